Context: an optimization exercise on an open-source flow, tuned for small area, a short achievable clock period and few clock cycles. The choices shown serve that exercise and are no tape-out recipe.
At most, simulation tests tie the RTL to the original design; equivalence was not proved.
Runs are listed by start time; runs that overlapped did not see each other's results, and the first one shown may already differ from the original design.
Some runs may be left out. An edit can pass the tests and still lose a function that they never use.
Function not checked in runs 2, 4 to 6, 8, 10 to 14 and 19 to 21: the RTL went through the layout flow alone.
Power and IR drop assume default switching activity.

--- design.v ---
module alu(
  input wire [7:0] A, B,
  input wire [2:0] select,
  output wire [7:0] alu_out,
  output wire carry_out
);
  reg [7:0] temp_out;
  reg temp_carry;
  always @(*)
  begin
    temp_carry = 0;
    case (select)
      3'b000: {temp_carry, temp_out} = A + B;
      3'b001: temp_out = A - B;
      3'b010: temp_out = A * B;
      3'b011: temp_out = (B == 8'd0) ? 8'hff : A / B;
      3'b100: temp_out = A >> 1;
      default: temp_out = 8'b0000_0000;
    endcase
  end
  assign alu_out = temp_out;
  assign carry_out = temp_carry;
endmodule
module bus(
  input wire memory_enable, memory_load,
  input wire opcode_reg_load,
  input wire register_bank_enable, register_bank_load,
  input wire [7:0] memory_out,
  input wire [7:0] register_bank_out,
  output wire [7:0] memory_in,
  output wire [7:0] opcode_reg_in,
  output wire [7:0] register_bank_in
);
  wire [7:0] bus_driver;
  assign bus_driver = memory_enable ? memory_out : 
                      register_bank_enable ? register_bank_out :
                      8'b0;
  wire [7:0] bus = bus_driver;
  assign memory_in = memory_load ? bus : 8'b0;
  assign opcode_reg_in = opcode_reg_load ? bus : 8'b0;
  assign register_bank_in = register_bank_load ? bus : 8'b0;
endmodule
module register_8bit(
  input wire clk, reset,
  input wire load,
  input wire [7:0] reg_in,
  output wire [7:0] reg_out
);
  reg [7:0] reg_reg;
  wire [7:0] reg_next;
  always @(posedge clk, posedge reset)
    if (reset)
      reg_reg <= 8'h11;
    else
      reg_reg <= reg_next;
  assign reg_next = load ? reg_in : reg_reg;
  assign reg_out = reg_reg;
endmodule
module special_reg(
  input wire clk, reset,
  input wire load,
  input wire [7:0] reg_in,
  output wire [7:0] reg_out
);
  reg [7:0] reg_reg;
  wire [7:0] reg_next;
  always @(posedge clk, posedge reset)
    if (reset)
      reg_reg <= 8'h55;
    else
      reg_reg <= reg_next;
  assign reg_next = load ? reg_in : reg_reg;
  assign reg_out = reg_reg;
endmodule
module register_bank(
 input wire clk, reset,
 input wire acc_sel,
 input wire [1:0] alu_b_sel, bank_out_sel,
 input wire [3:0] destination_sel,
 input wire [2:0] source_sel, 
 input wire [7:0] bank_data_in,    
 input wire [7:0] acc_data_in,     
 output reg [7:0] bank_data_out,  
 output wire [7:0] alu_acc_out,         
 output reg [7:0] alu_B_out
);
  wire [7:0] a_out, b_out, c_out, d_out;
  wire [7:0] a_in, b_in, c_in, d_in;
  wire [7:0] source_a_in, source_b_in, source_c_in, source_d_in;
  wire [7:0] dest_a_out, dest_b_out, dest_c_out, dest_d_out;
  reg [7:0] source_out;
  wire load_a, load_b, load_c, load_d;
  special_reg register_a(
    .clk(clk), .reset(reset),
    .load(load_a),
    .reg_in(a_in),
    .reg_out(a_out)
  );
  register_8bit register_b(
    .clk(clk), .reset(reset),
    .load(load_b),
    .reg_in(b_in),
    .reg_out(b_out)
  );
  register_8bit register_c(
    .clk(clk), .reset(reset),
    .load(load_c),
    .reg_in(c_in),
    .reg_out(c_out)
  );
  register_8bit register_d(
    .clk(clk), .reset(reset),
    .load(load_d),
    .reg_in(d_in),
    .reg_out(d_out)
  );
  assign source_a_in = a_out;
  assign source_b_in = b_out;
  assign source_c_in = c_out;
  assign source_d_in = d_out;
  assign load_a = destination_sel[0];
  assign load_b = destination_sel[1];
  assign load_c = destination_sel[2];
  assign load_d = destination_sel[3];
  always @*
  begin
    case (source_sel)
      3'b000:
        source_out = source_a_in;
      3'b001:
        source_out = source_b_in;
      3'b010:
        source_out = source_c_in;
      3'b011:
        source_out = source_d_in;
      3'b100:
        source_out = bank_data_in;
      default:
        source_out = bank_data_in;
    endcase
  end
  assign a_in = acc_sel ? source_out : acc_data_in;
  assign b_in = source_out;
  assign c_in = source_out;
  assign d_in = source_out;
  always @*
  begin
    case (alu_b_sel)
      2'b01:
        alu_B_out = b_out;
      2'b10:
        alu_B_out = c_out;
      2'b11:
        alu_B_out = d_out;
      default:
        alu_B_out = 8'b0;
    endcase
    case (bank_out_sel)
      2'b00:
        bank_data_out = a_out;
      2'b01:
        bank_data_out = b_out;
      2'b10:
        bank_data_out = c_out;
      default:
        bank_data_out = d_out;
    endcase
  end
  assign alu_acc_out = a_out;
endmodule
module register_file(
  input wire clk, reset,
  input wire [7:0] in_data,
  input wire [7:0] address,
  input wire wr, rd,
  output wire [7:0] out_data
);
  reg [7:0] file [255:0];
  always @(posedge clk)
    if (wr)
      file[address] <= in_data;
  assign out_data = file[address];
endmodule
module move_decoder(
  input wire [7:0] opcode,
  output reg acc_sel,
  output reg [2:0] source_reg_sel,
  output reg [3:0] destination_reg_flag
);
  always @* begin
    source_reg_sel = 3'b000;
    acc_sel = 1'b0;
    destination_reg_flag = 4'b0000;
    case (opcode)
      8'h00:
      begin
        source_reg_sel = 3'b001;
        acc_sel = 1'b1;
        destination_reg_flag = 4'b0001;
      end
      8'h01:
      begin
        source_reg_sel = 3'b010;
        acc_sel = 1'b1;
        destination_reg_flag = 4'b0001;
      end
      8'h02:
      begin
        source_reg_sel = 3'b011;
        acc_sel = 1'b1;
        destination_reg_flag = 4'b0001;
      end
      8'h03:
      begin
        source_reg_sel = 3'b000;
        destination_reg_flag = 4'b0010;
      end
      8'h04:
      begin
        source_reg_sel = 3'b010;
        destination_reg_flag = 4'b0010;
      end
      8'h05:
      begin
        source_reg_sel = 3'b011;
        destination_reg_flag = 4'b0010;
      end
      8'h06:
      begin
        source_reg_sel = 3'b001;
        destination_reg_flag = 4'b0100;
      end
      8'h07:
      begin
        source_reg_sel = 3'b000;
        destination_reg_flag = 4'b0100;
      end
      8'h08:
      begin
        source_reg_sel = 3'b011;
        destination_reg_flag = 4'b0100;
      end
      8'h09:
      begin
        source_reg_sel = 3'b001;
        destination_reg_flag = 4'b1000;
      end
      8'h0a:
      begin
        source_reg_sel = 3'b010;
        destination_reg_flag = 4'b1000;
      end
      8'h0b:
      begin
        source_reg_sel = 3'b000;
        destination_reg_flag = 4'b1000;
      end
      default: ;
    endcase
  end
endmodule
module arithmetic_decoder(
  input wire [7:0] opcode,
  output reg [2:0] alu_sel,
  output reg acc_sel,
  output reg [1:0] alu_b_sel,
  output reg [3:0] destination_reg_flag
);
  always @* begin
    alu_sel = 3'b000;
    acc_sel = 1'b0;
    alu_b_sel = 2'b00;
    destination_reg_flag = 4'b0000;
    case (opcode)
      8'h0c:
      begin
        alu_sel = 3'b000;
        acc_sel = 1'b0;
        alu_b_sel = 2'b01;
        destination_reg_flag = 4'b0001;
      end
      8'h0d:
      begin
        alu_sel = 3'b000;
        acc_sel = 1'b0;
        alu_b_sel = 2'b10;
        destination_reg_flag = 4'b0001;
      end
      8'h0e:
      begin
        alu_sel = 3'b000;
        acc_sel = 1'b0;
        alu_b_sel = 2'b11;
        destination_reg_flag = 4'b0001;
      end
      8'h0f:
      begin
        alu_sel = 3'b001;
        acc_sel = 1'b0;
        alu_b_sel = 2'b01;
        destination_reg_flag = 4'b0001;
      end
      8'h10:
      begin
        alu_sel = 3'b001;
        acc_sel = 1'b0;
        alu_b_sel = 2'b10;
        destination_reg_flag = 4'b0001;
      end
      8'h11:
      begin
        alu_sel = 3'b001;
        acc_sel = 1'b0;
        alu_b_sel = 2'b11;
        destination_reg_flag = 4'b0001;
      end
      8'h12:
      begin
        alu_sel = 3'b010;
        acc_sel = 1'b0;
        alu_b_sel = 2'b01;
        destination_reg_flag = 4'b0001;
      end
      8'h13:
      begin
        alu_sel = 3'b010;
        acc_sel = 1'b0;
        alu_b_sel = 2'b10;
        destination_reg_flag = 4'b0001;
      end
      8'h14:
      begin
        alu_sel = 3'b010;
        acc_sel = 1'b0;
        alu_b_sel = 2'b11;
        destination_reg_flag = 4'b0001;
      end
      8'h15:
      begin
        alu_sel = 3'b011;
        acc_sel = 1'b0;
        alu_b_sel = 2'b01;
        destination_reg_flag = 4'b0001;
      end
      8'h16:
      begin
        alu_sel = 3'b011;
        acc_sel = 1'b0;
        alu_b_sel = 2'b10;
        destination_reg_flag = 4'b0001;
      end
      8'h17:
      begin
        alu_sel = 3'b011;
        acc_sel = 1'b0;
        alu_b_sel = 2'b11;
        destination_reg_flag = 4'b0001;
      end
      default: ;
    endcase
  end
endmodule
module memory_decoder(
  input wire [7:0] opcode,
  output reg [1:0] bank_out_sel,
  output reg [3:0] destination_reg_flag,
  output reg [1:0] state_control
);
  always @* begin
    bank_out_sel = 2'b00;
    destination_reg_flag = 4'b0000;
    state_control = 2'b00;
    case (opcode)
      8'h18:
      begin
        destination_reg_flag = 4'b0001;
        state_control = 2'b01;
      end
      8'h19:
      begin
        destination_reg_flag = 4'b0010;
        state_control = 2'b01;
      end
      8'h1a:
      begin
        destination_reg_flag = 4'b0100;
        state_control = 2'b01;
      end
      8'h1b:
      begin
        destination_reg_flag = 4'b1000;
        state_control = 2'b01;
      end
      8'h1c:
      begin
        bank_out_sel = 2'b00;
        state_control = 2'b10;
      end
      8'h1d:
      begin
        bank_out_sel = 2'b01;
        state_control = 2'b10;
      end
      8'h1e:
      begin
        bank_out_sel = 2'b10;
        state_control = 2'b10;
      end
      8'h1f:
      begin
        bank_out_sel = 2'b11;
        state_control = 2'b10;
      end
      default: ;
    endcase
  end
endmodule
module decoder(
  input wire [7:0] opcode,
  output reg [2:0] alu_sel,
  output reg acc_sel,
  output reg [1:0] alu_b_sel, bank_out_sel,
  output reg [2:0] source_reg_sel,
  output reg [3:0] destination_reg_flag,
  output reg [1:0] state_control
);
  wire acc_sel_move;
  wire [2:0] source_reg_sel_move;
  wire [3:0] destination_reg_flag_move;
  wire [2:0] alu_sel_arith;
  wire acc_sel_arith;
  wire [1:0] alu_b_sel_arith;
  wire [3:0] destination_reg_flag_arith;
  wire [1:0] bank_out_sel_memory;
  wire [3:0] destination_reg_flag_memory;
  wire [1:0] state_control_memory;
  move_decoder move_decoder_m(
    .opcode(opcode),
    .acc_sel(acc_sel_move),
    .source_reg_sel(source_reg_sel_move),
    .destination_reg_flag(destination_reg_flag_move)
  );
  arithmetic_decoder arithmetic_decoder_m(
    .opcode(opcode),
    .alu_sel(alu_sel_arith),
    .acc_sel(acc_sel_arith),
    .alu_b_sel(alu_b_sel_arith),
    .destination_reg_flag(destination_reg_flag_arith)
  );
  memory_decoder memory_decoder_m(
    .opcode(opcode),
    .bank_out_sel(bank_out_sel_memory),
    .destination_reg_flag(destination_reg_flag_memory),
    .state_control(state_control_memory)
  );
  always @* begin
    alu_sel = 3'b000;
    acc_sel = 1'b0;
    alu_b_sel = 2'b00; bank_out_sel = 2'b00;
    source_reg_sel = 3'b000;
    destination_reg_flag = 4'b0000;
    state_control = 2'b00;
    case ({(opcode >= 8'h00 && opcode <= 8'h0b), (opcode >= 8'h0c && opcode <= 8'h17), (opcode >= 8'h18 && opcode <= 8'h1f)})
      3'b100:   
      begin
        acc_sel = acc_sel_move;
        source_reg_sel = source_reg_sel_move;
        destination_reg_flag = destination_reg_flag_move;
      end
      3'b010:   
      begin
        alu_sel = alu_sel_arith;
        acc_sel = acc_sel_arith;
        alu_b_sel = alu_b_sel_arith;
        destination_reg_flag = destination_reg_flag_arith;
      end
      3'b001:
      begin
        bank_out_sel = bank_out_sel_memory;
        destination_reg_flag = destination_reg_flag_memory;
        state_control = state_control_memory;
      end
      default:   
        state_control = (opcode == 8'hff) ? 2'b11 : 2'b00;
    endcase
  end
endmodule
module controller(
  input wire clk, reset, op,
  input wire [7:0] opcode,
  output reg [2:0] alu_sel,
  output reg acc_sel,
  output reg [1:0] alu_b_sel, bank_out_sel,
  output reg [3:0] destination_reg_sel,
  output reg [2:0] source_reg_sel,
  output wire [7:0] bank_data_in,
  output reg memory_enable_bus, memory_load_bus,
  output reg opcode_reg_load_bus,
  output reg register_bank_enable_bus, register_bank_load_bus,
  output reg write,
  output reg [7:0] address,
  output wire done
);
  reg [7:0] opcode_reg, opcode_next;
  reg [7:0] pc_reg, pc_next;     
  reg [7:0] address_reg, address_next;   
  reg [3:0] state_reg, state_next;
  reg [7:0] source_reg, source_next;
  wire [2:0] alu_sel_decoder;
  wire acc_sel_decoder;
  wire [1:0] alu_b_sel_decoder, bank_out_sel_decoder;
  wire [2:0] source_reg_sel_decoder;
  wire [3:0] destination_reg_flag_decoder;
  wire [1:0] state_control;
  decoder decoder_module(
    .opcode(opcode_reg),
    .alu_sel(alu_sel_decoder),
    .acc_sel(acc_sel_decoder),
    .alu_b_sel(alu_b_sel_decoder), .bank_out_sel(bank_out_sel_decoder),
    .source_reg_sel(source_reg_sel_decoder),
    .destination_reg_flag(destination_reg_flag_decoder),
    .state_control(state_control)
  );
  always @(posedge clk, posedge reset)
    if (reset) 
    begin
      state_reg <= 4'b0000;
      pc_reg <= 8'b0;
      opcode_reg <= 8'b0;
      source_reg <= 8'b0;
      address_reg <= 8'b0;
    end
    else
    begin
      state_reg <= state_next;
      pc_reg <= pc_next;
      opcode_reg <= opcode_next;
      source_reg <= source_next;
      address_reg <= address_next;
    end
  always @* begin
    state_next = state_reg;
    pc_next = pc_reg;
    opcode_next = opcode_reg;
    source_next = source_reg;
    address_next = address_reg;
    alu_sel = alu_sel_decoder;
    acc_sel = acc_sel_decoder;
    alu_b_sel = alu_b_sel_decoder; bank_out_sel = bank_out_sel_decoder;
    source_reg_sel = source_reg_sel_decoder;
    destination_reg_sel = 4'b0;
    memory_enable_bus = 1'b0; memory_load_bus = 1'b0;
    opcode_reg_load_bus = 1'b0;
    register_bank_enable_bus = 1'b0; register_bank_load_bus = 1'b0;
    address = pc_reg;
    write = 1'b0;
    case (state_reg)
      4'b0000:
      begin
        if (op)
        begin
          state_next = 4'b0001;
          opcode_next = opcode;
          memory_enable_bus = 1'b1;
          opcode_reg_load_bus = 1'b1;
          pc_next = pc_reg + 1;
        end
      end
      4'b0001:
      begin
        state_next = 4'b0010;
      end
      4'b0010:
      begin
        case (state_control)
          2'b00:
          begin
            destination_reg_sel = destination_reg_flag_decoder;
            state_next = 4'b0000;
          end
          2'b01:
            state_next = 4'b0011;
          2'b10:
            state_next = 4'b0101;
          default:
            state_next = 4'b1000;
        endcase
      end
      4'b0011:
      begin
        memory_enable_bus = 1'b1;
        opcode_reg_load_bus = 1'b1;
        source_next = opcode;
        pc_next = pc_reg + 1;
        state_next = 4'b0100;
      end
      4'b0100:
      begin
        source_reg_sel = 3'b100;
        acc_sel = 1'b1;
        destination_reg_sel = destination_reg_flag_decoder;
        state_next = 4'b0000;
      end
      4'b0101:
      begin
        memory_enable_bus = 1'b1;
        opcode_reg_load_bus = 1'b1;
        address_next = opcode;
        pc_next = pc_reg + 1;
        state_next = 4'b0110;
      end
      4'b0110:
      begin
        address = address_reg;
        register_bank_enable_bus = 1'b1;
        memory_load_bus = 1'b1;
        state_next = 4'b0111;
      end
      4'b0111:
      begin
        address = address_reg;
        register_bank_enable_bus = 1'b1;
        memory_load_bus = 1'b1;
        write = 1'b1;
        state_next = 4'b0000;
      end
      4'b1000:
      begin
        if (!op)
          state_next = 4'b0000;
      end
      default:
        state_next = 4'b0000;
    endcase
  end
  assign bank_data_in = source_reg;
  assign done = (state_reg == 4'b1000);
endmodule
module processor(
  input wire clk, reset,
  input wire op,  
  input wire [7:0] in_data,
  input wire user_write_memory,
  input wire [7:0] user_address,
  output wire [7:0] out_data,  
  output wire done             
);
  wire [7:0] opcode_memory;
  wire [7:0] opcode;
  wire [7:0] address;
  wire [7:0] cu_address;
  wire [7:0] result;
  wire [7:0] result_memory;
  wire [7:0] register_bank_in;
  wire write;
  wire cu_write;
  wire [7:0] alu_out;    
  wire [7:0] alu_a;
  wire [7:0] alu_b;
  wire [2:0] alu_signals;
  wire acc_sel;
  wire [1:0] alu_b_sel, bank_out_sel;
  wire [3:0] destination_reg_sel;
  wire [2:0] source_reg_sel;
  wire memory_enable_bus, memory_load_bus;
  wire opcode_reg_load_bus;
  wire register_bank_enable_bus, register_bank_load_bus;
  wire [7:0] memory_input;
  assign address = (op) ? cu_address : user_address;
  assign write = (op) ? cu_write : user_write_memory;
  assign memory_input = (op) ? result_memory : in_data;
  alu alu_unit(
    .A(alu_a), .B(alu_b),
    .select(alu_signals),
    .alu_out(alu_out)
  );
  register_bank register_bank_unit(
    .clk(clk), .reset(reset),
    .acc_sel(acc_sel),
    .alu_b_sel(alu_b_sel), .bank_out_sel(bank_out_sel),
    .destination_sel(destination_reg_sel),
    .source_sel(source_reg_sel),
    .bank_data_in(register_bank_in),
    .acc_data_in(alu_out),
    .bank_data_out(result),
    .alu_acc_out(alu_a),
    .alu_B_out(alu_b)
  );
  bus bus_unit(
    .memory_enable(memory_enable_bus), .memory_load(memory_load_bus),
    .opcode_reg_load(opcode_reg_load_bus),
    .register_bank_enable(register_bank_enable_bus), .register_bank_load(register_bank_load_bus),
    .memory_out(opcode_memory),
    .memory_in(result_memory),
    .register_bank_out(result),
    .opcode_reg_in(opcode)
  );
  register_file memory_unit(
    .clk(clk), .reset(reset),
    .wr(write), .rd(1'b1),
    .address(address),
    .in_data(memory_input),
    .out_data(opcode_memory)
  );
  controller control_unit(
    .clk(clk), .reset(reset), .op(op),
    .opcode(opcode),
    .alu_sel(alu_signals),
    .acc_sel(acc_sel),
    .alu_b_sel(alu_b_sel), .bank_out_sel(bank_out_sel),
    .destination_reg_sel(destination_reg_sel),
    .source_reg_sel(source_reg_sel),
    .bank_data_in(register_bank_in),
    .memory_enable_bus(memory_enable_bus), .memory_load_bus(memory_load_bus),
    .opcode_reg_load_bus(opcode_reg_load_bus),
    .register_bank_enable_bus(register_bank_enable_bus), .register_bank_load_bus(register_bank_load_bus),
    .write(cu_write),
    .address(cu_address),
    .done(done)
  );
  assign out_data = opcode_memory;
endmodule
--- run.sh ---
#!/bin/bash
# synth_recipe.tcl (not shown) runs the flow's synth.tcl, then flattens the netlist and writes it again
# the make line also repeats each setting of config.mk as NAME=value (left out here)
make -C /OpenROAD-flow-scripts/flow DESIGN_CONFIG=/design/flow/config.mk WORK_HOME=/design/flow/orfs CLKGATE_MAP_FILE= SYNTH_SCRIPT=/design/flow/synth_recipe.tcl finish
--- config.mk ---
export PLATFORM = sky130hd
export DESIGN_NAME = processor
export DESIGN_NICKNAME = processor
export VERILOG_FILES = /design/flow/design.v
export SDC_FILE = /design/flow/constraint.sdc
export NUM_CORES = 8
export LEC_CHECK = 0
export CAP_MARGIN = 20
export CORE_MARGIN = 2
export CORE_UTILIZATION = 50
export PLACE_DENSITY = 0.6
export SLEW_MARGIN = 20
--- constraint.sdc ---
create_clock -name core_clock -period 12.5 [get_ports {clk}]
set_input_delay 2.5000 -clock core_clock [delete_from_list [all_inputs] [get_ports {clk}]]
set_output_delay 2.5000 -clock core_clock [all_outputs]
set_load 0.01 [all_outputs]
==> flow_metrics.tcl, run 1 <==
set metrics [dict create \
    gp_congestion 1.00 \
    wl_per_cell_um 37.5 \
    first_pass_iters 6 \
    wl_mm 292 \
    dieWidth_um 422 \
    grt_pass1_vias 49948 \
    combinationalPowerShare 0.412 \
    cts_hold_buf 0 \
    top_register "memory_unit.file" \
    hold_ws_ns 0.503 \
    skew_ns 0.0349 \
    pwr-share-clk 0.256 \
    ir_drop_uv 822 \
    avgSynthCellArea_um2 17.5 \
    p_int_w 0.0160 \
    rsz0062_at_grt "yes" \
    numCtsBuffers 208 \
    synth_sequential_area_ratio 0.724 \
    path_common_cell "buf_4" \
    io_pins 29 \
    cts_sinks 2116 \
    power_switching_w 0.00809 \
    setup_viol_count_final 0 \
    critPathMaxFanout 5 \
    grt_overflow_total 0 \
    rows 153 \
    final_common_cell "edfxtp_1" \
    worstSkewPairLatency_ns 0.86 \
    drv_cap 0 \
    finalMaxSlewViolations 0 \
    crit_type "reg -> reg" \
    syn_area_mm2 0.0874 \
    grt_pass1_wl_mm 404 \
    place_inst 7367 \
    worst_pin_slew_ns 1.29 \
    fin_cells 7782 \
    initial_core_util 0.503 \
    coreArea_mm2 0.174 \
    synth-edff-count 2048 \
    cts_htree_levels 4 \
    swShare 0.335 \
    root_buffer "clkbuf_16" \
    drc 0 \
    fp.dieH_um 422 \
    netlist-cell-type-count 89 \
    seqPwrFrac 0.332 \
    relSlewSlack 0.128 \
    drt-vias-per-instance 6.71 \
    postRouteAntennaNets 0 \
    antenna_found_initial 12 \
    worstSetupStartpointType "flip-flop" \
    ys.flop_type "edfxtp_1" \
    io_buffer_count 28 \
    power.density_mw_per_mm2 244 \
    clk_path_buf_depth 3 \
    ys_warn_count 10 \
    drive_gt1_frac 0.214 \
    hpwl_mm 190 \
    clkTransAtPathRegs_ns 0.06 \
    cp_slowest_stage_delay_ns 0.44 \
    syn-instance-count 5003 \
    outcome "timing/DRC/antenna clean" \
    synth-seq-cells 2116 \
    tritoncts "yes" \
    min_path_type "reg -> reg" \
    final_nets 5385 \
    crit_path_end_kind "flip-flop" \
    detail_route.iter0.violations 8451 \
    worstPathRequired_ns 13.28 \
    largest_reg_flops 2048 \
    fin_crit_sh 0.983 \
    p_leak_nw 32.4 \
    fmax_mhz 81.4 \
    grt_usage 0.327 \
    cp.arrival_ns 13.07 \
    grt_max_degree 197 \
    via_count 52222 \
    period_minus_slack_ns 12.29 \
    final_cell_mix "2048 x edfxtp_1, 428 x nor2_1, 398 x mux4_2, 291 x buf_4, 282 x nand2_1" \
    dieArea_mm2 0.178 \
    async_reset_ff_frac 0.0321 \
    hold_violations 0 \
    syn_to_final_growth_pct 13.2 \
    cp_slowest_cell "or4_4" \
]
==> cell families (layout without fill, tap and decap cells) <==
| kind of cell | count (synthesis) | after routing | synth area share |
|---|---|---|---|
| AO/OA/AOI/OAI | 702 | 702 | 0.0536 |
| other | 0 | 3 | 0 |
| flip-flops | 2116 | 2116 | 0.724 |
| AND/OR/NAND/NOR | 1087 | 1087 | 0.0560 |
| multiplexers | 609 | 609 | 0.129 |
| XOR/XNOR | 39 | 39 | 0.00407 |
| buffers and inverters | 360 | 811 | 0.0202 |
| adder cells (fa/ha/maj) | 90 | 90 | 0.0140 |
==> final timing paths <==
check                                                          from                                  endpoint  slack (ns)  cells past startpoint
max                                      control_unit.opcode_reg[1]  register_bank_unit.register_a.reg_reg[0]        0.21                     71
min                        register_bank_unit.register_d.reg_reg[4]  register_bank_unit.register_d.reg_reg[4]        0.50                      2
max reg2reg                              control_unit.opcode_reg[1]  register_bank_unit.register_a.reg_reg[0]        0.21                     71
min reg2reg                register_bank_unit.register_d.reg_reg[4]  register_bank_unit.register_d.reg_reg[4]        0.50                      2
max in group asynchronous                                     reset  register_bank_unit.register_a.reg_reg[1]        9.56                      3
min in group asynchronous                                     reset                 control_unit.state_reg[1]        2.27                      3
==> layer usage <==
| layer | vias up | global-route usage | wire length (µm) |
|---|---|---|---|
| li1 | 20688 | - | - |
| met1 | 27238 | 0.461 | 112000 |
| met2 | 3582 | 0.472 | 127000 |
| met3 | 704 | 0.0980 | 37400 |
| met4 | 10 | 0.146 | 15700 |
| met5 | - | 0 | 84 |
==> layout make-up <==
type / count / area [µm²]
clock inverter: 121 / 1150
timing repair buffer: 341 / 2860
inverter: 81 / 305
sequential: 2116 / 63200
multi-input combinational: 2527 / 23000
antenna: 3 / 7.51
clock buffer: 268 / 5480
tap: 2325 / 2910
fill: 13365 / 74900
==> what timing repair did <==
item                                    in CTS  in global routing
endpoints found under the setup margin       2                  1
resized for setup                           51                 23
setup buffers                               18                  5
pin swaps                                   25                 30
==> stage by stage <==
step | setup slack (ns) | power [W] | cell area [µm²] | TNS (ns) | util
detailed placement | -1.25 | 0.0168 | 91700 | -1.37 | 0.528
finish | 0.208 | 0.0241 | 98900 | 0 | 0.569
CTS | 0.0119 | 0.0238 | 98700 | 0 | 0.568
global placement | -1.06 | 0.0167 | 91700 | -1.06 | 0.528
floorplan | -3.74 | 0.0134 | 87400 | -7653.82 | -
global route | -0.390 | 0.0252 | 98900 | -0.390 | 0.569
==> Yosys cell counts, drive strengths merged (12+ instances only) <==
master	instances	area [µm²]
o211ai	22	165
o21a	17	128
mux4	405	9150
nand3	108	541
buf	152	983
nand3b	15	113
a221oi	17	149
nor2	441	1680
mux2	24	278
o2111ai	17	149
a22oi	168	1260
nand4	35	219
o22ai	73	463
a22o	17	149
xnor2	27	236
clkbuf	127	478
fa	13	260
a21oi	98	490
and3	24	150
o21ai	143	716
nor4	25	175
nor3b	12	90.1
edfxtp	2048	61500
nor3	51	260
mux2i	180	1800
ha	77	963
dfrtp	58	1450
nand2	300	1130
inv	76	285
a31oi	46	288
or2	16	100
==> worst max-delay path: cells and delay by family, from the launching register on <==
| kind | cells | cell delay (ns) |
|---|---|---|
| AO/OA/AOI/OAI | 32 | 4.79 |
| buffers and inverters | 12 | 1.54 |
| adder cells (fa/ha/maj) | 8 | 2.04 |
| multiplexers | 2 | 0.62 |
| XOR/XNOR | 1 | 0.13 |
| flip-flops | 1 | 0.39 |
| AND/OR/NAND/NOR | 16 | 2.66 |
==> power by group through the flow <==
| stage | logic [W] | registers [W] | clock network, W |
|---|---|---|---|
| 3_3_place_gp | 0.00852 | 0.00814 | 0 |
| 4_1_cts | 0.00958 | 0.00799 | 0.00622 |
| 3_5_place_dp | 0.00861 | 0.00814 | 0 |
| 5_1_grt | 0.0107 | 0.00800 | 0.00648 |
| 2_1_floorplan | 0.00519 | 0.00818 | 0 |
| 6_report | 0.00994 | 0.00800 | 0.00618 |
Testbench counts, summed over its fixed seeds: cycles 19,984.
==> inputs of run 2 (changes only) <==
==> design.v (replaced) <==
module div8(input wire [7:0] a, input wire [7:0] d, output wire [7:0] q);
  wire [3:0] x1 = a[7:4];
  wire [7:0] ix = {x1, d[3:0]};
  localparam [255:0] TQ0 = 256'hff3f7f153f931f910fcf07cd03eb01e100f70075003b0019000f000500030001;
  localparam [255:0] TR0 = 256'h55d52a00d57d0a80f5750288fd5500a0ff5d0020ffd50008fff50000fffd0000;
  localparam [255:0] TQ1 = 256'h00f700f700750075003b003b00190019000f000f000500050003000300010001;
  localparam [255:0] TR1 = 256'h335199590ca00620f319f99100c00068ff31ff9100080000fff1fff900000000;
  localparam [255:0] TQ2 = 256'h000f000f000f000f000500050005000500030003000300030001000100010001;
  localparam [255:0] TR2 = 256'h0f018721c381e18100c0004000200000ff01ff81ffc1ffe10000000000000000;
  localparam [255:0] TQ3 = 256'h0003000300030003000300030003000300010001000100010001000100010001;
  localparam [255:0] TR3 = 256'h00018001c001e001f001f801fc01fe0100000000000000000000000000000000;
  wire [3:0] qh0 = {TQ3[ix], TQ2[ix], TQ1[ix], TQ0[ix]};
  wire [3:0] r10 = {TR3[ix], TR2[ix], TR1[ix], TR0[ix]};
  wire dhi = |d[7:4];
  wire [3:0] qh = dhi ? 4'd0 : qh0;
  wire [3:0] r1 = dhi ? x1 : r10;
  wire [9:0]  d3  = {2'b0, d} + {1'b0, d, 1'b0};
  wire [10:0] d5  = {3'b0, d} + {1'b0, d, 2'b0};
  wire [10:0] d7  = {d, 3'b0} - {3'b0, d};
  wire [11:0] d9  = {1'b0, d, 3'b0} + {4'b0, d};
  wire [11:0] d11 = {1'b0, d, 3'b0} + {2'b0, d3};
  wire [11:0] d13 = {1'b0, d, 3'b0} + {1'b0, d5};
  wire [11:0] d15 = {d, 4'b0} - {4'b0, d};
  wire [11:0] m1  = {4'b0, d};
  wire [11:0] m2  = {3'b0, d, 1'b0};
  wire [11:0] m3  = {2'b0, d3};
  wire [11:0] m4  = {2'b0, d, 2'b0};
  wire [11:0] m5  = {1'b0, d5};
  wire [11:0] m6  = {1'b0, d3, 1'b0};
  wire [11:0] m7  = {1'b0, d7};
  wire [11:0] m8  = {1'b0, d, 3'b0};
  wire [11:0] m9  = d9;
  wire [11:0] m10 = {d5, 1'b0};
  wire [11:0] m11 = d11;
  wire [11:0] m12 = {d3, 2'b0};
  wire [11:0] m13 = d13;
  wire [11:0] m14 = {d7, 1'b0};
  wire [11:0] m15 = d15;
  wire [7:0] x2 = {r1, a[3:0]};
  wire [15:1] t;
  assign t[1]  = (m1[11:8]  == 4'd0) && (m1[7:0]  <= x2);
  assign t[2]  = (m2[11:8]  == 4'd0) && (m2[7:0]  <= x2);
  assign t[3]  = (m3[11:8]  == 4'd0) && (m3[7:0]  <= x2);
  assign t[4]  = (m4[11:8]  == 4'd0) && (m4[7:0]  <= x2);
  assign t[5]  = (m5[11:8]  == 4'd0) && (m5[7:0]  <= x2);
  assign t[6]  = (m6[11:8]  == 4'd0) && (m6[7:0]  <= x2);
  assign t[7]  = (m7[11:8]  == 4'd0) && (m7[7:0]  <= x2);
  assign t[8]  = (m8[11:8]  == 4'd0) && (m8[7:0]  <= x2);
  assign t[9]  = (m9[11:8]  == 4'd0) && (m9[7:0]  <= x2);
  assign t[10] = (m10[11:8] == 4'd0) && (m10[7:0] <= x2);
  assign t[11] = (m11[11:8] == 4'd0) && (m11[7:0] <= x2);
  assign t[12] = (m12[11:8] == 4'd0) && (m12[7:0] <= x2);
  assign t[13] = (m13[11:8] == 4'd0) && (m13[7:0] <= x2);
  assign t[14] = (m14[11:8] == 4'd0) && (m14[7:0] <= x2);
  assign t[15] = (m15[11:8] == 4'd0) && (m15[7:0] <= x2);
  wire [3:0] ql;
  assign ql[3] = t[8];
  assign ql[2] = t[4] & ~t[8] | t[12];
  assign ql[1] = t[2] & ~t[4] | t[6] & ~t[8] | t[10] & ~t[12] | t[14];
  assign ql[0] = t[1] & ~t[2] | t[3] & ~t[4] | t[5] & ~t[6] | t[7] & ~t[8]
               | t[9] & ~t[10] | t[11] & ~t[12] | t[13] & ~t[14] | t[15];
  assign q = {qh, ql};
endmodule
module execute(
  input wire [7:0] ra, rb, rc, rd,
  input wire [23:0] w,               
  input wire [3:0] u1a, u1b,
  input wire [1:0] u1op,
  input wire [3:0] u2a, u2b,
  input wire u2sub,
  input wire [3:0] ta, tb, tc, td, s0t, s1t,
  output wire [7:0] na, nb, nc, nd, s0d, s1d
);
  localparam [3:0] T_U1 = 4'd7, T_U2 = 4'd8;
  function [7:0] early;
    input [3:0] t;
    input [7:0] a, b, c, d;
    input [23:0] w;
    begin
      case (t[2:0])
        3'd0: early = a;
        3'd1: early = b;
        3'd2: early = c;
        3'd3: early = d;
        3'd4: early = w[7:0];
        3'd5: early = w[15:8];
        default: early = w[23:16];
      endcase
    end
  endfunction
  wire [7:0] x1a = early(u1a, ra, rb, rc, rd, w);
  wire [7:0] x1b = early(u1b, ra, rb, rc, rd, w);
  wire [7:0] q;
  div8 divider(.a(x1a), .d(x1b), .q(q));
  reg [7:0] u1;
  always @* begin
    case (u1op)
      2'd0: u1 = x1a + x1b;
      2'd1: u1 = x1a - x1b;
      2'd2: u1 = x1a * x1b;
      default: u1 = q;
    endcase
  end
  wire [7:0] x2a = (u2a == T_U1) ? u1 : early(u2a, ra, rb, rc, rd, w);
  wire [7:0] x2b = (u2b == T_U1) ? u1 : early(u2b, ra, rb, rc, rd, w);
  wire [7:0] u2 = u2sub ? x2a - x2b : x2a + x2b;
  function [7:0] pick;
    input [3:0] t;
    input [7:0] e, r1, r2;
    begin
      pick = (t == T_U2) ? r2 : (t == T_U1) ? r1 : e;
    end
  endfunction
  assign na = pick(ta, early(ta, ra, rb, rc, rd, w), u1, u2);
  assign nb = pick(tb, early(tb, ra, rb, rc, rd, w), u1, u2);
  assign nc = pick(tc, early(tc, ra, rb, rc, rd, w), u1, u2);
  assign nd = pick(td, early(td, ra, rb, rc, rd, w), u1, u2);
  assign s0d = pick(s0t, early(s0t, ra, rb, rc, rd, w), u1, u2);
  assign s1d = pick(s1t, early(s1t, ra, rb, rc, rd, w), u1, u2);
endmodule
module membank(
  input wire clk,
  input wire we,
  input wire [4:0] wrow,
  input wire [7:0] wdata,
  input wire [4:0] rrow,
  output wire [7:0] rdata
);
  reg [7:0] mem [0:31];
  always @(posedge clk)
    if (we)
      mem[wrow] <= wdata;
  assign rdata = mem[rrow];
endmodule
module group_decoder(
  input wire [63:0] win_all,      
  input wire [4:0] row_lo,        
  input wire [4:0] row_hi,        
  output wire [3:0] len,          
  output wire [8:1] len_oh,       
  output wire halt,
  output wire [3:0] u1a, u1b,     
  output wire [1:0] u1op,         
  output wire [3:0] u2a, u2b,     
  output wire u2sub,
  output wire [3:0] ta, tb, tc, td,  
  output wire [23:0] imm,         
  output wire s0v, s1v,           
  output wire [7:0] s0a, s1a,
  output wire [3:0] s0t, s1t
);
  localparam [3:0] T_U1 = 4'd7, T_U2 = 4'd8;
  wire [7:0] win [0:8];
  genvar j;
  generate for (j = 0; j < 8; j = j + 1) begin: wb
    assign win[j] = win_all[8*j +: 8];
  end endgenerate
  assign win[8] = 8'd0;
  wire [7:0] len2, is_mov, is_alu, is_as, is_mvi, is_st, is_halt;
  wire [1:0] mdst [0:7];
  wire [1:0] msrc [0:7];
  wire [1:0] asrc [0:7];
  wire [1:0] aop  [0:7];
  generate for (j = 0; j < 8; j = j + 1) begin: dc
    wire [7:0] o = win[j];
    assign len2[j]   = (o[7:3] == 5'b00011);
    assign is_mov[j] = (o <= 8'h0b);
    assign is_alu[j] = (o >= 8'h0c) && (o <= 8'h17);
    assign is_as[j]  = (o >= 8'h0c) && (o <= 8'h11);
    assign is_mvi[j] = (o[7:2] == 6'b000110);
    assign is_st[j]  = (o[7:2] == 6'b000111);
    assign is_halt[j] = (o == 8'hff);
    reg [1:0] d, s, as, ao;
    always @* begin
      case (o[3:0])
        4'h0: begin d = 2'd0; s = 2'd1; end
        4'h1: begin d = 2'd0; s = 2'd2; end
        4'h2: begin d = 2'd0; s = 2'd3; end
        4'h3: begin d = 2'd1; s = 2'd0; end
        4'h4: begin d = 2'd1; s = 2'd2; end
        4'h5: begin d = 2'd1; s = 2'd3; end
        4'h6: begin d = 2'd2; s = 2'd1; end
        4'h7: begin d = 2'd2; s = 2'd0; end
        4'h8: begin d = 2'd2; s = 2'd3; end
        4'h9: begin d = 2'd3; s = 2'd1; end
        4'ha: begin d = 2'd3; s = 2'd2; end
        default: begin d = 2'd3; s = 2'd0; end
      endcase
      case (o[4:0])
        5'h0c, 5'h0f, 5'h12, 5'h15: as = 2'd1;
        5'h0d, 5'h10, 5'h13, 5'h16: as = 2'd2;
        default: as = 2'd3;
      endcase
      ao = (o <= 8'h0e) ? 2'd0 : (o <= 8'h11) ? 2'd1 : (o <= 8'h14) ? 2'd2 : 2'd3;
    end
    assign mdst[j] = d;
    assign msrc[j] = s;
    assign asrc[j] = as;
    assign aop[j]  = ao;
  end endgenerate
  wire [7:0] st;
  assign st[0] = 1'b1;
  generate for (j = 1; j < 8; j = j + 1) begin: sc
    assign st[j] = ~(st[j-1] & len2[j-1]);
  end endgenerate
  wire [7:0] alu_s = st & is_alu;
  wire [7:0] st_s  = st & is_st;
  wire [7:0] mvi_s = st & is_mvi;
  wire [7:0] alu_ge1, alu_ge2, st_ge1, st_ge2, mvi_ge1, mvi_ge2, mvi_ge3;
  assign alu_ge1[0] = 1'b0; assign alu_ge2[0] = 1'b0;
  assign st_ge1[0]  = 1'b0; assign st_ge2[0]  = 1'b0;
  assign mvi_ge1[0] = 1'b0; assign mvi_ge2[0] = 1'b0; assign mvi_ge3[0] = 1'b0;
  generate for (j = 1; j < 8; j = j + 1) begin: cnt
    assign alu_ge1[j] = alu_ge1[j-1] | alu_s[j-1];
    assign alu_ge2[j] = alu_ge2[j-1] | (alu_ge1[j-1] & alu_s[j-1]);
    assign st_ge1[j]  = st_ge1[j-1] | st_s[j-1];
    assign st_ge2[j]  = st_ge2[j-1] | (st_ge1[j-1] & st_s[j-1]);
    assign mvi_ge1[j] = mvi_ge1[j-1] | mvi_s[j-1];
    assign mvi_ge2[j] = mvi_ge2[j-1] | (mvi_ge1[j-1] & mvi_s[j-1]);
    assign mvi_ge3[j] = mvi_ge3[j-1] | (mvi_ge2[j-1] & mvi_s[j-1]);
  end endgenerate
  wire [7:0] smc;
  generate for (j = 0; j < 8; j = j + 1) begin: sm
    assign smc[j] = (win[j+1][7:3] == row_lo) | (win[j+1][7:3] == row_hi);
  end endgenerate
  wire [7:0] bank_clash;
  generate for (j = 0; j < 8; j = j + 1) begin: bc
    if (j < 2) begin: n
      assign bank_clash[j] = 1'b0;
    end else begin: y
      wire [j-1:0] hit;
      genvar q;
      for (q = 0; q < j - 1; q = q + 1) begin: hq
        assign hit[q] = st_s[q] & (win[q+1][2:0] == win[j+1][2:0]);
      end
      assign hit[j-1] = 1'b0;
      assign bank_clash[j] = |hit;
    end
  end endgenerate
  wire [7:0] cb, ca;
  generate for (j = 0; j < 8; j = j + 1) begin: cut
    wire fits = (j < 7) ? 1'b1 : ~len2[j];
    assign cb[j] = st[j] & (~fits
                   | (is_alu[j] & (alu_ge2[j] | (alu_ge1[j] & ~is_as[j])))
                   | (is_st[j] & (st_ge2[j] | bank_clash[j]))
                   | (is_mvi[j] & mvi_ge3[j]));
    assign ca[j] = st[j] & (is_halt[j] | (is_st[j] & smc[j]));
  end endgenerate
  wire [8:1] bnd;
  generate for (j = 1; j <= 8; j = j + 1) begin: bd
    wire b_cb = (j < 8) ? cb[(j < 8) ? j : 0] : 1'b1;
    wire b_c1 = ca[j-1] & ~len2[j-1];
    wire b_c2 = (j >= 2) ? (ca[(j >= 2) ? j-2 : 0] & len2[(j >= 2) ? j-2 : 0]) : 1'b0;
    assign bnd[j] = b_cb | b_c1 | b_c2;
  end endgenerate
  wire [8:1] prior;    
  assign prior[1] = 1'b0;
  generate for (j = 2; j <= 8; j = j + 1) begin: bf
    assign prior[j] = prior[j-1] | bnd[j-1];
  end endgenerate
  assign len_oh = bnd & ~prior;
  assign len = len_oh[1] ? 4'd1 : len_oh[2] ? 4'd2 : len_oh[3] ? 4'd3 : len_oh[4] ? 4'd4 :
               len_oh[5] ? 4'd5 : len_oh[6] ? 4'd6 : len_oh[7] ? 4'd7 : 4'd8;
  wire [7:0] inc;
  generate for (j = 0; j < 8; j = j + 1) begin: ic
    assign inc[j] = st[j] & ~prior[j+1];
  end endgenerate
  wire [15:0] t [0:8];
  wire [3:0] srct [0:7];
  assign t[0] = {4'd3, 4'd2, 4'd1, 4'd0};
  generate for (j = 0; j < 8; j = j + 1) begin: tg
    wire [3:0] tcur [0:3];
    assign tcur[0] = t[j][3:0];
    assign tcur[1] = t[j][7:4];
    assign tcur[2] = t[j][11:8];
    assign tcur[3] = t[j][15:12];
    wire [1:0] ss = is_mov[j] ? msrc[j] : is_alu[j] ? asrc[j] : win[j][1:0];
    assign srct[j] = tcur[ss];
    wire [3:0] nv = is_mov[j] ? srct[j] :
                    is_mvi[j] ? (mvi_ge2[j] ? 4'd6 : mvi_ge1[j] ? 4'd5 : 4'd4) :
                    (alu_ge1[j] ? T_U2 : T_U1);
    wire wr = st[j] & (is_mov[j] | is_mvi[j] | is_alu[j]);
    wire [1:0] wd = is_mov[j] ? mdst[j] : is_mvi[j] ? win[j][1:0] : 2'd0;
    wire [3:0] tn [0:3];
    genvar r;
    for (r = 0; r < 4; r = r + 1) begin: rg
      assign tn[r] = (wr && wd == r) ? nv : tcur[r];
    end
    assign t[j+1] = {tn[3], tn[2], tn[1], tn[0]};
  end endgenerate
  reg [15:0] tend;
  integer k;
  always @* begin
    tend = 16'd0;
    for (k = 1; k <= 8; k = k + 1)
      tend = tend | ({16{len_oh[k]}} & t[k]);
  end
  assign ta = tend[3:0];
  assign tb = tend[7:4];
  assign tc = tend[11:8];
  assign td = tend[15:12];
  wire [7:0] first_alu  = alu_s & ~alu_ge1;
  wire [7:0] second_alu = alu_s & alu_ge1 & ~alu_ge2;
  wire [7:0] first_st   = st_s & ~st_ge1;
  wire [7:0] second_st  = st_s & st_ge1 & ~st_ge2;
  wire [7:0] mvi0 = mvi_s & ~mvi_ge1;
  wire [7:0] mvi1 = mvi_s & mvi_ge1 & ~mvi_ge2;
  wire [7:0] mvi2 = mvi_s & mvi_ge2 & ~mvi_ge3;
  reg [3:0] r_u1a, r_u1b, r_u2a, r_u2b, r_s0t, r_s1t;
  reg [1:0] r_u1op;
  reg       r_u2sub, r_s0v, r_s1v, r_halt;
  reg [7:0] r_s0a, r_s1a;
  reg [23:0] r_imm;
  integer i;
  always @* begin
    r_u1a = 4'd0; r_u1b = 4'd0; r_u2a = 4'd0; r_u2b = 4'd0;
    r_s0t = 4'd0; r_s1t = 4'd0; r_u1op = 2'd0; r_u2sub = 1'b0;
    r_s0v = 1'b0; r_s1v = 1'b0; r_halt = 1'b0;
    r_s0a = 8'd0; r_s1a = 8'd0; r_imm = 24'd0;
    for (i = 0; i < 8; i = i + 1) begin
      if (first_alu[i]) begin
        r_u1a = r_u1a | t[i][3:0];
        r_u1b = r_u1b | srct[i];
        r_u1op = r_u1op | aop[i];
      end
      if (second_alu[i]) begin
        r_u2a = r_u2a | t[i][3:0];
        r_u2b = r_u2b | srct[i];
        r_u2sub = r_u2sub | (aop[i] == 2'd1);
      end
      if (first_st[i]) begin
        r_s0t = r_s0t | srct[i];
        r_s0a = r_s0a | win[i+1];
        r_s0v = r_s0v | inc[i];
      end
      if (second_st[i]) begin
        r_s1t = r_s1t | srct[i];
        r_s1a = r_s1a | win[i+1];
        r_s1v = r_s1v | inc[i];
      end
      if (mvi0[i]) r_imm[7:0]   = r_imm[7:0]   | win[i+1];
      if (mvi1[i]) r_imm[15:8]  = r_imm[15:8]  | win[i+1];
      if (mvi2[i]) r_imm[23:16] = r_imm[23:16] | win[i+1];
      if (is_halt[i] & inc[i]) r_halt = 1'b1;
    end
  end
  assign u1a = r_u1a; assign u1b = r_u1b; assign u1op = r_u1op;
  assign u2a = r_u2a; assign u2b = r_u2b; assign u2sub = r_u2sub;
  assign s0t = r_s0t; assign s1t = r_s1t;
  assign s0v = r_s0v; assign s1v = r_s1v;
  assign s0a = r_s0a; assign s1a = r_s1a;
  assign imm = r_imm;
  assign halt = r_halt;
endmodule
module processor(
  input wire clk, reset,
  input wire op,  
  input wire [7:0] in_data,
  input wire user_write_memory,
  input wire [7:0] user_address,
  output wire [7:0] out_data,  
  output wire done             
);
  reg [7:0] reg_a, reg_b, reg_c, reg_d;
  reg [7:0] pc;
  reg [4:0] row_hi;       
  reg       f_halted;     
  reg       done_r;
  reg        g_valid;
  reg        g_halt;
  reg [23:0] g_imm;       
  reg [3:0]  g_u1a, g_u1b;
  reg [1:0]  g_u1op;
  reg [3:0]  g_u2a, g_u2b;
  reg        g_u2sub;
  reg [3:0]  g_ta, g_tb, g_tc, g_td;
  reg        g_s0v, g_s1v;
  reg [7:0]  g_s0a, g_s1a;
  reg [3:0]  g_s0t, g_s1t;
  wire [7:0] a_new, b_new, c_new, d_new, s0d, s1d;
  execute ex(
    .ra(reg_a), .rb(reg_b), .rc(reg_c), .rd(reg_d), .w(g_imm),
    .u1a(g_u1a), .u1b(g_u1b), .u1op(g_u1op),
    .u2a(g_u2a), .u2b(g_u2b), .u2sub(g_u2sub),
    .ta(g_ta), .tb(g_tb), .tc(g_tc), .td(g_td), .s0t(g_s0t), .s1t(g_s1t),
    .na(a_new), .nb(b_new), .nc(c_new), .nd(d_new), .s0d(s0d), .s1d(s1d)
  );
  wire [2:0] pcl = pc[2:0];
  wire [7:0] cw0 = {8{g_valid & g_s0v}} & (8'd1 << g_s0a[2:0]);
  wire [7:0] cw1 = {8{g_valid & g_s1v}} & (8'd1 << g_s1a[2:0]);
  wire [7:0] uwb = {8{~op & user_write_memory}} & (8'd1 << user_address[2:0]);
  wire [63:0] banks_all;
  genvar b;
  generate for (b = 0; b < 8; b = b + 1) begin: bk
    wire [4:0] rrow = op ? ((pcl > b) ? row_hi : pc[7:3]) : user_address[7:3];
    wire       we   = cw0[b] | cw1[b] | uwb[b];
    wire [4:0] wrow = cw0[b] ? g_s0a[7:3] : cw1[b] ? g_s1a[7:3] : user_address[7:3];
    wire [7:0] wdat = cw0[b] ? s0d : cw1[b] ? s1d : in_data;
    membank m(.clk(clk), .we(we), .wrow(wrow), .wdata(wdat), .rrow(rrow),
              .rdata(banks_all[8*b +: 8]));
  end endgenerate
  assign out_data = banks_all[{user_address[2:0], 3'b000} +: 8];
  wire [127:0] banks_2x = {banks_all, banks_all};
  wire [63:0] win_all = banks_2x[{pcl, 3'b000} +: 64];
  wire [3:0] f_len;
  wire [8:1] f_len_oh;
  wire [23:0] f_imm;
  wire       f_halt;
  wire [3:0] f_u1a, f_u1b, f_u2a, f_u2b;
  wire [1:0] f_u1op;
  wire       f_u2sub;
  wire [3:0] f_ta, f_tb, f_tc, f_td;
  wire       f_s0v, f_s1v;
  wire [7:0] f_s0a, f_s1a;
  wire [3:0] f_s0t, f_s1t;
  group_decoder dec(
    .win_all(win_all), .row_lo(pc[7:3]), .row_hi(row_hi),
    .len(f_len), .len_oh(f_len_oh), .halt(f_halt), .imm(f_imm),
    .u1a(f_u1a), .u1b(f_u1b), .u1op(f_u1op),
    .u2a(f_u2a), .u2b(f_u2b), .u2sub(f_u2sub),
    .ta(f_ta), .tb(f_tb), .tc(f_tc), .td(f_td),
    .s0v(f_s0v), .s1v(f_s1v), .s0a(f_s0a), .s1a(f_s1a), .s0t(f_s0t), .s1t(f_s1t)
  );
  wire hz0 = g_s0v & ((g_s0a[7:3] == pc[7:3]) | (g_s0a[7:3] == row_hi));
  wire hz1 = g_s1v & ((g_s1a[7:3] == pc[7:3]) | (g_s1a[7:3] == row_hi));
  wire f_go = op & ~f_halted & ~done_r & ~(g_valid & (hz0 | hz1));
  wire [3:0] pcl_sum = {1'b0, pcl} + f_len;
  wire       f_carry = pcl_sum[3];
  wire [7:0] pc_next = {f_carry ? row_hi : pc[7:3], pcl_sum[2:0]};
  wire [4:0] row_hi_next = f_carry ? row_hi + 5'd1 : row_hi;
  always @(posedge clk, posedge reset)
    if (reset) begin
      reg_a <= 8'h55; reg_b <= 8'h11; reg_c <= 8'h11; reg_d <= 8'h11;
      pc <= 8'd0; row_hi <= 5'd1;
      f_halted <= 1'b0; done_r <= 1'b0;
      g_valid <= 1'b0;
    end else begin
      if (g_valid) begin
        reg_a <= a_new; reg_b <= b_new; reg_c <= c_new; reg_d <= d_new;
      end
      if (f_go) begin
        pc <= pc_next;
        row_hi <= row_hi_next;
      end
      g_valid <= f_go;
      if (!op) begin
        f_halted <= 1'b0;
        done_r <= 1'b0;
      end else begin
        if (f_go && f_halt) f_halted <= 1'b1;
        if (g_valid && g_halt) done_r <= 1'b1;
      end
    end
  always @(posedge clk) begin
    g_halt <= f_halt;
    g_imm <= f_imm;
    g_u1a <= f_u1a; g_u1b <= f_u1b; g_u1op <= f_u1op;
    g_u2a <= f_u2a; g_u2b <= f_u2b; g_u2sub <= f_u2sub;
    g_ta <= f_ta; g_tb <= f_tb; g_tc <= f_tc; g_td <= f_td;
    g_s0v <= f_s0v; g_s0a <= f_s0a; g_s0t <= f_s0t;
    g_s1v <= f_s1v; g_s1a <= f_s1a; g_s1t <= f_s1t;
  end
  assign done = done_r;
endmodule
--- a/config.mk
+++ b/config.mk
@@ -9,4 +9,5 @@
 export CORE_MARGIN = 2
 export CORE_UTILIZATION = 50
 export PLACE_DENSITY = 0.6
+export SETUP_SLACK_MARGIN = 4
 export SLEW_MARGIN = 20
==> run 2 against run 1 <==
Effect of this change:
- still clean on timing, DRC and antenna
- first-iteration DRC count rose by 92%
- via count grew 100%
- clock-buffer cell count shrank 3
- final cell count increased by 93%
- global-route usage increased by 8.0 points
- synthesized cell count rose by 110%
- fmax is 22% higher
- core utilization increased by 6.7 points
- final area rose by 53%
- wire length increased by 77%
==> flow_metrics.tcl, run 2 <==
set metrics [dict create \
    initial_core_util 0.504 \
    worstSetupStartpointType "input pin" \
    hold_end "done_r" \
    rr_worst_depth 37 \
    period_minus_slack_ns 10.09 \
    crit_path_end_kind "flip-flop" \
    finalMaxSlewViolations 0 \
    async_reset_ff_frac 0.0220 \
    worstPathRequired_ns 13.21 \
    synth-edff-count 2048 \
    met3_usage 0.105 \
    cts_sinks 2180 \
    setup_viol_count_final 0 \
    rows 179 \
    drc 0 \
    coreArea_mm2 0.238 \
    synth.most_common_cell "edfxtp_1" \
    final_cell_mix "2048 x edfxtp_1, 1086 x nand2_1, 1035 x buf_4, 835 x nor2_1, 440 x a21oi_1" \
    grt_pass1_wl_mm 719 \
    wl_mm 516 \
    drive_gt1_frac 0.282 \
    io_pins 29 \
    hpwl_mm 343 \
    io_buffer_count 28 \
    min_path_cells 2 \
    numCtsBuffers 219 \
    synthTopCellsByCount "2048 x edfxtp_1, 1138 x nand2_1, 916 x nor2_1" \
    min_path_type "reg -> reg" \
    synth_sequential_area_ratio 0.536 \
    clkTransAtPathRegs_ns 0.07 \
    ys.flop_type "edfxtp_1" \
    fmax_mhz 99.1 \
    ys_warn_count 4 \
    worstReg2RegStart "pc[0]" \
    synth_area_leader_cell "edfxtp_1" \
    root_buffer "clkbuf_16" \
    final_common_cell "edfxtp_1" \
    dieArea_mm2 0.244 \
    postRouteAntennaNets 0 \
    grt-busiest-layer "met2" \
    cp_slowest_cell "mux4_2" \
    antenna_found_initial 22 \
    worstSkewPairLatency_ns 0.95 \
    first_pass_iters 9 \
    fin_crit_sh 0.807 \
    netlist-cell-type-count 144 \
    largest_reg_flops 2048 \
    final_nets 11913 \
    drv_cap 0 \
    synth_top_area_frac 0.512 \
    grt_pass1_vias 97089 \
    clk_path_buf_depth 3 \
    skew_ns 0.135 \
    synth_area_leaders "edfxtp_1 51%, mux4_2 4.1%, mux2i_1 3.6%, nand2_1 3.6%, nor2_1 2.9%" \
    use_met2 0.592 \
    path_common_cell "buf_6" \
    dieWidth_um 494 \
    via_count 104245 \
    fp.dieH_um 494 \
    top_register "bk.m.mem" \
    syn_to_final_growth_pct 26.2 \
    cp_slowest_stage_delay_ns 0.55 \
    top_regs "bk.m.mem (2048), g_imm (24)" \
    hold_violations 0 \
    avgSynthCellArea_um2 11.4 \
    rr_endpoint "g_ta[0]" \
    detail_route.iter0.violations 16258 \
    tritoncts "yes" \
    drt-vias-per-instance 6.96 \
    grt_overflow_total 0 \
    grt_max_degree 57 \
    outcome "timing/DRC/antenna clean" \
    fin_cells 14985 \
    wl_per_cell_um 34.4 \
    cts_htree_levels 4 \
    relSlewSlack 0.146 \
    worst_pin_slew_ns 1.27 \
    globalRouteMet1Util 0.559 \
    rsz0062_at_grt "yes" \
    synth-seq-cells 2180 \
    min_from "g_halt" \
    syn_area_mm2 0.120 \
    gp_congestion 1.06 \
    cp.arrival_ns 10.81 \
    grt_usage 0.406 \
    place_inst 13821 \
    syn-instance-count 10550 \
    critPathMaxFanout 7 \
    crit_type "in -> reg" \
    rrSetupSlack_ns 2.63 \
]
run 2: cell types whose count changed after synthesis, moves of 246 or more:
cell / before / now
nand2_1: 300 / 1138
nor2_1: 438 / 916
a21oi_1: 98 / 536
o21ai_0: 137 / 524
clkbuf_1: 126 / 392
mux2i_1: 180 / 436
nand3_1: 108 / 354
run 2: repair_timing:
action                                  in CTS  in global routing
hold buffers                                 0                  0
endpoints found under the setup margin    2180               2137
gates resized for setup                   1172                524
buffers inserted                           496                159
pin swaps                                  325                243
cloned                                      61                 33
run 2: critical path: cells and delay by family:
| family | cells | cell delay [ns] |
|---|---|---|
| compound gates | 13 | 2.83 |
| simple gates | 10 | 2.69 |
| buf+inv | 13 | 1.83 |
| mux | 3 | 0.89 |
run 2: metal layers:
metal / routed length, µm / vias to the layer above / part of all wire
li1: - / 43264 / -
met1: 197000 / 51619 / 0.38
met2: 220000 / 7723 / 0.43
met3: 65800 / 1633 / 0.13
met4: 33600 / 6 / 0.065
met5: 77 / - / 0.00015
run 2: area by class of cell:
cell class,count,area [µm²]
clock inverter,135,1550
clock buffer,265,5710
multi-input combinational,7453,58900
fill,18505,86700
antenna,12,30.0
sequential,2180,64400
tap,3167,3960
timing repair buffer,1546,16100
inverter,227,908
run 2: worst max path at each step:
stage / cells after the start / slack [ns] / endpoint / from
2_1_floorplan: 32 / 2.75 / g_ta[0] / op
4_1_cts: 38 / 2.64 / g_td[0] / op
3_3_place_gp: 32 / -0.67 / g_u1b[1] / user_address[3]
3_5_place_dp: 34 / -0.34 / g_ta[1] / user_address[3]
5_1_grt: 40 / 2.35 / g_s0t[1] / op
6_report: 39 / 2.41 / g_ta[0] / op
run 2: logic make-up (layout without fill, tap and decap cells):
| group | count (synthesis) | in the layout | synth area share |
|---|---|---|---|
| compound gates | 2924 | 2945 | 0.173 |
| other cells | 1 | 14 | 0.0000312 |
| xor+xnor | 204 | 204 | 0.0149 |
| mux | 728 | 728 | 0.0842 |
| flops | 2180 | 2180 | 0.536 |
| buf+inv | 945 | 2173 | 0.0355 |
| fa+ha+maj | 267 | 267 | 0.0290 |
| simple gates | 3301 | 3307 | 0.127 |
run 2: metrics by stage:
| step | instance area, µm² | setup TNS, ns | worst slack (ns) | utilization | hold slack, ns |
|---|---|---|---|---|---|
| detailed placement | 129000 | -5.75 | -0.340 | 0.540 | 0.473 |
| global placement | 129000 | -11.29 | -0.667 | 0.540 | 0.465 |
| global route | 152000 | 0 | 2.35 | 0.636 | 0.515 |
| CTS | 147000 | 0 | 2.64 | 0.618 | 0.485 |
| finish | 152000 | 0 | 2.41 | 0.636 | 0.480 |
| floorplan | 121000 | 0 | 2.75 | - | 0.447 |
Power of run 2 is not shown: the default activity estimate is doubtful for this run.
==> inputs of run 3 (changes only) <==
--- a/design.v
+++ b/design.v
@@ -90,8 +90,9 @@
   endfunction
   wire [7:0] x1a = early(u1a, ra, rb, rc, rd, w);
   wire [7:0] x1b = early(u1b, ra, rb, rc, rd, w);
+  wire [7:0] dv = u1b[1] ? (u1b[0] ? rd : rc) : rb;
   wire [7:0] q;
-  div8 divider(.a(x1a), .d(x1b), .q(q));
+  div8 divider(.a(ra), .d(dv), .q(q));
   reg [7:0] u1;
   always @* begin
     case (u1op)
@@ -136,7 +137,6 @@
   input wire [63:0] win_all,      
   input wire [4:0] row_lo,        
   input wire [4:0] row_hi,        
-  output wire [3:0] len,          
   output wire [8:1] len_oh,       
   output wire halt,
   output wire [3:0] u1a, u1b,     
@@ -151,52 +151,59 @@
 );
   localparam [3:0] T_U1 = 4'd7, T_U2 = 4'd8;
   wire [7:0] win [0:8];
-  genvar j;
+  genvar j, r, k;
   generate for (j = 0; j < 8; j = j + 1) begin: wb
     assign win[j] = win_all[8*j +: 8];
   end endgenerate
   assign win[8] = 8'd0;
-  wire [7:0] len2, is_mov, is_alu, is_as, is_mvi, is_st, is_halt;
-  wire [1:0] mdst [0:7];
-  wire [1:0] msrc [0:7];
-  wire [1:0] asrc [0:7];
-  wire [1:0] aop  [0:7];
+  wire [7:0] len2, is_mov, is_alu, is_as, is_mvi, is_st, is_halt, is_div;
+  wire [3:0] wr [0:7];    
+  wire [3:0] rd [0:7];    
+  wire [1:0] aop [0:7];
   generate for (j = 0; j < 8; j = j + 1) begin: dc
     wire [7:0] o = win[j];
-    assign len2[j]   = (o[7:3] == 5'b00011);
-    assign is_mov[j] = (o <= 8'h0b);
-    assign is_alu[j] = (o >= 8'h0c) && (o <= 8'h17);
-    assign is_as[j]  = (o >= 8'h0c) && (o <= 8'h11);
-    assign is_mvi[j] = (o[7:2] == 6'b000110);
-    assign is_st[j]  = (o[7:2] == 6'b000111);
+    assign len2[j]    = (o[7:3] == 5'b00011);
+    assign is_mov[j]  = (o <= 8'h0b);
+    assign is_alu[j]  = (o >= 8'h0c) && (o <= 8'h17);
+    assign is_as[j]   = (o >= 8'h0c) && (o <= 8'h11);
+    assign is_div[j]  = (o >= 8'h15) && (o <= 8'h17);
+    assign is_mvi[j]  = (o[7:2] == 6'b000110);
+    assign is_st[j]   = (o[7:2] == 6'b000111);
     assign is_halt[j] = (o == 8'hff);
-    reg [1:0] d, s, as, ao;
+    reg [3:0] w, s;
     always @* begin
-      case (o[3:0])
-        4'h0: begin d = 2'd0; s = 2'd1; end
-        4'h1: begin d = 2'd0; s = 2'd2; end
-        4'h2: begin d = 2'd0; s = 2'd3; end
-        4'h3: begin d = 2'd1; s = 2'd0; end
-        4'h4: begin d = 2'd1; s = 2'd2; end
-        4'h5: begin d = 2'd1; s = 2'd3; end
-        4'h6: begin d = 2'd2; s = 2'd1; end
-        4'h7: begin d = 2'd2; s = 2'd0; end
-        4'h8: begin d = 2'd2; s = 2'd3; end
-        4'h9: begin d = 2'd3; s = 2'd1; end
-        4'ha: begin d = 2'd3; s = 2'd2; end
-        default: begin d = 2'd3; s = 2'd0; end
-      endcase
-      case (o[4:0])
-        5'h0c, 5'h0f, 5'h12, 5'h15: as = 2'd1;
-        5'h0d, 5'h10, 5'h13, 5'h16: as = 2'd2;
-        default: as = 2'd3;
-      endcase
-      ao = (o <= 8'h0e) ? 2'd0 : (o <= 8'h11) ? 2'd1 : (o <= 8'h14) ? 2'd2 : 2'd3;
+      w = 4'b0000; s = 4'b0000;
+      if (o <= 8'h0b) begin
+        case (o[3:0])
+          4'h0: begin w = 4'b0001; s = 4'b0010; end
+          4'h1: begin w = 4'b0001; s = 4'b0100; end
+          4'h2: begin w = 4'b0001; s = 4'b1000; end
+          4'h3: begin w = 4'b0010; s = 4'b0001; end
+          4'h4: begin w = 4'b0010; s = 4'b0100; end
+          4'h5: begin w = 4'b0010; s = 4'b1000; end
+          4'h6: begin w = 4'b0100; s = 4'b0010; end
+          4'h7: begin w = 4'b0100; s = 4'b0001; end
+          4'h8: begin w = 4'b0100; s = 4'b1000; end
+          4'h9: begin w = 4'b1000; s = 4'b0010; end
+          4'ha: begin w = 4'b1000; s = 4'b0100; end
+          default: begin w = 4'b1000; s = 4'b0001; end
+        endcase
+      end else if (o <= 8'h17) begin
+        w = 4'b0001;
+        case (o[4:0])
+          5'h0c, 5'h0f, 5'h12, 5'h15: s = 4'b0010;
+          5'h0d, 5'h10, 5'h13, 5'h16: s = 4'b0100;
+          default: s = 4'b1000;
+        endcase
+      end else if (o[7:2] == 6'b000110) begin
+        w = 4'b0001 << o[1:0];
+      end else if (o[7:2] == 6'b000111) begin
+        s = 4'b0001 << o[1:0];
+      end
     end
-    assign mdst[j] = d;
-    assign msrc[j] = s;
-    assign asrc[j] = as;
-    assign aop[j]  = ao;
+    assign wr[j] = w;
+    assign rd[j] = s;
+    assign aop[j] = (o <= 8'h0e) ? 2'd0 : (o <= 8'h11) ? 2'd1 : (o <= 8'h14) ? 2'd2 : 2'd3;
   end endgenerate
   wire [7:0] st;
   assign st[0] = 1'b1;
@@ -207,9 +214,11 @@
   wire [7:0] st_s  = st & is_st;
   wire [7:0] mvi_s = st & is_mvi;
   wire [7:0] alu_ge1, alu_ge2, st_ge1, st_ge2, mvi_ge1, mvi_ge2, mvi_ge3;
+  wire [3:0] wb4 [0:7];
   assign alu_ge1[0] = 1'b0; assign alu_ge2[0] = 1'b0;
   assign st_ge1[0]  = 1'b0; assign st_ge2[0]  = 1'b0;
   assign mvi_ge1[0] = 1'b0; assign mvi_ge2[0] = 1'b0; assign mvi_ge3[0] = 1'b0;
+  assign wb4[0] = 4'b0000;
   generate for (j = 1; j < 8; j = j + 1) begin: cnt
     assign alu_ge1[j] = alu_ge1[j-1] | alu_s[j-1];
     assign alu_ge2[j] = alu_ge2[j-1] | (alu_ge1[j-1] & alu_s[j-1]);
@@ -218,6 +227,7 @@
     assign mvi_ge1[j] = mvi_ge1[j-1] | mvi_s[j-1];
     assign mvi_ge2[j] = mvi_ge2[j-1] | (mvi_ge1[j-1] & mvi_s[j-1]);
     assign mvi_ge3[j] = mvi_ge3[j-1] | (mvi_ge2[j-1] & mvi_s[j-1]);
+    assign wb4[j] = wb4[j-1] | ({4{st[j-1]}} & wr[j-1]);
   end endgenerate
   wire [7:0] smc;
   generate for (j = 0; j < 8; j = j + 1) begin: sm
@@ -228,20 +238,19 @@
     if (j < 2) begin: n
       assign bank_clash[j] = 1'b0;
     end else begin: y
-      wire [j-1:0] hit;
-      genvar q;
-      for (q = 0; q < j - 1; q = q + 1) begin: hq
-        assign hit[q] = st_s[q] & (win[q+1][2:0] == win[j+1][2:0]);
+      wire [j-2:0] hit;
+      for (k = 0; k < j - 1; k = k + 1) begin: hq
+        assign hit[k] = st_s[k] & (win[k+1][2:0] == win[j+1][2:0]);
       end
-      assign hit[j-1] = 1'b0;
       assign bank_clash[j] = |hit;
     end
   end endgenerate
   wire [7:0] cb, ca;
   generate for (j = 0; j < 8; j = j + 1) begin: cut
-    wire fits = (j < 7) ? 1'b1 : ~len2[j];
-    assign cb[j] = st[j] & (~fits
-                   | (is_alu[j] & (alu_ge2[j] | (alu_ge1[j] & ~is_as[j])))
+    wire nofit = (j == 7) & len2[j];
+    wire div_late = is_div[j] & (wb4[j][0] | |(wb4[j] & rd[j]));
+    assign cb[j] = st[j] & (nofit
+                   | (is_alu[j] & (alu_ge2[j] | (alu_ge1[j] & ~is_as[j]) | div_late))
                    | (is_st[j] & (st_ge2[j] | bank_clash[j]))
                    | (is_mvi[j] & mvi_ge3[j]));
     assign ca[j] = st[j] & (is_halt[j] | (is_st[j] & smc[j]));
@@ -259,46 +268,40 @@
     assign prior[j] = prior[j-1] | bnd[j-1];
   end endgenerate
   assign len_oh = bnd & ~prior;
-  assign len = len_oh[1] ? 4'd1 : len_oh[2] ? 4'd2 : len_oh[3] ? 4'd3 : len_oh[4] ? 4'd4 :
-               len_oh[5] ? 4'd5 : len_oh[6] ? 4'd6 : len_oh[7] ? 4'd7 : 4'd8;
   wire [7:0] inc;
   generate for (j = 0; j < 8; j = j + 1) begin: ic
     assign inc[j] = st[j] & ~prior[j+1];
   end endgenerate
-  wire [15:0] t [0:8];
+  wire [3:0] t [0:8][0:3];
   wire [3:0] srct [0:7];
-  assign t[0] = {4'd3, 4'd2, 4'd1, 4'd0};
+  generate for (r = 0; r < 4; r = r + 1) begin: t0
+    assign t[0][r] = r;
+  end endgenerate
   generate for (j = 0; j < 8; j = j + 1) begin: tg
-    wire [3:0] tcur [0:3];
-    assign tcur[0] = t[j][3:0];
-    assign tcur[1] = t[j][7:4];
-    assign tcur[2] = t[j][11:8];
-    assign tcur[3] = t[j][15:12];
-    wire [1:0] ss = is_mov[j] ? msrc[j] : is_alu[j] ? asrc[j] : win[j][1:0];
-    assign srct[j] = tcur[ss];
-    wire [3:0] nv = is_mov[j] ? srct[j] :
-                    is_mvi[j] ? (mvi_ge2[j] ? 4'd6 : mvi_ge1[j] ? 4'd5 : 4'd4) :
-                    (alu_ge1[j] ? T_U2 : T_U1);
-    wire wr = st[j] & (is_mov[j] | is_mvi[j] | is_alu[j]);
-    wire [1:0] wd = is_mov[j] ? mdst[j] : is_mvi[j] ? win[j][1:0] : 2'd0;
-    wire [3:0] tn [0:3];
-    genvar r;
+    assign srct[j] = ({4{rd[j][0]}} & t[j][0]) | ({4{rd[j][1]}} & t[j][1])
+                   | ({4{rd[j][2]}} & t[j][2]) | ({4{rd[j][3]}} & t[j][3]);
+    wire [3:0] cv = is_mvi[j] ? (mvi_ge2[j] ? 4'd6 : mvi_ge1[j] ? 4'd5 : 4'd4)
+                              : (alu_ge1[j] ? T_U2 : T_U1);
     for (r = 0; r < 4; r = r + 1) begin: rg
-      assign tn[r] = (wr && wd == r) ? nv : tcur[r];
+      wire w  = st[j] & wr[j][r];
+      wire wm = w & is_mov[j];
+      wire wc = w & ~is_mov[j];
+      assign t[j+1][r] = ({4{~w}} & t[j][r]) | ({4{wm}} & srct[j]) | ({4{wc}} & cv);
     end
-    assign t[j+1] = {tn[3], tn[2], tn[1], tn[0]};
   end endgenerate
-  reg [15:0] tend;
-  integer k;
+  reg [3:0] tend [0:3];
+  integer i, m;
   always @* begin
-    tend = 16'd0;
-    for (k = 1; k <= 8; k = k + 1)
-      tend = tend | ({16{len_oh[k]}} & t[k]);
+    for (m = 0; m < 4; m = m + 1) begin
+      tend[m] = 4'd0;
+      for (i = 1; i <= 8; i = i + 1)
+        tend[m] = tend[m] | ({4{len_oh[i]}} & t[i][m]);
+    end
   end
-  assign ta = tend[3:0];
-  assign tb = tend[7:4];
-  assign tc = tend[11:8];
-  assign td = tend[15:12];
+  assign ta = tend[0];
+  assign tb = tend[1];
+  assign tc = tend[2];
+  assign td = tend[3];
   wire [7:0] first_alu  = alu_s & ~alu_ge1;
   wire [7:0] second_alu = alu_s & alu_ge1 & ~alu_ge2;
   wire [7:0] first_st   = st_s & ~st_ge1;
@@ -311,37 +314,28 @@
   reg       r_u2sub, r_s0v, r_s1v, r_halt;
   reg [7:0] r_s0a, r_s1a;
   reg [23:0] r_imm;
-  integer i;
   always @* begin
     r_u1a = 4'd0; r_u1b = 4'd0; r_u2a = 4'd0; r_u2b = 4'd0;
     r_s0t = 4'd0; r_s1t = 4'd0; r_u1op = 2'd0; r_u2sub = 1'b0;
     r_s0v = 1'b0; r_s1v = 1'b0; r_halt = 1'b0;
     r_s0a = 8'd0; r_s1a = 8'd0; r_imm = 24'd0;
     for (i = 0; i < 8; i = i + 1) begin
-      if (first_alu[i]) begin
-        r_u1a = r_u1a | t[i][3:0];
-        r_u1b = r_u1b | srct[i];
-        r_u1op = r_u1op | aop[i];
-      end
-      if (second_alu[i]) begin
-        r_u2a = r_u2a | t[i][3:0];
-        r_u2b = r_u2b | srct[i];
-        r_u2sub = r_u2sub | (aop[i] == 2'd1);
-      end
-      if (first_st[i]) begin
-        r_s0t = r_s0t | srct[i];
-        r_s0a = r_s0a | win[i+1];
-        r_s0v = r_s0v | inc[i];
-      end
-      if (second_st[i]) begin
-        r_s1t = r_s1t | srct[i];
-        r_s1a = r_s1a | win[i+1];
-        r_s1v = r_s1v | inc[i];
-      end
-      if (mvi0[i]) r_imm[7:0]   = r_imm[7:0]   | win[i+1];
-      if (mvi1[i]) r_imm[15:8]  = r_imm[15:8]  | win[i+1];
-      if (mvi2[i]) r_imm[23:16] = r_imm[23:16] | win[i+1];
-      if (is_halt[i] & inc[i]) r_halt = 1'b1;
+      r_u1a = r_u1a | ({4{first_alu[i]}} & t[i][0]);
+      r_u1b = r_u1b | ({4{first_alu[i]}} & srct[i]);
+      r_u1op = r_u1op | ({2{first_alu[i]}} & aop[i]);
+      r_u2a = r_u2a | ({4{second_alu[i]}} & t[i][0]);
+      r_u2b = r_u2b | ({4{second_alu[i]}} & srct[i]);
+      r_u2sub = r_u2sub | (second_alu[i] & aop[i][0]);
+      r_s0t = r_s0t | ({4{first_st[i]}} & srct[i]);
+      r_s0a = r_s0a | ({8{first_st[i]}} & win[i+1]);
+      r_s0v = r_s0v | (first_st[i] & inc[i]);
+      r_s1t = r_s1t | ({4{second_st[i]}} & srct[i]);
+      r_s1a = r_s1a | ({8{second_st[i]}} & win[i+1]);
+      r_s1v = r_s1v | (second_st[i] & inc[i]);
+      r_imm[7:0]   = r_imm[7:0]   | ({8{mvi0[i]}} & win[i+1]);
+      r_imm[15:8]  = r_imm[15:8]  | ({8{mvi1[i]}} & win[i+1]);
+      r_imm[23:16] = r_imm[23:16] | ({8{mvi2[i]}} & win[i+1]);
+      r_halt = r_halt | (is_halt[i] & inc[i]);
     end
   end
   assign u1a = r_u1a; assign u1b = r_u1b; assign u1op = r_u1op;
@@ -363,9 +357,10 @@
 );
   reg [7:0] reg_a, reg_b, reg_c, reg_d;
   reg [7:0] pc;
-  reg [4:0] row_hi;       
   reg       f_halted;     
   reg       done_r;
+  reg [63:0] rb0, rb1;
+  reg [7:0]  rv0, rv1;    
   reg        g_valid;
   reg        g_halt;
   reg [23:0] g_imm;       
@@ -377,6 +372,9 @@
   reg        g_s0v, g_s1v;
   reg [7:0]  g_s0a, g_s1a;
   reg [3:0]  g_s0t, g_s1t;
+  wire [4:0] row0 = pc[7:3];
+  wire [4:0] row1 = row0 + 5'd1;
+  wire [4:0] row2 = row0 + 5'd2;
   wire [7:0] a_new, b_new, c_new, d_new, s0d, s1d;
   execute ex(
     .ra(reg_a), .rb(reg_b), .rc(reg_c), .rd(reg_d), .w(g_imm),
@@ -385,24 +383,26 @@
     .ta(g_ta), .tb(g_tb), .tc(g_tc), .td(g_td), .s0t(g_s0t), .s1t(g_s1t),
     .na(a_new), .nb(b_new), .nc(c_new), .nd(d_new), .s0d(s0d), .s1d(s1d)
   );
-  wire [2:0] pcl = pc[2:0];
+  wire all0 = &rv0;
+  wire all1 = &rv1;
+  wire [4:0] frow = ~all0 ? row0 : ~all1 ? row1 : row2;
+  wire [4:0] rrow = op ? frow : user_address[7:3];
   wire [7:0] cw0 = {8{g_valid & g_s0v}} & (8'd1 << g_s0a[2:0]);
   wire [7:0] cw1 = {8{g_valid & g_s1v}} & (8'd1 << g_s1a[2:0]);
   wire [7:0] uwb = {8{~op & user_write_memory}} & (8'd1 << user_address[2:0]);
-  wire [63:0] banks_all;
+  wire [63:0] bank_row;
   genvar b;
   generate for (b = 0; b < 8; b = b + 1) begin: bk
-    wire [4:0] rrow = op ? ((pcl > b) ? row_hi : pc[7:3]) : user_address[7:3];
     wire       we   = cw0[b] | cw1[b] | uwb[b];
     wire [4:0] wrow = cw0[b] ? g_s0a[7:3] : cw1[b] ? g_s1a[7:3] : user_address[7:3];
     wire [7:0] wdat = cw0[b] ? s0d : cw1[b] ? s1d : in_data;
     membank m(.clk(clk), .we(we), .wrow(wrow), .wdata(wdat), .rrow(rrow),
-              .rdata(banks_all[8*b +: 8]));
+              .rdata(bank_row[8*b +: 8]));
   end endgenerate
-  assign out_data = banks_all[{user_address[2:0], 3'b000} +: 8];
-  wire [127:0] banks_2x = {banks_all, banks_all};
-  wire [63:0] win_all = banks_2x[{pcl, 3'b000} +: 64];
-  wire [3:0] f_len;
+  assign out_data = bank_row[{user_address[2:0], 3'b000} +: 8];
+  wire [2:0] pcl = pc[2:0];
+  wire [127:0] rbuf = {rb1, rb0};
+  wire [63:0] win_all = rbuf[{pcl, 3'b000} +: 64];
   wire [8:1] f_len_oh;
   wire [23:0] f_imm;
   wire       f_halt;
@@ -414,34 +414,41 @@
   wire [7:0] f_s0a, f_s1a;
   wire [3:0] f_s0t, f_s1t;
   group_decoder dec(
-    .win_all(win_all), .row_lo(pc[7:3]), .row_hi(row_hi),
-    .len(f_len), .len_oh(f_len_oh), .halt(f_halt), .imm(f_imm),
+    .win_all(win_all), .row_lo(row0), .row_hi(row1),
+    .len_oh(f_len_oh), .halt(f_halt), .imm(f_imm),
     .u1a(f_u1a), .u1b(f_u1b), .u1op(f_u1op),
     .u2a(f_u2a), .u2b(f_u2b), .u2sub(f_u2sub),
     .ta(f_ta), .tb(f_tb), .tc(f_tc), .td(f_td),
     .s0v(f_s0v), .s1v(f_s1v), .s0a(f_s0a), .s1a(f_s1a), .s0t(f_s0t), .s1t(f_s1t)
   );
-  wire hz0 = g_s0v & ((g_s0a[7:3] == pc[7:3]) | (g_s0a[7:3] == row_hi));
-  wire hz1 = g_s1v & ((g_s1a[7:3] == pc[7:3]) | (g_s1a[7:3] == row_hi));
-  wire f_go = op & ~f_halted & ~done_r & ~(g_valid & (hz0 | hz1));
-  wire [3:0] pcl_sum = {1'b0, pcl} + f_len;
-  wire       f_carry = pcl_sum[3];
-  wire [7:0] pc_next = {f_carry ? row_hi : pc[7:3], pcl_sum[2:0]};
-  wire [4:0] row_hi_next = f_carry ? row_hi + 5'd1 : row_hi;
+  wire hz0 = g_s0v & ((g_s0a[7:3] == row0) | (g_s0a[7:3] == row1) | (g_s0a[7:3] == row2));
+  wire hz1 = g_s1v & ((g_s1a[7:3] == row0) | (g_s1a[7:3] == row1) | (g_s1a[7:3] == row2));
+  wire hz = g_valid & (hz0 | hz1);
+  wire f_run = op & ~f_halted & ~done_r;
+  wire f_go = f_run & all0 & all1 & ~hz;
+  wire f_load = f_run & ~(all0 & all1) & ~hz;    
+  reg [3:0] pcl_sum;
+  integer k;
+  always @* begin
+    pcl_sum = 4'd0;
+    for (k = 1; k <= 8; k = k + 1)
+      pcl_sum = pcl_sum | ({4{f_len_oh[k]}} & ({1'b0, pcl} + k));
+  end
+  wire f_carry = pcl_sum[3];
+  wire [7:0] snoop0 = {8{uwb != 8'd0 && user_address[7:3] == row0}} & uwb;
+  wire [7:0] snoop1 = {8{uwb != 8'd0 && user_address[7:3] == row1}} & uwb;
   always @(posedge clk, posedge reset)
     if (reset) begin
       reg_a <= 8'h55; reg_b <= 8'h11; reg_c <= 8'h11; reg_d <= 8'h11;
-      pc <= 8'd0; row_hi <= 5'd1;
+      pc <= 8'd0;
       f_halted <= 1'b0; done_r <= 1'b0;
       g_valid <= 1'b0;
+      rv0 <= 8'd0; rv1 <= 8'd0;
     end else begin
       if (g_valid) begin
         reg_a <= a_new; reg_b <= b_new; reg_c <= c_new; reg_d <= d_new;
       end
-      if (f_go) begin
-        pc <= pc_next;
-        row_hi <= row_hi_next;
-      end
+      if (f_go) pc <= {f_carry ? row1 : row0, pcl_sum[2:0]};
       g_valid <= f_go;
       if (!op) begin
         f_halted <= 1'b0;
@@ -450,7 +457,33 @@
         if (f_go && f_halt) f_halted <= 1'b1;
         if (g_valid && g_halt) done_r <= 1'b1;
       end
+      if (hz) begin
+        rv0 <= 8'd0; rv1 <= 8'd0;
+      end else if (f_go && f_carry) begin
+        rv0 <= rv1; rv1 <= 8'hff;
+      end else if (f_load) begin
+        if (!all0) rv0 <= 8'hff;
+        else rv1 <= 8'hff;
+      end else begin
+        rv0 <= rv0 | snoop0;
+        rv1 <= rv1 | snoop1;
+      end
     end
+  genvar y;
+  generate for (y = 0; y < 8; y = y + 1) begin: rbb
+    always @(posedge clk) begin
+      if (f_go && f_carry) begin
+        rb0[8*y +: 8] <= rb1[8*y +: 8];
+        rb1[8*y +: 8] <= bank_row[8*y +: 8];
+      end else if (f_load) begin
+        if (!all0) rb0[8*y +: 8] <= bank_row[8*y +: 8];
+        else rb1[8*y +: 8] <= bank_row[8*y +: 8];
+      end else begin
+        if (snoop0[y]) rb0[8*y +: 8] <= in_data;
+        if (snoop1[y]) rb1[8*y +: 8] <= in_data;
+      end
+    end
+  end endgenerate
   always @(posedge clk) begin
     g_halt <= f_halt;
     g_imm <= f_imm;
--- a/config.mk
+++ b/config.mk
@@ -9,5 +9,5 @@
 export CORE_MARGIN = 2
 export CORE_UTILIZATION = 50
 export PLACE_DENSITY = 0.6
-export SETUP_SLACK_MARGIN = 4
+export SETUP_SLACK_MARGIN = 5
 export SLEW_MARGIN = 20
==> run 3 against run 2 <==
Effect of this change:
- clock-buffer cell count grew 12
- synthesized cell count fell by 6.3%
- register-to-register slack better by 1.2 ns
- die area increased by 2.8%
- fmax increased by 16%
- sequential cell count rose by 139
- synthesized area grew 2.8%
- worst setup slack improved by 1.4 ns
- wire length decreased by 2.4%
- hold slack gained 0.015 ns
- critical endpoint is now bk[2].m.mem[19][7]
- largest cell class unchanged
==> flow_metrics.tcl, run 3 <==
set metrics [dict create \
    outcome "timing/DRC/antenna clean" \
    hold_ws_ns 0.495 \
    worstPathRequired_ns 13.28 \
    worst_pin_slew_ns 1.42 \
    dieArea_mm2 0.251 \
    final_cell_mix "2176 x edfxtp_1, 1080 x nand2_1, 795 x nor2_1, 632 x mux4_2, 553 x buf_4" \
    fin_crit_sh 0.696 \
    synth-seq-cells 2319 \
    drive_gt1_frac 0.254 \
    cts_htree_levels 4 \
    hpwl_mm 314 \
    numCtsBuffers 231 \
    wl_per_cell_um 36.3 \
    final_util 0.606 \
    syn_area_mm2 0.123 \
    root_buffer "clkbuf_16" \
    met3_usage 0.0829 \
    via_count 97817 \
    grt_max_degree 77 \
    synth-edff-count 2176 \
    cts_sinks 2319 \
    top_register "bk.m.mem" \
    post-place-ws_ns 1.51 \
    fp.dieH_um 501 \
    cp_slowest_stage_delay_ns 0.66 \
    syn_to_final_growth_pct 20.6 \
    final_common_cell "edfxtp_1" \
    largest_reg_flops 2048 \
    grt_overflow_total 0 \
    synthTopCellsByCount "2176 x edfxtp_1, 1117 x nand2_1, 852 x nor2_1" \
    wl_mm 503 \
    grt-busiest-layer "met2" \
    fin_ws_ns 3.81 \
    synth_area_leader_cell "edfxtp_1" \
    first_pass_iters 9 \
    detail_route.iter0.violations 14687 \
    relSlewSlack 0.0535 \
    crit_type "reg -> reg" \
    syn-instance-count 9882 \
    regArea_mm2 0.0685 \
    cts_hold_buf 0 \
    drc 0 \
    fmax_mhz 115 \
    rows 182 \
    grt_pass1_wl_mm 702 \
    avgSynthCellArea_um2 12.5 \
    grt_pass1_vias 92008 \
    synth_top_area_frac 0.529 \
    setup_viol_count_final 0 \
    use_met2 0.581 \
    top_regs "bk.m.mem (2048), rb0 (64), rb1 (64)" \
    synth_area_leaders "edfxtp_1 53%, mux4_2 12%, nand2_1 3.4%, nor2_1 2.6%, ha_1 2.4%" \
    ys_warn_count 5 \
    period_minus_slack_ns 8.69 \
    finalMaxSlewViolations 0 \
    worstSetupStartpointType "flip-flop" \
    coreArea_mm2 0.246 \
    ys.flop_type "edfxtp_1" \
    final_nets 10694 \
    tritoncts "yes" \
    synth.most_common_cell "edfxtp_1" \
    cp_slowest_cell "dfstp_4" \
    postRouteAntennaNets 0 \
    synth_sequential_area_ratio 0.555 \
    clk_path_buf_depth 3 \
    cp.arrival_ns 9.47 \
    skew_ns 0.127 \
    fin_setup_tns_ns 0 \
    drt-vias-per-instance 7.06 \
    multiInputGateArea_mm2 0.0567 \
    netlist-cell-type-count 108 \
    crit_path_end_kind "flip-flop" \
    globalRouteMet1Util 0.534 \
    clkTransAtPathRegs_ns 0.07 \
    fillers 18983 \
    initial_core_util 0.503 \
    worstSkewPairLatency_ns 0.95 \
    critPathMaxFanout 9 \
    io_buffer_count 28 \
    dieWidth_um 501 \
    path_common_cell "buf_6" \
    io_pins 29 \
    antenna_found_initial 29 \
    rsz0062_at_grt "yes" \
    async_reset_ff_frac 0.0254 \
    drv_cap 0 \
    min_path_type "reg -> reg" \
    hold_violations 0 \
    gp_congestion 1.01 \
    grt_usage 0.392 \
]
==> run 3: cell types whose count changed after synthesis, moves of 61 or more <==
cell	before	now
edfxtp_1	2048	2176
a21o_1	72	146
mux2i_1	436	240
mux4_2	217	632
buf_1	76	137
buf_2	150	60
a22oi_1	128	51
nor2_1	916	852
clkbuf_1	392	457
o21ai_0	524	444
==> run 3: repair_timing <==
| item | CTS | global route |
|---|---|---|
| resized for setup | 837 | 271 |
| pin swaps | 151 | 119 |
| setup buffers | 309 | 109 |
| gates cloned | 99 | 18 |
| setup endpoints to repair | 2408 | 2378 |
==> run 3: final timing paths <==
kind / slack (ns) / from / depth (start not counted) / to
max in group asynchronous: 9.40 / reset / 3 / pc[5]
min in group asynchronous: 2.26 / reset / 3 / pc[0]
max reg2reg: 3.81 / reg_b[0] / 51 / bk[2].m.mem[19][7]
min: 0.50 / rv1[6] / 1 / rv1[6]
max: 3.81 / reg_b[0] / 51 / bk[2].m.mem[19][7]
min reg2reg: 0.50 / rv1[6] / 1 / rv1[6]
==> run 3: cell type report <==
type                            instances  area share
Timing Repair Buffer                  935      0.0763
Clock buffer                          277      0.0400
Sequential cell                      2319       0.460
Inverter                              184     0.00507
Tap cell                             3220      0.0270
Clock inverter                        154      0.0105
Multi-Input combinational cell       6747       0.381
Antenna cell                           16    0.000269
Timing Repair inverter                  1   0.0000336
==> run 3: through the flow <==
stage / instance area (µm²) / std cells
after CTS: 146000 / 13706
after global placement: 129000 / 12866
after detailed placement: 129000 / 12867
final: 149000 / 13853
after floorplan: 124000 / 9883
after global routing: 149000 / 13848
==> run 3: kinds of logic (layout without fill, tap and decap cells) <==
| family | after synthesis | in the layout | share of synthesized area |
|---|---|---|---|
| adder cells (fa/ha/maj) | 256 | 256 | 0.0271 |
| buffers and inverters | 859 | 1551 | 0.0275 |
| AO/OA/AOI/OAI | 2359 | 2397 | 0.129 |
| flip-flops | 2319 | 2319 | 0.555 |
| XOR/XNOR | 225 | 225 | 0.0160 |
| multiplexers | 937 | 939 | 0.141 |
| other | 1 | 18 | 0.0000304 |
| AND/OR/NAND/NOR | 2926 | 2928 | 0.105 |
==> run 3: worst max-delay path: cells and delay by family, from the launching register on <==
kind,cells,cell delay [ns]
xor gates and xnor gates,2,0.28
muxes,3,0.96
adders and majority gates,4,0.84
buffers and inverters,15,1.92
and+or+nand+nor,5,0.43
AOI/OAI and AO/OA,22,3.46
DFF,1,0.66
==> run 3: layer usage <==
metal | share of wire | wire (µm)
met5 | 0.00015 | 77
met1 | 0.38 | 189000
met4 | 0.074 | 37500
met3 | 0.11 | 56100
met2 | 0.44 | 220000
Testbench counts for the RTL of run 3, summed over its fixed seeds: cycles 1,471.
Power of run 3 is left out: the tool's default activity adds up to more than one toggle a clock period on the data nets, which glitch-free logic cannot reach.
==> inputs of run 4 (changes only) <==
--- a/design.v
+++ b/design.v
@@ -356,11 +356,15 @@
   output wire done             
 );
   reg [7:0] reg_a, reg_b, reg_c, reg_d;
-  reg [7:0] pc;
+  reg [7:0] pc;           
+  reg       running;      
   reg       f_halted;     
   reg       done_r;
-  reg [63:0] rb0, rb1;
-  reg [7:0]  rv0, rv1;    
+  reg [63:0] rb0, rb1, rb2;
+  reg [7:0]  rv0, rv1, rv2;
+  reg        g_ready;
+  reg [7:0]  pcf;         
+  reg        pcf_up;      
   reg        g_valid;
   reg        g_halt;
   reg [23:0] g_imm;       
@@ -372,9 +376,22 @@
   reg        g_s0v, g_s1v;
   reg [7:0]  g_s0a, g_s1a;
   reg [3:0]  g_s0t, g_s1t;
+  wire       sel1 = g_ready & ~running;
+  wire       up1 = sel1 & pcf_up;
+  wire [7:0] fp = sel1 ? pcf : pc;
   wire [4:0] row0 = pc[7:3];
   wire [4:0] row1 = row0 + 5'd1;
   wire [4:0] row2 = row0 + 5'd2;
+  wire [4:0] frow0 = fp[7:3];
+  wire [4:0] frow1 = frow0 + 5'd1;
+  wire [4:0] frow2 = frow0 + 5'd2;
+  wire all0 = &rv0;
+  wire all1 = &rv1;
+  wire all2 = &rv2;
+  wire [63:0] pair_lo = up1 ? rb1 : rb0;
+  wire [63:0] pair_hi = up1 ? rb2 : rb1;
+  wire pair_ok = up1 ? (all1 & all2) : (all0 & all1);
+  wire e_go = g_valid | (sel1 & op);
   wire [7:0] a_new, b_new, c_new, d_new, s0d, s1d;
   execute ex(
     .ra(reg_a), .rb(reg_b), .rc(reg_c), .rd(reg_d), .w(g_imm),
@@ -383,12 +400,10 @@
     .ta(g_ta), .tb(g_tb), .tc(g_tc), .td(g_td), .s0t(g_s0t), .s1t(g_s1t),
     .na(a_new), .nb(b_new), .nc(c_new), .nd(d_new), .s0d(s0d), .s1d(s1d)
   );
-  wire all0 = &rv0;
-  wire all1 = &rv1;
-  wire [4:0] frow = ~all0 ? row0 : ~all1 ? row1 : row2;
+  wire [4:0] frow = ~all0 ? row0 : ~all1 ? row1 : frow2;
   wire [4:0] rrow = op ? frow : user_address[7:3];
-  wire [7:0] cw0 = {8{g_valid & g_s0v}} & (8'd1 << g_s0a[2:0]);
-  wire [7:0] cw1 = {8{g_valid & g_s1v}} & (8'd1 << g_s1a[2:0]);
+  wire [7:0] cw0 = {8{e_go & g_s0v}} & (8'd1 << g_s0a[2:0]);
+  wire [7:0] cw1 = {8{e_go & g_s1v}} & (8'd1 << g_s1a[2:0]);
   wire [7:0] uwb = {8{~op & user_write_memory}} & (8'd1 << user_address[2:0]);
   wire [63:0] bank_row;
   genvar b;
@@ -400,9 +415,9 @@
               .rdata(bank_row[8*b +: 8]));
   end endgenerate
   assign out_data = bank_row[{user_address[2:0], 3'b000} +: 8];
-  wire [2:0] pcl = pc[2:0];
-  wire [127:0] rbuf = {rb1, rb0};
-  wire [63:0] win_all = rbuf[{pcl, 3'b000} +: 64];
+  wire [2:0] fpl = fp[2:0];
+  wire [127:0] pair = {pair_hi, pair_lo};
+  wire [63:0] win_all = pair[{fpl, 3'b000} +: 64];
   wire [8:1] f_len_oh;
   wire [23:0] f_imm;
   wire       f_halt;
@@ -414,84 +429,114 @@
   wire [7:0] f_s0a, f_s1a;
   wire [3:0] f_s0t, f_s1t;
   group_decoder dec(
-    .win_all(win_all), .row_lo(row0), .row_hi(row1),
+    .win_all(win_all), .row_lo(frow0), .row_hi(frow1),
     .len_oh(f_len_oh), .halt(f_halt), .imm(f_imm),
     .u1a(f_u1a), .u1b(f_u1b), .u1op(f_u1op),
     .u2a(f_u2a), .u2b(f_u2b), .u2sub(f_u2sub),
     .ta(f_ta), .tb(f_tb), .tc(f_tc), .td(f_td),
     .s0v(f_s0v), .s1v(f_s1v), .s0a(f_s0a), .s1a(f_s1a), .s0t(f_s0t), .s1t(f_s1t)
   );
-  wire hz0 = g_s0v & ((g_s0a[7:3] == row0) | (g_s0a[7:3] == row1) | (g_s0a[7:3] == row2));
-  wire hz1 = g_s1v & ((g_s1a[7:3] == row0) | (g_s1a[7:3] == row1) | (g_s1a[7:3] == row2));
-  wire hz = g_valid & (hz0 | hz1);
-  wire f_run = op & ~f_halted & ~done_r;
-  wire f_go = f_run & all0 & all1 & ~hz;
-  wire f_load = f_run & ~(all0 & all1) & ~hz;    
-  reg [3:0] pcl_sum;
+  wire hz0 = g_s0v & ((g_s0a[7:3] == frow0) | (g_s0a[7:3] == frow1) | (g_s0a[7:3] == frow2));
+  wire hz1 = g_s1v & ((g_s1a[7:3] == frow0) | (g_s1a[7:3] == frow1) | (g_s1a[7:3] == frow2));
+  wire hz = e_go & (hz0 | hz1);
+  wire f_run = op & ~f_halted & ~done_r & ~(sel1 & g_halt);
+  wire f_go = f_run & pair_ok & ~hz;
+  wire f_load = f_run & ~pair_ok & ~hz;    
+  wire f_rb2 = op & ~f_run & ~sel1 & all0 & all1 & ~hz;
+  reg [3:0] fpl_sum;
   integer k;
   always @* begin
-    pcl_sum = 4'd0;
+    fpl_sum = 4'd0;
     for (k = 1; k <= 8; k = k + 1)
-      pcl_sum = pcl_sum | ({4{f_len_oh[k]}} & ({1'b0, pcl} + k));
+      fpl_sum = fpl_sum | ({4{f_len_oh[k]}} & ({1'b0, fpl} + k));
   end
-  wire f_carry = pcl_sum[3];
-  wire [7:0] snoop0 = {8{uwb != 8'd0 && user_address[7:3] == row0}} & uwb;
-  wire [7:0] snoop1 = {8{uwb != 8'd0 && user_address[7:3] == row1}} & uwb;
+  wire f_carry = fpl_sum[3];
+  wire [7:0] fp_next = {f_carry ? frow1 : frow0, fpl_sum[2:0]};
+  wire uw = ~op & user_write_memory;
+  wire [7:0] snoop0 = {8{uw && user_address[7:3] == row0}} & uwb;
+  wire [7:0] snoop1 = {8{uw && user_address[7:3] == row1}} & uwb;
+  wire [7:0] snoop2 = {8{uw && user_address[7:3] == row2}} & uwb;
+  wire snoop01 = |(snoop0 | snoop1);
   always @(posedge clk, posedge reset)
     if (reset) begin
       reg_a <= 8'h55; reg_b <= 8'h11; reg_c <= 8'h11; reg_d <= 8'h11;
       pc <= 8'd0;
-      f_halted <= 1'b0; done_r <= 1'b0;
-      g_valid <= 1'b0;
-      rv0 <= 8'd0; rv1 <= 8'd0;
+      running <= 1'b0; f_halted <= 1'b0; done_r <= 1'b0;
+      g_valid <= 1'b0; g_ready <= 1'b0;
+      rv0 <= 8'd0; rv1 <= 8'd0; rv2 <= 8'd0;
     end else begin
-      if (g_valid) begin
+      running <= op;
+      if (e_go) begin
         reg_a <= a_new; reg_b <= b_new; reg_c <= c_new; reg_d <= d_new;
       end
-      if (f_go) pc <= {f_carry ? row1 : row0, pcl_sum[2:0]};
       g_valid <= f_go;
-      if (!op) begin
+      if (op) begin
+        pc <= f_go ? fp_next : fp;
+        g_ready <= 1'b0;
+        if ((f_go && f_halt) || (sel1 && g_halt)) f_halted <= 1'b1;
+        if (e_go && g_halt) done_r <= 1'b1;
+        if (hz) begin
+          rv0 <= 8'd0; rv1 <= 8'd0; rv2 <= 8'd0;
+        end else if (sel1) begin
+          rv0 <= 8'hff; rv1 <= 8'hff; rv2 <= 8'd0;
+        end else if (f_go) begin
+          if (f_carry) begin
+            rv0 <= rv1; rv1 <= 8'hff;
+          end
+          rv2 <= 8'd0;
+        end else if (f_load) begin
+          if (!all0) rv0 <= 8'hff;
+          else rv1 <= 8'hff;
+        end else if (f_rb2) begin
+          rv2 <= 8'hff;
+        end
+      end else begin
         f_halted <= 1'b0;
         done_r <= 1'b0;
-      end else begin
-        if (f_go && f_halt) f_halted <= 1'b1;
-        if (g_valid && g_halt) done_r <= 1'b1;
-      end
-      if (hz) begin
-        rv0 <= 8'd0; rv1 <= 8'd0;
-      end else if (f_go && f_carry) begin
-        rv0 <= rv1; rv1 <= 8'hff;
-      end else if (f_load) begin
-        if (!all0) rv0 <= 8'hff;
-        else rv1 <= 8'hff;
-      end else begin
         rv0 <= rv0 | snoop0;
         rv1 <= rv1 | snoop1;
+        rv2 <= rv2 | snoop2;
+        if (!g_ready) begin
+          pcf <= fp_next;
+          pcf_up <= f_carry;
+          g_ready <= all0 & all1 & (all2 | ~f_carry) & ~snoop01;
+        end else if (snoop01) begin
+          g_ready <= 1'b0;
+        end
       end
     end
   genvar y;
   generate for (y = 0; y < 8; y = y + 1) begin: rbb
     always @(posedge clk) begin
-      if (f_go && f_carry) begin
-        rb0[8*y +: 8] <= rb1[8*y +: 8];
-        rb1[8*y +: 8] <= bank_row[8*y +: 8];
-      end else if (f_load) begin
-        if (!all0) rb0[8*y +: 8] <= bank_row[8*y +: 8];
-        else rb1[8*y +: 8] <= bank_row[8*y +: 8];
+      if (op) begin
+        if (sel1) begin
+          rb0[8*y +: 8] <= (f_go && f_carry) ? pair_hi[8*y +: 8] : pair_lo[8*y +: 8];
+          rb1[8*y +: 8] <= (f_go && f_carry) ? bank_row[8*y +: 8] : pair_hi[8*y +: 8];
+        end else if (f_go && f_carry) begin
+          rb0[8*y +: 8] <= rb1[8*y +: 8];
+          rb1[8*y +: 8] <= bank_row[8*y +: 8];
+        end else if (f_load) begin
+          if (!all0) rb0[8*y +: 8] <= bank_row[8*y +: 8];
+          else rb1[8*y +: 8] <= bank_row[8*y +: 8];
+        end else if (f_rb2) begin
+          rb2[8*y +: 8] <= bank_row[8*y +: 8];
+        end
       end else begin
         if (snoop0[y]) rb0[8*y +: 8] <= in_data;
         if (snoop1[y]) rb1[8*y +: 8] <= in_data;
+        if (snoop2[y]) rb2[8*y +: 8] <= in_data;
       end
     end
   end endgenerate
-  always @(posedge clk) begin
-    g_halt <= f_halt;
-    g_imm <= f_imm;
-    g_u1a <= f_u1a; g_u1b <= f_u1b; g_u1op <= f_u1op;
-    g_u2a <= f_u2a; g_u2b <= f_u2b; g_u2sub <= f_u2sub;
-    g_ta <= f_ta; g_tb <= f_tb; g_tc <= f_tc; g_td <= f_td;
-    g_s0v <= f_s0v; g_s0a <= f_s0a; g_s0t <= f_s0t;
-    g_s1v <= f_s1v; g_s1a <= f_s1a; g_s1t <= f_s1t;
-  end
+  always @(posedge clk)
+    if (op || !g_ready) begin
+      g_halt <= f_halt;
+      g_imm <= f_imm;
+      g_u1a <= f_u1a; g_u1b <= f_u1b; g_u1op <= f_u1op;
+      g_u2a <= f_u2a; g_u2b <= f_u2b; g_u2sub <= f_u2sub;
+      g_ta <= f_ta; g_tb <= f_tb; g_tc <= f_tc; g_td <= f_td;
+      g_s0v <= f_s0v; g_s0a <= f_s0a; g_s0t <= f_s0t;
+      g_s1v <= f_s1v; g_s1a <= f_s1a; g_s1t <= f_s1t;
+    end
   assign done = done_r;
 endmodule
--- a/config.mk
+++ b/config.mk
@@ -9,5 +9,5 @@
 export CORE_MARGIN = 2
 export CORE_UTILIZATION = 50
 export PLACE_DENSITY = 0.6
-export SETUP_SLACK_MARGIN = 5
+export SETUP_SLACK_MARGIN = 4
 export SLEW_MARGIN = 20
==> run 4 against run 3 <==
Effect of this change:
- still clean on timing, DRC and antenna
- hold slack got worse by 0.015 ns
- synthesized cell count is 11% higher
- fmax fell by 1.2%
- final cell count grew 9.0%
- critical endpoint is now bk[7].m.mem[17][7]
==> flow_metrics.tcl, run 4 <==
set metrics [dict create \
    outcome "timing/DRC/antenna clean" \
    drt-vias-per-instance 6.88 \
    syn_to_final_growth_pct 17.3 \
    wl_per_cell_um 34.8 \
    postRouteAntennaNets 0 \
    final_cell_mix "2333 x edfxtp_1, 1508 x nand2_1, 910 x nor2_1, 616 x buf_4, 576 x mux4_2" \
    synth_area_leader_cell "edfxtp_1" \
    drv_cap 0 \
    synthTopCellsByCount "2333 x edfxtp_1, 1528 x nand2_1, 946 x nor2_1" \
    skew_ns 0.0519 \
    antenna_found_initial 34 \
    path_delay_family "compound AO/OA/AOI/OAI gates" \
    period_minus_slack_ns 8.80 \
    initial_core_util 0.502 \
    syn-instance-count 10962 \
    cts_sinks 2402 \
    crit_buf_inv 9 \
    place_inst 14315 \
    grt_pass1_wl_mm 736 \
    via_count 103902 \
    clkTransAtPathRegs_ns 0.06 \
    path_common_cell "a21oi_2" \
    drive_gt1_frac 0.220 \
    dieWidth_um 517 \
    cp.arrival_ns 9.42 \
    fp.dieH_um 517 \
    ys_warn_count 5 \
    fin_setup_tns_ns 0 \
    grt_pass1_vias 99151 \
    crit_path_end_kind "flip-flop" \
    ys.flop_type "edfxtp_1" \
    root_buffer "clkbuf_16" \
    cts_hold_buf 0 \
    finalMaxSlewViolations 0 \
    fin_cells 15101 \
    netlist-cell-type-count 122 \
    largest_reg_flops 2048 \
    cp_slowest_cell "edfxtp_1" \
    synth.most_common_cell "edfxtp_1" \
    top_register "bk.m.mem" \
    grt_usage 0.384 \
    hpwl_mm 359 \
    synth-seq-cells 2402 \
    synth_area_leaders "edfxtp_1 53%, mux4_2 9.9%, nand2_1 4.4%, mux2i_1 3.3%, nor2_1 2.7%" \
    first_pass_iters 10 \
    top_regs "bk.m.mem (2048), rb1 (64), rb2 (64)" \
    final_nets 11653 \
    wl_mm 525 \
    hold_violations 0 \
    min_path_type "reg -> reg" \
    final_common_cell "edfxtp_1" \
    detail_route.iter0.violations 15693 \
    drc 0 \
    rsz0062_at_grt "yes" \
    tritoncts "yes" \
    setup_viol_count_final 0 \
    final_util 0.589 \
    async_reset_ff_frac 0.0287 \
    critPathMaxFanout 8 \
    avgSynthCellArea_um2 12.0 \
    grt_max_degree 119 \
    gp_congestion 1.02 \
    fillers 21113 \
    fmax_mhz 114 \
    relSlewSlack 0.105 \
    worstSetupStartpointType "flip-flop" \
    worst_pin_slew_ns 1.34 \
    io_buffer_count 28 \
    numCtsBuffers 262 \
    clk_path_buf_depth 4 \
    synth_sequential_area_ratio 0.546 \
    io_pins 29 \
    grt_overflow_total 0 \
    fin_crit_sh 0.704 \
    synth-edff-count 2333 \
    syn_area_mm2 0.132 \
    worstPathRequired_ns 13.12 \
    synth_top_area_frac 0.532 \
    coreArea_mm2 0.262 \
    dieArea_mm2 0.267 \
    worstSkewPairLatency_ns 0.91 \
    rows 188 \
    crit_type "reg -> reg" \
    cp_slowest_stage_delay_ns 0.46 \
    cts_htree_levels 5 \
]
## run 4: per-stage QoR
step                cell area [µm²]  setup slack (ns)  hold slack [ns]
floorplan                    132000              4.03            0.446
global route                 154000              3.42            0.513
finish                       154000              3.70            0.480
detailed placement           138000              1.11            0.472
CTS                          152000              3.91            0.484
global placement             138000              1.09            0.462
## run 4: routing by layer
| layer | track usage | share of wire |
|---|---|---|
| met5 | 0 | 0.00044 |
| met4 | 0.227 | 0.070 |
| met3 | 0.0903 | 0.11 |
| met2 | 0.583 | 0.45 |
| met1 | 0.503 | 0.37 |
## run 4: area by class of cell
cell class | count | area, µm² | share of cell area
Timing Repair Buffer | 873 | 8800 | 0.0570
Timing Repair inverter | 1 | 11.3 | 0.0000730
Sequential cell | 2402 | 71800 | 0.465
Tap cell | 3515 | 4400 | 0.0285
Antenna cell | 20 | 50.0 | 0.000324
Multi-Input combinational cell | 7665 | 60500 | 0.392
Inverter | 171 | 737 | 0.00477
Clock buffer | 325 | 6960 | 0.0451
Clock inverter | 129 | 1090 | 0.00705
## run 4: worst paths after layout
path                       cells after the start  slack, ns            endpoint  startpoint
setup / recovery                              44       3.70  bk[7].m.mem[17][7]    g_u1b[0]
setup reg to reg                              44       3.70  bk[7].m.mem[17][7]    g_u1b[0]
hold reg to reg                                2       0.48              rv1[6]      rv1[6]
hold / removal                                 2       0.48              rv1[6]      rv1[6]
min in group asynchronous                      2       2.47             running       reset
max in group asynchronous                      3       8.91            reg_c[1]       reset
## run 4: kinds of logic after synthesis
group,share of synthesized area
AOI/OAI and AO/OA,0.124
xor gates and xnor gates,0.0152
adders and majority gates,0.0257
buffers and inverters,0.0284
DFF,0.546
muxes,0.143
other,0.0000285
and+or+nand+nor,0.119
## run 4: timing repair
| action | in CTS | in global routing |
|---|---|---|
| pin swaps | 102 | 125 |
| resized for setup | 599 | 306 |
| cloned | 33 | 15 |
| setup endpoints to repair | 2412 | 1621 |
| setup buffers | 157 | 105 |
## run 4: worst min-delay path, cell delays in order, from the launching register on
cell and delay, ns:
dfrtp_1 0.34, nand2_1 0.05, o21ai_0 0.06
Power of run 4 is not shown: the default activity estimate is doubtful for this run.
==> inputs of run 5 (changes only) <==
--- a/design.v
+++ b/design.v
@@ -67,7 +67,7 @@
   input wire [3:0] u1a, u1b,
   input wire [1:0] u1op,
   input wire [3:0] u2a, u2b,
-  input wire u2sub,
+  input wire u2sub, u2mul,
   input wire [3:0] ta, tb, tc, td, s0t, s1t,
   output wire [7:0] na, nb, nc, nd, s0d, s1d
 );
@@ -93,18 +93,22 @@
   wire [7:0] dv = u1b[1] ? (u1b[0] ? rd : rc) : rb;
   wire [7:0] q;
   div8 divider(.a(ra), .d(dv), .q(q));
-  reg [7:0] u1;
+  reg [7:0] u1m;
   always @* begin
-    case (u1op)
-      2'd0: u1 = x1a + x1b;
-      2'd1: u1 = x1a - x1b;
-      2'd2: u1 = x1a * x1b;
-      default: u1 = q;
+    case (u1op[1:0])
+      2'd0: u1m = x1a + x1b;
+      2'd1: u1m = x1a - x1b;
+      default: u1m = x1a * x1b;
     endcase
   end
-  wire [7:0] x2a = (u2a == T_U1) ? u1 : early(u2a, ra, rb, rc, rd, w);
-  wire [7:0] x2b = (u2b == T_U1) ? u1 : early(u2b, ra, rb, rc, rd, w);
-  wire [7:0] u2 = u2sub ? x2a - x2b : x2a + x2b;
+  wire [7:0] u1 = (u1op == 2'd3) ? q : u1m;
+  wire [7:0] e2a = early(u2a, ra, rb, rc, rd, w);
+  wire [7:0] e2b = early(u2b, ra, rb, rc, rd, w);
+  wire [7:0] x2a = (u2a == T_U1) ? u1 : e2a;
+  wire [7:0] x2b = (u2b == T_U1) ? u1 : e2b;
+  wire [7:0] m2a = (u2a == T_U1) ? u1m : e2a;
+  wire [7:0] m2b = (u2b == T_U1) ? u1m : e2b;
+  wire [7:0] u2 = u2mul ? m2a * m2b : u2sub ? x2a - x2b : x2a + x2b;
   function [7:0] pick;
     input [3:0] t;
     input [7:0] e, r1, r2;
@@ -142,7 +146,7 @@
   output wire [3:0] u1a, u1b,     
   output wire [1:0] u1op,         
   output wire [3:0] u2a, u2b,     
-  output wire u2sub,
+  output wire u2sub, u2mul,
   output wire [3:0] ta, tb, tc, td,  
   output wire [23:0] imm,         
   output wire s0v, s1v,           
@@ -156,7 +160,7 @@
     assign win[j] = win_all[8*j +: 8];
   end endgenerate
   assign win[8] = 8'd0;
-  wire [7:0] len2, is_mov, is_alu, is_as, is_mvi, is_st, is_halt, is_div;
+  wire [7:0] len2, is_mov, is_alu, is_as, is_mul, is_mvi, is_st, is_halt, is_div;
   wire [3:0] wr [0:7];    
   wire [3:0] rd [0:7];    
   wire [1:0] aop [0:7];
@@ -166,6 +170,7 @@
     assign is_mov[j]  = (o <= 8'h0b);
     assign is_alu[j]  = (o >= 8'h0c) && (o <= 8'h17);
     assign is_as[j]   = (o >= 8'h0c) && (o <= 8'h11);
+    assign is_mul[j]  = (o >= 8'h12) && (o <= 8'h14);
     assign is_div[j]  = (o >= 8'h15) && (o <= 8'h17);
     assign is_mvi[j]  = (o[7:2] == 6'b000110);
     assign is_st[j]   = (o[7:2] == 6'b000111);
@@ -213,11 +218,12 @@
   wire [7:0] alu_s = st & is_alu;
   wire [7:0] st_s  = st & is_st;
   wire [7:0] mvi_s = st & is_mvi;
-  wire [7:0] alu_ge1, alu_ge2, st_ge1, st_ge2, mvi_ge1, mvi_ge2, mvi_ge3;
+  wire [7:0] alu_ge1, alu_ge2, st_ge1, st_ge2, mvi_ge1, mvi_ge2, mvi_ge3, div_ge1;
   wire [3:0] wb4 [0:7];
   assign alu_ge1[0] = 1'b0; assign alu_ge2[0] = 1'b0;
   assign st_ge1[0]  = 1'b0; assign st_ge2[0]  = 1'b0;
   assign mvi_ge1[0] = 1'b0; assign mvi_ge2[0] = 1'b0; assign mvi_ge3[0] = 1'b0;
+  assign div_ge1[0] = 1'b0;
   assign wb4[0] = 4'b0000;
   generate for (j = 1; j < 8; j = j + 1) begin: cnt
     assign alu_ge1[j] = alu_ge1[j-1] | alu_s[j-1];
@@ -227,8 +233,14 @@
     assign mvi_ge1[j] = mvi_ge1[j-1] | mvi_s[j-1];
     assign mvi_ge2[j] = mvi_ge2[j-1] | (mvi_ge1[j-1] & mvi_s[j-1]);
     assign mvi_ge3[j] = mvi_ge3[j-1] | (mvi_ge2[j-1] & mvi_s[j-1]);
+    assign div_ge1[j] = div_ge1[j-1] | (alu_s[j-1] & is_div[j-1]);
     assign wb4[j] = wb4[j-1] | ({4{st[j-1]}} & wr[j-1]);
   end endgenerate
+  wire [3:0] w2 [0:7];
+  assign w2[0] = 4'b0000;
+  generate for (j = 1; j < 8; j = j + 1) begin: w2c
+    assign w2[j] = w2[j-1] | ({4{st[j-1] & (alu_ge2[j-1] | (alu_ge1[j-1] & alu_s[j-1]))}} & wr[j-1]);
+  end endgenerate
   wire [7:0] smc;
   generate for (j = 0; j < 8; j = j + 1) begin: sm
     assign smc[j] = (win[j+1][7:3] == row_lo) | (win[j+1][7:3] == row_hi);
@@ -250,7 +262,9 @@
     wire nofit = (j == 7) & len2[j];
     wire div_late = is_div[j] & (wb4[j][0] | |(wb4[j] & rd[j]));
     assign cb[j] = st[j] & (nofit
-                   | (is_alu[j] & (alu_ge2[j] | (alu_ge1[j] & ~is_as[j]) | div_late))
+                   | (is_st[j] & |(w2[j] & rd[j]))
+                   | (is_alu[j] & (alu_ge2[j] | div_late
+                                   | (alu_ge1[j] & (is_div[j] | (is_mul[j] & div_ge1[j])))))
                    | (is_st[j] & (st_ge2[j] | bank_clash[j]))
                    | (is_mvi[j] & mvi_ge3[j]));
     assign ca[j] = st[j] & (is_halt[j] | (is_st[j] & smc[j]));
@@ -311,12 +325,12 @@
   wire [7:0] mvi2 = mvi_s & mvi_ge2 & ~mvi_ge3;
   reg [3:0] r_u1a, r_u1b, r_u2a, r_u2b, r_s0t, r_s1t;
   reg [1:0] r_u1op;
-  reg       r_u2sub, r_s0v, r_s1v, r_halt;
+  reg       r_u2sub, r_u2mul, r_s0v, r_s1v, r_halt;
   reg [7:0] r_s0a, r_s1a;
   reg [23:0] r_imm;
   always @* begin
     r_u1a = 4'd0; r_u1b = 4'd0; r_u2a = 4'd0; r_u2b = 4'd0;
-    r_s0t = 4'd0; r_s1t = 4'd0; r_u1op = 2'd0; r_u2sub = 1'b0;
+    r_s0t = 4'd0; r_s1t = 4'd0; r_u1op = 2'd0; r_u2sub = 1'b0; r_u2mul = 1'b0;
     r_s0v = 1'b0; r_s1v = 1'b0; r_halt = 1'b0;
     r_s0a = 8'd0; r_s1a = 8'd0; r_imm = 24'd0;
     for (i = 0; i < 8; i = i + 1) begin
@@ -325,7 +339,8 @@
       r_u1op = r_u1op | ({2{first_alu[i]}} & aop[i]);
       r_u2a = r_u2a | ({4{second_alu[i]}} & t[i][0]);
       r_u2b = r_u2b | ({4{second_alu[i]}} & srct[i]);
-      r_u2sub = r_u2sub | (second_alu[i] & aop[i][0]);
+      r_u2sub = r_u2sub | (second_alu[i] & (aop[i] == 2'd1));
+      r_u2mul = r_u2mul | (second_alu[i] & (aop[i] == 2'd2));
       r_s0t = r_s0t | ({4{first_st[i]}} & srct[i]);
       r_s0a = r_s0a | ({8{first_st[i]}} & win[i+1]);
       r_s0v = r_s0v | (first_st[i] & inc[i]);
@@ -339,7 +354,7 @@
     end
   end
   assign u1a = r_u1a; assign u1b = r_u1b; assign u1op = r_u1op;
-  assign u2a = r_u2a; assign u2b = r_u2b; assign u2sub = r_u2sub;
+  assign u2a = r_u2a; assign u2b = r_u2b; assign u2sub = r_u2sub; assign u2mul = r_u2mul;
   assign s0t = r_s0t; assign s1t = r_s1t;
   assign s0v = r_s0v; assign s1v = r_s1v;
   assign s0a = r_s0a; assign s1a = r_s1a;
@@ -356,54 +371,39 @@
   output wire done             
 );
   reg [7:0] reg_a, reg_b, reg_c, reg_d;
-  reg [7:0] pc;           
-  reg       running;      
+  reg [7:0] pc;
   reg       f_halted;     
   reg       done_r;
-  reg [63:0] rb0, rb1, rb2;
-  reg [7:0]  rv0, rv1, rv2;
-  reg        g_ready;
-  reg [7:0]  pcf;         
-  reg        pcf_up;      
+  reg [63:0] rb0, rb1;
+  reg [7:0]  rv0, rv1;    
   reg        g_valid;
   reg        g_halt;
   reg [23:0] g_imm;       
   reg [3:0]  g_u1a, g_u1b;
   reg [1:0]  g_u1op;
   reg [3:0]  g_u2a, g_u2b;
-  reg        g_u2sub;
+  reg        g_u2sub, g_u2mul;
   reg [3:0]  g_ta, g_tb, g_tc, g_td;
   reg        g_s0v, g_s1v;
   reg [7:0]  g_s0a, g_s1a;
   reg [3:0]  g_s0t, g_s1t;
-  wire       sel1 = g_ready & ~running;
-  wire       up1 = sel1 & pcf_up;
-  wire [7:0] fp = sel1 ? pcf : pc;
   wire [4:0] row0 = pc[7:3];
   wire [4:0] row1 = row0 + 5'd1;
   wire [4:0] row2 = row0 + 5'd2;
-  wire [4:0] frow0 = fp[7:3];
-  wire [4:0] frow1 = frow0 + 5'd1;
-  wire [4:0] frow2 = frow0 + 5'd2;
-  wire all0 = &rv0;
-  wire all1 = &rv1;
-  wire all2 = &rv2;
-  wire [63:0] pair_lo = up1 ? rb1 : rb0;
-  wire [63:0] pair_hi = up1 ? rb2 : rb1;
-  wire pair_ok = up1 ? (all1 & all2) : (all0 & all1);
-  wire e_go = g_valid | (sel1 & op);
   wire [7:0] a_new, b_new, c_new, d_new, s0d, s1d;
   execute ex(
     .ra(reg_a), .rb(reg_b), .rc(reg_c), .rd(reg_d), .w(g_imm),
     .u1a(g_u1a), .u1b(g_u1b), .u1op(g_u1op),
-    .u2a(g_u2a), .u2b(g_u2b), .u2sub(g_u2sub),
+    .u2a(g_u2a), .u2b(g_u2b), .u2sub(g_u2sub), .u2mul(g_u2mul),
     .ta(g_ta), .tb(g_tb), .tc(g_tc), .td(g_td), .s0t(g_s0t), .s1t(g_s1t),
     .na(a_new), .nb(b_new), .nc(c_new), .nd(d_new), .s0d(s0d), .s1d(s1d)
   );
-  wire [4:0] frow = ~all0 ? row0 : ~all1 ? row1 : frow2;
+  wire all0 = &rv0;
+  wire all1 = &rv1;
+  wire [4:0] frow = ~all0 ? row0 : ~all1 ? row1 : row2;
   wire [4:0] rrow = op ? frow : user_address[7:3];
-  wire [7:0] cw0 = {8{e_go & g_s0v}} & (8'd1 << g_s0a[2:0]);
-  wire [7:0] cw1 = {8{e_go & g_s1v}} & (8'd1 << g_s1a[2:0]);
+  wire [7:0] cw0 = {8{g_valid & g_s0v}} & (8'd1 << g_s0a[2:0]);
+  wire [7:0] cw1 = {8{g_valid & g_s1v}} & (8'd1 << g_s1a[2:0]);
   wire [7:0] uwb = {8{~op & user_write_memory}} & (8'd1 << user_address[2:0]);
   wire [63:0] bank_row;
   genvar b;
@@ -415,128 +415,98 @@
               .rdata(bank_row[8*b +: 8]));
   end endgenerate
   assign out_data = bank_row[{user_address[2:0], 3'b000} +: 8];
-  wire [2:0] fpl = fp[2:0];
-  wire [127:0] pair = {pair_hi, pair_lo};
-  wire [63:0] win_all = pair[{fpl, 3'b000} +: 64];
+  wire [2:0] pcl = pc[2:0];
+  wire [127:0] rbuf = {rb1, rb0};
+  wire [63:0] win_all = rbuf[{pcl, 3'b000} +: 64];
   wire [8:1] f_len_oh;
   wire [23:0] f_imm;
   wire       f_halt;
   wire [3:0] f_u1a, f_u1b, f_u2a, f_u2b;
   wire [1:0] f_u1op;
-  wire       f_u2sub;
+  wire       f_u2sub, f_u2mul;
   wire [3:0] f_ta, f_tb, f_tc, f_td;
   wire       f_s0v, f_s1v;
   wire [7:0] f_s0a, f_s1a;
   wire [3:0] f_s0t, f_s1t;
   group_decoder dec(
-    .win_all(win_all), .row_lo(frow0), .row_hi(frow1),
+    .win_all(win_all), .row_lo(row0), .row_hi(row1),
     .len_oh(f_len_oh), .halt(f_halt), .imm(f_imm),
     .u1a(f_u1a), .u1b(f_u1b), .u1op(f_u1op),
-    .u2a(f_u2a), .u2b(f_u2b), .u2sub(f_u2sub),
+    .u2a(f_u2a), .u2b(f_u2b), .u2sub(f_u2sub), .u2mul(f_u2mul),
     .ta(f_ta), .tb(f_tb), .tc(f_tc), .td(f_td),
     .s0v(f_s0v), .s1v(f_s1v), .s0a(f_s0a), .s1a(f_s1a), .s0t(f_s0t), .s1t(f_s1t)
   );
-  wire hz0 = g_s0v & ((g_s0a[7:3] == frow0) | (g_s0a[7:3] == frow1) | (g_s0a[7:3] == frow2));
-  wire hz1 = g_s1v & ((g_s1a[7:3] == frow0) | (g_s1a[7:3] == frow1) | (g_s1a[7:3] == frow2));
-  wire hz = e_go & (hz0 | hz1);
-  wire f_run = op & ~f_halted & ~done_r & ~(sel1 & g_halt);
-  wire f_go = f_run & pair_ok & ~hz;
-  wire f_load = f_run & ~pair_ok & ~hz;    
-  wire f_rb2 = op & ~f_run & ~sel1 & all0 & all1 & ~hz;
-  reg [3:0] fpl_sum;
+  wire hz0 = g_s0v & ((g_s0a[7:3] == row0) | (g_s0a[7:3] == row1) | (g_s0a[7:3] == row2));
+  wire hz1 = g_s1v & ((g_s1a[7:3] == row0) | (g_s1a[7:3] == row1) | (g_s1a[7:3] == row2));
+  wire hz = g_valid & (hz0 | hz1);
+  wire f_run = op & ~f_halted & ~done_r;
+  wire f_go = f_run & all0 & all1 & ~hz;
+  wire f_load = f_run & ~(all0 & all1) & ~hz;    
+  reg [3:0] pcl_sum;
   integer k;
   always @* begin
-    fpl_sum = 4'd0;
+    pcl_sum = 4'd0;
     for (k = 1; k <= 8; k = k + 1)
-      fpl_sum = fpl_sum | ({4{f_len_oh[k]}} & ({1'b0, fpl} + k));
+      pcl_sum = pcl_sum | ({4{f_len_oh[k]}} & ({1'b0, pcl} + k));
   end
-  wire f_carry = fpl_sum[3];
-  wire [7:0] fp_next = {f_carry ? frow1 : frow0, fpl_sum[2:0]};
-  wire uw = ~op & user_write_memory;
-  wire [7:0] snoop0 = {8{uw && user_address[7:3] == row0}} & uwb;
-  wire [7:0] snoop1 = {8{uw && user_address[7:3] == row1}} & uwb;
-  wire [7:0] snoop2 = {8{uw && user_address[7:3] == row2}} & uwb;
-  wire snoop01 = |(snoop0 | snoop1);
+  wire f_carry = pcl_sum[3];
+  wire [7:0] snoop0 = {8{uwb != 8'd0 && user_address[7:3] == row0}} & uwb;
+  wire [7:0] snoop1 = {8{uwb != 8'd0 && user_address[7:3] == row1}} & uwb;
   always @(posedge clk, posedge reset)
     if (reset) begin
       reg_a <= 8'h55; reg_b <= 8'h11; reg_c <= 8'h11; reg_d <= 8'h11;
       pc <= 8'd0;
-      running <= 1'b0; f_halted <= 1'b0; done_r <= 1'b0;
-      g_valid <= 1'b0; g_ready <= 1'b0;
-      rv0 <= 8'd0; rv1 <= 8'd0; rv2 <= 8'd0;
+      f_halted <= 1'b0; done_r <= 1'b0;
+      g_valid <= 1'b0;
+      rv0 <= 8'd0; rv1 <= 8'd0;
     end else begin
-      running <= op;
-      if (e_go) begin
+      if (g_valid) begin
         reg_a <= a_new; reg_b <= b_new; reg_c <= c_new; reg_d <= d_new;
       end
+      if (f_go) pc <= {f_carry ? row1 : row0, pcl_sum[2:0]};
       g_valid <= f_go;
-      if (op) begin
-        pc <= f_go ? fp_next : fp;
-        g_ready <= 1'b0;
-        if ((f_go && f_halt) || (sel1 && g_halt)) f_halted <= 1'b1;
-        if (e_go && g_halt) done_r <= 1'b1;
-        if (hz) begin
-          rv0 <= 8'd0; rv1 <= 8'd0; rv2 <= 8'd0;
-        end else if (sel1) begin
-          rv0 <= 8'hff; rv1 <= 8'hff; rv2 <= 8'd0;
-        end else if (f_go) begin
-          if (f_carry) begin
-            rv0 <= rv1; rv1 <= 8'hff;
-          end
-          rv2 <= 8'd0;
-        end else if (f_load) begin
-          if (!all0) rv0 <= 8'hff;
-          else rv1 <= 8'hff;
-        end else if (f_rb2) begin
-          rv2 <= 8'hff;
-        end
-      end else begin
+      if (!op) begin
         f_halted <= 1'b0;
         done_r <= 1'b0;
+      end else begin
+        if (f_go && f_halt) f_halted <= 1'b1;
+        if (g_valid && g_halt) done_r <= 1'b1;
+      end
+      if (hz) begin
+        rv0 <= 8'd0; rv1 <= 8'd0;
+      end else if (f_go && f_carry) begin
+        rv0 <= rv1; rv1 <= 8'hff;
+      end else if (f_load) begin
+        if (!all0) rv0 <= 8'hff;
+        else rv1 <= 8'hff;
+      end else begin
         rv0 <= rv0 | snoop0;
         rv1 <= rv1 | snoop1;
-        rv2 <= rv2 | snoop2;
-        if (!g_ready) begin
-          pcf <= fp_next;
-          pcf_up <= f_carry;
-          g_ready <= all0 & all1 & (all2 | ~f_carry) & ~snoop01;
-        end else if (snoop01) begin
-          g_ready <= 1'b0;
-        end
       end
     end
   genvar y;
   generate for (y = 0; y < 8; y = y + 1) begin: rbb
     always @(posedge clk) begin
-      if (op) begin
-        if (sel1) begin
-          rb0[8*y +: 8] <= (f_go && f_carry) ? pair_hi[8*y +: 8] : pair_lo[8*y +: 8];
-          rb1[8*y +: 8] <= (f_go && f_carry) ? bank_row[8*y +: 8] : pair_hi[8*y +: 8];
-        end else if (f_go && f_carry) begin
-          rb0[8*y +: 8] <= rb1[8*y +: 8];
-          rb1[8*y +: 8] <= bank_row[8*y +: 8];
-        end else if (f_load) begin
-          if (!all0) rb0[8*y +: 8] <= bank_row[8*y +: 8];
-          else rb1[8*y +: 8] <= bank_row[8*y +: 8];
-        end else if (f_rb2) begin
-          rb2[8*y +: 8] <= bank_row[8*y +: 8];
-        end
+      if (f_go && f_carry) begin
+        rb0[8*y +: 8] <= rb1[8*y +: 8];
+        rb1[8*y +: 8] <= bank_row[8*y +: 8];
+      end else if (f_load) begin
+        if (!all0) rb0[8*y +: 8] <= bank_row[8*y +: 8];
+        else rb1[8*y +: 8] <= bank_row[8*y +: 8];
       end else begin
         if (snoop0[y]) rb0[8*y +: 8] <= in_data;
         if (snoop1[y]) rb1[8*y +: 8] <= in_data;
-        if (snoop2[y]) rb2[8*y +: 8] <= in_data;
       end
     end
   end endgenerate
-  always @(posedge clk)
-    if (op || !g_ready) begin
-      g_halt <= f_halt;
-      g_imm <= f_imm;
-      g_u1a <= f_u1a; g_u1b <= f_u1b; g_u1op <= f_u1op;
-      g_u2a <= f_u2a; g_u2b <= f_u2b; g_u2sub <= f_u2sub;
-      g_ta <= f_ta; g_tb <= f_tb; g_tc <= f_tc; g_td <= f_td;
-      g_s0v <= f_s0v; g_s0a <= f_s0a; g_s0t <= f_s0t;
-      g_s1v <= f_s1v; g_s1a <= f_s1a; g_s1t <= f_s1t;
-    end
+  always @(posedge clk) begin
+    g_halt <= f_halt;
+    g_imm <= f_imm;
+    g_u1a <= f_u1a; g_u1b <= f_u1b; g_u1op <= f_u1op;
+    g_u2a <= f_u2a; g_u2b <= f_u2b; g_u2sub <= f_u2sub; g_u2mul <= f_u2mul;
+    g_ta <= f_ta; g_tb <= f_tb; g_tc <= f_tc; g_td <= f_td;
+    g_s0v <= f_s0v; g_s0a <= f_s0a; g_s0t <= f_s0t;
+    g_s1v <= f_s1v; g_s1a <= f_s1a; g_s1t <= f_s1t;
+  end
   assign done = done_r;
 endmodule
==> run 5 against run 4 <==
Effect of this change:
- die area decreased by 4.3%
- global-route usage decreased by 0.68 points
- first-iteration DRC count decreased by 13%
- sequential cell count decreased by 82
- critical path depth decreased by 7
- largest cell class unchanged
- highest routed layer unchanged
==> flow_metrics.tcl, run 5 <==
set metrics [dict create \
    outcome "timing/DRC/antenna clean" \
    synth_area_leaders "edfxtp_1 52%, mux4_2 11%, nand2_1 3.8%, ha_1 2.5%, nor2_1 2.4%" \
    synth_top_area_frac 0.519 \
    grt_max_degree 97 \
    cp.arrival_ns 9.50 \
    clkTransAtPathRegs_ns 0.06 \
    grt_usage 0.377 \
    worstSetupStartpointType "flip-flop" \
    hold_end "rv1[3]" \
    numCtsBuffers 231 \
    drv_cap 0 \
    synth-edff-count 2176 \
    worst_pin_slew_ns 1.26 \
    rr_worst_depth 37 \
    grt_pass1_wl_mm 697 \
    finalMaxSlewViolations 0 \
    final_common_cell "edfxtp_1" \
    coreArea_mm2 0.251 \
    gp_congestion 1.03 \
    grt_pass1_vias 93906 \
    top_register "bk.m.mem" \
    dieWidth_um 506 \
    min_path_cells 1 \
    fmax_mhz 112 \
    synthTopCellsByCount "2176 x edfxtp_1, 1260 x nand2_1, 817 x nor2_1" \
    critPathMaxFanout 32 \
    worstPathRequired_ns 13.08 \
    setup_viol_count_final 0 \
    netlist-cell-type-count 126 \
    drt-vias-per-instance 6.89 \
    wl_per_cell_um 34.9 \
    via_count 97562 \
    initial_core_util 0.502 \
    fin_crit_sh 0.713 \
    synth.most_common_cell "edfxtp_1" \
    hpwl_mm 337 \
    dieArea_mm2 0.256 \
    cp_slowest_stage_delay_ns 0.73 \
    cp_slowest_cell "dfxtp_1" \
    synth_sequential_area_ratio 0.544 \
    worstReg2RegStart "g_imm[11]" \
    wl_mm 494 \
    cts_htree_levels 4 \
    relSlewSlack 0.158 \
    drc 0 \
    postRouteAntennaNets 0 \
    syn_area_mm2 0.126 \
    io_pins 29 \
    rows 184 \
    rsz0062_at_grt "yes" \
    min_from "rv1[3]" \
    crit_type "reg -> reg" \
    hold_violations 0 \
    avgSynthCellArea_um2 12.3 \
    skew_ns 0.152 \
    async_reset_ff_frac 0.0254 \
    rr_endpoint "bk[6].m.mem[31][7]" \
    largest_reg_flops 2048 \
    final_nets 10905 \
    final_util 0.590 \
    fp.dieH_um 506 \
    rrSetupSlack_ns 3.59 \
    crit_path_end_kind "flip-flop" \
    grt_overflow_total 0 \
    min_path_type "reg -> reg" \
    worstSkewPairLatency_ns 0.95 \
    top_regs "bk.m.mem (2048), rb0 (64), rb1 (64)" \
    antenna_found_initial 27 \
    synth-seq-cells 2320 \
    root_buffer "clkbuf_16" \
    cts_sinks 2320 \
    ys_warn_count 5 \
    syn-instance-count 10222 \
    first_pass_iters 10 \
    synth_area_leader_cell "edfxtp_1" \
    syn_to_final_growth_pct 17.5 \
    drive_gt1_frac 0.239 \
    ys.flop_type "edfxtp_1" \
    tritoncts "yes" \
    cp-startpoint "g_imm[11]" \
    io_buffer_count 28 \
    period_minus_slack_ns 8.91 \
    clk_path_buf_depth 3 \
    final_cell_mix "2176 x edfxtp_1, 1249 x nand2_1, 778 x nor2_1, 630 x mux4_2, 599 x buf_4" \
    fin_setup_tns_ns 0 \
    detail_route.iter0.violations 13704 \
]
==> run 5: changes by cell type in the layout (fill, tap and decap cells not counted), sizes merged, moves of 50 or more <==
cell | previous run | this run
clkbuf | 336 | 286
nor2 | 946 | 820
edfxtp | 2333 | 2176
nand2 | 1531 | 1263
dfxtp | 0 | 85
mux2i | 437 | 240
o21ai | 653 | 519
nand3 | 407 | 341
mux4 | 576 | 630
==> run 5: area by class of cell <==
cell class,instances,area [µm²]
antenna,17,42.5
clock buffer,277,5960
timing repair inverter,1,5.00
multi-input combinational,6998,57400
tap,3348,4190
clock inverter,155,1840
timing repair buffer,850,9060
fill,19931,103000
sequential,2320,68600
inverter,201,790
==> run 5: timing repair <==
| action | 4_1_cts | 5_1_grt |
|---|---|---|
| buffers inserted | 195 | 103 |
| hold buffers | 0 | 0 |
| resized for setup | 584 | 241 |
| cloned | 39 | 8 |
| pin swaps | 65 | 99 |
| endpoints found under the setup margin | 2398 | 2086 |
==> run 5: how the worst max path moves through the flow <==
stage                          to  slack [ns]  cells after the start
6_report       bk[6].m.mem[31][7]        3.59                     37
5_1_grt        bk[6].m.mem[29][7]        3.27                     37
4_1_cts         bk[7].m.mem[4][7]        3.59                     37
3_5_place_dp    bk[7].m.mem[4][7]        1.46                     31
3_3_place_gp          out_data[0]        1.19                     11
2_1_floorplan   bk[4].m.mem[0][7]        4.01                     37
==> run 5: per-stage QoR <==
step	hold slack, ns	instance area [µm²]	instances	setup slack, ns
after floorplan	0.464	126000	10223	4.01
after global routing	0.502	148000	14164	3.27
final	0.490	148000	14167	3.59
after detailed placement	0.479	132000	13370	1.46
after CTS	0.493	146000	14036	3.59
after global placement	0.473	132000	13365	1.19
==> run 5: critical path: cells and delay by family (launching register included) <==
family / cells / cell delay (ns)
adder cells (fa/ha/maj): 9 / 3.85
XOR/XNOR: 7 / 1.09
buffers and inverters: 10 / 1.08
AO/OA/AOI/OAI: 6 / 0.90
flip-flops: 1 / 0.73
multiplexers: 3 / 0.65
AND/OR/NAND/NOR: 2 / 0.32
==> run 5: cell families (layout without fill, tap and decap cells) <==
kind of cell	after synthesis	after routing	synth area share
buf+inv	916	1484	0.0290
mux	1012	1014	0.145
simple gates	3115	3115	0.110
other cells	1	19	0.0000298
xor+xnor	237	237	0.0168
fa+ha+maj	284	284	0.0300
flops	2320	2320	0.544
compound gates	2337	2346	0.125
==> run 5: layer usage <==
layer / vias to the layer above / global-route usage / part of all wire
met4: 10 / 0.215 / 0.067
met1: 49571 / 0.509 / 0.38
met2: 6050 / 0.571 / 0.45
met3: 1290 / 0.0759 / 0.10
met5: - / 0 / 0.00051
li1: 40641 / - / -
Power of run 5 is not shown: default switching activity piles up to over one toggle a cycle in this logic, so the estimate is an artifact.
==> inputs of run 6 (changes only) <==
--- a/config.mk
+++ b/config.mk
@@ -9,5 +9,5 @@
 export CORE_MARGIN = 2
 export CORE_UTILIZATION = 50
 export PLACE_DENSITY = 0.6
-export SETUP_SLACK_MARGIN = 4
+export SETUP_SLACK_MARGIN = 3
 export SLEW_MARGIN = 20
==> run 6 against run 5 <==
Effect of this change:
- sequential share of layout area rose by 1.6 points
- final area fell by 3.4%
- via count fell by 2.3%
- worst setup slack got worse by 0.66 ns
- critical path type is now in -> out
- critical endpoint is now out_data[4]
==> flow_metrics.tcl, run 6 <==
set metrics [dict create \
    outcome "timing/DRC/antenna clean" \
    root_buffer "clkbuf_16" \
    synth_top_area_frac 0.519 \
    crit_path_end_kind "primary output" \
    period_minus_slack_ns 9.58 \
    skew_ns 0.140 \
    cts_htree_levels 4 \
    syn_area_mm2 0.126 \
    async_reset_ff_frac 0.0254 \
    cp_slowest_stage_delay_ns 0.92 \
    drt-vias-per-instance 6.84 \
    final_cell_mix "2176 x edfxtp_1, 1260 x nand2_1, 803 x nor2_1, 630 x mux4_2, 518 x a21oi_1" \
    postRouteAntennaNets 0 \
    critPathMaxFanout 20 \
    synth-seq-cells 2320 \
    hpwl_mm 329 \
    coreArea_mm2 0.251 \
    syn_to_final_growth_pct 13.5 \
    cp.arrival_ns 7.08 \
    numCtsBuffers 232 \
    path_delay_family "buffers and inverters" \
    syn-instance-count 10222 \
    regArea_mm2 0.0686 \
    wl_mm 471 \
    drc 0 \
    fillers 20458 \
    clkTransAtPathRegs_ns 0.05 \
    synth_area_leader_cell "edfxtp_1" \
    via_count 95319 \
    avgSynthCellArea_um2 12.3 \
    multiInputGateArea_mm2 0.0555 \
    dieArea_mm2 0.256 \
    fin_setup_tns_ns 0 \
    initial_core_util 0.502 \
    min_path_type "reg -> reg" \
    synth_area_leaders "edfxtp_1 52%, mux4_2 11%, nand2_1 3.8%, ha_1 2.5%, nor2_1 2.4%" \
    crit_buf_inv 7 \
    worst_pin_slew_ns 1.24 \
    grt_max_degree 65 \
    fmax_mhz 104 \
    finalMaxSlewViolations 0 \
    synth_sequential_area_ratio 0.544 \
    worstSkewPairLatency_ns 0.96 \
    rsz0062_at_grt "yes" \
    rr_worst_depth 22 \
    drive_gt1_frac 0.202 \
    place_inst 13374 \
    io_pins 29 \
    rrSetupSlack_ns 3.07 \
    cts_sinks 2320 \
    worstReg2RegStart "pc[1]" \
    wl_per_cell_um 33.8 \
    ys.flop_type "edfxtp_1" \
    cp-startpoint "user_address[3]" \
    dieWidth_um 506 \
    setup_viol_count_final 0 \
    top_register "bk.m.mem" \
    io_buffer_count 28 \
    netlist-cell-type-count 126 \
    largest_reg_flops 2048 \
    clk_path_buf_depth 3 \
    grt_usage 0.357 \
    top_regs "bk.m.mem (2048), rb0 (64), rb1 (64)" \
    final_nets 10672 \
    fin_ws_ns 2.92 \
    fin_cells 13932 \
    tritoncts "yes" \
    synth.most_common_cell "edfxtp_1" \
    fp.dieH_um 506 \
    antenna_found_initial 20 \
    hold_violations 0 \
    drv_cap 0 \
    synthTopCellsByCount "2176 x edfxtp_1, 1260 x nand2_1, 817 x nor2_1" \
    fin_crit_sh 0.766 \
    rr_endpoint "rb0[36]" \
    crit_cells 14 \
    relSlewSlack 0.169 \
    synth-edff-count 2176 \
    ys_warn_count 5 \
    cp_slowest_cell "a31oi_1" \
    detail_route.iter0.violations 13091 \
    rows 184 \
    grt_pass1_wl_mm 667 \
    gp_congestion 1.04 \
    post-place-ws_ns 1.32 \
    grt_overflow_total 0 \
    grt_pass1_vias 91371 \
    worstSetupStartpointType "input pin" \
    first_pass_iters 7 \
    crit_type "in -> out" \
    worstPathCellList "clkdlybuf4s50_1 -> buf_4 -> o21ai_4 -> buf_12 -> buf_4 -> buf_16 -> buf_16 -> mux4_2 -> nand2_1 -> nand3_1 -> a31oi_1 -> mux4_2 -> mux2i_4 -> clkdlybuf4s50_1" \
    final_common_cell "edfxtp_1" \
    worstPathRequired_ns 10.00 \
    setup.worst_path.end "out_data[4]" \
]
-- run 6: cell types whose count changed in the layout (fill, tap and decap cells not counted), sizes merged, moves of 6 or more --
cell,change
clkbuf,+6
clkdlybuf4s50,+9
clkinvlp,+8
buf,-227
bufbuf,-13
clkinv,-8
-- run 6: cell families after synthesis --
family / Yosys count / synth area share
AO/OA/AOI/OAI: 2337 / 0.125
XOR/XNOR: 237 / 0.0168
adder cells (fa/ha/maj): 284 / 0.0300
buffers and inverters: 916 / 0.0290
flip-flops: 2320 / 0.544
multiplexers: 1012 / 0.145
other: 1 / 0.0000298
AND/OR/NAND/NOR: 3115 / 0.110
-- run 6: per-stage QoR --
step / hold slack, ns / util / area (µm²)
5_1_grt: 0.501 / 0.569 / 143000
3_3_place_gp: 0.473 / 0.527 / 132000
3_5_place_dp: 0.481 / 0.528 / 132000
6_report: 0.492 / 0.569 / 143000
2_1_floorplan: 0.464 / - / 126000
4_1_cts: 0.493 / 0.564 / 141000
-- run 6: what timing repair did --
action | 4_1_cts | 5_1_grt
gates cloned | 4 | 14
hold buffers | 0 | 0
resized for setup | 177 | 138
hold endpoints to repair | 0 | 0
pin swaps | 8 | 37
buffers inserted | 35 | 56
setup endpoints to repair | 2091 | 725
-- run 6: worst min path at each step --
stage | start | to | slack, ns | depth (start not counted)
after detailed placement | rv1[4] | rv1[4] | 0.48 | 1
final | rv1[4] | rv1[4] | 0.49 | 1
after floorplan | rv1[3] | rv1[3] | 0.46 | 1
after global placement | rv1[4] | rv1[4] | 0.47 | 1
after global routing | rv1[2] | rv1[2] | 0.50 | 1
after CTS | rv1[4] | rv1[4] | 0.49 | 1
-- run 6: metal layers --
| layer | wire [µm] | part of all wire | GRT usage |
|---|---|---|---|
| met5 | 247 | 0.00052 | 0.00463 |
| met4 | 33300 | 0.071 | 0.203 |
| met3 | 45700 | 0.097 | 0.0700 |
| met2 | 213000 | 0.45 | 0.552 |
| met1 | 179000 | 0.38 | 0.473 |
-- run 6: area by class of cell --
| class | count | share of cell area |
|---|---|---|
| Antenna cell | 12 | 0.000210 |
| Timing Repair inverter | 2 | 0.0000876 |
| Tap cell | 3348 | 0.0293 |
| Clock buffer | 282 | 0.0427 |
| Clock inverter | 154 | 0.0121 |
| Inverter | 201 | 0.00546 |
| Sequential cell | 2320 | 0.480 |
| Multi-Input combinational cell | 6992 | 0.389 |
| Timing Repair Buffer | 621 | 0.0414 |
Power of run 6 is left out for the same reason.
==> inputs of run 7 (changes only) <==
==> design.v: back to that of run 3 <==
--- a/config.mk
+++ b/config.mk
@@ -9,5 +9,5 @@
 export CORE_MARGIN = 2
 export CORE_UTILIZATION = 50
 export PLACE_DENSITY = 0.6
-export SETUP_SLACK_MARGIN = 3
+export SETUP_SLACK_MARGIN = 4
 export SLEW_MARGIN = 20
==> run 7 against run 6 <==
Effect of this change:
- clock-buffer cell count is 24 lower
- core utilization is 0.86 points higher
- die area is 1.9% lower
- global-route usage is 0.93 points higher
- hold slack better by 0.0081 ns
- via count is 1.7% lower
- sequential share of layout area is 0.24 points higher
- non-clock buffer count is 14 higher
- synthesized area is 1.9% lower
- still clean
- largest cell class unchanged
==> flow_metrics.tcl, run 7 <==
set metrics [dict create \
    outcome "timing/DRC/antenna clean" \
    multiInputGateArea_mm2 0.0546 \
    relSlewSlack 0.0552 \
    grt_max_degree 106 \
    first_pass_iters 9 \
    path_delay_family "compound AO/OA/AOI/OAI gates" \
    async_reset_ff_frac 0.0254 \
    crit_type "reg -> reg" \
    dieArea_mm2 0.251 \
    drv_cap 0 \
    cts_htree_levels 4 \
    synth_area_leaders "edfxtp_1 53%, mux4_2 12%, nand2_1 3.4%, nor2_1 2.6%, ha_1 2.4%" \
    skew_ns 0.0592 \
    drc 0 \
    numCtsBuffers 223 \
    synth-seq-cells 2319 \
    fmax_mhz 115 \
    worst_pin_slew_ns 1.41 \
    dieWidth_um 501 \
    coreArea_mm2 0.246 \
    via_count 93664 \
    ys.flop_type "edfxtp_1" \
    top_regs "bk.m.mem (2048), rb0 (64), rb1 (64)" \
    worstSetupStartpointType "flip-flop" \
    grt_overflow_total 0 \
    largest_reg_flops 2048 \
    hpwl_mm 319 \
    synth_sequential_area_ratio 0.555 \
    io_buffer_count 28 \
    min_from "rv1[2]" \
    min_path_cells 1 \
    postRouteAntennaNets 0 \
    synth_top_area_frac 0.529 \
    ys_warn_count 5 \
    top_register "bk.m.mem" \
    hold_end "rv1[2]" \
    setup_viol_count_final 0 \
    rows 182 \
    detail_route.iter0.violations 13194 \
    worstPathRequired_ns 13.15 \
    final_nets 10359 \
    fin_setup_tns_ns 0 \
    grt_usage 0.366 \
    syn-instance-count 9882 \
    synth_area_leader_cell "edfxtp_1" \
    final_common_cell "edfxtp_1" \
    crit_path_end_kind "flip-flop" \
    syn_area_mm2 0.123 \
    wl_per_cell_um 34.6 \
    io_pins 29 \
    rr_worst_depth 41 \
    cp_slowest_cell "dfstp_4" \
    netlist-cell-type-count 108 \
    cts_sinks 2319 \
    grt_pass1_vias 90109 \
    initial_core_util 0.503 \
    clk_path_buf_depth 3 \
    synth-edff-count 2176 \
    synth.most_common_cell "edfxtp_1" \
    critPathMaxFanout 8 \
    crit_buf_inv 8 \
    period_minus_slack_ns 8.68 \
    final_cell_mix "2176 x edfxtp_1, 1111 x nand2_1, 828 x nor2_1, 632 x mux4_2, 506 x a21oi_1" \
    final_util 0.578 \
    tritoncts "yes" \
    cp_slowest_stage_delay_ns 0.67 \
    syn_to_final_growth_pct 15.0 \
    hold_violations 0 \
    rsz0062_at_grt "yes" \
    cts_hold_buf 0 \
    worstReg2RegStart "reg_d[0]" \
    cp.arrival_ns 9.33 \
    clkTransAtPathRegs_ns 0.06 \
    rrSetupSlack_ns 3.82 \
    min_path_type "reg -> reg" \
    drive_gt1_frac 0.207 \
    fp.dieH_um 501 \
    synthTopCellsByCount "2176 x edfxtp_1, 1117 x nand2_1, 852 x nor2_1" \
    rr_endpoint "bk[3].m.mem[23][7]" \
    wl_mm 468 \
    avgSynthCellArea_um2 12.5 \
    finalMaxSlewViolations 0 \
    antenna_found_initial 22 \
    root_buffer "clkbuf_16" \
    drt-vias-per-instance 6.93 \
    regArea_mm2 0.0685 \
    worstSkewPairLatency_ns 0.91 \
    gp_congestion 1.02 \
    fin_crit_sh 0.695 \
    grt_pass1_wl_mm 664 \
    fillers 19483 \
]
[run 7: what timing repair did]
item	CTS	global route
cloned	29	17
setup buffers	90	52
setup endpoints to repair	2402	1868
hold endpoints to repair	0	0
pin swaps	66	24
gates resized for setup	408	169
[run 7: layout make-up]
type	count	area share
sequential	2319	0.483
inverter	184	0.00513
antenna	14	0.000247
clock inverter	158	0.0113
clock buffer	258	0.0404
timing repair buffer	635	0.0478
multi-input combinational	6721	0.384
tap	3220	0.0284
[run 7: worst max-delay path by stage]
| stage | start | to | slack [ns] | depth (start not counted) |
|---|---|---|---|---|
| 3_5_place_dp | g_u1b[0] | bk[3].m.mem[29][7] | 1.58 | 34 |
| 3_3_place_gp | op | out_data[2] | 1.16 | 13 |
| 6_report | reg_d[0] | bk[3].m.mem[23][7] | 3.82 | 41 |
| 5_1_grt | reg_d[0] | bk[3].m.mem[23][7] | 3.46 | 44 |
| 4_1_cts | pc[2] | rb1[63] | 3.89 | 21 |
| 2_1_floorplan | reg_d[0] | bk[6].m.mem[0][7] | 4.04 | 41 |
[run 7: worst register-to-register path: cells and delay by family, from the launching register on]
family	cells	cell delay (ns)
muxes	3	0.79
xor gates and xnor gates	3	0.55
and+or+nand+nor	3	0.60
DFF	1	0.67
adders and majority gates	4	0.91
buffers and inverters	8	1.29
AOI/OAI and AO/OA	20	3.64
[run 7: logic make-up after synthesis]
kind of cell	count (synthesis)	share of synthesized area
compound gates	2359	0.129
xor+xnor	225	0.0160
fa+ha+maj	256	0.0271
buf+inv	859	0.0275
flops	2319	0.555
mux	937	0.141
other cells	1	0.0000304
simple gates	2926	0.105
[run 7: layer usage]
metal,share of wire,vias up,GRT usage
met3,0.096,1420,0.0664
met4,0.074,6,0.224
met1,0.37,47004,0.482
li1,-,39225,-
met5,0.00013,-,0
met2,0.46,6009,0.567
[run 7: per-stage QoR]
step | hold slack [ns] | cell area (µm²) | instances | setup WS, ns
floorplan | 0.464 | 124000 | 9883 | 4.04
global placement | 0.476 | 129000 | 12887 | 1.16
detailed placement | 0.485 | 129000 | 12889 | 1.58
CTS | 0.499 | 140000 | 13424 | 3.89
global route | 0.520 | 142000 | 13503 | 3.46
finish | 0.500 | 142000 | 13509 | 3.82
Testbench counts for the RTL of run 7, summed over its fixed seeds: cycles 1,471.
Power of run 7 is left out for the same reason.
==> inputs of run 8 (changes only) <==
==> design.v (replaced) <==
module div8(input wire [7:0] a, input wire [7:0] d, output wire [7:0] q);
  wire [3:0] x1 = a[7:4];
  wire [7:0] ix = {x1, d[3:0]};
  localparam [255:0] TQ0 = 256'hff3f7f153f931f910fcf07cd03eb01e100f70075003b0019000f000500030001;
  localparam [255:0] TR0 = 256'h55d52a00d57d0a80f5750288fd5500a0ff5d0020ffd50008fff50000fffd0000;
  localparam [255:0] TQ1 = 256'h00f700f700750075003b003b00190019000f000f000500050003000300010001;
  localparam [255:0] TR1 = 256'h335199590ca00620f319f99100c00068ff31ff9100080000fff1fff900000000;
  localparam [255:0] TQ2 = 256'h000f000f000f000f000500050005000500030003000300030001000100010001;
  localparam [255:0] TR2 = 256'h0f018721c381e18100c0004000200000ff01ff81ffc1ffe10000000000000000;
  localparam [255:0] TQ3 = 256'h0003000300030003000300030003000300010001000100010001000100010001;
  localparam [255:0] TR3 = 256'h00018001c001e001f001f801fc01fe0100000000000000000000000000000000;
  wire [3:0] qh0 = {TQ3[ix], TQ2[ix], TQ1[ix], TQ0[ix]};
  wire [3:0] r10 = {TR3[ix], TR2[ix], TR1[ix], TR0[ix]};
  wire dhi = |d[7:4];
  wire [3:0] qh = dhi ? 4'd0 : qh0;
  wire [3:0] r1 = dhi ? x1 : r10;
  wire [9:0]  d3  = {2'b0, d} + {1'b0, d, 1'b0};
  wire [10:0] d5  = {3'b0, d} + {1'b0, d, 2'b0};
  wire [10:0] d7  = {d, 3'b0} - {3'b0, d};
  wire [11:0] d9  = {1'b0, d, 3'b0} + {4'b0, d};
  wire [11:0] d11 = {1'b0, d, 3'b0} + {2'b0, d3};
  wire [11:0] d13 = {1'b0, d, 3'b0} + {1'b0, d5};
  wire [11:0] d15 = {d, 4'b0} - {4'b0, d};
  wire [11:0] m1  = {4'b0, d};
  wire [11:0] m2  = {3'b0, d, 1'b0};
  wire [11:0] m3  = {2'b0, d3};
  wire [11:0] m4  = {2'b0, d, 2'b0};
  wire [11:0] m5  = {1'b0, d5};
  wire [11:0] m6  = {1'b0, d3, 1'b0};
  wire [11:0] m7  = {1'b0, d7};
  wire [11:0] m8  = {1'b0, d, 3'b0};
  wire [11:0] m9  = d9;
  wire [11:0] m10 = {d5, 1'b0};
  wire [11:0] m11 = d11;
  wire [11:0] m12 = {d3, 2'b0};
  wire [11:0] m13 = d13;
  wire [11:0] m14 = {d7, 1'b0};
  wire [11:0] m15 = d15;
  wire [7:0] x2 = {r1, a[3:0]};
  wire [15:1] t;
  assign t[1]  = (m1[11:8]  == 4'd0) && (m1[7:0]  <= x2);
  assign t[2]  = (m2[11:8]  == 4'd0) && (m2[7:0]  <= x2);
  assign t[3]  = (m3[11:8]  == 4'd0) && (m3[7:0]  <= x2);
  assign t[4]  = (m4[11:8]  == 4'd0) && (m4[7:0]  <= x2);
  assign t[5]  = (m5[11:8]  == 4'd0) && (m5[7:0]  <= x2);
  assign t[6]  = (m6[11:8]  == 4'd0) && (m6[7:0]  <= x2);
  assign t[7]  = (m7[11:8]  == 4'd0) && (m7[7:0]  <= x2);
  assign t[8]  = (m8[11:8]  == 4'd0) && (m8[7:0]  <= x2);
  assign t[9]  = (m9[11:8]  == 4'd0) && (m9[7:0]  <= x2);
  assign t[10] = (m10[11:8] == 4'd0) && (m10[7:0] <= x2);
  assign t[11] = (m11[11:8] == 4'd0) && (m11[7:0] <= x2);
  assign t[12] = (m12[11:8] == 4'd0) && (m12[7:0] <= x2);
  assign t[13] = (m13[11:8] == 4'd0) && (m13[7:0] <= x2);
  assign t[14] = (m14[11:8] == 4'd0) && (m14[7:0] <= x2);
  assign t[15] = (m15[11:8] == 4'd0) && (m15[7:0] <= x2);
  wire [3:0] ql;
  assign ql[3] = t[8];
  assign ql[2] = t[4] & ~t[8] | t[12];
  assign ql[1] = t[2] & ~t[4] | t[6] & ~t[8] | t[10] & ~t[12] | t[14];
  assign ql[0] = t[1] & ~t[2] | t[3] & ~t[4] | t[5] & ~t[6] | t[7] & ~t[8]
               | t[9] & ~t[10] | t[11] & ~t[12] | t[13] & ~t[14] | t[15];
  assign q = {qh, ql};
endmodule
module add8c(input wire [7:0] x, input wire [7:0] y, input wire ci, output wire [7:0] s);
  wire [7:0] g0 = x & y;
  wire [7:0] p0 = x ^ y;
  wire [7:0] g1, p1, g2, p2, g3;
  genvar i;
  generate for (i = 0; i < 8; i = i + 1) begin: l1
    if (i == 0) begin: a
      assign g1[i] = g0[0] | (p0[0] & ci);
      assign p1[i] = 1'b0;
    end else begin: b
      assign g1[i] = g0[i] | (p0[i] & g0[i-1]);
      assign p1[i] = p0[i] & p0[i-1];
    end
  end endgenerate
  generate for (i = 0; i < 8; i = i + 1) begin: l2
    if (i == 1) begin: a
      assign g2[i] = g1[1] | (p1[1] & ci);
      assign p2[i] = 1'b0;
    end else if (i < 2) begin: b
      assign g2[i] = g1[i];
      assign p2[i] = 1'b0;
    end else begin: c
      assign g2[i] = g1[i] | (p1[i] & g1[i-2]);
      assign p2[i] = p1[i] & p1[i-2];
    end
  end endgenerate
  generate for (i = 0; i < 7; i = i + 1) begin: l3
    if (i < 4) begin: a
      assign g3[i] = (i == 2 || i == 3) ? (g2[i] | (p2[i] & ci)) : g2[i];
    end else begin: b
      assign g3[i] = g2[i] | (p2[i] & g2[i-4]);
    end
  end endgenerate
  assign g3[7] = 1'b0;
  wire [7:0] c = {g3[6:0], ci};
  assign s = p0 ^ c;
endmodule
module mul8(input wire [7:0] a, input wire [7:0] b, output wire [7:0] p);
  wire pp0_0 = a[0] & b[0];
  wire pp0_1 = a[1] & b[0];
  wire pp0_2 = a[2] & b[0];
  wire pp0_3 = a[3] & b[0];
  wire pp0_4 = a[4] & b[0];
  wire pp0_5 = a[5] & b[0];
  wire pp0_6 = a[6] & b[0];
  wire pp0_7 = a[7] & b[0];
  wire pp1_0 = a[0] & b[1];
  wire pp1_1 = a[1] & b[1];
  wire pp1_2 = a[2] & b[1];
  wire pp1_3 = a[3] & b[1];
  wire pp1_4 = a[4] & b[1];
  wire pp1_5 = a[5] & b[1];
  wire pp1_6 = a[6] & b[1];
  wire pp2_0 = a[0] & b[2];
  wire pp2_1 = a[1] & b[2];
  wire pp2_2 = a[2] & b[2];
  wire pp2_3 = a[3] & b[2];
  wire pp2_4 = a[4] & b[2];
  wire pp2_5 = a[5] & b[2];
  wire pp3_0 = a[0] & b[3];
  wire pp3_1 = a[1] & b[3];
  wire pp3_2 = a[2] & b[3];
  wire pp3_3 = a[3] & b[3];
  wire pp3_4 = a[4] & b[3];
  wire pp4_0 = a[0] & b[4];
  wire pp4_1 = a[1] & b[4];
  wire pp4_2 = a[2] & b[4];
  wire pp4_3 = a[3] & b[4];
  wire pp5_0 = a[0] & b[5];
  wire pp5_1 = a[1] & b[5];
  wire pp5_2 = a[2] & b[5];
  wire pp6_0 = a[0] & b[6];
  wire pp6_1 = a[1] & b[6];
  wire pp7_0 = a[0] & b[7];
  wire s1 = pp0_6 ^ pp1_5;
  wire c1 = pp0_6 & pp1_5;
  wire s2 = pp0_7 ^ pp1_6 ^ pp2_5;
  wire c2 = (pp0_7 & pp1_6) | (pp0_7 & pp2_5) | (pp1_6 & pp2_5);
  wire s3 = pp3_4 ^ pp4_3;
  wire c3 = pp3_4 & pp4_3;
  wire s4 = pp0_4 ^ pp1_3;
  wire c4 = pp0_4 & pp1_3;
  wire s5 = pp0_5 ^ pp1_4 ^ pp2_3;
  wire c5 = (pp0_5 & pp1_4) | (pp0_5 & pp2_3) | (pp1_4 & pp2_3);
  wire s6 = pp3_2 ^ pp4_1;
  wire c6 = pp3_2 & pp4_1;
  wire s7 = s1 ^ pp2_4 ^ pp3_3;
  wire c7 = (s1 & pp2_4) | (s1 & pp3_3) | (pp2_4 & pp3_3);
  wire s8 = pp4_2 ^ pp5_1 ^ pp6_0;
  wire c8 = (pp4_2 & pp5_1) | (pp4_2 & pp6_0) | (pp5_1 & pp6_0);
  wire s9 = c1 ^ s2 ^ s3;
  wire c9 = (c1 & s2) | (c1 & s3) | (s2 & s3);
  wire s10 = pp5_2 ^ pp6_1 ^ pp7_0;
  wire c10 = (pp5_2 & pp6_1) | (pp5_2 & pp7_0) | (pp6_1 & pp7_0);
  wire s11 = pp0_3 ^ pp1_2;
  wire c11 = pp0_3 & pp1_2;
  wire s12 = s4 ^ pp2_2 ^ pp3_1;
  wire c12 = (s4 & pp2_2) | (s4 & pp3_1) | (pp2_2 & pp3_1);
  wire s13 = c4 ^ s5 ^ s6;
  wire c13 = (c4 & s5) | (c4 & s6) | (s5 & s6);
  wire s14 = c5 ^ c6 ^ s7;
  wire c14 = (c5 & c6) | (c5 & s7) | (c6 & s7);
  wire s15 = c7 ^ c8 ^ s9;
  wire c15 = (c7 & c8) | (c7 & s9) | (c8 & s9);
  wire s16 = pp0_2 ^ pp1_1;
  wire c16 = pp0_2 & pp1_1;
  wire s17 = s11 ^ pp2_1 ^ pp3_0;
  wire c17 = (s11 & pp2_1) | (s11 & pp3_0) | (pp2_1 & pp3_0);
  wire s18 = c11 ^ s12 ^ pp4_0;
  wire c18 = (c11 & s12) | (c11 & pp4_0) | (s12 & pp4_0);
  wire s19 = c12 ^ s13 ^ pp5_0;
  wire c19 = (c12 & s13) | (c12 & pp5_0) | (s13 & pp5_0);
  wire s20 = c13 ^ s14 ^ s8;
  wire c20 = (c13 & s14) | (c13 & s8) | (s14 & s8);
  wire s21 = c14 ^ s15 ^ s10;
  wire c21 = (c14 & s15) | (c14 & s10) | (s15 & s10);
  wire [7:0] ra = {c20, c19, c18, c17, c16, s16, pp0_1, pp0_0};
  wire [7:0] rb = {s21, s20, s19, s18, s17, pp2_0, pp1_0, 1'b0};
  add8c fin(.x(ra), .y(rb), .ci(1'b0), .s(p));
endmodule
module execute(
  input wire [7:0] ra, rb, rc, rd,
  input wire [23:0] w,               
  input wire [3:0] u1a, u1b,
  input wire [1:0] u1op,
  input wire [3:0] u2a, u2b,
  input wire u2sub, u2mul,
  input wire [3:0] ta, tb, tc, td, s0t, s1t, s2t,
  output wire [7:0] na, nb, nc, nd, s0d, s1d, s2d
);
  localparam [3:0] T_U1 = 4'd7, T_U2 = 4'd8;
  function [7:0] early;
    input [3:0] t;
    input [7:0] a, b, c, d;
    input [23:0] w;
    begin
      case (t[2:0])
        3'd0: early = a;
        3'd1: early = b;
        3'd2: early = c;
        3'd3: early = d;
        3'd4: early = w[7:0];
        3'd5: early = w[15:8];
        default: early = w[23:16];
      endcase
    end
  endfunction
  wire [7:0] x1a = early(u1a, ra, rb, rc, rd, w);
  wire [7:0] x1b = early(u1b, ra, rb, rc, rd, w);
  wire [7:0] dv = u1b[1] ? (u1b[0] ? rd : rc) : rb;
  wire [7:0] q;
  div8 divider(.a(ra), .d(dv), .q(q));
  wire       sub1 = (u1op == 2'd1);
  wire [7:0] as1, mu1;
  add8c add1(.x(x1a), .y(x1b ^ {8{sub1}}), .ci(sub1), .s(as1));
  mul8 mul1(.a(x1a), .b(x1b), .p(mu1));
  wire [7:0] u1m = u1op[1] ? mu1 : as1;
  wire [7:0] u1 = (u1op == 2'd3) ? q : u1m;
  wire [7:0] e2a = early(u2a, ra, rb, rc, rd, w);
  wire [7:0] e2b = early(u2b, ra, rb, rc, rd, w);
  wire [7:0] x2a = (u2a == T_U1) ? u1 : e2a;
  wire [7:0] x2b = (u2b == T_U1) ? u1 : e2b;
  wire [7:0] m2a = (u2a == T_U1) ? u1m : e2a;
  wire [7:0] m2b = (u2b == T_U1) ? u1m : e2b;
  wire [7:0] as2, mu2;
  add8c add2(.x(x2a), .y(x2b ^ {8{u2sub}}), .ci(u2sub), .s(as2));
  mul8 mul2(.a(m2a), .b(m2b), .p(mu2));
  wire [7:0] u2 = u2mul ? mu2 : as2;
  function [7:0] pick;
    input [3:0] t;
    input [7:0] e, r1, r2;
    begin
      pick = (t == T_U2) ? r2 : (t == T_U1) ? r1 : e;
    end
  endfunction
  assign na = pick(ta, early(ta, ra, rb, rc, rd, w), u1, u2);
  assign nb = pick(tb, early(tb, ra, rb, rc, rd, w), u1, u2);
  assign nc = pick(tc, early(tc, ra, rb, rc, rd, w), u1, u2);
  assign nd = pick(td, early(td, ra, rb, rc, rd, w), u1, u2);
  assign s0d = pick(s0t, early(s0t, ra, rb, rc, rd, w), u1, u2);
  assign s1d = pick(s1t, early(s1t, ra, rb, rc, rd, w), u1, u2);
  assign s2d = pick(s2t, early(s2t, ra, rb, rc, rd, w), u1, u2);
endmodule
module membank(
  input wire clk,
  input wire we,
  input wire [4:0] wrow,
  input wire [7:0] wdata,
  input wire [4:0] rrow,
  output wire [7:0] rdata
);
  reg [7:0] mem [0:31];
  always @(posedge clk)
    if (we)
      mem[wrow] <= wdata;
  assign rdata = mem[rrow];
endmodule
module group_decoder(
  input wire [71:0] win_all,      
  input wire [4:0] row_lo,        
  input wire [4:0] row_hi,        
  input wire short,               
  output wire [9:1] len_oh,       
  output wire halt,
  output wire [3:0] u1a, u1b,     
  output wire [1:0] u1op,         
  output wire [3:0] u2a, u2b,     
  output wire u2sub, u2mul,
  output wire [3:0] ta, tb, tc, td,  
  output wire [23:0] imm,         
  output wire s0v, s1v, s2v,      
  output wire [7:0] s0a, s1a, s2a,
  output wire [3:0] s0t, s1t, s2t
);
  localparam integer W = 9;       
  localparam integer K = 6;       
  localparam [3:0] T_U1 = 4'd7, T_U2 = 4'd8;
  wire [7:0] win [0:W];
  genvar j, r, k;
  generate for (j = 0; j < W; j = j + 1) begin: wb
    assign win[j] = win_all[8*j +: 8];
  end endgenerate
  assign win[W] = 8'd0;
  wire [W:0] two;    
  generate for (j = 0; j < W; j = j + 1) begin: tw
    assign two[j] = (win[j][7:3] == 5'b00011);
  end endgenerate
  assign two[W] = 1'b0;
  wire [W+2:0] sp [0:K];
  assign sp[0] = {{(W+2){1'b0}}, 1'b1};
  generate for (k = 0; k < K; k = k + 1) begin: spk
    reg [W+2:0] nxt;
    integer p;
    always @* begin
      nxt = {(W+3){1'b0}};
      for (p = 0; p <= W; p = p + 1) begin
        nxt[p+1] = nxt[p+1] | (sp[k][p] & ~two[p]);
        nxt[p+2] = nxt[p+2] | (sp[k][p] & two[p]);
      end
    end
    assign sp[k+1] = nxt;
  end endgenerate
  wire [7:0] op [0:K-1];
  wire [7:0] nx [0:K-1];
  wire [K-1:0] fit;
  generate for (k = 0; k < K; k = k + 1) begin: sl
    reg [7:0] o, n;
    integer p;
    always @* begin
      o = 8'd0; n = 8'd0;
      for (p = k; p < W; p = p + 1) begin
        o = o | ({8{sp[k][p]}} & win[p]);
        n = n | ({8{sp[k][p]}} & win[p+1]);
      end
    end
    assign op[k] = o;
    assign nx[k] = n;
    assign fit[k] = ~|sp[k+1][W+2:W+1] & ~(short & sp[k+1][W]);
  end endgenerate
  wire [K-1:0] is_mov, is_alu, is_as, is_mul, is_mvi, is_st, is_halt, is_div;
  wire [3:0] wr [0:K-1];    
  wire [3:0] rd [0:K-1];    
  wire [1:0] aop [0:K-1];
  generate for (k = 0; k < K; k = k + 1) begin: dc
    wire [7:0] o = op[k];
    assign is_mov[k]  = (o <= 8'h0b);
    assign is_alu[k]  = (o >= 8'h0c) && (o <= 8'h17);
    assign is_as[k]   = (o >= 8'h0c) && (o <= 8'h11);
    assign is_mul[k]  = (o >= 8'h12) && (o <= 8'h14);
    assign is_div[k]  = (o >= 8'h15) && (o <= 8'h17);
    assign is_mvi[k]  = (o[7:2] == 6'b000110);
    assign is_st[k]   = (o[7:2] == 6'b000111);
    assign is_halt[k] = (o == 8'hff);
    reg [3:0] w, s;
    always @* begin
      w = 4'b0000; s = 4'b0000;
      if (o <= 8'h0b) begin
        case (o[3:0])
          4'h0: begin w = 4'b0001; s = 4'b0010; end
          4'h1: begin w = 4'b0001; s = 4'b0100; end
          4'h2: begin w = 4'b0001; s = 4'b1000; end
          4'h3: begin w = 4'b0010; s = 4'b0001; end
          4'h4: begin w = 4'b0010; s = 4'b0100; end
          4'h5: begin w = 4'b0010; s = 4'b1000; end
          4'h6: begin w = 4'b0100; s = 4'b0010; end
          4'h7: begin w = 4'b0100; s = 4'b0001; end
          4'h8: begin w = 4'b0100; s = 4'b1000; end
          4'h9: begin w = 4'b1000; s = 4'b0010; end
          4'ha: begin w = 4'b1000; s = 4'b0100; end
          default: begin w = 4'b1000; s = 4'b0001; end
        endcase
      end else if (o <= 8'h17) begin
        w = 4'b0001;
        case (o[4:0])
          5'h0c, 5'h0f, 5'h12, 5'h15: s = 4'b0010;
          5'h0d, 5'h10, 5'h13, 5'h16: s = 4'b0100;
          default: s = 4'b1000;
        endcase
      end else if (o[7:2] == 6'b000110) begin
        w = 4'b0001 << o[1:0];
      end else if (o[7:2] == 6'b000111) begin
        s = 4'b0001 << o[1:0];
      end
    end
    assign wr[k] = w;
    assign rd[k] = s;
    assign aop[k] = (o <= 8'h0e) ? 2'd0 : (o <= 8'h11) ? 2'd1 : (o <= 8'h14) ? 2'd2 : 2'd3;
  end endgenerate
  wire [K-1:0] alu_ge1, alu_ge2, st_ge1, st_ge2, st_ge3, mvi_ge1, mvi_ge2, mvi_ge3, div_ge1;
  wire [3:0] wb4 [0:K-1];
  wire [3:0] w2 [0:K-1];
  assign alu_ge1[0] = 1'b0; assign alu_ge2[0] = 1'b0;
  assign st_ge1[0]  = 1'b0; assign st_ge2[0]  = 1'b0; assign st_ge3[0] = 1'b0;
  assign mvi_ge1[0] = 1'b0; assign mvi_ge2[0] = 1'b0; assign mvi_ge3[0] = 1'b0;
  assign div_ge1[0] = 1'b0;
  assign wb4[0] = 4'b0000;
  assign w2[0] = 4'b0000;
  generate for (k = 1; k < K; k = k + 1) begin: cnt
    assign alu_ge1[k] = alu_ge1[k-1] | is_alu[k-1];
    assign alu_ge2[k] = alu_ge2[k-1] | (alu_ge1[k-1] & is_alu[k-1]);
    assign st_ge1[k]  = st_ge1[k-1] | is_st[k-1];
    assign st_ge2[k]  = st_ge2[k-1] | (st_ge1[k-1] & is_st[k-1]);
    assign st_ge3[k]  = st_ge3[k-1] | (st_ge2[k-1] & is_st[k-1]);
    assign mvi_ge1[k] = mvi_ge1[k-1] | is_mvi[k-1];
    assign mvi_ge2[k] = mvi_ge2[k-1] | (mvi_ge1[k-1] & is_mvi[k-1]);
    assign mvi_ge3[k] = mvi_ge3[k-1] | (mvi_ge2[k-1] & is_mvi[k-1]);
    assign div_ge1[k] = div_ge1[k-1] | (is_alu[k-1] & is_div[k-1]);
    assign wb4[k] = wb4[k-1] | wr[k-1];
    assign w2[k] = w2[k-1] | ({4{alu_ge2[k-1] | (alu_ge1[k-1] & is_alu[k-1])}} & wr[k-1]);
  end endgenerate
  wire [K-1:0] first_alu  = is_alu & ~alu_ge1;
  wire [K-1:0] second_alu = is_alu & alu_ge1 & ~alu_ge2;
  wire [K-1:0] first_st   = is_st & ~st_ge1;
  wire [K-1:0] second_st  = is_st & st_ge1 & ~st_ge2;
  wire [K-1:0] third_st   = is_st & st_ge2 & ~st_ge3;
  wire [K-1:0] mvi0 = is_mvi & ~mvi_ge1;
  wire [K-1:0] mvi1 = is_mvi & mvi_ge1 & ~mvi_ge2;
  wire [K-1:0] mvi2 = is_mvi & mvi_ge2 & ~mvi_ge3;
  reg [7:0] r_s0a, r_s1a, r_s2a;
  integer i;
  always @* begin
    r_s0a = 8'd0; r_s1a = 8'd0; r_s2a = 8'd0;
    for (i = 0; i < K; i = i + 1) begin
      r_s0a = r_s0a | ({8{first_st[i]}} & nx[i]);
      r_s1a = r_s1a | ({8{second_st[i]}} & nx[i]);
      r_s2a = r_s2a | ({8{third_st[i]}} & nx[i]);
    end
  end
  assign s0a = r_s0a; assign s1a = r_s1a; assign s2a = r_s2a;
  wire smc0 = (r_s0a[7:3] == row_lo) | (r_s0a[7:3] == row_hi);
  wire smc1 = (r_s1a[7:3] == row_lo) | (r_s1a[7:3] == row_hi);
  wire smc2 = (r_s2a[7:3] == row_lo) | (r_s2a[7:3] == row_hi);
  wire clash1 = (r_s1a[2:0] == r_s0a[2:0]);
  wire clash2 = (r_s2a[2:0] == r_s0a[2:0]) | (r_s2a[2:0] == r_s1a[2:0]);
  wire [K-1:0] cb, ca;
  generate for (k = 0; k < K; k = k + 1) begin: cut
    wire div_late = is_div[k] & (wb4[k][0] | |(wb4[k] & rd[k]));
    assign cb[k] = ~fit[k]
                 | (is_alu[k] & (alu_ge2[k] | div_late
                                 | (alu_ge1[k] & (is_div[k] | (is_mul[k] & div_ge1[k])))))
                 | (is_st[k] & (st_ge3[k] | |(w2[k] & rd[k])
                                | (second_st[k] & clash1) | (third_st[k] & clash2)))
                 | (is_mvi[k] & mvi_ge3[k]);
    assign ca[k] = is_halt[k] | (first_st[k] & smc0) | (second_st[k] & smc1) | (third_st[k] & smc2);
  end endgenerate
  wire [K:1] stop;
  generate for (k = 1; k <= K; k = k + 1) begin: sp1
    if (k < K) begin: m
      assign stop[k] = cb[k] | ca[k-1];
    end else begin: l
      assign stop[k] = 1'b1;
    end
  end endgenerate
  wire [K:1] prior;    
  assign prior[1] = 1'b0;
  generate for (k = 2; k <= K; k = k + 1) begin: pr
    assign prior[k] = prior[k-1] | stop[k-1];
  end endgenerate
  wire [K:1] n_oh = stop & ~prior;
  wire [K-1:0] inc;
  assign inc[0] = 1'b1;
  generate for (k = 1; k < K; k = k + 1) begin: ic
    assign inc[k] = ~prior[k+1 > K ? K : k+1] & ~stop[k];
  end endgenerate
  reg [9:1] r_len;
  always @* begin
    r_len = 9'd0;
    for (i = 1; i <= K; i = i + 1)
      r_len = r_len | ({9{n_oh[i]}} & sp[i][9:1]);
  end
  assign len_oh = r_len;
  wire [3:0] t [0:K][0:3];
  wire [3:0] srct [0:K-1];
  generate for (r = 0; r < 4; r = r + 1) begin: t0
    assign t[0][r] = r;
  end endgenerate
  generate for (k = 0; k < K; k = k + 1) begin: tg
    assign srct[k] = ({4{rd[k][0]}} & t[k][0]) | ({4{rd[k][1]}} & t[k][1])
                   | ({4{rd[k][2]}} & t[k][2]) | ({4{rd[k][3]}} & t[k][3]);
    wire [3:0] cv = is_mvi[k] ? (mvi_ge2[k] ? 4'd6 : mvi_ge1[k] ? 4'd5 : 4'd4)
                              : (alu_ge1[k] ? T_U2 : T_U1);
    for (r = 0; r < 4; r = r + 1) begin: rg
      wire w  = wr[k][r];
      wire wm = w & is_mov[k];
      wire wc = w & ~is_mov[k];
      assign t[k+1][r] = ({4{~w}} & t[k][r]) | ({4{wm}} & srct[k]) | ({4{wc}} & cv);
    end
  end endgenerate
  reg [3:0] tend [0:3];
  integer m;
  always @* begin
    for (m = 0; m < 4; m = m + 1) begin
      tend[m] = 4'd0;
      for (i = 1; i <= K; i = i + 1)
        tend[m] = tend[m] | ({4{n_oh[i]}} & t[i][m]);
    end
  end
  assign ta = tend[0];
  assign tb = tend[1];
  assign tc = tend[2];
  assign td = tend[3];
  reg [3:0] r_u1a, r_u1b, r_u2a, r_u2b, r_s0t, r_s1t, r_s2t;
  reg [1:0] r_u1op;
  reg       r_u2sub, r_u2mul, r_s0v, r_s1v, r_s2v, r_halt;
  reg [23:0] r_imm;
  always @* begin
    r_u1a = 4'd0; r_u1b = 4'd0; r_u2a = 4'd0; r_u2b = 4'd0;
    r_s0t = 4'd0; r_s1t = 4'd0; r_s2t = 4'd0;
    r_u1op = 2'd0; r_u2sub = 1'b0; r_u2mul = 1'b0;
    r_s0v = 1'b0; r_s1v = 1'b0; r_s2v = 1'b0; r_halt = 1'b0;
    r_imm = 24'd0;
    for (i = 0; i < K; i = i + 1) begin
      r_u1a = r_u1a | ({4{first_alu[i]}} & t[i][0]);
      r_u1b = r_u1b | ({4{first_alu[i]}} & srct[i]);
      r_u1op = r_u1op | ({2{first_alu[i]}} & aop[i]);
      r_u2a = r_u2a | ({4{second_alu[i]}} & t[i][0]);
      r_u2b = r_u2b | ({4{second_alu[i]}} & srct[i]);
      r_u2sub = r_u2sub | (second_alu[i] & (aop[i] == 2'd1));
      r_u2mul = r_u2mul | (second_alu[i] & (aop[i] == 2'd2));
      r_s0t = r_s0t | ({4{first_st[i]}} & srct[i]);
      r_s0v = r_s0v | (first_st[i] & inc[i]);
      r_s1t = r_s1t | ({4{second_st[i]}} & srct[i]);
      r_s1v = r_s1v | (second_st[i] & inc[i]);
      r_s2t = r_s2t | ({4{third_st[i]}} & srct[i]);
      r_s2v = r_s2v | (third_st[i] & inc[i]);
      r_imm[7:0]   = r_imm[7:0]   | ({8{mvi0[i]}} & nx[i]);
      r_imm[15:8]  = r_imm[15:8]  | ({8{mvi1[i]}} & nx[i]);
      r_imm[23:16] = r_imm[23:16] | ({8{mvi2[i]}} & nx[i]);
      r_halt = r_halt | (is_halt[i] & inc[i]);
    end
  end
  assign u1a = r_u1a; assign u1b = r_u1b; assign u1op = r_u1op;
  assign u2a = r_u2a; assign u2b = r_u2b; assign u2sub = r_u2sub; assign u2mul = r_u2mul;
  assign s0t = r_s0t; assign s1t = r_s1t; assign s2t = r_s2t;
  assign s0v = r_s0v; assign s1v = r_s1v; assign s2v = r_s2v;
  assign imm = r_imm;
  assign halt = r_halt;
endmodule
module processor(
  input wire clk, reset,
  input wire op,  
  input wire [7:0] in_data,
  input wire user_write_memory,
  input wire [7:0] user_address,
  output wire [7:0] out_data,  
  output wire done             
);
  reg [7:0] reg_a, reg_b, reg_c, reg_d;
  reg [7:0] pc;
  reg       f_halted;     
  reg       done_r;
  reg [63:0] rb0, rb1;
  reg [7:0]  rv0, rv1;    
  reg        g_valid;
  reg        g_halt;
  reg [23:0] g_imm;       
  reg [3:0]  g_u1a, g_u1b;
  reg [1:0]  g_u1op;
  reg [3:0]  g_u2a, g_u2b;
  reg        g_u2sub, g_u2mul;
  reg [3:0]  g_ta, g_tb, g_tc, g_td;
  reg        g_s0v, g_s1v, g_s2v;
  reg [7:0]  g_s0a, g_s1a, g_s2a;
  reg [3:0]  g_s0t, g_s1t, g_s2t;
  wire [4:0] row0 = pc[7:3];
  wire [4:0] row1 = row0 + 5'd1;
  wire [4:0] row2 = row0 + 5'd2;
  wire [7:0] a_new, b_new, c_new, d_new, s0d, s1d, s2d;
  execute ex(
    .ra(reg_a), .rb(reg_b), .rc(reg_c), .rd(reg_d), .w(g_imm),
    .u1a(g_u1a), .u1b(g_u1b), .u1op(g_u1op),
    .u2a(g_u2a), .u2b(g_u2b), .u2sub(g_u2sub), .u2mul(g_u2mul),
    .ta(g_ta), .tb(g_tb), .tc(g_tc), .td(g_td), .s0t(g_s0t), .s1t(g_s1t), .s2t(g_s2t),
    .na(a_new), .nb(b_new), .nc(c_new), .nd(d_new), .s0d(s0d), .s1d(s1d), .s2d(s2d)
  );
  wire all0 = &rv0;
  wire all1 = &rv1;
  wire [4:0] frow = ~all0 ? row0 : ~all1 ? row1 : row2;
  wire [4:0] rrow = op ? frow : user_address[7:3];
  wire [7:0] cw0 = {8{g_valid & g_s0v}} & (8'd1 << g_s0a[2:0]);
  wire [7:0] cw1 = {8{g_valid & g_s1v}} & (8'd1 << g_s1a[2:0]);
  wire [7:0] cw2 = {8{g_valid & g_s2v}} & (8'd1 << g_s2a[2:0]);
  wire [7:0] uwb = {8{~op & user_write_memory}} & (8'd1 << user_address[2:0]);
  wire [63:0] bank_row;
  genvar b;
  generate for (b = 0; b < 8; b = b + 1) begin: bk
    wire       we   = cw0[b] | cw1[b] | cw2[b] | uwb[b];
    wire [4:0] wrow = cw0[b] ? g_s0a[7:3] : cw1[b] ? g_s1a[7:3] : cw2[b] ? g_s2a[7:3] : user_address[7:3];
    wire [7:0] wdat = cw0[b] ? s0d : cw1[b] ? s1d : cw2[b] ? s2d : in_data;
    membank m(.clk(clk), .we(we), .wrow(wrow), .wdata(wdat), .rrow(rrow),
              .rdata(bank_row[8*b +: 8]));
  end endgenerate
  assign out_data = bank_row[{user_address[2:0], 3'b000} +: 8];
  wire [2:0] pcl = pc[2:0];
  wire [127:0] rbuf = {rb1, rb0};
  wire [71:0] win_all = rbuf[{pcl, 3'b000} +: 72];
  wire [9:1] f_len_oh;
  wire [23:0] f_imm;
  wire       f_halt;
  wire [3:0] f_u1a, f_u1b, f_u2a, f_u2b;
  wire [1:0] f_u1op;
  wire       f_u2sub, f_u2mul;
  wire [3:0] f_ta, f_tb, f_tc, f_td;
  wire       f_s0v, f_s1v, f_s2v;
  wire [7:0] f_s0a, f_s1a, f_s2a;
  wire [3:0] f_s0t, f_s1t, f_s2t;
  group_decoder dec(
    .win_all(win_all), .row_lo(row0), .row_hi(row1), .short(pcl == 3'd7),
    .len_oh(f_len_oh), .halt(f_halt), .imm(f_imm),
    .u1a(f_u1a), .u1b(f_u1b), .u1op(f_u1op),
    .u2a(f_u2a), .u2b(f_u2b), .u2sub(f_u2sub), .u2mul(f_u2mul),
    .ta(f_ta), .tb(f_tb), .tc(f_tc), .td(f_td),
    .s0v(f_s0v), .s1v(f_s1v), .s2v(f_s2v), .s0a(f_s0a), .s1a(f_s1a), .s2a(f_s2a),
    .s0t(f_s0t), .s1t(f_s1t), .s2t(f_s2t)
  );
  wire hz0 = g_s0v & ((g_s0a[7:3] == row0) | (g_s0a[7:3] == row1) | (g_s0a[7:3] == row2));
  wire hz1 = g_s1v & ((g_s1a[7:3] == row0) | (g_s1a[7:3] == row1) | (g_s1a[7:3] == row2));
  wire hz2 = g_s2v & ((g_s2a[7:3] == row0) | (g_s2a[7:3] == row1) | (g_s2a[7:3] == row2));
  wire hz = g_valid & (hz0 | hz1 | hz2);
  wire f_run = op & ~f_halted & ~done_r;
  wire f_go = f_run & all0 & all1 & ~hz;
  wire f_load = f_run & ~(all0 & all1) & ~hz;    
  reg [4:0] pcl_sum;
  integer k;
  always @* begin
    pcl_sum = 5'd0;
    for (k = 1; k <= 9; k = k + 1)
      pcl_sum = pcl_sum | ({5{f_len_oh[k]}} & ({2'b0, pcl} + k));
  end
  wire f_carry = pcl_sum[3];
  wire f_carry2 = pcl_sum[4];
  wire [7:0] snoop0 = {8{uwb != 8'd0 && user_address[7:3] == row0}} & uwb;
  wire [7:0] snoop1 = {8{uwb != 8'd0 && user_address[7:3] == row1}} & uwb;
  always @(posedge clk, posedge reset)
    if (reset) begin
      reg_a <= 8'h55; reg_b <= 8'h11; reg_c <= 8'h11; reg_d <= 8'h11;
      pc <= 8'd0;
      f_halted <= 1'b0; done_r <= 1'b0;
      g_valid <= 1'b0;
      rv0 <= 8'd0; rv1 <= 8'd0;
    end else begin
      if (g_valid) begin
        reg_a <= a_new; reg_b <= b_new; reg_c <= c_new; reg_d <= d_new;
      end
      if (f_go) pc <= {f_carry2 ? row2 : f_carry ? row1 : row0, pcl_sum[2:0]};
      g_valid <= f_go;
      if (!op) begin
        f_halted <= 1'b0;
        done_r <= 1'b0;
      end else begin
        if (f_go && f_halt) f_halted <= 1'b1;
        if (g_valid && g_halt) done_r <= 1'b1;
      end
      if (hz) begin
        rv0 <= 8'd0; rv1 <= 8'd0;
      end else if (f_go && f_carry2) begin
        rv0 <= 8'hff; rv1 <= 8'd0;
      end else if (f_go && f_carry) begin
        rv0 <= rv1; rv1 <= 8'hff;
      end else if (f_load) begin
        if (!all0) rv0 <= 8'hff;
        else rv1 <= 8'hff;
      end else begin
        rv0 <= rv0 | snoop0;
        rv1 <= rv1 | snoop1;
      end
    end
  genvar y;
  generate for (y = 0; y < 8; y = y + 1) begin: rbb
    always @(posedge clk) begin
      if (f_go && f_carry2) begin
        rb0[8*y +: 8] <= bank_row[8*y +: 8];
      end else if (f_go && f_carry) begin
        rb0[8*y +: 8] <= rb1[8*y +: 8];
        rb1[8*y +: 8] <= bank_row[8*y +: 8];
      end else if (f_load) begin
        if (!all0) rb0[8*y +: 8] <= bank_row[8*y +: 8];
        else rb1[8*y +: 8] <= bank_row[8*y +: 8];
      end else begin
        if (snoop0[y]) rb0[8*y +: 8] <= in_data;
        if (snoop1[y]) rb1[8*y +: 8] <= in_data;
      end
    end
  end endgenerate
  always @(posedge clk) begin
    g_halt <= f_halt;
    g_imm <= f_imm;
    g_u1a <= f_u1a; g_u1b <= f_u1b; g_u1op <= f_u1op;
    g_u2a <= f_u2a; g_u2b <= f_u2b; g_u2sub <= f_u2sub; g_u2mul <= f_u2mul;
    g_ta <= f_ta; g_tb <= f_tb; g_tc <= f_tc; g_td <= f_td;
    g_s0v <= f_s0v; g_s0a <= f_s0a; g_s0t <= f_s0t;
    g_s1v <= f_s1v; g_s1a <= f_s1a; g_s1t <= f_s1t;
    g_s2v <= f_s2v; g_s2a <= f_s2a; g_s2t <= f_s2t;
  end
  assign done = done_r;
endmodule
==> run 8 against run 7 <==
Effect of this change:
- still clean
- die area rose by 6.1%
- final cell count rose by 22%
- wire length rose by 19%
- final area rose by 9.5%
- first-iteration DRC count rose by 27%
- core utilization rose by 2.0 points
- fmax fell by 5.2%
- highest routed layer unchanged
==> flow_metrics.tcl, run 8 <==
set metrics [dict create \
    drive_gt1_frac 0.185 \
    final_common_cell "edfxtp_1" \
    fin_crit_sh 0.733 \
    final_nets 13100 \
    io_pins 29 \
    cp.arrival_ns 9.76 \
    globalRouteMet1Util 0.526 \
    drc 0 \
    synth_top_area_frac 0.498 \
    detail_route.iter0.violations 16704 \
    cts_htree_levels 4 \
    critPathMaxFanout 11 \
    dieArea_mm2 0.266 \
    skew_ns 0.133 \
    final_cell_mix "2176 x edfxtp_1, 1714 x nand2_1, 868 x nor2_1, 673 x a211oi_1, 658 x buf_4" \
    hpwl_mm 352 \
    first_pass_iters 13 \
    dieWidth_um 516 \
    drv_cap 0 \
    syn_area_mm2 0.131 \
    grt_usage 0.399 \
    setup_viol_count_final 0 \
    netlist-cell-type-count 133 \
    antenna_found_initial 25 \
    rr_worst_depth 38 \
    postRouteAntennaNets 0 \
    grt-busiest-layer "met2" \
    wl_per_cell_um 33.6 \
    hold_violations 0 \
    finalMaxSlewViolations 0 \
    outcome "timing/DRC/antenna clean" \
    synth_area_leader_cell "edfxtp_1" \
    grt_overflow_total 0 \
    synthTopCellsByCount "2176 x edfxtp_1, 1729 x nand2_1, 903 x nor2_1" \
    root_buffer "clkbuf_16" \
    rows 187 \
    via_count 113984 \
    use_met2 0.593 \
    path_common_cell "xnor2_1" \
    synth.most_common_cell "edfxtp_1" \
    numCtsBuffers 242 \
    wl_mm 556 \
    ys.flop_type "edfxtp_1" \
    top_register "bk.m.mem" \
    gp_congestion 1.08 \
    worstPathRequired_ns 13.10 \
    synth_sequential_area_ratio 0.525 \
    regArea_mm2 0.0689 \
    relSlewSlack 0.0749 \
    met3_usage 0.0907 \
    multiInputGateArea_mm2 0.0629 \
    rsz0062_at_grt "yes" \
    initial_core_util 0.504 \
    io_buffer_count 28 \
    period_minus_slack_ns 9.16 \
    grt_pass1_vias 105032 \
    synth-edff-count 2176 \
    syn_to_final_growth_pct 18.6 \
    synth-seq-cells 2333 \
    min_path_type "reg -> reg" \
    fp.dieH_um 516 \
    clkTransAtPathRegs_ns 0.06 \
    async_reset_ff_frac 0.0253 \
    fmax_mhz 109 \
    fin_setup_tns_ns 0 \
    crit_path_end_kind "flip-flop" \
    grt_pass1_wl_mm 770 \
    ys_warn_count 5 \
    grt_max_degree 129 \
    tritoncts "yes" \
    cp_slowest_cell "fa_1" \
    min_path_cells 1 \
    drt-vias-per-instance 6.89 \
    worst_pin_slew_ns 1.38 \
    worstSkewPairLatency_ns 0.97 \
    fillers 21313 \
    cts_sinks 2333 \
    top_regs "bk.m.mem (2048), rb0 (64), rb1 (64)" \
    clk_path_buf_depth 4 \
    crit_type "reg -> reg" \
    synth_area_leaders "edfxtp_1 50%, nand2_1 5.0%, a211oi_1 4.7%, and2_1 3.0%, a21oi_1 2.9%" \
    largest_reg_flops 2048 \
    cp_slowest_stage_delay_ns 0.58 \
    avgSynthCellArea_um2 10.5 \
    coreArea_mm2 0.260 \
    worstSetupStartpointType "flip-flop" \
    syn-instance-count 12533 \
]
-- run 8: timing repair --
| action | 4_1_cts | 5_1_grt |
|---|---|---|
| hold buffers | 0 | 0 |
| cloned | 67 | 25 |
| endpoints found under the setup margin | 2395 | 2353 |
| setup buffers | 250 | 168 |
| resized for setup | 770 | 383 |
| pin swaps | 185 | 136 |
-- run 8: cell type report --
type | count | area share
Sequential cell | 2333 | 0.443
Multi-Input combinational cell | 9004 | 0.405
Timing Repair Buffer | 952 | 0.0661
Clock buffer | 306 | 0.0416
Tap cell | 3496 | 0.0281
Clock inverter | 133 | 0.00879
Inverter | 287 | 0.00719
Antenna cell | 33 | 0.000531
-- run 8: cells by family after synthesis --
| logic type | Yosys count | synth area share |
|---|---|---|
| other | 1 | 0.0000286 |
| buffers and inverters | 1256 | 0.0383 |
| and+or+nand+nor | 4109 | 0.144 |
| adders and majority gates | 262 | 0.0265 |
| DFF | 2333 | 0.525 |
| xor gates and xnor gates | 195 | 0.0130 |
| AOI/OAI and AO/OA | 3846 | 0.202 |
| muxes | 531 | 0.0513 |
-- run 8: metrics by stage --
step                      setup slack [ns]  cells  hold slack, ns  cell area [µm²]  utilization
final                                 3.34  16544           0.495           155000        0.598
after global routing                  3.06  16526           0.498           155000        0.597
after CTS                             3.44  16316           0.493           152000        0.583
after detailed placement              1.67  15560           0.480           137000        0.526
after global placement                1.51  15554           0.476           137000        0.526
after floorplan                       3.86  12534           0.463           131000            -
-- run 8: critical path: cells and delay by family (launching register included) --
kind                       cells  cell delay, ns
DFF                            1            0.29
xor gates and xnor gates      11            1.77
buffers and inverters          5            0.68
and+or+nand+nor                5            0.80
adders and majority gates      8            3.54
AOI/OAI and AO/OA              8            1.50
muxes                          1            0.30
-- run 8: final timing paths --
path | start | slack (ns) | to
hold / removal | rv1[4] | 0.49 | rv1[4]
hold reg to reg | rv1[4] | 0.49 | rv1[4]
setup / recovery | g_imm[8] | 3.34 | bk[7].m.mem[26][7]
setup reg to reg | g_imm[8] | 3.34 | bk[7].m.mem[26][7]
max in group asynchronous | reset | 9.39 | pc[1]
min in group asynchronous | reset | 2.24 | reg_a[3]
-- run 8: metal layers --
layer	vias up	wire length, µm
li1	48402	-
met1	56341	210000
met2	7440	241000
met3	1785	61600
met4	16	43800
met5	-	248
Power of run 8 is not shown: the default activity estimate is doubtful for this run.
==> inputs of run 9 (changes only) <==
--- a/design.v
+++ b/design.v
@@ -1,102 +1,28 @@
-module div8(input wire [7:0] a, input wire [7:0] d, output wire [7:0] q);
-  wire [3:0] x1 = a[7:4];
-  wire [7:0] ix = {x1, d[3:0]};
-  localparam [255:0] TQ0 = 256'hff3f7f153f931f910fcf07cd03eb01e100f70075003b0019000f000500030001;
-  localparam [255:0] TR0 = 256'h55d52a00d57d0a80f5750288fd5500a0ff5d0020ffd50008fff50000fffd0000;
-  localparam [255:0] TQ1 = 256'h00f700f700750075003b003b00190019000f000f000500050003000300010001;
-  localparam [255:0] TR1 = 256'h335199590ca00620f319f99100c00068ff31ff9100080000fff1fff900000000;
-  localparam [255:0] TQ2 = 256'h000f000f000f000f000500050005000500030003000300030001000100010001;
-  localparam [255:0] TR2 = 256'h0f018721c381e18100c0004000200000ff01ff81ffc1ffe10000000000000000;
-  localparam [255:0] TQ3 = 256'h0003000300030003000300030003000300010001000100010001000100010001;
-  localparam [255:0] TR3 = 256'h00018001c001e001f001f801fc01fe0100000000000000000000000000000000;
-  wire [3:0] qh0 = {TQ3[ix], TQ2[ix], TQ1[ix], TQ0[ix]};
-  wire [3:0] r10 = {TR3[ix], TR2[ix], TR1[ix], TR0[ix]};
-  wire dhi = |d[7:4];
-  wire [3:0] qh = dhi ? 4'd0 : qh0;
-  wire [3:0] r1 = dhi ? x1 : r10;
-  wire [9:0]  d3  = {2'b0, d} + {1'b0, d, 1'b0};
-  wire [10:0] d5  = {3'b0, d} + {1'b0, d, 2'b0};
-  wire [10:0] d7  = {d, 3'b0} - {3'b0, d};
-  wire [11:0] d9  = {1'b0, d, 3'b0} + {4'b0, d};
-  wire [11:0] d11 = {1'b0, d, 3'b0} + {2'b0, d3};
-  wire [11:0] d13 = {1'b0, d, 3'b0} + {1'b0, d5};
-  wire [11:0] d15 = {d, 4'b0} - {4'b0, d};
-  wire [11:0] m1  = {4'b0, d};
-  wire [11:0] m2  = {3'b0, d, 1'b0};
-  wire [11:0] m3  = {2'b0, d3};
-  wire [11:0] m4  = {2'b0, d, 2'b0};
-  wire [11:0] m5  = {1'b0, d5};
-  wire [11:0] m6  = {1'b0, d3, 1'b0};
-  wire [11:0] m7  = {1'b0, d7};
-  wire [11:0] m8  = {1'b0, d, 3'b0};
-  wire [11:0] m9  = d9;
-  wire [11:0] m10 = {d5, 1'b0};
-  wire [11:0] m11 = d11;
-  wire [11:0] m12 = {d3, 2'b0};
-  wire [11:0] m13 = d13;
-  wire [11:0] m14 = {d7, 1'b0};
-  wire [11:0] m15 = d15;
-  wire [7:0] x2 = {r1, a[3:0]};
-  wire [15:1] t;
-  assign t[1]  = (m1[11:8]  == 4'd0) && (m1[7:0]  <= x2);
-  assign t[2]  = (m2[11:8]  == 4'd0) && (m2[7:0]  <= x2);
-  assign t[3]  = (m3[11:8]  == 4'd0) && (m3[7:0]  <= x2);
-  assign t[4]  = (m4[11:8]  == 4'd0) && (m4[7:0]  <= x2);
-  assign t[5]  = (m5[11:8]  == 4'd0) && (m5[7:0]  <= x2);
-  assign t[6]  = (m6[11:8]  == 4'd0) && (m6[7:0]  <= x2);
-  assign t[7]  = (m7[11:8]  == 4'd0) && (m7[7:0]  <= x2);
-  assign t[8]  = (m8[11:8]  == 4'd0) && (m8[7:0]  <= x2);
-  assign t[9]  = (m9[11:8]  == 4'd0) && (m9[7:0]  <= x2);
-  assign t[10] = (m10[11:8] == 4'd0) && (m10[7:0] <= x2);
-  assign t[11] = (m11[11:8] == 4'd0) && (m11[7:0] <= x2);
-  assign t[12] = (m12[11:8] == 4'd0) && (m12[7:0] <= x2);
-  assign t[13] = (m13[11:8] == 4'd0) && (m13[7:0] <= x2);
-  assign t[14] = (m14[11:8] == 4'd0) && (m14[7:0] <= x2);
-  assign t[15] = (m15[11:8] == 4'd0) && (m15[7:0] <= x2);
-  wire [3:0] ql;
-  assign ql[3] = t[8];
-  assign ql[2] = t[4] & ~t[8] | t[12];
-  assign ql[1] = t[2] & ~t[4] | t[6] & ~t[8] | t[10] & ~t[12] | t[14];
-  assign ql[0] = t[1] & ~t[2] | t[3] & ~t[4] | t[5] & ~t[6] | t[7] & ~t[8]
-               | t[9] & ~t[10] | t[11] & ~t[12] | t[13] & ~t[14] | t[15];
-  assign q = {qh, ql};
+module addk #(parameter W = 8) (input wire [W-1:0] x, input wire [W-1:0] y,
+                                input wire ci, output wire [W-1:0] s);
+  localparam integer NL = (W <= 1) ? 0 : (W <= 2) ? 1 : (W <= 4) ? 2 : (W <= 8) ? 3 : 4;
+  wire [W-1:0] p = x ^ y;
+  wire [W:0] P [0:NL];
+  wire [W:0] V [0:NL];
+  assign P[0] = {p, 1'b0};
+  assign V[0] = {x, ci};
+  genvar i, l;
+  generate for (l = 0; l < NL; l = l + 1) begin: lv
+    for (i = 0; i <= W; i = i + 1) begin: bt
+      if (i >= (1 << l)) begin: m
+        assign P[l+1][i] = P[l][i] & P[l][i - (1 << l)];
+        assign V[l+1][i] = P[l][i] ? V[l][i - (1 << l)] : V[l][i];
+      end else begin: k
+        assign P[l+1][i] = P[l][i];
+        assign V[l+1][i] = V[l][i];
+      end
+    end
+  end endgenerate
+  wire [W-1:0] c = V[NL][W-1:0];
+  assign s = p ^ c;
 endmodule
 module add8c(input wire [7:0] x, input wire [7:0] y, input wire ci, output wire [7:0] s);
-  wire [7:0] g0 = x & y;
-  wire [7:0] p0 = x ^ y;
-  wire [7:0] g1, p1, g2, p2, g3;
-  genvar i;
-  generate for (i = 0; i < 8; i = i + 1) begin: l1
-    if (i == 0) begin: a
-      assign g1[i] = g0[0] | (p0[0] & ci);
-      assign p1[i] = 1'b0;
-    end else begin: b
-      assign g1[i] = g0[i] | (p0[i] & g0[i-1]);
-      assign p1[i] = p0[i] & p0[i-1];
-    end
-  end endgenerate
-  generate for (i = 0; i < 8; i = i + 1) begin: l2
-    if (i == 1) begin: a
-      assign g2[i] = g1[1] | (p1[1] & ci);
-      assign p2[i] = 1'b0;
-    end else if (i < 2) begin: b
-      assign g2[i] = g1[i];
-      assign p2[i] = 1'b0;
-    end else begin: c
-      assign g2[i] = g1[i] | (p1[i] & g1[i-2]);
-      assign p2[i] = p1[i] & p1[i-2];
-    end
-  end endgenerate
-  generate for (i = 0; i < 7; i = i + 1) begin: l3
-    if (i < 4) begin: a
-      assign g3[i] = (i == 2 || i == 3) ? (g2[i] | (p2[i] & ci)) : g2[i];
-    end else begin: b
-      assign g3[i] = g2[i] | (p2[i] & g2[i-4]);
-    end
-  end endgenerate
-  assign g3[7] = 1'b0;
-  wire [7:0] c = {g3[6:0], ci};
-  assign s = p0 ^ c;
+  addk #(8) a(.x(x), .y(y), .ci(ci), .s(s));
 endmodule
 module mul8(input wire [7:0] a, input wire [7:0] b, output wire [7:0] p);
   wire pp0_0 = a[0] & b[0];
@@ -136,50 +62,136 @@
   wire pp6_1 = a[1] & b[6];
   wire pp7_0 = a[0] & b[7];
   wire s1 = pp0_6 ^ pp1_5;
-  wire c1 = pp0_6 & pp1_5;
-  wire s2 = pp0_7 ^ pp1_6 ^ pp2_5;
-  wire c2 = (pp0_7 & pp1_6) | (pp0_7 & pp2_5) | (pp1_6 & pp2_5);
+  wire c1 = s1 ? 1'b0 : pp0_6;
+  wire h2 = pp0_7 ^ pp1_6;
+  wire s2 = h2 ^ pp2_5;
+  wire c2 = h2 ? pp2_5 : pp0_7;
   wire s3 = pp3_4 ^ pp4_3;
-  wire c3 = pp3_4 & pp4_3;
+  wire c3 = s3 ? 1'b0 : pp3_4;
   wire s4 = pp0_4 ^ pp1_3;
-  wire c4 = pp0_4 & pp1_3;
-  wire s5 = pp0_5 ^ pp1_4 ^ pp2_3;
-  wire c5 = (pp0_5 & pp1_4) | (pp0_5 & pp2_3) | (pp1_4 & pp2_3);
+  wire c4 = s4 ? 1'b0 : pp0_4;
+  wire h5 = pp0_5 ^ pp1_4;
+  wire s5 = h5 ^ pp2_3;
+  wire c5 = h5 ? pp2_3 : pp0_5;
   wire s6 = pp3_2 ^ pp4_1;
-  wire c6 = pp3_2 & pp4_1;
-  wire s7 = s1 ^ pp2_4 ^ pp3_3;
-  wire c7 = (s1 & pp2_4) | (s1 & pp3_3) | (pp2_4 & pp3_3);
-  wire s8 = pp4_2 ^ pp5_1 ^ pp6_0;
-  wire c8 = (pp4_2 & pp5_1) | (pp4_2 & pp6_0) | (pp5_1 & pp6_0);
-  wire s9 = c1 ^ s2 ^ s3;
-  wire c9 = (c1 & s2) | (c1 & s3) | (s2 & s3);
-  wire s10 = pp5_2 ^ pp6_1 ^ pp7_0;
-  wire c10 = (pp5_2 & pp6_1) | (pp5_2 & pp7_0) | (pp6_1 & pp7_0);
+  wire c6 = s6 ? 1'b0 : pp3_2;
+  wire h7 = s1 ^ pp2_4;
+  wire s7 = h7 ^ pp3_3;
+  wire c7 = h7 ? pp3_3 : s1;
+  wire h8 = pp4_2 ^ pp5_1;
+  wire s8 = h8 ^ pp6_0;
+  wire c8 = h8 ? pp6_0 : pp4_2;
+  wire h9 = c1 ^ s2;
+  wire s9 = h9 ^ s3;
+  wire c9 = h9 ? s3 : c1;
+  wire h10 = pp5_2 ^ pp6_1;
+  wire s10 = h10 ^ pp7_0;
+  wire c10 = h10 ? pp7_0 : pp5_2;
   wire s11 = pp0_3 ^ pp1_2;
-  wire c11 = pp0_3 & pp1_2;
-  wire s12 = s4 ^ pp2_2 ^ pp3_1;
-  wire c12 = (s4 & pp2_2) | (s4 & pp3_1) | (pp2_2 & pp3_1);
-  wire s13 = c4 ^ s5 ^ s6;
-  wire c13 = (c4 & s5) | (c4 & s6) | (s5 & s6);
-  wire s14 = c5 ^ c6 ^ s7;
-  wire c14 = (c5 & c6) | (c5 & s7) | (c6 & s7);
-  wire s15 = c7 ^ c8 ^ s9;
-  wire c15 = (c7 & c8) | (c7 & s9) | (c8 & s9);
+  wire c11 = s11 ? 1'b0 : pp0_3;
+  wire h12 = s4 ^ pp2_2;
+  wire s12 = h12 ^ pp3_1;
+  wire c12 = h12 ? pp3_1 : s4;
+  wire h13 = c4 ^ s5;
+  wire s13 = h13 ^ s6;
+  wire c13 = h13 ? s6 : c4;
+  wire h14 = c5 ^ c6;
+  wire s14 = h14 ^ s7;
+  wire c14 = h14 ? s7 : c5;
+  wire h15 = c7 ^ c8;
+  wire s15 = h15 ^ s9;
+  wire c15 = h15 ? s9 : c7;
   wire s16 = pp0_2 ^ pp1_1;
-  wire c16 = pp0_2 & pp1_1;
-  wire s17 = s11 ^ pp2_1 ^ pp3_0;
-  wire c17 = (s11 & pp2_1) | (s11 & pp3_0) | (pp2_1 & pp3_0);
-  wire s18 = c11 ^ s12 ^ pp4_0;
-  wire c18 = (c11 & s12) | (c11 & pp4_0) | (s12 & pp4_0);
-  wire s19 = c12 ^ s13 ^ pp5_0;
-  wire c19 = (c12 & s13) | (c12 & pp5_0) | (s13 & pp5_0);
-  wire s20 = c13 ^ s14 ^ s8;
-  wire c20 = (c13 & s14) | (c13 & s8) | (s14 & s8);
-  wire s21 = c14 ^ s15 ^ s10;
-  wire c21 = (c14 & s15) | (c14 & s10) | (s15 & s10);
+  wire c16 = s16 ? 1'b0 : pp0_2;
+  wire h17 = s11 ^ pp2_1;
+  wire s17 = h17 ^ pp3_0;
+  wire c17 = h17 ? pp3_0 : s11;
+  wire h18 = c11 ^ s12;
+  wire s18 = h18 ^ pp4_0;
+  wire c18 = h18 ? pp4_0 : c11;
+  wire h19 = c12 ^ s13;
+  wire s19 = h19 ^ pp5_0;
+  wire c19 = h19 ? pp5_0 : c12;
+  wire h20 = c13 ^ s14;
+  wire s20 = h20 ^ s8;
+  wire c20 = h20 ? s8 : c13;
+  wire h21 = c14 ^ s15;
+  wire s21 = h21 ^ s10;
+  wire c21 = h21 ? s10 : c14;
   wire [7:0] ra = {c20, c19, c18, c17, c16, s16, pp0_1, pp0_0};
   wire [7:0] rb = {s21, s20, s19, s18, s17, pp2_0, pp1_0, 1'b0};
-  add8c fin(.x(ra), .y(rb), .ci(1'b0), .s(p));
+  addk #(8) fin(.x(ra), .y(rb), .ci(1'b0), .s(p));
+endmodule
+module ge8(input wire [7:0] x, input wire [7:0] y, output wire ge);
+  wire [7:0] eq = ~(x ^ y);
+  wire [3:0] e1, g1;
+  genvar i;
+  generate for (i = 0; i < 4; i = i + 1) begin: l1
+    assign e1[i] = eq[2*i+1] & eq[2*i];
+    assign g1[i] = eq[2*i+1] ? x[2*i] : x[2*i+1];
+  end endgenerate
+  wire [1:0] e2, g2;
+  generate for (i = 0; i < 2; i = i + 1) begin: l2
+    assign e2[i] = e1[2*i+1] & e1[2*i];
+    assign g2[i] = e1[2*i+1] ? g1[2*i] : g1[2*i+1];
+  end endgenerate
+  wire e3 = e2[1] & e2[0];
+  wire g3 = e2[1] ? g2[0] : g2[1];
+  assign ge = e3 | g3;
+endmodule
+module div8(input wire [7:0] a, input wire [7:0] d, output wire [7:0] q);
+  wire [3:0] x1 = a[7:4];
+  wire [7:0] ix = {x1, d[3:0]};
+  localparam [255:0] TQ0 = 256'hff3f7f153f931f910fcf07cd03eb01e100f70075003b0019000f000500030001;
+  localparam [255:0] TR0 = 256'h55d52a00d57d0a80f5750288fd5500a0ff5d0020ffd50008fff50000fffd0000;
+  localparam [255:0] TQ1 = 256'h00f700f700750075003b003b00190019000f000f000500050003000300010001;
+  localparam [255:0] TR1 = 256'h335199590ca00620f319f99100c00068ff31ff9100080000fff1fff900000000;
+  localparam [255:0] TQ2 = 256'h000f000f000f000f000500050005000500030003000300030001000100010001;
+  localparam [255:0] TR2 = 256'h0f018721c381e18100c0004000200000ff01ff81ffc1ffe10000000000000000;
+  localparam [255:0] TQ3 = 256'h0003000300030003000300030003000300010001000100010001000100010001;
+  localparam [255:0] TR3 = 256'h00018001c001e001f001f801fc01fe0100000000000000000000000000000000;
+  wire [3:0] qh0 = {TQ3[ix], TQ2[ix], TQ1[ix], TQ0[ix]};
+  wire [3:0] r10 = {TR3[ix], TR2[ix], TR1[ix], TR0[ix]};
+  wire dhi = |d[7:4];
+  wire [3:0] qh = dhi ? 4'd0 : qh0;
+  wire [3:0] r1 = dhi ? x1 : r10;
+  wire [11:0] m1  = {4'b0, d};
+  wire [11:0] m2  = {3'b0, d, 1'b0};
+  wire [11:0] m4  = {2'b0, d, 2'b0};
+  wire [11:0] m8  = {1'b0, d, 3'b0};
+  wire [11:0] m16 = {d, 4'b0};
+  wire [11:0] m3, m5, m7, m9, m11, m13, m15;
+  addk #(12) a3 (.x(m2),  .y(m1),  .ci(1'b0), .s(m3));
+  addk #(12) a5 (.x(m4),  .y(m1),  .ci(1'b0), .s(m5));
+  addk #(12) a7 (.x(m8),  .y(~m1), .ci(1'b1), .s(m7));
+  addk #(12) a9 (.x(m8),  .y(m1),  .ci(1'b0), .s(m9));
+  addk #(12) a11(.x(m8),  .y(m3),  .ci(1'b0), .s(m11));
+  addk #(12) a13(.x(m8),  .y(m5),  .ci(1'b0), .s(m13));
+  addk #(12) a15(.x(m16), .y(~m1), .ci(1'b1), .s(m15));
+  wire [11:0] m6  = {m3[10:0], 1'b0};
+  wire [11:0] m10 = {m5[10:0], 1'b0};
+  wire [11:0] m12 = {m3[9:0], 2'b0};
+  wire [11:0] m14 = {m7[10:0], 1'b0};
+  wire [11:0] mk [1:15];
+  assign mk[1] = m1;   assign mk[2] = m2;   assign mk[3] = m3;   assign mk[4] = m4;
+  assign mk[5] = m5;   assign mk[6] = m6;   assign mk[7] = m7;   assign mk[8] = m8;
+  assign mk[9] = m9;   assign mk[10] = m10; assign mk[11] = m11; assign mk[12] = m12;
+  assign mk[13] = m13; assign mk[14] = m14; assign mk[15] = m15;
+  wire [7:0] x2 = {r1, a[3:0]};
+  wire [15:1] t;
+  genvar k;
+  generate for (k = 1; k < 16; k = k + 1) begin: cmp
+    wire ge;
+    ge8 c(.x(x2), .y(mk[k][7:0]), .ge(ge));
+    assign t[k] = (mk[k][11:8] == 4'd0) & ge;
+  end endgenerate
+  wire [3:0] ql;
+  assign ql[3] = t[8];
+  assign ql[2] = t[4] & ~t[8] | t[12];
+  assign ql[1] = t[2] & ~t[4] | t[6] & ~t[8] | t[10] & ~t[12] | t[14];
+  assign ql[0] = t[1] & ~t[2] | t[3] & ~t[4] | t[5] & ~t[6] | t[7] & ~t[8]
+               | t[9] & ~t[10] | t[11] & ~t[12] | t[13] & ~t[14] | t[15];
+  assign q = {qh, ql};
 endmodule
 module execute(
   input wire [7:0] ra, rb, rc, rd,
@@ -249,14 +261,21 @@
   input wire we,
   input wire [4:0] wrow,
   input wire [7:0] wdata,
-  input wire [4:0] rrow,
+  input wire [31:0] rsel,
   output wire [7:0] rdata
 );
   reg [7:0] mem [0:31];
   always @(posedge clk)
     if (we)
       mem[wrow] <= wdata;
-  assign rdata = mem[rrow];
+  reg [7:0] r;
+  integer i;
+  always @* begin
+    r = 8'd0;
+    for (i = 0; i < 32; i = i + 1)
+      r = r | ({8{rsel[i]}} & mem[i]);
+  end
+  assign rdata = r;
 endmodule
 module group_decoder(
   input wire [71:0] win_all,      
@@ -560,6 +579,7 @@
   wire all1 = &rv1;
   wire [4:0] frow = ~all0 ? row0 : ~all1 ? row1 : row2;
   wire [4:0] rrow = op ? frow : user_address[7:3];
+  wire [31:0] rsel = 32'd1 << rrow;
   wire [7:0] cw0 = {8{g_valid & g_s0v}} & (8'd1 << g_s0a[2:0]);
   wire [7:0] cw1 = {8{g_valid & g_s1v}} & (8'd1 << g_s1a[2:0]);
   wire [7:0] cw2 = {8{g_valid & g_s2v}} & (8'd1 << g_s2a[2:0]);
@@ -570,7 +590,7 @@
     wire       we   = cw0[b] | cw1[b] | cw2[b] | uwb[b];
     wire [4:0] wrow = cw0[b] ? g_s0a[7:3] : cw1[b] ? g_s1a[7:3] : cw2[b] ? g_s2a[7:3] : user_address[7:3];
     wire [7:0] wdat = cw0[b] ? s0d : cw1[b] ? s1d : cw2[b] ? s2d : in_data;
-    membank m(.clk(clk), .we(we), .wrow(wrow), .wdata(wdat), .rrow(rrow),
+    membank m(.clk(clk), .we(we), .wrow(wrow), .wdata(wdat), .rsel(rsel),
               .rdata(bank_row[8*b +: 8]));
   end endgenerate
   assign out_data = bank_row[{user_address[2:0], 3'b000} +: 8];
==> flow/run.sh (new file) <==
#!/bin/bash
# The standard flow's own layout (standard.sh), except that synthesis skips ORFS's adder
# step (Yosys extract_fa and the full/half-adder cell map): ABC then maps the
# arithmetic as plain logic and times it as a whole. Everything else, the
# registers included, is the standard synthesis and layout.
set -euo pipefail
here=$(pwd)

# ORFS's synth.tcl without the block from "Technology mapping of adders" up
# to "Technology mapping of latches"
sed '/^# Technology mapping of adders/,/^# Technology mapping of latches/{/^# Technology mapping of latches/!d}' \
  "$FLOW_HOME/scripts/synth.tcl" > "$here/synth_noadder.tcl"
grep -q '^# Technology mapping of latches' "$here/synth_noadder.tcl"
! grep -q 'extract_fa' "$here/synth_noadder.tcl"

# The standard flow's synthesis script, sourcing that instead of ORFS's synth.tcl
sed "s#source \$::env(SCRIPTS_DIR)/synth.tcl#source $here/synth_noadder.tcl#" \
  synth_recipe.tcl > "$here/synth_recipe_noadder.tcl"
grep -q 'synth_noadder.tcl' "$here/synth_recipe_noadder.tcl"

# standard.sh with that synthesis script
sed "s#SYNTH_SCRIPT=[^ ]*#SYNTH_SCRIPT=$here/synth_recipe_noadder.tcl#" standard.sh > "$here/standard_noadder.sh"
grep -q 'synth_recipe_noadder.tcl' "$here/standard_noadder.sh"

bash "$here/standard_noadder.sh" finish > "$here/orfs_make.log" 2>&1
==> standard.sh (new file) <==
#!/bin/bash
# synth_recipe.tcl (not shown) runs the flow's synth.tcl, then flattens the netlist and writes it again
# the make line also repeats each setting of config.mk as NAME=value (left out here)
make -C /OpenROAD-flow-scripts/flow DESIGN_CONFIG=/design/flow/config.mk WORK_HOME=/design/flow/orfs CLKGATE_MAP_FILE= SYNTH_SCRIPT=/design/flow/synth_recipe.tcl "${@:-finish}"
removed: run.sh
==> run 9 against run 8 <==
Effect of this change:
- still clean
- fmax is 5.4% higher
- synthesized cell count decreased by 13%
- non-clock buffer count increased by 255
- highest routed layer unchanged
==> flow_metrics.tcl, run 9 <==
set metrics [dict create \
    outcome "timing/DRC/antenna clean" \
    top_register "bk.m.mem" \
    synth.most_common_cell "edfxtp_1" \
    fp.dieH_um 501 \
    synthTopCellsByCount "2176 x edfxtp_1, 1033 x nor2_1, 884 x nand2_1" \
    cp_slowest_stage_delay_ns 0.71 \
    rows 182 \
    tritoncts "yes" \
    grt_usage 0.485 \
    antenna_found_initial 54 \
    period_minus_slack_ns 8.69 \
    cp_slowest_cell "or4_4" \
    detail_route.iter0.violations 21016 \
    crit_type "in -> out" \
    postRouteAntennaNets 0 \
    top_regs "bk.m.mem (2048), rb0 (64), rb1 (64)" \
    syn_to_final_growth_pct 21.4 \
    final_cell_mix "2176 x edfxtp_1, 912 x nor2_1, 882 x buf_4, 853 x nand2_1, 673 x a22oi_1" \
    largest_reg_flops 2048 \
    numCtsBuffers 227 \
    final_nets 11602 \
    cts_htree_levels 4 \
    fmax_mhz 115 \
    syn-instance-count 10950 \
    synth-edff-count 2176 \
    cp.arrival_ns 6.19 \
    drv_cap 0 \
    drive_gt1_frac 0.228 \
    synth_sequential_area_ratio 0.557 \
    grt_overflow_total 0 \
    setup_viol_count_final 0 \
    crit_path_end_kind "primary output" \
    grt_max_degree 81 \
    synth-seq-cells 2333 \
    dieArea_mm2 0.251 \
    async_reset_ff_frac 0.0253 \
    rsz0062_at_grt "yes" \
    wl_per_cell_um 42.2 \
    root_buffer "clkbuf_16" \
    fin_setup_tns_ns 0 \
    io_pins 29 \
    synth_area_leaders "edfxtp_1 53%, a22oi_1 4.3%, nor2_1 3.1%, nand2_1 2.7%, mux4_2 2.7%" \
    netlist-cell-type-count 120 \
    worst_pin_slew_ns 1.30 \
    finalMaxSlewViolations 0 \
    worstPathRequired_ns 10.00 \
    grt_pass1_vias 102788 \
    gp_congestion 1.06 \
    min_path_type "reg -> reg" \
    clkTransAtPathRegs_ns 0.07 \
    dieWidth_um 501 \
    drt-vias-per-instance 7.59 \
    synth_top_area_frac 0.529 \
    fin_crit_sh 0.695 \
    worstPathCellList "buf_6 -> buf_12 -> o21ai_4 -> buf_12 -> nor2_4 -> nand2_4 -> buf_6 -> nor2_4 -> clkbuf_16 -> buf_8 -> a22oi_2 -> nand4_1 -> or4_4 -> mux4_2 -> mux2_4 -> buf_6" \
    io_buffer_count 28 \
    cts_sinks 2333 \
    ys_warn_count 8 \
    drc 0 \
    worstSkewPairLatency_ns 0.97 \
    critPathMaxFanout 7 \
    path_common_cell "buf_6" \
    first_pass_iters 10 \
    synth_area_leader_cell "edfxtp_1" \
    hpwl_mm 400 \
    grt_pass1_wl_mm 847 \
    wl_mm 635 \
    skew_ns 0.148 \
    worstSetupStartpointType "input pin" \
    cts_hold_buf 0 \
    syn_area_mm2 0.123 \
    hold_violations 0 \
    avgSynthCellArea_um2 11.3 \
    initial_core_util 0.503 \
    ys.flop_type "edfxtp_1" \
    coreArea_mm2 0.246 \
    final_common_cell "edfxtp_1" \
    via_count 114107 \
    clk_path_buf_depth 3 \
    relSlewSlack 0.132 \
]
-- run 9: worst max-delay path: cells and delay by family --
kind,cells,cell delay [ns]
AND/OR/NAND/NOR,5,1.12
buffers and inverters,7,1.07
multiplexers,2,0.91
AO/OA/AOI/OAI,2,0.54
-- run 9: layout make-up --
type | instances | area, µm²
Antenna cell | 48 | 120
Clock buffer | 270 | 5890
Clock inverter | 151 | 1910
Fill cell | 19250 | 95800
Inverter | 199 | 753
Multi-Input combinational cell | 7614 | 55700
Sequential cell | 2333 | 68800
Tap cell | 3220 | 4030
Timing Repair Buffer | 1207 | 12600
-- run 9: final timing paths --
path / startpoint / end / slack (ns) / cells after the start
setup / recovery: user_address[6] / out_data[3] / 3.81 / 16
hold / removal: rv0[0] / rv0[0] / 0.52 / 2
setup reg to reg: pc[1] / rb0[49] / 3.86 / 31
hold reg to reg: rv0[0] / rv0[0] / 0.52 / 2
max in group asynchronous: reset / pc[0] / 9.43 / 3
min in group asynchronous: reset / reg_c[6] / 2.19 / 3
-- run 9: per-layer routing --
metal	vias up	global-route usage	wire (µm)
met1	55561	0.591	210000
met4	52	0.400	67900
li1	44766	-	-
met2	10703	0.703	264000
met5	-	0.000965	696
met3	3025	0.156	91600
-- run 9: timing repair --
| action | CTS | global route |
|---|---|---|
| gates resized for setup | 708 | 386 |
| pin swaps | 189 | 135 |
| endpoints found under the setup margin | 1661 | 1233 |
| gates cloned | 51 | 20 |
| setup buffers | 297 | 166 |
-- run 9: metrics by stage --
| stage | cell area, µm² | util | setup WS [ns] | std cells | hold WS, ns |
|---|---|---|---|---|---|
| 3_5_place_dp | 131000 | 0.533 | 1.78 | 14033 | 0.511 |
| 4_1_cts | 146000 | 0.593 | 3.95 | 14802 | 0.524 |
| 5_1_grt | 150000 | 0.610 | 3.75 | 15005 | 0.557 |
| 2_1_floorplan | 123000 | - | 4.47 | 10951 | 0.469 |
| 3_3_place_gp | 131000 | 0.532 | 1.83 | 14028 | 0.502 |
| 6_report | 150000 | 0.610 | 3.81 | 15042 | 0.524 |
-- run 9: cell families (layout without fill, tap and decap cells) --
family	Yosys count	after routing	synth area share
flops	2333	2333	0.557
compound gates	3561	3572	0.204
simple gates	3187	3189	0.120
buf+inv	1017	1827	0.0329
mux	572	572	0.0646
xor+xnor	229	229	0.0173
fa+ha+maj	50	50	0.00405
other cells	1	50	0.0000304
Testbench counts for the RTL of run 9, summed over its fixed seeds: cycles 1,339.
Power of run 9 is not shown: the default activity estimate is doubtful for this run.
==> inputs of run 10 (changes only) <==
--- a/design.v
+++ b/design.v
@@ -262,20 +262,25 @@
   input wire [4:0] wrow,
   input wire [7:0] wdata,
   input wire [31:0] rsel,
-  output wire [7:0] rdata
+  input wire usel,             
+  output wire [7:0] rdata,
+  output wire [7:0] udata      
 );
   reg [7:0] mem [0:31];
   always @(posedge clk)
     if (we)
       mem[wrow] <= wdata;
-  reg [7:0] r;
-  integer i;
+  reg [7:0] qt [0:3];
+  integer i, j;
   always @* begin
-    r = 8'd0;
-    for (i = 0; i < 32; i = i + 1)
-      r = r | ({8{rsel[i]}} & mem[i]);
+    for (j = 0; j < 4; j = j + 1) begin
+      qt[j] = 8'd0;
+      for (i = 8 * j; i < 8 * j + 8; i = i + 1)
+        qt[j] = qt[j] | ({8{rsel[i]}} & mem[i]);
+    end
   end
-  assign rdata = r;
+  assign rdata = qt[0] | qt[1] | qt[2] | qt[3];
+  assign udata = ({8{usel}} & qt[0]) | ({8{usel}} & qt[1]) | ({8{usel}} & qt[2]) | ({8{usel}} & qt[3]);
 endmodule
 module group_decoder(
   input wire [71:0] win_all,      
@@ -585,15 +590,18 @@
   wire [7:0] cw2 = {8{g_valid & g_s2v}} & (8'd1 << g_s2a[2:0]);
   wire [7:0] uwb = {8{~op & user_write_memory}} & (8'd1 << user_address[2:0]);
   wire [63:0] bank_row;
+  wire [63:0] bank_user;
+  wire [7:0]  ubank = 8'd1 << user_address[2:0];
   genvar b;
   generate for (b = 0; b < 8; b = b + 1) begin: bk
     wire       we   = cw0[b] | cw1[b] | cw2[b] | uwb[b];
     wire [4:0] wrow = cw0[b] ? g_s0a[7:3] : cw1[b] ? g_s1a[7:3] : cw2[b] ? g_s2a[7:3] : user_address[7:3];
     wire [7:0] wdat = cw0[b] ? s0d : cw1[b] ? s1d : cw2[b] ? s2d : in_data;
     membank m(.clk(clk), .we(we), .wrow(wrow), .wdata(wdat), .rsel(rsel),
-              .rdata(bank_row[8*b +: 8]));
+              .usel(ubank[b]), .rdata(bank_row[8*b +: 8]), .udata(bank_user[8*b +: 8]));
   end endgenerate
-  assign out_data = bank_row[{user_address[2:0], 3'b000} +: 8];
+  assign out_data = bank_user[7:0] | bank_user[15:8] | bank_user[23:16] | bank_user[31:24]
+                  | bank_user[39:32] | bank_user[47:40] | bank_user[55:48] | bank_user[63:56];
   wire [2:0] pcl = pc[2:0];
   wire [127:0] rbuf = {rb1, rb0};
   wire [71:0] win_all = rbuf[{pcl, 3'b000} +: 72];
==> run 10 against run 9 <==
Effect of this change:
- clock-buffer cell count unchanged
- critical path depth did not move
- hold slack got worse by 0.026 ns
- synthesized area down 0.98%
- die area is 0.97% lower
- wire length down 6.9%
- final area fell by 2.7%
- final cell count shrank 1.4%
- still clean on timing, DRC and antenna
- clock skew decreased by 0.038 ns
- largest cell class unchanged
- non-clock buffer count down 50
- register-to-register slack worse by 0.02 ns
==> flow_metrics.tcl, run 10 <==
set metrics [dict create \
    outcome "timing/DRC/antenna clean" \
    rsz0062_at_grt "yes" \
    grt_pass1_vias 100844 \
    detail_route.iter0.violations 18794 \
    grt_overflow_total 0 \
    antenna_found_initial 28 \
    drive_gt1_frac 0.216 \
    grt_max_degree 79 \
    min_path_type "reg -> reg" \
    synth_sequential_area_ratio 0.563 \
    initial_core_util 0.503 \
    rr_endpoint "bk[1].m.mem[18][5]" \
    postRouteAntennaNets 0 \
    hpwl_mm 406 \
    synth-edff-count 2176 \
    critPathMaxFanout 8 \
    cp-startpoint "user_address[7]" \
    worstSkewPairLatency_ns 0.94 \
    place_inst 13940 \
    fin_ws_ns 3.79 \
    drt-vias-per-instance 7.40 \
    drc 0 \
    fillers 19549 \
    worstSetupStartpointType "input pin" \
    cts_hold_buf 0 \
    rrSetupSlack_ns 3.84 \
    clkTransAtPathRegs_ns 0.06 \
    setup_viol_count_final 0 \
    crit_path_end_kind "primary output" \
    largest_reg_flops 2048 \
    first_pass_iters 10 \
    syn_area_mm2 0.122 \
    drv_cap 0 \
    async_reset_ff_frac 0.0253 \
    finalMaxSlewViolations 0 \
    io_buffer_count 28 \
    top_regs "bk.m.mem (2048), rb0 (64), rb1 (64)" \
    fmax_mhz 115 \
    final_cell_mix "2176 x edfxtp_1, 922 x buf_4, 917 x nand2_1, 909 x nor2_1, 670 x a22oi_1" \
    root_buffer "clkbuf_16" \
    coreArea_mm2 0.243 \
    synth.most_common_cell "edfxtp_1" \
    fin_setup_tns_ns 0 \
    final_nets 11436 \
    fin_crit_sh 0.697 \
    synth_top_area_frac 0.534 \
    netlist-cell-type-count 142 \
    rr_worst_depth 26 \
    synthTopCellsByCount "2176 x edfxtp_1, 1028 x nor2_1, 941 x nand2_1" \
    io_pins 29 \
    dieArea_mm2 0.249 \
    synth-seq-cells 2333 \
    worst_pin_slew_ns 1.36 \
    synth_area_leaders "edfxtp_1 53%, a22oi_1 4.3%, nor2_1 3.2%, nand2_1 2.9%, o21ai_0 2.6%" \
    grt_pass1_wl_mm 803 \
    wl_per_cell_um 39.8 \
    fp.dieH_um 499 \
    cp.arrival_ns 6.21 \
    clk_path_buf_depth 3 \
    worstPathRequired_ns 10.00 \
    worstReg2RegStart "reg_d[4]" \
    dieWidth_um 499 \
    placed_cell_area_mm2 0.130 \
    skew_ns 0.110 \
    crit_type "in -> out" \
    setup.worst_path.end "out_data[6]" \
    tritoncts "yes" \
    ys_warn_count 9 \
    wl_mm 591 \
    ys.flop_type "edfxtp_1" \
    syn_to_final_growth_pct 19.3 \
    rows 181 \
    syn-instance-count 10814 \
    post-place-ws_ns 0.958 \
    via_count 109782 \
    numCtsBuffers 229 \
    relSlewSlack 0.0935 \
    fin_cells 14837 \
    period_minus_slack_ns 8.71 \
    gp_congestion 1.07 \
    final_cell_area_mm2 0.146 \
    final_common_cell "edfxtp_1" \
    hold_violations 0 \
    multiInputGateArea_mm2 0.0540 \
    top_register "bk.m.mem" \
    avgSynthCellArea_um2 11.3 \
    regArea_mm2 0.0688 \
    cts_htree_levels 4 \
    synth_area_leader_cell "edfxtp_1" \
    cts_sinks 2333 \
    grt_usage 0.458 \
]
==> run 10: critical path, cell delays in order <==
cell	delay, ns
buf_6	0.08
buf_12	0.12
nor2_4	0.04
a21oi_4	0.20
nand3b_1	0.19
buf_6	0.15
nor2_4	0.07
buf_8	0.17
buf_16	0.18
buf_8	0.17
a22oi_1	0.18
nand4_1	0.43
or4_4	0.68
a22oi_1	0.22
nand4_1	0.46
buf_2	0.33
==> run 10: worst min-delay path by stage <==
stage / startpoint / end / cells after the start
after global routing: rv0[1] / rv0[1] / 1
after detailed placement: rv0[1] / rv0[1] / 1
final: rv0[1] / rv0[1] / 1
after CTS: rv0[1] / rv0[1] / 1
after global placement: rv1[7] / rv1[7] / 1
after floorplan: rv0[3] / rv0[3] / 1
==> run 10: cell families (layout without fill, tap and decap cells) <==
family | after synthesis | after routing | synth area share
AOI/OAI and AO/OA | 3608 | 3614 | 0.209
xor gates and xnor gates | 235 | 235 | 0.0175
adders and majority gates | 51 | 51 | 0.00418
buffers and inverters | 936 | 1729 | 0.0337
DFF | 2333 | 2333 | 0.563
muxes | 543 | 543 | 0.0559
other | 1 | 19 | 0.0000307
and+or+nand+nor | 3107 | 3111 | 0.117
==> run 10: layout make-up <==
| type | count | area share |
|---|---|---|
| Timing Repair Buffer | 1157 | 0.0730 |
| Clock inverter | 163 | 0.0128 |
| Inverter | 139 | 0.00363 |
| Clock buffer | 270 | 0.0408 |
| Tap cell | 3202 | 0.0275 |
| Antenna cell | 17 | 0.000292 |
| Sequential cell | 2333 | 0.472 |
| Multi-Input combinational cell | 7556 | 0.370 |
==> run 10: repair_timing <==
item | 4_1_cts | 5_1_grt
hold endpoints to repair | 0 | 0
gates cloned | 13 | 15
gates resized for setup | 573 | 350
setup buffers | 241 | 173
pin swaps | 155 | 167
endpoints found under the setup margin | 1904 | 1559
==> run 10: per-stage QoR <==
| step | utilization | hold slack [ns] |
|---|---|---|
| floorplan | - | 0.464 |
| global placement | 0.531 | 0.475 |
| detailed placement | 0.532 | 0.483 |
| CTS | 0.585 | 0.496 |
| global route | 0.599 | 0.505 |
| finish | 0.600 | 0.498 |
==> run 10: layer usage <==
metal	share of wire	GRT usage
met2	0.43	0.683
met5	0.00050	0.000965
met1	0.34	0.566
met4	0.096	0.343
met3	0.13	0.129
Power of run 10 is not shown: the default activity estimate is doubtful for this run.
==> inputs of run 11 (changes only) <==
--- a/design.v
+++ b/design.v
@@ -200,10 +200,12 @@
   input wire [1:0] u1op,
   input wire [3:0] u2a, u2b,
   input wire u2sub, u2mul,
+  input wire [3:0] u3a, u3b,
+  input wire u3sub,
   input wire [3:0] ta, tb, tc, td, s0t, s1t, s2t,
   output wire [7:0] na, nb, nc, nd, s0d, s1d, s2d
 );
-  localparam [3:0] T_U1 = 4'd7, T_U2 = 4'd8;
+  localparam [3:0] T_U1 = 4'd7, T_U2 = 4'd8, T_U3 = 4'd9;
   function [7:0] early;
     input [3:0] t;
     input [7:0] a, b, c, d;
@@ -241,20 +243,24 @@
   add8c add2(.x(x2a), .y(x2b ^ {8{u2sub}}), .ci(u2sub), .s(as2));
   mul8 mul2(.a(m2a), .b(m2b), .p(mu2));
   wire [7:0] u2 = u2mul ? mu2 : as2;
+  wire [7:0] x3a = (u3a == T_U2) ? u2 : (u3a == T_U1) ? u1 : early(u3a, ra, rb, rc, rd, w);
+  wire [7:0] x3b = (u3b == T_U2) ? u2 : (u3b == T_U1) ? u1 : early(u3b, ra, rb, rc, rd, w);
+  wire [7:0] u3;
+  add8c add3(.x(x3a), .y(x3b ^ {8{u3sub}}), .ci(u3sub), .s(u3));
   function [7:0] pick;
     input [3:0] t;
-    input [7:0] e, r1, r2;
+    input [7:0] e, r1, r2, r3;
     begin
-      pick = (t == T_U2) ? r2 : (t == T_U1) ? r1 : e;
+      pick = (t == T_U3) ? r3 : (t == T_U2) ? r2 : (t == T_U1) ? r1 : e;
     end
   endfunction
-  assign na = pick(ta, early(ta, ra, rb, rc, rd, w), u1, u2);
-  assign nb = pick(tb, early(tb, ra, rb, rc, rd, w), u1, u2);
-  assign nc = pick(tc, early(tc, ra, rb, rc, rd, w), u1, u2);
-  assign nd = pick(td, early(td, ra, rb, rc, rd, w), u1, u2);
-  assign s0d = pick(s0t, early(s0t, ra, rb, rc, rd, w), u1, u2);
-  assign s1d = pick(s1t, early(s1t, ra, rb, rc, rd, w), u1, u2);
-  assign s2d = pick(s2t, early(s2t, ra, rb, rc, rd, w), u1, u2);
+  assign na = pick(ta, early(ta, ra, rb, rc, rd, w), u1, u2, u3);
+  assign nb = pick(tb, early(tb, ra, rb, rc, rd, w), u1, u2, u3);
+  assign nc = pick(tc, early(tc, ra, rb, rc, rd, w), u1, u2, u3);
+  assign nd = pick(td, early(td, ra, rb, rc, rd, w), u1, u2, u3);
+  assign s0d = pick(s0t, early(s0t, ra, rb, rc, rd, w), u1, u2, u3);
+  assign s1d = pick(s1t, early(s1t, ra, rb, rc, rd, w), u1, u2, u3);
+  assign s2d = pick(s2t, early(s2t, ra, rb, rc, rd, w), u1, u2, u3);
 endmodule
 module membank(
   input wire clk,
@@ -293,6 +299,8 @@
   output wire [1:0] u1op,         
   output wire [3:0] u2a, u2b,     
   output wire u2sub, u2mul,
+  output wire [3:0] u3a, u3b,     
+  output wire u3sub,
   output wire [3:0] ta, tb, tc, td,  
   output wire [23:0] imm,         
   output wire s0v, s1v, s2v,      
@@ -301,7 +309,7 @@
 );
   localparam integer W = 9;       
   localparam integer K = 6;       
-  localparam [3:0] T_U1 = 4'd7, T_U2 = 4'd8;
+  localparam [3:0] T_U1 = 4'd7, T_U2 = 4'd8, T_U3 = 4'd9;
   wire [7:0] win [0:W];
   genvar j, r, k;
   generate for (j = 0; j < W; j = j + 1) begin: wb
@@ -393,10 +401,10 @@
     assign rd[k] = s;
     assign aop[k] = (o <= 8'h0e) ? 2'd0 : (o <= 8'h11) ? 2'd1 : (o <= 8'h14) ? 2'd2 : 2'd3;
   end endgenerate
-  wire [K-1:0] alu_ge1, alu_ge2, st_ge1, st_ge2, st_ge3, mvi_ge1, mvi_ge2, mvi_ge3, div_ge1;
+  wire [K-1:0] alu_ge1, alu_ge2, alu_ge3, st_ge1, st_ge2, st_ge3, mvi_ge1, mvi_ge2, mvi_ge3, div_ge1;
   wire [3:0] wb4 [0:K-1];
   wire [3:0] w2 [0:K-1];
-  assign alu_ge1[0] = 1'b0; assign alu_ge2[0] = 1'b0;
+  assign alu_ge1[0] = 1'b0; assign alu_ge2[0] = 1'b0; assign alu_ge3[0] = 1'b0;
   assign st_ge1[0]  = 1'b0; assign st_ge2[0]  = 1'b0; assign st_ge3[0] = 1'b0;
   assign mvi_ge1[0] = 1'b0; assign mvi_ge2[0] = 1'b0; assign mvi_ge3[0] = 1'b0;
   assign div_ge1[0] = 1'b0;
@@ -405,6 +413,7 @@
   generate for (k = 1; k < K; k = k + 1) begin: cnt
     assign alu_ge1[k] = alu_ge1[k-1] | is_alu[k-1];
     assign alu_ge2[k] = alu_ge2[k-1] | (alu_ge1[k-1] & is_alu[k-1]);
+    assign alu_ge3[k] = alu_ge3[k-1] | (alu_ge2[k-1] & is_alu[k-1]);
     assign st_ge1[k]  = st_ge1[k-1] | is_st[k-1];
     assign st_ge2[k]  = st_ge2[k-1] | (st_ge1[k-1] & is_st[k-1]);
     assign st_ge3[k]  = st_ge3[k-1] | (st_ge2[k-1] & is_st[k-1]);
@@ -417,6 +426,7 @@
   end endgenerate
   wire [K-1:0] first_alu  = is_alu & ~alu_ge1;
   wire [K-1:0] second_alu = is_alu & alu_ge1 & ~alu_ge2;
+  wire [K-1:0] third_alu  = is_alu & alu_ge2 & ~alu_ge3;
   wire [K-1:0] first_st   = is_st & ~st_ge1;
   wire [K-1:0] second_st  = is_st & st_ge1 & ~st_ge2;
   wire [K-1:0] third_st   = is_st & st_ge2 & ~st_ge3;
@@ -443,7 +453,7 @@
   generate for (k = 0; k < K; k = k + 1) begin: cut
     wire div_late = is_div[k] & (wb4[k][0] | |(wb4[k] & rd[k]));
     assign cb[k] = ~fit[k]
-                 | (is_alu[k] & (alu_ge2[k] | div_late
+                 | (is_alu[k] & (alu_ge3[k] | (alu_ge2[k] & ~is_as[k]) | div_late
                                  | (alu_ge1[k] & (is_div[k] | (is_mul[k] & div_ge1[k])))))
                  | (is_st[k] & (st_ge3[k] | |(w2[k] & rd[k])
                                 | (second_st[k] & clash1) | (third_st[k] & clash2)))
@@ -485,7 +495,7 @@
     assign srct[k] = ({4{rd[k][0]}} & t[k][0]) | ({4{rd[k][1]}} & t[k][1])
                    | ({4{rd[k][2]}} & t[k][2]) | ({4{rd[k][3]}} & t[k][3]);
     wire [3:0] cv = is_mvi[k] ? (mvi_ge2[k] ? 4'd6 : mvi_ge1[k] ? 4'd5 : 4'd4)
-                              : (alu_ge1[k] ? T_U2 : T_U1);
+                              : (alu_ge2[k] ? T_U3 : alu_ge1[k] ? T_U2 : T_U1);
     for (r = 0; r < 4; r = r + 1) begin: rg
       wire w  = wr[k][r];
       wire wm = w & is_mov[k];
@@ -506,14 +516,15 @@
   assign tb = tend[1];
   assign tc = tend[2];
   assign td = tend[3];
-  reg [3:0] r_u1a, r_u1b, r_u2a, r_u2b, r_s0t, r_s1t, r_s2t;
+  reg [3:0] r_u1a, r_u1b, r_u2a, r_u2b, r_u3a, r_u3b, r_s0t, r_s1t, r_s2t;
   reg [1:0] r_u1op;
-  reg       r_u2sub, r_u2mul, r_s0v, r_s1v, r_s2v, r_halt;
+  reg       r_u2sub, r_u2mul, r_u3sub, r_s0v, r_s1v, r_s2v, r_halt;
   reg [23:0] r_imm;
   always @* begin
     r_u1a = 4'd0; r_u1b = 4'd0; r_u2a = 4'd0; r_u2b = 4'd0;
     r_s0t = 4'd0; r_s1t = 4'd0; r_s2t = 4'd0;
     r_u1op = 2'd0; r_u2sub = 1'b0; r_u2mul = 1'b0;
+    r_u3a = 4'd0; r_u3b = 4'd0; r_u3sub = 1'b0;
     r_s0v = 1'b0; r_s1v = 1'b0; r_s2v = 1'b0; r_halt = 1'b0;
     r_imm = 24'd0;
     for (i = 0; i < K; i = i + 1) begin
@@ -524,6 +535,9 @@
       r_u2b = r_u2b | ({4{second_alu[i]}} & srct[i]);
       r_u2sub = r_u2sub | (second_alu[i] & (aop[i] == 2'd1));
       r_u2mul = r_u2mul | (second_alu[i] & (aop[i] == 2'd2));
+      r_u3a = r_u3a | ({4{third_alu[i]}} & t[i][0]);
+      r_u3b = r_u3b | ({4{third_alu[i]}} & srct[i]);
+      r_u3sub = r_u3sub | (third_alu[i] & (aop[i] == 2'd1));
       r_s0t = r_s0t | ({4{first_st[i]}} & srct[i]);
       r_s0v = r_s0v | (first_st[i] & inc[i]);
       r_s1t = r_s1t | ({4{second_st[i]}} & srct[i]);
@@ -538,6 +552,7 @@
   end
   assign u1a = r_u1a; assign u1b = r_u1b; assign u1op = r_u1op;
   assign u2a = r_u2a; assign u2b = r_u2b; assign u2sub = r_u2sub; assign u2mul = r_u2mul;
+  assign u3a = r_u3a; assign u3b = r_u3b; assign u3sub = r_u3sub;
   assign s0t = r_s0t; assign s1t = r_s1t; assign s2t = r_s2t;
   assign s0v = r_s0v; assign s1v = r_s1v; assign s2v = r_s2v;
   assign imm = r_imm;
@@ -565,6 +580,8 @@
   reg [1:0]  g_u1op;
   reg [3:0]  g_u2a, g_u2b;
   reg        g_u2sub, g_u2mul;
+  reg [3:0]  g_u3a, g_u3b;
+  reg        g_u3sub;
   reg [3:0]  g_ta, g_tb, g_tc, g_td;
   reg        g_s0v, g_s1v, g_s2v;
   reg [7:0]  g_s0a, g_s1a, g_s2a;
@@ -577,6 +594,7 @@
     .ra(reg_a), .rb(reg_b), .rc(reg_c), .rd(reg_d), .w(g_imm),
     .u1a(g_u1a), .u1b(g_u1b), .u1op(g_u1op),
     .u2a(g_u2a), .u2b(g_u2b), .u2sub(g_u2sub), .u2mul(g_u2mul),
+    .u3a(g_u3a), .u3b(g_u3b), .u3sub(g_u3sub),
     .ta(g_ta), .tb(g_tb), .tc(g_tc), .td(g_td), .s0t(g_s0t), .s1t(g_s1t), .s2t(g_s2t),
     .na(a_new), .nb(b_new), .nc(c_new), .nd(d_new), .s0d(s0d), .s1d(s1d), .s2d(s2d)
   );
@@ -611,6 +629,8 @@
   wire [3:0] f_u1a, f_u1b, f_u2a, f_u2b;
   wire [1:0] f_u1op;
   wire       f_u2sub, f_u2mul;
+  wire [3:0] f_u3a, f_u3b;
+  wire       f_u3sub;
   wire [3:0] f_ta, f_tb, f_tc, f_td;
   wire       f_s0v, f_s1v, f_s2v;
   wire [7:0] f_s0a, f_s1a, f_s2a;
@@ -620,6 +640,7 @@
     .len_oh(f_len_oh), .halt(f_halt), .imm(f_imm),
     .u1a(f_u1a), .u1b(f_u1b), .u1op(f_u1op),
     .u2a(f_u2a), .u2b(f_u2b), .u2sub(f_u2sub), .u2mul(f_u2mul),
+    .u3a(f_u3a), .u3b(f_u3b), .u3sub(f_u3sub),
     .ta(f_ta), .tb(f_tb), .tc(f_tc), .td(f_td),
     .s0v(f_s0v), .s1v(f_s1v), .s2v(f_s2v), .s0a(f_s0a), .s1a(f_s1a), .s2a(f_s2a),
     .s0t(f_s0t), .s1t(f_s1t), .s2t(f_s2t)
@@ -698,6 +719,7 @@
     g_imm <= f_imm;
     g_u1a <= f_u1a; g_u1b <= f_u1b; g_u1op <= f_u1op;
     g_u2a <= f_u2a; g_u2b <= f_u2b; g_u2sub <= f_u2sub; g_u2mul <= f_u2mul;
+    g_u3a <= f_u3a; g_u3b <= f_u3b; g_u3sub <= f_u3sub;
     g_ta <= f_ta; g_tb <= f_tb; g_tc <= f_tc; g_td <= f_td;
     g_s0v <= f_s0v; g_s0a <= f_s0a; g_s0t <= f_s0t;
     g_s1v <= f_s1v; g_s1a <= f_s1a; g_s1t <= f_s1t;
==> run 11 against run 10 <==
Effect of this change:
- clock-buffer cell count is 9 higher
- synthesized cell count grew 4.3%
- hold slack got worse by 0.0054 ns
- synthesized area rose by 2.5%
- die area increased by 2.4%
- clock skew up 0.019 ns
- core utilization grew 0.70 points
- critical path type unchanged
==> flow_metrics.tcl, run 11 <==
set metrics [dict create \
    outcome "timing/DRC/antenna clean" \
    cp_slowest_stage_delay_ns 0.56 \
    dieArea_mm2 0.255 \
    drv_cap 0 \
    io_buffer_count 28 \
    worstPathRequired_ns 10.00 \
    fp.dieH_um 505 \
    syn_area_mm2 0.125 \
    rr_worst_depth 37 \
    clkTransAtPathRegs_ns 0.07 \
    top_regs "bk.m.mem (2048), rb0 (64), rb1 (64)" \
    post-place-ws_ns 1.44 \
    hpwl_mm 398 \
    relSlewSlack 0.120 \
    cp.arrival_ns 6.18 \
    largest_reg_flops 2048 \
    final_cell_mix "2176 x edfxtp_1, 981 x buf_4, 914 x nand2_1, 892 x nor2_1, 694 x a22oi_1" \
    fmax_mhz 115 \
    hold_violations 0 \
    fillers 19937 \
    via_count 114479 \
    final_nets 11946 \
    grt_pass1_wl_mm 818 \
    wl_per_cell_um 38.9 \
    top_register "bk.m.mem" \
    min_from "rv1[1]" \
    synth-edff-count 2176 \
    io_pins 29 \
    ys.flop_type "edfxtp_1" \
    rsz0062_at_grt "yes" \
    grt_overflow_total 0 \
    min_path_type "reg -> reg" \
    gp_congestion 1.10 \
    fin_crit_sh 0.695 \
    coreArea_mm2 0.249 \
    drc 0 \
    synth_area_leader_cell "edfxtp_1" \
    grt_usage 0.451 \
    final_common_cell "edfxtp_1" \
    path_common_cell "buf_4" \
    drt-vias-per-instance 7.40 \
    synth.most_common_cell "edfxtp_1" \
    grt_max_degree 79 \
    rr_endpoint "rb1[7]" \
    synthTopCellsByCount "2176 x edfxtp_1, 1015 x nor2_1, 953 x nand2_1" \
    skew_ns 0.129 \
    worstSetupStartpointType "input pin" \
    setup_viol_count_final 0 \
    crit_path_end_kind "primary output" \
    syn_to_final_growth_pct 20.5 \
    hold_end "rv1[1]" \
    period_minus_slack_ns 8.68 \
    critPathMaxFanout 21 \
    worst_pin_slew_ns 1.31 \
    root_buffer "clkbuf_16" \
    cts_htree_levels 4 \
    numCtsBuffers 228 \
    rows 183 \
    syn-instance-count 11276 \
    cts_hold_buf 0 \
    ys_warn_count 9 \
    avgSynthCellArea_um2 11.1 \
    worstPathCellList "buf_4 -> nor2_2 -> a21o_1 -> nor2_1 -> nand2_2 -> buf_4 -> nor2_4 -> buf_4 -> a22o_1 -> a221oi_2 -> nand4_1 -> or3_1 -> mux2_2 -> nand2_1 -> o211ai_1 -> buf_2" \
    synth_top_area_frac 0.522 \
    initial_core_util 0.503 \
    wl_mm 602 \
    cts_sinks 2342 \
    netlist-cell-type-count 143 \
    crit_type "in -> out" \
    drive_gt1_frac 0.229 \
    rrSetupSlack_ns 3.94 \
    dieWidth_um 505 \
    clk_path_buf_depth 3 \
    detail_route.iter0.violations 19894 \
    worstSkewPairLatency_ns 0.98 \
    worstReg2RegStart "pc[0]" \
    async_reset_ff_frac 0.0252 \
    fin_setup_tns_ns 0 \
    cp_slowest_cell "buf_4" \
    antenna_found_initial 30 \
    min_path_cells 1 \
    synth-seq-cells 2342 \
    synth_sequential_area_ratio 0.551 \
    finalMaxSlewViolations 0 \
    fin_ws_ns 3.82 \
    synth_area_leaders "edfxtp_1 52%, a22oi_1 4.3%, nor2_1 3.0%, nand2_1 2.9%, o21ai_0 2.4%" \
    tritoncts "yes" \
    first_pass_iters 11 \
    grt_pass1_vias 103026 \
    postRouteAntennaNets 0 \
]
==> run 11: cell count changes after synthesis, moves of 20 or more <==
cell / previous run / this run
a22oi_1: 693 / 713
nand4_1: 159 / 193
o21ai_1: 59 / 109
o211ai_1: 106 / 135
o21ai_0: 643 / 605
buf_2: 53 / 129
a21oi_1: 507 / 587
mux2_1: 53 / 1
mux2i_1: 301 / 266
nand2b_1: 54 / 88
o21a_1: 52 / 124
buf_6: 44 / 22
o221ai_1: 93 / 136
nand3_1: 281 / 317
==> run 11: routing by layer <==
layer | up-vias | GRT usage | wire, µm
met3 | 2515 | 0.110 | 81200
met5 | - | 0 | 111
met4 | 16 | 0.312 | 55300
met2 | 9971 | 0.670 | 257000
met1 | 55907 | 0.583 | 209000
li1 | 46070 | - | -
==> run 11: worst max-delay path by stage <==
stage                     from                 to  slack [ns]  cells after the start
2_1_floorplan         reg_b[0]  bk[0].m.mem[0][6]        3.97                     29
3_3_place_gp             pc[0]            rb1[19]        1.45                     28
3_5_place_dp             pc[0]             rb1[2]        1.44                     29
4_1_cts                  pc[0]            rb1[34]        4.00                     33
5_1_grt                  pc[0]             rb1[2]        3.80                     36
6_report       user_address[4]        out_data[7]        3.82                     16
==> run 11: cell families after synthesis <==
kind of cell | after synthesis | share of synthesized area
compound gates | 3935 | 0.224
mux | 473 | 0.0498
other cells | 1 | 0.0000299
xor+xnor | 250 | 0.0185
fa+ha+maj | 51 | 0.00417
simple gates | 3217 | 0.119
flops | 2342 | 0.551
buf+inv | 1007 | 0.0339
==> run 11: worst max-delay path, delay by kind of cell <==
kind,cells,cell delay [ns]
mux,1,0.25
compound gates,4,0.69
buf+inv,4,1.18
simple gates,7,1.54
==> run 11: cell type report <==
| class | instances | area (µm²) | area share |
|---|---|---|---|
| sequential | 2342 | 69000 | 0.457 |
| multi-input combinational | 7942 | 57400 | 0.380 |
| timing repair buffer | 1267 | 12300 | 0.0814 |
| clock buffer | 279 | 5930 | 0.0393 |
| tap | 3330 | 4170 | 0.0276 |
| clock inverter | 143 | 1510 | 0.0100 |
| inverter | 145 | 562 | 0.00372 |
| antenna | 29 | 72.6 | 0.000481 |
==> run 11: metrics by stage <==
step / hold slack [ns] / instance area, µm² / cells / util
3_5_place_dp: 0.479 / 131000 / 14362 / 0.528
5_1_grt: 0.503 / 151000 / 15450 / 0.606
2_1_floorplan: 0.463 / 125000 / 11277 / -
4_1_cts: 0.493 / 145000 / 15098 / 0.584
6_report: 0.492 / 151000 / 15477 / 0.607
3_3_place_gp: 0.477 / 131000 / 14355 / 0.528
==> run 11: what timing repair did <==
item	CTS	global route
buffers inserted	286	308
endpoints found under the hold margin	0	0
resized for setup	744	483
pin swaps	158	183
setup endpoints to repair	2402	2107
gates cloned	28	26
Power of run 11 is not shown: the default activity estimate is doubtful for this run.
==> inputs of run 12 (changes only) <==
--- a/config.mk
+++ b/config.mk
@@ -9,5 +9,5 @@
 export CORE_MARGIN = 2
 export CORE_UTILIZATION = 50
 export PLACE_DENSITY = 0.6
-export SETUP_SLACK_MARGIN = 4
+export SETUP_SLACK_MARGIN = 5
 export SLEW_MARGIN = 20
==> run 12 against run 11 <==
Effect of this change:
- still clean on timing, DRC and antenna
- synthesized area stayed put
- final area is 11% higher
- via count is 8.0% higher
- hold slack worse by 0.00063 ns
- clock skew decreased by 0.0053 ns
- critical path depth increased by 2
==> flow_metrics.tcl, run 12 <==
set metrics [dict create \
    synth_top_area_frac 0.522 \
    drive_gt1_frac 0.325 \
    dieWidth_um 505 \
    grt_pass1_vias 112419 \
    synth_sequential_area_ratio 0.551 \
    synth_area_leader_cell "edfxtp_1" \
    gp_congestion 1.10 \
    rr_worst_depth 38 \
    detail_route.iter0.violations 23315 \
    dieArea_mm2 0.255 \
    root_buffer "clkbuf_16" \
    crit_type "in -> out" \
    synthTopCellsByCount "2176 x edfxtp_1, 1015 x nor2_1, 953 x nand2_1" \
    worst_pin_slew_ns 1.34 \
    ys.flop_type "edfxtp_1" \
    syn_to_final_growth_pct 33.6 \
    rrSetupSlack_ns 3.76 \
    worstSkewPairLatency_ns 0.95 \
    clkTransAtPathRegs_ns 0.06 \
    hold_violations 0 \
    rows 183 \
    first_pass_iters 10 \
    initial_core_util 0.503 \
    setup_viol_count_final 0 \
    fmax_mhz 113 \
    top_regs "bk.m.mem (2048), rb0 (64), rb1 (64)" \
    postRouteAntennaNets 0 \
    antenna_found_initial 47 \
    grt_usage 0.504 \
    final_cell_mix "2176 x edfxtp_1, 1159 x buf_4, 828 x nor2_1, 822 x nand2_1, 674 x a22oi_1" \
    grt_max_degree 82 \
    numCtsBuffers 231 \
    fin_crit_sh 0.706 \
    syn_area_mm2 0.125 \
    async_reset_ff_frac 0.0252 \
    drt-vias-per-instance 7.62 \
    worstSetupStartpointType "input pin" \
    relSlewSlack 0.0990 \
    io_pins 29 \
    critPathMaxFanout 12 \
    worstPathRequired_ns 10.00 \
    hpwl_mm 416 \
    ys_warn_count 9 \
    final_nets 12672 \
    cts_hold_buf 0 \
    avgSynthCellArea_um2 11.1 \
    grt_overflow_total 0 \
    io_buffer_count 28 \
    cp-startpoint "op" \
    setup.worst_path.end "out_data[2]" \
    synth_area_leaders "edfxtp_1 52%, a22oi_1 4.3%, nor2_1 3.0%, nand2_1 2.9%, o21ai_0 2.4%" \
    worstReg2RegStart "pc[0]" \
    largest_reg_flops 2048 \
    skew_ns 0.124 \
    cts_sinks 2342 \
    syn-instance-count 11276 \
    cp.arrival_ns 6.32 \
    rsz0062_at_grt "yes" \
    grt_pass1_wl_mm 903 \
    fin_setup_tns_ns 0 \
    drv_cap 0 \
    clk_path_buf_depth 3 \
    drc 0 \
    cts_htree_levels 4 \
    tritoncts "yes" \
    via_count 123656 \
    synth-seq-cells 2342 \
    synth.most_common_cell "edfxtp_1" \
    min_path_type "reg -> reg" \
    outcome "timing/DRC/antenna clean" \
    wl_mm 681 \
    rr_endpoint "rb0[22]" \
    wl_per_cell_um 42.0 \
    hold_ws_ns 0.492 \
    crit_path_end_kind "primary output" \
    netlist-cell-type-count 143 \
    coreArea_mm2 0.249 \
    final_common_cell "edfxtp_1" \
    top_register "bk.m.mem" \
    fp.dieH_um 505 \
    period_minus_slack_ns 8.82 \
    finalMaxSlewViolations 0 \
    synth-edff-count 2176 \
]
==> run 12: cell counts after synthesis <==
Identical to the previous run, type by type.
==> run 12: final cells by class <==
| class | count | area (µm²) |
|---|---|---|
| clock inverters | 171 | 2090 |
| inverters | 145 | 573 |
| well taps | 3330 | 4170 |
| diodes | 32 | 80.1 |
| repair buffers | 1939 | 22000 |
| fillers | 17881 | 81500 |
| clock buffers | 266 | 5950 |
| flip-flops and latches | 2342 | 69000 |
| multi-input cells | 7993 | 63500 |
==> run 12: worst min path at each step <==
| stage | to | startpoint | cells past startpoint | slack (ns) |
|---|---|---|---|---|
| global route | rv1[6] | rv1[6] | 1 | 0.50 |
| finish | rv1[3] | rv1[3] | 1 | 0.49 |
| global placement | rv1[4] | rv1[4] | 1 | 0.47 |
| CTS | rv1[6] | rv1[6] | 1 | 0.49 |
| floorplan | rv0[0] | rv0[0] | 1 | 0.46 |
| detailed placement | rv1[6] | rv1[6] | 1 | 0.48 |
==> run 12: what timing repair did <==
item	in CTS	in global routing
endpoints found under the setup margin	2438	2391
hold endpoints to repair	0	0
buffers inserted	807	330
resized for setup	1802	950
cloned	142	57
pin swaps	455	437
==> run 12: worst max-delay path: stages <==
cell and delay [ns]:
buf_12 0.13, buf_12 0.14, nor2_4 0.04, a21oi_2 0.14
buf_6 0.16, nand2b_4 0.19, buf_12 0.14, nor2_4 0.06
buf_12 0.13, buf_4 0.15, buf_12 0.16, a22o_1 0.30
a221oi_1 0.45, nand4_1 0.19, or3_4 0.57, a22oi_1 0.20
nand4_1 0.33, buf_2 0.27
==> run 12: cell families (layout without fill, tap and decap cells) <==
logic type                 Yosys count  count (layout)  synth area share
DFF                               2342            2342             0.551
buffers and inverters             1007            2521            0.0339
muxes                              473             479            0.0498
AOI/OAI and AO/OA                 3935            3987             0.224
adders and majority gates           51              51           0.00417
other                                1              34         0.0000299
and+or+nand+nor                   3217            3224             0.119
xor gates and xnor gates           250             250            0.0185
==> run 12: through the flow <==
step                      setup slack, ns  instance area (µm²)   util  std cells
after floorplan                      4.72               126000      -      11277
after global placement               1.36               132000  0.531      14390
after detailed placement             1.44               132000  0.532      14399
after CTS                            3.90               159000  0.637      15785
after global routing                 3.72               167000  0.672      16193
final                                3.68               167000  0.672      16218
==> run 12: routing by layer <==
metal | global-route usage | wire [µm]
met2 | 0.724 | 278000
met5 | 0.00131 | 510
met4 | 0.451 | 83700
met3 | 0.180 | 103000
met1 | 0.592 | 215000
Power of run 12 is not shown: the default activity estimate is doubtful for this run.
==> inputs of run 13 (changes only) <==
--- a/config.mk
+++ b/config.mk
@@ -7,7 +7,7 @@
 export LEC_CHECK = 0
 export CAP_MARGIN = 20
 export CORE_MARGIN = 2
-export CORE_UTILIZATION = 50
-export PLACE_DENSITY = 0.6
-export SETUP_SLACK_MARGIN = 5
+export CORE_UTILIZATION = 65
+export PLACE_DENSITY = 0.75
+export SETUP_SLACK_MARGIN = 4
 export SLEW_MARGIN = 20
==> run 13 against run 12 <==
Effect of this change:
- the flow now stops in global routing (5_1_grt)
- synthesized area did not move
- synthesized cell count did not move
==> flow_metrics.tcl, run 13 <==
set metrics [dict create \
    synth_area_leaders "edfxtp_1 52%, a22oi_1 4.3%, nor2_1 3.0%, nand2_1 2.9%, o21ai_0 2.4%" \
    synth_sequential_area_ratio 0.551 \
    numCtsBuffers 210 \
    async_reset_ff_frac 0.0252 \
    outcome "stopped before the end" \
    hpwl_mm 391 \
    ys.flop_type "edfxtp_1" \
    place_inst 13508 \
    placed_cell_area_mm2 0.130 \
    rows 161 \
    clk_path_buf_depth 3 \
    io_pins 29 \
    synth.most_common_cell "edfxtp_1" \
    io_buffer_count 28 \
    error "[ERROR GRT-0116] Global routing finished with congestion. Check the congestion regions in the DRC Viewer." \
    cts_htree_levels 4 \
    avgSynthCellArea_um2 11.1 \
    root_buffer "clkbuf_16" \
    synth-edff-count 2176 \
    synthTopCellsByCount "2176 x edfxtp_1, 1015 x nor2_1, 953 x nand2_1" \
    grt_overflow_total 1240 \
    cts_hold_buf 0 \
    grt_pass1_vias 142397 \
    synth-seq-cells 2342 \
    grt_usage 0.843 \
    synth_area_leader_cell "edfxtp_1" \
    fp.dieH_um 443 \
    initial_core_util 0.653 \
    grt_max_degree 79 \
    synth_top_area_frac 0.522 \
    syn_area_mm2 0.125 \
    dieWidth_um 443 \
    gp_congestion 1.17 \
    cts_sinks 2342 \
    syn-instance-count 11276 \
    grt_pass1_wl_mm 1180 \
    ys_warn_count 9 \
    haltStage "global routing (5_1_grt)" \
    netlist-cell-type-count 143 \
]
-- run 13: cell counts after synthesis --
No cell type changed its count.
-- run 13: stage by stage --
step	hold WS, ns	setup slack (ns)
CTS	0.498	3.86
global placement	0.475	1.54
floorplan	0.463	3.97
detailed placement	0.481	1.42
-- run 13: how the worst min path moves through the flow --
| stage | to | startpoint | slack (ns) |
|---|---|---|---|
| 2_1_floorplan | rv0[0] | rv0[0] | 0.46 |
| 3_3_place_gp | rv1[6] | rv1[6] | 0.47 |
| 3_5_place_dp | rv1[6] | rv1[6] | 0.48 |
| 4_1_cts | rv0[0] | rv0[0] | 0.50 |
-- run 13: what timing repair did --
| item | in CTS |
|---|---|
| resized for setup | 970 |
| cloned | 47 |
| pin swaps | 248 |
| setup buffers | 431 |
| endpoints found under the setup margin | 2404 |
-- run 13: kinds of logic after synthesis --
| family | Yosys count | share of synthesized area |
|---|---|---|
| compound gates | 3935 | 0.224 |
| simple gates | 3217 | 0.119 |
| flops | 2342 | 0.551 |
| buf+inv | 1007 | 0.0339 |
| mux | 473 | 0.0498 |
| xor+xnor | 250 | 0.0185 |
| fa+ha+maj | 51 | 0.00417 |
| other cells | 1 | 0.0000299 |
-- run 13: per-layer routing --
layer	overflow	track usage
met1	181	0.845
met5	32	0.496
met2	456	0.951
met4	378	0.823
met3	193	0.756
==> inputs of run 14 (changes only) <==
--- a/config.mk
+++ b/config.mk
@@ -7,7 +7,9 @@
 export LEC_CHECK = 0
 export CAP_MARGIN = 20
 export CORE_MARGIN = 2
-export CORE_UTILIZATION = 65
-export PLACE_DENSITY = 0.75
+export CORE_UTILIZATION = 50
+export CTS_CLUSTER_DIAMETER = 100
+export CTS_CLUSTER_SIZE = 22
+export PLACE_DENSITY = 0.6
 export SETUP_SLACK_MARGIN = 4
 export SLEW_MARGIN = 20
==> run 14 against run 13 <==
Effect of this change:
- synthesized area did not move
- now clean on timing, DRC and antenna
- synthesized cell count stayed put
==> flow_metrics.tcl, run 14 <==
set metrics [dict create \
    min_path_type "reg -> reg" \
    numCtsBuffers 120 \
    fp.dieH_um 505 \
    io_pins 29 \
    ys.flop_type "edfxtp_1" \
    detail_route.iter0.violations 20051 \
    grt_overflow_total 0 \
    clkTransAtPathRegs_ns 0.10 \
    rsz0062_at_grt "yes" \
    crit_buf_inv 11 \
    largest_reg_flops 2048 \
    worstPathRequired_ns 13.20 \
    use_met2 0.663 \
    worstSetupStartpointType "flip-flop" \
    final_nets 11815 \
    synth_top_area_frac 0.522 \
    async_reset_ff_frac 0.0252 \
    dieArea_mm2 0.255 \
    synth_sequential_area_ratio 0.551 \
    wl_mm 600 \
    final_cell_mix "2176 x edfxtp_1, 958 x buf_4, 916 x nand2_1, 888 x nor2_1, 688 x a22oi_1" \
    relSlewSlack 0.134 \
    rows 183 \
    outcome "timing/DRC/antenna clean" \
    drc 0 \
    worst_pin_slew_ns 1.29 \
    syn_area_mm2 0.125 \
    path_delay_family "compound AO/OA/AOI/OAI gates" \
    syn_to_final_growth_pct 17.4 \
    dieWidth_um 505 \
    finalMaxSlewViolations 0 \
    synthTopCellsByCount "2176 x edfxtp_1, 1015 x nor2_1, 953 x nand2_1" \
    root_buffer "clkbuf_16" \
    globalRouteMet1Util 0.585 \
    drv_cap 0 \
    via_count 113315 \
    tritoncts "yes" \
    setup_viol_count_final 0 \
    syn-instance-count 11276 \
    worstSkewPairLatency_ns 0.91 \
    grt_pass1_vias 102038 \
    hpwl_mm 398 \
    synth_area_leaders "edfxtp_1 52%, a22oi_1 4.3%, nor2_1 3.0%, nand2_1 2.9%, o21ai_0 2.4%" \
    cp_slowest_cell "o221ai_1" \
    drt-vias-per-instance 7.46 \
    synth_area_leader_cell "edfxtp_1" \
    cts_htree_levels 3 \
    crit_type "reg -> reg" \
    clk_path_buf_depth 3 \
    crit_path_end_kind "flip-flop" \
    period_minus_slack_ns 8.58 \
    final_common_cell "edfxtp_1" \
    netlist-cell-type-count 143 \
    cts_sinks 2342 \
    gp_congestion 1.10 \
    initial_core_util 0.503 \
    antenna_found_initial 25 \
    hold_violations 0 \
    fmax_mhz 117 \
    grt_usage 0.450 \
    cp.arrival_ns 9.29 \
    fin_setup_tns_ns 0 \
    synth-seq-cells 2342 \
    synth.most_common_cell "edfxtp_1" \
    fin_crit_sh 0.687 \
    met3_usage 0.105 \
    io_buffer_count 28 \
    cp_slowest_stage_delay_ns 0.77 \
    top_regs "bk.m.mem (2048), rb0 (64), rb1 (64)" \
    grt_max_degree 79 \
    grt_pass1_wl_mm 816 \
    coreArea_mm2 0.249 \
    ys_warn_count 9 \
    postRouteAntennaNets 0 \
    first_pass_iters 20 \
    wl_per_cell_um 39.5 \
    drive_gt1_frac 0.219 \
    grt-busiest-layer "met2" \
    critPathMaxFanout 30 \
    skew_ns 0.131 \
    synth-edff-count 2176 \
    top_register "bk.m.mem" \
    avgSynthCellArea_um2 11.1 \
    cts_hold_buf 0 \
]
-- run 14: cell counts after synthesis --
Identical to the previous run, type by type.
-- run 14: cells by family after synthesis --
logic type	share of synthesized area
AND/OR/NAND/NOR	0.119
buffers and inverters	0.0339
multiplexers	0.0498
other	0.0000299
AO/OA/AOI/OAI	0.224
XOR/XNOR	0.0185
flip-flops	0.551
adder cells (fa/ha/maj)	0.00417
-- run 14: path summary, 6_finish.rpt --
kind	to	cells after the start	from	slack [ns]
min	rv1[4]	1	rv1[4]	0.50
max	rv1[4]	33	pc[0]	3.92
max in group asynchronous	pc[1]	3	reset	9.34
max reg2reg	rv1[4]	33	pc[0]	3.92
min in group asynchronous	reg_b[7]	3	reset	2.26
min reg2reg	rv1[4]	1	rv1[4]	0.50
-- run 14: through the flow --
step           setup WS, ns  cells  hold slack, ns  utilization  cell area, µm²
3_3_place_gp           1.45  14355           0.477        0.528          131000
6_report               3.92  15182           0.501        0.591          147000
3_5_place_dp           1.44  14362           0.479        0.528          131000
2_1_floorplan          3.97  11277           0.463            -          125000
5_1_grt                3.83  15162           0.511        0.591          147000
4_1_cts                4.00  14842           0.502        0.569          142000
-- run 14: area by class of cell --
type / instances / area, µm²
fillers: 20408 / 102000
flip-flops and latches: 2342 / 69000
multi-input cells: 7941 / 57600
repair buffers: 1245 / 12200
well taps: 3330 / 4170
clock buffers: 139 / 3070
inverters: 145 / 562
clock inverters: 17 / 307
diodes: 23 / 57.6
-- run 14: what timing repair did --
action,4_1_cts,5_1_grt
buffers inserted,292,285
pin swaps,159,201
gates cloned,32,20
resized for setup,771,495
setup endpoints to repair,2403,2108
-- run 14: per-layer routing --
layer | part of all wire | wire length [µm] | up-vias
met5 | 0.00014 | 86 | -
met3 | 0.13 | 80700 | 2354
met1 | 0.35 | 208000 | 55514
met2 | 0.43 | 255000 | 9815
li1 | - | - | 45618
met4 | 0.093 | 55900 | 14
Power of run 14 is not shown: the default activity estimate is doubtful for this run.
==> inputs of run 15 (changes only) <==
--- a/design.v
+++ b/design.v
@@ -155,35 +155,45 @@
   wire dhi = |d[7:4];
   wire [3:0] qh = dhi ? 4'd0 : qh0;
   wire [3:0] r1 = dhi ? x1 : r10;
-  wire [11:0] m1  = {4'b0, d};
-  wire [11:0] m2  = {3'b0, d, 1'b0};
-  wire [11:0] m4  = {2'b0, d, 2'b0};
-  wire [11:0] m8  = {1'b0, d, 3'b0};
-  wire [11:0] m16 = {d, 4'b0};
-  wire [11:0] m3, m5, m7, m9, m11, m13, m15;
-  addk #(12) a3 (.x(m2),  .y(m1),  .ci(1'b0), .s(m3));
-  addk #(12) a5 (.x(m4),  .y(m1),  .ci(1'b0), .s(m5));
-  addk #(12) a7 (.x(m8),  .y(~m1), .ci(1'b1), .s(m7));
-  addk #(12) a9 (.x(m8),  .y(m1),  .ci(1'b0), .s(m9));
-  addk #(12) a11(.x(m8),  .y(m3),  .ci(1'b0), .s(m11));
-  addk #(12) a13(.x(m8),  .y(m5),  .ci(1'b0), .s(m13));
-  addk #(12) a15(.x(m16), .y(~m1), .ci(1'b1), .s(m15));
-  wire [11:0] m6  = {m3[10:0], 1'b0};
-  wire [11:0] m10 = {m5[10:0], 1'b0};
-  wire [11:0] m12 = {m3[9:0], 2'b0};
-  wire [11:0] m14 = {m7[10:0], 1'b0};
-  wire [11:0] mk [1:15];
-  assign mk[1] = m1;   assign mk[2] = m2;   assign mk[3] = m3;   assign mk[4] = m4;
-  assign mk[5] = m5;   assign mk[6] = m6;   assign mk[7] = m7;   assign mk[8] = m8;
-  assign mk[9] = m9;   assign mk[10] = m10; assign mk[11] = m11; assign mk[12] = m12;
-  assign mk[13] = m13; assign mk[14] = m14; assign mk[15] = m15;
+  wire [8:0] m1 = {1'b0, d};
+  wire [8:0] m2 = {d, 1'b0};
+  wire [8:0] m4 = {d[6:0], 2'b0};
+  wire [8:0] m8 = {d[5:0], 3'b0};
+  wire [8:0] m3, m5, m7, m9, m11, m13, m15;
+  addk #(9) a3 (.x({1'b0, d[6:0], 1'b0}), .y({2'b0, d[6:0]}), .ci(1'b0), .s(m3));
+  addk #(9) a5 (.x({1'b0, d[5:0], 2'b0}), .y({3'b0, d[5:0]}), .ci(1'b0), .s(m5));
+  addk #(9) a7 (.x({d[5:0], 3'b0}),  .y(~{3'b0, d[5:0]}), .ci(1'b1), .s(m7));
+  addk #(9) a9 (.x({1'b0, d[4:0], 3'b0}), .y({4'b0, d[4:0]}), .ci(1'b0), .s(m9));
+  addk #(9) a11(.x({1'b0, d[4:0], 3'b0}), .y({2'b0, m3[6:0]}), .ci(1'b0), .s(m11));
+  addk #(9) a13(.x({1'b0, d[4:0], 3'b0}), .y({1'b0, m5[7:0]}), .ci(1'b0), .s(m13));
+  addk #(9) a15(.x({d[4:0], 4'b0}),  .y(~{4'b0, d[4:0]}), .ci(1'b1), .s(m15));
+  wire d7 = d[7];
+  wire d6 = |d[7:6];
+  wire d5 = |d[7:5];
+  wire [15:1] ov;
+  wire [7:0] mk [1:15];
+  assign ov[1]  = m1[8];                 assign mk[1]  = m1[7:0];
+  assign ov[2]  = m2[8];                 assign mk[2]  = m2[7:0];
+  assign ov[3]  = d7 | m3[8];            assign mk[3]  = m3[7:0];
+  assign ov[4]  = d6;                    assign mk[4]  = m4[7:0];
+  assign ov[5]  = d6 | m5[8];            assign mk[5]  = m5[7:0];
+  assign ov[6]  = d7 | m3[8] | m3[7];    assign mk[6]  = {m3[6:0], 1'b0};
+  assign ov[7]  = d6 | m7[8];            assign mk[7]  = m7[7:0];
+  assign ov[8]  = d5;                    assign mk[8]  = m8[7:0];
+  assign ov[9]  = d5 | m9[8];            assign mk[9]  = m9[7:0];
+  assign ov[10] = d6 | m5[8] | m5[7];    assign mk[10] = {m5[6:0], 1'b0};
+  assign ov[11] = d5 | m11[8];           assign mk[11] = m11[7:0];
+  assign ov[12] = d7 | |m3[8:6];         assign mk[12] = {m3[5:0], 2'b0};
+  assign ov[13] = d5 | m13[8];           assign mk[13] = m13[7:0];
+  assign ov[14] = d6 | m7[8] | m7[7];    assign mk[14] = {m7[6:0], 1'b0};
+  assign ov[15] = d5 | m15[8];           assign mk[15] = m15[7:0];
   wire [7:0] x2 = {r1, a[3:0]};
   wire [15:1] t;
   genvar k;
   generate for (k = 1; k < 16; k = k + 1) begin: cmp
     wire ge;
-    ge8 c(.x(x2), .y(mk[k][7:0]), .ge(ge));
-    assign t[k] = (mk[k][11:8] == 4'd0) & ge;
+    ge8 c(.x(x2), .y(mk[k]), .ge(ge));
+    assign t[k] = ~ov[k] & ge;
   end endgenerate
   wire [3:0] ql;
   assign ql[3] = t[8];
@@ -202,8 +212,8 @@
   input wire u2sub, u2mul,
   input wire [3:0] u3a, u3b,
   input wire u3sub,
-  input wire [3:0] ta, tb, tc, td, s0t, s1t, s2t,
-  output wire [7:0] na, nb, nc, nd, s0d, s1d, s2d
+  input wire [3:0] ta, tb, tc, td, s0t, s1t, s2t, s3t,
+  output wire [7:0] na, nb, nc, nd, s0d, s1d, s2d, s3d
 );
   localparam [3:0] T_U1 = 4'd7, T_U2 = 4'd8, T_U3 = 4'd9;
   function [7:0] early;
@@ -261,6 +271,7 @@
   assign s0d = pick(s0t, early(s0t, ra, rb, rc, rd, w), u1, u2, u3);
   assign s1d = pick(s1t, early(s1t, ra, rb, rc, rd, w), u1, u2, u3);
   assign s2d = pick(s2t, early(s2t, ra, rb, rc, rd, w), u1, u2, u3);
+  assign s3d = pick(s3t, early(s3t, ra, rb, rc, rd, w), u1, u2, u3);
 endmodule
 module membank(
   input wire clk,
@@ -289,11 +300,11 @@
   assign udata = ({8{usel}} & qt[0]) | ({8{usel}} & qt[1]) | ({8{usel}} & qt[2]) | ({8{usel}} & qt[3]);
 endmodule
 module group_decoder(
-  input wire [71:0] win_all,      
+  input wire [79:0] win_all,      
   input wire [4:0] row_lo,        
   input wire [4:0] row_hi,        
-  input wire short,               
-  output wire [9:1] len_oh,       
+  input wire [10:1] endok,        
+  output wire [10:1] len_oh,      
   output wire halt,
   output wire [3:0] u1a, u1b,     
   output wire [1:0] u1op,         
@@ -303,12 +314,12 @@
   output wire u3sub,
   output wire [3:0] ta, tb, tc, td,  
   output wire [23:0] imm,         
-  output wire s0v, s1v, s2v,      
-  output wire [7:0] s0a, s1a, s2a,
-  output wire [3:0] s0t, s1t, s2t
+  output wire s0v, s1v, s2v, s3v,  
+  output wire [7:0] s0a, s1a, s2a, s3a,
+  output wire [3:0] s0t, s1t, s2t, s3t
 );
-  localparam integer W = 9;       
-  localparam integer K = 6;       
+  localparam integer W = 10;      
+  localparam integer K = 7;       
   localparam [3:0] T_U1 = 4'd7, T_U2 = 4'd8, T_U3 = 4'd9;
   wire [7:0] win [0:W];
   genvar j, r, k;
@@ -335,22 +346,35 @@
     end
     assign sp[k+1] = nxt;
   end endgenerate
+  wire [W-1:0] smc_b;
+  wire [7:0] bank_b [0:W-1];
+  generate for (j = 0; j < W; j = j + 1) begin: sb
+    assign smc_b[j] = (win[j+1][7:3] == row_lo) | (win[j+1][7:3] == row_hi);
+    assign bank_b[j] = 8'd1 << win[j+1][2:0];
+  end endgenerate
   wire [7:0] op [0:K-1];
   wire [7:0] nx [0:K-1];
+  wire [7:0] sbank [0:K-1];
+  wire [K-1:0] ssmc;
   wire [K-1:0] fit;
   generate for (k = 0; k < K; k = k + 1) begin: sl
-    reg [7:0] o, n;
+    reg [7:0] o, n, bk;
+    reg sm;
     integer p;
     always @* begin
-      o = 8'd0; n = 8'd0;
+      o = 8'd0; n = 8'd0; bk = 8'd0; sm = 1'b0;
       for (p = k; p < W; p = p + 1) begin
         o = o | ({8{sp[k][p]}} & win[p]);
         n = n | ({8{sp[k][p]}} & win[p+1]);
+        bk = bk | ({8{sp[k][p]}} & bank_b[p]);
+        sm = sm | (sp[k][p] & smc_b[p]);
       end
     end
     assign op[k] = o;
     assign nx[k] = n;
-    assign fit[k] = ~|sp[k+1][W+2:W+1] & ~(short & sp[k+1][W]);
+    assign sbank[k] = bk;
+    assign ssmc[k] = sm;
+    assign fit[k] = |(sp[k+1][W:1] & endok);
   end endgenerate
   wire [K-1:0] is_mov, is_alu, is_as, is_mul, is_mvi, is_st, is_halt, is_div;
   wire [3:0] wr [0:K-1];    
@@ -401,11 +425,11 @@
     assign rd[k] = s;
     assign aop[k] = (o <= 8'h0e) ? 2'd0 : (o <= 8'h11) ? 2'd1 : (o <= 8'h14) ? 2'd2 : 2'd3;
   end endgenerate
-  wire [K-1:0] alu_ge1, alu_ge2, alu_ge3, st_ge1, st_ge2, st_ge3, mvi_ge1, mvi_ge2, mvi_ge3, div_ge1;
+  wire [K-1:0] alu_ge1, alu_ge2, alu_ge3, st_ge1, st_ge2, st_ge3, st_ge4, mvi_ge1, mvi_ge2, mvi_ge3, div_ge1;
   wire [3:0] wb4 [0:K-1];
   wire [3:0] w2 [0:K-1];
   assign alu_ge1[0] = 1'b0; assign alu_ge2[0] = 1'b0; assign alu_ge3[0] = 1'b0;
-  assign st_ge1[0]  = 1'b0; assign st_ge2[0]  = 1'b0; assign st_ge3[0] = 1'b0;
+  assign st_ge1[0]  = 1'b0; assign st_ge2[0]  = 1'b0; assign st_ge3[0] = 1'b0; assign st_ge4[0] = 1'b0;
   assign mvi_ge1[0] = 1'b0; assign mvi_ge2[0] = 1'b0; assign mvi_ge3[0] = 1'b0;
   assign div_ge1[0] = 1'b0;
   assign wb4[0] = 4'b0000;
@@ -417,6 +441,7 @@
     assign st_ge1[k]  = st_ge1[k-1] | is_st[k-1];
     assign st_ge2[k]  = st_ge2[k-1] | (st_ge1[k-1] & is_st[k-1]);
     assign st_ge3[k]  = st_ge3[k-1] | (st_ge2[k-1] & is_st[k-1]);
+    assign st_ge4[k]  = st_ge4[k-1] | (st_ge3[k-1] & is_st[k-1]);
     assign mvi_ge1[k] = mvi_ge1[k-1] | is_mvi[k-1];
     assign mvi_ge2[k] = mvi_ge2[k-1] | (mvi_ge1[k-1] & is_mvi[k-1]);
     assign mvi_ge3[k] = mvi_ge3[k-1] | (mvi_ge2[k-1] & is_mvi[k-1]);
@@ -430,35 +455,37 @@
   wire [K-1:0] first_st   = is_st & ~st_ge1;
   wire [K-1:0] second_st  = is_st & st_ge1 & ~st_ge2;
   wire [K-1:0] third_st   = is_st & st_ge2 & ~st_ge3;
+  wire [K-1:0] fourth_st  = is_st & st_ge3 & ~st_ge4;
   wire [K-1:0] mvi0 = is_mvi & ~mvi_ge1;
   wire [K-1:0] mvi1 = is_mvi & mvi_ge1 & ~mvi_ge2;
   wire [K-1:0] mvi2 = is_mvi & mvi_ge2 & ~mvi_ge3;
-  reg [7:0] r_s0a, r_s1a, r_s2a;
+  wire [7:0] sb4 [0:K-1];
+  assign sb4[0] = 8'd0;
+  generate for (k = 1; k < K; k = k + 1) begin: sbc
+    assign sb4[k] = sb4[k-1] | ({8{is_st[k-1]}} & sbank[k-1]);
+  end endgenerate
+  reg [7:0] r_s0a, r_s1a, r_s2a, r_s3a;
   integer i;
   always @* begin
-    r_s0a = 8'd0; r_s1a = 8'd0; r_s2a = 8'd0;
+    r_s0a = 8'd0; r_s1a = 8'd0; r_s2a = 8'd0; r_s3a = 8'd0;
     for (i = 0; i < K; i = i + 1) begin
       r_s0a = r_s0a | ({8{first_st[i]}} & nx[i]);
       r_s1a = r_s1a | ({8{second_st[i]}} & nx[i]);
       r_s2a = r_s2a | ({8{third_st[i]}} & nx[i]);
+      r_s3a = r_s3a | ({8{fourth_st[i]}} & nx[i]);
     end
   end
-  assign s0a = r_s0a; assign s1a = r_s1a; assign s2a = r_s2a;
-  wire smc0 = (r_s0a[7:3] == row_lo) | (r_s0a[7:3] == row_hi);
-  wire smc1 = (r_s1a[7:3] == row_lo) | (r_s1a[7:3] == row_hi);
-  wire smc2 = (r_s2a[7:3] == row_lo) | (r_s2a[7:3] == row_hi);
-  wire clash1 = (r_s1a[2:0] == r_s0a[2:0]);
-  wire clash2 = (r_s2a[2:0] == r_s0a[2:0]) | (r_s2a[2:0] == r_s1a[2:0]);
+  assign s0a = r_s0a; assign s1a = r_s1a; assign s2a = r_s2a; assign s3a = r_s3a;
   wire [K-1:0] cb, ca;
   generate for (k = 0; k < K; k = k + 1) begin: cut
     wire div_late = is_div[k] & (wb4[k][0] | |(wb4[k] & rd[k]));
     assign cb[k] = ~fit[k]
                  | (is_alu[k] & (alu_ge3[k] | (alu_ge2[k] & ~is_as[k]) | div_late
                                  | (alu_ge1[k] & (is_div[k] | (is_mul[k] & div_ge1[k])))))
-                 | (is_st[k] & (st_ge3[k] | |(w2[k] & rd[k])
-                                | (second_st[k] & clash1) | (third_st[k] & clash2)))
+                 | (is_st[k] & (st_ge4[k] | |(w2[k] & rd[k])
+                                | |(sbank[k] & sb4[k])))
                  | (is_mvi[k] & mvi_ge3[k]);
-    assign ca[k] = is_halt[k] | (first_st[k] & smc0) | (second_st[k] & smc1) | (third_st[k] & smc2);
+    assign ca[k] = is_halt[k] | (is_st[k] & ssmc[k]);
   end endgenerate
   wire [K:1] stop;
   generate for (k = 1; k <= K; k = k + 1) begin: sp1
@@ -479,11 +506,11 @@
   generate for (k = 1; k < K; k = k + 1) begin: ic
     assign inc[k] = ~prior[k+1 > K ? K : k+1] & ~stop[k];
   end endgenerate
-  reg [9:1] r_len;
+  reg [10:1] r_len;
   always @* begin
-    r_len = 9'd0;
+    r_len = 10'd0;
     for (i = 1; i <= K; i = i + 1)
-      r_len = r_len | ({9{n_oh[i]}} & sp[i][9:1]);
+      r_len = r_len | ({10{n_oh[i]}} & sp[i][10:1]);
   end
   assign len_oh = r_len;
   wire [3:0] t [0:K][0:3];
@@ -516,16 +543,16 @@
   assign tb = tend[1];
   assign tc = tend[2];
   assign td = tend[3];
-  reg [3:0] r_u1a, r_u1b, r_u2a, r_u2b, r_u3a, r_u3b, r_s0t, r_s1t, r_s2t;
+  reg [3:0] r_u1a, r_u1b, r_u2a, r_u2b, r_u3a, r_u3b, r_s0t, r_s1t, r_s2t, r_s3t;
   reg [1:0] r_u1op;
-  reg       r_u2sub, r_u2mul, r_u3sub, r_s0v, r_s1v, r_s2v, r_halt;
+  reg       r_u2sub, r_u2mul, r_u3sub, r_s0v, r_s1v, r_s2v, r_s3v, r_halt;
   reg [23:0] r_imm;
   always @* begin
     r_u1a = 4'd0; r_u1b = 4'd0; r_u2a = 4'd0; r_u2b = 4'd0;
-    r_s0t = 4'd0; r_s1t = 4'd0; r_s2t = 4'd0;
+    r_s0t = 4'd0; r_s1t = 4'd0; r_s2t = 4'd0; r_s3t = 4'd0;
     r_u1op = 2'd0; r_u2sub = 1'b0; r_u2mul = 1'b0;
     r_u3a = 4'd0; r_u3b = 4'd0; r_u3sub = 1'b0;
-    r_s0v = 1'b0; r_s1v = 1'b0; r_s2v = 1'b0; r_halt = 1'b0;
+    r_s0v = 1'b0; r_s1v = 1'b0; r_s2v = 1'b0; r_s3v = 1'b0; r_halt = 1'b0;
     r_imm = 24'd0;
     for (i = 0; i < K; i = i + 1) begin
       r_u1a = r_u1a | ({4{first_alu[i]}} & t[i][0]);
@@ -544,6 +571,8 @@
       r_s1v = r_s1v | (second_st[i] & inc[i]);
       r_s2t = r_s2t | ({4{third_st[i]}} & srct[i]);
       r_s2v = r_s2v | (third_st[i] & inc[i]);
+      r_s3t = r_s3t | ({4{fourth_st[i]}} & srct[i]);
+      r_s3v = r_s3v | (fourth_st[i] & inc[i]);
       r_imm[7:0]   = r_imm[7:0]   | ({8{mvi0[i]}} & nx[i]);
       r_imm[15:8]  = r_imm[15:8]  | ({8{mvi1[i]}} & nx[i]);
       r_imm[23:16] = r_imm[23:16] | ({8{mvi2[i]}} & nx[i]);
@@ -553,8 +582,8 @@
   assign u1a = r_u1a; assign u1b = r_u1b; assign u1op = r_u1op;
   assign u2a = r_u2a; assign u2b = r_u2b; assign u2sub = r_u2sub; assign u2mul = r_u2mul;
   assign u3a = r_u3a; assign u3b = r_u3b; assign u3sub = r_u3sub;
-  assign s0t = r_s0t; assign s1t = r_s1t; assign s2t = r_s2t;
-  assign s0v = r_s0v; assign s1v = r_s1v; assign s2v = r_s2v;
+  assign s0t = r_s0t; assign s1t = r_s1t; assign s2t = r_s2t; assign s3t = r_s3t;
+  assign s0v = r_s0v; assign s1v = r_s1v; assign s2v = r_s2v; assign s3v = r_s3v;
   assign imm = r_imm;
   assign halt = r_halt;
 endmodule
@@ -583,20 +612,20 @@
   reg [3:0]  g_u3a, g_u3b;
   reg        g_u3sub;
   reg [3:0]  g_ta, g_tb, g_tc, g_td;
-  reg        g_s0v, g_s1v, g_s2v;
-  reg [7:0]  g_s0a, g_s1a, g_s2a;
-  reg [3:0]  g_s0t, g_s1t, g_s2t;
+  reg        g_s0v, g_s1v, g_s2v, g_s3v;
+  reg [7:0]  g_s0a, g_s1a, g_s2a, g_s3a;
+  reg [3:0]  g_s0t, g_s1t, g_s2t, g_s3t;
   wire [4:0] row0 = pc[7:3];
   wire [4:0] row1 = row0 + 5'd1;
   wire [4:0] row2 = row0 + 5'd2;
-  wire [7:0] a_new, b_new, c_new, d_new, s0d, s1d, s2d;
+  wire [7:0] a_new, b_new, c_new, d_new, s0d, s1d, s2d, s3d;
   execute ex(
     .ra(reg_a), .rb(reg_b), .rc(reg_c), .rd(reg_d), .w(g_imm),
     .u1a(g_u1a), .u1b(g_u1b), .u1op(g_u1op),
     .u2a(g_u2a), .u2b(g_u2b), .u2sub(g_u2sub), .u2mul(g_u2mul),
     .u3a(g_u3a), .u3b(g_u3b), .u3sub(g_u3sub),
-    .ta(g_ta), .tb(g_tb), .tc(g_tc), .td(g_td), .s0t(g_s0t), .s1t(g_s1t), .s2t(g_s2t),
-    .na(a_new), .nb(b_new), .nc(c_new), .nd(d_new), .s0d(s0d), .s1d(s1d), .s2d(s2d)
+    .ta(g_ta), .tb(g_tb), .tc(g_tc), .td(g_td), .s0t(g_s0t), .s1t(g_s1t), .s2t(g_s2t), .s3t(g_s3t),
+    .na(a_new), .nb(b_new), .nc(c_new), .nd(d_new), .s0d(s0d), .s1d(s1d), .s2d(s2d), .s3d(s3d)
   );
   wire all0 = &rv0;
   wire all1 = &rv1;
@@ -606,24 +635,31 @@
   wire [7:0] cw0 = {8{g_valid & g_s0v}} & (8'd1 << g_s0a[2:0]);
   wire [7:0] cw1 = {8{g_valid & g_s1v}} & (8'd1 << g_s1a[2:0]);
   wire [7:0] cw2 = {8{g_valid & g_s2v}} & (8'd1 << g_s2a[2:0]);
+  wire [7:0] cw3 = {8{g_valid & g_s3v}} & (8'd1 << g_s3a[2:0]);
   wire [7:0] uwb = {8{~op & user_write_memory}} & (8'd1 << user_address[2:0]);
   wire [63:0] bank_row;
   wire [63:0] bank_user;
   wire [7:0]  ubank = 8'd1 << user_address[2:0];
   genvar b;
   generate for (b = 0; b < 8; b = b + 1) begin: bk
-    wire       we   = cw0[b] | cw1[b] | cw2[b] | uwb[b];
-    wire [4:0] wrow = cw0[b] ? g_s0a[7:3] : cw1[b] ? g_s1a[7:3] : cw2[b] ? g_s2a[7:3] : user_address[7:3];
-    wire [7:0] wdat = cw0[b] ? s0d : cw1[b] ? s1d : cw2[b] ? s2d : in_data;
+    wire       we   = cw0[b] | cw1[b] | cw2[b] | cw3[b] | uwb[b];
+    wire [4:0] wrow = cw0[b] ? g_s0a[7:3] : cw1[b] ? g_s1a[7:3] : cw2[b] ? g_s2a[7:3]
+                    : cw3[b] ? g_s3a[7:3] : user_address[7:3];
+    wire [7:0] wdat = cw0[b] ? s0d : cw1[b] ? s1d : cw2[b] ? s2d : cw3[b] ? s3d : in_data;
     membank m(.clk(clk), .we(we), .wrow(wrow), .wdata(wdat), .rsel(rsel),
               .usel(ubank[b]), .rdata(bank_row[8*b +: 8]), .udata(bank_user[8*b +: 8]));
   end endgenerate
   assign out_data = bank_user[7:0] | bank_user[15:8] | bank_user[23:16] | bank_user[31:24]
                   | bank_user[39:32] | bank_user[47:40] | bank_user[55:48] | bank_user[63:56];
   wire [2:0] pcl = pc[2:0];
-  wire [127:0] rbuf = {rb1, rb0};
-  wire [71:0] win_all = rbuf[{pcl, 3'b000} +: 72];
-  wire [9:1] f_len_oh;
+  wire [143:0] rbuf = {16'd0, rb1, rb0};
+  wire [79:0] win_all = rbuf[{pcl, 3'b000} +: 80];
+  wire [10:1] endok;
+  genvar e;
+  generate for (e = 1; e <= 10; e = e + 1) begin: eo
+    assign endok[e] = ({1'b0, pcl} + e <= 4'd15);
+  end endgenerate
+  wire [10:1] f_len_oh;
   wire [23:0] f_imm;
   wire       f_halt;
   wire [3:0] f_u1a, f_u1b, f_u2a, f_u2b;
@@ -632,35 +668,36 @@
   wire [3:0] f_u3a, f_u3b;
   wire       f_u3sub;
   wire [3:0] f_ta, f_tb, f_tc, f_td;
-  wire       f_s0v, f_s1v, f_s2v;
-  wire [7:0] f_s0a, f_s1a, f_s2a;
-  wire [3:0] f_s0t, f_s1t, f_s2t;
+  wire       f_s0v, f_s1v, f_s2v, f_s3v;
+  wire [7:0] f_s0a, f_s1a, f_s2a, f_s3a;
+  wire [3:0] f_s0t, f_s1t, f_s2t, f_s3t;
   group_decoder dec(
-    .win_all(win_all), .row_lo(row0), .row_hi(row1), .short(pcl == 3'd7),
+    .win_all(win_all), .row_lo(row0), .row_hi(row1), .endok(endok),
     .len_oh(f_len_oh), .halt(f_halt), .imm(f_imm),
     .u1a(f_u1a), .u1b(f_u1b), .u1op(f_u1op),
     .u2a(f_u2a), .u2b(f_u2b), .u2sub(f_u2sub), .u2mul(f_u2mul),
     .u3a(f_u3a), .u3b(f_u3b), .u3sub(f_u3sub),
     .ta(f_ta), .tb(f_tb), .tc(f_tc), .td(f_td),
-    .s0v(f_s0v), .s1v(f_s1v), .s2v(f_s2v), .s0a(f_s0a), .s1a(f_s1a), .s2a(f_s2a),
-    .s0t(f_s0t), .s1t(f_s1t), .s2t(f_s2t)
+    .s0v(f_s0v), .s1v(f_s1v), .s2v(f_s2v), .s3v(f_s3v),
+    .s0a(f_s0a), .s1a(f_s1a), .s2a(f_s2a), .s3a(f_s3a),
+    .s0t(f_s0t), .s1t(f_s1t), .s2t(f_s2t), .s3t(f_s3t)
   );
   wire hz0 = g_s0v & ((g_s0a[7:3] == row0) | (g_s0a[7:3] == row1) | (g_s0a[7:3] == row2));
   wire hz1 = g_s1v & ((g_s1a[7:3] == row0) | (g_s1a[7:3] == row1) | (g_s1a[7:3] == row2));
   wire hz2 = g_s2v & ((g_s2a[7:3] == row0) | (g_s2a[7:3] == row1) | (g_s2a[7:3] == row2));
-  wire hz = g_valid & (hz0 | hz1 | hz2);
+  wire hz3 = g_s3v & ((g_s3a[7:3] == row0) | (g_s3a[7:3] == row1) | (g_s3a[7:3] == row2));
+  wire hz = g_valid & (hz0 | hz1 | hz2 | hz3);
   wire f_run = op & ~f_halted & ~done_r;
   wire f_go = f_run & all0 & all1 & ~hz;
   wire f_load = f_run & ~(all0 & all1) & ~hz;    
-  reg [4:0] pcl_sum;
+  reg [3:0] pcl_sum;
   integer k;
   always @* begin
-    pcl_sum = 5'd0;
-    for (k = 1; k <= 9; k = k + 1)
-      pcl_sum = pcl_sum | ({5{f_len_oh[k]}} & ({2'b0, pcl} + k));
+    pcl_sum = 4'd0;
+    for (k = 1; k <= 10; k = k + 1)
+      pcl_sum = pcl_sum | ({4{f_len_oh[k]}} & ({1'b0, pcl} + k));
   end
   wire f_carry = pcl_sum[3];
-  wire f_carry2 = pcl_sum[4];
   wire [7:0] snoop0 = {8{uwb != 8'd0 && user_address[7:3] == row0}} & uwb;
   wire [7:0] snoop1 = {8{uwb != 8'd0 && user_address[7:3] == row1}} & uwb;
   always @(posedge clk, posedge reset)
@@ -674,7 +711,7 @@
       if (g_valid) begin
         reg_a <= a_new; reg_b <= b_new; reg_c <= c_new; reg_d <= d_new;
       end
-      if (f_go) pc <= {f_carry2 ? row2 : f_carry ? row1 : row0, pcl_sum[2:0]};
+      if (f_go) pc <= {f_carry ? row1 : row0, pcl_sum[2:0]};
       g_valid <= f_go;
       if (!op) begin
         f_halted <= 1'b0;
@@ -685,8 +722,6 @@
       end
       if (hz) begin
         rv0 <= 8'd0; rv1 <= 8'd0;
-      end else if (f_go && f_carry2) begin
-        rv0 <= 8'hff; rv1 <= 8'd0;
       end else if (f_go && f_carry) begin
         rv0 <= rv1; rv1 <= 8'hff;
       end else if (f_load) begin
@@ -700,9 +735,7 @@
   genvar y;
   generate for (y = 0; y < 8; y = y + 1) begin: rbb
     always @(posedge clk) begin
-      if (f_go && f_carry2) begin
-        rb0[8*y +: 8] <= bank_row[8*y +: 8];
-      end else if (f_go && f_carry) begin
+      if (f_go && f_carry) begin
         rb0[8*y +: 8] <= rb1[8*y +: 8];
         rb1[8*y +: 8] <= bank_row[8*y +: 8];
       end else if (f_load) begin
@@ -724,6 +757,7 @@
     g_s0v <= f_s0v; g_s0a <= f_s0a; g_s0t <= f_s0t;
     g_s1v <= f_s1v; g_s1a <= f_s1a; g_s1t <= f_s1t;
     g_s2v <= f_s2v; g_s2a <= f_s2a; g_s2t <= f_s2t;
+    g_s3v <= f_s3v; g_s3a <= f_s3a; g_s3t <= f_s3t;
   end
   assign done = done_r;
 endmodule
--- a/config.mk
+++ b/config.mk
@@ -8,8 +8,6 @@
 export CAP_MARGIN = 20
 export CORE_MARGIN = 2
 export CORE_UTILIZATION = 50
-export CTS_CLUSTER_DIAMETER = 100
-export CTS_CLUSTER_SIZE = 22
 export PLACE_DENSITY = 0.6
 export SETUP_SLACK_MARGIN = 4
 export SLEW_MARGIN = 20
==> run 15 against run 14 <==
Effect of this change:
- still clean on timing, DRC and antenna
- sequential cell count up 13
- clock-buffer cell count up 141
- non-clock buffer count down 107
- die area up 4.5%
- via count up 9.1%
- final area up 4.9%
- register-to-register slack better by 0.03 ns
- global-route usage up 1.5 points
- wire length up 6.8%
- hold slack worse by 0.0010 ns
- sequential share of layout area down 2.0 points
- core utilization up 0.20 points
- critical path type unchanged
- highest routed layer unchanged
==> flow_metrics.tcl, run 15 <==
set metrics [dict create \
    grt_max_degree 69 \
    coreArea_mm2 0.260 \
    skew_ns 0.154 \
    tritoncts "yes" \
    synth_xor_area_frac 0.0199 \
    fp.dieH_um 516 \
    via_count 123583 \
    multiInputGateArea_mm2 0.0619 \
    drc 0 \
    path_common_cell "buf_4" \
    final_cell_mix "2176 x edfxtp_1, 1100 x nor2_1, 963 x nand2_1, 912 x a22oi_1, 905 x buf_4" \
    cp_slowest_cell "mux4_2" \
    grt_usage 0.465 \
    final_common_cell "edfxtp_1" \
    drive_gt1_frac 0.203 \
    min_from "rv1[1]" \
    root_buffer "clkbuf_16" \
    post-place-ws_ns 1.65 \
    detail_route.iter0.violations 21018 \
    synth_area_leaders "edfxtp_1 50%, a22oi_1 5.4%, nor2_1 3.4%, nand2_1 2.8%, a21oi_1 2.8%" \
    top_regs "bk.m.mem (2048), rb0 (64), rb1 (64)" \
    synth-seq-cells 2355 \
    drv_cap 0 \
    final_util 0.593 \
    cp-startpoint "pc[0]" \
    antenna_found_initial 32 \
    synth-edff-count 2176 \
    rows 187 \
    finalMaxSlewViolations 0 \
    ys.flop_type "edfxtp_1" \
    hold_violations 0 \
    cts_htree_levels 4 \
    clkTransAtPathRegs_ns 0.06 \
    async_reset_ff_frac 0.0251 \
    min_path_type "reg -> reg" \
    grt_pass1_wl_mm 881 \
    regArea_mm2 0.0693 \
    dieArea_mm2 0.266 \
    period_minus_slack_ns 8.55 \
    path_delay_family "compound AO/OA/AOI/OAI gates" \
    fin_setup_tns_ns 0 \
    top_register "bk.m.mem" \
    crit_type "reg -> reg" \
    yosys.area_share.adder 0.00254 \
    fin_ws_ns 3.95 \
    io_pins 29 \
    grt_overflow_total 0 \
    netlist-cell-type-count 141 \
    wl_mm 641 \
    synth_top_family_by_area "compound AO/OA/AOI/OAI gates" \
    synth-simple-area-share 0.130 \
    worstPathRequired_ns 13.20 \
    min_path_cells 1 \
    crit_cells 34 \
    synth_top_area_frac 0.499 \
    synthTopCellsByCount "2176 x edfxtp_1, 1197 x nor2_1, 986 x nand2_1" \
    io_buffer_count 28 \
    gp_congestion 1.11 \
    grt_pass1_vias 112598 \
    syn_to_final_growth_pct 17.7 \
    rsz0062_at_grt "yes" \
    worstReg2RegStart "pc[0]" \
    worstSetupStartpointType "flip-flop" \
    relSlewSlack 0.0554 \
    synth-compound-area-share 0.237 \
    hold_ws_ns 0.500 \
    avgSynthCellArea_um2 10.7 \
    crit_buf_inv 12 \
    worst_pin_slew_ns 1.42 \
    drt-vias-per-instance 7.56 \
    largest_reg_flops 2048 \
    syn_area_mm2 0.131 \
    outcome "timing/DRC/antenna clean" \
    first_pass_iters 13 \
    worstSkewPairLatency_ns 0.96 \
    cts_sinks 2355 \
    crit_path_end_kind "flip-flop" \
    synth_sequential_area_ratio 0.528 \
    ys_warn_count 9 \
    hpwl_mm 436 \
    rr_worst_depth 34 \
    setup_viol_count_final 0 \
    synthMuxAreaShare 0.0466 \
    final_nets 12664 \
    cp.arrival_ns 9.25 \
    critPathMaxFanout 16 \
    wl_per_cell_um 39.2 \
    numCtsBuffers 240 \
    fin_crit_sh 0.684 \
    clk_path_buf_depth 4 \
    cp_slowest_stage_delay_ns 0.57 \
    fillers 21194 \
    cts_hold_buf 0 \
    dieWidth_um 516 \
    syn-instance-count 12216 \
    fmax_mhz 117 \
    synth.most_common_cell "edfxtp_1" \
    postRouteAntennaNets 0 \
    synth_area_leader_cell "edfxtp_1" \
    initial_core_util 0.504 \
]
[run 15: layer usage]
layer  up-vias  part of all wire  GRT usage
met2     11344              0.42      0.673
met4        24             0.092      0.331
met5         -           0.00034          0
li1      49530                 -          -
met3      2814              0.14      0.143
met1     59871              0.35      0.590
[run 15: area by class of cell]
type                       instances  share of cell area
inverter                         131             0.00334
tap                             3496              0.0284
multi-input combinational       8778               0.402
antenna                           20            0.000325
timing repair buffer            1138              0.0677
sequential                      2355               0.449
clock inverter                   150             0.00923
clock buffer                     280              0.0402
[run 15: final timing paths]
path	to	slack [ns]
worst max-delay path	rv1[5]	3.95
worst min-delay path	rv1[1]	0.50
worst max register to register	rv1[5]	3.95
worst min register to register	rv1[1]	0.50
max in group asynchronous	pc[1]	9.16
min in group asynchronous	reg_c[5]	1.92
[run 15: cells by family (layout without fill, tap and decap cells)]
logic type      count (synthesis)  in the layout
xor+xnor                      278            278
simple gates                 3652           3654
mux                           443            443
buf+inv                      1098           1699
fa+ha+maj                      33             33
compound gates               4356           4368
flops                        2355           2355
other cells                     1             22
[run 15: through the flow]
| stage | instance area [µm²] | instances |
|---|---|---|
| 2_1_floorplan | 131000 | 12217 |
| 3_5_place_dp | 138000 | 15412 |
| 6_report | 154000 | 16348 |
| 5_1_grt | 154000 | 16335 |
| 4_1_cts | 150000 | 16126 |
| 3_3_place_gp | 137000 | 15404 |
[run 15: what timing repair did]
item                                     CTS  global route
endpoints found under the setup margin  2414          2149
hold endpoints to repair                   0             0
pin swaps                                181           124
cloned                                    22             9
buffers inserted                         262           186
resized for setup                        585           412
Testbench counts for the RTL of run 15, summed over its fixed seeds: cycles 1,180.
Power of run 15 is left out: the tool's default activity adds up to more than one toggle a clock period on the data nets, which glitch-free logic cannot reach.
==> inputs of run 16 (changes only) <==
--- a/config.mk
+++ b/config.mk
@@ -8,6 +8,8 @@
 export CAP_MARGIN = 20
 export CORE_MARGIN = 2
 export CORE_UTILIZATION = 50
+export CTS_CLUSTER_DIAMETER = 100
+export CTS_CLUSTER_SIZE = 22
 export PLACE_DENSITY = 0.6
 export SETUP_SLACK_MARGIN = 4
 export SLEW_MARGIN = 20
==> run 16 against run 15 <==
Effect of this change:
- still clean
- hold slack gained 0.0061 ns
- first-iteration DRC count grew 2.1%
- synthesized cell count is the same
- core utilization shrank 1.8 points
- synthesized area is the same
- sequential cell count is the same
- non-clock buffer count shrank 65
- global-route usage shrank 0.50 points
- wire length shrank 0.90%
- critical endpoint unchanged
- highest routed layer unchanged
==> flow_metrics.tcl, run 16 <==
set metrics [dict create \
    avgSynthCellArea_um2 10.7 \
    numCtsBuffers 130 \
    drc 0 \
    relSlewSlack 0.0833 \
    synth.most_common_cell "edfxtp_1" \
    outcome "timing/DRC/antenna clean" \
    syn_area_mm2 0.131 \
    drv_cap 0 \
    grt_pass1_wl_mm 870 \
    critPathMaxFanout 15 \
    grt_overflow_total 0 \
    synth_top_area_frac 0.499 \
    detail_route.iter0.violations 21457 \
    worstSetupStartpointType "flip-flop" \
    yosys.area_share.adder 0.00254 \
    io_pins 29 \
    final_cell_mix "2176 x edfxtp_1, 1106 x nor2_1, 962 x nand2_1, 914 x a22oi_1, 856 x buf_4" \
    fin_setup_tns_ns 0 \
    syn_to_final_growth_pct 14.1 \
    grt_pass1_vias 110882 \
    wl_per_cell_um 39.7 \
    crit_type "reg -> reg" \
    synth-simple-area-share 0.130 \
    skew_ns 0.0932 \
    syn-instance-count 12216 \
    rsz0062_at_grt "yes" \
    fmax_mhz 115 \
    cts_hold_buf 0 \
    top_regs "bk.m.mem (2048), rb0 (64), rb1 (64)" \
    first_pass_iters 8 \
    setup_viol_count_final 0 \
    finalMaxSlewViolations 0 \
    worstSkewPairLatency_ns 0.89 \
    initial_core_util 0.504 \
    drive_gt1_frac 0.184 \
    cp_slowest_stage_delay_ns 0.77 \
    coreArea_mm2 0.260 \
    hold_violations 0 \
    worst_pin_slew_ns 1.37 \
    dieArea_mm2 0.266 \
    rows 187 \
    placed_cell_area_mm2 0.138 \
    crit_buf_inv 9 \
    postRouteAntennaNets 0 \
    wl_mm 635 \
    synth_area_leader_cell "edfxtp_1" \
    synth_xor_area_frac 0.0199 \
    dieWidth_um 516 \
    final_common_cell "edfxtp_1" \
    fin_cells 16009 \
    cp.arrival_ns 9.41 \
    multiInputGateArea_mm2 0.0616 \
    final_cell_area_mm2 0.149 \
    worstPathRequired_ns 13.21 \
    largest_reg_flops 2048 \
    clk_path_buf_depth 3 \
    fp.dieH_um 516 \
    async_reset_ff_frac 0.0251 \
    hpwl_mm 436 \
    path_common_cell "buf_4" \
    synthTopCellsByCount "2176 x edfxtp_1, 1197 x nor2_1, 986 x nand2_1" \
    synth-compound-area-share 0.237 \
    via_count 122124 \
    root_buffer "clkbuf_16" \
    io_buffer_count 28 \
    ys_warn_count 9 \
    cp_slowest_cell "a221oi_1" \
    synth_top_family_by_area "compound AO/OA/AOI/OAI gates" \
    cts_sinks 2355 \
    top_register "bk.m.mem" \
    min_path_type "reg -> reg" \
    grt_max_degree 69 \
    fin_crit_sh 0.696 \
    crit_path_end_kind "flip-flop" \
    regArea_mm2 0.0693 \
    cts_htree_levels 4 \
    drt-vias-per-instance 7.63 \
    synth_area_leaders "edfxtp_1 50%, a22oi_1 5.4%, nor2_1 3.4%, nand2_1 2.8%, a21oi_1 2.8%" \
    netlist-cell-type-count 141 \
    grt_usage 0.460 \
    place_inst 15412 \
    path_delay_family "compound AO/OA/AOI/OAI gates" \
    final_nets 12486 \
    synthMuxAreaShare 0.0466 \
    gp_congestion 1.11 \
    period_minus_slack_ns 8.70 \
    synth-seq-cells 2355 \
    ys.flop_type "edfxtp_1" \
    tritoncts "yes" \
    synth_sequential_area_ratio 0.528 \
    clkTransAtPathRegs_ns 0.10 \
    fillers 21636 \
    synth-edff-count 2176 \
    antenna_found_initial 32 \
]
[run 16: metal layers]
layer / vias to the layer above / global-route usage / wire [µm] / part of all wire
met1: 59391 / 0.590 / 222000 / 0.35
met2: 11088 / 0.666 / 265000 / 0.42
met4: 16 / 0.323 / 58500 / 0.092
met3: 2632 / 0.136 / 89100 / 0.14
li1: 48997 / - / - / -
met5: - / 0 / 95 / 0.00015
[run 16: per-stage QoR]
stage | util | setup WS (ns) | hold slack (ns)
detailed placement | 0.529 | 1.65 | 0.488
finish | 0.574 | 3.80 | 0.507
global route | 0.574 | 3.69 | 0.533
floorplan | - | 4.07 | 0.469
global placement | 0.528 | 1.57 | 0.478
CTS | 0.562 | 3.92 | 0.509
[run 16: kinds of logic after synthesis]
family,after synthesis
flip-flops,2355
adder cells (fa/ha/maj),33
XOR/XNOR,278
AND/OR/NAND/NOR,3652
buffers and inverters,1098
other,1
AO/OA/AOI/OAI,4356
multiplexers,443
[run 16: worst register-to-register path, delay by kind of cell, from the launching register on]
kind | cells | cell delay (ns)
compound gates | 12 | 3.47
buf+inv | 9 | 2.00
flops | 1 | 0.53
mux | 1 | 0.58
simple gates | 10 | 1.99
[run 16: cell type report]
type | count | area share
antenna | 20 | 0.000335
clock buffer | 135 | 0.0219
clock inverter | 24 | 0.00353
inverter | 131 | 0.00343
multi-input combinational | 8775 | 0.412
sequential | 2355 | 0.464
tap | 3496 | 0.0293
timing repair buffer | 1073 | 0.0661
[run 16: timing repair]
item	4_1_cts	5_1_grt
setup endpoints to repair	2413	2280
pin swaps	173	108
resized for setup	559	345
buffers inserted	247	132
cloned	20	12
[run 16: final timing paths]
kind	startpoint	to	slack [ns]	cells past startpoint
max	pc[0]	rv1[5]	3.80	32
min in group asynchronous	reset	reg_c[3]	1.91	2
max reg2reg	pc[0]	rv1[5]	3.80	32
max in group asynchronous	reset	pc[1]	9.17	3
min reg2reg	rv1[1]	rv1[1]	0.51	1
min	rv1[1]	rv1[1]	0.51	1
Power of run 16 is left out for the same reason.
==> inputs of run 17 (changes only) <==
--- a/config.mk
+++ b/config.mk
@@ -11,5 +11,5 @@
 export CTS_CLUSTER_DIAMETER = 100
 export CTS_CLUSTER_SIZE = 22
 export PLACE_DENSITY = 0.6
-export SETUP_SLACK_MARGIN = 4
+export SETUP_SLACK_MARGIN = 4.3
 export SLEW_MARGIN = 20
==> run 17 against run 16 <==
Effect of this change:
- synthesized cell count did not move
- final cell count is 2.3% higher
- critical path depth decreased by 15
- clock skew up 0.010 ns
- synthesized area stayed put
- worst setup slack improved by 0.34 ns
- wire length is 1.2% lower
==> flow_metrics.tcl, run 17 <==
set metrics [dict create \
    root_buffer "clkbuf_16" \
    rr_worst_depth 36 \
    grt_pass1_vias 111576 \
    top_register "bk.m.mem" \
    synth_area_leader_cell "edfxtp_1" \
    async_reset_ff_frac 0.0251 \
    hpwl_mm 412 \
    dieArea_mm2 0.266 \
    cp.arrival_ns 5.86 \
    cts_htree_levels 3 \
    final_nets 12855 \
    dieWidth_um 516 \
    min_path_type "reg -> reg" \
    tritoncts "yes" \
    min_path_cells 1 \
    io_buffer_count 28 \
    synth_sequential_area_ratio 0.528 \
    hold_violations 0 \
    io_pins 29 \
    final_common_cell "edfxtp_1" \
    largest_reg_flops 2048 \
    worstPathRequired_ns 10.00 \
    finalMaxSlewViolations 0 \
    grt_usage 0.449 \
    coreArea_mm2 0.260 \
    rows 187 \
    worstPathCellList "buf_6 -> buf_6 -> nor2_4 -> a21oi_4 -> clkinv_4 -> nand2b_4 -> nor2_4 -> buf_12 -> buf_16 -> a22oi_2 -> nand4_1 -> nor3_2 -> nand4_1 -> buf_6 -> a22oi_2 -> nand4_1 -> buf_2" \
    syn_area_mm2 0.131 \
    fin_setup_tns_ns 0 \
    syn-instance-count 12216 \
    multiInputGateArea_mm2 0.0638 \
    drt-vias-per-instance 7.56 \
    ys.flop_type "edfxtp_1" \
    wl_mm 627 \
    hold_end "rv1[2]" \
    crit_path_end_kind "primary output" \
    worst_pin_slew_ns 1.42 \
    worstReg2RegStart "pc[0]" \
    skew_ns 0.103 \
    grt_pass1_wl_mm 855 \
    first_pass_iters 14 \
    critPathMaxFanout 6 \
    cp_slowest_cell "nand4_1" \
    worstSkewPairLatency_ns 0.89 \
    wl_per_cell_um 38.3 \
    numCtsBuffers 121 \
    rsz0062_at_grt "yes" \
    synth_area_leaders "edfxtp_1 50%, a22oi_1 5.4%, nor2_1 3.4%, nand2_1 2.8%, a21oi_1 2.8%" \
    path_delay_family "simple AND/OR/NAND/NOR gates" \
    relSlewSlack 0.0525 \
    grt_overflow_total 0 \
    rr_endpoint "rb1[62]" \
    crit_buf_inv 7 \
    hold_ws_ns 0.513 \
    fmax_mhz 120 \
    drive_gt1_frac 0.228 \
    period_minus_slack_ns 8.36 \
    via_count 123743 \
    synth.most_common_cell "edfxtp_1" \
    synthTopCellsByCount "2176 x edfxtp_1, 1197 x nor2_1, 986 x nand2_1" \
    synth-seq-cells 2355 \
    cp_slowest_stage_delay_ns 0.42 \
    grt_max_degree 72 \
    final_cell_mix "2176 x edfxtp_1, 1097 x nor2_1, 1018 x buf_4, 955 x nand2_1, 876 x a22oi_1" \
    setup_viol_count_final 0 \
    outcome "timing/DRC/antenna clean" \
    min_from "rv1[2]" \
    cts_hold_buf 0 \
    drc 0 \
    clk_path_buf_depth 3 \
    worstSetupStartpointType "input pin" \
    clkTransAtPathRegs_ns 0.09 \
    synth-edff-count 2176 \
    gp_congestion 1.14 \
    avgSynthCellArea_um2 10.7 \
    ys_warn_count 9 \
    fp.dieH_um 516 \
    syn_to_final_growth_pct 19.1 \
    crit_type "in -> out" \
    rrSetupSlack_ns 4.17 \
    fin_crit_sh 0.669 \
    regArea_mm2 0.0693 \
    cts_sinks 2355 \
    initial_core_util 0.504 \
    synth_top_area_frac 0.499 \
    antenna_found_initial 34 \
    netlist-cell-type-count 141 \
    detail_route.iter0.violations 23298 \
    postRouteAntennaNets 0 \
    fillers 21132 \
    top_regs "bk.m.mem (2048), rb0 (64), rb1 (64)" \
    drv_cap 0 \
]
run 17: cell counts after synthesis:
Identical to the previous run, type by type.
run 17: cells by family after synthesis:
kind of cell    synth area share
other cells            0.0000286
fa+ha+maj                0.00254
compound gates             0.237
mux                       0.0466
flops                      0.528
xor+xnor                  0.0199
buf+inv                   0.0353
simple gates               0.130
run 17: through the flow:
step                      instance area, µm²  setup slack (ns)  std cells   util
after floorplan                       131000              4.54      12217      -
after global placement                137000              1.31      15314  0.525
after detailed placement              137000              1.13      15320  0.526
after CTS                             149000              4.26      15964  0.573
after global routing                  156000              4.04      16361  0.600
final                                 156000              4.14      16372  0.600
run 17: repair_timing:
item                                    4_1_cts  5_1_grt
gates resized for setup                     971      625
gates cloned                                 43       39
pin swaps                                   319      265
buffers inserted                            452      336
endpoints found under the setup margin     2426     2345
run 17: worst max path at each step:
stage	startpoint	to	slack (ns)	cells after the start
floorplan	reg_b[0]	bk[5].m.mem[0][3]	4.54	25
finish	user_address[6]	out_data[4]	4.14	17
detailed placement	g_u1b[0]	bk[2].m.mem[5][6]	1.13	28
CTS	pc[0]	g_u2b[2]	4.26	33
global placement	g_u1b[0]	bk[2].m.mem[19][6]	1.31	28
global route	pc[0]	rb1[0]	4.04	36
run 17: worst register-to-register path, delay by kind of cell, from the launching register on:
kind / cells / cell delay, ns
buf+inv: 13 / 2.41
mux: 1 / 0.48
simple gates: 10 / 1.86
compound gates: 12 / 2.78
flops: 1 / 0.55
run 17: final cells by class:
type                       instances  share of cell area
clock inverter                    19             0.00205
antenna                           15            0.000241
multi-input combinational       8786               0.409
inverter                         131             0.00334
tap                             3496              0.0280
timing repair buffer            1440              0.0940
clock buffer                     130              0.0196
sequential                      2355               0.444
run 17: per-layer routing:
layer	vias to the layer above	GRT usage	wire [µm]
met4	24	0.296	55300
met2	11045	0.660	265000
met3	2808	0.126	87000
met5	-	0	163
li1	49814	-	-
met1	60052	0.581	220000
Power of run 17 is left out for the same reason.
==> inputs of run 18 (changes only) <==
--- a/config.mk
+++ b/config.mk
@@ -8,8 +8,8 @@
 export CAP_MARGIN = 20
 export CORE_MARGIN = 2
 export CORE_UTILIZATION = 50
-export CTS_CLUSTER_DIAMETER = 100
-export CTS_CLUSTER_SIZE = 22
+export CTS_CLUSTER_DIAMETER = 110
+export CTS_CLUSTER_SIZE = 26
 export PLACE_DENSITY = 0.6
-export SETUP_SLACK_MARGIN = 4.3
+export SETUP_SLACK_MARGIN = 4
 export SLEW_MARGIN = 20
==> run 18 against run 17 <==
Effect of this change:
- register-to-register slack worse by 0.18 ns
- die area stayed put
- final area down 4.0%
- synthesized cell count is the same
- global-route usage rose by 0.99 points
- final cell count down 2.1%
- synthesized area unchanged
- clock skew down 0.012 ns
- core utilization down 2.4 points
- via count down 1.6%
==> flow_metrics.tcl, run 18 <==
set metrics [dict create \
    ys.flop_type "edfxtp_1" \
    netlist-cell-type-count 141 \
    grt_overflow_total 0 \
    synth.most_common_cell "edfxtp_1" \
    final_cell_mix "2176 x edfxtp_1, 1102 x nor2_1, 964 x nand2_1, 908 x a22oi_1, 887 x buf_4" \
    largest_reg_flops 2048 \
    initial_core_util 0.504 \
    wl_mm 634 \
    cp.arrival_ns 6.05 \
    hold_violations 0 \
    synth_sequential_area_ratio 0.528 \
    drive_gt1_frac 0.189 \
    hpwl_mm 436 \
    io_buffer_count 28 \
    drt-vias-per-instance 7.59 \
    period_minus_slack_ns 8.55 \
    root_buffer "clkbuf_16" \
    first_pass_iters 13 \
    crit_buf_inv 6 \
    setup_viol_count_final 0 \
    syn_to_final_growth_pct 14.3 \
    gp_congestion 1.11 \
    wl_per_cell_um 39.6 \
    synth_area_leaders "edfxtp_1 50%, a22oi_1 5.4%, nor2_1 3.4%, nand2_1 2.8%, a21oi_1 2.8%" \
    crit_path_end_kind "primary output" \
    top_register "bk.m.mem" \
    worstSetupStartpointType "input pin" \
    grt_usage 0.459 \
    detail_route.iter0.violations 20833 \
    grt_pass1_vias 110799 \
    async_reset_ff_frac 0.0251 \
    worstPathCellList "clkdlybuf4s15_2 -> o21ai_4 -> or2_2 -> nor2_4 -> buf_12 -> buf_16 -> buf_8 -> a22oi_1 -> nand4_1 -> nor3_4 -> nand4_1 -> buf_4 -> a22oi_1 -> nand4_1 -> buf_2" \
    path_delay_family "simple AND/OR/NAND/NOR gates" \
    grt_pass1_wl_mm 870 \
    numCtsBuffers 104 \
    worstPathRequired_ns 10.00 \
    top_regs "bk.m.mem (2048), rb0 (64), rb1 (64)" \
    postRouteAntennaNets 0 \
    cp_slowest_cell "nand4_1" \
    syn-instance-count 12216 \
    cp_slowest_stage_delay_ns 0.41 \
    drv_cap 0 \
    final_common_cell "edfxtp_1" \
    drc 0 \
    clk_path_buf_depth 3 \
    syn_area_mm2 0.131 \
    avgSynthCellArea_um2 10.7 \
    coreArea_mm2 0.260 \
    min_path_type "reg -> reg" \
    io_pins 29 \
    dieArea_mm2 0.266 \
    final_nets 12519 \
    relSlewSlack 0.0944 \
    fin_setup_tns_ns 0 \
    cts_sinks 2355 \
    rrSetupSlack_ns 3.99 \
    ys_warn_count 9 \
    rsz0062_at_grt "yes" \
    grt_max_degree 69 \
    worstSkewPairLatency_ns 0.85 \
    rows 187 \
    cts_htree_levels 3 \
    fp.dieH_um 516 \
    fin_crit_sh 0.684 \
    dieWidth_um 516 \
    synth_top_area_frac 0.499 \
    synthTopCellsByCount "2176 x edfxtp_1, 1197 x nor2_1, 986 x nand2_1" \
    worst_pin_slew_ns 1.36 \
    crit_type "in -> out" \
    clkTransAtPathRegs_ns 0.11 \
    synth-seq-cells 2355 \
    via_count 121727 \
    critPathMaxFanout 12 \
    synth-edff-count 2176 \
    finalMaxSlewViolations 0 \
    tritoncts "yes" \
    path_common_cell "nand4_1" \
    antenna_found_initial 31 \
    outcome "timing/DRC/antenna clean" \
    fmax_mhz 117 \
    skew_ns 0.0912 \
    synth_area_leader_cell "edfxtp_1" \
]
==> run 18: cell counts after synthesis <==
No cell type changed its count.
==> run 18: repair_timing <==
item                                   4_1_cts  5_1_grt
gates resized for setup                    561      456
cloned                                      23       13
setup endpoints to repair                 2413     2194
endpoints found under the hold margin        0        0
buffers inserted                           274      158
pin swaps                                  189      158
hold buffers                                 0        0
==> run 18: worst register-to-register path: cells and delay by family (launching register included) <==
kind            cells  cell delay, ns
compound gates     13            3.28
xor+xnor            1            0.09
fa+ha+maj           1            0.47
buf+inv             7            1.51
flops               1            0.61
mux                 2            0.46
simple gates        7            1.81
==> run 18: cell type report <==
class                      instances  area [µm²]
sequential                      2355       69300
clock inverter                    16         317
timing repair buffer            1133       10700
tap                             3496        4370
antenna                           17        42.5
multi-input combinational       8774       61900
fill                           21644      110000
inverter                         131         513
clock buffer                     110        2650
==> run 18: per-stage QoR <==
step                std cells  hold slack, ns  utilization  setup slack, ns  cell area, µm²
finish                  16032           0.514        0.576             3.95          150000
global route            16021           0.537        0.576             3.85          150000
CTS                     15835           0.512        0.561             3.93          146000
detailed placement      15412           0.488        0.529             1.65          138000
global placement        15404           0.478        0.528             1.57          137000
floorplan               12217           0.469            -             4.07          131000
==> run 18: worst paths after layout <==
kind | startpoint | end | depth (start not counted)
setup / recovery | user_address[3] | out_data[6] | 15
min in group asynchronous | reset | reg_c[3] | 2
hold / removal | rv1[1] | rv1[1] | 1
max in group asynchronous | reset | pc[1] | 3
setup reg to reg | reg_a[1] | bk[7].m.mem[22][6] | 31
hold reg to reg | rv1[1] | rv1[1] | 1
==> run 18: layer usage <==
layer,up-vias,part of all wire,global-route usage
li1,49060,-,-
met1,59274,0.35,0.588
met2,10805,0.42,0.669
met3,2568,0.14,0.135
met4,20,0.091,0.321
met5,-,0.00019,0
==> run 18: logic make-up (layout without fill, tap and decap cells) <==
group	Yosys count	in the layout	synth area share
flip-flops	2355	2355	0.528
other	1	19	0.0000286
AND/OR/NAND/NOR	3652	3653	0.130
multiplexers	443	443	0.0466
adder cells (fa/ha/maj)	33	33	0.00254
buffers and inverters	1098	1390	0.0353
XOR/XNOR	278	278	0.0199
AO/OA/AOI/OAI	4356	4365	0.237
Power of run 18 is left out for the same reason.
==> inputs of run 19 (changes only) <==
--- a/design.v
+++ b/design.v
@@ -597,7 +597,10 @@
   output wire done             
 );
   reg [7:0] reg_a, reg_b, reg_c, reg_d;
-  reg [7:0] pc;
+  reg [7:0] pc;           
+  reg [7:0] pc_start;     
+  reg       running;      
+  reg       g_ready;      
   reg       f_halted;     
   reg       done_r;
   reg [63:0] rb0, rb1;
@@ -618,6 +621,8 @@
   wire [4:0] row0 = pc[7:3];
   wire [4:0] row1 = row0 + 5'd1;
   wire [4:0] row2 = row0 + 5'd2;
+  wire sel1 = g_ready & ~running;       
+  wire e_go = g_valid | (sel1 & op);
   wire [7:0] a_new, b_new, c_new, d_new, s0d, s1d, s2d, s3d;
   execute ex(
     .ra(reg_a), .rb(reg_b), .rc(reg_c), .rd(reg_d), .w(g_imm),
@@ -632,10 +637,10 @@
   wire [4:0] frow = ~all0 ? row0 : ~all1 ? row1 : row2;
   wire [4:0] rrow = op ? frow : user_address[7:3];
   wire [31:0] rsel = 32'd1 << rrow;
-  wire [7:0] cw0 = {8{g_valid & g_s0v}} & (8'd1 << g_s0a[2:0]);
-  wire [7:0] cw1 = {8{g_valid & g_s1v}} & (8'd1 << g_s1a[2:0]);
-  wire [7:0] cw2 = {8{g_valid & g_s2v}} & (8'd1 << g_s2a[2:0]);
-  wire [7:0] cw3 = {8{g_valid & g_s3v}} & (8'd1 << g_s3a[2:0]);
+  wire [7:0] cw0 = {8{e_go & g_s0v}} & (8'd1 << g_s0a[2:0]);
+  wire [7:0] cw1 = {8{e_go & g_s1v}} & (8'd1 << g_s1a[2:0]);
+  wire [7:0] cw2 = {8{e_go & g_s2v}} & (8'd1 << g_s2a[2:0]);
+  wire [7:0] cw3 = {8{e_go & g_s3v}} & (8'd1 << g_s3a[2:0]);
   wire [7:0] uwb = {8{~op & user_write_memory}} & (8'd1 << user_address[2:0]);
   wire [63:0] bank_row;
   wire [63:0] bank_user;
@@ -655,9 +660,10 @@
   wire [143:0] rbuf = {16'd0, rb1, rb0};
   wire [79:0] win_all = rbuf[{pcl, 3'b000} +: 80];
   wire [10:1] endok;
+  wire ahead = ~running & ~g_ready;
   genvar e;
   generate for (e = 1; e <= 10; e = e + 1) begin: eo
-    assign endok[e] = ({1'b0, pcl} + e <= 4'd15);
+    assign endok[e] = ({1'b0, pcl} + e <= (ahead ? 4'd7 : 4'd15));
   end endgenerate
   wire [10:1] f_len_oh;
   wire [23:0] f_imm;
@@ -686,8 +692,8 @@
   wire hz1 = g_s1v & ((g_s1a[7:3] == row0) | (g_s1a[7:3] == row1) | (g_s1a[7:3] == row2));
   wire hz2 = g_s2v & ((g_s2a[7:3] == row0) | (g_s2a[7:3] == row1) | (g_s2a[7:3] == row2));
   wire hz3 = g_s3v & ((g_s3a[7:3] == row0) | (g_s3a[7:3] == row1) | (g_s3a[7:3] == row2));
-  wire hz = g_valid & (hz0 | hz1 | hz2 | hz3);
-  wire f_run = op & ~f_halted & ~done_r;
+  wire hz = e_go & (hz0 | hz1 | hz2 | hz3);
+  wire f_run = op & ~f_halted & ~done_r & ~(sel1 & g_halt);
   wire f_go = f_run & all0 & all1 & ~hz;
   wire f_load = f_run & ~(all0 & all1) & ~hz;    
   reg [3:0] pcl_sum;
@@ -700,25 +706,40 @@
   wire f_carry = pcl_sum[3];
   wire [7:0] snoop0 = {8{uwb != 8'd0 && user_address[7:3] == row0}} & uwb;
   wire [7:0] snoop1 = {8{uwb != 8'd0 && user_address[7:3] == row1}} & uwb;
+  wire snoop01 = |(snoop0 | snoop1);
+  wire [7:0] pc_next = {f_carry ? row1 : row0, pcl_sum[2:0]};
   always @(posedge clk, posedge reset)
     if (reset) begin
       reg_a <= 8'h55; reg_b <= 8'h11; reg_c <= 8'h11; reg_d <= 8'h11;
       pc <= 8'd0;
+      running <= 1'b0; g_ready <= 1'b0;
       f_halted <= 1'b0; done_r <= 1'b0;
       g_valid <= 1'b0;
       rv0 <= 8'd0; rv1 <= 8'd0;
     end else begin
-      if (g_valid) begin
+      running <= op;
+      if (e_go) begin
         reg_a <= a_new; reg_b <= b_new; reg_c <= c_new; reg_d <= d_new;
       end
-      if (f_go) pc <= {f_carry ? row1 : row0, pcl_sum[2:0]};
       g_valid <= f_go;
       if (!op) begin
         f_halted <= 1'b0;
         done_r <= 1'b0;
+        if (!g_ready) begin
+          if (all0 && all1 && !f_carry && !snoop01) begin
+            g_ready <= 1'b1;
+            pc_start <= pc;
+            pc <= pc_next;
+          end
+        end else if (snoop01) begin
+          g_ready <= 1'b0;
+          pc <= pc_start;
+        end
       end else begin
-        if (f_go && f_halt) f_halted <= 1'b1;
-        if (g_valid && g_halt) done_r <= 1'b1;
+        g_ready <= 1'b0;
+        if (f_go) pc <= pc_next;
+        if ((f_go && f_halt) || (sel1 && g_halt)) f_halted <= 1'b1;
+        if (e_go && g_halt) done_r <= 1'b1;
       end
       if (hz) begin
         rv0 <= 8'd0; rv1 <= 8'd0;
@@ -747,7 +768,8 @@
       end
     end
   end endgenerate
-  always @(posedge clk) begin
+  always @(posedge clk)
+    if (op || !g_ready) begin
     g_halt <= f_halt;
     g_imm <= f_imm;
     g_u1a <= f_u1a; g_u1b <= f_u1b; g_u1op <= f_u1op;
@@ -758,6 +780,6 @@
     g_s1v <= f_s1v; g_s1a <= f_s1a; g_s1t <= f_s1t;
     g_s2v <= f_s2v; g_s2a <= f_s2a; g_s2t <= f_s2t;
     g_s3v <= f_s3v; g_s3a <= f_s3a; g_s3t <= f_s3t;
-  end
+    end
   assign done = done_r;
 endmodule
==> run 19 against run 18 <==
Effect of this change:
- still clean on timing, DRC and antenna
- clock skew shrank 0.00052 ns
- global-route usage increased by 1.2 points
- synthesized area is 1.1% higher
- clock-buffer cell count is 2 higher
- non-clock buffer count is 228 higher
- final area increased by 3.2%
- largest cell class unchanged
==> flow_metrics.tcl, run 19 <==
set metrics [dict create \
    worstReg2RegStart "pc[0]" \
    critPathMaxFanout 12 \
    rr_endpoint "rv1[4]" \
    drt-vias-per-instance 7.61 \
    cts_hold_buf 0 \
    numCtsBuffers 106 \
    initial_core_util 0.504 \
    fin_crit_sh 0.707 \
    relSlewSlack 0.0612 \
    syn_to_final_growth_pct 16.7 \
    io_buffer_count 28 \
    drc 0 \
    min_path_cells 1 \
    synth.most_common_cell "edfxtp_1" \
    crit_type "reg -> reg" \
    final_nets 13074 \
    hold_end "rv1[1]" \
    grt_pass1_vias 114758 \
    cts_htree_levels 3 \
    min_from "rv1[1]" \
    rsz0062_at_grt "yes" \
    synth_area_leaders "edfxtp_1 52%, a22oi_1 4.3%, nor2_1 4.0%, a21oi_1 3.2%, nand2_1 3.0%" \
    root_buffer "clkbuf_16" \
    top_layer_used "met5" \
    cts_sinks 2365 \
    skew_ns 0.0907 \
    detail_route.iter0.violations 23117 \
    finalMaxSlewViolations 0 \
    grt_max_degree 73 \
    min_path_type "reg -> reg" \
    antenna_found_initial 27 \
    multiInputGateArea_mm2 0.0629 \
    crit_path_end_kind "flip-flop" \
    worstSkewPairLatency_ns 0.89 \
    syn_area_mm2 0.132 \
    hold_violations 0 \
    hpwl_mm 445 \
    clk_path_buf_depth 3 \
    dieWidth_um 519 \
    final_cell_mix "2304 x edfxtp_1, 1251 x nor2_1, 1037 x buf_4, 1023 x nand2_1, 781 x a21oi_1" \
    cp-startpoint "pc[0]" \
    cp_slowest_stage_delay_ns 0.67 \
    placed_cell_area_mm2 0.140 \
    fp.dieH_um 519 \
    rrSetupSlack_ns 3.67 \
    worstPathRequired_ns 13.23 \
    first_pass_iters 12 \
    fmax_mhz 113 \
    netlist-cell-type-count 122 \
    setup_viol_count_final 0 \
    synth_top_area_frac 0.522 \
    gp_congestion 1.06 \
    via_count 126441 \
    synthTopCellsByCount "2304 x edfxtp_1, 1409 x nor2_1, 1064 x nand2_1" \
    tritoncts "yes" \
    largest_reg_flops 2048 \
    m1WireLength_mm 221 \
    fin_ws_ns 3.67 \
    final_common_cell "edfxtp_1" \
    grt_usage 0.471 \
    worst_pin_slew_ns 1.40 \
    post-place-ws_ns 0.825 \
    grt_pass1_wl_mm 904 \
    regArea_mm2 0.0707 \
    synth-seq-cells 2365 \
    cp.arrival_ns 9.56 \
    rr_worst_depth 35 \
    synth-edff-count 2304 \
    rows 188 \
    top_regs "bk.m.mem (2048), rb0 (64), rb1 (64)" \
    cp_slowest_cell "a222oi_1" \
    clkTransAtPathRegs_ns 0.11 \
    io_pins 29 \
    outcome "timing/DRC/antenna clean" \
    avgSynthCellArea_um2 10.6 \
    final_cell_area_mm2 0.155 \
    syn-instance-count 12536 \
    worstSetupStartpointType "flip-flop" \
    ys.flop_type "edfxtp_1" \
    synth_area_leader_cell "edfxtp_1" \
    wl_met3_mm 97.1 \
    fillers 21611 \
    ys_warn_count 9 \
    wl_mm 665 \
    period_minus_slack_ns 8.83 \
    postRouteAntennaNets 0 \
    drive_gt1_frac 0.203 \
    fin_setup_tns_ns 0 \
    wl_met2_mm 278 \
    grt_overflow_total 0 \
    wl_per_cell_um 40.0 \
    synth_sequential_area_ratio 0.534 \
    dieArea_mm2 0.269 \
    top_register "bk.m.mem" \
    drv_cap 0 \
    coreArea_mm2 0.263 \
    async_reset_ff_frac 0.0258 \
]
-- run 19: cell types whose count changed after synthesis, moves of 91 or more --
cell and change:
o21ai_0 +176, dfxtp_1 -120, a221oi_1 +91, edfxtp_1 +128
a22o_1 +110, nor2_1 +212, a22oi_1 -168, a21oi_1 +134
-- run 19: per-stage QoR --
| stage | instances | utilization | hold WS, ns |
|---|---|---|---|
| 6_report | 16615 | 0.588 | 0.505 |
| 5_1_grt | 16601 | 0.588 | 0.506 |
| 4_1_cts | 16355 | 0.570 | 0.504 |
| 3_5_place_dp | 15850 | 0.533 | 0.481 |
| 3_3_place_gp | 15843 | 0.532 | 0.473 |
| 2_1_floorplan | 12537 | - | 0.420 |
-- run 19: cells by family (layout without fill, tap and decap cells) --
family	after synthesis	count (layout)	share of synthesized area
xor gates and xnor gates	281	281	0.0196
adders and majority gates	37	37	0.00280
buffers and inverters	1103	1624	0.0336
other	1	24	0.0000283
DFF	2365	2365	0.534
and+or+nand+nor	3788	3799	0.129
AOI/OAI and AO/OA	4451	4460	0.232
muxes	510	510	0.0495
-- run 19: worst max path at each step --
stage / to
final: rv1[4]
after global routing: pc[3]
after CTS: g_tc[2]
after detailed placement: g_tc[2]
after global placement: g_u1b[2]
after floorplan: bk[1].m.mem[0][6]
-- run 19: worst max-delay path: cells and delay by family (launching register included) --
family	cells	cell delay, ns
DFF	1	0.52
buffers and inverters	10	1.63
muxes	1	0.36
and+or+nand+nor	10	2.62
AOI/OAI and AO/OA	14	3.56
-- run 19: cell type report --
class	instances	share of cell area
Clock inverter	20	0.00250
Multi-Input combinational cell	9089	0.407
Clock buffer	112	0.0173
Tap cell	3515	0.0284
Inverter	131	0.00337
Sequential cell	2365	0.458
Timing Repair Buffer	1361	0.0837
Antenna cell	22	0.000356
-- run 19: per-layer routing --
metal / global-route usage / up-vias
met5: 0.00178 / -
met4: 0.365 / 32
met3: 0.132 / 3199
met2: 0.688 / 12054
met1: 0.591 / 60799
li1: - / 50357
-- run 19: repair_timing --
item / CTS / global route
gates cloned: 29 / 37
setup buffers: 344 / 190
gates resized for setup: 793 / 545
endpoints found under the setup margin: 2441 / 1882
pin swaps: 191 / 158
Power of run 19 is not shown: the default activity estimate is doubtful for this run.
==> inputs of run 20 (changes only) <==
--- a/design.v
+++ b/design.v
@@ -268,10 +268,10 @@
   assign nb = pick(tb, early(tb, ra, rb, rc, rd, w), u1, u2, u3);
   assign nc = pick(tc, early(tc, ra, rb, rc, rd, w), u1, u2, u3);
   assign nd = pick(td, early(td, ra, rb, rc, rd, w), u1, u2, u3);
-  assign s0d = pick(s0t, early(s0t, ra, rb, rc, rd, w), u1, u2, u3);
-  assign s1d = pick(s1t, early(s1t, ra, rb, rc, rd, w), u1, u2, u3);
-  assign s2d = pick(s2t, early(s2t, ra, rb, rc, rd, w), u1, u2, u3);
-  assign s3d = pick(s3t, early(s3t, ra, rb, rc, rd, w), u1, u2, u3);
+  assign s0d = (s0t == T_U1) ? u1 : early(s0t, ra, rb, rc, rd, w);
+  assign s1d = (s1t == T_U1) ? u1 : early(s1t, ra, rb, rc, rd, w);
+  assign s2d = (s2t == T_U1) ? u1 : early(s2t, ra, rb, rc, rd, w);
+  assign s3d = (s3t == T_U1) ? u1 : early(s3t, ra, rb, rc, rd, w);
 endmodule
 module membank(
   input wire clk,
@@ -597,10 +597,7 @@
   output wire done             
 );
   reg [7:0] reg_a, reg_b, reg_c, reg_d;
-  reg [7:0] pc;           
-  reg [7:0] pc_start;     
-  reg       running;      
-  reg       g_ready;      
+  reg [7:0] pc;
   reg       f_halted;     
   reg       done_r;
   reg [63:0] rb0, rb1;
@@ -621,8 +618,6 @@
   wire [4:0] row0 = pc[7:3];
   wire [4:0] row1 = row0 + 5'd1;
   wire [4:0] row2 = row0 + 5'd2;
-  wire sel1 = g_ready & ~running;       
-  wire e_go = g_valid | (sel1 & op);
   wire [7:0] a_new, b_new, c_new, d_new, s0d, s1d, s2d, s3d;
   execute ex(
     .ra(reg_a), .rb(reg_b), .rc(reg_c), .rd(reg_d), .w(g_imm),
@@ -637,10 +632,10 @@
   wire [4:0] frow = ~all0 ? row0 : ~all1 ? row1 : row2;
   wire [4:0] rrow = op ? frow : user_address[7:3];
   wire [31:0] rsel = 32'd1 << rrow;
-  wire [7:0] cw0 = {8{e_go & g_s0v}} & (8'd1 << g_s0a[2:0]);
-  wire [7:0] cw1 = {8{e_go & g_s1v}} & (8'd1 << g_s1a[2:0]);
-  wire [7:0] cw2 = {8{e_go & g_s2v}} & (8'd1 << g_s2a[2:0]);
-  wire [7:0] cw3 = {8{e_go & g_s3v}} & (8'd1 << g_s3a[2:0]);
+  wire [7:0] cw0 = {8{g_valid & g_s0v}} & (8'd1 << g_s0a[2:0]);
+  wire [7:0] cw1 = {8{g_valid & g_s1v}} & (8'd1 << g_s1a[2:0]);
+  wire [7:0] cw2 = {8{g_valid & g_s2v}} & (8'd1 << g_s2a[2:0]);
+  wire [7:0] cw3 = {8{g_valid & g_s3v}} & (8'd1 << g_s3a[2:0]);
   wire [7:0] uwb = {8{~op & user_write_memory}} & (8'd1 << user_address[2:0]);
   wire [63:0] bank_row;
   wire [63:0] bank_user;
@@ -660,10 +655,9 @@
   wire [143:0] rbuf = {16'd0, rb1, rb0};
   wire [79:0] win_all = rbuf[{pcl, 3'b000} +: 80];
   wire [10:1] endok;
-  wire ahead = ~running & ~g_ready;
   genvar e;
   generate for (e = 1; e <= 10; e = e + 1) begin: eo
-    assign endok[e] = ({1'b0, pcl} + e <= (ahead ? 4'd7 : 4'd15));
+    assign endok[e] = ({1'b0, pcl} + e <= 4'd15);
   end endgenerate
   wire [10:1] f_len_oh;
   wire [23:0] f_imm;
@@ -692,8 +686,8 @@
   wire hz1 = g_s1v & ((g_s1a[7:3] == row0) | (g_s1a[7:3] == row1) | (g_s1a[7:3] == row2));
   wire hz2 = g_s2v & ((g_s2a[7:3] == row0) | (g_s2a[7:3] == row1) | (g_s2a[7:3] == row2));
   wire hz3 = g_s3v & ((g_s3a[7:3] == row0) | (g_s3a[7:3] == row1) | (g_s3a[7:3] == row2));
-  wire hz = e_go & (hz0 | hz1 | hz2 | hz3);
-  wire f_run = op & ~f_halted & ~done_r & ~(sel1 & g_halt);
+  wire hz = g_valid & (hz0 | hz1 | hz2 | hz3);
+  wire f_run = op & ~f_halted & ~done_r;
   wire f_go = f_run & all0 & all1 & ~hz;
   wire f_load = f_run & ~(all0 & all1) & ~hz;    
   reg [3:0] pcl_sum;
@@ -706,40 +700,25 @@
   wire f_carry = pcl_sum[3];
   wire [7:0] snoop0 = {8{uwb != 8'd0 && user_address[7:3] == row0}} & uwb;
   wire [7:0] snoop1 = {8{uwb != 8'd0 && user_address[7:3] == row1}} & uwb;
-  wire snoop01 = |(snoop0 | snoop1);
-  wire [7:0] pc_next = {f_carry ? row1 : row0, pcl_sum[2:0]};
   always @(posedge clk, posedge reset)
     if (reset) begin
       reg_a <= 8'h55; reg_b <= 8'h11; reg_c <= 8'h11; reg_d <= 8'h11;
       pc <= 8'd0;
-      running <= 1'b0; g_ready <= 1'b0;
       f_halted <= 1'b0; done_r <= 1'b0;
       g_valid <= 1'b0;
       rv0 <= 8'd0; rv1 <= 8'd0;
     end else begin
-      running <= op;
-      if (e_go) begin
+      if (g_valid) begin
         reg_a <= a_new; reg_b <= b_new; reg_c <= c_new; reg_d <= d_new;
       end
+      if (f_go) pc <= {f_carry ? row1 : row0, pcl_sum[2:0]};
       g_valid <= f_go;
       if (!op) begin
         f_halted <= 1'b0;
         done_r <= 1'b0;
-        if (!g_ready) begin
-          if (all0 && all1 && !f_carry && !snoop01) begin
-            g_ready <= 1'b1;
-            pc_start <= pc;
-            pc <= pc_next;
-          end
-        end else if (snoop01) begin
-          g_ready <= 1'b0;
-          pc <= pc_start;
-        end
       end else begin
-        g_ready <= 1'b0;
-        if (f_go) pc <= pc_next;
-        if ((f_go && f_halt) || (sel1 && g_halt)) f_halted <= 1'b1;
-        if (e_go && g_halt) done_r <= 1'b1;
+        if (f_go && f_halt) f_halted <= 1'b1;
+        if (g_valid && g_halt) done_r <= 1'b1;
       end
       if (hz) begin
         rv0 <= 8'd0; rv1 <= 8'd0;
@@ -768,8 +747,7 @@
       end
     end
   end endgenerate
-  always @(posedge clk)
-    if (op || !g_ready) begin
+  always @(posedge clk) begin
     g_halt <= f_halt;
     g_imm <= f_imm;
     g_u1a <= f_u1a; g_u1b <= f_u1b; g_u1op <= f_u1op;
@@ -780,6 +758,6 @@
     g_s1v <= f_s1v; g_s1a <= f_s1a; g_s1t <= f_s1t;
     g_s2v <= f_s2v; g_s2a <= f_s2a; g_s2t <= f_s2t;
     g_s3v <= f_s3v; g_s3a <= f_s3a; g_s3t <= f_s3t;
-    end
+  end
   assign done = done_r;
 endmodule
==> run 20 against run 19 <==
Effect of this change:
- still clean
- global-route usage down 0.65 points
- clock skew up 0.0053 ns
- synthesized area down 1.5%
- non-clock buffer count down 403
- sequential cell count down 10
- via count down 4.2%
- final cell count down 4.9%
- critical path depth down 18
- hold slack better by 0.011 ns
- clock-buffer cell count up 10
- register-to-register slack better by 0.31 ns
- core utilization down 2.1 points
- largest cell class unchanged
- highest routed layer unchanged
==> flow_metrics.tcl, run 20 <==
set metrics [dict create \
    wl_per_cell_um 40.3 \
    final_common_cell "edfxtp_1" \
    crit_path_end_kind "primary output" \
    synth_sequential_area_ratio 0.531 \
    cts_sinks 2355 \
    syn-instance-count 12224 \
    period_minus_slack_ns 8.58 \
    synth-seq-cells 2355 \
    fp.dieH_um 515 \
    synth-edff-count 2176 \
    wl_mm 637 \
    antenna_found_initial 25 \
    top_register "bk.m.mem" \
    final_cell_mix "2176 x edfxtp_1, 1148 x nor2_1, 988 x nand2_1, 801 x a21oi_1, 774 x buf_4" \
    gp_congestion 1.05 \
    crit_type "reg -> out" \
    grt_pass1_vias 110907 \
    cts_htree_levels 3 \
    hold_violations 0 \
    finalMaxSlewViolations 0 \
    async_reset_ff_frac 0.0251 \
    synth.most_common_cell "edfxtp_1" \
    root_buffer "clkbuf_16" \
    fin_crit_sh 0.686 \
    worst_pin_slew_ns 1.35 \
    worstPathCellList "buf_4 -> o211ai_1 -> nor4_1 -> xnor2_1 -> a21oi_4 -> nand2_4 -> buf_4 -> nor2_4 -> buf_4 -> buf_12 -> a22o_1 -> a221oi_2 -> nand3_2 -> or4_4 -> a22oi_2 -> nand4_1 -> buf_2" \
    fin_setup_tns_ns 0 \
    io_buffer_count 28 \
    clk_path_buf_depth 3 \
    detail_route.iter0.violations 22816 \
    skew_ns 0.0960 \
    clkTransAtPathRegs_ns 0.10 \
    cp.arrival_ns 6.08 \
    ys.flop_type "edfxtp_1" \
    avgSynthCellArea_um2 10.7 \
    drt-vias-per-instance 7.67 \
    via_count 121155 \
    postRouteAntennaNets 0 \
    netlist-cell-type-count 142 \
    grt_usage 0.465 \
    drv_cap 0 \
    coreArea_mm2 0.259 \
    rows 187 \
    first_pass_iters 9 \
    synth_top_area_frac 0.501 \
    worstSkewPairLatency_ns 0.90 \
    regArea_mm2 0.0693 \
    rsz0062_at_grt "yes" \
    cp_slowest_stage_delay_ns 0.98 \
    worstSetupStartpointType "flip-flop" \
    synthTopCellsByCount "2176 x edfxtp_1, 1281 x nor2_1, 1012 x nand2_1" \
    syn_area_mm2 0.130 \
    synth_area_leader_cell "edfxtp_1" \
    drive_gt1_frac 0.171 \
    fillers 21608 \
    drc 0 \
    initial_core_util 0.503 \
    worstPathRequired_ns 10.00 \
    outcome "timing/DRC/antenna clean" \
    tritoncts "yes" \
    syn_to_final_growth_pct 12.7 \
    fmax_mhz 117 \
    top_regs "bk.m.mem (2048), rb0 (64), rb1 (64)" \
    dieWidth_um 515 \
    io_pins 29 \
    largest_reg_flops 2048 \
    grt_overflow_total 0 \
    final_nets 12371 \
    dieArea_mm2 0.265 \
    crit_buf_inv 5 \
    critPathMaxFanout 23 \
    grt_pass1_wl_mm 873 \
    path_common_cell "buf_4" \
    grt_max_degree 73 \
    path_delay_family "simple AND/OR/NAND/NOR gates" \
    setup_viol_count_final 0 \
    multiInputGateArea_mm2 0.0611 \
    relSlewSlack 0.0992 \
    hpwl_mm 435 \
    min_path_type "reg -> reg" \
    numCtsBuffers 106 \
    synth_area_leaders "edfxtp_1 50%, a22oi_1 4.1%, nor2_1 3.7%, a21oi_1 3.3%, nand2_1 2.9%" \
    cp_slowest_cell "xnor2_1" \
    ys_warn_count 9 \
]
## run 20: cell families after synthesis
kind of cell               Yosys count  synth area share
buffers and inverters             1073            0.0340
other                                1         0.0000287
AOI/OAI and AO/OA                 4307             0.232
muxes                              509            0.0512
and+or+nand+nor                   3681             0.131
DFF                               2355             0.531
adders and majority gates           35           0.00270
xor gates and xnor gates           263            0.0187
## run 20: layer usage
metal,vias up,routed length [µm],global-route usage
met1,58600,218000,0.586
met3,2795,89200,0.129
li1,48587,-,-
met5,-,124,0.000731
met4,16,60500,0.341
met2,11157,270000,0.684
## run 20: what timing repair did
item                                    CTS  global route
endpoints found under the setup margin  395           344
gates resized for setup                 494           238
pin swaps                               116            88
setup buffers                           188            85
cloned                                   19             8
hold buffers                              0             0
## run 20: path summary, 6_finish.rpt
check                      startpoint     endpoint  slack [ns]  cells past startpoint
min in group asynchronous       reset     reg_c[5]        1.85                      2
setup reg to reg                pc[2]       rv1[5]        3.98                     28
hold / removal                 rv1[1]       rv1[1]        0.52                      1
setup / recovery                pc[5]  out_data[4]        3.92                     17
max in group asynchronous       reset        pc[1]        9.27                      3
hold reg to reg                rv1[1]       rv1[1]        0.52                      1
## run 20: layout make-up
class                           instances  share of cell area
Clock inverter                         19             0.00264
Sequential cell                      2355               0.471
Inverter                              118             0.00309
Clock buffer                          122              0.0186
Multi-Input combinational cell       8812               0.415
Tap cell                             3402              0.0290
Antenna cell                           15            0.000255
Timing Repair Buffer                  958              0.0599
## run 20: worst reg2reg max path: cells and delay by family, from the launching register on
family / cells / cell delay, ns
AOI/OAI and AO/OA: 8 / 1.82
and+or+nand+nor: 12 / 3.55
buffers and inverters: 7 / 1.95
muxes: 1 / 0.31
DFF: 1 / 0.83
## run 20: through the flow
| stage | setup slack, ns | util | hold slack [ns] | area, µm² | instances |
|---|---|---|---|---|---|
| after floorplan | 4.86 | - | 0.469 | 131000 | 12225 |
| after global placement | 0.904 | 0.528 | 0.479 | 137000 | 15318 |
| after detailed placement | 1.14 | 0.529 | 0.488 | 137000 | 15327 |
| after CTS | 3.85 | 0.557 | 0.511 | 145000 | 15675 |
| after global routing | 3.88 | 0.566 | 0.533 | 147000 | 15790 |
| final | 3.92 | 0.567 | 0.516 | 147000 | 15801 |
Power of run 20 is not shown: the default activity estimate is doubtful for this run.
==> inputs of run 21 (changes only) <==
--- a/design.v
+++ b/design.v
@@ -597,7 +597,11 @@
   output wire done             
 );
   reg [7:0] reg_a, reg_b, reg_c, reg_d;
-  reg [7:0] pc;
+  reg [7:0] pc;           
+  reg [7:0] pc_start;     
+  reg [7:0] pcl_oh;       
+  reg       running;      
+  reg       g_ready;      
   reg       f_halted;     
   reg       done_r;
   reg [63:0] rb0, rb1;
@@ -618,6 +622,8 @@
   wire [4:0] row0 = pc[7:3];
   wire [4:0] row1 = row0 + 5'd1;
   wire [4:0] row2 = row0 + 5'd2;
+  wire sel1 = g_ready & ~running;       
+  wire e_go = g_valid | (sel1 & op);
   wire [7:0] a_new, b_new, c_new, d_new, s0d, s1d, s2d, s3d;
   execute ex(
     .ra(reg_a), .rb(reg_b), .rc(reg_c), .rd(reg_d), .w(g_imm),
@@ -632,10 +638,10 @@
   wire [4:0] frow = ~all0 ? row0 : ~all1 ? row1 : row2;
   wire [4:0] rrow = op ? frow : user_address[7:3];
   wire [31:0] rsel = 32'd1 << rrow;
-  wire [7:0] cw0 = {8{g_valid & g_s0v}} & (8'd1 << g_s0a[2:0]);
-  wire [7:0] cw1 = {8{g_valid & g_s1v}} & (8'd1 << g_s1a[2:0]);
-  wire [7:0] cw2 = {8{g_valid & g_s2v}} & (8'd1 << g_s2a[2:0]);
-  wire [7:0] cw3 = {8{g_valid & g_s3v}} & (8'd1 << g_s3a[2:0]);
+  wire [7:0] cw0 = {8{e_go & g_s0v}} & (8'd1 << g_s0a[2:0]);
+  wire [7:0] cw1 = {8{e_go & g_s1v}} & (8'd1 << g_s1a[2:0]);
+  wire [7:0] cw2 = {8{e_go & g_s2v}} & (8'd1 << g_s2a[2:0]);
+  wire [7:0] cw3 = {8{e_go & g_s3v}} & (8'd1 << g_s3a[2:0]);
   wire [7:0] uwb = {8{~op & user_write_memory}} & (8'd1 << user_address[2:0]);
   wire [63:0] bank_row;
   wire [63:0] bank_user;
@@ -653,11 +659,18 @@
                   | bank_user[39:32] | bank_user[47:40] | bank_user[55:48] | bank_user[63:56];
   wire [2:0] pcl = pc[2:0];
   wire [143:0] rbuf = {16'd0, rb1, rb0};
-  wire [79:0] win_all = rbuf[{pcl, 3'b000} +: 80];
+  reg [79:0] win_all;
+  integer s;
+  always @* begin
+    win_all = 80'd0;
+    for (s = 0; s < 8; s = s + 1)
+      win_all = win_all | ({80{pcl_oh[s]}} & rbuf[8*s +: 80]);
+  end
   wire [10:1] endok;
+  wire ahead = ~running & ~g_ready;
   genvar e;
   generate for (e = 1; e <= 10; e = e + 1) begin: eo
-    assign endok[e] = ({1'b0, pcl} + e <= 4'd15);
+    assign endok[e] = ({1'b0, pcl} + e <= (ahead ? 4'd7 : 4'd15));
   end endgenerate
   wire [10:1] f_len_oh;
   wire [23:0] f_imm;
@@ -686,8 +699,8 @@
   wire hz1 = g_s1v & ((g_s1a[7:3] == row0) | (g_s1a[7:3] == row1) | (g_s1a[7:3] == row2));
   wire hz2 = g_s2v & ((g_s2a[7:3] == row0) | (g_s2a[7:3] == row1) | (g_s2a[7:3] == row2));
   wire hz3 = g_s3v & ((g_s3a[7:3] == row0) | (g_s3a[7:3] == row1) | (g_s3a[7:3] == row2));
-  wire hz = g_valid & (hz0 | hz1 | hz2 | hz3);
-  wire f_run = op & ~f_halted & ~done_r;
+  wire hz = e_go & (hz0 | hz1 | hz2 | hz3);
+  wire f_run = op & ~f_halted & ~done_r & ~(sel1 & g_halt);
   wire f_go = f_run & all0 & all1 & ~hz;
   wire f_load = f_run & ~(all0 & all1) & ~hz;    
   reg [3:0] pcl_sum;
@@ -700,25 +713,46 @@
   wire f_carry = pcl_sum[3];
   wire [7:0] snoop0 = {8{uwb != 8'd0 && user_address[7:3] == row0}} & uwb;
   wire [7:0] snoop1 = {8{uwb != 8'd0 && user_address[7:3] == row1}} & uwb;
+  wire snoop01 = |(snoop0 | snoop1);
+  wire [7:0] pc_next = {f_carry ? row1 : row0, pcl_sum[2:0]};
   always @(posedge clk, posedge reset)
     if (reset) begin
       reg_a <= 8'h55; reg_b <= 8'h11; reg_c <= 8'h11; reg_d <= 8'h11;
       pc <= 8'd0;
+      pcl_oh <= 8'd1;
+      running <= 1'b0; g_ready <= 1'b0;
       f_halted <= 1'b0; done_r <= 1'b0;
       g_valid <= 1'b0;
       rv0 <= 8'd0; rv1 <= 8'd0;
     end else begin
-      if (g_valid) begin
+      running <= op;
+      if (e_go) begin
         reg_a <= a_new; reg_b <= b_new; reg_c <= c_new; reg_d <= d_new;
       end
-      if (f_go) pc <= {f_carry ? row1 : row0, pcl_sum[2:0]};
       g_valid <= f_go;
       if (!op) begin
         f_halted <= 1'b0;
         done_r <= 1'b0;
+        if (!g_ready) begin
+          if (all0 && all1 && !f_carry && !snoop01) begin
+            g_ready <= 1'b1;
+            pc_start <= pc;
+            pc <= pc_next;
+            pcl_oh <= 8'd1 << pc_next[2:0];
+          end
+        end else if (snoop01) begin
+          g_ready <= 1'b0;
+          pc <= pc_start;
+          pcl_oh <= 8'd1 << pc_start[2:0];
+        end
       end else begin
-        if (f_go && f_halt) f_halted <= 1'b1;
-        if (g_valid && g_halt) done_r <= 1'b1;
+        g_ready <= 1'b0;
+        if (f_go) begin
+          pc <= pc_next;
+          pcl_oh <= 8'd1 << pc_next[2:0];
+        end
+        if ((f_go && f_halt) || (sel1 && g_halt)) f_halted <= 1'b1;
+        if (e_go && g_halt) done_r <= 1'b1;
       end
       if (hz) begin
         rv0 <= 8'd0; rv1 <= 8'd0;
@@ -747,7 +781,8 @@
       end
     end
   end endgenerate
-  always @(posedge clk) begin
+  always @(posedge clk)
+    if (op || !g_ready) begin
     g_halt <= f_halt;
     g_imm <= f_imm;
     g_u1a <= f_u1a; g_u1b <= f_u1b; g_u1op <= f_u1op;
@@ -758,6 +793,6 @@
     g_s1v <= f_s1v; g_s1a <= f_s1a; g_s1t <= f_s1t;
     g_s2v <= f_s2v; g_s2a <= f_s2a; g_s2t <= f_s2t;
     g_s3v <= f_s3v; g_s3a <= f_s3a; g_s3t <= f_s3t;
-  end
+    end
   assign done = done_r;
 endmodule
==> run 21 against run 20 <==
Effect of this change:
- final area rose by 2.9%
- global-route usage rose by 1.4 points
- wire length rose by 6.6%
- largest cell class unchanged
- still clean
==> flow_metrics.tcl, run 21 <==
set metrics [dict create \
    postRouteAntennaNets 0 \
    cp_slowest_stage_delay_ns 0.66 \
    synth.most_common_cell "edfxtp_1" \
    dieArea_mm2 0.270 \
    final_common_cell "edfxtp_1" \
    antenna_found_initial 28 \
    synth_area_leaders "edfxtp_1 52%, a22oi_1 5.7%, nor2_1 3.9%, a21oi_1 3.2%, nand2_1 2.7%" \
    fin_setup_tns_ns 0 \
    initial_core_util 0.502 \
    top_register "bk.m.mem" \
    outcome "timing/DRC/antenna clean" \
    wl_mm 680 \
    worstSetupStartpointType "input pin" \
    syn_area_mm2 0.133 \
    synth_area_leader_cell "edfxtp_1" \
    crit_buf_inv 6 \
    ys_warn_count 9 \
    fin_crit_sh 0.700 \
    numCtsBuffers 105 \
    crit_type "in -> out" \
    grt_pass1_vias 114784 \
    wl_per_cell_um 41.4 \
    final_nets 12824 \
    grt_max_degree 93 \
    worstSkewPairLatency_ns 0.85 \
    detail_route.iter0.violations 26623 \
    pwr-share-clk 0.095 \
    drt-vias-per-instance 7.77 \
    ys.flop_type "edfxtp_1" \
    period_minus_slack_ns 8.76 \
    grt_overflow_total 0 \
    synthTopCellsByCount "2304 x edfxtp_1, 1370 x nor2_1, 1002 x a22oi_1" \
    root_buffer "clkbuf_16" \
    fmax_mhz 114 \
    hpwl_mm 448 \
    clk_path_buf_depth 3 \
    worstPathRequired_ns 10.00 \
    rsz0062_at_grt "yes" \
    drc 0 \
    top_regs "bk.m.mem (2048), rb0 (64), rb1 (64)" \
    power.total_w 0.0427 \
    cp.arrival_ns 6.26 \
    grt_pass1_wl_mm 918 \
    min_path_type "reg -> reg" \
    drv_cap 0 \
    cts_sinks 2373 \
    crit_path_end_kind "primary output" \
    worstPathCellList "buf_16 -> buf_4 -> a21oi_4 -> nor2_1 -> nand2_2 -> buf_4 -> nor2_4 -> buf_12 -> buf_12 -> a221oi_2 -> nand4_1 -> or3_4 -> mux4_2 -> mux2_4 -> buf_6" \
    clkTransAtPathRegs_ns 0.10 \
    cts_hold_buf 0 \
    async_reset_ff_frac 0.0291 \
    grt_usage 0.479 \
    seqPwrFrac 0.251 \
    final_cell_mix "2304 x edfxtp_1, 1229 x nor2_1, 981 x a22oi_1, 937 x nand2_1, 863 x buf_4" \
    synth_sequential_area_ratio 0.534 \
    io_buffer_count 28 \
    dieWidth_um 519 \
    rows 189 \
    combinationalPowerShare 0.654 \
    power.density_mw_per_mm2 282 \
    cts_htree_levels 3 \
    tritoncts "yes" \
    drive_gt1_frac 0.175 \
    relSlewSlack 0.0892 \
    skew_ns 0.123 \
    largest_reg_flops 2048 \
    first_pass_iters 14 \
    critPathMaxFanout 8 \
    io_pins 29 \
    syn-instance-count 12616 \
    power_switching_w 0.0229 \
    synth-seq-cells 2373 \
    worst_pin_slew_ns 1.37 \
    gp_congestion 1.11 \
    p_int_w 0.0198 \
    finalMaxSlewViolations 0 \
    synth_top_area_frac 0.521 \
    setup_viol_count_final 0 \
    via_count 127494 \
    cp_slowest_cell "or3_4" \
    p_leak_nw 48.5 \
    fp.dieH_um 519 \
    syn_to_final_growth_pct 13.9 \
    hold_violations 0 \
    path_delay_family "simple AND/OR/NAND/NOR gates" \
    swShare 0.535 \
    avgSynthCellArea_um2 10.5 \
    ir_drop_uv 261 \
    coreArea_mm2 0.265 \
    synth-edff-count 2304 \
    netlist-cell-type-count 127 \
]
==> run 21: cell types whose count changed in the layout (fill, tap and decap cells not counted), sizes merged, moves of 39 or more <==
cell    delta
buf      +148
nand2     -46
and4      +39
nand4     +80
mux2i    -149
edfxtp   +128
nor2      +94
mux4      -61
a22oi    +282
dfxtp    -120
o21ai     +68
==> run 21: final timing paths <==
| kind | from | endpoint | slack [ns] | depth (start not counted) |
|---|---|---|---|---|
| worst max-delay path | op | out_data[3] | 3.74 | 15 |
| worst min-delay path | rv1[1] | rv1[1] | 0.51 | 1 |
| worst max register to register | pcl_oh[4] | g_tb[2] | 3.83 | 21 |
| worst min register to register | rv1[1] | rv1[1] | 0.51 | 1 |
| max in group asynchronous | reset | reg_b[5] | 9.18 | 3 |
| min in group asynchronous | reset | g_ready | 2.08 | 2 |
==> run 21: metrics by stage <==
| stage | setup WS [ns] | hold WS, ns | util | area [µm²] | std cells |
|---|---|---|---|---|---|
| floorplan | 4.47 | 0.423 | - | 133000 | 12617 |
| global placement | 1.50 | 0.478 | 0.525 | 139000 | 15752 |
| detailed placement | 1.59 | 0.481 | 0.526 | 139000 | 15761 |
| CTS | 3.96 | 0.505 | 0.560 | 148000 | 16174 |
| global route | 3.85 | 0.523 | 0.572 | 151000 | 16375 |
| finish | 3.74 | 0.506 | 0.572 | 151000 | 16401 |
==> run 21: what timing repair did <==
| item | CTS | global route |
|---|---|---|
| resized for setup | 643 | 259 |
| endpoints found under the setup margin | 505 | 376 |
| pin swaps | 163 | 133 |
| setup buffers | 242 | 173 |
| cloned | 34 | 12 |
==> run 21: metal layers <==
layer,track usage,share of wire
met4,0.367,0.10
met5,0.000176,0.00020
met3,0.138,0.15
met2,0.700,0.41
met1,0.601,0.33
==> run 21: cell type report <==
class,count,area [µm²]
inverter,136,520
multi-input combinational,9071,61300
timing repair buffer,1117,11000
sequential,2373,71000
antenna,34,85.1
fill,21956,113000
clock buffer,119,2680
tap,3533,4420
clock inverter,18,327
==> run 21: logic make-up after synthesis <==
logic type / Yosys count / synth area share
flops: 2373 / 0.534
simple gates: 3828 / 0.134
fa+ha+maj: 35 / 0.00266
xor+xnor: 269 / 0.0185
mux: 286 / 0.0269
buf+inv: 1183 / 0.0371
compound gates: 4641 / 0.246
other cells: 1 / 0.0000282
==> run 21: power groups by stage <==
stage / Clock (W) / Combinational (W) / Sequential [W]
global placement: 0 / 0.0227 / 0.0108
CTS: 0.00404 / 0.0251 / 0.0106
global route: 0.00429 / 0.0281 / 0.0107
finish: 0.00407 / 0.0279 / 0.0107
floorplan: 0 / 0.0134 / 0.0101
detailed placement: 0 / 0.0229 / 0.0108
==> inputs of run 22 (changes only) <==
--- a/design.v
+++ b/design.v
@@ -599,7 +599,6 @@
   reg [7:0] reg_a, reg_b, reg_c, reg_d;
   reg [7:0] pc;           
   reg [7:0] pc_start;     
-  reg [7:0] pcl_oh;       
   reg       running;      
   reg       g_ready;      
   reg       f_halted;     
@@ -659,13 +658,7 @@
                   | bank_user[39:32] | bank_user[47:40] | bank_user[55:48] | bank_user[63:56];
   wire [2:0] pcl = pc[2:0];
   wire [143:0] rbuf = {16'd0, rb1, rb0};
-  reg [79:0] win_all;
-  integer s;
-  always @* begin
-    win_all = 80'd0;
-    for (s = 0; s < 8; s = s + 1)
-      win_all = win_all | ({80{pcl_oh[s]}} & rbuf[8*s +: 80]);
-  end
+  wire [79:0] win_all = rbuf[{pcl, 3'b000} +: 80];
   wire [10:1] endok;
   wire ahead = ~running & ~g_ready;
   genvar e;
@@ -719,7 +712,6 @@
     if (reset) begin
       reg_a <= 8'h55; reg_b <= 8'h11; reg_c <= 8'h11; reg_d <= 8'h11;
       pc <= 8'd0;
-      pcl_oh <= 8'd1;
       running <= 1'b0; g_ready <= 1'b0;
       f_halted <= 1'b0; done_r <= 1'b0;
       g_valid <= 1'b0;
@@ -738,19 +730,14 @@
             g_ready <= 1'b1;
             pc_start <= pc;
             pc <= pc_next;
-            pcl_oh <= 8'd1 << pc_next[2:0];
           end
         end else if (snoop01) begin
           g_ready <= 1'b0;
           pc <= pc_start;
-          pcl_oh <= 8'd1 << pc_start[2:0];
         end
       end else begin
         g_ready <= 1'b0;
-        if (f_go) begin
-          pc <= pc_next;
-          pcl_oh <= 8'd1 << pc_next[2:0];
-        end
+        if (f_go) pc <= pc_next;
         if ((f_go && f_halt) || (sel1 && g_halt)) f_halted <= 1'b1;
         if (e_go && g_halt) done_r <= 1'b1;
       end
--- a/config.mk
+++ b/config.mk
@@ -11,5 +11,5 @@
 export CTS_CLUSTER_DIAMETER = 110
 export CTS_CLUSTER_SIZE = 26
 export PLACE_DENSITY = 0.6
-export SETUP_SLACK_MARGIN = 4
+export SETUP_SLACK_MARGIN = 3.7
 export SLEW_MARGIN = 20
==> run 22 against run 21 <==
Effect of this change:
- clock-buffer cell count up 5
- first-iteration DRC count down 13%
- critical endpoint is now out_data[6]
- fmax down 1.6%
==> flow_metrics.tcl, run 22 <==
set metrics [dict create \
    cp-startpoint "user_address[7]" \
    cp_slowest_stage_delay_ns 0.69 \
    cts_htree_levels 3 \
    first_pass_iters 14 \
    grt_max_degree 73 \
    antenna_found_initial 37 \
    initial_core_util 0.503 \
    synth_area_leaders "edfxtp_1 52%, a22oi_1 4.1%, nor2_1 3.7%, a21oi_1 3.2%, nand2_1 3.0%" \
    synthMuxAreaShare 0.0426 \
    final_common_cell "edfxtp_1" \
    fin_crit_sh 0.712 \
    synthTopCellsByCount "2304 x edfxtp_1, 1299 x nor2_1, 1068 x nand2_1" \
    synth.most_common_cell "edfxtp_1" \
    synth-simple-area-share 0.129 \
    worstReg2RegStart "pc[0]" \
    fin_cells 16100 \
    cts_sinks 2365 \
    synth_top_family_by_area "compound AO/OA/AOI/OAI gates" \
    critPathMaxFanout 26 \
    rsz0062_at_grt "yes" \
    cts_hold_buf 0 \
    top_layer_used "met5" \
    drive_gt1_frac 0.165 \
    crit_cells 16 \
    crit_buf_inv 5 \
    wl_mm 652 \
    synth-seq-cells 2365 \
    coreArea_mm2 0.263 \
    cp_slowest_cell "or4_4" \
    fin_setup_tns_ns 0 \
    rr_worst_depth 33 \
    yosys.area_share.adder 0.00227 \
    worst_pin_slew_ns 1.28 \
    root_buffer "clkbuf_16" \
    hold_ws_ns 0.503 \
    worstSetupStartpointType "input pin" \
    wl_met2_mm 271 \
    crit_type "in -> out" \
    min_path_type "reg -> reg" \
    io_buffer_count 28 \
    synth_top_area_frac 0.523 \
    path_common_cell "buf_4" \
    finalMaxSlewViolations 0 \
    drt-vias-per-instance 7.65 \
    top_regs "bk.m.mem (2048), rb0 (64), rb1 (64)" \
    largest_reg_flops 2048 \
    ys_warn_count 9 \
    fmax_mhz 112 \
    wl_per_cell_um 40.5 \
    crit_path_end_kind "primary output" \
    hpwl_mm 452 \
    syn-instance-count 12397 \
    detail_route.iter0.violations 23063 \
    numCtsBuffers 104 \
    worstSkewPairLatency_ns 0.88 \
    tritoncts "yes" \
    setup.worst_path.end "out_data[6]" \
    wl_met3_mm 93.3 \
    skew_ns 0.0829 \
    period_minus_slack_ns 8.90 \
    relSlewSlack 0.120 \
    place_inst 15680 \
    worstPathRequired_ns 10.00 \
    rr_endpoint "rv1[5]" \
    clkTransAtPathRegs_ns 0.09 \
    drc 0 \
    postRouteAntennaNets 0 \
    clk_path_buf_depth 3 \
    syn_to_final_growth_pct 11.7 \
    io_pins 29 \
    setup_viol_count_final 0 \
    synth-edff-count 2304 \
    synth_xor_area_frac 0.0197 \
    grt_usage 0.468 \
    fp.dieH_um 518 \
    synth_area_leader_cell "edfxtp_1" \
    rrSetupSlack_ns 3.77 \
    path_delay_family "simple AND/OR/NAND/NOR gates" \
    dieArea_mm2 0.269 \
    rows 188 \
    grt_pass1_vias 111375 \
    synth_sequential_area_ratio 0.535 \
    drv_cap 0 \
    dieWidth_um 518 \
    worstPathCellList "clkdlybuf4s50_1 -> buf_6 -> nor2_2 -> a21o_1 -> nor2_1 -> nand2_2 -> buf_4 -> nor2_4 -> buf_4 -> a22o_1 -> a221oi_1 -> nand3_1 -> or4_4 -> a22oi_2 -> nand4_1 -> dlygate4sd2_1" \
    syn_area_mm2 0.132 \
    outcome "timing/DRC/antenna clean" \
    synth-compound-area-share 0.238 \
    via_count 123192 \
    gp_congestion 1.15 \
    async_reset_ff_frac 0.0258 \
    final_cell_mix "2304 x edfxtp_1, 1172 x nor2_1, 1037 x nand2_1, 840 x buf_4, 765 x a21oi_1" \
    top_register "bk.m.mem" \
    grt_pass1_wl_mm 892 \
    fin_ws_ns 3.60 \
    cp.arrival_ns 6.40 \
    netlist-cell-type-count 133 \
    post-place-ws_ns 1.19 \
    avgSynthCellArea_um2 10.7 \
    m1WireLength_mm 222 \
    final_nets 12553 \
    grt_overflow_total 0 \
    ys.flop_type "edfxtp_1" \
    hold_violations 0 \
]
==> run 22: cell types whose count changed after synthesis, sizes merged, moves of 25 or more <==
| cell | change |
|---|---|
| clkbuf | -76 |
| a31oi | +25 |
| a211oi | -40 |
| nor2 | -72 |
| o21ai | +79 |
| mux4 | +57 |
| mux2i | +58 |
| nand4 | -82 |
| and4 | -40 |
| nand2 | +101 |
| nor3 | -52 |
| a22oi | -274 |
| o21a | +70 |
==> run 22: cell type report <==
type                       instances  area (µm²)
clock inverter                    13         270
antenna                           21        52.6
fill                           22259      115000
timing repair buffer             976        8290
tap                             3515        4400
multi-input combinational       8968       60700
clock buffer                     124        2740
inverter                         118         454
sequential                      2365       70700
==> run 22: what timing repair did <==
| action | 4_1_cts | 5_1_grt |
|---|---|---|
| resized for setup | 360 | 282 |
| buffers inserted | 169 | 73 |
| pin swaps | 81 | 69 |
| cloned | 9 | 0 |
| setup endpoints to repair | 378 | 369 |
==> run 22: cells by family after synthesis <==
family	Yosys count
buf+inv	1072
simple gates	3730
fa+ha+maj	30
flops	2365
xor+xnor	276
mux	416
other cells	1
compound gates	4507
==> run 22: how the worst min path moves through the flow <==
| stage | startpoint | end | slack [ns] | depth (start not counted) |
|---|---|---|---|---|
| finish | rv1[4] | rv1[4] | 0.50 | 1 |
| global route | rv1[5] | rv1[5] | 0.53 | 1 |
| CTS | rv0[3] | rv0[3] | 0.50 | 1 |
| detailed placement | rv1[4] | rv1[4] | 0.48 | 1 |
| global placement | rv1[7] | rv1[7] | 0.47 | 1 |
| floorplan | pc[3] | pc_start[3] | 0.42 | 0 |
==> run 22: per-layer routing <==
metal  GRT usage  vias to the layer above
li1            -                    49304
met1       0.585                    60044
met2       0.677                    11030
met3       0.143                     2790
met4       0.363                       24
met5           0                        -
==> run 22: per-stage QoR <==
step	instance area, µm²	utilization
2_1_floorplan	132000	-
3_3_place_gp	139000	0.529
3_5_place_dp	139000	0.530
4_1_cts	145000	0.554
5_1_grt	148000	0.562
6_report	148000	0.562
==> run 22: worst reg2reg max path: cells and delay by family, from the launching register on <==
family,cells,cell delay [ns]
AOI/OAI and AO/OA,11,2.63
and+or+nand+nor,9,2.72
DFF,1,0.48
muxes,2,0.75
buffers and inverters,11,2.02
Testbench counts for the RTL of run 22, summed over its fixed seeds: cycles 1,121.
Power of run 22 is not shown: default switching activity piles up to over one toggle a cycle in this logic, so the estimate is an artifact.
==> inputs of run 23 (changes only) <==
==> config.mk (replaced) <==
export PLATFORM = sky130hd
export DESIGN_NAME = processor
export DESIGN_NICKNAME = processor
export VERILOG_FILES = /design/flow/design.v
export SDC_FILE = /design/flow/constraint.sdc
export NUM_CORES = 8
export LEC_CHECK = 0
export CAP_MARGIN = 0
export CORE_MARGIN = 2
export CORE_UTILIZATION = 50
export CTS_CLUSTER_DIAMETER = 110
export CTS_CLUSTER_SIZE = 26
export PLACE_DENSITY = 0.6
export SETUP_SLACK_MARGIN = 4
export SLEW_MARGIN = 0
==> run 23 against run 22 <==
Effect of this change:
- core utilization is 0.69 points higher
- die area did not move
- synthesized area stayed put
- synthesized cell count stayed put
- critical path depth up 15
- global-route usage up 0.32 points
- now fails the layout checks on max-capacitance violations, max-slew violations
- fmax is 3.9% higher
- first-iteration DRC count is 4.1% higher
- worst setup slack improved by 0.34 ns
- sequential share of layout area down 0.58 points
==> flow_metrics.tcl, run 23 <==
set metrics [dict create \
    antenna_found_initial 41 \
    clkTransAtPathRegs_ns 0.11 \
    relSlewSlack -0.0727 \
    cts_sinks 2365 \
    cp.arrival_ns 9.25 \
    root_buffer "clkbuf_16" \
    final_nets 12631 \
    grt_pass1_vias 111882 \
    grt_pass1_wl_mm 896 \
    drv_cap 6 \
    tritoncts "yes" \
    synth_sequential_area_ratio 0.535 \
    syn_to_final_growth_pct 13.0 \
    io_pins 29 \
    synth.most_common_cell "edfxtp_1" \
    violations "max-capacitance violations, max-slew violations" \
    initial_core_util 0.503 \
    coreArea_mm2 0.263 \
    drt-vias-per-instance 7.68 \
    worstSkewPairLatency_ns 0.87 \
    m1WireLength_mm 222 \
    io_buffer_count 28 \
    drc 0 \
    fin_crit_sh 0.685 \
    detail_route.iter0.violations 24002 \
    critPathMaxFanout 16 \
    rows 188 \
    wl_met2_mm 274 \
    syn-instance-count 12397 \
    skew_ns 0.103 \
    gp_congestion 1.15 \
    hold_violations 0 \
    outcome "failed layout checks" \
    grt_usage 0.471 \
    path_common_cell "buf_4" \
    wl_met3_mm 98.3 \
    crit_path_end_kind "flip-flop" \
    hpwl_mm 451 \
    fmax_mhz 117 \
    finalMaxSlewViolations 25 \
    avgSynthCellArea_um2 10.7 \
    min_path_type "reg -> reg" \
    worstPathRequired_ns 13.19 \
    synth_area_leaders "edfxtp_1 52%, a22oi_1 4.1%, nor2_1 3.7%, a21oi_1 3.2%, nand2_1 3.0%" \
    final_common_cell "edfxtp_1" \
    grt_overflow_total 0 \
    synthTopCellsByCount "2304 x edfxtp_1, 1299 x nor2_1, 1068 x nand2_1" \
    cp_slowest_cell "or4_4" \
    rsz0062_at_grt "yes" \
    cp_slowest_stage_delay_ns 0.67 \
    wl_per_cell_um 40.9 \
    dieArea_mm2 0.269 \
    fp.dieH_um 518 \
    post-place-ws_ns 1.16 \
    synth_area_leader_cell "edfxtp_1" \
    hold_ws_ns 0.503 \
    setup_viol_count_final 0 \
    synth-edff-count 2304 \
    worst_pin_slew_ns 1.60 \
    netlist-cell-type-count 133 \
    first_pass_iters 12 \
    syn_area_mm2 0.132 \
    drive_gt1_frac 0.173 \
    grt_max_degree 73 \
    final_cell_mix "2304 x edfxtp_1, 1226 x nor2_1, 1033 x nand2_1, 867 x buf_4, 765 x a21oi_1" \
    ys.flop_type "edfxtp_1" \
    top_register "bk.m.mem" \
    postRouteAntennaNets 0 \
    via_count 124303 \
    numCtsBuffers 104 \
    async_reset_ff_frac 0.0258 \
    top_layer_used "met5" \
    dieWidth_um 518 \
    synth_top_area_frac 0.523 \
    synth-seq-cells 2365 \
    largest_reg_flops 2048 \
    clk_path_buf_depth 3 \
    worstSetupStartpointType "flip-flop" \
    cts_htree_levels 3 \
    crit_type "reg -> reg" \
    period_minus_slack_ns 8.56 \
    fin_setup_tns_ns 0 \
    top_regs "bk.m.mem (2048), rb0 (64), rb1 (64)" \
    ys_warn_count 9 \
    fin_ws_ns 3.94 \
    wl_mm 663 \
]
-- run 23: layout make-up --
type / count / area, µm²
diodes: 28 / 70.1
clock buffers: 123 / 2700
clock inverters: 15 / 305
fillers: 21910 / 113000
inverters: 118 / 455
multi-input cells: 8970 / 61300
flip-flops and latches: 2365 / 70800
well taps: 3515 / 4400
repair buffers: 1052 / 9460
-- run 23: what timing repair did --
item,in CTS,in global routing
endpoints found under the hold margin,0,0
gates resized for setup,547,365
pin swaps,146,109
hold buffers,0,0
setup buffers,207,113
gates cloned,13,14
setup endpoints to repair,591,401
-- run 23: critical path: cells and delay by family, from the launching register on --
family / cells / cell delay, ns
flops: 1 / 0.56
mux: 2 / 0.75
compound gates: 13 / 3.41
simple gates: 7 / 1.83
buf+inv: 9 / 1.84
-- run 23: logic make-up (layout without fill, tap and decap cells) --
| kind of cell | count (synthesis) | in the layout | share of synthesized area |
|---|---|---|---|
| xor gates and xnor gates | 276 | 276 | 0.0197 |
| muxes | 416 | 416 | 0.0426 |
| adders and majority gates | 30 | 30 | 0.00227 |
| DFF | 2365 | 2365 | 0.535 |
| other | 1 | 30 | 0.0000284 |
| and+or+nand+nor | 3730 | 3734 | 0.129 |
| buffers and inverters | 1072 | 1308 | 0.0336 |
| AOI/OAI and AO/OA | 4507 | 4512 | 0.238 |
-- run 23: metrics by stage --
stage | cell area (µm²) | cells | util
after floorplan | 132000 | 12398 | -
after global placement | 139000 | 15668 | 0.529
after detailed placement | 139000 | 15669 | 0.529
after CTS | 146000 | 16027 | 0.558
after global routing | 149000 | 16165 | 0.569
final | 149000 | 16186 | 0.569
-- run 23: path summary, 6_finish.rpt --
| check | from | endpoint | slack (ns) | cells after the start |
|---|---|---|---|---|
| worst min register to register | rv0[3] | rv0[3] | 0.50 | 1 |
| min in group asynchronous | reset | rv0[2] | 2.32 | 2 |
| worst min-delay path | rv0[3] | rv0[3] | 0.50 | 1 |
| worst max-delay path | pc[0] | rv1[5] | 3.94 | 31 |
| max in group asynchronous | reset | reg_b[2] | 9.01 | 3 |
| worst max register to register | pc[0] | rv1[5] | 3.94 | 31 |
-- run 23: per-layer routing --
layer | GRT usage | vias up
li1 | - | 49438
met1 | 0.588 | 60273
met2 | 0.683 | 11611
met3 | 0.145 | 2955
met4 | 0.362 | 26
met5 | 0 | -
Power of run 23 is left out for the same reason.
==> inputs of run 24 (changes only) <==
--- a/design.v
+++ b/design.v
@@ -320,68 +320,102 @@
 );
   localparam integer W = 10;      
   localparam integer K = 7;       
+  localparam integer SPW = W + 3;  
   localparam [3:0] T_U1 = 4'd7, T_U2 = 4'd8, T_U3 = 4'd9;
-  wire [7:0] win [0:W];
   genvar j, r, k;
-  generate for (j = 0; j < W; j = j + 1) begin: wb
-    assign win[j] = win_all[8*j +: 8];
-  end endgenerate
-  assign win[W] = 8'd0;
-  wire [W:0] two;    
-  generate for (j = 0; j < W; j = j + 1) begin: tw
-    assign two[j] = (win[j][7:3] == 5'b00011);
-  end endgenerate
-  assign two[W] = 1'b0;
-  wire [W+2:0] sp [0:K];
-  assign sp[0] = {{(W+2){1'b0}}, 1'b1};
-  generate for (k = 0; k < K; k = k + 1) begin: spk
-    reg [W+2:0] nxt;
+  wire [8*(W+1)-1:0] win = {8'd0, win_all};
+  function [SPW-1:0] sp_next;
+    input [SPW-1:0] cur;
+    input [W:0] two;
     integer p;
-    always @* begin
-      nxt = {(W+3){1'b0}};
+    begin
+      sp_next = {SPW{1'b0}};
       for (p = 0; p <= W; p = p + 1) begin
-        nxt[p+1] = nxt[p+1] | (sp[k][p] & ~two[p]);
-        nxt[p+2] = nxt[p+2] | (sp[k][p] & two[p]);
+        sp_next[p+1] = sp_next[p+1] | (cur[p] & ~two[p]);
+        sp_next[p+2] = sp_next[p+2] | (cur[p] & two[p]);
       end
     end
-    assign sp[k+1] = nxt;
-  end endgenerate
-  wire [W-1:0] smc_b;
-  wire [7:0] bank_b [0:W-1];
-  generate for (j = 0; j < W; j = j + 1) begin: sb
-    assign smc_b[j] = (win[j+1][7:3] == row_lo) | (win[j+1][7:3] == row_hi);
-    assign bank_b[j] = 8'd1 << win[j+1][2:0];
-  end endgenerate
-  wire [7:0] op [0:K-1];
-  wire [7:0] nx [0:K-1];
-  wire [7:0] sbank [0:K-1];
-  wire [K-1:0] ssmc;
-  wire [K-1:0] fit;
-  generate for (k = 0; k < K; k = k + 1) begin: sl
-    reg [7:0] o, n, bk;
-    reg sm;
+  endfunction
+  function [7:0] byte_at;
+    input [SPW-1:0] oh;
+    input [8*(W+1)-1:0] v;
+    input integer sh;
     integer p;
-    always @* begin
-      o = 8'd0; n = 8'd0; bk = 8'd0; sm = 1'b0;
-      for (p = k; p < W; p = p + 1) begin
-        o = o | ({8{sp[k][p]}} & win[p]);
-        n = n | ({8{sp[k][p]}} & win[p+1]);
-        bk = bk | ({8{sp[k][p]}} & bank_b[p]);
-        sm = sm | (sp[k][p] & smc_b[p]);
-      end
+    begin
+      byte_at = 8'd0;
+      for (p = 0; p < W; p = p + 1)
+        byte_at = byte_at | ({8{oh[p]}} & v[8*(p+sh) +: 8]);
+    end
+  endfunction
+  function flag_at;
+    input [SPW-1:0] oh;
+    input [W-1:0] v;
+    begin
+      flag_at = |(oh[W-1:0] & v);
+    end
+  endfunction
+  function [7:0] field8_at;
+    input [SPW-1:0] oh;
+    input [8*W-1:0] v;
+    integer p;
+    begin
+      field8_at = 8'd0;
+      for (p = 0; p < W; p = p + 1)
+        field8_at = field8_at | ({8{oh[p]}} & v[8*p +: 8]);
     end
-    assign op[k] = o;
-    assign nx[k] = n;
-    assign sbank[k] = bk;
-    assign ssmc[k] = sm;
-    assign fit[k] = |(sp[k+1][W:1] & endok);
+  endfunction
+  function [3:0] cap4;
+    input [K-1:0] oh;
+    input [4*K-1:0] v;
+    integer q;
+    begin
+      cap4 = 4'd0;
+      for (q = 0; q < K; q = q + 1)
+        cap4 = cap4 | ({4{oh[q]}} & v[4*q +: 4]);
+    end
+  endfunction
+  function [7:0] cap8;
+    input [K-1:0] oh;
+    input [8*K-1:0] v;
+    integer q;
+    begin
+      cap8 = 8'd0;
+      for (q = 0; q < K; q = q + 1)
+        cap8 = cap8 | ({8{oh[q]}} & v[8*q +: 8]);
+    end
+  endfunction
+  wire [W:0] two;
+  wire [W-1:0] smc_b;
+  wire [8*W-1:0] bank_b;
+  generate for (j = 0; j < W; j = j + 1) begin: pb
+    wire [7:0] nb = win[8*(j+1) +: 8];
+    assign two[j] = (win[8*j+3 +: 5] == 5'b00011);
+    assign smc_b[j] = (nb[7:3] == row_lo) | (nb[7:3] == row_hi);
+    assign bank_b[8*j +: 8] = 8'd1 << nb[2:0];
+  end endgenerate
+  assign two[W] = 1'b0;
+  wire [(K+1)*SPW-1:0] sp;
+  assign sp[0 +: SPW] = {{(SPW-1){1'b0}}, 1'b1};
+  generate for (k = 0; k < K; k = k + 1) begin: spk
+    assign sp[(k+1)*SPW +: SPW] = sp_next(sp[k*SPW +: SPW], two);
+  end endgenerate
+  wire [8*K-1:0] op, nx, sbank;
+  wire [K-1:0] ssmc, fit;
+  generate for (k = 0; k < K; k = k + 1) begin: sl
+    wire [SPW-1:0] at = sp[k*SPW +: SPW];
+    wire [SPW-1:0] after = sp[(k+1)*SPW +: SPW];
+    assign op[8*k +: 8] = byte_at(at, win, 0);
+    assign nx[8*k +: 8] = byte_at(at, win, 1);
+    assign sbank[8*k +: 8] = field8_at(at, bank_b);
+    assign ssmc[k] = flag_at(at, smc_b);
+    assign fit[k] = |(after[W:1] & endok);
   end endgenerate
   wire [K-1:0] is_mov, is_alu, is_as, is_mul, is_mvi, is_st, is_halt, is_div;
-  wire [3:0] wr [0:K-1];    
-  wire [3:0] rd [0:K-1];    
-  wire [1:0] aop [0:K-1];
+  wire [4*K-1:0] wr;        
+  wire [4*K-1:0] rd;        
+  wire [2*K-1:0] aop;
   generate for (k = 0; k < K; k = k + 1) begin: dc
-    wire [7:0] o = op[k];
+    wire [7:0] o = op[8*k +: 8];
     assign is_mov[k]  = (o <= 8'h0b);
     assign is_alu[k]  = (o >= 8'h0c) && (o <= 8'h17);
     assign is_as[k]   = (o >= 8'h0c) && (o <= 8'h11);
@@ -421,19 +455,20 @@
         s = 4'b0001 << o[1:0];
       end
     end
-    assign wr[k] = w;
-    assign rd[k] = s;
-    assign aop[k] = (o <= 8'h0e) ? 2'd0 : (o <= 8'h11) ? 2'd1 : (o <= 8'h14) ? 2'd2 : 2'd3;
+    assign wr[4*k +: 4] = w;
+    assign rd[4*k +: 4] = s;
+    assign aop[2*k +: 2] = (o <= 8'h0e) ? 2'd0 : (o <= 8'h11) ? 2'd1 : (o <= 8'h14) ? 2'd2 : 2'd3;
   end endgenerate
   wire [K-1:0] alu_ge1, alu_ge2, alu_ge3, st_ge1, st_ge2, st_ge3, st_ge4, mvi_ge1, mvi_ge2, mvi_ge3, div_ge1;
-  wire [3:0] wb4 [0:K-1];
-  wire [3:0] w2 [0:K-1];
+  wire [4*K-1:0] wb4, w2;
+  wire [8*K-1:0] sb4;
   assign alu_ge1[0] = 1'b0; assign alu_ge2[0] = 1'b0; assign alu_ge3[0] = 1'b0;
   assign st_ge1[0]  = 1'b0; assign st_ge2[0]  = 1'b0; assign st_ge3[0] = 1'b0; assign st_ge4[0] = 1'b0;
   assign mvi_ge1[0] = 1'b0; assign mvi_ge2[0] = 1'b0; assign mvi_ge3[0] = 1'b0;
   assign div_ge1[0] = 1'b0;
-  assign wb4[0] = 4'b0000;
-  assign w2[0] = 4'b0000;
+  assign wb4[3:0] = 4'b0000;
+  assign w2[3:0] = 4'b0000;
+  assign sb4[7:0] = 8'd0;
   generate for (k = 1; k < K; k = k + 1) begin: cnt
     assign alu_ge1[k] = alu_ge1[k-1] | is_alu[k-1];
     assign alu_ge2[k] = alu_ge2[k-1] | (alu_ge1[k-1] & is_alu[k-1]);
@@ -446,8 +481,10 @@
     assign mvi_ge2[k] = mvi_ge2[k-1] | (mvi_ge1[k-1] & is_mvi[k-1]);
     assign mvi_ge3[k] = mvi_ge3[k-1] | (mvi_ge2[k-1] & is_mvi[k-1]);
     assign div_ge1[k] = div_ge1[k-1] | (is_alu[k-1] & is_div[k-1]);
-    assign wb4[k] = wb4[k-1] | wr[k-1];
-    assign w2[k] = w2[k-1] | ({4{alu_ge2[k-1] | (alu_ge1[k-1] & is_alu[k-1])}} & wr[k-1]);
+    assign wb4[4*k +: 4] = wb4[4*(k-1) +: 4] | wr[4*(k-1) +: 4];
+    assign w2[4*k +: 4] = w2[4*(k-1) +: 4]
+                        | ({4{alu_ge2[k-1] | (alu_ge1[k-1] & is_alu[k-1])}} & wr[4*(k-1) +: 4]);
+    assign sb4[8*k +: 8] = sb4[8*(k-1) +: 8] | ({8{is_st[k-1]}} & sbank[8*(k-1) +: 8]);
   end endgenerate
   wire [K-1:0] first_alu  = is_alu & ~alu_ge1;
   wire [K-1:0] second_alu = is_alu & alu_ge1 & ~alu_ge2;
@@ -459,31 +496,20 @@
   wire [K-1:0] mvi0 = is_mvi & ~mvi_ge1;
   wire [K-1:0] mvi1 = is_mvi & mvi_ge1 & ~mvi_ge2;
   wire [K-1:0] mvi2 = is_mvi & mvi_ge2 & ~mvi_ge3;
-  wire [7:0] sb4 [0:K-1];
-  assign sb4[0] = 8'd0;
-  generate for (k = 1; k < K; k = k + 1) begin: sbc
-    assign sb4[k] = sb4[k-1] | ({8{is_st[k-1]}} & sbank[k-1]);
-  end endgenerate
-  reg [7:0] r_s0a, r_s1a, r_s2a, r_s3a;
-  integer i;
-  always @* begin
-    r_s0a = 8'd0; r_s1a = 8'd0; r_s2a = 8'd0; r_s3a = 8'd0;
-    for (i = 0; i < K; i = i + 1) begin
-      r_s0a = r_s0a | ({8{first_st[i]}} & nx[i]);
-      r_s1a = r_s1a | ({8{second_st[i]}} & nx[i]);
-      r_s2a = r_s2a | ({8{third_st[i]}} & nx[i]);
-      r_s3a = r_s3a | ({8{fourth_st[i]}} & nx[i]);
-    end
-  end
-  assign s0a = r_s0a; assign s1a = r_s1a; assign s2a = r_s2a; assign s3a = r_s3a;
+  assign s0a = cap8(first_st, nx);
+  assign s1a = cap8(second_st, nx);
+  assign s2a = cap8(third_st, nx);
+  assign s3a = cap8(fourth_st, nx);
   wire [K-1:0] cb, ca;
   generate for (k = 0; k < K; k = k + 1) begin: cut
-    wire div_late = is_div[k] & (wb4[k][0] | |(wb4[k] & rd[k]));
+    wire [3:0] wbk = wb4[4*k +: 4];
+    wire [3:0] rdk = rd[4*k +: 4];
+    wire div_late = is_div[k] & (wbk[0] | |(wbk & rdk));
     assign cb[k] = ~fit[k]
                  | (is_alu[k] & (alu_ge3[k] | (alu_ge2[k] & ~is_as[k]) | div_late
                                  | (alu_ge1[k] & (is_div[k] | (is_mul[k] & div_ge1[k])))))
-                 | (is_st[k] & (st_ge4[k] | |(w2[k] & rd[k])
-                                | |(sbank[k] & sb4[k])))
+                 | (is_st[k] & (st_ge4[k] | |(w2[4*k +: 4] & rdk)
+                                | |(sbank[8*k +: 8] & sb4[8*k +: 8])))
                  | (is_mvi[k] & mvi_ge3[k]);
     assign ca[k] = is_halt[k] | (is_st[k] & ssmc[k]);
   end endgenerate
@@ -506,86 +532,94 @@
   generate for (k = 1; k < K; k = k + 1) begin: ic
     assign inc[k] = ~prior[k+1 > K ? K : k+1] & ~stop[k];
   end endgenerate
-  reg [10:1] r_len;
-  always @* begin
-    r_len = 10'd0;
-    for (i = 1; i <= K; i = i + 1)
-      r_len = r_len | ({10{n_oh[i]}} & sp[i][10:1]);
-  end
-  assign len_oh = r_len;
-  wire [3:0] t [0:K][0:3];
-  wire [3:0] srct [0:K-1];
-  generate for (r = 0; r < 4; r = r + 1) begin: t0
-    assign t[0][r] = r;
-  end endgenerate
+  wire [10*K-1:0] ends;
+  generate for (k = 1; k <= K; k = k + 1) begin: en
+    assign ends[10*(k-1) +: 10] = sp[k*SPW+1 +: 10];
+  end endgenerate
+  function [10:1] sel_len;
+    input [K:1] oh;
+    input [10*K-1:0] v;
+    integer q;
+    begin
+      sel_len = 10'd0;
+      for (q = 1; q <= K; q = q + 1)
+        sel_len = sel_len | ({10{oh[q]}} & v[10*(q-1) +: 10]);
+    end
+  endfunction
+  assign len_oh = sel_len(n_oh, ends);
+  wire [16*(K+1)-1:0] t;
+  wire [4*K-1:0] srct;
+  assign t[15:0] = {4'd3, 4'd2, 4'd1, 4'd0};
   generate for (k = 0; k < K; k = k + 1) begin: tg
-    assign srct[k] = ({4{rd[k][0]}} & t[k][0]) | ({4{rd[k][1]}} & t[k][1])
-                   | ({4{rd[k][2]}} & t[k][2]) | ({4{rd[k][3]}} & t[k][3]);
+    wire [15:0] tk = t[16*k +: 16];
+    wire [3:0] rdk = rd[4*k +: 4];
+    wire [3:0] wrk = wr[4*k +: 4];
+    wire [3:0] sr = ({4{rdk[0]}} & tk[3:0]) | ({4{rdk[1]}} & tk[7:4])
+                  | ({4{rdk[2]}} & tk[11:8]) | ({4{rdk[3]}} & tk[15:12]);
+    assign srct[4*k +: 4] = sr;
     wire [3:0] cv = is_mvi[k] ? (mvi_ge2[k] ? 4'd6 : mvi_ge1[k] ? 4'd5 : 4'd4)
                               : (alu_ge2[k] ? T_U3 : alu_ge1[k] ? T_U2 : T_U1);
     for (r = 0; r < 4; r = r + 1) begin: rg
-      wire w  = wr[k][r];
+      wire w  = wrk[r];
       wire wm = w & is_mov[k];
       wire wc = w & ~is_mov[k];
-      assign t[k+1][r] = ({4{~w}} & t[k][r]) | ({4{wm}} & srct[k]) | ({4{wc}} & cv);
+      assign t[16*(k+1) + 4*r +: 4] = ({4{~w}} & tk[4*r +: 4]) | ({4{wm}} & sr) | ({4{wc}} & cv);
     end
   end endgenerate
-  reg [3:0] tend [0:3];
-  integer m;
-  always @* begin
-    for (m = 0; m < 4; m = m + 1) begin
-      tend[m] = 4'd0;
-      for (i = 1; i <= K; i = i + 1)
-        tend[m] = tend[m] | ({4{n_oh[i]}} & t[i][m]);
-    end
-  end
-  assign ta = tend[0];
-  assign tb = tend[1];
-  assign tc = tend[2];
-  assign td = tend[3];
-  reg [3:0] r_u1a, r_u1b, r_u2a, r_u2b, r_u3a, r_u3b, r_s0t, r_s1t, r_s2t, r_s3t;
-  reg [1:0] r_u1op;
-  reg       r_u2sub, r_u2mul, r_u3sub, r_s0v, r_s1v, r_s2v, r_s3v, r_halt;
-  reg [23:0] r_imm;
-  always @* begin
-    r_u1a = 4'd0; r_u1b = 4'd0; r_u2a = 4'd0; r_u2b = 4'd0;
-    r_s0t = 4'd0; r_s1t = 4'd0; r_s2t = 4'd0; r_s3t = 4'd0;
-    r_u1op = 2'd0; r_u2sub = 1'b0; r_u2mul = 1'b0;
-    r_u3a = 4'd0; r_u3b = 4'd0; r_u3sub = 1'b0;
-    r_s0v = 1'b0; r_s1v = 1'b0; r_s2v = 1'b0; r_s3v = 1'b0; r_halt = 1'b0;
-    r_imm = 24'd0;
-    for (i = 0; i < K; i = i + 1) begin
-      r_u1a = r_u1a | ({4{first_alu[i]}} & t[i][0]);
-      r_u1b = r_u1b | ({4{first_alu[i]}} & srct[i]);
-      r_u1op = r_u1op | ({2{first_alu[i]}} & aop[i]);
-      r_u2a = r_u2a | ({4{second_alu[i]}} & t[i][0]);
-      r_u2b = r_u2b | ({4{second_alu[i]}} & srct[i]);
-      r_u2sub = r_u2sub | (second_alu[i] & (aop[i] == 2'd1));
-      r_u2mul = r_u2mul | (second_alu[i] & (aop[i] == 2'd2));
-      r_u3a = r_u3a | ({4{third_alu[i]}} & t[i][0]);
-      r_u3b = r_u3b | ({4{third_alu[i]}} & srct[i]);
-      r_u3sub = r_u3sub | (third_alu[i] & (aop[i] == 2'd1));
-      r_s0t = r_s0t | ({4{first_st[i]}} & srct[i]);
-      r_s0v = r_s0v | (first_st[i] & inc[i]);
-      r_s1t = r_s1t | ({4{second_st[i]}} & srct[i]);
-      r_s1v = r_s1v | (second_st[i] & inc[i]);
-      r_s2t = r_s2t | ({4{third_st[i]}} & srct[i]);
-      r_s2v = r_s2v | (third_st[i] & inc[i]);
-      r_s3t = r_s3t | ({4{fourth_st[i]}} & srct[i]);
-      r_s3v = r_s3v | (fourth_st[i] & inc[i]);
-      r_imm[7:0]   = r_imm[7:0]   | ({8{mvi0[i]}} & nx[i]);
-      r_imm[15:8]  = r_imm[15:8]  | ({8{mvi1[i]}} & nx[i]);
-      r_imm[23:16] = r_imm[23:16] | ({8{mvi2[i]}} & nx[i]);
-      r_halt = r_halt | (is_halt[i] & inc[i]);
-    end
-  end
-  assign u1a = r_u1a; assign u1b = r_u1b; assign u1op = r_u1op;
-  assign u2a = r_u2a; assign u2b = r_u2b; assign u2sub = r_u2sub; assign u2mul = r_u2mul;
-  assign u3a = r_u3a; assign u3b = r_u3b; assign u3sub = r_u3sub;
-  assign s0t = r_s0t; assign s1t = r_s1t; assign s2t = r_s2t; assign s3t = r_s3t;
-  assign s0v = r_s0v; assign s1v = r_s1v; assign s2v = r_s2v; assign s3v = r_s3v;
-  assign imm = r_imm;
-  assign halt = r_halt;
+  function [15:0] sel_t;
+    input [K:1] oh;
+    input [16*(K+1)-1:0] v;
+    integer q;
+    begin
+      sel_t = 16'd0;
+      for (q = 1; q <= K; q = q + 1)
+        sel_t = sel_t | ({16{oh[q]}} & v[16*q +: 16]);
+    end
+  endfunction
+  wire [15:0] tend = sel_t(n_oh, t);
+  assign ta = tend[3:0];
+  assign tb = tend[7:4];
+  assign tc = tend[11:8];
+  assign td = tend[15:12];
+  wire [4*K-1:0] ta_k;
+  generate for (k = 0; k < K; k = k + 1) begin: tak
+    assign ta_k[4*k +: 4] = t[16*k +: 4];
+  end endgenerate
+  wire [K-1:0] op_sub, op_mul;
+  generate for (k = 0; k < K; k = k + 1) begin: om
+    assign op_sub[k] = (aop[2*k +: 2] == 2'd1);
+    assign op_mul[k] = (aop[2*k +: 2] == 2'd2);
+  end endgenerate
+  function [1:0] cap2;
+    input [K-1:0] oh;
+    input [2*K-1:0] v;
+    integer q;
+    begin
+      cap2 = 2'd0;
+      for (q = 0; q < K; q = q + 1)
+        cap2 = cap2 | ({2{oh[q]}} & v[2*q +: 2]);
+    end
+  endfunction
+  assign u1a = cap4(first_alu, ta_k);
+  assign u1b = cap4(first_alu, srct);
+  assign u1op = cap2(first_alu, aop);
+  assign u2a = cap4(second_alu, ta_k);
+  assign u2b = cap4(second_alu, srct);
+  assign u2sub = |(second_alu & op_sub);
+  assign u2mul = |(second_alu & op_mul);
+  assign u3a = cap4(third_alu, ta_k);
+  assign u3b = cap4(third_alu, srct);
+  assign u3sub = |(third_alu & op_sub);
+  assign s0t = cap4(first_st, srct);
+  assign s1t = cap4(second_st, srct);
+  assign s2t = cap4(third_st, srct);
+  assign s3t = cap4(fourth_st, srct);
+  assign s0v = |(first_st & inc);
+  assign s1v = |(second_st & inc);
+  assign s2v = |(third_st & inc);
+  assign s3v = |(fourth_st & inc);
+  assign imm = {cap8(mvi2, nx), cap8(mvi1, nx), cap8(mvi0, nx)};
+  assign halt = |(is_halt & inc);
 endmodule
 module processor(
   input wire clk, reset,
--- a/config.mk
+++ b/config.mk
@@ -5,11 +5,11 @@
 export SDC_FILE = /design/flow/constraint.sdc
 export NUM_CORES = 8
 export LEC_CHECK = 0
-export CAP_MARGIN = 0
+export CAP_MARGIN = 20
 export CORE_MARGIN = 2
 export CORE_UTILIZATION = 50
 export CTS_CLUSTER_DIAMETER = 110
 export CTS_CLUSTER_SIZE = 26
 export PLACE_DENSITY = 0.6
 export SETUP_SLACK_MARGIN = 4
-export SLEW_MARGIN = 0
+export SLEW_MARGIN = 20
==> run 24 against run 23 <==
Effect of this change:
- the run now finishes clean
- critical path depth decreased by 17
- hold slack improved by 0.0028 ns
- largest cell class unchanged
- core utilization increased by 0.31 points
- sequential share of layout area decreased by 0.60 points
- global-route usage increased by 0.59 points
- clock skew decreased by 0.0038 ns
- non-clock buffer count increased by 25
- die area increased by 0.50%
- final area increased by 1.3%
- synthesized cell count increased by 1.3%
- wire length increased by 1.4%
==> flow_metrics.tcl, run 24 <==
set metrics [dict create \
    coreArea_mm2 0.265 \
    fillers 22002 \
    top_regs "bk.m.mem (2048), rb0 (64), rb1 (64)" \
    multiInputGateArea_mm2 0.0624 \
    synth_top_family_by_area "compound AO/OA/AOI/OAI gates" \
    worstReg2RegStart "pc[0]" \
    drive_gt1_frac 0.179 \
    grt_pass1_wl_mm 911 \
    synth_xor_area_frac 0.0188 \
    cts_htree_levels 3 \
    io_buffer_count 28 \
    critPathMaxFanout 32 \
    gp_congestion 1.10 \
    syn_area_mm2 0.133 \
    fin_setup_tns_ns 0 \
    worstPathRequired_ns 10.00 \
    synth_area_leader_cell "edfxtp_1" \
    synth.most_common_cell "edfxtp_1" \
    worst_pin_slew_ns 1.33 \
    io_pins 29 \
    cp.arrival_ns 6.09 \
    via_count 125972 \
    largest_reg_flops 2048 \
    skew_ns 0.0988 \
    period_minus_slack_ns 8.59 \
    netlist-cell-type-count 119 \
    relSlewSlack 0.101 \
    final_nets 12836 \
    regArea_mm2 0.0707 \
    synth_area_leaders "edfxtp_1 52%, nor2_1 4.2%, a22oi_1 4.0%, a21oi_1 3.2%, o21ai_0 2.9%" \
    synth-simple-area-share 0.130 \
    grt_usage 0.477 \
    grt_pass1_vias 113155 \
    synthTopCellsByCount "2304 x edfxtp_1, 1482 x nor2_1, 982 x nand2_1" \
    grt_overflow_total 0 \
    synth-seq-cells 2365 \
    cp-startpoint "user_address[5]" \
    final_cell_mix "2304 x edfxtp_1, 1332 x nor2_1, 949 x nand2_1, 869 x buf_4, 782 x a21oi_1" \
    async_reset_ff_frac 0.0258 \
    fmax_mhz 116 \
    numCtsBuffers 107 \
    setup_viol_count_final 0 \
    root_buffer "clkbuf_16" \
    ys.flop_type "edfxtp_1" \
    fp.dieH_um 519 \
    worstSetupStartpointType "input pin" \
    rsz0062_at_grt "yes" \
    yosys.area_share.adder 0.00241 \
    cts_sinks 2365 \
    finalMaxSlewViolations 0 \
    rows 189 \
    synth_sequential_area_ratio 0.532 \
    clk_path_buf_depth 3 \
    wl_mm 672 \
    wl_per_cell_um 41.0 \
    final_common_cell "edfxtp_1" \
    dieArea_mm2 0.270 \
    synth-edff-count 2304 \
    worstSkewPairLatency_ns 0.86 \
    min_path_type "reg -> reg" \
    synth_top_area_frac 0.521 \
    crit_type "in -> out" \
    outcome "timing/DRC/antenna clean" \
    syn-instance-count 12564 \
    synthMuxAreaShare 0.0498 \
    detail_route.iter0.violations 25343 \
    hold_violations 0 \
    avgSynthCellArea_um2 10.6 \
    top_register "bk.m.mem" \
    drt-vias-per-instance 7.68 \
    tritoncts "yes" \
    drc 0 \
    syn_to_final_growth_pct 13.9 \
    postRouteAntennaNets 0 \
    initial_core_util 0.502 \
    antenna_found_initial 32 \
    drv_cap 0 \
    min_from "rv1[5]" \
    crit_path_end_kind "primary output" \
    dieWidth_um 519 \
    grt_max_degree 119 \
    final_util 0.572 \
    synth-compound-area-share 0.234 \
    hpwl_mm 454 \
    clkTransAtPathRegs_ns 0.09 \
    fin_crit_sh 0.687 \
    first_pass_iters 13 \
    cts_hold_buf 0 \
    ys_warn_count 8 \
]
-- run 24: area by class of cell --
| class | count | area share |
|---|---|---|
| Sequential cell | 2365 | 0.467 |
| Multi-Input combinational cell | 9119 | 0.412 |
| Timing Repair Buffer | 1077 | 0.0666 |
| Tap cell | 3533 | 0.0292 |
| Clock buffer | 119 | 0.0180 |
| Inverter | 146 | 0.00372 |
| Clock inverter | 21 | 0.00261 |
| Antenna cell | 18 | 0.000298 |
-- run 24: path summary, 6_finish.rpt --
path                          endpoint  slack, ns  depth (start not counted)
setup / recovery           out_data[1]       3.91                         14
hold reg to reg                 rv1[5]       0.51                          1
max in group asynchronous        pc[2]       8.93                          3
setup reg to reg              g_s0t[0]       4.05                         29
hold / removal                  rv1[5]       0.51                          1
min in group asynchronous      g_ready       2.46                          2
-- run 24: cells by family after synthesis --
family / count (synthesis)
AOI/OAI and AO/OA: 4499
xor gates and xnor gates: 262
adders and majority gates: 32
buffers and inverters: 1096
DFF: 2365
muxes: 508
other: 1
and+or+nand+nor: 3801
-- run 24: metrics by stage --
step	area [µm²]	worst slack (ns)	instances	hold slack (ns)
global route	151000	3.91	16384	0.515
detailed placement	140000	1.52	15854	0.480
finish	151000	3.91	16398	0.505
floorplan	133000	4.63	12565	0.420
CTS	149000	3.90	16263	0.500
global placement	140000	1.52	15843	0.475
-- run 24: timing repair --
action,4_1_cts,5_1_grt
setup buffers,241,96
endpoints found under the setup margin,1023,372
resized for setup,577,324
pin swaps,155,80
gates cloned,28,11
-- run 24: metal layers --
metal / up-vias / wire length, µm / GRT usage
met1: 61215 / 230000 / 0.611
met3: 2912 / 99600 / 0.146
met4: 30 / 66400 / 0.352
met2: 11778 / 275000 / 0.682
met5: - / 278 / 0.000176
li1: 50037 / - / -
-- run 24: worst max-delay path: stages --
cell and delay (ns):
buf_4 0.19, nor2_1 0.19, a21oi_2 0.15, nand2_8 0.25, buf_4 0.16, nor2_4 0.06, buf_12 0.19, a22o_1 0.30
a221oi_1 0.20, nand3_1 0.20, or4_4 0.64, mux4_2 0.49, mux2_4 0.32, buf_6 0.13
Testbench counts for the RTL of run 24, summed over its fixed seeds: cycles 1,121.
Power of run 24 is left out for the same reason.
==> inputs of run 25 (changes only) <==
==> flow/run.sh (replaced) <==
#!/bin/bash
set -euo pipefail
here=$(pwd)
flowdir=$(cd "$(dirname "$0")" && pwd)

# ORFS's synth.tcl without the block from "Technology mapping of adders" up
# to "Technology mapping of latches", and with ABC given our script
sed -e '/^# Technology mapping of adders/,/^# Technology mapping of latches/{/^# Technology mapping of latches/!d}' \
    -e "s#^  log_cmd abc {\*}\$abc_args#  log_cmd abc {*}[lreplace \$abc_args 1 1 $flowdir/abc_map.script]#" \
  "$FLOW_HOME/scripts/synth.tcl" > "$here/synth_noadder.tcl"
grep -q '^# Technology mapping of latches' "$here/synth_noadder.tcl"
! grep -q 'extract_fa' "$here/synth_noadder.tcl"
grep -q 'abc_map.script' "$here/synth_noadder.tcl"

# The standard flow's synthesis script, sourcing that instead of ORFS's synth.tcl
sed "s#source \$::env(SCRIPTS_DIR)/synth.tcl#source $here/synth_noadder.tcl#" \
  synth_recipe.tcl > "$here/synth_recipe_noadder.tcl"
grep -q 'synth_noadder.tcl' "$here/synth_recipe_noadder.tcl"

# standard.sh with that synthesis script
sed "s#SYNTH_SCRIPT=[^ ]*#SYNTH_SCRIPT=$here/synth_recipe_noadder.tcl#" standard.sh > "$here/standard_noadder.sh"
grep -q 'synth_recipe_noadder.tcl' "$here/standard_noadder.sh"

bash "$here/standard_noadder.sh" finish > "$here/orfs_make.log" 2>&1
==> flow/abc_map.script (new file) <==
&get -n
&st
&dch
&nf
&st
&syn2
&if -g -K 6
&synch2
&nf
&put
buffer -c
topo
stime -c
upsize -c
dnsize -c
==> run 25 against run 24 <==
Effect of this change:
- fmax down 1.4%
- worst setup slack worse by 0.13 ns
- non-clock buffer count down 84
- register-to-register slack worse by 0.09 ns
- highest routed layer unchanged
- wire length down 3.2%
- critical endpoint is now out_data[6]
==> flow_metrics.tcl, run 25 <==
set metrics [dict create \
    outcome "timing/DRC/antenna clean" \
    dieArea_mm2 0.263 \
    fp.dieH_um 513 \
    wl_per_cell_um 42.0 \
    top_regs "bk.m.mem (2048), rb0 (64), rb1 (64)" \
    antenna_found_initial 29 \
    finalMaxSlewViolations 0 \
    initial_core_util 0.503 \
    synth-seq-cells 2365 \
    fin_setup_tns_ns 0 \
    gp_congestion 1.11 \
    crit_buf_inv 5 \
    avgSynthCellArea_um2 11.0 \
    wl_mm 650 \
    async_reset_ff_frac 0.0258 \
    syn-instance-count 11792 \
    regArea_mm2 0.0708 \
    worstPathCellList "buf_16 -> buf_12 -> nor2_4 -> a21oi_4 -> nand3b_1 -> buf_4 -> nor2_4 -> buf_8 -> a22o_1 -> a221oi_2 -> nand3_1 -> or4_4 -> a22oi_2 -> nand4_1 -> buf_2" \
    largest_reg_flops 2048 \
    dieWidth_um 513 \
    hold_violations 0 \
    setup_viol_count_final 0 \
    top_register "bk.m.mem" \
    relSlewSlack 0.131 \
    critPathMaxFanout 32 \
    cts_sinks 2365 \
    postRouteAntennaNets 0 \
    final_common_cell "edfxtp_1" \
    period_minus_slack_ns 8.71 \
    drive_gt1_frac 0.187 \
    drv_cap 0 \
    worstSetupStartpointType "input pin" \
    hpwl_mm 435 \
    rsz0062_at_grt "yes" \
    fmax_mhz 115 \
    numCtsBuffers 106 \
    io_buffer_count 28 \
    synth_area_leaders "edfxtp_1 53%, a22oi_1 4.6%, nor2_1 3.8%, nand2_1 2.8%, a21oi_1 2.6%" \
    fin_cells 15460 \
    first_pass_iters 14 \
    synth.most_common_cell "edfxtp_1" \
    ys.flop_type "edfxtp_1" \
    synthTopCellsByCount "2304 x edfxtp_1, 1305 x nor2_1, 958 x nand2_1" \
    final_cell_mix "2304 x edfxtp_1, 1174 x nor2_1, 922 x nand2_1, 776 x buf_4, 755 x a22oi_1" \
    via_count 120230 \
    tritoncts "yes" \
    synth_sequential_area_ratio 0.546 \
    worst_pin_slew_ns 1.30 \
    cts_hold_buf 0 \
    detail_route.iter0.violations 23191 \
    grt_pass1_wl_mm 875 \
    netlist-cell-type-count 141 \
    cp_slowest_stage_delay_ns 0.61 \
    skew_ns 0.131 \
    crit_path_end_kind "primary output" \
    worstPathRequired_ns 10.00 \
    grt_pass1_vias 108775 \
    clk_path_buf_depth 3 \
    coreArea_mm2 0.257 \
    grt_overflow_total 0 \
    cp.arrival_ns 6.21 \
    crit_type "in -> out" \
    synth_area_leader_cell "edfxtp_1" \
    drt-vias-per-instance 7.78 \
    cts_htree_levels 3 \
    worstSkewPairLatency_ns 0.88 \
    synth-edff-count 2304 \
    rows 186 \
    cp_slowest_cell "or4_4" \
    io_pins 29 \
    synth_top_area_frac 0.534 \
    root_buffer "clkbuf_16" \
    place_inst 14864 \
    final_util 0.573 \
    final_nets 12044 \
    fin_crit_sh 0.697 \
    clkTransAtPathRegs_ns 0.10 \
    multiInputGateArea_mm2 0.0594 \
    min_path_type "reg -> reg" \
    drc 0 \
    syn_to_final_growth_pct 13.9 \
    fillers 21166 \
    syn_area_mm2 0.129 \
    path_delay_family "simple AND/OR/NAND/NOR gates" \
    grt_usage 0.473 \
    path_common_cell "nor2_4" \
    ys_warn_count 8 \
    grt_max_degree 116 \
]
==> run 25: cell types whose count changed after synthesis, moves of 33 or more <==
cell / delta
o211ai_1: -43
nor3_1: -47
a211oi_1: -65
o221ai_1: +41
a21oi_1: -170
nor2_1: -177
a22oi_1: +72
o21ai_0: -160
a222oi_1: +63
mux2_2: -43
clkbuf_1: -104
inv_1: -33
mux2i_1: -120
==> run 25: path summary, 6_finish.rpt <==
| path | endpoint | slack [ns] | startpoint | depth (start not counted) |
|---|---|---|---|---|
| max | out_data[6] | 3.79 | op | 15 |
| min | rv1[4] | 0.50 | rv1[4] | 1 |
| max reg2reg | g_tc[1] | 3.96 | pc[0] | 28 |
| min reg2reg | rv1[4] | 0.50 | rv1[4] | 1 |
| max in group asynchronous | reg_b[3] | 9.07 | reset | 3 |
| min in group asynchronous | pc[4] | 1.98 | reset | 2 |
==> run 25: repair_timing <==
action | CTS | global route
setup endpoints to repair | 385 | 425
cloned | 31 | 24
gates resized for setup | 605 | 364
pin swaps | 171 | 119
buffers inserted | 243 | 127
==> run 25: logic make-up (layout without fill, tap and decap cells) <==
family	Yosys count	in the layout	synth area share
compound gates	4203	4222	0.234
simple gates	3557	3568	0.127
flops	2365	2365	0.546
buf+inv	1007	1238	0.0323
mux	344	344	0.0375
xor+xnor	276	276	0.0200
fa+ha+maj	39	39	0.00302
other cells	1	24	0.0000290
==> run 25: worst reg2reg max path: cells and delay by family (launching register included) <==
kind / cells / cell delay [ns]
multiplexers: 2 / 0.96
AND/OR/NAND/NOR: 9 / 2.37
AO/OA/AOI/OAI: 8 / 2.50
flip-flops: 1 / 0.44
buffers and inverters: 9 / 2.00
==> run 25: final cells by class <==
cell class              instances  area share
clock buffers                 119      0.0183
diodes                         22    0.000373
multi-input cells            8451       0.403
inverters                     107     0.00278
flip-flops and latches       2365       0.480
clock inverters                19     0.00248
well taps                    3384      0.0287
repair buffers                993      0.0644
==> run 25: layer usage <==
layer | vias up | global-route usage | share of wire
met5 | - | 0.00365 | 0.00032
met4 | 20 | 0.386 | 0.11
met3 | 3011 | 0.141 | 0.15
met2 | 11467 | 0.682 | 0.42
met1 | 58281 | 0.586 | 0.33
li1 | 47451 | - | -
==> run 25: metrics by stage <==
| stage | area (µm²) | hold slack [ns] | setup slack, ns |
|---|---|---|---|
| 2_1_floorplan | 129000 | 0.420 | 4.76 |
| 3_3_place_gp | 135000 | 0.475 | 1.08 |
| 3_5_place_dp | 135000 | 0.481 | 1.11 |
| 4_1_cts | 144000 | 0.507 | 3.93 |
| 5_1_grt | 147000 | 0.519 | 3.86 |
| 6_report | 147000 | 0.501 | 3.79 |
Power of run 25 is left out for the same reason.
==> inputs of run 26 (changes only) <==
==> flow/abc_map.script (replaced) <==
&get -n
&st
&dch
&nf
&st
&syn2
&if -g -K 6
&synch2
&nf
&st
&syn2
&if -g -K 6
&synch2
&nf
&put
buffer -c
topo
stime -c
upsize -c
dnsize -c
==> run 26 against run 25 <==
Effect of this change:
- final area up 0.79%
- non-clock buffer count up 53
- hold slack better by 0.0062 ns
- sequential share of layout area down 0.38 points
- synthesized area up 1.3%
- global-route usage down 0.30 points
- critical path type unchanged
==> flow_metrics.tcl, run 26 <==
set metrics [dict create \
    outcome "timing/DRC/antenna clean" \
    initial_core_util 0.501 \
    finalMaxSlewViolations 0 \
    ys.flop_type "edfxtp_1" \
    rr_worst_depth 34 \
    ys_warn_count 8 \
    cp.arrival_ns 6.08 \
    fillers 22037 \
    worstSetupStartpointType "input pin" \
    drv_cap 0 \
    avgSynthCellArea_um2 10.8 \
    cts_hold_buf 0 \
    largest_reg_flops 2048 \
    grt_usage 0.469 \
    numCtsBuffers 105 \
    wl_mm 650 \
    multiInputGateArea_mm2 0.0604 \
    detail_route.iter0.violations 22307 \
    synth_top_area_frac 0.528 \
    period_minus_slack_ns 8.58 \
    final_nets 12451 \
    min_from "rv0[4]" \
    min_path_type "reg -> reg" \
    clk_path_buf_depth 3 \
    cts_sinks 2365 \
    worst_pin_slew_ns 1.37 \
    drt-vias-per-instance 7.64 \
    top_register "bk.m.mem" \
    skew_ns 0.102 \
    io_buffer_count 28 \
    final_common_cell "edfxtp_1" \
    rows 188 \
    drive_gt1_frac 0.178 \
    worstPathRequired_ns 10.00 \
    async_reset_ff_frac 0.0258 \
    gp_congestion 1.07 \
    setup_viol_count_final 0 \
    hold_violations 0 \
    fin_setup_tns_ns 0 \
    critPathMaxFanout 18 \
    wl_per_cell_um 40.6 \
    fmax_mhz 116 \
    grt_pass1_wl_mm 879 \
    syn_area_mm2 0.131 \
    grt_max_degree 129 \
    drc 0 \
    netlist-cell-type-count 131 \
    fin_crit_sh 0.687 \
    synth.most_common_cell "edfxtp_1" \
    hpwl_mm 437 \
    root_buffer "clkbuf_16" \
    synth_sequential_area_ratio 0.539 \
    first_pass_iters 12 \
    final_cell_mix "2304 x edfxtp_1, 1278 x nor2_1, 950 x nand2_1, 855 x buf_4, 716 x a21oi_1" \
    crit_path_end_kind "primary output" \
    antenna_found_initial 26 \
    fp.dieH_um 516 \
    postRouteAntennaNets 0 \
    clkTransAtPathRegs_ns 0.10 \
    crit_type "in -> out" \
    grt_pass1_vias 110104 \
    dieArea_mm2 0.266 \
    io_pins 29 \
    rr_endpoint "g_s3t[1]" \
    via_count 122101 \
    syn_to_final_growth_pct 13.3 \
    synth-edff-count 2304 \
    rrSetupSlack_ns 4.03 \
    dieWidth_um 516 \
    min_path_cells 1 \
    synth_area_leaders "edfxtp_1 53%, nor2_1 4.1%, a22oi_1 4.1%, a21oi_1 3.0%, nand2_1 2.8%" \
    regArea_mm2 0.0707 \
    syn-instance-count 12186 \
    synthTopCellsByCount "2304 x edfxtp_1, 1438 x nor2_1, 975 x nand2_1" \
    hold_end "rv0[4]" \
    tritoncts "yes" \
    rsz0062_at_grt "yes" \
    synth-seq-cells 2365 \
    worstSkewPairLatency_ns 0.90 \
    worstReg2RegStart "pc[0]" \
    grt_overflow_total 0 \
    top_regs "bk.m.mem (2048), rb0 (64), rb1 (64)" \
    coreArea_mm2 0.262 \
    synth_area_leader_cell "edfxtp_1" \
    cts_htree_levels 3 \
    relSlewSlack 0.0789 \
]
## run 26: cell count changes in the layout (fill, tap and decap cells not counted), sizes merged, moves of 25 or more
cell | before | now
nor2 | 1327 | 1451
a21oi | 711 | 804
a22oi | 790 | 712
nand3 | 267 | 342
mux2i | 189 | 255
buf | 951 | 1009
nand4 | 215 | 164
nor3 | 205 | 255
a222oi | 79 | 32
a211oi | 149 | 191
nor2b | 96 | 61
o21ai | 671 | 700
mux2 | 58 | 84
a21o | 65 | 90
## run 26: layout make-up
| type | instances | area share |
|---|---|---|
| multi-input combinational | 8816 | 0.407 |
| antenna | 19 | 0.000320 |
| timing repair buffer | 1046 | 0.0645 |
| sequential | 2365 | 0.476 |
| clock buffer | 112 | 0.0179 |
| inverter | 97 | 0.00254 |
| tap | 3515 | 0.0296 |
| clock inverter | 19 | 0.00247 |
## run 26: through the flow
stage	instances	instance area [µm²]	setup slack (ns)	hold slack, ns	utilization
after floorplan	12187	131000	4.78	0.420	-
after global placement	15390	137000	0.994	0.474	0.525
after detailed placement	15398	138000	1.16	0.484	0.526
after CTS	15786	146000	3.95	0.507	0.557
after global routing	15975	149000	3.92	0.530	0.568
final	15989	149000	3.92	0.507	0.568
## run 26: kinds of logic after synthesis
logic type                 Yosys count  synth area share
AOI/OAI and AO/OA                 4298             0.231
xor gates and xnor gates           272            0.0193
adders and majority gates           36           0.00276
buffers and inverters             1028            0.0324
DFF                               2365             0.539
muxes                              440            0.0450
other                                1         0.0000286
and+or+nand+nor                   3746             0.131
## run 26: repair_timing
item                       in CTS  in global routing
gates cloned                   27                 10
setup endpoints to repair     612                362
gates resized for setup       548                270
pin swaps                     148                109
setup buffers                 230                159
## run 26: how the worst max path moves through the flow
| stage | start | endpoint | slack (ns) | cells after the start |
|---|---|---|---|---|
| after global placement | pc[0] | g_td[2] | 0.99 | 28 |
| after global routing | user_address[5] | out_data[4] | 3.92 | 19 |
| after detailed placement | pc[0] | g_td[2] | 1.16 | 28 |
| after floorplan | op | out_data[5] | 4.78 | 15 |
| final | op | out_data[5] | 3.92 | 14 |
| after CTS | pc[0] | rv0[5] | 3.95 | 28 |
## run 26: per-layer routing
layer,vias to the layer above,track usage,part of all wire
met5,-,0,0.00028
met4,22,0.364,0.099
met3,2779,0.125,0.14
met2,11271,0.694,0.42
met1,59346,0.586,0.34
li1,48683,-,-
## run 26: worst max-delay path: stages
cell	delay (ns)
buf_12	0.17
nor2_2	0.10
a21oi_2	0.45
nand2_4	0.13
buf_4	0.18
buf_12	0.14
nor2_4	0.40
bufbuf_16	0.47
a22oi_1	0.16
nand4_1	0.13
or3_1	0.34
a22oi_1	0.17
o211ai_1	0.42
buf_2	0.22
Power of run 26 is not shown: the default activity estimate is doubtful for this run.
==> inputs of run 27 (changes only) <==
--- a/flow/run.sh
+++ b/flow/run.sh
@@ -1,4 +1,12 @@
 #!/bin/bash
+# The standard flow's own layout (standard.sh), except for two changes to synthesis:
+#  - ORFS's adder step (Yosys extract_fa and the full/half-adder cell map) is
+#    skipped, so ABC maps the arithmetic as plain logic and times it whole;
+#  - ABC runs flow/abc_map.script instead of ORFS's abc_speed.script: the
+#    same commands, but one round of restructuring (&st &syn2 &if &synch2
+#    &nf) after the first mapping instead of five, which saves area.
+# Everything else, the registers included, is the standard synthesis and
+# layout. Each tool's output goes to orfs_make.log and ORFS's own logs.
 set -euo pipefail
 here=$(pwd)
 flowdir=$(cd "$(dirname "$0")" && pwd)
==> flow/abc_map.script (replaced) <==
&get -n
&st
&dch
&nf
&st
&syn2
&if -g -K 6
&synch2
&nf
&put
buffer -c
topo
stime -c
upsize -c
dnsize -c
==> run 27 against run 26 <==
Effect of this change:
- still clean on timing, DRC and antenna
- worst setup slack worse by 0.13 ns
- fmax down 1.5%
- synthesized cell count fell by 3.2%
- hold slack lost 0.0062 ns
- core utilization grew 0.52 points
- global-route usage is 0.30 points higher
- sequential cell count unchanged
- register-to-register slack worse by 0.07 ns
- sequential share of layout area up 0.38 points
- wire length is essentially flat
- clock skew rose by 0.029 ns
- critical path type unchanged
- highest routed layer unchanged
==> flow_metrics.tcl, run 27 <==
set metrics [dict create \
    relSlewSlack 0.131 \
    grt_max_degree 116 \
    largest_reg_flops 2048 \
    drc 0 \
    crit_type "in -> out" \
    synth_area_leader_cell "edfxtp_1" \
    grt_pass1_vias 108775 \
    cts_sinks 2365 \
    first_pass_iters 14 \
    worstSkewPairLatency_ns 0.88 \
    fp.dieH_um 513 \
    hold_violations 0 \
    tritoncts "yes" \
    syn_area_mm2 0.129 \
    ys.flop_type "edfxtp_1" \
    multiInputGateArea_mm2 0.0594 \
    cp.arrival_ns 6.21 \
    synth_sequential_area_ratio 0.546 \
    detail_route.iter0.violations 23191 \
    clkTransAtPathRegs_ns 0.10 \
    wl_mm 650 \
    drv_cap 0 \
    dieArea_mm2 0.263 \
    grt_usage 0.473 \
    worstPathRequired_ns 10.00 \
    synth-seq-cells 2365 \
    netlist-cell-type-count 141 \
    cts_hold_buf 0 \
    worstSetupStartpointType "input pin" \
    period_minus_slack_ns 8.71 \
    antenna_found_initial 29 \
    initial_core_util 0.503 \
    fin_crit_sh 0.697 \
    outcome "timing/DRC/antenna clean" \
    synth_top_area_frac 0.534 \
    min_path_type "reg -> reg" \
    regArea_mm2 0.0708 \
    cts_htree_levels 3 \
    coreArea_mm2 0.257 \
    grt_pass1_wl_mm 875 \
    wl_per_cell_um 42.0 \
    worst_pin_slew_ns 1.30 \
    top_regs "bk.m.mem (2048), rb0 (64), rb1 (64)" \
    fmax_mhz 115 \
    crit_path_end_kind "primary output" \
    ys_warn_count 8 \
    final_nets 12044 \
    final_cell_mix "2304 x edfxtp_1, 1174 x nor2_1, 922 x nand2_1, 776 x buf_4, 755 x a22oi_1" \
    via_count 120230 \
    gp_congestion 1.11 \
    drive_gt1_frac 0.187 \
    root_buffer "clkbuf_16" \
    rsz0062_at_grt "yes" \
    hpwl_mm 435 \
    syn-instance-count 11792 \
    critPathMaxFanout 32 \
    synth_area_leaders "edfxtp_1 53%, a22oi_1 4.6%, nor2_1 3.8%, nand2_1 2.8%, a21oi_1 2.6%" \
    async_reset_ff_frac 0.0258 \
    rows 186 \
    setup_viol_count_final 0 \
    dieWidth_um 513 \
    io_buffer_count 28 \
    grt_overflow_total 0 \
    synthTopCellsByCount "2304 x edfxtp_1, 1305 x nor2_1, 958 x nand2_1" \
    io_pins 29 \
    drt-vias-per-instance 7.78 \
    postRouteAntennaNets 0 \
    fillers 21166 \
    top_register "bk.m.mem" \
    synth-edff-count 2304 \
    fin_setup_tns_ns 0 \
    synth.most_common_cell "edfxtp_1" \
    avgSynthCellArea_um2 11.0 \
    numCtsBuffers 106 \
    clk_path_buf_depth 3 \
    skew_ns 0.131 \
    final_common_cell "edfxtp_1" \
    syn_to_final_growth_pct 13.9 \
    finalMaxSlewViolations 0 \
]
-- run 27: cell families (layout without fill, tap and decap cells) --
group	count (synthesis)	in the layout	share of synthesized area
compound gates	4203	4222	0.234
xor+xnor	276	276	0.0200
fa+ha+maj	39	39	0.00302
buf+inv	1007	1238	0.0323
flops	2365	2365	0.546
mux	344	344	0.0375
other cells	1	24	0.0000290
simple gates	3557	3568	0.127
-- run 27: worst paths after layout --
check                      slack, ns  cells past startpoint   start          end
max in group asynchronous       9.07                      3   reset     reg_b[3]
min reg2reg                     0.50                      1  rv1[4]       rv1[4]
max reg2reg                     3.96                     28   pc[0]      g_tc[1]
min                             0.50                      1  rv1[4]       rv1[4]
max                             3.79                     15      op  out_data[6]
min in group asynchronous       1.98                      2   reset        pc[4]
-- run 27: layout make-up --
cell class,instances,area share
sequential,2365,0.480
inverter,107,0.00278
clock buffer,119,0.0183
clock inverter,19,0.00248
antenna,22,0.000373
timing repair buffer,993,0.0644
tap,3384,0.0287
multi-input combinational,8451,0.403
-- run 27: through the flow --
step	worst slack [ns]	cells	cell area [µm²]	util	hold WS [ns]
after global placement	1.08	14858	135000	0.526	0.475
after detailed placement	1.11	14864	135000	0.527	0.481
final	3.79	15460	147000	0.573	0.501
after global routing	3.86	15445	147000	0.573	0.519
after floorplan	4.76	11793	129000	-	0.420
after CTS	3.93	15276	144000	0.560	0.507
-- run 27: critical path, cell delays in order --
cell      delay (ns)
buf_16          0.16
buf_12          0.14
nor2_4          0.04
a21oi_4         0.22
nand3b_1        0.23
buf_4           0.20
nor2_4          0.11
buf_8           0.23
a22o_1          0.31
a221oi_2        0.24
nand3_1         0.12
or4_4           0.61
a22oi_2         0.20
nand4_1         0.47
buf_2           0.34
-- run 27: repair_timing --
action | CTS | global route
hold endpoints to repair | 0 | 0
gates resized for setup | 605 | 364
setup buffers | 243 | 127
endpoints found under the setup margin | 385 | 425
pin swaps | 171 | 119
cloned | 31 | 24
-- run 27: metal layers --
metal / wire, µm / track usage / up-vias
met2: 270000 / 0.682 / 11467
met1: 216000 / 0.586 / 58281
met5: 211 / 0.00365 / -
li1: - / - / 47451
met3: 95200 / 0.141 / 3011
met4: 68700 / 0.386 / 20
Power of run 27 is not shown: default switching activity piles up to over one toggle a cycle in this logic, so the estimate is an artifact.
==> inputs of run 28 (changes only) <==
--- a/config.mk
+++ b/config.mk
@@ -11,5 +11,5 @@
 export CTS_CLUSTER_DIAMETER = 110
 export CTS_CLUSTER_SIZE = 26
 export PLACE_DENSITY = 0.6
-export SETUP_SLACK_MARGIN = 4
+export SETUP_SLACK_MARGIN = 4.25
 export SLEW_MARGIN = 20
==> run 28 against run 27 <==
Effect of this change:
- critical path depth is the same
- hold slack better by 0.0026 ns
- core utilization up 1.7 points
- critical endpoint is now out_data[4]
- sequential share of layout area fell by 1.4 points
- non-clock buffer count is 265 higher
- clock-buffer cell count stayed put
- final area is 2.9% higher
- still clean
- via count rose by 1.8%
- final cell count is 1.8% higher
- worst setup slack better by 0.11 ns
- sequential cell count unchanged
- clock skew shrank 0.012 ns
==> flow_metrics.tcl, run 28 <==
set metrics [dict create \
    fillers 20811 \
    cts_sinks 2365 \
    final_common_cell "edfxtp_1" \
    fmax_mhz 116 \
    largest_reg_flops 2048 \
    clk_path_buf_depth 3 \
    final_cell_area_mm2 0.152 \
    crit_type "in -> out" \
    drv_cap 0 \
    dieWidth_um 513 \
    clkTransAtPathRegs_ns 0.09 \
    placed_cell_area_mm2 0.135 \
    numCtsBuffers 106 \
    drive_gt1_frac 0.217 \
    antenna_found_initial 32 \
    dieArea_mm2 0.263 \
    hold_violations 0 \
    detail_route.iter0.violations 23800 \
    postRouteAntennaNets 0 \
    first_pass_iters 14 \
    grt_pass1_wl_mm 884 \
    coreArea_mm2 0.257 \
    top_regs "bk.m.mem (2048), rb0 (64), rb1 (64)" \
    grt_max_degree 116 \
    netlist-cell-type-count 141 \
    synth_top_area_frac 0.534 \
    io_buffer_count 28 \
    grt_overflow_total 0 \
    async_reset_ff_frac 0.0258 \
    worst_pin_slew_ns 1.30 \
    syn_to_final_growth_pct 17.2 \
    grt_pass1_vias 109583 \
    ys.flop_type "edfxtp_1" \
    period_minus_slack_ns 8.60 \
    fp.dieH_um 513 \
    fin_crit_sh 0.688 \
    ys_warn_count 8 \
    tritoncts "yes" \
    wl_per_cell_um 42.2 \
    top_register "bk.m.mem" \
    grt_usage 0.478 \
    drc 0 \
    place_inst 14864 \
    critPathMaxFanout 7 \
    initial_core_util 0.503 \
    wl_mm 665 \
    worstPathRequired_ns 10.00 \
    synth-edff-count 2304 \
    io_pins 29 \
    root_buffer "clkbuf_16" \
    synth.most_common_cell "edfxtp_1" \
    synthTopCellsByCount "2304 x edfxtp_1, 1305 x nor2_1, 958 x nand2_1" \
    synth_sequential_area_ratio 0.546 \
    relSlewSlack 0.126 \
    min_path_type "reg -> reg" \
    outcome "timing/DRC/antenna clean" \
    synth_area_leader_cell "edfxtp_1" \
    worstSkewPairLatency_ns 0.87 \
    synth-seq-cells 2365 \
    cp.arrival_ns 6.10 \
    final_nets 12316 \
    skew_ns 0.119 \
    finalMaxSlewViolations 0 \
    worstSetupStartpointType "input pin" \
    cts_hold_buf 0 \
    final_cell_mix "2304 x edfxtp_1, 1161 x nor2_1, 951 x buf_4, 913 x nand2_1, 739 x a22oi_1" \
    rows 186 \
    fin_cells 15735 \
    hpwl_mm 435 \
    avgSynthCellArea_um2 11.0 \
    via_count 122413 \
    syn-instance-count 11792 \
    setup_viol_count_final 0 \
    gp_congestion 1.11 \
    synth_area_leaders "edfxtp_1 53%, a22oi_1 4.6%, nor2_1 3.8%, nand2_1 2.8%, a21oi_1 2.6%" \
    syn_area_mm2 0.129 \
    fin_setup_tns_ns 0 \
    crit_path_end_kind "primary output" \
    final_util 0.590 \
    cts_htree_levels 3 \
    rsz0062_at_grt "yes" \
    drt-vias-per-instance 7.78 \
]
## run 28: cell counts after synthesis
Identical to the previous run, type by type.
## run 28: routing by layer
metal  up-vias  global-route usage  wire (µm)
met3      3212               0.143     101000
met1     59063               0.592     217000
met4        20               0.387      71400
met5         -             0.00603        383
li1      48021                   -          -
met2     12097               0.691     275000
## run 28: worst max-delay path, stage by stage
cell and delay [ns]:
buf_16 0.15, buf_6 0.12, nor2_4 0.03, a21oi_4 0.23, nand3b_1 0.29, buf_12 0.16
nor2_4 0.11, clkbuf_16 0.21, buf_4 0.19, a22oi_2 0.20, nand4_1 0.29, or4_4 0.65
a22oi_2 0.20, nand4_1 0.42, buf_2 0.31
## run 28: through the flow
stage                     setup slack (ns)  hold WS [ns]
after global placement                1.08         0.475
after floorplan                       4.76         0.420
after detailed placement              1.11         0.481
after global routing                  3.98         0.519
after CTS                             4.22         0.507
final                                 3.90         0.504
## run 28: kinds of logic after synthesis
logic type | count (synthesis) | synth area share
compound gates | 4203 | 0.234
xor+xnor | 276 | 0.0200
fa+ha+maj | 39 | 0.00302
buf+inv | 1007 | 0.0323
flops | 2365 | 0.546
mux | 344 | 0.0375
other cells | 1 | 0.0000290
simple gates | 3557 | 0.127
## run 28: final cells by class
class                   count  area (µm²)  share of cell area
diodes                     25        62.6            0.000412
flip-flops and latches   2365       70800               0.466
clock inverters            19         365             0.00241
well taps                3384        4230              0.0279
repair buffers           1258       12400              0.0814
multi-input cells        8458       60800               0.401
inverters                 107         413             0.00272
clock buffers             119        2700              0.0178
## run 28: worst paths after layout
path                               end  startpoint  cells past startpoint  slack, ns
max                        out_data[4]          op                     15       3.90
min in group asynchronous        pc[6]       reset                      2       1.97
min reg2reg                     rv0[7]      rv0[7]                      1       0.50
min                             rv0[7]      rv0[7]                      1       0.50
max in group asynchronous     reg_b[3]       reset                      3       9.06
max reg2reg                    rb0[46]       pc[0]                     31       4.19
## run 28: repair_timing
action,in CTS,in global routing
pin swaps,201,220
cloned,41,42
gates resized for setup,784,531
setup endpoints to repair,727,449
setup buffers,308,303
Power of run 28 is left out for the same reason.

==> static timing again, ports no longer ideal <==
No port has a modelled driver above. Below, the same layouts with a new extraction and two added sets of constraints. Step 1 sets driving cells, clkbuf_16 on the clock port and buf_2 on the other inputs (assumed; they add their load-dependent delay and slew). Step 2 times the ports against the registers' clock, not the clock port: input delays grow and output delays shrink by t, the midpoint of the rising clock arrivals with the driver on. Slacks: ideal / step 1 / step 2; pairs: ideal / step 1.
run	t (ns)	setup slack, ns	worst setup path after step 2	slew at the worst register clock pin (ns)
run 1	0.925	0.208 / 0.208 / 0.208	register to register	0.07 / 0.07
run 2	0.985	2.407 / 2.434 / 1.449	input to register	0.07 / 0.07
run 3	0.984	3.806 / 3.806 / 3.806	register to register	0.07 / 0.07
run 4	0.986	3.705 / 3.705 / 3.705	register to register	0.06 / 0.06
run 5	0.976	3.585 / 3.585 / 3.585	register to register	0.07 / 0.07
run 6	0.978	2.921 / 2.784 / 2.784	input to output	0.07 / 0.07
run 7	0.972	3.818 / 3.818 / 3.818	register to register	0.07 / 0.07
run 8	1.009	3.343 / 3.343 / 3.343	register to register	0.10 / 0.10
run 9	0.996	3.813 / 3.647 / 3.647	input to output	0.08 / 0.08
run 10	0.998	3.790 / 3.562 / 3.562	input to output	0.07 / 0.07
run 11	0.995	3.818 / 3.650 / 3.650	input to output	0.10 / 0.10
run 12	1.008	3.679 / 3.506 / 3.506	input to output	0.07 / 0.07
run 14	0.928	3.917 / 3.688 / 3.688	input to output	0.10 / 0.10
run 15	0.988	3.948 / 3.773 / 3.773	input to output	0.07 / 0.07
run 16	0.947	3.799 / 3.768 / 3.768	input to output	0.10 / 0.10
run 17	0.936	4.139 / 3.854 / 3.854	input to output	0.10 / 0.10
run 18	0.902	3.951 / 3.798 / 3.798	input to output	0.11 / 0.11
run 19	0.949	3.666 / 3.666 / 3.666	register to register	0.11 / 0.11
run 20	0.951	3.919 / 3.822 / 3.822	input to output	0.12 / 0.12
run 21	0.888	3.744 / 3.492 / 3.492	input to output	0.12 / 0.12
run 22	0.918	3.603 / 3.387 / 3.387	input to output	0.12 / 0.12
run 23	0.914	3.941 / 3.782 / 3.782	input to output	0.11 / 0.11
run 24	0.902	3.911 / 3.631 / 3.631	input to output	0.12 / 0.12
run 25	0.917	3.785 / 3.607 / 3.607	input to output	0.12 / 0.12
run 26	0.936	3.916 / 3.774 / 3.774	input to output	0.12 / 0.12
run 27	0.917	3.785 / 3.607 / 3.607	input to output	0.12 / 0.12
run 28	0.920	3.896 / 3.553 / 3.553	input to output	0.12 / 0.12
For run 2, which loses most, drivers alone change the setup slack by +0.027 ns; drivers and shift together by -0.958 ns.
